This is an optimization exercise on Yosys and OpenROAD, whose aim is small area and a short achievable clock period, not a production implementation. At most, simulation tests tie the RTL to the original design; equivalence was not proved. Order is by start time. A run may have started before the one above it ended, and the first run may already hold edits. The series may have gaps, and a smaller design here may also do less where the tests do not look. The RTL of runs 5 to 8, 11 and 16 was laid out without a check of its function. Power and IR drop assume default switching activity.

## run.sh

```bash
#!/bin/bash
# synth_recipe.tcl (not shown) runs the flow's synth.tcl, then flattens the netlist and writes it again
# the make line also repeats each setting of config.mk as NAME=value (left out here)
make -C /OpenROAD-flow-scripts/flow DESIGN_CONFIG=/design/flow/config.mk WORK_HOME=/design/flow/orfs CLKGATE_MAP_FILE= SYNTH_SCRIPT=/design/flow/synth_recipe.tcl finish
```

## config.mk

```make
export PLATFORM = sky130hd
export DESIGN_NAME = elidon_core
export DESIGN_NICKNAME = elidon_core
export VERILOG_FILES = /design/flow/design.v
export SDC_FILE = /design/flow/constraint.sdc
export NUM_CORES = 4
export LEC_CHECK = 0
export CAP_MARGIN = 20
export CORE_MARGIN = 2
export CORE_UTILIZATION = 40
export SLEW_MARGIN = 20
```

## constraint.sdc

```tcl
create_clock -name core_clock -period 32.0 [get_ports {clock}]
set_input_delay 6.4000 -clock core_clock [delete_from_list [all_inputs] [get_ports {clock}]]
set_output_delay 6.4000 -clock core_clock [all_outputs]
set_load 0.01 [all_outputs]
```

## design.v

```verilog
module FetchStage(
  input         clock,
  input         reset,
  input         io_branch_enable,
  input  [15:0] io_branch_pc,
  output [15:0] io_f2d_pc,
  output [15:0] io_f2d_instruction,
  output [15:0] io_imem_pc,
  input  [15:0] io_imem_instruction
);
  wire [15:0] instructionMemory_io_pc;  
  wire [15:0] instructionMemory_io_instruction;  
  reg [15:0] pcReg;  
  wire [15:0] _pc_T_1 = pcReg + 16'h2;  
  reg [15:0] io_f2d_instruction_REG;  
  assign io_imem_pc = instructionMemory_io_pc;
  assign instructionMemory_io_instruction = io_imem_instruction;
  assign io_f2d_pc = pcReg;  
  assign io_f2d_instruction = io_f2d_instruction_REG;  
  assign instructionMemory_io_pc = io_branch_enable ? io_branch_pc : _pc_T_1;  
  always @(posedge clock) begin
    if (reset) begin  
      pcReg <= 16'hfffe;  
    end else if (io_branch_enable) begin  
      pcReg <= io_branch_pc;
    end else begin
      pcReg <= _pc_T_1;
    end
    io_f2d_instruction_REG <= instructionMemory_io_instruction;  
  end
endmodule
module DecodeStage(
  input         clock,
  input         reset,
  input  [15:0] io_f2d_pc,
  input  [15:0] io_f2d_instruction,
  output [15:0] io_d2e_pc,
  output [15:0] io_d2e_instruction,
  output [15:0] io_d2e_rs1,
  output [15:0] io_d2e_rs2,
  input  [15:0] io_m2w_rd,
  input  [3:0]  io_m2w_rdAdress,
  input         io_m2w_writeBack
);
  reg [15:0] registerFile_0;  
  reg [15:0] registerFile_1;  
  reg [15:0] registerFile_2;  
  reg [15:0] registerFile_3;  
  reg [15:0] registerFile_4;  
  reg [15:0] registerFile_5;  
  reg [15:0] registerFile_6;  
  reg [15:0] registerFile_7;  
  reg [15:0] registerFile_8;  
  reg [15:0] registerFile_9;  
  reg [15:0] registerFile_10;  
  reg [15:0] registerFile_11;  
  reg [15:0] registerFile_12;  
  reg [15:0] registerFile_13;  
  reg [15:0] registerFile_14;  
  reg [15:0] registerFile_15;  
  wire [3:0] opcode = io_f2d_instruction[15:12];  
  reg [15:0] d2eReg_pc;  
  reg [15:0] d2eReg_instruction;  
  reg [15:0] d2eReg_rs1;  
  reg [15:0] d2eReg_rs2;  
  wire [3:0] _d2eReg_rs1_T_3 = opcode[3] ? io_f2d_instruction[7:4] : io_f2d_instruction[11:8];  
  wire [15:0] _GEN_1 = 4'h1 == _d2eReg_rs1_T_3 ? registerFile_1 : registerFile_0;  
  wire [15:0] _GEN_2 = 4'h2 == _d2eReg_rs1_T_3 ? registerFile_2 : _GEN_1;  
  wire [15:0] _GEN_3 = 4'h3 == _d2eReg_rs1_T_3 ? registerFile_3 : _GEN_2;  
  wire [15:0] _GEN_4 = 4'h4 == _d2eReg_rs1_T_3 ? registerFile_4 : _GEN_3;  
  wire [15:0] _GEN_5 = 4'h5 == _d2eReg_rs1_T_3 ? registerFile_5 : _GEN_4;  
  wire [15:0] _GEN_6 = 4'h6 == _d2eReg_rs1_T_3 ? registerFile_6 : _GEN_5;  
  wire [15:0] _GEN_7 = 4'h7 == _d2eReg_rs1_T_3 ? registerFile_7 : _GEN_6;  
  wire [15:0] _GEN_8 = 4'h8 == _d2eReg_rs1_T_3 ? registerFile_8 : _GEN_7;  
  wire [15:0] _GEN_9 = 4'h9 == _d2eReg_rs1_T_3 ? registerFile_9 : _GEN_8;  
  wire [15:0] _GEN_10 = 4'ha == _d2eReg_rs1_T_3 ? registerFile_10 : _GEN_9;  
  wire [15:0] _GEN_11 = 4'hb == _d2eReg_rs1_T_3 ? registerFile_11 : _GEN_10;  
  wire [15:0] _GEN_17 = 4'h1 == io_f2d_instruction[3:0] ? registerFile_1 : registerFile_0;  
  wire [15:0] _GEN_18 = 4'h2 == io_f2d_instruction[3:0] ? registerFile_2 : _GEN_17;  
  wire [15:0] _GEN_19 = 4'h3 == io_f2d_instruction[3:0] ? registerFile_3 : _GEN_18;  
  wire [15:0] _GEN_20 = 4'h4 == io_f2d_instruction[3:0] ? registerFile_4 : _GEN_19;  
  wire [15:0] _GEN_21 = 4'h5 == io_f2d_instruction[3:0] ? registerFile_5 : _GEN_20;  
  wire [15:0] _GEN_22 = 4'h6 == io_f2d_instruction[3:0] ? registerFile_6 : _GEN_21;  
  wire [15:0] _GEN_23 = 4'h7 == io_f2d_instruction[3:0] ? registerFile_7 : _GEN_22;  
  wire [15:0] _GEN_24 = 4'h8 == io_f2d_instruction[3:0] ? registerFile_8 : _GEN_23;  
  wire [15:0] _GEN_25 = 4'h9 == io_f2d_instruction[3:0] ? registerFile_9 : _GEN_24;  
  wire [15:0] _GEN_26 = 4'ha == io_f2d_instruction[3:0] ? registerFile_10 : _GEN_25;  
  wire [15:0] _GEN_27 = 4'hb == io_f2d_instruction[3:0] ? registerFile_11 : _GEN_26;  
  assign io_d2e_pc = d2eReg_pc;  
  assign io_d2e_instruction = d2eReg_instruction;  
  assign io_d2e_rs1 = d2eReg_rs1;  
  assign io_d2e_rs2 = d2eReg_rs2;  
  always @(posedge clock) begin
    if (reset) begin  
      registerFile_0 <= 16'h0;  
    end else if (io_m2w_writeBack) begin  
      if (4'h0 == io_m2w_rdAdress) begin  
        registerFile_0 <= io_m2w_rd;  
      end
    end
    if (reset) begin  
      registerFile_1 <= 16'h0;  
    end else if (io_m2w_writeBack) begin  
      if (4'h1 == io_m2w_rdAdress) begin  
        registerFile_1 <= io_m2w_rd;  
      end
    end
    if (reset) begin  
      registerFile_2 <= 16'h0;  
    end else if (io_m2w_writeBack) begin  
      if (4'h2 == io_m2w_rdAdress) begin  
        registerFile_2 <= io_m2w_rd;  
      end
    end
    if (reset) begin  
      registerFile_3 <= 16'h0;  
    end else if (io_m2w_writeBack) begin  
      if (4'h3 == io_m2w_rdAdress) begin  
        registerFile_3 <= io_m2w_rd;  
      end
    end
    if (reset) begin  
      registerFile_4 <= 16'h0;  
    end else if (io_m2w_writeBack) begin  
      if (4'h4 == io_m2w_rdAdress) begin  
        registerFile_4 <= io_m2w_rd;  
      end
    end
    if (reset) begin  
      registerFile_5 <= 16'h0;  
    end else if (io_m2w_writeBack) begin  
      if (4'h5 == io_m2w_rdAdress) begin  
        registerFile_5 <= io_m2w_rd;  
      end
    end
    if (reset) begin  
      registerFile_6 <= 16'h0;  
    end else if (io_m2w_writeBack) begin  
      if (4'h6 == io_m2w_rdAdress) begin  
        registerFile_6 <= io_m2w_rd;  
      end
    end
    if (reset) begin  
      registerFile_7 <= 16'h0;  
    end else if (io_m2w_writeBack) begin  
      if (4'h7 == io_m2w_rdAdress) begin  
        registerFile_7 <= io_m2w_rd;  
      end
    end
    if (reset) begin  
      registerFile_8 <= 16'h0;  
    end else if (io_m2w_writeBack) begin  
      if (4'h8 == io_m2w_rdAdress) begin  
        registerFile_8 <= io_m2w_rd;  
      end
    end
    if (reset) begin  
      registerFile_9 <= 16'h0;  
    end else if (io_m2w_writeBack) begin  
      if (4'h9 == io_m2w_rdAdress) begin  
        registerFile_9 <= io_m2w_rd;  
      end
    end
    if (reset) begin  
      registerFile_10 <= 16'h0;  
    end else if (io_m2w_writeBack) begin  
      if (4'ha == io_m2w_rdAdress) begin  
        registerFile_10 <= io_m2w_rd;  
      end
    end
    if (reset) begin  
      registerFile_11 <= 16'h0;  
    end else if (io_m2w_writeBack) begin  
      if (4'hb == io_m2w_rdAdress) begin  
        registerFile_11 <= io_m2w_rd;  
      end
    end
    if (reset) begin  
      registerFile_12 <= 16'h0;  
    end else if (io_m2w_writeBack) begin  
      if (4'hc == io_m2w_rdAdress) begin  
        registerFile_12 <= io_m2w_rd;  
      end
    end
    if (reset) begin  
      registerFile_13 <= 16'h0;  
    end else if (io_m2w_writeBack) begin  
      if (4'hd == io_m2w_rdAdress) begin  
        registerFile_13 <= io_m2w_rd;  
      end
    end
    if (reset) begin  
      registerFile_14 <= 16'h0;  
    end else if (io_m2w_writeBack) begin  
      if (4'he == io_m2w_rdAdress) begin  
        registerFile_14 <= io_m2w_rd;  
      end
    end
    if (reset) begin  
      registerFile_15 <= 16'h0;  
    end else if (io_m2w_writeBack) begin  
      if (4'hf == io_m2w_rdAdress) begin  
        registerFile_15 <= io_m2w_rd;  
      end
    end
    d2eReg_pc <= io_f2d_pc;  
    d2eReg_instruction <= io_f2d_instruction;  
    if (4'hf == _d2eReg_rs1_T_3) begin  
      d2eReg_rs1 <= registerFile_15;  
    end else if (4'he == _d2eReg_rs1_T_3) begin  
      d2eReg_rs1 <= registerFile_14;  
    end else if (4'hd == _d2eReg_rs1_T_3) begin  
      d2eReg_rs1 <= registerFile_13;  
    end else if (4'hc == _d2eReg_rs1_T_3) begin  
      d2eReg_rs1 <= registerFile_12;  
    end else begin
      d2eReg_rs1 <= _GEN_11;
    end
    if (4'hf == io_f2d_instruction[3:0]) begin  
      d2eReg_rs2 <= registerFile_15;  
    end else if (4'he == io_f2d_instruction[3:0]) begin  
      d2eReg_rs2 <= registerFile_14;  
    end else if (4'hd == io_f2d_instruction[3:0]) begin  
      d2eReg_rs2 <= registerFile_13;  
    end else if (4'hc == io_f2d_instruction[3:0]) begin  
      d2eReg_rs2 <= registerFile_12;  
    end else begin
      d2eReg_rs2 <= _GEN_27;
    end
  end
endmodule
module ExecuteStage(
  input         clock,
  input         reset,
  output        io_branch_enable,
  output [15:0] io_branch_pc,
  input  [15:0] io_d2e_pc,
  input  [15:0] io_d2e_instruction,
  input  [15:0] io_d2e_rs1,
  input  [15:0] io_d2e_rs2,
  output [15:0] io_e2m_resultOrAdress,
  output [15:0] io_e2m_rdAdressOrStoreValue,
  output        io_e2m_writeBack,
  output        io_e2m_store,
  output        io_e2m_load
);
  reg [15:0] e2mReg_resultOrAdress;  
  reg [15:0] e2mReg_rdAdressOrStoreValue;  
  reg  e2mReg_writeBack;  
  reg  e2mReg_store;  
  reg  e2mReg_load;  
  wire [3:0] opcode = io_d2e_instruction[15:12];  
  wire [15:0] _GEN_0 = 4'hf == opcode ? io_d2e_pc : 16'h0;  
  wire [15:0] _GEN_2 = 4'hc == opcode ? io_d2e_pc : _GEN_0;  
  wire [15:0] _GEN_4 = 4'he == opcode ? io_d2e_pc : _GEN_2;  
  wire [15:0] _GEN_7 = 4'hb == opcode ? 16'h0 : _GEN_4;  
  wire [15:0] _GEN_10 = 4'ha == opcode ? 16'h0 : _GEN_7;  
  wire [15:0] _GEN_12 = 4'h8 == opcode | 4'h9 == opcode ? io_d2e_rs1 : _GEN_10;  
  wire [15:0] _GEN_16 = 4'h7 == opcode ? 16'h0 : _GEN_12;  
  wire [15:0] _GEN_19 = 4'h6 == opcode ? 16'h0 : _GEN_16;  
  wire [15:0] _GEN_22 = 4'h5 == opcode ? 16'h0 : _GEN_19;  
  wire [15:0] _GEN_25 = 4'h4 == opcode ? 16'h0 : _GEN_22;  
  wire [15:0] _GEN_27 = 4'h3 == opcode ? io_d2e_rs1 : _GEN_25;  
  wire [15:0] _GEN_30 = 4'h2 == opcode ? io_d2e_rs1 : _GEN_27;  
  wire [15:0] _GEN_34 = 4'h1 == opcode ? 16'h0 : _GEN_30;  
  wire [15:0] toAdd1 = 4'h0 == opcode ? 16'h0 : _GEN_34;  
  wire [15:0] _toAdd2_T = io_d2e_rs2;  
  wire [15:0] _toAdd2_T_4 = 16'sh0 - $signed(io_d2e_rs2);  
  wire [7:0] _toAdd2Temp_T_1 = io_d2e_instruction[7:0];  
  wire [15:0] _toAdd2_T_6 = {{8{_toAdd2Temp_T_1[7]}},_toAdd2Temp_T_1};  
  wire [11:0] _toAdd2Temp_T_3 = io_d2e_instruction[11:0];  
  wire [15:0] _toAdd2_T_7 = {{4{_toAdd2Temp_T_3[11]}},_toAdd2Temp_T_3};  
  wire [15:0] _GEN_1 = 4'hf == opcode ? _toAdd2_T_7 : 16'h0;  
  wire [15:0] _GEN_3 = 4'hc == opcode ? _toAdd2_T_6 : _GEN_1;  
  wire [15:0] _GEN_5 = 4'he == opcode ? 16'h2 : _GEN_3;  
  wire [15:0] _GEN_8 = 4'hb == opcode ? 16'h0 : _GEN_5;  
  wire [15:0] _GEN_11 = 4'ha == opcode ? 16'h0 : _GEN_8;  
  wire [15:0] _GEN_13 = 4'h8 == opcode | 4'h9 == opcode ? {{12'd0}, io_d2e_instruction[3:0]} : _GEN_11;  
  wire [15:0] _GEN_17 = 4'h7 == opcode ? 16'h0 : _GEN_13;  
  wire [15:0] _GEN_20 = 4'h6 == opcode ? 16'h0 : _GEN_17;  
  wire [15:0] _GEN_23 = 4'h5 == opcode ? 16'h0 : _GEN_20;  
  wire [15:0] _GEN_26 = 4'h4 == opcode ? 16'h0 : _GEN_23;  
  wire [15:0] _GEN_28 = 4'h3 == opcode ? _toAdd2_T_4 : _GEN_26;  
  wire [15:0] _GEN_31 = 4'h2 == opcode ? io_d2e_rs2 : _GEN_28;  
  wire [15:0] _GEN_35 = 4'h1 == opcode ? 16'h0 : _GEN_31;  
  wire [15:0] toAdd2 = 4'h0 == opcode ? 16'h0 : _GEN_35;  
  wire [15:0] added = toAdd1 + toAdd2;  
  wire  _io_branch_enable_T = opcode == 4'hd;  
  wire  _io_branch_enable_T_1 = opcode == 4'he;  
  wire  _io_branch_enable_T_2 = opcode == 4'hd | _io_branch_enable_T_1;  
  wire  _io_branch_enable_T_3 = opcode == 4'hf;  
  wire  _io_branch_enable_T_4 = _io_branch_enable_T_2 | _io_branch_enable_T_3;  
  wire  _io_branch_enable_T_5 = opcode == 4'hc;  
  wire  _io_branch_enable_T_6 = io_d2e_rs1 == 16'h0;  
  wire  _io_branch_enable_T_7 = opcode == 4'hc & _io_branch_enable_T_6;  
  wire  _e2mReg_rdAdressOrStoreValue_T = opcode == 4'h9;  
  wire [15:0] _e2mReg_resultOrAdress_T = io_d2e_rs1 & io_d2e_rs2;  
  wire [15:0] _e2mReg_resultOrAdress_T_1 = io_d2e_rs1 | io_d2e_rs2;  
  wire [15:0] _e2mReg_resultOrAdress_T_2 = ~_e2mReg_resultOrAdress_T_1;  
  wire [15:0] _e2mReg_resultOrAdress_T_5 = 16'h0 - io_d2e_rs2;  
  wire [15:0] _e2mReg_resultOrAdress_T_6 = io_d2e_rs1 >> _e2mReg_resultOrAdress_T_5;  
  wire [15:0] _GEN_37 = io_d2e_rs1;  
  wire [15:0] _e2mReg_resultOrAdress_T_7 = _GEN_37 << io_d2e_rs2;  
  wire [15:0] _e2mReg_resultOrAdress_T_8 = io_d2e_rs2[15] ? _e2mReg_resultOrAdress_T_6 :
    _e2mReg_resultOrAdress_T_7;  
  wire [15:0] _e2mReg_resultOrAdress_T_9 = io_d2e_rs1;  
  wire [16:0] _e2mReg_resultOrAdress_T_14 = $signed(io_d2e_rs1) / $signed(io_d2e_rs2);  
  wire [16:0] _e2mReg_resultOrAdress_T_15 = io_d2e_rs2 == 16'h0 ? 17'h0 : _e2mReg_resultOrAdress_T_14;
  wire [31:0] _e2mReg_resultOrAdress_T_19 = $signed(io_d2e_rs1) * $signed(io_d2e_rs2);  
  wire [15:0] _e2mReg_resultOrAdress_T_22 = {io_d2e_instruction[7:0],io_d2e_rs1[7:0]};  
  wire [15:0] _e2mReg_resultOrAdress_T_25 = {io_d2e_rs1[15:8],io_d2e_instruction[7:0]};  
  wire [15:0] _GEN_6 = 4'hb == opcode ? _e2mReg_resultOrAdress_T_25 : added;  
  wire [15:0] _GEN_9 = 4'ha == opcode ? _e2mReg_resultOrAdress_T_22 : _GEN_6;  
  wire [15:0] _GEN_14 = 4'h8 == opcode | 4'h9 == opcode ? added : _GEN_9;  
  wire [31:0] _GEN_15 = 4'h7 == opcode ? _e2mReg_resultOrAdress_T_19 : {{16'd0}, _GEN_14};  
  wire [31:0] _GEN_18 = 4'h6 == opcode ? {{15'd0}, _e2mReg_resultOrAdress_T_15} : _GEN_15;  
  wire [31:0] _GEN_21 = 4'h5 == opcode ? {{31'd0}, $signed(_e2mReg_resultOrAdress_T_9) < $signed(_toAdd2_T)} : _GEN_18;  
  wire [31:0] _GEN_24 = 4'h4 == opcode ? {{16'd0}, _e2mReg_resultOrAdress_T_8} : _GEN_21;  
  wire [31:0] _GEN_29 = 4'h3 == opcode ? {{16'd0}, added} : _GEN_24;  
  wire [31:0] _GEN_32 = 4'h2 == opcode ? {{16'd0}, added} : _GEN_29;  
  wire [31:0] _GEN_33 = 4'h1 == opcode ? {{16'd0}, _e2mReg_resultOrAdress_T_2} : _GEN_32;  
  wire [31:0] _GEN_36 = 4'h0 == opcode ? {{16'd0}, _e2mReg_resultOrAdress_T} : _GEN_33;  
  wire [31:0] _GEN_39 = reset ? 32'h0 : _GEN_36;  
  assign io_branch_enable = _io_branch_enable_T_4 | _io_branch_enable_T_7;  
  assign io_branch_pc = _io_branch_enable_T_1 | _io_branch_enable_T ? io_d2e_rs1 : added;  
  assign io_e2m_resultOrAdress = e2mReg_resultOrAdress;  
  assign io_e2m_rdAdressOrStoreValue = e2mReg_rdAdressOrStoreValue;  
  assign io_e2m_writeBack = e2mReg_writeBack;  
  assign io_e2m_store = e2mReg_store;  
  assign io_e2m_load = e2mReg_load;  
  always @(posedge clock) begin
    e2mReg_resultOrAdress <= _GEN_39[15:0];  
    if (reset) begin  
      e2mReg_rdAdressOrStoreValue <= 16'h0;  
    end else if (opcode == 4'h9) begin  
      e2mReg_rdAdressOrStoreValue <= io_d2e_rs1;
    end else begin
      e2mReg_rdAdressOrStoreValue <= {{12'd0}, io_d2e_instruction[11:8]};
    end
    if (reset) begin  
      e2mReg_writeBack <= 1'h0;  
    end else begin
      e2mReg_writeBack <= ~(_e2mReg_rdAdressOrStoreValue_T | _io_branch_enable_T_3 | _io_branch_enable_T |
        _io_branch_enable_T_5);  
    end
    if (reset) begin  
      e2mReg_store <= 1'h0;  
    end else begin
      e2mReg_store <= _e2mReg_rdAdressOrStoreValue_T;  
    end
    if (reset) begin  
      e2mReg_load <= 1'h0;  
    end else begin
      e2mReg_load <= opcode == 4'h8;  
    end
  end
endmodule
module MemoryStage(
  input         clock,
  output [15:0] io_data_adress,
  output        io_data_read,
  input  [15:0] io_data_readValue,
  output        io_data_write,
  output [15:0] io_data_writeValue,
  input  [15:0] io_e2m_resultOrAdress,
  input  [15:0] io_e2m_rdAdressOrStoreValue,
  input         io_e2m_writeBack,
  input         io_e2m_store,
  input         io_e2m_load,
  output [15:0] io_m2w_rd,
  output [3:0]  io_m2w_rdAdress,
  output        io_m2w_writeBack
);
  reg [15:0] writeValueReg;  
  assign io_data_adress = io_e2m_resultOrAdress;  
  assign io_data_read = io_e2m_load;  
  assign io_data_write = io_e2m_store;  
  assign io_data_writeValue = io_e2m_rdAdressOrStoreValue;  
  assign io_m2w_rd = io_e2m_load ? io_data_readValue : writeValueReg;  
  assign io_m2w_rdAdress = io_e2m_rdAdressOrStoreValue[3:0];  
  assign io_m2w_writeBack = io_e2m_load | io_e2m_writeBack;  
  always @(posedge clock) begin
    writeValueReg <= io_e2m_rdAdressOrStoreValue;  
  end
endmodule
module elidon_core(
  input         clock,
  input         reset,
  output [15:0] imem_addr,
  input  [15:0] imem_rdata,
  output [15:0] dmem_addr,
  output        dmem_read,
  output        dmem_write,
  output [15:0] dmem_wdata,
  input  [15:0] dmem_rdata
);
  wire        branch_enable;
  wire [15:0] branch_pc;
  wire [15:0] f2d_pc;
  wire [15:0] f2d_instruction;
  wire [15:0] d2e_pc;
  wire [15:0] d2e_instruction;
  wire [15:0] d2e_rs1;
  wire [15:0] d2e_rs2;
  wire [15:0] e2m_resultOrAdress;
  wire [15:0] e2m_rdAdressOrStoreValue;
  wire        e2m_writeBack;
  wire        e2m_store;
  wire        e2m_load;
  wire [15:0] m2w_rd;
  wire [3:0]  m2w_rdAdress;
  wire        m2w_writeBack;
  FetchStage fetchStage (
    .clock(clock),
    .reset(reset),
    .io_branch_enable(branch_enable),
    .io_branch_pc(branch_pc),
    .io_f2d_pc(f2d_pc),
    .io_f2d_instruction(f2d_instruction),
    .io_imem_pc(imem_addr),
    .io_imem_instruction(imem_rdata)
  );
  DecodeStage decodeStage (
    .clock(clock),
    .reset(reset),
    .io_f2d_pc(f2d_pc),
    .io_f2d_instruction(f2d_instruction),
    .io_d2e_pc(d2e_pc),
    .io_d2e_instruction(d2e_instruction),
    .io_d2e_rs1(d2e_rs1),
    .io_d2e_rs2(d2e_rs2),
    .io_m2w_rd(m2w_rd),
    .io_m2w_rdAdress(m2w_rdAdress),
    .io_m2w_writeBack(m2w_writeBack)
  );
  ExecuteStage executeStage (
    .clock(clock),
    .reset(reset),
    .io_branch_enable(branch_enable),
    .io_branch_pc(branch_pc),
    .io_d2e_pc(d2e_pc),
    .io_d2e_instruction(d2e_instruction),
    .io_d2e_rs1(d2e_rs1),
    .io_d2e_rs2(d2e_rs2),
    .io_e2m_resultOrAdress(e2m_resultOrAdress),
    .io_e2m_rdAdressOrStoreValue(e2m_rdAdressOrStoreValue),
    .io_e2m_writeBack(e2m_writeBack),
    .io_e2m_store(e2m_store),
    .io_e2m_load(e2m_load)
  );
  MemoryStage memoryStage (
    .clock(clock),
    .io_data_adress(dmem_addr),
    .io_data_read(dmem_read),
    .io_data_readValue(dmem_rdata),
    .io_data_write(dmem_write),
    .io_data_writeValue(dmem_wdata),
    .io_e2m_resultOrAdress(e2m_resultOrAdress),
    .io_e2m_rdAdressOrStoreValue(e2m_rdAdressOrStoreValue),
    .io_e2m_writeBack(e2m_writeBack),
    .io_e2m_store(e2m_store),
    .io_e2m_load(e2m_load),
    .io_m2w_rd(m2w_rd),
    .io_m2w_rdAdress(m2w_rdAdress),
    .io_m2w_writeBack(m2w_writeBack)
  );
endmodule
```

==> run summary, run 1 <==
* Status: no timing/DRC/antenna violations
* Post-route DRC at 0
* CP arrival at 31,030 ps
* Die height at between 200 and 300 um
* Clock root buffer: clkbuf_16
* Die Wd at ~300 um
* Worst slew pin tran at approximately 1100 ps
* CTS tree: done
* Clock insertion delay at the later pin of the skew report at between 600 and 700 ps
* Vias in the first global route at between 30,000 and 40,000
* Mapped Area at between 30,000 and 40,000 sq um
* CTS sink cnt at just over 400
* Slew headroom at roughly 28%
* Top cell type's share of synthesized area at between 20% and 30%
* Clock buffer count from CTS at 45
* Slowest-stage cell, CP: a311o_2
* Hpwl dp at about 100 mm
* Die area at 89,700 sq um
* Grt ovf at 0
* Total Routed Length at around 140 mm
* Htree depth at 2
* Crit start category: register
* Top_reg_cell synth: dfxtp_1
* Final Hold Fails at 0
* EDFF count, synth at 0
* Synth area leaders: dfxtp_1, ha_1, nor2_1
* Largest family of logic cells by synthesized area: compound AO/OA/AOI/OAI gates
* Final GP Congestion at around 1.0
* ANT cells at 0
* CP startpoint: decodeStage.d2eReg_rs2[0]
* Layout Cells excl Fill at ~5,800
* Avg Inst Size Synth at approximately 7.7 sq um
* Clk_skew at 33.7 ps
* CP Class: reg2reg
* Tmin final at a little over 30,000 ps
* Via density at about 6.1
* # Max-Cap Violations at 0
* CP Max Fanout at 23
* Setup WS post-layout at between 1000 and 1500 ps
* Fmax at between 30 and 40 MHz
* Final core utilization at between 40% and 50%
* # IOs at 84
* Mux contribution to synthesized area at 5.41%
* Initial antenna violation count at 2
* R2R setup slack at 1440 ps
* Post-synthesis sequential area ratio at between 20 and 25%
* Largest net degree at the start of global routing at 121
* Post-route ant nets at 0
* Synthesized flop and latch total at between 400 and 500
* Critical Path Sink Type: register
* Post-synthesis compound-gate area fraction at a little over a quarter
* Fillcell total at around 8,700
* Cell mode on critical path: ha_1
* Mapped Cells at approximately 4,600
* Pre-CTS setup slack at -984 ps
* Yosys top cell by area: dfxtp_1
* Syn nets at ~4,900
* Hold_sp: fetchStage.io_f2d_instruction_REG[12]
* Global-route wire length before repair at approximately 210 mm
* Total number of yosys warnings at 4
* Post-CTS Hold Fix Bufs at 0
* Worst Hold Slack at between 300 and 400 ps
* Total track usage at 30.6%
* Synth unique cells at roughly 100
* Final-stage net count at 4,980
* FF-to-FF Start: decodeStage.d2eReg_rs2[0]
* Period utilization at between 90% and 100%
* 1st-iter DRT viols at 3,418
* Async S/R FF share, synth at 0%
* DR vias at around 35,000
* Pre-Repair DR Iteration Count at 8
* Crit path required time at 32,460 ps
* WL per Instance at between 20 and 25 um
* Worst path max stage delay at around 470 ps
* Synthesis-to-finish area growth at 13.9%
* Count of placed standard cells including taps at roughly 5,700
* Share of cells above drive strength 1 at 11.6%
* Adder-cell share of the synthesized area at about 15%
* Max-slew violations at 0
* Simple logic cell fraction of the synthesized area at around 19%
* Xor/xnor cell area share of the yosys netlist at under 10%
* CTS clock-pin slew for the worst setup and hold paths at around 80 ps
* Initial Util at about two fifths
* Min-Delay Path Class: reg2reg
* CTS Buffer Depth at 3
* Final setup fails at 0
* Floorplan row count at 108
* Port-buffer cells at between 80 and 90
* Core ar. at approximately 87,000 sq um
-- cell usage in the layout (no fill, tap or decap), types with 30 or more instances in the layout --
| cell | instances |
|---|---|
| a31oi_1 | 43 |
| o21a_1 | 44 |
| nor2_1 | 639 |
| or3_1 | 31 |
| a211oi_1 | 312 |
| xnor2_1 | 130 |
| nand2_1 | 398 |
| mux2_2 | 30 |
| clkdlybuf4s50_1 | 82 |
| dfxtp_1 | 401 |
| a21o_1 | 39 |
| or2_2 | 47 |
| clkbuf_16 | 45 |
| o21ai_0 | 191 |
| nand3_1 | 81 |
| o211ai_1 | 62 |
| xor2_1 | 46 |
| ha_1 | 282 |
| a22oi_1 | 40 |
| o22ai_1 | 94 |
| a21oi_1 | 261 |
| inv_1 | 203 |
| buf_4 | 218 |
| mux2i_1 | 107 |
| nand2b_1 | 34 |
| fa_1 | 80 |
| nand4_1 | 31 |
| nor3_1 | 79 |
-- worst max-delay path, delay by kind of cell (launching register included) --
family | cells | cell delay, ps
AO/OA/AOI/OAI | 69 | 14520
AND/OR/NAND/NOR | 34 | 5870
adder cells (fa/ha/maj) | 16 | 5050
buffers and inverters | 14 | 2250
multiplexers | 6 | 1790
XOR/XNOR | 2 | 590
flip-flops | 1 | 360
-- per-stage QoR --
step                      TNS (ps)  area (sq um)
after CTS                        0         39200
final                            0         39800
after global placement       -1430         37700
after global routing         -2800         39800
after floorplan                  0         35000
after detailed placement     -6910         37700
-- logic make-up after synthesis --
kind of cell | after synthesis
DFF | 403
muxes | 166
xor gates and xnor gates | 184
AOI/OAI and AO/OA | 1392
and+or+nand+nor | 1507
buffers and inverters | 535
other | 2
adders and majority gates | 362
-- area by class of cell --
type,instances,area (sq um),share of cell area [%]
clock inverter,12,136,0.343
timing repair buffer,305,2530,6.35
multi-input combinational,3614,25500,64.1
inverter,215,811,2.04
tap,1155,1450,3.63
sequential,403,8070,20.3
clock buffer,66,1310,3.28
-- cell usage after synthesis (18+ instances only) --
cell type    n
dfxtp_1    403
mux2_2      30
o22ai_1     95
xnor2_1    135
ha_1       282
a211o_1     23
nand2b_1    34
a21o_1      39
fa_1        80
clkbuf_1   280
nor2_1     657
nand4_1     31
nand2_1    401
o21ai_0    208
nand3_1     83
o211ai_1    62
nor4_1      28
o31ai_1     22
buf_1       26
a22oi_1     40
or3_1       31
mux2i_1    120
or2_2       47
nor3_1      89
a21oi_1    274
a22o_1      18
nor2b_1     27
o21a_1      47
xor2_1      47
a211oi_1   319
inv_1      204
o41ai_1     18
a222oi_1    18
a41oi_1     24
a31oi_1     47
-- layer usage --
metal	vias to the layer above	part of all wire, %	routed length [um]	track usage, %
li1	16600	-	-	-
met1	16800	41	58700	39.7
met2	1546	46	64800	49.7
met3	401	7.7	10900	4.70
met4	0	5.6	8020	14.7
met5	-	0	0	0
-- path summary, 6_finish.rpt --
| kind | to | cells past startpoint |
|---|---|---|
| max | executeStage.e2mReg_resultOrAdress[9] | 141 |
| min | decodeStage.d2eReg_instruction[12] | 0 |
| max reg2reg | executeStage.e2mReg_resultOrAdress[9] | 141 |
| min reg2reg | decodeStage.d2eReg_instruction[12] | 0 |
-- timing repair --
action                     CTS  global route
pin swaps                    0            25
resized for setup           14            89
buffers inserted             0            28
setup endpoints to repair   15            16
gates cloned                 0             1
Power of run 1 is not shown: the default activity estimate is doubtful for this run.
==> inputs of run 2 (changes only) <==
==> design.v (replaced) <==
module elidon_core(
  input         clock,
  input         reset,
  output [15:0] imem_addr,
  input  [15:0] imem_rdata,
  output [15:0] dmem_addr,
  output        dmem_read,
  output        dmem_write,
  output [15:0] dmem_wdata,
  input  [15:0] dmem_rdata
);
  localparam integer K1 = 3;
  reg  [15:0] pcReg;
  reg  [15:0] f_ins;
  reg  [255:0] rf;
  reg  [15:0] d_ins;
  reg  [15:0] d_rs1;
  reg  [15:0] d_rs2;
  reg  [15:0] d_tgt;
  reg  [2*K1-1:0]  d_rem;
  reg  [2*K1-1:0]  d_qhi;
  reg  [15-2*K1:0] d_alo;
  reg  [15:0] d_ub;
  reg  [17:0] d_ub3;
  reg         d_neg;
  reg  [15:0] e_res;
  reg         e_neg;
  reg  [15:0] e_rdsv;
  reg         e_wb;
  reg         e_st;
  reg         e_ld;
  reg  [15:0] m_wv;
  wire [3:0]  op = d_ins[15:12];
  wire        op_c = op == 4'hc;
  wire        op_d = op == 4'hd;
  wire        op_e = op == 4'he;
  wire        op_f = op == 4'hf;
  wire        rs1_zero = d_rs1 == 16'h0;
  wire        br_en = op_d | op_e | op_f | (op_c & rs1_zero);
  wire [15:0] br_pc = (op_d | op_e) ? d_rs1 : d_tgt;
  assign imem_addr = br_en ? br_pc : pcReg + 16'h2;
  always @(posedge clock) begin
    if (reset) pcReg <= 16'hfffe;
    else pcReg <= imem_addr;
    f_ins <= imem_rdata;
  end
  wire [3:0]  f_op = f_ins[15:12];
  wire [3:0]  ra = f_op[3] ? f_ins[7:4] : f_ins[11:8];
  wire [3:0]  rb = f_ins[3:0];
  wire [15:0] rA = rf[ra*16 +: 16];
  wire [15:0] rB = rf[rb*16 +: 16];
  wire [15:0] wb_data = e_ld ? dmem_rdata : m_wv;
  wire [3:0]  wb_addr = e_rdsv[3:0];
  wire        wb_en = e_ld | e_wb;
  wire [15:0] wb_d = reset ? 16'h0 : wb_data;
  genvar gi;
  generate
    for (gi = 0; gi < 16; gi = gi + 1) begin : g_rf
      always @(posedge clock) begin
        if (reset | (wb_en & (wb_addr == gi))) rf[gi*16 +: 16] <= wb_d;
      end
    end
  endgenerate
  wire [15:0] f_off = (f_op == 4'hc) ? {{8{f_ins[7]}}, f_ins[7:0]} :
                      (f_op == 4'he) ? 16'h2 : {{4{f_ins[11]}}, f_ins[11:0]};
  wire        sa = rA[15];
  wire        sb = rB[15];
  wire [15:0] ua = sa ? 16'h0 - rA : rA;
  wire [15:0] ub = sb ? 16'h0 - rB : rB;
  wire [17:0] ub3 = {2'b0, ub} + {1'b0, ub, 1'b0};
  function automatic [19:0] div_row;   
    input [16:0] x;     
    input [15:0] b;
    input [17:0] b3;
    reg [18:0] d1, d2, d3;
    begin
      d1 = {2'b0, x} - {3'b0, b};
      d2 = {2'b0, x} - {2'b0, b, 1'b0};
      d3 = {2'b0, x} - {1'b0, b3};
      if (!d3[18])      div_row = {1'b0, 2'd3, d3[16:0]};
      else if (!d2[18]) div_row = {1'b0, 2'd2, d2[16:0]};
      else if (!d1[18]) div_row = {1'b0, 2'd1, d1[16:0]};
      else              div_row = {1'b0, 2'd0, x};
    end
  endfunction
  wire [14:0] drem [0:K1];
  wire [1:0]  dq [0:K1-1];
  assign drem[0] = 15'h0;
  generate
    for (gi = 0; gi < K1; gi = gi + 1) begin : g_drow
      localparam integer WI = (2*gi < 15) ? 2*gi : 15;        
      localparam integer WO = (2*gi+2 < 15) ? 2*gi+2 : 15;    
      wire [16:0] x;
      wire [19:0] r;
      if (WI == 0) begin : g_x0
        assign x = {15'h0, ua[15-2*gi], ua[14-2*gi]};
      end else begin : g_x
        assign x = {{(15-WI){1'b0}}, drem[gi][WI-1:0], ua[15-2*gi], ua[14-2*gi]};
      end
      assign r = div_row(x, ub, ub3);
      assign dq[gi] = r[18:17];
      assign drem[gi+1] = {{(15-WO){1'b0}}, r[WO-1:0]};
    end
  endgenerate
  wire [2*K1-1:0] dq_all;
  generate
    for (gi = 0; gi < K1; gi = gi + 1) begin : g_dq
      assign dq_all[2*K1-1-2*gi -: 2] = dq[gi];
    end
  endgenerate
  always @(posedge clock) begin
    d_ins <= f_ins;
    d_rs1 <= rA;
    d_rs2 <= rB;
    d_tgt <= pcReg + f_off;
    d_rem <= drem[K1][2*K1-1:0];
    d_qhi <= dq_all;
    d_alo <= ua[15-2*K1:0];
    d_ub  <= ub;
    d_ub3 <= ub3;
    d_neg <= sa ^ sb;
  end
  wire [14:0] erem [K1:8];
  wire [1:0]  eq [K1:7];
  assign erem[K1] = {{(15-2*K1){1'b0}}, d_rem};
  generate
    for (gi = K1; gi < 8; gi = gi + 1) begin : g_erow
      localparam integer WI = (2*gi < 15) ? 2*gi : 15;
      localparam integer WO = (2*gi+2 < 15) ? 2*gi+2 : 15;
      wire [16:0] x;
      wire [19:0] r;
      assign x = {{(15-WI){1'b0}}, erem[gi][WI-1:0], d_alo[15-2*gi], d_alo[14-2*gi]};
      assign r = div_row(x, d_ub, d_ub3);
      assign eq[gi] = r[18:17];
      assign erem[gi+1] = {{(15-WO){1'b0}}, r[WO-1:0]};
    end
  endgenerate
  wire [15:0] quo;
  assign quo[15:16-2*K1] = d_qhi;
  generate
    for (gi = K1; gi < 8; gi = gi + 1) begin : g_eq
      assign quo[15-2*gi -: 2] = eq[gi];
    end
  endgenerate
  wire        b_zero = d_rs2 == 16'h0;
  wire        use_sub = (op == 4'h3) | (op == 4'h5);
  wire [15:0] add_b = use_sub ? ~d_rs2 :
                      (op[3] ? {12'h0, d_ins[3:0]} : d_rs2);
  wire [15:0] added = d_rs1 + add_b + {15'h0, use_sub};
  wire        slt = (d_rs1[15] ^ d_rs2[15]) ? d_rs1[15] : added[15];
  wire [15:0] nrs2 = 16'h0 - d_rs2;
  wire        sh_right = d_rs2[15];
  wire [3:0]  sh_amt = sh_right ? nrs2[3:0] : d_rs2[3:0];
  wire        sh_big = sh_right ? (nrs2[15:4] != 12'h0) : (d_rs2[15:4] != 12'h0);
  wire [15:0] sh_in;
  wire [15:0] sh_l = sh_in << sh_amt;
  wire [15:0] sh_out;
  generate
    for (gi = 0; gi < 16; gi = gi + 1) begin : g_rev
      assign sh_in[gi] = sh_right ? d_rs1[15-gi] : d_rs1[gi];
      assign sh_out[gi] = sh_big ? 1'b0 : (sh_right ? sh_l[15-gi] : sh_l[gi]);
    end
  endgenerate
  wire [15:0] mul = d_rs1 * d_rs2;
  reg [15:0] alu;
  always @(*) begin
    case (op)
      4'h0: alu = d_rs1 & d_rs2;
      4'h1: alu = ~(d_rs1 | d_rs2);
      4'h2: alu = added;
      4'h3: alu = added;
      4'h4: alu = sh_out;
      4'h5: alu = {15'h0, slt};
      4'h6: alu = b_zero ? 16'h0 : quo;
      4'h7: alu = mul;
      4'h8: alu = added;
      4'h9: alu = added;
      4'ha: alu = {d_ins[7:0], d_rs1[7:0]};
      4'hb: alu = {d_rs1[15:8], d_ins[7:0]};
      4'hd: alu = 16'h0;
      default: alu = d_tgt;
    endcase
  end
  always @(posedge clock) begin
    if (reset) begin
      e_res  <= 16'h0;
      e_neg  <= 1'b0;
      e_rdsv <= 16'h0;
      e_wb   <= 1'b0;
      e_st   <= 1'b0;
      e_ld   <= 1'b0;
    end else begin
      e_res  <= alu;
      e_neg  <= (op == 4'h6) & d_neg & ~b_zero;
      e_rdsv <= (op == 4'h9) ? d_rs1 : {12'h0, d_ins[11:8]};
      e_wb   <= ~((op == 4'h9) | op_f | op_d | op_c);
      e_st   <= op == 4'h9;
      e_ld   <= op == 4'h8;
    end
  end
  assign dmem_addr  = e_neg ? 16'h0 - e_res : e_res;
  assign dmem_read  = e_ld;
  assign dmem_write = e_st;
  assign dmem_wdata = e_rdsv;
  always @(posedge clock) begin
    m_wv <= e_rdsv;
  end
endmodule
==> run summary, run 2 <==
* RSZ-0062 raised after global routing: no
* Synth area leaders: edfxtp_1, dfxtp_1, ha_1
* Final GP Congestion at 0.929 (-9.0%)
* Largest net degree at the start of global routing at 75 (-38%)
* Synth unique cells at 85 (-13%)
* Fillcell total at 8,209 (-5.6%)
* Hold Path Sink: d_ins[14]
* Synthesized flop and latch total at 458 (+14%)
* Htree depth at 2 (unchanged)
* Yosys top cell by area: edfxtp_1
* Clock buffer count from CTS at 49 (+8.9%)
* Core ar. at 86,900 sq um (+0.31%)
* Regs by FF count: rf: 256 flops, d_ub3: 18 flops
* # Max-Cap Violations at 0 (unchanged)
* Post-synthesis compound-gate area fraction at 14.4% (-13 points)
* Post-route setup TNS at 0 ps (unchanged)
* Grt ovf at 0 (unchanged)
* Cell mode on critical path: a21o_1
* Initial Util at 40.4% (+0.083 points)
* Commonest non-fill, non-tap cell in the layout: ha_1
* Avg Inst Size Synth at 10.1 sq um (+32%)
* Total track usage at 23.7% (-6.8 points)
* Max-slew violations at 0 (unchanged)
* Top cell type's share of synthesized area at 21.9% (-1.2 points)
* FF-to-FF Start: d_ub3[0]
* LEAKAGE at ~16 nW
* Floorplan row count at 108 (unchanged)
* Final Hold Fails at 0 (unchanged)
* Port-buffer cells at 83 (unchanged)
* Initial antenna violation count at 3 (+1)
* Global-route wire length before repair at 163 mm (-23%)
* Top cells by count, synth: ha_1, nand2_1, edfxtp_1
* Clock insertion delay at the later pin of the skew report at 620 ps (about the same)
* Reg2reg path depth at 54 (-62%)
* Worst path max stage delay at 700 ps (+230 ps)
* Post-route ant nets at 0 (unchanged)
* Mapped Area at 35,100 sq um (+0.52%)
* Die Wd at 300 um (+0.26%)
* Most frequent cells in the layout: ha_1, nand2_1, edfxtp_1
* Largest reg by FF count: rf
* Count leader, synth: ha_1
* Pre-Repair DR Iteration Count at 8 (unchanged)
* Post-CTS Setup Inserts at 0 (unchanged)
* Worst Hold Slack at 354 ps (+23.5 ps)
* Simple logic cell fraction of the synthesized area at 13.1% (-6.2 points)
* Crit start category: register
* CP Max Fanout at 44 (+91%)
* Fmax at 68.8 MHz (+110%)
* Final-stage net count at 3,972 (-20%)
* # IOs at 84 (unchanged)
* Setup WS post-layout at 17,460 ps (+16,020 ps)
* Hold_sp: f_ins[14]
* Share of cells above drive strength 1 at 10.5% (-1.1 points)
* EDFF count, synth at 256 (+256)
* Vias in the first global route at 26,500 (-21%)
* Adder-cell share of the synthesized area at 16.8% (+2.1 points)
* Final core utilization at 45.0% (-0.96 points)
* Crit path required time at 32,510 ps (+50 ps)
* Tmin final at 14,540 ps (-16,020 ps)
* Slew headroom at 22.6% (-5.7 points)
* Finished Cell Area at 39,100 sq um (-1.8%)
* CP Class: reg2reg
* Xor/xnor cell area share of the yosys netlist at 5.99% (+1.3 points)
* CTS sink cnt at 458 (+14%)
* CTS tree: done
* Mapped Cells at 3,470 (-24%)
* Critical Path Sink Type: register
* Pre-CTS setup slack at 17,700 ps (+18,680 ps)
* Worst slew pin tran at 1160 ps (+86.2 ps)
* Top_reg_cell synth: edfxtp_1
* Die height at 300 um (+0.26%)
* Via density at 5.87 (-4.3%)
* Largest family of logic cells by synthesized area: adder cells
* Status: no timing/DRC/antenna violations
* Post-route DRC at 0 (unchanged)
* Min-Delay Path Class: reg2reg
* Syn nets at 3,912 (-21%)
* Max IR drop VDD at between 0.00005 and 0.00006 V
* Mux contribution to synthesized area at 11.9% (+6.5 points)
* Slowest-stage cell, CP: o31ai_1
* Clock root buffer: clkbuf_16
* Hpwl dp at 78.3 mm (-24%)
* Total Routed Length at 109 mm (-24%)
* Worst r2r dst: e_res[0]
* Power per cell area at slightly above 90 nW/um^2
* Total number of yosys warnings at 1 (-3)
* Hold Path Depth at 0 (unchanged)
* 1st-iter DRT viols at 2,851 (-17%)
* CTS clock-pin slew for the worst setup and hold paths at 70 ps (about the same)
* Placed Area at 37,400 sq um (-0.61%)
* Max reg flops at between 200 and 300
* Post-CTS Hold Fix Bufs at 0 (unchanged)
* Final setup fails at 0 (unchanged)
* DR vias at 27,700 (-22%)
* Period utilization at 45.4% (-50 points)
* WL per Instance at 23.0 um (-6.9%)
* Synthesis-to-finish area growth at 11.3%
* CP arrival at 15,050 ps (-15,980 ps)
* Die area at 90,200 sq um (+0.51%)
* Async S/R FF share, synth at 0% (unchanged)
* Clk_skew at 41.6 ps (+7.89 ps)
* Cts repair resizes at 0 (-14)
* Post-synthesis sequential area ratio at 33.4% (+10 points)
* R2R setup slack at 17,460 ps (+16,020 ps)
* CTS Buffer Depth at 3 (unchanged)
## run 2: logic make-up (layout without fill, tap and decap cells)
| family | Yosys count | count (layout) |
|---|---|---|
| DFF | 458 | 458 |
| adders and majority gates | 408 | 408 |
| muxes | 236 | 236 |
| AOI/OAI and AO/OA | 770 | 770 |
| other | 0 | 1 |
| buffers and inverters | 407 | 506 |
| and+or+nand+nor | 953 | 953 |
| xor gates and xnor gates | 238 | 238 |
## run 2: worst max-delay path by stage
stage | slack (ps) | startpoint | cells after the start | end
6_report | 17460 | d_ub3[0] | 54 | e_res[0]
5_1_grt | 16240 | d_ub3[0] | 54 | e_res[0]
4_1_cts | 17610 | d_ub3[0] | 54 | e_res[0]
3_5_place_dp | 17700 | d_ub3[0] | 54 | e_res[0]
3_3_place_gp | 18170 | d_ub3[0] | 54 | e_res[0]
2_1_floorplan | 20080 | d_ub3[0] | 55 | e_res[0]
## run 2: through the flow
step	instances	power (mW)
2_1_floorplan	3470	2.47
3_3_place_gp	4634	3.04
3_5_place_dp	4634	3.05
4_1_cts	4724	3.64
5_1_grt	4724	3.96
6_report	4725	3.65
## run 2: per-layer routing
metal | vias to the layer above | wire length (um) | track usage (%)
met5 | - | 12 | 0
met3 | 195 | 9190 | 4.58
met4 | 2 | 3130 | 6.87
met1 | 13600 | 47600 | 33.4
li1 | 12800 | - | -
met2 | 1174 | 48600 | 37.2
## run 2: power by group
part / switching, mW / total, mW / leakage, nW / internal [mW]
registers: 0.0604 / 0.753 / 4.33 / 0.693
clock network: 0.246 / 0.576 / 0.804 / 0.330
logic: 1.34 / 2.32 / 10.9 / 0.976
total: 1.65 / 3.65 / 16.0 / 2.00
## run 2: worst max-delay path: cells and delay by family (launching register included)
family / cells / cell delay, ps
flip-flops: 1 / 320
AND/OR/NAND/NOR: 8 / 1360
buffers and inverters: 2 / 540
AO/OA/AOI/OAI: 36 / 9200
adder cells (fa/ha/maj): 6 / 2150
multiplexers: 2 / 840
## run 2: cell type report
class	instances	area, sq um	share of cell area [%]
tap	1155	1450	3.70
timing repair buffer	158	1390	3.55
clock inverter	27	322	0.822
sequential	458	11700	30.0
antenna	1	2.50	0.00640
clock buffer	63	1330	3.39
inverter	258	968	2.48
multi-input combinational	2605	21900	56.0
==> inputs of run 3 (changes only) <==
--- a/config.mk
+++ b/config.mk
@@ -9,3 +9,3 @@
 export CORE_MARGIN = 2
-export CORE_UTILIZATION = 40
+export CORE_UTILIZATION = 70
 export SLEW_MARGIN = 20
==> run summary, run 3 <==
* Worst path max stage delay at 600 ps (-100 ps)
* CTS sink cnt at 458 (unchanged)
* Die Wd at 228 um (-24%)
* Cts repair resizes at 0 (unchanged)
* Slew headroom at 15.3% (-7.3 points)
* Via density at 7.37 (+26%)
* Setup WS post-layout at 17,090 ps (-365 ps)
* Htree depth at 2 (unchanged)
* Sequential share of power at 20.4% (-0.2 points)
* WP buf/inv at 2 (unchanged)
* Power, Total at 3.77 mW (+3.2%)
* Top cells by count, synth: ha_1, nand2_1, edfxtp_1
* # Max-Cap Violations at 0 (unchanged)
* Die area at 52,000 sq um (-42%)
* Tmin final at 14,910 ps (+365 ps)
* Count of placed standard cells including taps at 4,137 (-11%)
* LEAKAGE at 15.9 nW (-0.69%)
* Post-CTS Hold Fix Bufs at 0 (unchanged)
* 1st-iter DRT viols at 4,902 (+72%)
* Share of cells above drive strength 1 at 10.2% (-0.37 points)
* Count leader, synth: ha_1
* Die height at 228 um (-24%)
* Regs by FF count: rf: 256 flops, d_ub3: 18 flops
* Final-stage net count at 3,956 (-0.40%)
* Pre-CTS setup slack at 17,560 ps (-139 ps)
* Most frequent cells in the layout: ha_1, nand2_1, edfxtp_1
* Core ar. at 49,900 sq um (-43%)
* Synth unique cells at 85 (unchanged)
* Avg Inst Size Synth at 10.1 sq um (unchanged)
* Clock buffer count from CTS at 45 (-8.2%)
* Layout Cells excl Fill at 4,223 (-11%)
* Vias in the first global route at 31,100 (+17%)
* Total number of yosys warnings at 1 (unchanged)
* Async S/R FF share, synth at 0% (unchanged)
* Floorplan row count at 82 (-24%)
* Max reg flops at 256 (unchanged)
* Total Routed Length at 127 mm (+17%)
* CTS tree: done
* Total track usage at 48.5% (+25 points)
* Pre-Repair DR Iteration Count at 9 (+1)
* Clock Power Share at 15.2% (-0.6 points)
* CP arrival at 15,460 ps (+410 ps)
* Critical Path Sink Type: register
* Final GP Congestion at 1.01 (+8.8%)
* Fmax at 67.1 MHz (-2.5%)
* Worst slew pin tran at 1230 ps (+73.9 ps)
* Sw Share at 47.0% (+1.8 points)
* Syn nets at 3,912 (unchanged)
* Synthesis-to-finish area growth at 9.15%
* Yosys top cell by area: edfxtp_1
* Synthesized flop and latch total at 458 (unchanged)
* # IOs at 84 (unchanged)
* Final setup fails at 0 (unchanged)
* Post-route ant nets at 0 (unchanged)
* Max IR drop VDD at 0.0000900 V (+65%)
* Crit start category: register
* Largest delay share family, worst path: compound AO/OA/AOI/OAI gates
* Synth area leaders: edfxtp_1, dfxtp_1, ha_1
* Top cell type's share of synthesized area at 21.9% (unchanged)
* Net Sw Power at 1.77 mW (+7.3%)
* Combinational cell fraction of total power at 64.3% (+0.7 points)
* CTS Buffer Depth at 3 (unchanged)
* Grt ovf at 0 (unchanged)
* CP startpoint: d_ub3[0]
* Hold_sp: e_rdsv[4]
* P_int at 2.00 mW (-0.11%)
* Hpwl dp at 82.3 mm (+5.1%)
* RSZ-0062 raised after global routing: no
* Initial Util at 70.4% (+30 points)
* Global-route wire length before repair at 190 mm (+16%)
* Power per cell area at 98.3 nW/um^2 (+5.3%)
* Min-Delay Path Class: reg2reg
* Final core utilization at 76.9% (+32 points)
* CP Class: reg2reg
* Cell mode on critical path: a21o_1
* Placed Area at 36,700 sq um (-1.9%)
* Period utilization at 46.6% (+1.1 points)
* EDFF count, synth at 256 (unchanged)
* FF-to-FF Start: d_ub3[0]
* Max-slew violations at 0 (unchanged)
* Post-synthesis sequential area ratio at 33.4% (unchanged)
* Clk_skew at 69.6 ps (+28.1 ps)
* Mapped Cells at 3,470 (unchanged)
* Largest net degree at the start of global routing at 75 (unchanged)
* Crit path required time at 32,550 ps (+40 ps)
* CTS clock-pin slew for the worst setup and hold paths at 70 ps (about the same)
* Port-buffer cells at 83 (unchanged)
* Status: no timing/DRC/antenna violations
* Finished Cell Area at 38,300 sq um (-2.0%)
* CP Max Fanout at 44 (unchanged)
* Post-route DRC at 0 (unchanged)
* Post-route setup TNS at 0 ps (unchanged)
* Slowest-stage cell, CP: o31ai_1
* Initial antenna violation count at 7 (+4)
* WL per Instance at 30.0 um (+30%)
* DR vias at 31,100 (+12%)
* Worst Hold Slack at 361 ps (+7.52 ps)
* Largest reg by FF count: rf
* Mapped Area at 35,100 sq um (unchanged)
* Commonest non-fill, non-tap cell in the layout: ha_1
* Final Hold Fails at 0 (unchanged)
* Top_reg_cell synth: edfxtp_1
* Post-CTS Setup Inserts at 0 (unchanged)
* Clock insertion delay at the later pin of the skew report at 650 ps (+30 ps)
* Clock root buffer: clkbuf_16
-- run 3: cell counts after synthesis --
Identical to the previous run, type by type.
-- run 3: worst paths after layout --
kind	endpoint	slack, ps	depth (start not counted)
setup / recovery	e_res[0]	17090	55
hold / removal	m_wv[4]	360	0
setup reg to reg	e_res[0]	17090	55
hold reg to reg	m_wv[4]	360	0
-- run 3: routing by layer --
| metal | up-vias | global-route usage, % | part of all wire [%] |
|---|---|---|---|
| li1 | 12700 | - | - |
| met1 | 14600 | 58.2 | 34 |
| met2 | 2855 | 73.4 | 43 |
| met3 | 911 | 15.7 | 14 |
| met4 | 4 | 36.2 | 9.5 |
| met5 | - | 0 | 0.016 |
-- run 3: power by group through the flow --
stage	clock network [mW]	logic (mW)	registers [mW]
CTS	0.566	2.35	0.761
global placement	0	2.22	0.763
detailed placement	0	2.30	0.769
floorplan	0	1.73	0.738
finish	0.574	2.42	0.769
global route	0.586	2.64	0.773
-- run 3: cells by family (layout without fill, tap and decap cells) --
| family | count (synthesis) | count (layout) | synth area share [%] |
|---|---|---|---|
| AOI/OAI and AO/OA | 770 | 770 | 14.4 |
| other | 0 | 1 | 0 |
| DFF | 458 | 458 | 33.4 |
| muxes | 236 | 236 | 11.9 |
| xor gates and xnor gates | 238 | 238 | 5.99 |
| and+or+nand+nor | 953 | 953 | 13.1 |
| adders and majority gates | 408 | 408 | 16.8 |
| buffers and inverters | 407 | 487 | 4.51 |
-- run 3: cell type report --
| cell class | instances | area [sq um] |
|---|---|---|
| well taps | 672 | 841 |
| flip-flops and latches | 458 | 11700 |
| diodes | 1 | 2.50 |
| repair buffers | 146 | 1300 |
| clock inverters | 27 | 347 |
| inverters | 258 | 968 |
| clock buffers | 56 | 1210 |
| multi-input cells | 2605 | 21900 |
| fillers | 2956 | 11500 |
==> inputs of run 4 (changes only) <==
==> flow/run.sh (new file) <==
#!/bin/bash
set -euo pipefail
cd "$(dirname "$0")/.."
bash standard.sh SETUP_SLACK_MARGIN=20 finish > standard_flow.log 2>&1
==> standard.sh (new file) <==
#!/bin/bash
# synth_recipe.tcl (not shown) runs the flow's synth.tcl, then flattens the netlist and writes it again
# the make line also repeats each setting of config.mk as NAME=value (left out here)
make -C /OpenROAD-flow-scripts/flow DESIGN_CONFIG=/design/flow/config.mk WORK_HOME=/design/flow/orfs CLKGATE_MAP_FILE= SYNTH_SCRIPT=/design/flow/synth_recipe.tcl "${@:-finish}"
--- a/config.mk
+++ b/config.mk
@@ -9,3 +9,3 @@
 export CORE_MARGIN = 2
-export CORE_UTILIZATION = 70
+export CORE_UTILIZATION = 40
 export SLEW_MARGIN = 20
removed: run.sh
==> run summary, run 4 <==
* Grt ovf at 0 (unchanged)
* Final GP Congestion at 0.929 (-8.1%)
* Net Sw Power at 1.73 mW (-2.2%)
* CP arrival at 12,150 ps (-3310 ps)
* Power per cell area at 94.8 nW/um^2 (-3.6%)
* Tmin final at 11,730 ps (-3180 ps)
* Synthesized flop and latch total at 458 (unchanged)
* Period utilization at 36.6% (-9.9 points)
* Post-route ant nets at 0 (unchanged)
* Max IR drop VDD at 0.0000558 V (-38%)
* # Max-Cap Violations at 0 (unchanged)
* Hold Path Depth at 0 (unchanged)
* RSZ-0062 raised after global routing: yes
* Clock Power Share at 15.1% (about the same)
* Clock root buffer: clkbuf_16
* Crit path depth at 55 (unchanged)
* Die Wd at 300 um (+32%)
* Clk_skew at 41.7 ps (-27.9 ps)
* Cell mode on critical path: a21o_1
* Most frequent cells in the layout: ha_1, nand2_1, edfxtp_1
* Slowest-stage cell, CP: or3_4
* EDFF count, synth at 256 (unchanged)
* Vias in the first global route at 26,700 (-14%)
* CP Class: reg2reg
* Core ar. at 86,900 sq um (+74%)
* Final setup fails at 0 (unchanged)
* Crit start category: register
* Largest reg by FF count: rf
* Synth area leaders: edfxtp_1, dfxtp_1, ha_1
* Crit path required time at 32,420 ps (-130 ps)
* Fillcell total at 8,098 (+170%)
* Synthesis-to-finish area growth at 14.7%
* Pre-Repair DR Iteration Count at 5 (-4)
* R2R setup slack at 20,270 ps (+3180 ps)
* Async S/R FF share, synth at 0% (unchanged)
* Mapped Area at 35,100 sq um (unchanged)
* Critical Path Sink Type: register
* Port-buffer cells at 83 (unchanged)
* Max reg flops at 256 (unchanged)
* Floorplan row count at 108 (+32%)
* # IOs at 84 (unchanged)
* Slew headroom at 24.4% (+9.1 points)
* Fmax at 85.3 MHz (+27%)
* Post-synthesis sequential area ratio at 33.4% (unchanged)
* P_int at 2.09 mW (+4.4%)
* Via density at 5.86 (-20%)
* Post-route setup TNS at 0 ps (unchanged)
* Sequential share of power at 19.8% (-0.6 points)
* Reg2reg path depth at 55 (unchanged)
* WL per Instance at 23.2 um (-23%)
* Worst path max stage delay at 500 ps (-100 ps)
* Worst slew pin tran at 1130 ps (-101 ps)
* CP Max Fanout at 7 (-84%)
* Post-CTS Hold Fix Bufs at 0 (unchanged)
* Count leader, synth: ha_1
* CTS clock-pin slew for the worst setup and hold paths at 60 ps (about the same)
* Die area at 90,200 sq um (+74%)
* Largest net degree at the start of global routing at 75 (unchanged)
* Status: no timing/DRC/antenna violations
* Total number of yosys warnings at 1 (unchanged)
* Top_reg_cell synth: edfxtp_1
* Final Hold Fails at 0 (unchanged)
* Avg Inst Size Synth at 10.1 sq um (unchanged)
* Combinational cell fraction of total power at 65.2% (+0.9 points)
* CTS Buffer Depth at 3 (unchanged)
* Top cells by count, synth: ha_1, nand2_1, edfxtp_1
* CTS tree: done
* Largest delay share family, worst path: compound AO/OA/AOI/OAI gates
* Total track usage at 23.9% (-25 points)
* Top cell type's share of synthesized area at 21.9% (unchanged)
* Final-stage net count at 4,037 (+2.0%)
* Yosys top cell by area: edfxtp_1
* Mapped Cells at 3,470 (unchanged)
* Post-route DRC at 0 (unchanged)
* Share of cells above drive strength 1 at 14.6% (+4.4 points)
* Hpwl dp at 78.3 mm (-4.9%)
* Regs by FF count: rf: 256 flops, d_ub3: 18 flops
* Initial antenna violation count at 5 (-2)
* CTS sink cnt at 458 (unchanged)
* Max-slew violations at 0 (unchanged)
* Sw Share at 45.3% (-1.6 points)
* LEAKAGE at 16.4 nW (+3.2%)
* Clock buffer count from CTS at 49 (+8.9%)
* Synth unique cells at 85 (unchanged)
* WP buf/inv at 4 (+2)
* Htree depth at 2 (unchanged)
* Commonest non-fill, non-tap cell in the layout: ha_1
* Initial Util at 40.4% (-30 points)
* Total Routed Length at 111 mm (-12%)
* Syn nets at 3,912 (unchanged)
* Die height at 300 um (+32%)
* 1st-iter DRT viols at 2,750 (-44%)
* DR vias at 28,100 (-9.8%)
* Clock insertion delay at the later pin of the skew report at 620 ps (-30 ps)
* Global-route wire length before repair at 165 mm (-13%)
* Min-Delay Path Class: reg2reg
* Power, Total at 3.82 mW (+1.3%)
==> run 4: cell counts after synthesis <==
No cell type changed its count.
==> run 4: timing repair <==
action | CTS | global route
endpoints found under the setup margin | 4 | 10
setup buffers | 7 | 52
pin swaps | 7 | 41
resized for setup | 55 | 75
gates cloned | 2 | 4
==> run 4: worst paths after layout <==
path,start,end
worst max-delay path,d_ub[15],e_res[1]
worst max register to register,d_ub[15],e_res[1]
worst min-delay path,f_ins[14],d_ins[14]
worst min register to register,f_ins[14],d_ins[14]
==> run 4: logic make-up after synthesis <==
group                    synth area share (%)
buffers and inverters                    4.51
flip-flops                               33.4
AO/OA/AOI/OAI                            14.4
AND/OR/NAND/NOR                          13.1
multiplexers                             11.9
adder cells (fa/ha/maj)                  16.8
XOR/XNOR                                 5.99
==> run 4: power groups by stage <==
stage	Combinational, mW	Clock (mW)	Sequential, mW
final	2.49	0.575	0.755
after global routing	2.76	0.608	0.761
after CTS	2.35	0.584	0.752
after detailed placement	2.28	0	0.763
after global placement	2.28	0	0.762
after floorplan	1.73	0	0.738
==> run 4: layout make-up <==
cell class,count,area [sq um],area share (%)
Multi-Input combinational cell,2606,22500,55.9
Sequential cell,458,11700,29.2
Timing Repair Buffer,222,1950,4.85
Tap cell,1155,1450,3.59
Clock buffer,63,1330,3.29
Inverter,258,980,2.43
Clock inverter,27,322,0.798
Antenna cell,1,2.50,0.00621
==> run 4: metal layers <==
metal  wire (um)  global-route usage, %  share of wire [%]
met5          12                      0              0.011
met4        3050                   6.33                2.7
met3        9420                   4.24                8.5
met2       50500                   37.9                 45
met1       48100                   33.7                 43
==> run 4: through the flow <==
| step | cell area (sq um) | setup slack [ps] | hold slack [ps] | cells | util [%] |
|---|---|---|---|---|---|
| 3_3_place_gp | 37400 | 18170 | 340 | 4634 | 43.1 |
| 3_5_place_dp | 37400 | 17700 | 337 | 4634 | 43.1 |
| 4_1_cts | 39400 | 20010 | 354 | 4733 | 45.4 |
| 2_1_floorplan | 35100 | 20080 | 322 | 3470 | - |
| 5_1_grt | 40300 | 19720 | 360 | 4789 | 46.3 |
| 6_report | 40300 | 20270 | 355 | 4790 | 46.3 |
==> inputs of run 5 (changes only) <==
--- a/design.v
+++ b/design.v
@@ -11,3 +11,2 @@
 );
-  localparam integer K1 = 3;
   reg  [15:0] pcReg;
@@ -19,10 +18,12 @@
   reg  [15:0] d_tgt;
-  reg  [2*K1-1:0]  d_rem;
-  reg  [2*K1-1:0]  d_qhi;
-  reg  [15-2*K1:0] d_alo;
+  reg  [7:0] d_rem;
+  reg  [7:0] d_qhi;
+  reg  [7:0] d_alo;
   reg  [15:0] d_ub;
-  reg  [17:0] d_ub3;
-  reg         d_neg;
+  reg         d_sa;
+  reg         d_sb;
+  reg  [17:0] d_t3;
   reg  [15:0] e_res;
   reg         e_neg;
+  reg         e_inc;
   reg  [15:0] e_rdsv;
@@ -67,45 +68,58 @@
   wire        sb = rB[15];
-  wire [15:0] ua = sa ? 16'h0 - rA : rA;
-  wire [15:0] ub = sb ? 16'h0 - rB : rB;
-  wire [17:0] ub3 = {2'b0, ub} + {1'b0, ub, 1'b0};
-  function automatic [19:0] div_row;   
-    input [16:0] x;     
-    input [15:0] b;
-    input [17:0] b3;
-    reg [18:0] d1, d2, d3;
-    begin
-      d1 = {2'b0, x} - {3'b0, b};
-      d2 = {2'b0, x} - {2'b0, b, 1'b0};
-      d3 = {2'b0, x} - {1'b0, b3};
-      if (!d3[18])      div_row = {1'b0, 2'd3, d3[16:0]};
-      else if (!d2[18]) div_row = {1'b0, 2'd2, d2[16:0]};
-      else if (!d1[18]) div_row = {1'b0, 2'd1, d1[16:0]};
-      else              div_row = {1'b0, 2'd0, x};
-    end
-  endfunction
-  wire [14:0] drem [0:K1];
-  wire [1:0]  dq [0:K1-1];
-  assign drem[0] = 15'h0;
-  generate
-    for (gi = 0; gi < K1; gi = gi + 1) begin : g_drow
-      localparam integer WI = (2*gi < 15) ? 2*gi : 15;        
-      localparam integer WO = (2*gi+2 < 15) ? 2*gi+2 : 15;    
-      wire [16:0] x;
-      wire [19:0] r;
-      if (WI == 0) begin : g_x0
-        assign x = {15'h0, ua[15-2*gi], ua[14-2*gi]};
-      end else begin : g_x
-        assign x = {{(15-WI){1'b0}}, drem[gi][WI-1:0], ua[15-2*gi], ua[14-2*gi]};
-      end
-      assign r = div_row(x, ub, ub3);
-      assign dq[gi] = r[18:17];
-      assign drem[gi+1] = {{(15-WO){1'b0}}, r[WO-1:0]};
-    end
-  endgenerate
-  wire [2*K1-1:0] dq_all;
-  generate
-    for (gi = 0; gi < K1; gi = gi + 1) begin : g_dq
-      assign dq_all[2*K1-1-2*gi -: 2] = dq[gi];
-    end
-  endgenerate
+  wire [15:0] ua1 = rA ^ {16{sa}};
+  wire [15:0] nb = rB ^ {16{sb}};
+  wire [15:0] ub = nb + {15'h0, sb};
+  wire [17:0] t3 = {2'b0, ub} + {1'b0, ub, 1'b0};
+  wire [1:0] r0_x = ua1[15:14];
+  wire [3:0] r0_a1 = {1'b0, r0_x, 1'b1} + {1'b0, ~nb[1:0], ~sb};
+  wire [2:0] r0_s1 = {~r0_a1[3], r0_a1[2:1]};
+  wire r0_g1 = (nb[15:2] == 14'h0) & ~r0_s1[2];
+  wire [2:0] r0_a2 = {1'b0, r0_x[1:1], 1'b1} + {1'b0, ~nb[0:0], ~sb};
+  wire [1:0] r0_s2 = {~r0_a2[2], r0_a2[1:1]};
+  wire r0_g2 = (nb[15:1] == 15'h0) & ~r0_s2[1];
+  wire [2:0] r0_s3 = {1'b0, r0_x} - {1'b0, t3[1:0]};
+  wire r0_g3 = (sb ? (nb < 16'd1) : (nb <= 16'd1)) & ~r0_s3[2];
+  wire [1:0] r0_q = {r0_g2, r0_g3 | (r0_g1 & ~r0_g2)};
+  wire [1:0] r0_r = r0_g3 ? r0_s3[1:0] : r0_g2 ? {r0_s2[0:0], r0_x[0]} :
+                       r0_g1 ? r0_s1[1:0] : r0_x;
+  wire [1:0] r0_ro = r0_r[1:0];
+  wire [3:0] r1_x = {r0_ro[1:0], ua1[13:12]};
+  wire [5:0] r1_a1 = {1'b0, r1_x, 1'b1} + {1'b0, ~nb[3:0], ~sb};
+  wire [4:0] r1_s1 = {~r1_a1[5], r1_a1[4:1]};
+  wire r1_g1 = (nb[15:4] == 12'h0) & ~r1_s1[4];
+  wire [4:0] r1_a2 = {1'b0, r1_x[3:1], 1'b1} + {1'b0, ~nb[2:0], ~sb};
+  wire [3:0] r1_s2 = {~r1_a2[4], r1_a2[3:1]};
+  wire r1_g2 = (nb[15:3] == 13'h0) & ~r1_s2[3];
+  wire [4:0] r1_s3 = {1'b0, r1_x} - {1'b0, t3[3:0]};
+  wire r1_g3 = (sb ? (nb < 16'd5) : (nb <= 16'd5)) & ~r1_s3[4];
+  wire [1:0] r1_q = {r1_g2, r1_g3 | (r1_g1 & ~r1_g2)};
+  wire [3:0] r1_r = r1_g3 ? r1_s3[3:0] : r1_g2 ? {r1_s2[2:0], r1_x[0]} :
+                       r1_g1 ? r1_s1[3:0] : r1_x;
+  wire [3:0] r1_ro = r1_r[3:0];
+  wire [5:0] r2_x = {r1_ro[3:0], ua1[11:10]};
+  wire [7:0] r2_a1 = {1'b0, r2_x, 1'b1} + {1'b0, ~nb[5:0], ~sb};
+  wire [6:0] r2_s1 = {~r2_a1[7], r2_a1[6:1]};
+  wire r2_g1 = (nb[15:6] == 10'h0) & ~r2_s1[6];
+  wire [6:0] r2_a2 = {1'b0, r2_x[5:1], 1'b1} + {1'b0, ~nb[4:0], ~sb};
+  wire [5:0] r2_s2 = {~r2_a2[6], r2_a2[5:1]};
+  wire r2_g2 = (nb[15:5] == 11'h0) & ~r2_s2[5];
+  wire [6:0] r2_s3 = {1'b0, r2_x} - {1'b0, t3[5:0]};
+  wire r2_g3 = (sb ? (nb < 16'd21) : (nb <= 16'd21)) & ~r2_s3[6];
+  wire [1:0] r2_q = {r2_g2, r2_g3 | (r2_g1 & ~r2_g2)};
+  wire [5:0] r2_r = r2_g3 ? r2_s3[5:0] : r2_g2 ? {r2_s2[4:0], r2_x[0]} :
+                       r2_g1 ? r2_s1[5:0] : r2_x;
+  wire [5:0] r2_ro = r2_r[5:0];
+  wire [7:0] r3_x = {r2_ro[5:0], ua1[9:8]};
+  wire [9:0] r3_a1 = {1'b0, r3_x, 1'b1} + {1'b0, ~nb[7:0], ~sb};
+  wire [8:0] r3_s1 = {~r3_a1[9], r3_a1[8:1]};
+  wire r3_g1 = (nb[15:8] == 8'h0) & ~r3_s1[8];
+  wire [8:0] r3_a2 = {1'b0, r3_x[7:1], 1'b1} + {1'b0, ~nb[6:0], ~sb};
+  wire [7:0] r3_s2 = {~r3_a2[8], r3_a2[7:1]};
+  wire r3_g2 = (nb[15:7] == 9'h0) & ~r3_s2[7];
+  wire [8:0] r3_s3 = {1'b0, r3_x} - {1'b0, t3[7:0]};
+  wire r3_g3 = (sb ? (nb < 16'd85) : (nb <= 16'd85)) & ~r3_s3[8];
+  wire [1:0] r3_q = {r3_g2, r3_g3 | (r3_g1 & ~r3_g2)};
+  wire [7:0] r3_r = r3_g3 ? r3_s3[7:0] : r3_g2 ? {r3_s2[6:0], r3_x[0]} :
+                       r3_g1 ? r3_s1[7:0] : r3_x;
+  wire [7:0] r3_ro = r3_r[7:0];
   always @(posedge clock) begin
@@ -115,32 +129,59 @@
     d_tgt <= pcReg + f_off;
-    d_rem <= drem[K1][2*K1-1:0];
-    d_qhi <= dq_all;
-    d_alo <= ua[15-2*K1:0];
+    d_rem <= r3_ro;
+    d_qhi <= {r0_q, r1_q, r2_q, r3_q};
+    d_alo <= ua1[7:0];
     d_ub  <= ub;
-    d_ub3 <= ub3;
-    d_neg <= sa ^ sb;
-  end
-  wire [14:0] erem [K1:8];
-  wire [1:0]  eq [K1:7];
-  assign erem[K1] = {{(15-2*K1){1'b0}}, d_rem};
-  generate
-    for (gi = K1; gi < 8; gi = gi + 1) begin : g_erow
-      localparam integer WI = (2*gi < 15) ? 2*gi : 15;
-      localparam integer WO = (2*gi+2 < 15) ? 2*gi+2 : 15;
-      wire [16:0] x;
-      wire [19:0] r;
-      assign x = {{(15-WI){1'b0}}, erem[gi][WI-1:0], d_alo[15-2*gi], d_alo[14-2*gi]};
-      assign r = div_row(x, d_ub, d_ub3);
-      assign eq[gi] = r[18:17];
-      assign erem[gi+1] = {{(15-WO){1'b0}}, r[WO-1:0]};
-    end
-  endgenerate
-  wire [15:0] quo;
-  assign quo[15:16-2*K1] = d_qhi;
-  generate
-    for (gi = K1; gi < 8; gi = gi + 1) begin : g_eq
-      assign quo[15-2*gi -: 2] = eq[gi];
-    end
-  endgenerate
+    d_sa  <= sa;
+    d_sb  <= sb;
+    d_t3  <= t3;
+  end
+  wire [9:0] r4_x = {d_rem[7:0], d_alo[7:6]};
+  wire [10:0] r4_s1 = {1'b0, r4_x[9:0]} - {1'b0, d_ub[9:0]};
+  wire r4_g1 = (d_ub[15:10] == 6'h0) & ~r4_s1[10];
+  wire [9:0] r4_s2 = {1'b0, r4_x[9:1]} - {1'b0, d_ub[8:0]};
+  wire r4_g2 = (d_ub[15:9] == 7'h0) & ~r4_s2[9];
+  wire [10:0] r4_s3 = {1'b0, r4_x} - {1'b0, d_t3[9:0]};
+  wire r4_g3 = (d_t3[17:10] == 8'h0) & ~r4_s3[10];
+  wire [1:0] r4_q = {r4_g2, r4_g3 | (r4_g1 & ~r4_g2)};
+  wire [9:0] r4_r = r4_g3 ? r4_s3[9:0] : r4_g2 ? {r4_s2[8:0], r4_x[0]} :
+                       r4_g1 ? r4_s1[9:0] : r4_x;
+  wire [9:0] r4_ro = r4_r[9:0];
+  wire [11:0] r5_x = {r4_ro[9:0], d_alo[5:4]};
+  wire [12:0] r5_s1 = {1'b0, r5_x[11:0]} - {1'b0, d_ub[11:0]};
+  wire r5_g1 = (d_ub[15:12] == 4'h0) & ~r5_s1[12];
+  wire [11:0] r5_s2 = {1'b0, r5_x[11:1]} - {1'b0, d_ub[10:0]};
+  wire r5_g2 = (d_ub[15:11] == 5'h0) & ~r5_s2[11];
+  wire [12:0] r5_s3 = {1'b0, r5_x} - {1'b0, d_t3[11:0]};
+  wire r5_g3 = (d_t3[17:12] == 6'h0) & ~r5_s3[12];
+  wire [1:0] r5_q = {r5_g2, r5_g3 | (r5_g1 & ~r5_g2)};
+  wire [11:0] r5_r = r5_g3 ? r5_s3[11:0] : r5_g2 ? {r5_s2[10:0], r5_x[0]} :
+                       r5_g1 ? r5_s1[11:0] : r5_x;
+  wire [11:0] r5_ro = r5_r[11:0];
+  wire [13:0] r6_x = {r5_ro[11:0], d_alo[3:2]};
+  wire [14:0] r6_s1 = {1'b0, r6_x[13:0]} - {1'b0, d_ub[13:0]};
+  wire r6_g1 = (d_ub[15:14] == 2'h0) & ~r6_s1[14];
+  wire [13:0] r6_s2 = {1'b0, r6_x[13:1]} - {1'b0, d_ub[12:0]};
+  wire r6_g2 = (d_ub[15:13] == 3'h0) & ~r6_s2[13];
+  wire [14:0] r6_s3 = {1'b0, r6_x} - {1'b0, d_t3[13:0]};
+  wire r6_g3 = (d_t3[17:14] == 4'h0) & ~r6_s3[14];
+  wire [1:0] r6_q = {r6_g2, r6_g3 | (r6_g1 & ~r6_g2)};
+  wire [13:0] r6_r = r6_g3 ? r6_s3[13:0] : r6_g2 ? {r6_s2[12:0], r6_x[0]} :
+                       r6_g1 ? r6_s1[13:0] : r6_x;
+  wire [13:0] r6_ro = r6_r[13:0];
+  wire [15:0] r7_x = {r6_ro[13:0], d_alo[1:0]};
+  wire [16:0] r7_s1 = {1'b0, r7_x[15:0]} - {1'b0, d_ub[15:0]};
+  wire r7_g1 = 1'b1 & ~r7_s1[16];
+  wire [15:0] r7_s2 = {1'b0, r7_x[15:1]} - {1'b0, d_ub[14:0]};
+  wire r7_g2 = (d_ub[15:15] == 1'h0) & ~r7_s2[15];
+  wire [16:0] r7_s3 = {1'b0, r7_x} - {1'b0, d_t3[15:0]};
+  wire r7_g3 = (d_t3[17:16] == 2'h0) & ~r7_s3[16];
+  wire [1:0] r7_q = {r7_g2, r7_g3 | (r7_g1 & ~r7_g2)};
+  wire [15:0] r7_r = r7_g3 ? r7_s3[15:0] : r7_g2 ? {r7_s2[14:0], r7_x[0]} :
+                       r7_g1 ? r7_s1[15:0] : r7_x;
+  wire [14:0] r7_ro = r7_r[14:0];
+  wire [15:0] quo = {d_qhi, r4_q, r5_q, r6_q, r7_q};
+  wire [15:0] bm1 = d_ub - 16'h1;
+  wire        q_fix = d_sa & (r7_ro == bm1[14:0]);
   wire        b_zero = d_rs2 == 16'h0;
+  wire        is_div = op == 4'h6;
   wire        use_sub = (op == 4'h3) | (op == 4'h5);
@@ -163,3 +204,20 @@
   endgenerate
-  wire [15:0] mul = d_rs1 * d_rs2;
+  wire [16:0] mb = {d_rs2, 1'b0};
+  reg  [15:0] pp [0:7];
+  reg  [7:0]  pneg;
+  integer i;
+  always @(*) begin
+    for (i = 0; i < 8; i = i + 1) begin : g_booth
+      reg b0, b1, b2;
+      reg [15:0] s;
+      b0 = mb[2*i]; b1 = mb[2*i+1]; b2 = mb[2*i+2];
+      s = (b1 ^ b0) ? d_rs1 :
+          ((b2 & ~b1 & ~b0) | (~b2 & b1 & b0)) ? {d_rs1[14:0], 1'b0} : 16'h0;
+      pneg[i] = b2 & ~(b1 & b0);
+      pp[i] = (pneg[i] ? ~s : s) << (2*i);
+    end
+  end
+  wire [15:0] mul = pp[0] + pp[1] + pp[2] + pp[3] + pp[4] + pp[5] + pp[6] + pp[7] +
+    {1'b0, pneg[7], 1'b0, pneg[6], 1'b0, pneg[5], 1'b0, pneg[4],
+     1'b0, pneg[3], 1'b0, pneg[2], 1'b0, pneg[1], 1'b0, pneg[0]};
   reg [15:0] alu;
@@ -187,2 +245,3 @@
       e_neg  <= 1'b0;
+      e_inc  <= 1'b0;
       e_rdsv <= 16'h0;
@@ -193,3 +252,4 @@
       e_res  <= alu;
-      e_neg  <= (op == 4'h6) & d_neg & ~b_zero;
+      e_neg  <= is_div & ~b_zero & (d_sa ^ d_sb);
+      e_inc  <= is_div & ~b_zero & (d_sa ^ d_sb ^ q_fix);
       e_rdsv <= (op == 4'h9) ? d_rs1 : {12'h0, d_ins[11:8]};
@@ -200,3 +260,3 @@
   end
-  assign dmem_addr  = e_neg ? 16'h0 - e_res : e_res;
+  assign dmem_addr  = (e_res ^ {16{e_neg}}) + {15'h0, e_inc};
   assign dmem_read  = e_ld;
==> run summary, run 5 <==
* 1st-iter DRT viols at 3,443 (+25%)
* Yosys top cell by area: edfxtp_1
* CTS sink cnt at 462 (+0.87%)
* Vias in the first global route at 31,300 (+17%)
* Status: no timing/DRC/antenna violations
* Multi-input gate area at 25,400 sq um (+13%)
* Synthesized flop and latch total at 462 (+0.87%)
* Final GP Congestion at 0.996 (+7.2%)
* Post-route ant nets at 0 (unchanged)
* Count leader, synth: nand2_1
* Clk_skew at 50.4 ps (+8.73 ps)
* Die area at 98,100 sq um (+8.8%)
* Post-CTS Hold Fix Bufs at 0 (unchanged)
* Regs by FF count: rf: 256 flops, d_t3: 18 flops
* Avg Inst Size Synth at 9.25 sq um (-8.6%)
* Largest net degree at the start of global routing at 69 (-8.0%)
* Mapped Area at 38,200 sq um (+8.9%)
* Final core utilization at 45.2% (-1.2 points)
* RSZ-0062 raised after global routing: yes
* Async S/R FF share, synth at 0% (unchanged)
* Slew headroom at 27.7% (+3.3 points)
* Fmax at 87.8 MHz (+3.0%)
* Port-buffer cells at 83 (unchanged)
* Clock buffer count from CTS at 51 (+4.1%)
* Top cell type's share of synthesized area at 20.1% (-1.8 points)
* CP Max Fanout at 17 (+10)
* # IOs at 84 (unchanged)
* Commonest non-fill, non-tap cell in the layout: nand2_1
* EDFF count, synth at 256 (unchanged)
* Worst path max stage delay at 510 ps (about the same)
* Tmin final at 11,390 ps (-341 ps)
* Slowest-stage cell, CP: or3b_2
* Hpwl dp at 97.4 mm (+24%)
* Most frequent cells in the layout: nand2_1, ha_1, xnor2_1
* Global-route wire length before repair at 198 mm (+20%)
* Synth unique cells at 88 (+3.5%)
* Min-Delay Path Class: reg2reg
* Floorplan row count at 113 (+4.6%)
* Crit start category: register
* Post-synthesis sequential area ratio at 30.9% (-2.5 points)
* Largest delay share family, worst path: compound AO/OA/AOI/OAI gates
* CTS tree: done
* Period utilization at 35.6% (-1.1 points)
* Synth area leaders: edfxtp_1, dfxtp_1, ha_1
* CTS clock-pin slew for the worst setup and hold paths at 80 ps (+20 ps)
* CP Class: reg2reg
* Share of cells above drive strength 1 at 10.3% (-4.2 points)
* Initial antenna violation count at 1 (-4)
* Final-stage net count at 4,562 (+13%)
* WP buf/inv at 3 (-1)
* Critical Path Sink Type: register
* Max-slew violations at 0 (unchanged)
* Total track usage at 26.2% (+2.3 points)
* Total number of yosys warnings at 2 (+1)
* Pre-Repair DR Iteration Count at 7 (+2)
* Worst slew pin tran at 1080 ps (-53.7 ps)
* Die Wd at 313 um (+4.3%)
* CP arrival at 11,880 ps (-270 ps)
* Post-route DRC at 0 (unchanged)
* Post-route setup TNS at 0 ps (unchanged)
* Core ar. at 94,900 sq um (+9.2%)
* Layout Cells excl Fill at 5,470 (+14%)
* Grt ovf at 0 (unchanged)
* Largest reg by FF count: rf
* Initial Util at 40.3% (-0.11 points)
* WL per Instance at 24.2 um (+4.3%)
* # Max-Cap Violations at 0 (unchanged)
* Count of placed standard cells including taps at 5,355 (+16%)
* Via density at 6.03 (+3.0%)
* Mapped Cells at 4,133 (+19%)
* Crit path required time at 32,500 ps (+80 ps)
* Total Routed Length at 132 mm (+19%)
* Seq. cell area at 11,800 sq um (+0.67%)
* Max reg flops at 256 (unchanged)
* Final Hold Fails at 0 (unchanged)
* Pre-CTS setup slack at 18,070 ps (+375 ps)
* Setup WS post-layout at 20,610 ps (+341 ps)
* Fillcell total at 9,101 (+12%)
* Synthesis-to-finish area growth at 12.1%
* Clock root buffer: clkbuf_16
* Top cells by count, synth: nand2_1, ha_1, xnor2_1
* Cell mode on critical path: ha_1
* Die height at 313 um (+4.3%)
* CTS Buffer Depth at 3 (unchanged)
* Final setup fails at 0 (unchanged)
* Htree depth at 2 (unchanged)
* Clock insertion delay at the later pin of the skew report at 630 ps (about the same)
* Syn nets at 4,533 (+16%)
* Top_reg_cell synth: edfxtp_1
* DR vias at 33,000 (+18%)
==> run 5: layout make-up <==
cell class                      instances  area share, %
Tap cell                             1265           3.69
Clock inverter                         22          0.686
Multi-Input combinational cell       3269           59.1
Timing Repair Buffer                  185           3.77
Inverter                              193           1.74
Antenna cell                            1        0.00584
Clock buffer                           73           3.40
Sequential cell                       462           27.6
==> run 5: worst reg2reg max path, delay by kind of cell (launching register included) <==
family | cells | cell delay, ps
adders and majority gates | 5 | 1800
buffers and inverters | 3 | 530
AOI/OAI and AO/OA | 23 | 5900
DFF | 1 | 500
and+or+nand+nor | 8 | 2210
muxes | 1 | 360
==> run 5: stage by stage <==
stage,hold slack [ps],cell area (sq um)
after floorplan,322,38200
after global placement,332,40600
after detailed placement,340,40600
after CTS,350,42500
after global routing,358,42900
final,350,42900
==> run 5: cells by family (layout without fill, tap and decap cells) <==
logic type / after synthesis / in the layout / share of synthesized area (%)
buf+inv: 402 / 473 / 4.15
simple gates: 1199 / 1199 / 14.9
xor+xnor: 381 / 381 / 8.73
fa+ha+maj: 367 / 367 / 13.1
mux: 220 / 220 / 8.72
compound gates: 1102 / 1102 / 19.5
flops: 462 / 462 / 30.9
other cells: 0 / 1 / 0
==> run 5: path summary, 6_finish.rpt <==
| kind | start | to | slack [ps] | cells after the start |
|---|---|---|---|---|
| max | d_t3[0] | e_inc | 20610 | 40 |
| max reg2reg | d_t3[0] | e_inc | 20610 | 40 |
| min reg2reg | f_ins[14] | d_ins[14] | 350 | 0 |
| min | f_ins[14] | d_ins[14] | 350 | 0 |
==> run 5: repair_timing <==
item	CTS	global route
gates resized for setup	40	55
endpoints found under the setup margin	4	12
setup buffers	3	14
pin swaps	0	4
==> run 5: per-layer routing <==
layer / vias up / track usage [%] / share of wire (%)
met3: 260 / 3.16 / 6.7
met2: 1358 / 43.4 / 47
met5: - / 0 / 0.011
li1: 15400 / - / -
met4: 2 / 9.98 / 4.0
met1: 16000 / 35.0 / 43
Power of run 5 is not shown: the default activity estimate is doubtful for this run.
==> inputs of run 6 (changes only) <==
--- a/design.v
+++ b/design.v
@@ -18,5 +18,5 @@
   reg  [15:0] d_tgt;
-  reg  [7:0] d_rem;
-  reg  [7:0] d_qhi;
-  reg  [7:0] d_alo;
+  reg  [5:0] d_rem;
+  reg  [5:0] d_qhi;
+  reg  [9:0] d_alo;
   reg  [15:0] d_ub;
@@ -68,3 +68,3 @@
   wire        sb = rB[15];
-  wire [15:0] ua1 = rA ^ {16{sa}};
+  wire [15:0] ua1 = sa ? 16'h0 - rA : rA;
   wire [15:0] nb = rB ^ {16{sb}};
@@ -73,10 +73,8 @@
   wire [1:0] r0_x = ua1[15:14];
-  wire [3:0] r0_a1 = {1'b0, r0_x, 1'b1} + {1'b0, ~nb[1:0], ~sb};
-  wire [2:0] r0_s1 = {~r0_a1[3], r0_a1[2:1]};
-  wire r0_g1 = (nb[15:2] == 14'h0) & ~r0_s1[2];
-  wire [2:0] r0_a2 = {1'b0, r0_x[1:1], 1'b1} + {1'b0, ~nb[0:0], ~sb};
-  wire [1:0] r0_s2 = {~r0_a2[2], r0_a2[1:1]};
-  wire r0_g2 = (nb[15:1] == 15'h0) & ~r0_s2[1];
+  wire [2:0] r0_s1 = {1'b0, r0_x[1:0]} - {1'b0, ub[1:0]};
+  wire r0_g1 = (ub[15:2] == 14'h0) & ~r0_s1[2];
+  wire [1:0] r0_s2 = {1'b0, r0_x[1:1]} - {1'b0, ub[0:0]};
+  wire r0_g2 = (ub[15:1] == 15'h0) & ~r0_s2[1];
   wire [2:0] r0_s3 = {1'b0, r0_x} - {1'b0, t3[1:0]};
-  wire r0_g3 = (sb ? (nb < 16'd1) : (nb <= 16'd1)) & ~r0_s3[2];
+  wire r0_g3 = (t3[17:2] == 16'h0) & ~r0_s3[2];
   wire [1:0] r0_q = {r0_g2, r0_g3 | (r0_g1 & ~r0_g2)};
@@ -86,10 +84,8 @@
   wire [3:0] r1_x = {r0_ro[1:0], ua1[13:12]};
-  wire [5:0] r1_a1 = {1'b0, r1_x, 1'b1} + {1'b0, ~nb[3:0], ~sb};
-  wire [4:0] r1_s1 = {~r1_a1[5], r1_a1[4:1]};
-  wire r1_g1 = (nb[15:4] == 12'h0) & ~r1_s1[4];
-  wire [4:0] r1_a2 = {1'b0, r1_x[3:1], 1'b1} + {1'b0, ~nb[2:0], ~sb};
-  wire [3:0] r1_s2 = {~r1_a2[4], r1_a2[3:1]};
-  wire r1_g2 = (nb[15:3] == 13'h0) & ~r1_s2[3];
+  wire [4:0] r1_s1 = {1'b0, r1_x[3:0]} - {1'b0, ub[3:0]};
+  wire r1_g1 = (ub[15:4] == 12'h0) & ~r1_s1[4];
+  wire [3:0] r1_s2 = {1'b0, r1_x[3:1]} - {1'b0, ub[2:0]};
+  wire r1_g2 = (ub[15:3] == 13'h0) & ~r1_s2[3];
   wire [4:0] r1_s3 = {1'b0, r1_x} - {1'b0, t3[3:0]};
-  wire r1_g3 = (sb ? (nb < 16'd5) : (nb <= 16'd5)) & ~r1_s3[4];
+  wire r1_g3 = (t3[17:4] == 14'h0) & ~r1_s3[4];
   wire [1:0] r1_q = {r1_g2, r1_g3 | (r1_g1 & ~r1_g2)};
@@ -99,10 +95,8 @@
   wire [5:0] r2_x = {r1_ro[3:0], ua1[11:10]};
-  wire [7:0] r2_a1 = {1'b0, r2_x, 1'b1} + {1'b0, ~nb[5:0], ~sb};
-  wire [6:0] r2_s1 = {~r2_a1[7], r2_a1[6:1]};
-  wire r2_g1 = (nb[15:6] == 10'h0) & ~r2_s1[6];
-  wire [6:0] r2_a2 = {1'b0, r2_x[5:1], 1'b1} + {1'b0, ~nb[4:0], ~sb};
-  wire [5:0] r2_s2 = {~r2_a2[6], r2_a2[5:1]};
-  wire r2_g2 = (nb[15:5] == 11'h0) & ~r2_s2[5];
+  wire [6:0] r2_s1 = {1'b0, r2_x[5:0]} - {1'b0, ub[5:0]};
+  wire r2_g1 = (ub[15:6] == 10'h0) & ~r2_s1[6];
+  wire [5:0] r2_s2 = {1'b0, r2_x[5:1]} - {1'b0, ub[4:0]};
+  wire r2_g2 = (ub[15:5] == 11'h0) & ~r2_s2[5];
   wire [6:0] r2_s3 = {1'b0, r2_x} - {1'b0, t3[5:0]};
-  wire r2_g3 = (sb ? (nb < 16'd21) : (nb <= 16'd21)) & ~r2_s3[6];
+  wire r2_g3 = (t3[17:6] == 12'h0) & ~r2_s3[6];
   wire [1:0] r2_q = {r2_g2, r2_g3 | (r2_g1 & ~r2_g2)};
@@ -111,11 +105,22 @@
   wire [5:0] r2_ro = r2_r[5:0];
-  wire [7:0] r3_x = {r2_ro[5:0], ua1[9:8]};
-  wire [9:0] r3_a1 = {1'b0, r3_x, 1'b1} + {1'b0, ~nb[7:0], ~sb};
-  wire [8:0] r3_s1 = {~r3_a1[9], r3_a1[8:1]};
-  wire r3_g1 = (nb[15:8] == 8'h0) & ~r3_s1[8];
-  wire [8:0] r3_a2 = {1'b0, r3_x[7:1], 1'b1} + {1'b0, ~nb[6:0], ~sb};
-  wire [7:0] r3_s2 = {~r3_a2[8], r3_a2[7:1]};
-  wire r3_g2 = (nb[15:7] == 9'h0) & ~r3_s2[7];
-  wire [8:0] r3_s3 = {1'b0, r3_x} - {1'b0, t3[7:0]};
-  wire r3_g3 = (sb ? (nb < 16'd85) : (nb <= 16'd85)) & ~r3_s3[8];
+  always @(posedge clock) begin
+    d_ins <= f_ins;
+    d_rs1 <= rA;
+    d_rs2 <= rB;
+    d_tgt <= pcReg + f_off;
+    d_rem <= r2_ro;
+    d_qhi <= {r0_q, r1_q, r2_q};
+    d_alo <= ua1[9:0];
+    d_ub  <= ub;
+    d_sa  <= sa;
+    d_sb  <= sb;
+    d_t3  <= t3;
+  end
+  wire [7:0] r3_x = {d_rem[5:0], d_alo[9:8]};
+  wire [8:0] r3_s1 = {1'b0, r3_x[7:0]} - {1'b0, d_ub[7:0]};
+  wire r3_g1 = (d_ub[15:8] == 8'h0) & ~r3_s1[8];
+  wire [7:0] r3_s2 = {1'b0, r3_x[7:1]} - {1'b0, d_ub[6:0]};
+  wire r3_g2 = (d_ub[15:7] == 9'h0) & ~r3_s2[7];
+  wire [8:0] r3_s3 = {1'b0, r3_x} - {1'b0, d_t3[7:0]};
+  wire r3_g3 = (d_t3[17:8] == 10'h0) & ~r3_s3[8];
   wire [1:0] r3_q = {r3_g2, r3_g3 | (r3_g1 & ~r3_g2)};
@@ -124,16 +129,3 @@
   wire [7:0] r3_ro = r3_r[7:0];
-  always @(posedge clock) begin
-    d_ins <= f_ins;
-    d_rs1 <= rA;
-    d_rs2 <= rB;
-    d_tgt <= pcReg + f_off;
-    d_rem <= r3_ro;
-    d_qhi <= {r0_q, r1_q, r2_q, r3_q};
-    d_alo <= ua1[7:0];
-    d_ub  <= ub;
-    d_sa  <= sa;
-    d_sb  <= sb;
-    d_t3  <= t3;
-  end
-  wire [9:0] r4_x = {d_rem[7:0], d_alo[7:6]};
+  wire [9:0] r4_x = {r3_ro[7:0], d_alo[7:6]};
   wire [10:0] r4_s1 = {1'b0, r4_x[9:0]} - {1'b0, d_ub[9:0]};
@@ -181,5 +173,5 @@
   wire [14:0] r7_ro = r7_r[14:0];
-  wire [15:0] quo = {d_qhi, r4_q, r5_q, r6_q, r7_q};
+  wire [15:0] quo = {d_qhi, r3_q, r4_q, r5_q, r6_q, r7_q};
   wire [15:0] bm1 = d_ub - 16'h1;
-  wire        q_fix = d_sa & (r7_ro == bm1[14:0]);
+  wire        q_fix = 1'b0;
   wire        b_zero = d_rs2 == 16'h0;
==> run summary, run 6 <==
* Mux contribution to synthesized area at 12.0% (+3.3 points)
* Finished Cell Area at 40,500 sq um (-5.6%)
* Post-synthesis compound-gate area fraction at 17.0% (-2.4 points)
* Xor/xnor cell area share of the yosys netlist at 7.79% (-0.94 points)
* Slowest-stage cell, CP: a2111o_1
* Regs by FF count: rf: 256 flops, d_t3: 18 flops
* CP Class: reg2reg
* CTS Buffer Depth at 3 (unchanged)
* Crit path required time at 32,480 ps (-20 ps)
* CP arrival at 12,000 ps (+120 ps)
* Count leader, synth: ha_1
* Final GP Congestion at 0.941 (-5.5%)
* Crit start category: register
* CTS tree: done
* DR vias at 29,100 (-12%)
* WP buf/inv at 5 (+2)
* Top cell type's share of synthesized area at 21.6% (+1.5 points)
* Max reg flops at 256 (unchanged)
* Vias in the first global route at 28,000 (-11%)
* Commonest non-fill, non-tap cell in the layout: ha_1
* Worst Hold Slack at 355 ps (+4.60 ps)
* Die Wd at 303 um (-3.4%)
* CP Max Fanout at 14 (-3)
* Layout Cells excl Fill at 4,863 (-11%)
* Avg Inst Size Synth at 10.0 sq um (+8.1%)
* Share of cells above drive strength 1 at 13.1% (+2.8 points)
* Fmax at 86.7 MHz (-1.2%)
* Clock insertion delay at the later pin of the skew report at 640 ps (about the same)
* Post-route DRC at 0 (unchanged)
* Synthesis-to-finish area growth at 13.5%
* Synth unique cells at 97 (+10%)
* Simple logic cell fraction of the synthesized area at 11.3% (-3.6 points)
* WL per Instance at 24.2 um (+0.13%)
* Pre-Repair DR Iteration Count at 6 (-1)
* Worst path max stage delay at 420 ps (-90 ps)
* Final-stage net count at 4,066 (-11%)
* Max-slew violations at 0 (unchanged)
* Cell mode on critical path: a21o_1
* Die height at 303 um (-3.4%)
* Worst slew pin tran at 1160 ps (+81.8 ps)
* Clock root buffer: clkbuf_16
* Largest family of logic cells by synthesized area: compound AO/OA/AOI/OAI gates
* Via density at 5.97 (-1.0%)
* Total number of yosys warnings at 2 (unchanged)
* CTS clock-pin slew for the worst setup and hold paths at 60 ps (-20 ps)
* # Max-Cap Violations at 0 (unchanged)
* Die area at 91,500 sq um (-6.7%)
* Mapped Cells at 3,565 (-14%)
* Post-synthesis sequential area ratio at 32.9% (+2.0 points)
* Clock buffer count from CTS at 50 (-2.0%)
* Syn nets at 3,977 (-12%)
* Post-route ant nets at 0 (unchanged)
* 1st-iter DRT viols at 3,002 (-13%)
* Status: no timing/DRC/antenna violations
* Clk_skew at 55.0 ps (+4.53 ps)
* Largest net degree at the start of global routing at 67 (-2.9%)
* Most frequent cells in the layout: ha_1, edfxtp_1, nand2_1
* Async S/R FF share, synth at 0% (unchanged)
* Core ar. at 88,400 sq um (-6.8%)
* Largest reg by FF count: rf
* Total Routed Length at 118 mm (-11%)
* Period utilization at 36.0% (+0.44 points)
* Htree depth at 2 (unchanged)
* EDFF count, synth at 256 (unchanged)
* Tmin final at 11,530 ps (+142 ps)
* CTS sink cnt at 458 (-0.87%)
* Global-route wire length before repair at 175 mm (-11%)
* Floorplan row count at 109 (-3.5%)
* Critical Path Sink Type: register
* Grt ovf at 0 (unchanged)
* Adder-cell share of the synthesized area at 14.6% (+1.5 points)
* Top cells by count, synth: ha_1, edfxtp_1, nand2_1
* Final Hold Fails at 0 (unchanged)
* Top_reg_cell synth: edfxtp_1
* Placed Area at 37,800 sq um (-6.8%)
* Min-Delay Path Class: reg2reg
* Synth area leaders: edfxtp_1, dfxtp_1, ha_1
* RSZ-0062 raised after global routing: yes
* Hpwl dp at 84.7 mm (-13%)
* Synthesized flop and latch total at 458 (-0.87%)
* Total track usage at 25.2% (-1.0 points)
* Slew headroom at 22.2% (-5.5 points)
* Largest delay share family, worst path: compound AO/OA/AOI/OAI gates
* Mapped Area at 35,700 sq um (-6.8%)
* Initial Util at 40.3% (about the same)
* Initial antenna violation count at 3 (+2)
* Post-route setup TNS at 0 ps (unchanged)
* R2R setup slack at 20,470 ps (-140 ps)
* Yosys top cell by area: edfxtp_1
* # IOs at 84 (unchanged)
* Fillcell total at 8,331 (-8.5%)
* Count of placed standard cells including taps at 4,717 (-12%)
* Port-buffer cells at 83 (unchanged)
* Final setup fails at 0 (unchanged)
-- run 6: changes by cell type in the layout (fill, tap and decap cells not counted), sizes merged, moves of 17 or more --
cell | previous run | this run
inv | 189 | 217
and3 | 48 | 19
nor2 | 272 | 228
mux4 | 87 | 116
o21a | 68 | 20
xnor2 | 279 | 214
nand2 | 379 | 239
nor3 | 97 | 59
o21ai | 189 | 172
a31oi | 36 | 18
mux2i | 115 | 147
nand3 | 131 | 71
a21oi | 260 | 217
a311oi | 27 | 9
-- run 6: final timing paths --
kind	from	endpoint	cells after the start
setup / recovery	d_t3[0]	e_res[0]	55
hold / removal	e_rdsv[7]	m_wv[7]	0
setup reg to reg	d_t3[0]	e_res[0]	55
hold reg to reg	e_rdsv[7]	m_wv[7]	0
-- run 6: timing repair --
action / 4_1_cts / 5_1_grt
endpoints found under the setup margin: 7 / 9
resized for setup: 55 / 82
hold endpoints to repair: 0 / 0
buffers inserted: 16 / 31
pin swaps: 11 / 33
hold buffers: 0 / 0
cloned: 2 / 1
-- run 6: metal layers --
layer	wire length [um]	global-route usage [%]	up-vias
met5	0	0	-
met4	4280	8.39	0
met3	10600	4.98	240
met2	53400	40.2	1359
met1	49500	34.2	14100
li1	-	-	13400
-- run 6: cell families (layout without fill, tap and decap cells) --
family          after synthesis  in the layout
simple gates                843            843
flops                       458            458
xor+xnor                    317            317
other cells                   0              2
mux                         279            279
buf+inv                     381            510
fa+ha+maj                   379            379
compound gates              908            910
-- run 6: worst register-to-register path: cells and delay by family (launching register included) --
family / cells / cell delay [ps]
AO/OA/AOI/OAI: 35 / 7000
adder cells (fa/ha/maj): 6 / 1880
flip-flops: 1 / 380
AND/OR/NAND/NOR: 6 / 690
multiplexers: 3 / 690
buffers and inverters: 5 / 750
-- run 6: through the flow --
step	utilization (%)	setup slack [ps]
after detailed placement	42.8	18050
final	45.8	20470
after CTS	45.1	19890
after global routing	45.8	19870
after floorplan	-	20040
after global placement	42.8	18370
-- run 6: area by class of cell --
cell class / instances / area, sq um / share of cell area [%]
Clock buffer: 66 / 1380 / 3.42
Sequential cell: 458 / 11700 / 29.0
Inverter: 220 / 841 / 2.08
Timing Repair Buffer: 196 / 1720 / 4.24
Multi-Input combinational cell: 2728 / 23000 / 56.8
Antenna cell: 2 / 5.00 / 0.0124
Clock inverter: 28 / 342 / 0.844
Tap cell: 1165 / 1460 / 3.60
Power of run 6 is not shown: the default activity estimate is doubtful for this run.
==> inputs of run 7 (changes only) <==
==> flow/run.sh (replaced) <==
#!/bin/bash
set -euo pipefail
cd "$(dirname "$0")/.."
bash standard.sh SETUP_SLACK_MARGIN=24 finish > standard_flow.log 2>&1
==> run summary, run 7 <==
* RSZ-0062 raised after global routing: yes
* Count leader, synth: ha_1
* Final Hold Fails at 0 (unchanged)
* Grt ovf at 0 (unchanged)
* CP Max Fanout at 9 (-5)
* Synth area leaders: edfxtp_1, dfxtp_1, ha_1
* Fmax at 91.4 MHz (+5.4%)
* Top_reg_cell synth: edfxtp_1
* Post-CTS Hold Fix Bufs at 0 (unchanged)
* Top cells by count, synth: ha_1, edfxtp_1, nand2_1
* CTS Buffer Depth at 3 (unchanged)
* Total track usage at 26.9% (+1.7 points)
* Avg Inst Size Synth at 10.0 sq um (unchanged)
* Slowest-stage cell, CP: ha_1
* Worst path max stage delay at 510 ps (+90 ps)
* Floorplan row count at 109 (unchanged)
* Clock insertion delay at the later pin of the skew report at 620 ps (-20 ps)
* Pre-Repair DR Iteration Count at 6 (unchanged)
* Clock buffer count from CTS at 48 (-4.0%)
* Post-route ant nets at 0 (unchanged)
* Synth unique cells at 97 (unchanged)
* Port-buffer cells at 83 (unchanged)
* Mapped Cells at 3,565 (unchanged)
* Crit start category: register
* Regs by FF count: rf: 256 flops, d_t3: 18 flops
* Syn nets at 3,977 (unchanged)
* Initial antenna violation count at 1 (-2)
* Hpwl dp at 85.2 mm (+0.69%)
* 1st-iter DRT viols at 2,977 (-0.83%)
* Tmin final at 10,940 ps (-588 ps)
* CTS clock-pin slew for the worst setup and hold paths at 70 ps (about the same)
* CTS sink cnt at 458 (unchanged)
* Yosys top cell by area: edfxtp_1
* Post-route DRC at 0 (unchanged)
* Die area at 91,500 sq um (unchanged)
* Synthesized flop and latch total at 458 (unchanged)
* Share of cells above drive strength 1 at 26.0% (+13 points)
* Period utilization at 34.2% (-1.8 points)
* CP arrival at 11,370 ps (-630 ps)
* EDFF count, synth at 256 (unchanged)
* Via density at 5.95 (-0.34%)
* Synthesis-to-finish area growth at 26.5%
* Clock root buffer: clkbuf_16
* Mapped Area at 35,700 sq um (unchanged)
* Layout Cells excl Fill at 5,105 (+5.0%)
* Commonest non-fill, non-tap cell in the layout: ha_1
* Final setup fails at 0 (unchanged)
* Min-Delay Path Class: reg2reg
* Finished Cell Area at 45,100 sq um (+11%)
* Final-stage net count at 4,312 (+6.1%)
* Count of placed standard cells including taps at 4,711 (-0.13%)
* Top cell type's share of synthesized area at 21.6% (unchanged)
* Die Wd at 303 um (unchanged)
* ANT cells at 0 (-2)
* Worst Hold Slack at 353 ps (-1.38 ps)
* Most frequent cells in the layout: ha_1, edfxtp_1, buf_4
* Core ar. at 88,400 sq um (unchanged)
* Post-route setup TNS at 0 ps (unchanged)
* Clk_skew at 39.8 ps (-15.2 ps)
* Status: no timing/DRC/antenna violations
* Fillcell total at 7,845 (-5.8%)
* Post-synthesis sequential area ratio at 32.9% (unchanged)
* Max reg flops at 256 (unchanged)
* # IOs at 84 (unchanged)
* Vias in the first global route at 29,700 (+5.9%)
* Async S/R FF share, synth at 0% (unchanged)
* Largest reg by FF count: rf
* Total number of yosys warnings at 2 (unchanged)
* Power per cell area at 106 nW/um^2
* Die height at 303 um (unchanged)
* Max-slew violations at 0 (unchanged)
* Largest net degree at the start of global routing at 74 (+10%)
* Slew headroom at 20.9% (-1.3 points)
* Worst slew pin tran at 1180 ps (+19.7 ps)
* Power, Total at 4.78 mW
* Global-route wire length before repair at 187 mm (+6.5%)
* Total Routed Length at 127 mm (+7.7%)
* # Max-Cap Violations at 0 (unchanged)
* CP Class: reg2reg
* Final GP Congestion at 0.956 (+1.6%)
* CTS tree: done
* Critical Path Sink Type: register
* LEAKAGE at between 15 and 20 nW
* Initial Util at 40.3% (unchanged)
* DR vias at 30,400 (+4.6%)
* Htree depth at 2 (unchanged)
* Max IR drop VDD at 0.000230 V
* Placed Area at 38,200 sq um (+1.1%)
* WL per Instance at 24.9 um (+2.6%)
* Crit path required time at 32,430 ps (-50 ps)
* Cell mode on critical path: buf_6
==> run 7: cell count changes in the layout (fill, tap and decap cells not counted), moves of 25 or more <==
| cell | change |
|---|---|
| clkdlybuf4s50_1 | -36 |
| ha_1 | -31 |
| a21oi_1 | -32 |
| ha_4 | +29 |
| nor2_1 | -26 |
| o21ai_0 | -25 |
| buf_6 | +75 |
| buf_4 | +140 |
==> run 7: final cells by class <==
| class | count | area (sq um) | area share [%] |
|---|---|---|---|
| clock buffer | 68 | 1400 | 3.11 |
| clock inverter | 22 | 226 | 0.502 |
| inverter | 220 | 877 | 1.95 |
| multi-input combinational | 2726 | 24900 | 55.3 |
| sequential | 458 | 11800 | 26.2 |
| tap | 1165 | 1460 | 3.23 |
| timing repair buffer | 446 | 4400 | 9.75 |
==> run 7: final timing paths <==
check                                from       end  slack [ps]  depth (start not counted)
worst max-delay path              d_ub[7]  e_res[2]       21060                         58
worst min-delay path            e_rdsv[6]   m_wv[6]         350                          0
worst max register to register    d_ub[7]  e_res[2]       21060                         58
worst min register to register  e_rdsv[6]   m_wv[6]         350                          0
==> run 7: cells by family (layout without fill, tap and decap cells) <==
| family | Yosys count | in the layout | synth area share (%) |
|---|---|---|---|
| multiplexers | 279 | 279 | 12.0 |
| flip-flops | 458 | 458 | 32.9 |
| XOR/XNOR | 317 | 317 | 7.79 |
| adder cells (fa/ha/maj) | 379 | 379 | 14.6 |
| AND/OR/NAND/NOR | 843 | 843 | 11.3 |
| AO/OA/AOI/OAI | 908 | 908 | 17.0 |
| buffers and inverters | 381 | 756 | 4.34 |
==> run 7: timing repair <==
| action | CTS | global route |
|---|---|---|
| pin swaps | 138 | 106 |
| setup endpoints to repair | 53 | 53 |
| gates cloned | 15 | 0 |
| buffers inserted | 214 | 74 |
| resized for setup | 501 | 184 |
==> run 7: power breakdown <==
part	switching, mW	internal, mW
Clock	0.249	0.326
Combinational	1.92	1.52
Sequential	0.0772	0.697
==> run 7: per-stage QoR <==
step	worst slack (ps)	util, %
2_1_floorplan	21320	-
3_3_place_gp	19610	43.3
3_5_place_dp	19190	43.3
4_1_cts	21210	49.4
5_1_grt	20670	51.0
6_report	21060	51.0
==> run 7: worst max-delay path, delay by kind of cell (launching register included) <==
| family | cells | cell delay, ps |
|---|---|---|
| flip-flops | 1 | 370 |
| AO/OA/AOI/OAI | 19 | 4460 |
| buffers and inverters | 23 | 2740 |
| multiplexers | 1 | 330 |
| adder cells (fa/ha/maj) | 4 | 1350 |
| AND/OR/NAND/NOR | 11 | 1420 |
==> run 7: routing by layer <==
layer | share of wire (%) | vias up | global-route usage, %
li1 | - | 13900 | -
met1 | 42 | 14800 | 36.3
met2 | 46 | 1379 | 43.2
met3 | 8.5 | 286 | 5.25
met4 | 3.9 | 2 | 9.54
met5 | 0.013 | - | 0
==> inputs of run 8 (changes only) <==
==> flow/run.sh (replaced) <==
#!/bin/bash
set -euo pipefail
cd "$(dirname "$0")/.."
bash standard.sh SETUP_SLACK_MARGIN=22 finish > standard_flow.log 2>&1
==> run summary, run 8 <==
* Grt ovf at 0 (unchanged)
* Clock root buffer: clkbuf_16
* Final GP Congestion at 0.963 (+0.78%)
* RSZ-0062 raised after global routing: yes
* # IOs at 84 (unchanged)
* Global-route wire length before repair at 177 mm (-5.4%)
* Top cell type's share of synthesized area at 21.6% (unchanged)
* Die area at 91,500 sq um (unchanged)
* Final core utilization at 48.2% (-2.8 points)
* Multi-input gate area at 24,100 sq um (-3.5%)
* Largest delay share family, worst path: compound AO/OA/AOI/OAI gates
* # Max-Cap Violations at 0 (unchanged)
* Final-stage net count at 4,180 (-3.1%)
* CTS tree: done
* Clock insertion delay at the later pin of the skew report at 640 ps (+20 ps)
* Count leader, synth: ha_1
* Crit path required time at 32,480 ps (+50 ps)
* Crit start category: register
* ANT cells at 0 (unchanged)
* Mapped Area at 35,700 sq um (unchanged)
* Hpwl dp at 84.6 mm (-0.72%)
* Total Routed Length at 121 mm (-5.0%)
* Clock buffer count from CTS at 49 (+2.1%)
* CP Class: reg2reg
* Post-synthesis sequential area ratio at 32.9% (unchanged)
* EDFF count, synth at 256 (unchanged)
* CP Max Fanout at 7 (-2)
* Avg Inst Size Synth at 10.0 sq um (unchanged)
* Fmax at 92.9 MHz (+1.6%)
* Synth area leaders: edfxtp_1, dfxtp_1, ha_1
* WL per Instance at 24.2 um (-2.5%)
* Largest reg by FF count: rf
* Top_reg_cell synth: edfxtp_1
* CTS sink cnt at 458 (unchanged)
* Die Wd at 303 um (unchanged)
* Pre-Repair DR Iteration Count at 6 (unchanged)
* Vias in the first global route at 28,400 (-4.5%)
* Period utilization at 33.6% (-0.55 points)
* Post-route DRC at 0 (unchanged)
* Commonest non-fill, non-tap cell in the layout: ha_1
* Total number of yosys warnings at 2 (unchanged)
* Core ar. at 88,400 sq um (unchanged)
* Initial antenna violation count at 6 (+5)
* Die height at 303 um (unchanged)
* Fillcell total at 8,142 (+3.8%)
* Yosys top cell by area: edfxtp_1
* WP buf/inv at 12 (-48%)
* Pre-CTS setup slack at 19,120 ps (-69.6 ps)
* Most frequent cells in the layout: ha_1, edfxtp_1, nand2_1
* 1st-iter DRT viols at 2,958 (-0.64%)
* Initial Util at 40.3% (unchanged)
* Largest net degree at the start of global routing at 56 (-24%)
* Syn nets at 3,977 (unchanged)
* Critical Path Sink Type: register
* Final Hold Fails at 0 (unchanged)
* CP arrival at 11,240 ps (-130 ps)
* Max-slew violations at 0 (unchanged)
* Tmin final at 10,760 ps (-175 ps)
* Clk_skew at 70.8 ps (+31.1 ps)
* Post-route setup TNS at 0 ps (unchanged)
* Final setup fails at 0 (unchanged)
* Post-route ant nets at 0 (unchanged)
* Total track usage at 25.5% (-1.5 points)
* Min-Delay Path Class: reg2reg
* Worst slew pin tran at 1110 ps (-75.2 ps)
* Regs by FF count: rf: 256 flops, d_t3: 18 flops
* Slew headroom at 26.2% (+5.3 points)
* CTS Buffer Depth at 3 (unchanged)
* Floorplan row count at 109 (unchanged)
* Worst path max stage delay at 370 ps (-140 ps)
* Htree depth at 2 (unchanged)
* Seq. cell area at 11,800 sq um (-0.30%)
* Top cells by count, synth: ha_1, edfxtp_1, nand2_1
* Synthesized flop and latch total at 458 (unchanged)
* DR vias at 29,700 (-2.2%)
* Port-buffer cells at 83 (unchanged)
* Async S/R FF share, synth at 0% (unchanged)
* Cell mode on critical path: buf_4
* CTS clock-pin slew for the worst setup and hold paths at 60 ps (about the same)
* Mapped Cells at 3,565 (unchanged)
* Via density at 5.98 (+0.44%)
* Synth unique cells at 97 (unchanged)
* Share of cells above drive strength 1 at 19.3% (-6.7 points)
* Setup WS post-layout at 21,240 ps (+175 ps)
* Synthesis-to-finish area growth at 19.4%
* Status: no timing/DRC/antenna violations
* Slowest-stage cell, CP: a311o_1
* Max reg flops at 256 (unchanged)
## run 8: cell counts after synthesis
No cell type changed its count.
## run 8: layer usage
metal	part of all wire [%]	up-vias	track usage [%]	wire length, um
met4	3.5	4	8.03	4210
met1	42	14500	34.2	50400
met5	0.017	-	0	20
met2	46	1317	41.5	55600
met3	8.5	267	4.74	10300
li1	-	13600	-	-
## run 8: worst paths after layout
kind | startpoint | end | slack [ps] | cells after the start
setup / recovery | d_ub[1] | e_res[0] | 21240 | 59
hold / removal | e_rdsv[15] | m_wv[15] | 340 | 0
setup reg to reg | d_ub[1] | e_res[0] | 21240 | 59
hold reg to reg | e_rdsv[15] | m_wv[15] | 340 | 0
## run 8: worst register-to-register path: cells and delay by family (launching register included)
| family | cells | cell delay [ps] |
|---|---|---|
| and+or+nand+nor | 8 | 960 |
| AOI/OAI and AO/OA | 32 | 6030 |
| DFF | 1 | 330 |
| xor gates and xnor gates | 1 | 160 |
| buffers and inverters | 12 | 1440 |
| adders and majority gates | 5 | 1390 |
| muxes | 1 | 330 |
## run 8: logic make-up after synthesis
logic type	count (synthesis)	synth area share, %
compound gates	908	17.0
buf+inv	381	4.34
flops	458	32.9
xor+xnor	317	7.79
simple gates	843	11.3
mux	279	12.0
fa+ha+maj	379	14.6
## run 8: timing repair
action | CTS | global route
hold buffers | 0 | 0
gates cloned | 1 | 2
pin swaps | 66 | 78
endpoints found under the setup margin | 14 | 11
buffers inserted | 103 | 59
resized for setup | 188 | 141
## run 8: final cells by class
| class | instances | area share, % |
|---|---|---|
| clock buffers | 66 | 3.12 |
| inverters | 220 | 2.01 |
| clock inverters | 25 | 0.817 |
| multi-input cells | 2727 | 56.5 |
| repair buffers | 312 | 6.48 |
| flip-flops and latches | 458 | 27.6 |
| well taps | 1165 | 3.42 |
## run 8: metrics by stage
step / std cells / hold WS, ps / area [sq um]
final: 4973 / 338 / 42600
after global routing: 4973 / 340 / 42600
after CTS: 4910 / 321 / 41300
after detailed placement: 4715 / 331 / 37900
after global placement: 4715 / 328 / 37900
after floorplan: 3565 / 322 / 35800
Power of run 8 is not shown: the default activity estimate is doubtful for this run.
==> inputs of run 9 (changes only) <==
--- a/design.v
+++ b/design.v
@@ -13,2 +13,7 @@
   reg  [15:0] f_ins;
+  reg  [15:0] f_rA;
+  reg  [15:0] f_rB;
+  reg         f_hitA;
+  reg         f_hitB;
+  reg  [15:0] w_last;
   reg  [255:0] rf;
@@ -18,5 +23,5 @@
   reg  [15:0] d_tgt;
-  reg  [5:0] d_rem;
-  reg  [5:0] d_qhi;
-  reg  [9:0] d_alo;
+  reg  [7:0] d_rem;
+  reg  [7:0] d_qhi;
+  reg  [7:0] d_alo;
   reg  [15:0] d_ub;
@@ -48,6 +53,6 @@
   wire [3:0]  f_op = f_ins[15:12];
-  wire [3:0]  ra = f_op[3] ? f_ins[7:4] : f_ins[11:8];
-  wire [3:0]  rb = f_ins[3:0];
-  wire [15:0] rA = rf[ra*16 +: 16];
-  wire [15:0] rB = rf[rb*16 +: 16];
+  wire [3:0]  ra = imem_rdata[15] ? imem_rdata[7:4] : imem_rdata[11:8];
+  wire [3:0]  rb = imem_rdata[3:0];
+  wire [15:0] rA = f_hitA ? w_last : f_rA;
+  wire [15:0] rB = f_hitB ? w_last : f_rB;
   wire [15:0] wb_data = e_ld ? dmem_rdata : m_wv;
@@ -64,2 +69,9 @@
   endgenerate
+  always @(posedge clock) begin
+    f_rA   <= rf[ra*16 +: 16];
+    f_rB   <= rf[rb*16 +: 16];
+    f_hitA <= reset | (wb_en & (wb_addr == ra));
+    f_hitB <= reset | (wb_en & (wb_addr == rb));
+    w_last <= wb_d;
+  end
   wire [15:0] f_off = (f_op == 4'hc) ? {{8{f_ins[7]}}, f_ins[7:0]} :
@@ -105,2 +117,13 @@
   wire [5:0] r2_ro = r2_r[5:0];
+  wire [7:0] r3_x = {r2_ro[5:0], ua1[9:8]};
+  wire [8:0] r3_s1 = {1'b0, r3_x[7:0]} - {1'b0, ub[7:0]};
+  wire r3_g1 = (ub[15:8] == 8'h0) & ~r3_s1[8];
+  wire [7:0] r3_s2 = {1'b0, r3_x[7:1]} - {1'b0, ub[6:0]};
+  wire r3_g2 = (ub[15:7] == 9'h0) & ~r3_s2[7];
+  wire [8:0] r3_s3 = {1'b0, r3_x} - {1'b0, t3[7:0]};
+  wire r3_g3 = (t3[17:8] == 10'h0) & ~r3_s3[8];
+  wire [1:0] r3_q = {r3_g2, r3_g3 | (r3_g1 & ~r3_g2)};
+  wire [7:0] r3_r = r3_g3 ? r3_s3[7:0] : r3_g2 ? {r3_s2[6:0], r3_x[0]} :
+                       r3_g1 ? r3_s1[7:0] : r3_x;
+  wire [7:0] r3_ro = r3_r[7:0];
   always @(posedge clock) begin
@@ -110,5 +133,5 @@
     d_tgt <= pcReg + f_off;
-    d_rem <= r2_ro;
-    d_qhi <= {r0_q, r1_q, r2_q};
-    d_alo <= ua1[9:0];
+    d_rem <= r3_ro;
+    d_qhi <= {r0_q, r1_q, r2_q, r3_q};
+    d_alo <= ua1[7:0];
     d_ub  <= ub;
@@ -118,14 +141,3 @@
   end
-  wire [7:0] r3_x = {d_rem[5:0], d_alo[9:8]};
-  wire [8:0] r3_s1 = {1'b0, r3_x[7:0]} - {1'b0, d_ub[7:0]};
-  wire r3_g1 = (d_ub[15:8] == 8'h0) & ~r3_s1[8];
-  wire [7:0] r3_s2 = {1'b0, r3_x[7:1]} - {1'b0, d_ub[6:0]};
-  wire r3_g2 = (d_ub[15:7] == 9'h0) & ~r3_s2[7];
-  wire [8:0] r3_s3 = {1'b0, r3_x} - {1'b0, d_t3[7:0]};
-  wire r3_g3 = (d_t3[17:8] == 10'h0) & ~r3_s3[8];
-  wire [1:0] r3_q = {r3_g2, r3_g3 | (r3_g1 & ~r3_g2)};
-  wire [7:0] r3_r = r3_g3 ? r3_s3[7:0] : r3_g2 ? {r3_s2[6:0], r3_x[0]} :
-                       r3_g1 ? r3_s1[7:0] : r3_x;
-  wire [7:0] r3_ro = r3_r[7:0];
-  wire [9:0] r4_x = {r3_ro[7:0], d_alo[7:6]};
+  wire [9:0] r4_x = {d_rem[7:0], d_alo[7:6]};
   wire [10:0] r4_s1 = {1'b0, r4_x[9:0]} - {1'b0, d_ub[9:0]};
@@ -173,3 +185,3 @@
   wire [14:0] r7_ro = r7_r[14:0];
-  wire [15:0] quo = {d_qhi, r3_q, r4_q, r5_q, r6_q, r7_q};
+  wire [15:0] quo = {d_qhi, r4_q, r5_q, r6_q, r7_q};
   wire [15:0] bm1 = d_ub - 16'h1;
@@ -183,2 +195,3 @@
   wire        slt = (d_rs1[15] ^ d_rs2[15]) ? d_rs1[15] : added[15];
+  wire        is_sh = op == 4'h4;
   wire [15:0] nrs2 = 16'h0 - d_rs2;
@@ -187,12 +200,15 @@
   wire        sh_big = sh_right ? (nrs2[15:4] != 12'h0) : (d_rs2[15:4] != 12'h0);
-  wire [15:0] sh_in;
-  wire [15:0] sh_l = sh_in << sh_amt;
-  wire [15:0] sh_out;
+  wire [15:0] sh_pow = sh_big ? 16'h0 : (16'h1 << sh_amt);
+  wire [15:0] rs1_rev;
+  wire [15:0] mul_rev;
+  wire [15:0] ma = (is_sh & sh_right) ? rs1_rev : d_rs1;
+  wire [15:0] mbv = is_sh ? sh_pow : d_rs2;
   generate
     for (gi = 0; gi < 16; gi = gi + 1) begin : g_rev
-      assign sh_in[gi] = sh_right ? d_rs1[15-gi] : d_rs1[gi];
-      assign sh_out[gi] = sh_big ? 1'b0 : (sh_right ? sh_l[15-gi] : sh_l[gi]);
+      assign rs1_rev[gi] = d_rs1[15-gi];
+      assign mul_rev[gi] = mul[15-gi];
     end
   endgenerate
-  wire [16:0] mb = {d_rs2, 1'b0};
+  wire [15:0] sh_out = sh_right ? mul_rev : mul;
+  wire [16:0] mb = {mbv, 1'b0};
   reg  [15:0] pp [0:7];
@@ -205,4 +221,4 @@
       b0 = mb[2*i]; b1 = mb[2*i+1]; b2 = mb[2*i+2];
-      s = (b1 ^ b0) ? d_rs1 :
-          ((b2 & ~b1 & ~b0) | (~b2 & b1 & b0)) ? {d_rs1[14:0], 1'b0} : 16'h0;
+      s = (b1 ^ b0) ? ma :
+          ((b2 & ~b1 & ~b0) | (~b2 & b1 & b0)) ? {ma[14:0], 1'b0} : 16'h0;
       pneg[i] = b2 & ~(b1 & b0);
==> run summary, run 9 <==
* Status: no timing/DRC/antenna violations
* Count leader, synth: ha_1
* Initial Util at 40.4% (+0.071 points)
* WL per Instance at 23.3 um (-3.8%)
* Max reg flops at 256 (unchanged)
* Commonest non-fill, non-tap cell in the layout: ha_1
* Core ar. at 90,000 sq um (+1.9%)
* CP Class: reg2reg
* Synthesized flop and latch total at 509 (+11%)
* Avg Inst Size Synth at 10.3 sq um (+2.9%)
* Mapped Cells at 3,534 (-0.87%)
* 1st-iter DRT viols at 2,686 (-9.2%)
* Hold Path Depth at 0 (unchanged)
* Seq. cell area at 12,800 sq um (+8.6%)
* Die area at 93,400 sq um (+2.0%)
* # Max-Cap Violations at 0 (unchanged)
* Mapped Area at 36,400 sq um (+2.0%)
* Clock buffer count from CTS at 55 (+12%)
* Synth unique cells at 94 (-3.1%)
* Period utilization at 31.4% (-2.2 points)
* Crit path required time at 32,480 ps (about the same)
* Post-route DRC at 0 (unchanged)
* Initial antenna violation count at 1 (-5)
* Die Wd at 306 um (+1.0%)
* # IOs at 84 (unchanged)
* Synth area leaders: edfxtp_1, dfxtp_1, ha_1
* CTS clock-pin slew for the worst setup and hold paths at 60 ps (about the same)
* Floorplan row count at 110 (+0.92%)
* Port-buffer cells at 83 (unchanged)
* Share of cells above drive strength 1 at 20.1% (+0.81 points)
* Final GP Congestion at 0.947 (-1.7%)
* Fillcell total at 8,168 (+0.32%)
* Grt ovf at 0 (unchanged)
* Hpwl dp at 81.7 mm (-3.4%)
* Critical Path Sink Type: register
* DR vias at 28,800 (-3.2%)
* CTS Buffer Depth at 3 (unchanged)
* Largest reg by FF count: rf
* RSZ-0062 raised after global routing: yes
* Worst slew pin tran at 1120 ps (+15.2 ps)
* Pre-Repair DR Iteration Count at 6 (unchanged)
* Final Hold Fails at 0 (unchanged)
* Vias in the first global route at 27,700 (-2.3%)
* Tmin final at 10,050 ps (-716 ps)
* CP Max Fanout at 6 (-1)
* Regs by FF count: rf: 256 flops, d_t3: 18 flops
* Reg2reg path depth at 48 (-19%)
* Most frequent cells in the layout: ha_1, nand2_1, edfxtp_1
* Fmax at 99.5 MHz (+7.1%)
* Total track usage at 23.9% (-1.5 points)
* CTS sink cnt at 509 (+11%)
* Clock root buffer: clkbuf_16
* Async S/R FF share, synth at 0% (unchanged)
* EDFF count, synth at 256 (unchanged)
* Top_reg_cell synth: edfxtp_1
* Max-slew violations at 0 (unchanged)
* Clock insertion delay at the later pin of the skew report at 640 ps (about the same)
* Post-route ant nets at 0 (unchanged)
* Total number of yosys warnings at 2 (unchanged)
* Crit start category: register
* Post-synthesis sequential area ratio at 35.1% (+2.2 points)
* Via density at 5.80 (-3.1%)
* Synthesis-to-finish area growth at 19.2%
* CTS tree: done
* Worst path max stage delay at 500 ps (+130 ps)
* Die height at 306 um (+1.0%)
* Yosys top cell by area: edfxtp_1
* Post-CTS Hold Fix Bufs at 0 (unchanged)
* Multi-input gate area at 23,500 sq um (-2.3%)
* Final-stage net count at 4,146 (-0.81%)
* Final setup fails at 0 (unchanged)
* Largest net degree at the start of global routing at 67 (+20%)
* Cell mode on critical path: a21o_1
* Htree depth at 2 (unchanged)
* Min-Delay Path Class: reg2reg
* CP arrival at 10,530 ps (-710 ps)
* Top cells by count, synth: ha_1, nand2_1, edfxtp_1
* Clk_skew at 55.4 ps (-15.4 ps)
* Post-route setup TNS at 0 ps (unchanged)
* Global-route wire length before repair at 172 mm (-2.5%)
* Slew headroom at 24.9% (-1.3 points)
* Top cell type's share of synthesized area at 21.1% (-0.43 points)
* Total Routed Length at 116 mm (-4.0%)
* Slowest-stage cell, CP: xor2_1
* Syn nets at 3,939 (-0.96%)
==> run 9: timing repair <==
| action | 4_1_cts | 5_1_grt |
|---|---|---|
| endpoints found under the setup margin | 29 | 31 |
| setup buffers | 86 | 79 |
| pin swaps | 42 | 115 |
| gates resized for setup | 122 | 161 |
| gates cloned | 1 | 3 |
==> run 9: kinds of logic (layout without fill, tap and decap cells) <==
kind of cell             count (synthesis)  in the layout  share of synthesized area [%]
buffers and inverters                  397            650                           4.14
multiplexers                           290            290                           13.0
flip-flops                             509            509                           35.1
other                                    0              1                              0
AO/OA/AOI/OAI                          829            830                           15.1
XOR/XNOR                               296            296                           7.32
adder cells (fa/ha/maj)                371            371                           14.1
AND/OR/NAND/NOR                        842            842                           11.2
==> run 9: cell type report <==
cell class / instances / share of cell area, %
multi-input cells: 2629 / 54.3
flip-flops and latches: 509 / 29.5
repair buffers: 310 / 6.22
clock buffers: 76 / 3.79
well taps: 1176 / 3.39
inverters: 236 / 2.12
clock inverters: 28 / 0.759
diodes: 1 / 0.00577
==> run 9: worst paths after layout <==
kind | slack (ps) | endpoint | from
setup reg to reg | 21950 | d_rem[5] | f_hitB
setup / recovery | 21950 | d_rem[5] | f_hitB
hold reg to reg | 350 | m_wv[5] | e_rdsv[5]
hold / removal | 350 | m_wv[5] | e_rdsv[5]
==> run 9: critical path, delay by kind of cell, from the launching register on <==
family / cells / cell delay (ps)
compound gates: 21 / 3810
simple gates: 14 / 2690
fa+ha+maj: 4 / 1050
mux: 3 / 780
buf+inv: 5 / 740
xor+xnor: 1 / 500
flops: 1 / 360
==> run 9: routing by layer <==
layer / vias to the layer above / GRT usage [%] / share of wire (%)
met5: - / 0 / 0.0078
met4: 2 / 7.16 / 3.2
li1: 13400 / - / -
met1: 14100 / 32.6 / 43
met3: 209 / 3.03 / 6.6
met2: 1101 / 39.8 / 47
==> run 9: metrics by stage <==
| step | cell area (sq um) | hold slack [ps] | cells | setup slack [ps] | util (%) |
|---|---|---|---|---|---|
| after floorplan | 36600 | 322 | 3534 | 21980 | - |
| after global placement | 38800 | 341 | 4690 | 20230 | 43.1 |
| after detailed placement | 38800 | 345 | 4690 | 19990 | 43.1 |
| after CTS | 42000 | 357 | 4881 | 21670 | 46.7 |
| after global routing | 43400 | 360 | 4964 | 21620 | 48.2 |
| final | 43400 | 355 | 4965 | 21950 | 48.2 |
Power of run 9 is not shown: the default activity estimate is doubtful for this run.
==> inputs of run 10 (changes only) <==
==> flow/run.sh (replaced) <==
#!/bin/bash
set -euo pipefail
cd "$(dirname "$0")/.."
bash standard.sh SETUP_SLACK_MARGIN=20 finish > standard_flow.log 2>&1
==> run summary, run 10 <==
* Floorplan row count at 110 (unchanged)
* Post-route setup TNS at 0 ps (unchanged)
* Regs by FF count: rf: 256 flops, d_t3: 18 flops
* Post-route DRC at 0 (unchanged)
* FF-to-FF Start: d_alo[6]
* Syn nets at 3,939 (unchanged)
* Top cells by count, synth: ha_1, nand2_1, edfxtp_1
* # Max-Cap Violations at 0 (unchanged)
* Hold_sp: e_rdsv[9]
* CTS Buffer Depth at 3 (unchanged)
* Period utilization at 35.4% (+4.0 points)
* Crit path required time at 32,500 ps (+20 ps)
* Synthesis-to-finish area growth at 12.7%
* Count leader, synth: ha_1
* Status: no timing/DRC/antenna violations
* Cell mode on critical path: a21o_1
* Final-stage net count at 3,988 (-3.8%)
* Worst r2r dst: e_res[0]
* Async S/R FF share, synth at 0% (unchanged)
* Worst Hold Slack at 324 ps (-30.8 ps)
* Final setup fails at 0 (unchanged)
* Fmax at 88.2 MHz (-11%)
* Total track usage at 23.4% (-0.56 points)
* Crit start category: register
* Total number of yosys warnings at 2 (unchanged)
* Die Wd at 306 um (unchanged)
* Hpwl dp at 80.8 mm (-1.2%)
* Initial Util at 40.4% (unchanged)
* Tmin final at 11,340 ps (+1290 ps)
* Clock insertion delay at the later pin of the skew report at 650 ps (about the same)
* Synth area leaders: edfxtp_1, dfxtp_1, ha_1
* Port-buffer cells at 83 (unchanged)
* Post-route ant nets at 0 (unchanged)
* Initial antenna violation count at 4 (+3)
* Min-Delay Path Class: reg2reg
* Synthesized flop and latch total at 509 (unchanged)
* Commonest non-fill, non-tap cell in the layout: ha_1
* Top_reg_cell synth: edfxtp_1
* Yosys top cell by area: edfxtp_1
* Share of cells above drive strength 1 at 12.7% (-7.5 points)
* Global-route wire length before repair at 168 mm (-2.6%)
* Reg2reg path depth at 53 (+10%)
* Slew headroom at 24.4% (-0.53 points)
* Hold Path Depth at 0 (unchanged)
* Total Routed Length at 111 mm (-4.1%)
* Via density at 5.79 (-0.10%)
* CP Class: reg2reg
* Largest net degree at the start of global routing at 77 (+15%)
* Die area at 93,400 sq um (unchanged)
* ANT cells at 0 (-1)
* CTS clock-pin slew for the worst setup and hold paths at 60 ps (about the same)
* Die height at 306 um (unchanged)
* # IOs at 84 (unchanged)
* RSZ-0062 raised after global routing: no
* Htree depth at 2 (unchanged)
* CP Max Fanout at 14 (+8)
* Core ar. at 90,000 sq um (unchanged)
* 1st-iter DRT viols at 2,840 (+5.7%)
* Avg Inst Size Synth at 10.3 sq um (unchanged)
* Hold Path Sink: m_wv[9]
* Final GP Congestion at 0.957 (+1.1%)
* WP buf/inv at 4 (-1)
* Vias in the first global route at 26,800 (-3.4%)
* Mapped Area at 36,400 sq um (unchanged)
* Slowest-stage cell, CP: or4b_2
* Clock root buffer: clkbuf_16
* DR vias at 27,800 (-3.4%)
* Max-slew violations at 0 (unchanged)
* Synth unique cells at 94 (unchanged)
* Critical Path Sink Type: register
* Final Hold Fails at 0 (unchanged)
* Max reg flops at 256 (unchanged)
* Grt ovf at 0 (unchanged)
* Fillcell total at 8,468 (+3.7%)
* Largest delay share family, worst path: compound AO/OA/AOI/OAI gates
* Mapped Cells at 3,534 (unchanged)
* Post-synthesis sequential area ratio at 35.1% (unchanged)
* Top cell type's share of synthesized area at 21.1% (unchanged)
* Pre-Repair DR Iteration Count at 6 (unchanged)
* Most frequent cells in the layout: ha_1, nand2_1, edfxtp_1
* EDFF count, synth at 256 (unchanged)
* Worst path max stage delay at 600 ps (+100 ps)
* Largest reg by FF count: rf
* Clk_skew at 72.9 ps (+17.4 ps)
* R2R setup slack at 20,660 ps (-1290 ps)
* CP arrival at 11,850 ps (+1320 ps)
* Worst slew pin tran at 1130 ps (+12.0 ps)
* Clock buffer count from CTS at 54 (-1.8%)
* CTS tree: done
* WL per Instance at 23.1 um (-0.86%)
* CTS sink cnt at 509 (unchanged)
-- run 10: timing repair --
| item | 4_1_cts | 5_1_grt |
|---|---|---|
| setup buffers | 2 | 13 |
| pin swaps | 1 | 8 |
| hold buffers | 0 | 0 |
| setup endpoints to repair | 12 | 12 |
| resized for setup | 17 | 45 |
-- run 10: cells by family (layout without fill, tap and decap cells) --
kind of cell,count (synthesis),in the layout,share of synthesized area (%)
AND/OR/NAND/NOR,842,842,11.2
adder cells (fa/ha/maj),371,371,14.1
flip-flops,509,509,35.1
AO/OA/AOI/OAI,829,829,15.1
buffers and inverters,397,490,4.14
multiplexers,290,290,13.0
XOR/XNOR,296,296,7.32
-- run 10: layout make-up --
class                   instances  area, sq um  area share, %
clock buffers                  76         1600           3.89
clock inverters                24          370          0.903
inverters                     236          891           2.17
multi-input cells            2628        22600           55.0
flip-flops and latches        509        12800           31.1
well taps                    1176         1470           3.59
repair buffers                154         1370           3.34
-- run 10: worst reg2reg max path, delay by kind of cell, from the launching register on --
kind	cells	cell delay [ps]
muxes	5	1370
DFF	1	300
adders and majority gates	5	1470
AOI/OAI and AO/OA	32	6240
and+or+nand+nor	7	1300
buffers and inverters	4	550
-- run 10: stage by stage --
step | utilization, % | setup WS (ps) | instances | instance area, sq um
6_report | 45.6 | 20660 | 4803 | 41000
5_1_grt | 45.6 | 19960 | 4803 | 41000
4_1_cts | 45.2 | 20000 | 4790 | 40700
3_5_place_dp | 42.9 | 19060 | 4688 | 38600
3_3_place_gp | 42.9 | 19350 | 4688 | 38600
2_1_floorplan | - | 20760 | 3534 | 36400
-- run 10: worst max path at each step --
stage	endpoint	cells after the start	from
4_1_cts	d_rem[6]	53	f_hitB
2_1_floorplan	d_rem[6]	54	f_hitB
5_1_grt	e_res[0]	52	d_alo[6]
6_report	e_res[0]	53	d_alo[6]
3_5_place_dp	d_rem[6]	53	f_hitB
3_3_place_gp	d_rem[6]	53	f_hitB
-- run 10: routing by layer --
metal	GRT usage (%)	up-vias	share of wire (%)
met5	0	-	0.024
met3	2.44	173	6.2
met1	32.3	13500	44
met4	6.63	4	2.9
met2	38.8	1045	47
li1	-	13100	-
Power of run 10 is not shown: the default activity estimate is doubtful for this run.
==> inputs of run 11 (changes only) <==
--- a/design.v
+++ b/design.v
@@ -11,3 +11,3 @@
 );
-  reg  [15:0] pcReg;
+  reg  [15:0] pc2;
   reg  [15:0] f_ins;
@@ -23,2 +23,6 @@
   reg  [15:0] d_tgt;
+  reg         d_jmp;
+  reg         d_bez;
+  reg         d_jr;
+  reg         d_z;
   reg  [7:0] d_rem;
@@ -43,9 +47,8 @@
   wire        op_f = op == 4'hf;
-  wire        rs1_zero = d_rs1 == 16'h0;
-  wire        br_en = op_d | op_e | op_f | (op_c & rs1_zero);
-  wire [15:0] br_pc = (op_d | op_e) ? d_rs1 : d_tgt;
-  assign imem_addr = br_en ? br_pc : pcReg + 16'h2;
-  always @(posedge clock) begin
-    if (reset) pcReg <= 16'hfffe;
-    else pcReg <= imem_addr;
+  wire        br_en = d_jmp | (d_bez & d_z);
+  wire [15:0] br_pc = d_jr ? d_rs1 : d_tgt;
+  assign imem_addr = br_en ? br_pc : pc2;
+  always @(posedge clock) begin
+    if (reset) pc2 <= 16'h0;
+    else pc2 <= imem_addr + 16'h2;
     f_ins <= imem_rdata;
@@ -76,4 +79,4 @@
   end
-  wire [15:0] f_off = (f_op == 4'hc) ? {{8{f_ins[7]}}, f_ins[7:0]} :
-                      (f_op == 4'he) ? 16'h2 : {{4{f_ins[11]}}, f_ins[11:0]};
+  wire [15:0] f_offm2 = (f_op == 4'hc) ? {{8{f_ins[7]}}, f_ins[7:0]} - 16'h2 :
+                        (f_op == 4'he) ? 16'h0 : {{4{f_ins[11]}}, f_ins[11:0]} - 16'h2;
   wire        sa = rA[15];
@@ -132,3 +135,7 @@
     d_rs2 <= rB;
-    d_tgt <= pcReg + f_off;
+    d_tgt <= pc2 + f_offm2;
+    d_jmp <= (f_op == 4'hd) | (f_op == 4'he) | (f_op == 4'hf);
+    d_bez <= f_op == 4'hc;
+    d_jr  <= (f_op == 4'hd) | (f_op == 4'he);
+    d_z   <= rA == 16'h0;
     d_rem <= r3_ro;
==> flow/run.sh (replaced) <==
#!/bin/bash
set -euo pipefail
cd "$(dirname "$0")/.."
bash standard.sh SETUP_SLACK_MARGIN=22 finish > standard_flow.log 2>&1
==> run summary, run 11 <==
* Status: no timing/DRC/antenna violations
* Setup WS post-layout at 21,990 ps (+1330 ps)
* Post-CTS Hold Fix Bufs at 0 (unchanged)
* CP Class: reg2reg
* Htree depth at 2 (unchanged)
* Yosys top cell by area: edfxtp_1
* Critical Path Sink Type: register
* # IOs at 84 (unchanged)
* Syn nets at 3,982 (+1.1%)
* Final-stage net count at 4,222 (+5.9%)
* Tmin final at 10,010 ps (-1330 ps)
* Initial antenna violation count at 6 (+2)
* Core ar. at 90,100 sq um (+0.15%)
* Top cell type's share of synthesized area at 21.1% (-0.036 points)
* CTS tree: done
* Via density at 5.82 (+0.59%)
* CTS sink cnt at 513 (+0.79%)
* Pre-Repair DR Iteration Count at 9 (+3)
* Count leader, synth: ha_1
* WL per Instance at 23.5 um (+1.9%)
* Top cells by count, synth: ha_1, nand2_1, dfxtp_1
* RSZ-0062 raised after global routing: yes
* Clk_skew at 18.0 ps (-54.8 ps)
* Slew headroom at 24.3% (-0.12 points)
* Mapped Area at 36,400 sq um (+0.17%)
* CTS clock-pin slew for the worst setup and hold paths at 60 ps (about the same)
* Synth unique cells at 96 (+2.1%)
* Grt ovf at 0 (unchanged)
* Vias in the first global route at 28,600 (+6.9%)
* Top_reg_cell synth: dfxtp_1
* Commonest non-fill, non-tap cell in the layout: ha_1
* Die height at 306 um (about the same)
* Total number of yosys warnings at 2 (unchanged)
* Port-buffer cells at 83 (unchanged)
* Clock insertion delay at the later pin of the skew report at 610 ps (-40 ps)
* Post-route setup TNS at 0 ps (unchanged)
* Synthesized flop and latch total at 513 (+0.79%)
* Post-synthesis sequential area ratio at 35.2% (+0.16 points)
* Async S/R FF share, synth at 0% (unchanged)
* Final setup fails at 0 (unchanged)
* Fmax at 99.9 MHz (+13%)
* Largest reg by FF count: rf
* Total track usage at 24.6% (+1.2 points)
* 1st-iter DRT viols at 2,860 (+0.70%)
* Worst path max stage delay at 430 ps (-170 ps)
* Hpwl dp at 82.8 mm (+2.6%)
* Max-slew violations at 0 (unchanged)
* Largest net degree at the start of global routing at 67 (-13%)
* Final Hold Fails at 0 (unchanged)
* CTS Buffer Depth at 3 (unchanged)
* CP Max Fanout at 8 (-6)
* Pre-CTS setup slack at 19,750 ps (+685 ps)
* Worst slew pin tran at 1130 ps (-2.41 ps)
* Die area at 93,500 sq um (+0.17%)
* Avg Inst Size Synth at 10.2 sq um (-1.0%)
* Slowest-stage cell, CP: nor2_1
* Mapped Cells at 3,576 (+1.2%)
* DR vias at 29,300 (+5.5%)
* Clock root buffer: clkbuf_16
* Synth area leaders: edfxtp_1, dfxtp_1, ha_1
* Post-route ant nets at 0 (unchanged)
* Clock buffer count from CTS at 53 (-1.9%)
* CP arrival at 10,480 ps (-1370 ps)
* Post-route DRC at 0 (unchanged)
* Most frequent cells in the layout: ha_1, nand2_1, edfxtp_1
* ANT cells at 0 (unchanged)
* Crit path required time at 32,470 ps (-30 ps)
* Crit start category: register
* # Max-Cap Violations at 0 (unchanged)
* Share of cells above drive strength 1 at 21.6% (+8.9 points)
* Initial Util at 40.4% (about the same)
* Synthesis-to-finish area growth at 20.3%
* Max reg flops at 256 (unchanged)
* Final GP Congestion at 0.985 (+2.9%)
* Period utilization at 31.3% (-4.2 points)
* EDFF count, synth at 256 (unchanged)
* Worst Hold Slack at 357 ps (+33.6 ps)
* Global-route wire length before repair at 177 mm (+5.3%)
* Die Wd at 306 um (about the same)
* Floorplan row count at 110 (unchanged)
* Total Routed Length at 119 mm (+6.8%)
* Regs by FF count: rf: 256 flops, d_t3: 17 flops
* Min-Delay Path Class: reg2reg
==> run 11: changes by cell type after synthesis, moves of 13 or more <==
cell,change
nor2_1,+38
xor2_1,+13
a21oi_1,-32
nand2b_1,-15
or2_2,-13
nand2_1,+33
a22oi_1,+13
a21boi_0,+14
o21ai_0,+54
nand3_1,-23
mux2i_1,-26
a21o_1,-15
==> run 11: area by class of cell <==
| class | instances | area, sq um |
|---|---|---|
| repair buffers | 343 | 2950 |
| flip-flops and latches | 513 | 12900 |
| fillers | 8123 | 46300 |
| clock inverters | 22 | 236 |
| inverters | 244 | 943 |
| multi-input cells | 2661 | 23800 |
| clock buffers | 78 | 1590 |
| well taps | 1176 | 1470 |
==> run 11: layer usage <==
layer,vias to the layer above,part of all wire (%),global-route usage [%],routed length [um]
met5,-,0.037,0,44
met4,6,3.4,7.84,4080
met3,237,7.9,4.70,9320
met2,1230,46,39.5,54300
met1,14300,43,33.5,50800
li1,13600,-,-,-
==> run 11: final timing paths <==
check | from | to | slack (ps) | cells past startpoint
setup / recovery | d_ub[15] | e_res[1] | 21990 | 57
hold / removal | e_rdsv[8] | m_wv[8] | 360 | 0
setup reg to reg | d_ub[15] | e_res[1] | 21990 | 57
hold reg to reg | e_rdsv[8] | m_wv[8] | 360 | 0
==> run 11: metrics by stage <==
| stage | instances | utilization [%] | cell area (sq um) |
|---|---|---|---|
| floorplan | 3576 | - | 36600 |
| global placement | 4718 | 42.9 | 38700 |
| detailed placement | 4718 | 42.9 | 38700 |
| CTS | 4976 | 47.2 | 42600 |
| global route | 5037 | 48.6 | 43800 |
| finish | 5037 | 48.6 | 43800 |
==> run 11: repair_timing <==
item | 4_1_cts | 5_1_grt
pin swaps | 121 | 135
setup buffers | 156 | 61
gates cloned | 2 | 0
endpoints found under the setup margin | 15 | 16
gates resized for setup | 217 | 175
==> run 11: worst max-delay path: cells and delay by family (launching register included) <==
kind | cells | cell delay (ps)
AOI/OAI and AO/OA | 23 | 3970
and+or+nand+nor | 11 | 2270
buffers and inverters | 19 | 2130
adders and majority gates | 3 | 860
DFF | 1 | 350
muxes | 1 | 270
==> run 11: logic make-up (layout without fill, tap and decap cells) <==
| logic type | after synthesis | after routing | share of synthesized area, % |
|---|---|---|---|
| flip-flops | 513 | 513 | 35.2 |
| multiplexers | 256 | 256 | 12.1 |
| buffers and inverters | 402 | 687 | 4.21 |
| AND/OR/NAND/NOR | 827 | 827 | 10.5 |
| adder cells (fa/ha/maj) | 372 | 372 | 14.1 |
| XOR/XNOR | 309 | 309 | 7.60 |
| AO/OA/AOI/OAI | 897 | 897 | 16.4 |
Power of run 11 is not shown: the default activity estimate is doubtful for this run.
==> inputs of run 12 (changes only) <==
--- a/design.v
+++ b/design.v
@@ -11,3 +11,3 @@
 );
-  reg  [15:0] pc2;
+  reg  [15:0] pcReg;
   reg  [15:0] f_ins;
@@ -23,6 +23,2 @@
   reg  [15:0] d_tgt;
-  reg         d_jmp;
-  reg         d_bez;
-  reg         d_jr;
-  reg         d_z;
   reg  [7:0] d_rem;
@@ -47,8 +43,9 @@
   wire        op_f = op == 4'hf;
-  wire        br_en = d_jmp | (d_bez & d_z);
-  wire [15:0] br_pc = d_jr ? d_rs1 : d_tgt;
-  assign imem_addr = br_en ? br_pc : pc2;
-  always @(posedge clock) begin
-    if (reset) pc2 <= 16'h0;
-    else pc2 <= imem_addr + 16'h2;
+  wire        rs1_zero = d_rs1 == 16'h0;
+  wire        br_en = op_d | op_e | op_f | (op_c & rs1_zero);
+  wire [15:0] br_pc = (op_d | op_e) ? d_rs1 : d_tgt;
+  assign imem_addr = br_en ? br_pc : pcReg + 16'h2;
+  always @(posedge clock) begin
+    if (reset) pcReg <= 16'hfffe;
+    else pcReg <= imem_addr;
     f_ins <= imem_rdata;
@@ -79,4 +76,4 @@
   end
-  wire [15:0] f_offm2 = (f_op == 4'hc) ? {{8{f_ins[7]}}, f_ins[7:0]} - 16'h2 :
-                        (f_op == 4'he) ? 16'h0 : {{4{f_ins[11]}}, f_ins[11:0]} - 16'h2;
+  wire [15:0] f_off = (f_op == 4'hc) ? {{8{f_ins[7]}}, f_ins[7:0]} :
+                      (f_op == 4'he) ? 16'h2 : {{4{f_ins[11]}}, f_ins[11:0]};
   wire        sa = rA[15];
@@ -135,7 +132,3 @@
     d_rs2 <= rB;
-    d_tgt <= pc2 + f_offm2;
-    d_jmp <= (f_op == 4'hd) | (f_op == 4'he) | (f_op == 4'hf);
-    d_bez <= f_op == 4'hc;
-    d_jr  <= (f_op == 4'hd) | (f_op == 4'he);
-    d_z   <= rA == 16'h0;
+    d_tgt <= pcReg + f_off;
     d_rem <= r3_ro;
--- a/config.mk
+++ b/config.mk
@@ -9,3 +9,3 @@
 export CORE_MARGIN = 2
-export CORE_UTILIZATION = 40
+export CORE_UTILIZATION = 60
 export SLEW_MARGIN = 20
==> run summary, run 12 <==
* Status: no timing/DRC/antenna violations
* Regs by FF count: rf: 256 flops, d_t3: 18 flops
* Final-stage net count at 4,118 (-2.5%)
* EDFF count, synth at 256 (unchanged)
* WP buf/inv at 9 (-10)
* Vias in the first global route at 29,600 (+3.6%)
* Htree depth at 2 (unchanged)
* Mapped Area at 36,400 sq um (-0.17%)
* Crit path required time at 32,460 ps (about the same)
* Synth unique cells at 94 (-2.1%)
* Min-Delay Path Class: reg2reg
* Post-synthesis sequential area ratio at 35.1% (-0.16 points)
* Final setup fails at 0 (unchanged)
* Syn nets at 3,939 (-1.1%)
* Critical Path Sink Type: register
* CP arrival at 10,670 ps (+190 ps)
* 1st-iter DRT viols at 3,172 (+11%)
* Total track usage at 36.7% (+12 points)
* Fillcell total at 4,271 (-47%)
* Slew headroom at 25.0% (+0.67 points)
* RSZ-0062 raised after global routing: yes
* Grt ovf at 0 (unchanged)
* Die area at 62,600 sq um (-33%)
* Worst path max stage delay at 420 ps (about the same)
* Clock buffer count from CTS at 50 (-5.7%)
* Largest delay share family, worst path: simple AND/OR/NAND/NOR gates
* Slowest-stage cell, CP: mux2i_2
* Largest reg by FF count: rf
* Top_reg_cell synth: edfxtp_1
* Crit start category: register
* Post-route setup TNS at 0 ps (unchanged)
* Avg Inst Size Synth at 10.3 sq um (+1.0%)
* Die height at 250 um (-18%)
* Port-buffer cells at 83 (unchanged)
* Seq. cell area at 12,800 sq um (-0.65%)
* CTS tree: done
* CP Class: reg2reg
* Core ar. at 60,100 sq um (-33%)
* Tmin final at 10,210 ps (+199 ps)
* Floorplan row count at 90 (-18%)
* CTS sink cnt at 509 (-0.78%)
* CP Max Fanout at 7 (-1)
* Synthesis-to-finish area growth at 17.0%
* Yosys top cell by area: edfxtp_1
* Final core utilization at 70.8% (+22 points)
* Clock insertion delay at the later pin of the skew report at 630 ps (+20 ps)
* Synthesized flop and latch total at 509 (-0.78%)
* Synth area leaders: edfxtp_1, dfxtp_1, ha_1
* # IOs at 84 (unchanged)
* Max-slew violations at 0 (unchanged)
* Max reg flops at 256 (unchanged)
* Mapped Cells at 3,534 (-1.2%)
* Die Wd at 250 um (-18%)
* CTS Buffer Depth at 3 (unchanged)
* WL per Instance at 26.0 um (+10%)
* Period utilization at 31.9% (+0.62 points)
* Final GP Congestion at 1.00 (+1.8%)
* Multi-input gate area at 23,600 sq um (-0.61%)
* Final Hold Fails at 0 (unchanged)
* Global-route wire length before repair at 177 mm (about the same)
* Total number of yosys warnings at 2 (unchanged)
* Fmax at 98.0 MHz (-1.9%)
* Count leader, synth: ha_1
* Clk_skew at 50.0 ps (+32.0 ps)
* Post-route ant nets at 0 (unchanged)
* ANT cells at 0 (unchanged)
* Largest net degree at the start of global routing at 67 (unchanged)
* Share of cells above drive strength 1 at 19.7% (-1.9 points)
* Hpwl dp at 82.0 mm (-1.1%)
* Worst slew pin tran at 1130 ps (-5.92 ps)
* Initial antenna violation count at 1 (-5)
* Most frequent cells in the layout: ha_1, edfxtp_1, nand2_1
* DR vias at 29,900 (+1.8%)
* Commonest non-fill, non-tap cell in the layout: ha_1
* Top cells by count, synth: ha_1, nand2_1, edfxtp_1
* Clock root buffer: clkbuf_16
* CTS clock-pin slew for the worst setup and hold paths at 60 ps (about the same)
* Async S/R FF share, synth at 0% (unchanged)
* Via density at 6.58 (+13%)
* Top cell type's share of synthesized area at 21.1% (+0.036 points)
* Total Routed Length at 118 mm (-0.68%)
* Post-route DRC at 0 (unchanged)
* Pre-Repair DR Iteration Count at 6 (-3)
* # Max-Cap Violations at 0 (unchanged)
* Initial Util at 60.5% (+20 points)
[run 12: repair_timing]
action	CTS	global route
gates resized for setup	129	161
setup buffers	96	54
hold buffers	0	0
endpoints found under the setup margin	12	15
gates cloned	2	2
pin swaps	68	117
[run 12: worst reg2reg max path: cells and delay by family (launching register included)]
family / cells / cell delay (ps)
DFF: 1 / 380
AOI/OAI and AO/OA: 17 / 2740
xor gates and xnor gates: 1 / 220
adders and majority gates: 4 / 1010
muxes: 3 / 1000
buffers and inverters: 9 / 1050
and+or+nand+nor: 17 / 3650
[run 12: final cells by class]
class	instances	share of cell area [%]
clock buffer	68	3.36
sequential	509	30.0
inverter	236	2.14
tap	782	2.30
multi-input combinational	2629	55.5
timing repair buffer	287	5.82
clock inverter	25	0.858
[run 12: per-stage QoR]
stage / setup WS [ps] / cells / hold WS, ps / instance area, sq um
after detailed placement: 20030 / 4289 / 348 / 38300
after CTS: 21950 / 4480 / 350 / 41400
after global placement: 20300 / 4289 / 339 / 38300
after global routing: 21410 / 4536 / 364 / 42600
after floorplan: 21980 / 3534 / 322 / 36600
final: 21790 / 4536 / 339 / 42600
[run 12: cells by family (layout without fill, tap and decap cells)]
| logic type | Yosys count | in the layout | synth area share, % |
|---|---|---|---|
| buffers and inverters | 397 | 616 | 4.14 |
| AO/OA/AOI/OAI | 829 | 829 | 15.1 |
| multiplexers | 290 | 290 | 13.0 |
| XOR/XNOR | 296 | 296 | 7.32 |
| adder cells (fa/ha/maj) | 371 | 371 | 14.1 |
| flip-flops | 509 | 509 | 35.1 |
| AND/OR/NAND/NOR | 842 | 843 | 11.2 |
[run 12: final timing paths]
path	endpoint	cells past startpoint	from	slack (ps)
setup reg to reg	d_rem[2]	51	f_hitB	21790
setup / recovery	d_rem[2]	51	f_hitB	21790
hold / removal	m_wv[15]	0	e_rdsv[15]	340
hold reg to reg	m_wv[15]	0	e_rdsv[15]	340
[run 12: routing by layer]
layer,vias to the layer above,track usage (%),wire [um]
met5,-,0,13
met4,2,19.1,6970
met3,444,5.63,9310
met2,1543,60.9,55800
met1,14500,46.7,45600
li1,13300,-,-
Power of run 12 is not shown: the default activity estimate is doubtful for this run.
==> inputs of run 13 (changes only) <==
--- a/config.mk
+++ b/config.mk
@@ -10,2 +10,4 @@
 export CORE_UTILIZATION = 60
+export CTS_BUF_LIST = sky130_fd_sc_hd__clkbuf_4 sky130_fd_sc_hd__clkbuf_8
+export CTS_CLUSTER_SIZE = 30
 export SLEW_MARGIN = 20
==> run summary, run 13 <==
* Floorplan row count at 90 (unchanged)
* Max reg flops at 256 (unchanged)
* Share of cells above drive strength 1 at 20.8% (+1.1 points)
* Multi-input gate area at 23,600 sq um (about the same)
* Status: no timing/DRC/antenna violations
* RSZ-0062 raised after global routing: yes
* Port-buffer cells at 83 (unchanged)
* EDFF count, synth at 256 (unchanged)
* R2R setup slack at 21,950 ps (+160 ps)
* # Max-Cap Violations at 0 (unchanged)
* Most frequent cells in the layout: ha_1, edfxtp_1, nand2_1
* Critical Path Sink Type: register
* Total number of yosys warnings at 2 (unchanged)
* Avg Inst Size Synth at 10.3 sq um (unchanged)
* CP Max Fanout at 6 (-1)
* Worst r2r dst: d_rem[5]
* Slowest-stage cell, CP: a2111o_1
* Initial antenna violation count at 0 (-1)
* Top_reg_cell synth: edfxtp_1
* Final core utilization at 70.5% (-0.31 points)
* Top cell type's share of synthesized area at 21.1% (unchanged)
* Commonest non-fill, non-tap cell in the layout: ha_1
* WL per Instance at 25.3 um (-2.4%)
* Pre-Repair DR Iteration Count at 5 (-1)
* Final Hold Fails at 0 (unchanged)
* Largest delay share family, worst path: compound AO/OA/AOI/OAI gates
* Final GP Congestion at 1.00 (unchanged)
* Async S/R FF share, synth at 0% (unchanged)
* Clk_skew at 36.2 ps (-13.8 ps)
* Global-route wire length before repair at 175 mm (-1.3%)
* Crit start category: register
* Post-route DRC at 0 (unchanged)
* Placed Area at 38,300 sq um (unchanged)
* Synthesis-to-finish area growth at 16.5%
* Die height at 250 um (unchanged)
* CTS clock-pin slew for the worst setup and hold paths at 60 ps (about the same)
* Total Routed Length at 116 mm (-1.4%)
* Post-CTS Hold Fix Bufs at 0 (unchanged)
* Total track usage at 36.3% (-0.42 points)
* Top cells by count, synth: ha_1, nand2_1, edfxtp_1
* Largest net degree at the start of global routing at 67 (unchanged)
* Mapped Area at 36,400 sq um (unchanged)
* Hpwl dp at 82.0 mm (unchanged)
* # IOs at 84 (unchanged)
* Post-route setup TNS at 0 ps (unchanged)
* Yosys top cell by area: edfxtp_1
* DR vias at 29,900 (+0.14%)
* Worst path max stage delay at 420 ps (about the same)
* CTS Buffer Depth at 3 (unchanged)
* Htree depth at 3 (+1)
* Clock insertion delay at the later pin of the skew report at 680 ps (+50 ps)
* Fillcell total at 4,357 (+2.0%)
* WP buf/inv at 5 (-4)
* Mapped Cells at 3,534 (unchanged)
* FF-to-FF Start: f_hitB
* Reg2reg path depth at 47 (-7.8%)
* Core ar. at 60,100 sq um (unchanged)
* Clock root buffer: clkbuf_8
* Synth unique cells at 94 (unchanged)
* Clock buffer count from CTS at 79 (+58%)
* Max-slew violations at 0 (unchanged)
* CTS tree: done
* Min-Delay Path Class: reg2reg
* Hold Path Depth at 0 (unchanged)
* CP arrival at 10,580 ps (-90 ps)
* Grt ovf at 0 (unchanged)
* CTS sink cnt at 509 (unchanged)
* Regs by FF count: rf: 256 flops, d_t3: 18 flops
* Hold_sp: e_rdsv[15]
* Post-route ant nets at 0 (unchanged)
* 1st-iter DRT viols at 2,999 (-5.5%)
* Slew headroom at 21.4% (-3.6 points)
* Vias in the first global route at 29,600 (-0.21%)
* Largest reg by FF count: rf
* Final setup fails at 0 (unchanged)
* Seq. cell area at 12,800 sq um (unchanged)
* Final-stage net count at 4,141 (+0.56%)
* Crit path required time at 32,530 ps (+70 ps)
* Initial Util at 60.5% (unchanged)
* Via density at 6.52 (-0.93%)
* Worst slew pin tran at 1180 ps (+53.6 ps)
* Finished Cell Area at 42,400 sq um (-0.44%)
* Synth area leaders: edfxtp_1, dfxtp_1, ha_1
* Hold Path Sink: m_wv[15]
* CP Class: reg2reg
* Die area at 62,600 sq um (unchanged)
* Synthesized flop and latch total at 509 (unchanged)
* Fmax at 99.5 MHz (+1.6%)
* CP startpoint: f_hitB
* Die Wd at 250 um (unchanged)
* Tmin final at 10,050 ps (-158 ps)
* Syn nets at 3,939 (unchanged)
* Count leader, synth: ha_1
* Post-synthesis sequential area ratio at 35.1% (unchanged)
* Period utilization at 31.4% (-0.49 points)
[run 13: kinds of logic (layout without fill, tap and decap cells)]
family | Yosys count | after routing | synth area share, %
fa+ha+maj | 371 | 371 | 14.1
compound gates | 829 | 829 | 15.1
other cells | 0 | 1 | 0
mux | 290 | 290 | 13.0
xor+xnor | 296 | 296 | 7.32
buf+inv | 397 | 664 | 4.14
simple gates | 842 | 843 | 11.2
flops | 509 | 509 | 35.1
[run 13: layout make-up]
cell class	instances	share of cell area, %
diodes	1	0.00590
flip-flops and latches	509	30.1
clock buffers	121	3.53
well taps	782	2.31
inverters	236	2.15
repair buffers	281	5.72
multi-input cells	2629	55.7
clock inverters	26	0.419
[run 13: how the worst max path moves through the flow]
stage | slack [ps] | endpoint | depth (start not counted)
2_1_floorplan | 21980 | d_rem[6] | 55
3_3_place_gp | 20300 | e_res[0] | 50
3_5_place_dp | 20030 | e_res[0] | 47
4_1_cts | 21910 | e_res[0] | 53
5_1_grt | 21470 | e_res[0] | 52
6_report | 21950 | d_rem[5] | 47
[run 13: metal layers]
metal | part of all wire, % | up-vias | track usage, %
li1 | - | 13400 | -
met4 | 6.1 | 0 | 20.2
met5 | 0 | - | 0
met1 | 39 | 14500 | 45.9
met2 | 47 | 1570 | 59.8
met3 | 8.0 | 439 | 5.65
[run 13: metrics by stage]
step	setup WS, ps	std cells	hold slack, ps
after floorplan	21980	3534	322
after global routing	21470	4584	372
after detailed placement	20030	4289	348
final	21950	4585	359
after CTS	21910	4530	361
after global placement	20300	4289	339
[run 13: timing repair]
action,CTS,global route
gates resized for setup,122,162
pin swaps,66,127
setup endpoints to repair,13,16
cloned,2,2
buffers inserted,92,52
Power of run 13 is not shown: the default activity estimate is doubtful for this run.
==> inputs of run 14 (changes only) <==
--- a/config.mk
+++ b/config.mk
@@ -9,5 +9,4 @@
 export CORE_MARGIN = 2
-export CORE_UTILIZATION = 60
-export CTS_BUF_LIST = sky130_fd_sc_hd__clkbuf_4 sky130_fd_sc_hd__clkbuf_8
-export CTS_CLUSTER_SIZE = 30
+export CORE_UTILIZATION = 40
 export SLEW_MARGIN = 20
+export TNS_END_PERCENT = 5
==> run summary, run 14 <==
* Hpwl dp at 82.2 mm (+0.27%)
* Met2 Routed Length at 54.6 mm (about the same)
* CTS Buffer Depth at 3 (unchanged)
* M1 WL at 49.4 mm (+9.8%)
* Top cell type's share of synthesized area at 21.1% (unchanged)
* Largest reg by FF count: rf
* Top cells by count, synth: ha_1, nand2_1, edfxtp_1
* Clock root buffer: clkbuf_16
* Largest net degree at the start of global routing at 71 (+6.0%)
* CTS tree: done
* Count leader, synth: ha_1
* Status: no timing/DRC/antenna violations
* Yosys top cell by area: edfxtp_1
* Synth unique cells at 94 (unchanged)
* Max reg flops at 256 (unchanged)
* Most frequent cells in the layout: ha_1, nand2_1, edfxtp_1
* Pre-Repair DR Iteration Count at 6 (+1)
* CP Max Fanout at 5 (-1)
* Tmin final at 10,060 ps (+7.40 ps)
* Synthesis-to-finish area growth at 18.2%
* Post-synthesis sequential area ratio at 35.1% (unchanged)
* Total number of yosys warnings at 2 (unchanged)
* Via density at 5.83 (-11%)
* Floorplan row count at 110 (+22%)
* Post-CTS Hold Fix Bufs at 0 (unchanged)
* Mapped Area at 36,400 sq um (unchanged)
* DR vias at 28,800 (-3.6%)
* Uppermost layer routed: met5
* Critical Path Sink Type: register
* Global-route wire length before repair at 172 mm (-1.2%)
* Share of cells above drive strength 1 at 19.1% (-1.7 points)
* Fillcell total at 8,290 (+90%)
* Commonest non-fill, non-tap cell in the layout: ha_1
* EDFF count, synth at 256 (unchanged)
* Period utilization at 31.4% (about the same)
* Top_reg_cell synth: edfxtp_1
* Vias in the first global route at 27,500 (-7.0%)
* Initial Util at 40.4% (-20 points)
* Post-route ant nets at 0 (unchanged)
* Regs by FF count: rf: 256 flops, d_t3: 18 flops
* Core ar. at 90,000 sq um (+50%)
* Worst slew pin tran at 1130 ps (-48.5 ps)
* # IOs at 84 (unchanged)
* Mapped Cells at 3,534 (unchanged)
* Slew headroom at 24.6% (+3.2 points)
* Slowest-stage cell, CP: a2111oi_4
* Fmax at 99.4 MHz (about the same)
* CTS sink cnt at 509 (unchanged)
* Cell mode on critical path: a21o_1
* Final GP Congestion at 0.956 (-4.6%)
* Syn nets at 3,939 (unchanged)
* Final Hold Fails at 0 (unchanged)
* Die area at 93,400 sq um (+49%)
* # Max-Cap Violations at 0 (unchanged)
* Die Wd at 306 um (+22%)
* Final setup fails at 0 (unchanged)
* Total track usage at 24.0% (-12 points)
* Port-buffer cells at 83 (unchanged)
* Clock buffer count from CTS at 55 (-30%)
* Initial antenna violation count at 4 (+4)
* Pre-CTS setup slack at 19,960 ps (-73.3 ps)
* Synth area leaders: edfxtp_1, dfxtp_1, ha_1
* Met3 Wirelength at 7.82 mm (-16%)
* Setup WS post-layout at 21,940 ps (-7.40 ps)
* Post-route DRC at 0 (unchanged)
* Final core utilization at 47.8% (-23 points)
* Grt ovf at 0 (unchanged)
* Post-route setup TNS at 0 ps (unchanged)
* CP Class: reg2reg
* Async S/R FF share, synth at 0% (unchanged)
* Clk_skew at 35.1 ps (-1.10 ps)
* Total Routed Length at 116 mm (-0.45%)
* Worst path max stage delay at 440 ps (+20 ps)
* Synthesized flop and latch total at 509 (unchanged)
* Die height at 306 um (+22%)
* RSZ-0062 raised after global routing: yes
* Crit start category: register
* WL per Instance at 23.4 um (-7.7%)
* Min-Delay Path Class: reg2reg
* Avg Inst Size Synth at 10.3 sq um (unchanged)
* Crit path required time at 32,470 ps (-60 ps)
* Htree depth at 2 (-1)
* CTS clock-pin slew for the worst setup and hold paths at 60 ps (about the same)
* Final-stage net count at 4,126 (-0.36%)
* Clock insertion delay at the later pin of the skew report at 640 ps (-40 ps)
* 1st-iter DRT viols at 2,773 (-7.5%)
* Max-slew violations at 0 (unchanged)
* CP arrival at 10,530 ps (-50 ps)
run 14: cell counts after synthesis:
Identical to the previous run, type by type.
run 14: through the flow:
step                cells  hold slack [ps]  area [sq um]
floorplan            3534              322         36600
global placement     4690              334         38800
detailed placement   4692              332         38800
CTS                  4866              349         41700
global route         4944              359         43000
finish               4945              344         43000
run 14: per-layer routing:
metal  up-vias  global-route usage [%]
li1      13400                       -
met3       222                    3.15
met1     14100                    32.7
met5         -                       0
met4         4                    7.15
met2      1132                    39.8
run 14: worst max-delay path: cells and delay by family (launching register included):
family / cells / cell delay, ps
flops: 1 / 390
fa+ha+maj: 5 / 1260
buf+inv: 4 / 430
compound gates: 35 / 6680
mux: 2 / 660
simple gates: 5 / 500
run 14: final timing paths:
path | startpoint | to | slack [ps] | cells after the start
min reg2reg | f_ins[3] | d_ins[3] | 340 | 0
max | d_t3[0] | e_res[0] | 21940 | 51
min | f_ins[3] | d_ins[3] | 340 | 0
max reg2reg | d_t3[0] | e_res[0] | 21940 | 51
run 14: repair_timing:
item,in CTS,in global routing
pin swaps,34,119
buffers inserted,68,76
gates cloned,2,2
endpoints found under the setup margin,28,32
gates resized for setup,91,159
run 14: layout make-up:
type | count | area [sq um] | area share, %
Antenna cell | 1 | 2.50 | 0.00582
Clock buffer | 76 | 1570 | 3.64
Clock inverter | 28 | 270 | 0.629
Inverter | 236 | 918 | 2.14
Multi-Input combinational cell | 2629 | 23500 | 54.6
Sequential cell | 509 | 12800 | 29.7
Tap cell | 1176 | 1470 | 3.42
Timing Repair Buffer | 290 | 2530 | 5.89
run 14: cells by family (layout without fill, tap and decap cells):
group                      Yosys count  count (layout)  synth area share [%]
xor gates and xnor gates           296             296                  7.32
DFF                                509             509                  35.1
AOI/OAI and AO/OA                  829             829                  15.1
muxes                              290             290                  13.0
adders and majority gates          371             371                  14.1
other                                0               1                     0
buffers and inverters              397             630                  4.14
and+or+nand+nor                    842             843                  11.2
Power of run 14 is not shown: the default activity estimate is doubtful for this run.
==> inputs of run 15 (changes only) <==
--- a/config.mk
+++ b/config.mk
@@ -7,2 +7,3 @@
 export LEC_CHECK = 0
+export ABC_AREA = 1
 export CAP_MARGIN = 20
@@ -10,3 +11,4 @@
 export CORE_UTILIZATION = 40
+export CTS_BUF_LIST = sky130_fd_sc_hd__clkbuf_4 sky130_fd_sc_hd__clkbuf_8
+export CTS_CLUSTER_SIZE = 30
 export SLEW_MARGIN = 20
-export TNS_END_PERCENT = 5
==> run summary, run 15 <==
* Worst path max stage delay at 620 ps (+180 ps)
* CTS tree: done
* Count leader, synth: nand2_1
* Post-route setup TNS at 0 ps (unchanged)
* Via density at 5.45 (-6.4%)
* Htree depth at 3 (+1)
* Fmax at 103 MHz (+3.4%)
* Total track usage at 27.3% (+3.3 points)
* RSZ-0062 raised after global routing: yes
* Initial Util at 40.3% (-0.14 points)
* # Max-Cap Violations at 0 (unchanged)
* Final Hold Fails at 0 (unchanged)
* CP arrival at 3320 ps (-7210 ps)
* Top cells by count, synth: nand2_1, inv_1, o21ai_0
* Syn nets at 5,231 (+33%)
* Slew headroom at 27.5% (+2.8 points)
* Placed Area at 39,800 sq um (+2.4%)
* Finished Cell Area at 42,700 sq um (-0.67%)
* 1st-iter DRT viols at 2,736 (-1.3%)
* Synth area leaders: edfxtp_1, dfxtp_1, ha_1
* CTS sink cnt at 509 (unchanged)
* Largest delay share family, worst path: buffers and inverters
* Uppermost layer routed: met4
* Met3 Wirelength at 7.51 mm (-4.0%)
* Largest net degree at the start of global routing at 129 (+82%)
* # IOs at 84 (unchanged)
* Synthesis-to-finish area growth at 13.9%
* Critical Path Sink Type: output port
* Final setup fails at 0 (unchanged)
* EDFF count, synth at 256 (unchanged)
* Die height at 310 um (+1.5%)
* Hpwl dp at 98.0 mm (+19%)
* Clock insertion delay at the later pin of the skew report at 730 ps (+90 ps)
* Core ar. at 93,000 sq um (+3.4%)
* Worst slew pin tran at 1080 ps (-49.2 ps)
* Post-route ant nets at 0 (unchanged)
* Most frequent cells in the layout: nand2_1, inv_1, o21ai_0
* Slowest-stage cell, CP: clkdlybuf4s50_1
* Grt ovf at 0 (unchanged)
* Pre-Repair DR Iteration Count at 6 (unchanged)
* Total Routed Length at 134 mm (+16%)
* Period utilization at 30.4% (-1.0 points)
* Total number of yosys warnings at 2 (unchanged)
* Die Wd at 310 um (+1.5%)
* Final GP Congestion at 0.988 (+3.3%)
* Mapped Area at 37,500 sq um (+3.0%)
* Port-buffer cells at 83 (unchanged)
* CP Max Fanout at 25 (+20)
* M1 WL at 56.6 mm (+14%)
* WP buf/inv at 3 (-1)
* Clk_skew at 51.5 ps (+16.4 ps)
* Final-stage net count at 5,331 (+29%)
* CP Class: reg2out
* Initial antenna violation count at 4 (unchanged)
* Multi-input gate area at 22,400 sq um (-4.6%)
* Max-slew violations at 0 (unchanged)
* Die area at 96,200 sq um (+3.0%)
* Met2 Routed Length at 63.4 mm (+16%)
* Status: no timing/DRC/antenna violations
* Clock root buffer: clkbuf_8
* FF-to-FF Start: d_ub[2]
* Global-route wire length before repair at 198 mm (+15%)
* WL per Instance at 21.4 um (-8.6%)
* CP startpoint: d_rs1[11]
* Share of cells above drive strength 1 at 11.0% (-8.1 points)
* Synth unique cells at 70 (-26%)
* Crit path required time at 25,600 ps (-6870 ps)
* Top_reg_cell synth: edfxtp_1
* Post-route DRC at 0 (unchanged)
* Min-Delay Path Class: reg2reg
* Hold_sp: e_rdsv[9]
* Floorplan row count at 112 (+1.8%)
* Commonest non-fill, non-tap cell in the layout: nand2_1
* Tmin final at 9720 ps (-335 ps)
* DR vias at 34,100 (+18%)
* CTS Buffer Depth at 3 (unchanged)
* Mapped Cells at 4,826 (+37%)
* Regs by FF count: rf: 256 flops, d_t3: 18 flops
* Vias in the first global route at 32,400 (+18%)
* Seq. cell area at 12,800 sq um (about the same)
* Cell mode on critical path: nand4_1
* Largest reg by FF count: rf
* Clock buffer count from CTS at 82 (+49%)
* Synthesized flop and latch total at 509 (unchanged)
* Yosys top cell by area: edfxtp_1
* Async S/R FF share, synth at 0% (unchanged)
* Crit start category: register
* Top cell type's share of synthesized area at 20.5% (-0.62 points)
* CP Cell Sequence: inv_1 -> nand4_1 -> nor2_1 -> nand4_1 -> o21ai_1 -> buf_4 -> o211ai_1 -> o21ai_0 -> clkdlybuf4s50_1
* Avg Inst Size Synth at 7.77 sq um (-25%)
* CTS clock-pin slew for the worst setup and hold paths at 60 ps (about the same)
* Fillcell total at 9,368 (+13%)
* Post-synthesis sequential area ratio at 34.0% (-1.0 points)
* Max reg flops at 256 (unchanged)
==> run 15: worst paths after layout <==
| check | endpoint | slack, ps | cells after the start |
|---|---|---|---|
| min | m_wv[9] | 350 | 0 |
| min reg2reg | m_wv[9] | 350 | 0 |
| max | imem_addr[1] | 22280 | 9 |
| max reg2reg | e_res[0] | 22610 | 66 |
==> run 15: layout make-up <==
| cell class | count | area share, % |
|---|---|---|
| Inverter | 642 | 5.73 |
| Multi-Input combinational cell | 3500 | 52.4 |
| Tap cell | 1254 | 3.67 |
| Timing Repair Buffer | 191 | 3.94 |
| Sequential cell | 509 | 29.9 |
| Antenna cell | 2 | 0.0117 |
| Clock inverter | 32 | 0.797 |
| Clock buffer | 121 | 3.52 |
==> run 15: metrics by stage <==
| step | std cells | setup slack [ps] | util [%] | hold slack, ps |
|---|---|---|---|---|
| floorplan | 4826 | 23200 | - | 324 |
| global placement | 6050 | 21090 | 42.7 | 334 |
| detailed placement | 6051 | 20830 | 42.7 | 338 |
| global route | 6250 | 21890 | 45.9 | 356 |
| CTS | 6209 | 21940 | 44.9 | 351 |
| finish | 6251 | 22280 | 45.9 | 350 |
==> run 15: cells by family (layout without fill, tap and decap cells) <==
kind of cell               after synthesis  after routing  synth area share, %
other                                    0              2                    0
muxes                                    3              3               0.0835
xor gates and xnor gates               253            253                 5.97
adders and majority gates              371            371                 13.6
buffers and inverters                  817            986                 8.37
AOI/OAI and AO/OA                     1333           1333                 20.3
and+or+nand+nor                       1540           1540                 17.6
DFF                                    509            509                 34.0
==> run 15: repair_timing <==
item | in CTS | in global routing
resized for setup | 36 | 129
setup buffers | 5 | 39
hold buffers | 0 | 0
hold endpoints to repair | 0 | 0
pin swaps | 2 | 20
endpoints found under the setup margin | 13 | 16
cloned | 0 | 1
==> run 15: per-layer routing <==
layer  global-route usage, %  vias to the layer above
met5                       0                        -
met2                    46.6                     1154
met4                    12.0                        0
met3                    3.21                      287
met1                    34.7                    16000
li1                        -                    16700
Power of run 15 is not shown: the default activity estimate is doubtful for this run.
==> inputs of run 16 (changes only) <==
--- a/design.v
+++ b/design.v
@@ -32,3 +32,2 @@
   reg         e_neg;
-  reg         e_inc;
   reg  [15:0] e_rdsv;
@@ -253,3 +252,2 @@
       e_neg  <= 1'b0;
-      e_inc  <= 1'b0;
       e_rdsv <= 16'h0;
@@ -261,3 +259,2 @@
       e_neg  <= is_div & ~b_zero & (d_sa ^ d_sb);
-      e_inc  <= is_div & ~b_zero & (d_sa ^ d_sb ^ q_fix);
       e_rdsv <= (op == 4'h9) ? d_rs1 : {12'h0, d_ins[11:8]};
@@ -268,3 +265,10 @@
   end
-  assign dmem_addr  = (e_res ^ {16{e_neg}}) + {15'h0, e_inc};
+  wire [15:0] below;
+  assign below[0] = 1'b0;
+  generate
+    for (gi = 1; gi < 16; gi = gi + 1) begin : g_below
+      assign below[gi] = |e_res[gi-1:0];
+    end
+  endgenerate
+  assign dmem_addr  = e_res ^ (below & {16{e_neg}});
   assign dmem_read  = e_ld;
==> run summary, run 16 <==
* Status: no timing/DRC/antenna violations
* RSZ-0062 raised after global routing: no
* FF-to-FF Start: f_hitB
* Die height at 308 um (-0.69%)
* Crit path required time at 25,600 ps (about the same)
* Post-route setup TNS at 0 ps (unchanged)
* Worst path max stage delay at 640 ps (+20 ps)
* CP Cell Sequence: inv_1 -> nand4_1 -> nor2_1 -> nand4_1 -> o21ai_1 -> buf_4 -> inv_1 -> o21ai_0 -> a21o_1 -> nand2_1 -> clkdlybuf4s50_1
* Post-CTS Hold Fix Bufs at 0 (unchanged)
* DR vias at 34,100 (+0.17%)
* Die Wd at 308 um (-0.69%)
* Post-route ant nets at 0 (unchanged)
* Tmin final at 9760 ps (+42.4 ps)
* Share of cells above drive strength 1 at 11.3% (+0.30 points)
* Core ar. at 91,700 sq um (-1.5%)
* Fmax at 102 MHz (-0.43%)
* Largest delay share family, worst path: buffers and inverters
* CP arrival at 3360 ps (+40 ps)
* Grt ovf at 0 (unchanged)
* CTS sink cnt at 509 (unchanged)
* Slowest-stage cell, CP: dfxtp_1
* Total track usage at 26.2% (-1.1 points)
* Top_reg_cell synth: edfxtp_1
* Worst slew pin tran at 1040 ps (-39.4 ps)
* Max-slew violations at 0 (unchanged)
* Async S/R FF share, synth at 0% (unchanged)
* Total Routed Length at 128 mm (-4.0%)
* CP Max Fanout at 25 (unchanged)
* Post-route DRC at 0 (unchanged)
* CP startpoint: d_rs1[5]
* Syn nets at 5,134 (-1.9%)
* CTS clock-pin slew for the worst setup and hold paths at 70 ps (about the same)
* Global-route wire length before repair at 190 mm (-3.8%)
* Yosys top cell by area: edfxtp_1
* Clk_skew at 53.8 ps (+2.31 ps)
* LEAKAGE at between 15 and 20 nW
* Initial antenna violation count at 4 (unchanged)
* Via density at 5.58 (+2.3%)
* Final-stage net count at 5,262 (-1.3%)
* # Max-Cap Violations at 0 (unchanged)
* Initial Util at 40.3% (+0.041 points)
* Hold_sp: e_rdsv[15]
* 1st-iter DRT viols at 3,294 (+20%)
* Die area at 94,800 sq um (-1.4%)
* Power per cell area at between 80 and 90 nW/um^2
* Count leader, synth: nand2_1
* CTS tree: done
* Mapped Cells at 4,731 (-2.0%)
* Clock insertion delay at the later pin of the skew report at 730 ps (about the same)
* Period utilization at 30.5% (+0.13 points)
* Power, Total at about 3.8 mW
* Crit start category: register
* Mapped Area at 37,000 sq um (-1.4%)
* Port-buffer cells at 83 (unchanged)
* Most frequent cells in the layout: nand2_1, o21ai_0, inv_1
* Hpwl dp at 91.1 mm (-7.1%)
* Max reg flops at 256 (unchanged)
* Total number of yosys warnings at 2 (unchanged)
* Slew headroom at 30.5% (+3.0 points)
* Synthesized flop and latch total at 509 (unchanged)
* CP Class: reg2out
* EDFF count, synth at 256 (unchanged)
* Commonest non-fill, non-tap cell in the layout: nand2_1
* Largest reg by FF count: rf
* # IOs at 84 (unchanged)
* Regs by FF count: rf: 256 flops, d_t3: 18 flops
* Critical Path Sink Type: output port
* Min-Delay Path Class: reg2reg
* Top cell type's share of synthesized area at 20.8% (+0.29 points)
* Largest net degree at the start of global routing at 102 (-21%)
* Post-synthesis sequential area ratio at 34.5% (+0.48 points)
* Clock buffer count from CTS at 89 (+8.5%)
* WL per Instance at 20.9 um (-2.0%)
* Floorplan row count at 111 (-0.89%)
* Final GP Congestion at 1.05 (+6.2%)
* Clock root buffer: clkbuf_8
* CTS Buffer Depth at 3 (unchanged)
* WP buf/inv at 4 (+1)
* Vias in the first global route at 31,600 (-2.5%)
* Avg Inst Size Synth at 7.81 sq um (+0.59%)
* Top cells by count, synth: nand2_1, o21ai_0, inv_1
* Htree depth at 3 (unchanged)
* Pre-Repair DR Iteration Count at 8 (+2)
* Synthesis-to-finish area growth at 14.9%
* Final Hold Fails at 0 (unchanged)
* Max IR drop VDD at ~0.000086 V
* Synth area leaders: edfxtp_1, dfxtp_1, ha_1
* Final setup fails at 0 (unchanged)
* Synth unique cells at 70 (unchanged)
[run 16: layout make-up]
type / count / area, sq um
timing repair buffer: 210 / 1830
tap: 1186 / 1480
clock inverter: 21 / 265
antenna: 1 / 2.50
fill: 9026 / 49200
sequential: 509 / 12800
multi-input combinational: 3450 / 22100
clock buffer: 143 / 1760
inverter: 599 / 2300
[run 16: repair_timing]
action                                  4_1_cts  5_1_grt
endpoints found under the setup margin       13       14
setup buffers                                14       55
hold endpoints to repair                      0        0
pin swaps                                     3       30
gates resized for setup                      44      147
cloned                                        0        2
[run 16: report_power, final]
group	total [mW]	switching (mW)	internal (mW)
Sequential	0.823	0.0645	0.759
Combinational	2.29	1.44	0.850
Clock	0.672	0.293	0.379
Total	3.78	1.80	1.99
[run 16: final timing paths]
kind / endpoint / slack, ps / depth (start not counted)
hold / removal: m_wv[15] / 350 / 0
setup / recovery: imem_addr[15] / 22240 / 11
setup reg to reg: d_rem[7] / 22500 / 63
hold reg to reg: m_wv[15] / 350 / 0
[run 16: routing by layer]
layer / up-vias / routed length (um) / GRT usage [%]
met5: - / 26 / 0
met2: 1331 / 56900 / 41.5
li1: 16400 / - / -
met4: 4 / 5880 / 10.8
met1: 16100 / 56000 / 35.8
met3: 307 / 9320 / 3.53
[run 16: kinds of logic after synthesis]
group,Yosys count,synth area share [%]
fa+ha+maj,369,13.8
buf+inv,773,8.05
flops,509,34.5
xor+xnor,247,5.91
simple gates,1551,17.7
mux,6,0.166
compound gates,1276,19.9
[run 16: per-stage QoR]
step / instance area [sq um] / utilization [%] / worst slack (ps) / instances / hold WS, ps
detailed placement: 39200 / 42.7 / 20290 / 5883 / 344
global placement: 39200 / 42.7 / 20460 / 5883 / 336
CTS: 41400 / 45.2 / 21970 / 6061 / 348
finish: 42500 / 46.3 / 22240 / 6119 / 347
floorplan: 37000 / - / 22970 / 4731 / 324
global route: 42500 / 46.3 / 21910 / 6119 / 355
==> inputs of run 17 (changes only) <==
--- a/design.v
+++ b/design.v
@@ -32,2 +32,3 @@
   reg         e_neg;
+  reg         e_inc;
   reg  [15:0] e_rdsv;
@@ -252,2 +253,3 @@
       e_neg  <= 1'b0;
+      e_inc  <= 1'b0;
       e_rdsv <= 16'h0;
@@ -259,2 +261,3 @@
       e_neg  <= is_div & ~b_zero & (d_sa ^ d_sb);
+      e_inc  <= is_div & ~b_zero & (d_sa ^ d_sb ^ q_fix);
       e_rdsv <= (op == 4'h9) ? d_rs1 : {12'h0, d_ins[11:8]};
@@ -265,10 +268,3 @@
   end
-  wire [15:0] below;
-  assign below[0] = 1'b0;
-  generate
-    for (gi = 1; gi < 16; gi = gi + 1) begin : g_below
-      assign below[gi] = |e_res[gi-1:0];
-    end
-  endgenerate
-  assign dmem_addr  = e_res ^ (below & {16{e_neg}});
+  assign dmem_addr  = (e_res ^ {16{e_neg}}) + {15'h0, e_inc};
   assign dmem_read  = e_ld;
==> flow/run.sh (replaced) <==
#!/bin/bash
set -euo pipefail
cd "$(dirname "$0")/.."
bash standard.sh SETUP_SLACK_MARGIN=23 finish > standard_flow.log 2>&1
==> run summary, run 17 <==
* Crit path required time at 25,600 ps (about the same)
* Yosys top cell by area: edfxtp_1
* Min-Delay Path Class: reg2reg
* Htree depth at 3 (unchanged)
* DR vias at 35,600 (+4.1%)
* Initial Util at 40.3% (-0.041 points)
* CP Max Fanout at 5 (-80%)
* 1st-iter DRT viols at 2,959 (-10%)
* Total Routed Length at 140 mm (+9.1%)
* Global-route wire length before repair at 202 mm (+6.2%)
* CTS Buffer Depth at 3 (unchanged)
* Crit start category: register
* WL per Instance at 21.7 um (+3.4%)
* Final setup fails at 0 (unchanged)
* Worst Hold Slack at 351 ps (+4.68 ps)
* Post-route ant nets at 0 (unchanged)
* Post-route setup TNS at 0 ps (unchanged)
* Clock root buffer: clkbuf_8
* FF-to-FF Start: d_ub[1]
* Async S/R FF share, synth at 0% (unchanged)
* Die height at 310 um (+0.69%)
* Slowest-stage cell, CP: dfxtp_4
* Hold Path Sink: m_wv[9]
* Synthesis-to-finish area growth at 23.1%
* Synth unique cells at 70 (unchanged)
* EDFF count, synth at 256 (unchanged)
* Most frequent cells in the layout: nand2_1, inv_1, o21ai_0
* Grt ovf at 0 (unchanged)
* Largest reg by FF count: rf
* Post-synthesis sequential area ratio at 34.0% (-0.48 points)
* Critical Path Sink Type: output port
* Die area at 96,200 sq um (+1.4%)
* Max reg flops at 256 (unchanged)
* Largest net degree at the start of global routing at 129 (+26%)
* Total number of yosys warnings at 2 (unchanged)
* Count leader, synth: nand2_1
* RSZ-0062 raised after global routing: yes
* Syn nets at 5,231 (+1.9%)
* # IOs at 84 (unchanged)
* Max-slew violations at 0 (unchanged)
* Hold Path Depth at 0 (unchanged)
* WP buf/inv at 5 (+1)
* Port-buffer cells at 83 (unchanged)
* CTS clock-pin slew for the worst setup and hold paths at 70 ps (about the same)
* Clock insertion delay at the later pin of the skew report at 730 ps (about the same)
* Mapped Cells at 4,826 (+2.0%)
* Avg Inst Size Synth at 7.77 sq um (-0.59%)
* Initial antenna violation count at 4 (unchanged)
* Core ar. at 93,000 sq um (+1.5%)
* Hpwl dp at 98.0 mm (+7.7%)
* Floorplan row count at 112 (+0.90%)
* Tmin final at 9200 ps (-561 ps)
* Largest delay share family, worst path: simple AND/OR/NAND/NOR gates
* Commonest non-fill, non-tap cell in the layout: nand2_1
* Worst r2r dst: e_res[0]
* Clk_skew at 53.8 ps (-0.0228 ps)
* CTS tree: done
* Clock buffer count from CTS at 82 (-7.9%)
* Post-CTS Hold Fix Bufs at 0 (unchanged)
* Regs by FF count: rf: 256 flops, d_t3: 18 flops
* Share of cells above drive strength 1 at 20.0% (+8.7 points)
* Vias in the first global route at 33,300 (+5.1%)
* Via density at 5.51 (-1.2%)
* Synth area leaders: edfxtp_1, dfxtp_1, ha_1
* Top cell type's share of synthesized area at 20.5% (-0.29 points)
* Layout Cells excl Fill at 6,452 (+5.4%)
* Count of placed standard cells including taps at 6,051 (+2.9%)
* Mapped Area at 37,500 sq um (+1.4%)
* CP Cell Sequence: buf_16 -> xnor2_4 -> nor2_2 -> nand2_2 -> nor3_4 -> inv_2 -> nor4_4 -> buf_4 -> buf_6 -> nand3_2 -> xor2_1 -> buf_2
* CP Class: reg2out
* Reg2reg path depth at 64 (+1.6%)
* Worst path max stage delay at 380 ps (-260 ps)
* Pre-Repair DR Iteration Count at 6 (-2)
* Slew headroom at 33.9% (+3.4 points)
* Period utilization at 28.8% (-1.8 points)
* Final core utilization at 49.6% (+3.2 points)
* Final-stage net count at 5,532 (+5.1%)
* # Max-Cap Violations at 0 (unchanged)
* Status: no timing/DRC/antenna violations
* Top_reg_cell synth: edfxtp_1
* Top cells by count, synth: nand2_1, inv_1, o21ai_0
* Die Wd at 310 um (+0.69%)
* R2R setup slack at 23,000 ps (+500 ps)
* Fmax at 109 MHz (+6.1%)
* CP arrival at 2800 ps (-560 ps)
* Post-route DRC at 0 (unchanged)
* Synthesized flop and latch total at 509 (unchanged)
* Final Hold Fails at 0 (unchanged)
* Final GP Congestion at 0.988 (-5.9%)
* Worst slew pin tran at 989 ps (-53.5 ps)
* Hold_sp: e_rdsv[9]
* Total track usage at 27.8% (+1.7 points)
* CTS sink cnt at 509 (unchanged)
[run 17: worst max path at each step]
stage | endpoint | start | cells after the start | slack, ps
after floorplan | d_rem[4] | f_hitB | 62 | 23200
after global placement | e_res[0] | d_t3[0] | 62 | 21090
after detailed placement | e_res[0] | d_t3[0] | 63 | 20830
after CTS | dmem_addr[14] | e_neg | 14 | 22760
after global routing | e_res[0] | d_ub[2] | 65 | 22410
final | dmem_addr[13] | e_neg | 12 | 22800
[run 17: metrics by stage]
stage	setup WS [ps]	area [sq um]
floorplan	23200	37500
global placement	21090	39700
detailed placement	20830	39800
CTS	22760	43200
global route	22410	46100
finish	22800	46100
[run 17: area by class of cell]
| class | instances | area (sq um) |
|---|---|---|
| sequential | 509 | 12800 |
| timing repair inverter | 3 | 16.3 |
| timing repair buffer | 385 | 3310 |
| fill | 8964 | 46900 |
| inverter | 642 | 2560 |
| antenna | 2 | 5.00 |
| clock inverter | 32 | 340 |
| tap | 1254 | 1570 |
| multi-input combinational | 3504 | 24000 |
| clock buffer | 121 | 1500 |
[run 17: what timing repair did]
action                     CTS  global route
cloned                       5             7
setup endpoints to repair   59            50
resized for setup          290           410
pin swaps                   32           193
setup buffers               81           153
[run 17: per-layer routing]
metal  track usage (%)  share of wire, %  vias up
met3              3.47               5.9      373
met2              47.4                47     1265
met4              13.6               5.5        2
met1              34.9                41    16900
li1                  -                 -    17000
met5                 0            0.0093        -
[run 17: logic make-up after synthesis]
group / after synthesis / synth area share [%]
AND/OR/NAND/NOR: 1540 / 17.6
AO/OA/AOI/OAI: 1333 / 20.3
buffers and inverters: 817 / 8.37
flip-flops: 509 / 34.0
adder cells (fa/ha/maj): 371 / 13.6
XOR/XNOR: 253 / 5.97
multiplexers: 3 / 0.0835
[run 17: worst reg2reg max path, delay by kind of cell, from the launching register on]
family | cells | cell delay (ps)
buffers and inverters | 6 | 670
adders and majority gates | 4 | 1280
DFF | 1 | 380
AOI/OAI and AO/OA | 29 | 4250
and+or+nand+nor | 25 | 2300
Power of run 17 is not shown: the default activity estimate is doubtful for this run.
==> inputs of run 18 (changes only) <==
--- a/design.v
+++ b/design.v
@@ -11,3 +11,3 @@
 );
-  reg  [15:0] pcReg;
+  reg  [15:0] pc2;
   reg  [15:0] f_ins;
@@ -23,2 +23,6 @@
   reg  [15:0] d_tgt;
+  reg         d_jmp;
+  reg         d_bez;
+  reg         d_jr;
+  reg         d_z;
   reg  [7:0] d_rem;
@@ -32,3 +36,2 @@
   reg         e_neg;
-  reg         e_inc;
   reg  [15:0] e_rdsv;
@@ -43,9 +46,8 @@
   wire        op_f = op == 4'hf;
-  wire        rs1_zero = d_rs1 == 16'h0;
-  wire        br_en = op_d | op_e | op_f | (op_c & rs1_zero);
-  wire [15:0] br_pc = (op_d | op_e) ? d_rs1 : d_tgt;
-  assign imem_addr = br_en ? br_pc : pcReg + 16'h2;
-  always @(posedge clock) begin
-    if (reset) pcReg <= 16'hfffe;
-    else pcReg <= imem_addr;
+  wire        br_en = d_jmp | (d_bez & d_z);
+  wire [15:0] br_pc = d_jr ? d_rs1 : d_tgt;
+  assign imem_addr = br_en ? br_pc : pc2;
+  always @(posedge clock) begin
+    if (reset) pc2 <= 16'h0;
+    else pc2 <= imem_addr + 16'h2;
     f_ins <= imem_rdata;
@@ -76,4 +78,4 @@
   end
-  wire [15:0] f_off = (f_op == 4'hc) ? {{8{f_ins[7]}}, f_ins[7:0]} :
-                      (f_op == 4'he) ? 16'h2 : {{4{f_ins[11]}}, f_ins[11:0]};
+  wire [15:0] f_offm2 = (f_op == 4'hc) ? {{8{f_ins[7]}}, f_ins[7:0]} - 16'h2 :
+                        (f_op == 4'he) ? 16'h0 : {{4{f_ins[11]}}, f_ins[11:0]} - 16'h2;
   wire        sa = rA[15];
@@ -132,3 +134,7 @@
     d_rs2 <= rB;
-    d_tgt <= pcReg + f_off;
+    d_tgt <= pc2 + f_offm2;
+    d_jmp <= (f_op == 4'hd) | (f_op == 4'he) | (f_op == 4'hf);
+    d_bez <= f_op == 4'hc;
+    d_jr  <= (f_op == 4'hd) | (f_op == 4'he);
+    d_z   <= rA == 16'h0;
     d_rem <= r3_ro;
@@ -253,3 +259,2 @@
       e_neg  <= 1'b0;
-      e_inc  <= 1'b0;
       e_rdsv <= 16'h0;
@@ -261,3 +266,2 @@
       e_neg  <= is_div & ~b_zero & (d_sa ^ d_sb);
-      e_inc  <= is_div & ~b_zero & (d_sa ^ d_sb ^ q_fix);
       e_rdsv <= (op == 4'h9) ? d_rs1 : {12'h0, d_ins[11:8]};
@@ -268,3 +272,10 @@
   end
-  assign dmem_addr  = (e_res ^ {16{e_neg}}) + {15'h0, e_inc};
+  wire [15:0] below;
+  assign below[0] = 1'b0;
+  generate
+    for (gi = 1; gi < 16; gi = gi + 1) begin : g_below
+      assign below[gi] = |e_res[gi-1:0];
+    end
+  endgenerate
+  assign dmem_addr  = e_res ^ (below & {16{e_neg}});
   assign dmem_read  = e_ld;
==> flow/run.sh (replaced) <==
#!/bin/bash
set -euo pipefail
cd "$(dirname "$0")/.."
bash standard.sh SETUP_SLACK_MARGIN=23 "BUFFER_PORTS_ARGS=-buffer_cell sky130_fd_sc_hd__buf_4" finish > standard_flow.log 2>&1
==> run summary, run 18 <==
* Status: no timing/DRC/antenna violations
* Hold Path Sink: m_wv[13]
* CP arrival at 10,240 ps (+7440 ps)
* Fillcell total at 8,719 (-2.7%)
* Max reg flops at 256 (unchanged)
* Count leader, synth: nand2_1
* Clk_skew at 38.9 ps (-14.9 ps)
* Worst Hold Slack at 356 ps (+4.88 ps)
* Initial Util at 40.4% (+0.17 points)
* Top cells by count, synth: nand2_1, inv_1, o21ai_0
* Adder-cell share of the synthesized area at 13.7% (+0.074 points)
* Largest family of logic cells by synthesized area: compound AO/OA/AOI/OAI gates
* Critical Path Sink Type: register
* FF-to-FF Start: f_hitB
* Die height at 309 um (-0.39%)
* Xor/xnor cell area share of the yosys netlist at 6.01% (+0.034 points)
* Core ar. at 91,900 sq um (-1.2%)
* Global-route wire length before repair at 198 mm (-2.2%)
* Mapped Cells at 4,736 (-1.9%)
* Total number of yosys warnings at 2 (unchanged)
* Grt ovf at 0 (unchanged)
* CTS sink cnt at 513 (+0.79%)
* WL per Instance at 21.4 um (-1.1%)
* Reg2reg path depth at 65 (+1.6%)
* Clock insertion delay at the later pin of the skew report at 740 ps (about the same)
* Hpwl dp at 91.9 mm (-6.3%)
* CTS clock-pin slew for the worst setup and hold paths at 60 ps (about the same)
* Min-Delay Path Class: reg2reg
* Hold Path Depth at 0 (unchanged)
* Vias in the first global route at 33,200 (-0.23%)
* Crit path required time at 32,580 ps (+6980 ps)
* Async S/R FF share, synth at 0% (unchanged)
* 1st-iter DRT viols at 3,608 (+22%)
* RSZ-0062 raised after global routing: yes
* Post-route ant nets at 0 (unchanged)
* Largest reg by FF count: rf
* Share of cells above drive strength 1 at 19.9% (-0.028 points)
* Fmax at 103 MHz (-4.7%)
* Synth area leaders: edfxtp_1, dfxtp_1, ha_1
* Final setup fails at 0 (unchanged)
* Post-route DRC at 0 (unchanged)
* Total Routed Length at 136 mm (-2.3%)
* Slew headroom at 21.7% (-12 points)
* Post-CTS Hold Fix Bufs at 0 (unchanged)
* Simple logic cell fraction of the synthesized area at 16.5% (-1.2 points)
* CTS tree: done
* Post-synthesis sequential area ratio at 34.5% (+0.48 points)
* Cell mode on critical path: nand2_2
* Mapped Area at 37,200 sq um (-0.78%)
* Clock root buffer: clkbuf_8
* Largest delay share family, worst path: simple AND/OR/NAND/NOR gates
* LEAKAGE at between 20 and 25 nW
* Synthesis-to-finish area growth at 23.5%
* Final-stage net count at 5,456 (-1.4%)
* Top_reg_cell synth: dfxtp_1
* Final GP Congestion at 1.01 (+1.8%)
* Htree depth at 3 (unchanged)
* Most frequent cells in the layout: nand2_1, inv_1, o21ai_0
* Syn nets at 5,140 (-1.7%)
* Slowest-stage cell, CP: nor4_4
* Initial antenna violation count at 6 (+2)
* Pre-Repair DR Iteration Count at 8 (+2)
* Max-slew violations at 0 (unchanged)
* EDFF count, synth at 256 (unchanged)
* Total track usage at 27.1% (-0.69 points)
* R2R setup slack at 22,340 ps (-660 ps)
* Mux contribution to synthesized area at 1.02% (+0.94 points)
* Port-buffer cells at 83 (unchanged)
* Post-synthesis compound-gate area fraction at 19.8% (-0.45 points)
* Die area at 95,400 sq um (-0.77%)
* CP Max Fanout at 8 (+3)
* Regs by FF count: rf: 256 flops, d_t3: 18 flops
* Synth unique cells at 65 (-7.1%)
* Commonest non-fill, non-tap cell in the layout: nand2_1
* DR vias at 35,600 (+0.25%)
* # Max-Cap Violations at 0 (unchanged)
* Floorplan row count at 111 (-0.89%)
* Period utilization at 30.2% (+1.4 points)
* Synthesized flop and latch total at 513 (+0.79%)
* Hold_sp: e_rdsv[13]
* Post-route setup TNS at 0 ps (unchanged)
* Final Hold Fails at 0 (unchanged)
* Crit start category: register
* Die Wd at 309 um (-0.39%)
* Top cell type's share of synthesized area at 20.7% (+0.16 points)
* Worst slew pin tran at 1170 ps (+179 ps)
* Power per cell area at 90.2 nW/um^2
* CP Class: reg2reg
* Largest net degree at the start of global routing at 133 (+3.1%)
* # IOs at 84 (unchanged)
* Avg Inst Size Synth at 7.85 sq um (+1.1%)
* CTS Buffer Depth at 3 (unchanged)
* Yosys top cell by area: edfxtp_1
* Tmin final at 9660 ps (+458 ps)
* Clock buffer count from CTS at 90 (+9.8%)
* WP buf/inv at 12 (+7)
* Worst path max stage delay at 380 ps (about the same)
* Max IR drop VDD at 0.000106 V
* Via density at 5.60 (+1.5%)
* Worst r2r dst: d_rem[7]
run 18: cell families after synthesis:
group	count (synthesis)
and+or+nand+nor	1442
muxes	38
adders and majority gates	370
xor gates and xnor gates	255
buffers and inverters	822
AOI/OAI and AO/OA	1296
DFF	513
run 18: through the flow:
step | utilization (%) | instance area [sq um] | total power, mW | std cells | worst slack (ps)
6_report | 50.0 | 45900 | 4.14 | 6370 | 22340
5_1_grt | 50.0 | 45900 | 4.43 | 6370 | 21920
4_1_cts | 47.4 | 43500 | 3.81 | 6261 | 22960
3_5_place_dp | 42.6 | 39200 | 2.99 | 5939 | 20580
3_3_place_gp | 42.6 | 39200 | 2.96 | 5939 | 20530
2_1_floorplan | - | 37200 | 2.33 | 4736 | 23260
run 18: worst max path at each step:
| stage | depth (start not counted) | from | end | slack, ps |
|---|---|---|---|---|
| floorplan | 65 | f_hitB | d_rem[3] | 23260 |
| global placement | 62 | f_hitB | d_rem[3] | 20530 |
| detailed placement | 61 | f_hitB | d_rem[3] | 20580 |
| CTS | 72 | f_hitB | d_t3[16] | 22960 |
| global route | 61 | f_hitB | d_rem[7] | 21920 |
| finish | 65 | f_hitB | d_rem[7] | 22340 |
run 18: worst register-to-register path, delay by kind of cell, from the launching register on:
family | cells | cell delay, ps
and+or+nand+nor | 30 | 3900
AOI/OAI and AO/OA | 17 | 2830
buffers and inverters | 12 | 1060
adders and majority gates | 4 | 1020
DFF | 1 | 360
xor gates and xnor gates | 2 | 350
run 18: final cells by class:
type	instances	area, sq um	area share (%)
timing repair inverter	1	5.00	0.0109
tap	1243	1560	3.39
antenna	4	10.0	0.0218
multi-input combinational	3404	23600	51.4
sequential	513	12800	28.0
inverter	648	2540	5.54
clock inverter	24	253	0.550
clock buffer	139	1690	3.69
timing repair buffer	394	3390	7.38
run 18: timing repair:
action | CTS | global route
cloned | 4 | 2
resized for setup | 279 | 333
setup endpoints to repair | 24 | 42
pin swaps | 88 | 182
setup buffers | 155 | 103
run 18: power breakdown:
| part | total [mW] | switching (mW) | internal, mW |
|---|---|---|---|
| Clock | 0.653 | 0.288 | 0.365 |
| Combinational | 2.68 | 1.64 | 1.03 |
| Sequential | 0.814 | 0.0566 | 0.758 |
| Total | 4.14 | 1.99 | 2.16 |
run 18: routing by layer:
metal / wire, um / global-route usage, % / share of wire (%) / vias to the layer above
met2: 61700 / 43.3 / 45 / 1608
li1: - / - / - / 16800
met3: 11500 / 4.65 / 8.5 / 366
met1: 56500 / 36.1 / 41 / 16900
met4: 6670 / 12.0 / 4.9 / 0
met5: 0 / 0 / 0 / -
==> inputs of run 19 (changes only) <==
==> flow/run.sh (replaced) <==
#!/bin/bash
set -euo pipefail
cd "$(dirname "$0")/.."
bash standard.sh SETUP_SLACK_MARGIN=22 finish > standard_flow.log 2>&1
==> run summary, run 19 <==
* Critical path capture point: dmem_addr[15]
* Xor/xnor cell area share of the yosys netlist at 6.01% (unchanged)
* Via density at 5.48 (-2.1%)
* Mapped Cells at 4,736 (unchanged)
* Avg Inst Size Synth at 7.85 sq um (unchanged)
* Crit path depth at 14 (-78%)
* Syn nets at 5,140 (unchanged)
* Pre-Repair DR Iteration Count at 6 (-2)
* Global-route wire length before repair at 191 mm (-3.6%)
* R2R setup slack at 22,520 ps (+180 ps)
* EDFF count, synth at 256 (unchanged)
* Top cells by count, synth: nand2_1, inv_1, o21ai_0
* 1st-iter DRT viols at 3,235 (-10%)
* CTS clock-pin slew for the worst setup and hold paths at 50 ps (about the same)
* CP startpoint: e_res[1]
* Clock insertion delay at the later pin of the skew report at 740 ps (about the same)
* Vias in the first global route at 31,600 (-4.7%)
* Die height at 309 um (unchanged)
* Clock buffer count from CTS at 88 (-2.2%)
* Clk_skew at 46.0 ps (+7.12 ps)
* CP Class: reg2out
* Critical Path Sink Type: output port
* Post-route ant nets at 0 (unchanged)
* Mapped Area at 37,200 sq um (unchanged)
* Htree depth at 3 (unchanged)
* CTS sink cnt at 513 (unchanged)
* Worst r2r dst: d_rem[1]
* Reg2reg path depth at 61 (-6.2%)
* Final GP Congestion at 1.03 (+2.5%)
* Post-route setup TNS at 0 ps (unchanged)
* Grt ovf at 0 (unchanged)
* Period utilization at 29.8% (-0.41 points)
* Hpwl dp at 92.0 mm (+0.11%)
* Power per cell area at 88.0 nW/um^2 (-2.5%)
* Largest reg by FF count: rf
* Post-CTS Hold Fix Bufs at 0 (unchanged)
* Power, Total at 3.76 mW (-9.3%)
* FF-to-FF Start: f_hitB
* Synth unique cells at 65 (unchanged)
* Floorplan row count at 111 (unchanged)
* Pre-CTS setup slack at 20,190 ps (-390 ps)
* Top_reg_cell synth: dfxtp_1
* Simple logic cell fraction of the synthesized area at 16.5% (unchanged)
* CTS tree: done
* Crit path required time at 25,600 ps (-6980 ps)
* Most frequent cells in the layout: nand2_1, inv_1, o21ai_0
* Synthesis-to-finish area growth at 14.9%
* Synth area leaders: edfxtp_1, dfxtp_1, ha_1
* Min-Delay Path Class: reg2reg
* CP arrival at 3130 ps (-7110 ps)
* CP Cell Sequence: nor2_1 -> nand2_1 -> nor2_1 -> nand2_1 -> nor2_1 -> inv_1 -> nor2_1 -> nand2_1 -> nor2_1 -> inv_1 -> o21ai_0 -> nand2_1 -> xor2_1 -> clkdlybuf4s50_1
* Worst path max stage delay at 570 ps (+190 ps)
* Max reg flops at 256 (unchanged)
* Adder-cell share of the synthesized area at 13.7% (unchanged)
* Total number of yosys warnings at 2 (unchanged)
* Max-slew violations at 0 (unchanged)
* Share of cells above drive strength 1 at 10.6% (-9.4 points)
* Slew headroom at 26.8% (+5.2 points)
* Largest delay share family, worst path: simple AND/OR/NAND/NOR gates
* Port-buffer cells at 83 (unchanged)
* Slowest-stage cell, CP: clkdlybuf4s50_1
* Setup WS post-layout at 22,470 ps (+130 ps)
* Count leader, synth: nand2_1
* CP Max Fanout at 3 (-5)
* Max IR drop VDD at 0.000109 V (+3.0%)
* Largest net degree at the start of global routing at 118 (-11%)
* Mux contribution to synthesized area at 1.02% (unchanged)
* Synthesized flop and latch total at 513 (unchanged)
* Yosys top cell by area: edfxtp_1
* Total Routed Length at 128 mm (-6.5%)
* # IOs at 84 (unchanged)
* Post-synthesis compound-gate area fraction at 19.8% (unchanged)
* WP buf/inv at 3 (-9)
* DR vias at 33,800 (-5.1%)
* CTS Buffer Depth at 3 (unchanged)
* Initial Util at 40.4% (unchanged)
* Cell mode on critical path: nor2_1
* Final Hold Fails at 0 (unchanged)
* Initial antenna violation count at 5 (-1)
* Clock root buffer: clkbuf_8
* Worst slew pin tran at 1100 ps (-70.1 ps)
* RSZ-0062 raised after global routing: yes
* Regs by FF count: rf: 256 flops, d_t3: 18 flops
* Post-route DRC at 0 (unchanged)
* Final-stage net count at 5,259 (-3.6%)
* Async S/R FF share, synth at 0% (unchanged)
* Core ar. at 91,900 sq um (unchanged)
* Crit start category: register
* Hold Path Depth at 0 (unchanged)
* Largest family of logic cells by synthesized area: compound AO/OA/AOI/OAI gates
* Post-synthesis sequential area ratio at 34.5% (unchanged)
* Total track usage at 26.2% (-0.95 points)
* WL per Instance at 20.7 um (-3.4%)
* Status: no timing/DRC/antenna violations
* Fmax at 105 MHz (+1.4%)
* Top cell type's share of synthesized area at 20.7% (unchanged)
* # Max-Cap Violations at 0 (unchanged)
* Commonest non-fill, non-tap cell in the layout: nand2_1
* Tmin final at 9530 ps (-130 ps)
* Die area at 95,400 sq um (unchanged)
* Die Wd at 309 um (unchanged)
* LEAKAGE at 19.1 nW (-6.6%)
* Final setup fails at 0 (unchanged)
-- run 19: cell counts after synthesis --
No cell type changed its count.
-- run 19: power by group --
group / switching [mW] / internal (mW)
logic: 1.45 / 0.839
clock network: 0.291 / 0.363
registers: 0.0567 / 0.757
-- run 19: how the worst min path moves through the flow --
stage                from        end  slack, ps
2_1_floorplan   f_ins[15]  d_ins[15]        330
3_3_place_gp     f_ins[8]   d_ins[8]        340
3_5_place_dp    e_rdsv[9]    m_wv[9]        340
4_1_cts         e_rdsv[9]    m_wv[9]        350
5_1_grt        e_rdsv[13]   m_wv[13]        360
6_report       e_rdsv[13]   m_wv[13]        350
-- run 19: kinds of logic after synthesis --
group | after synthesis
adders and majority gates | 370
muxes | 38
DFF | 513
AOI/OAI and AO/OA | 1296
buffers and inverters | 822
and+or+nand+nor | 1442
xor gates and xnor gates | 255
-- run 19: routing by layer --
metal / up-vias / wire length (um) / GRT usage [%]
li1: 16400 / - / -
met1: 15800 / 56300 / 36.1
met2: 1320 / 56000 / 40.9
met3: 291 / 9640 / 3.96
met4: 4 / 5660 / 11.0
met5: - / 31 / 0
-- run 19: repair_timing --
| item | CTS | global route |
|---|---|---|
| pin swaps | 10 | 34 |
| gates resized for setup | 71 | 137 |
| endpoints found under the setup margin | 12 | 12 |
| hold endpoints to repair | 0 | 0 |
| gates cloned | 0 | 2 |
| buffers inserted | 12 | 54 |
-- run 19: layout make-up --
class | instances | area [sq um]
antenna | 1 | 2.50
clock buffer | 130 | 1620
clock inverter | 32 | 338
fill | 9187 | 49200
inverter | 648 | 2470
multi-input combinational | 3402 | 22100
sequential | 513 | 12800
tap | 1243 | 1560
timing repair buffer | 202 | 1760
-- run 19: per-stage QoR --
step | hold WS, ps | std cells | cell area [sq um] | utilization (%)
2_1_floorplan | 331 | 4736 | 37200 | -
3_3_place_gp | 339 | 5940 | 39400 | 42.8
3_5_place_dp | 344 | 5940 | 39400 | 42.8
4_1_cts | 354 | 6114 | 41700 | 45.3
5_1_grt | 362 | 6171 | 42700 | 46.5
6_report | 354 | 6171 | 42700 | 46.5
==> inputs of run 20 (changes only) <==
--- a/design.v
+++ b/design.v
@@ -82,5 +82,14 @@
   wire        sb = rB[15];
-  wire [15:0] ua1 = sa ? 16'h0 - rA : rA;
-  wire [15:0] nb = rB ^ {16{sb}};
-  wire [15:0] ub = nb + {15'h0, sb};
+  wire [15:0] a_below;
+  wire [15:0] b_below;
+  assign a_below[0] = 1'b0;
+  assign b_below[0] = 1'b0;
+  generate
+    for (gi = 1; gi < 16; gi = gi + 1) begin : g_abs
+      assign a_below[gi] = |rA[gi-1:0];
+      assign b_below[gi] = |rB[gi-1:0];
+    end
+  endgenerate
+  wire [15:0] ua1 = rA ^ ({16{sa}} & a_below);
+  wire [15:0] ub = rB ^ ({16{sb}} & b_below);
   wire [17:0] t3 = {2'b0, ub} + {1'b0, ub, 1'b0};
@@ -88,7 +97,7 @@
   wire [2:0] r0_s1 = {1'b0, r0_x[1:0]} - {1'b0, ub[1:0]};
-  wire r0_g1 = (ub[15:2] == 14'h0) & ~r0_s1[2];
+  wire r0_g1 = (sb ? ((&rB[15:2]) & (|rB[1:0])) : ~(|rB[15:2])) & ~r0_s1[2];
   wire [1:0] r0_s2 = {1'b0, r0_x[1:1]} - {1'b0, ub[0:0]};
-  wire r0_g2 = (ub[15:1] == 15'h0) & ~r0_s2[1];
+  wire r0_g2 = (sb ? ((&rB[15:1]) & (|rB[0:0])) : ~(|rB[15:1])) & ~r0_s2[1];
   wire [2:0] r0_s3 = {1'b0, r0_x} - {1'b0, t3[1:0]};
-  wire r0_g3 = (t3[17:2] == 16'h0) & ~r0_s3[2];
+  wire r0_g3 = (sb ? (rB >= 16'd65535) : (rB <= 16'd1)) & ~r0_s3[2];
   wire [1:0] r0_q = {r0_g2, r0_g3 | (r0_g1 & ~r0_g2)};
@@ -99,7 +108,7 @@
   wire [4:0] r1_s1 = {1'b0, r1_x[3:0]} - {1'b0, ub[3:0]};
-  wire r1_g1 = (ub[15:4] == 12'h0) & ~r1_s1[4];
+  wire r1_g1 = (sb ? ((&rB[15:4]) & (|rB[3:0])) : ~(|rB[15:4])) & ~r1_s1[4];
   wire [3:0] r1_s2 = {1'b0, r1_x[3:1]} - {1'b0, ub[2:0]};
-  wire r1_g2 = (ub[15:3] == 13'h0) & ~r1_s2[3];
+  wire r1_g2 = (sb ? ((&rB[15:3]) & (|rB[2:0])) : ~(|rB[15:3])) & ~r1_s2[3];
   wire [4:0] r1_s3 = {1'b0, r1_x} - {1'b0, t3[3:0]};
-  wire r1_g3 = (t3[17:4] == 14'h0) & ~r1_s3[4];
+  wire r1_g3 = (sb ? (rB >= 16'd65531) : (rB <= 16'd5)) & ~r1_s3[4];
   wire [1:0] r1_q = {r1_g2, r1_g3 | (r1_g1 & ~r1_g2)};
@@ -110,7 +119,7 @@
   wire [6:0] r2_s1 = {1'b0, r2_x[5:0]} - {1'b0, ub[5:0]};
-  wire r2_g1 = (ub[15:6] == 10'h0) & ~r2_s1[6];
+  wire r2_g1 = (sb ? ((&rB[15:6]) & (|rB[5:0])) : ~(|rB[15:6])) & ~r2_s1[6];
   wire [5:0] r2_s2 = {1'b0, r2_x[5:1]} - {1'b0, ub[4:0]};
-  wire r2_g2 = (ub[15:5] == 11'h0) & ~r2_s2[5];
+  wire r2_g2 = (sb ? ((&rB[15:5]) & (|rB[4:0])) : ~(|rB[15:5])) & ~r2_s2[5];
   wire [6:0] r2_s3 = {1'b0, r2_x} - {1'b0, t3[5:0]};
-  wire r2_g3 = (t3[17:6] == 12'h0) & ~r2_s3[6];
+  wire r2_g3 = (sb ? (rB >= 16'd65515) : (rB <= 16'd21)) & ~r2_s3[6];
   wire [1:0] r2_q = {r2_g2, r2_g3 | (r2_g1 & ~r2_g2)};
@@ -121,7 +130,7 @@
   wire [8:0] r3_s1 = {1'b0, r3_x[7:0]} - {1'b0, ub[7:0]};
-  wire r3_g1 = (ub[15:8] == 8'h0) & ~r3_s1[8];
+  wire r3_g1 = (sb ? ((&rB[15:8]) & (|rB[7:0])) : ~(|rB[15:8])) & ~r3_s1[8];
   wire [7:0] r3_s2 = {1'b0, r3_x[7:1]} - {1'b0, ub[6:0]};
-  wire r3_g2 = (ub[15:7] == 9'h0) & ~r3_s2[7];
+  wire r3_g2 = (sb ? ((&rB[15:7]) & (|rB[6:0])) : ~(|rB[15:7])) & ~r3_s2[7];
   wire [8:0] r3_s3 = {1'b0, r3_x} - {1'b0, t3[7:0]};
-  wire r3_g3 = (t3[17:8] == 10'h0) & ~r3_s3[8];
+  wire r3_g3 = (sb ? (rB >= 16'd65451) : (rB <= 16'd85)) & ~r3_s3[8];
   wire [1:0] r3_q = {r3_g2, r3_g3 | (r3_g1 & ~r3_g2)};
==> flow/run.sh (replaced) <==
#!/bin/bash
set -euo pipefail
cd "$(dirname "$0")/.."
bash standard.sh SETUP_SLACK_MARGIN=22 "BUFFER_PORTS_ARGS=-buffer_cell sky130_fd_sc_hd__buf_4" finish > standard_flow.log 2>&1
==> run summary, run 20 <==
* Status: no timing/DRC/antenna violations
* Tmin final at 9190 ps (-339 ps)
* Cell mode on critical path: nand2_1
* Fillcell total at 9,156 (-0.34%)
* Global-route wire length before repair at 186 mm (-2.2%)
* # Max-Cap Violations at 0 (unchanged)
* P_int at 2.12 mW (+8.0%)
* Total track usage at 25.7% (-0.47 points)
* Synthesized flop and latch total at 513 (unchanged)
* WL per Instance at 20.5 um (-0.71%)
* Worst slew pin tran at 1290 ps (+194 ps)
* Total number of yosys warnings at 2 (unchanged)
* Most frequent cells in the layout: nand2_1, o21ai_0, inv_1
* Grt ovf at 0 (unchanged)
* Synth area leaders: edfxtp_1, dfxtp_1, ha_1
* Slew headroom at 13.0% (-14 points)
* # IOs at 84 (unchanged)
* Share of cells above drive strength 1 at 9.78% (-0.78 points)
* Max reg flops at 256 (unchanged)
* Commonest non-fill, non-tap cell in the layout: nand2_1
* DR vias at 33,100 (-2.1%)
* Period utilization at 28.7% (-1.1 points)
* Top_reg_cell synth: dfxtp_1
* Post-route ant nets at 0 (unchanged)
* Sequential share of power at 19.6% (-2.1 points)
* CTS Buffer Depth at 3 (unchanged)
* Setup WS post-layout at 22,810 ps (+339 ps)
* Hold_sp: f_ins[0]
* Final setup fails at 0 (unchanged)
* Total Routed Length at 123 mm (-3.4%)
* CP arrival at 9760 ps (+6630 ps)
* Critical Path Sink Type: register
* Post-CTS Hold Fix Bufs at 0 (unchanged)
* 1st-iter DRT viols at 3,354 (+3.7%)
* Slowest-stage cell, CP: o21ai_4
* Crit path required time at 32,570 ps (+6970 ps)
* Post-synthesis sequential area ratio at 35.0% (+0.49 points)
* Regs by FF count: rf: 256 flops, d_t3: 18 flops
* Largest reg by FF count: rf
* Crit start category: register
* Sw Share at 49.0% (+1.1 points)
* Power per cell area at 102 nW/um^2 (+15%)
* Post-route DRC at 0 (unchanged)
* Post-route setup TNS at 0 ps (unchanged)
* R2R setup slack at 22,810 ps (+290 ps)
* Synth unique cells at 68 (+4.6%)
* Net Sw Power at 2.03 mW (+13%)
* Final GP Congestion at 0.993 (-3.6%)
* Avg Inst Size Synth at 7.82 sq um (-0.36%)
* Count leader, synth: nand2_1
* CTS clock-pin slew for the worst setup and hold paths at 60 ps (about the same)
* CP Class: reg2reg
* M1 WL at 53.5 mm (-5.1%)
* Die height at 307 um (-0.70%)
* Clock Power Share at 15.1% (-2.3 points)
* Min-Delay Path Class: reg2reg
* Max-slew violations at 0 (unchanged)
* Final Hold Fails at 0 (unchanged)
* Pre-Repair DR Iteration Count at 7 (+1)
* Hpwl dp at 87.8 mm (-4.6%)
* Clock insertion delay at the later pin of the skew report at 680 ps (-60 ps)
* Fmax at 109 MHz (+3.7%)
* Initial antenna violation count at 5 (unchanged)
* Floorplan row count at 111 (unchanged)
* Top cell type's share of synthesized area at 21.0% (+0.30 points)
* Final-stage net count at 5,136 (-2.3%)
* Power, Total at 4.15 mW (+10%)
* Htree depth at 3 (unchanged)
* Async S/R FF share, synth at 0% (unchanged)
* Yosys top cell by area: edfxtp_1
* Mapped Cells at 4,686 (-1.1%)
* EDFF count, synth at 256 (unchanged)
* Largest net degree at the start of global routing at 129 (+9.3%)
* Clock root buffer: clkbuf_8
* Vias in the first global route at 31,200 (-1.4%)
* Met2 Routed Length at 55.6 mm (-0.66%)
* Combinational cell fraction of total power at 65.3% (+4.4 points)
* Uppermost layer routed: met5
* Port-buffer cells at 83 (unchanged)
* Clk_skew at 28.0 ps (-18.0 ps)
* FF-to-FF Start: d_t3[0]
* RSZ-0062 raised after global routing: yes
* Core ar. at 91,200 sq um (-0.76%)
* CP Max Fanout at 29 (+26)
* Top cells by count, synth: nand2_1, o21ai_0, inv_1
* Initial Util at 40.2% (-0.27 points)
* Met3 Wirelength at 8.61 mm (-11%)
* CTS tree: done
* Via density at 5.52 (+0.62%)
* Pre-CTS setup slack at 21,030 ps (+841 ps)
* CTS sink cnt at 513 (unchanged)
* Worst path max stage delay at 640 ps (+70 ps)
* Clock buffer count from CTS at 88 (unchanged)
* LEAKAGE at 18.3 nW (-4.4%)
* Mapped Area at 36,700 sq um (-1.4%)
* Syn nets at 5,074 (-1.3%)
* Die Wd at 307 um (-0.70%)
* Die area at 94,100 sq um (-1.4%)
* CP startpoint: d_t3[0]
* Max IR drop VDD at 0.000114 V (+4.5%)
* Synthesis-to-finish area growth at 11.5%
run 20: changes by cell type after synthesis, moves of 17 or more:
cell | before | now
mux2i_1 | 38 | 4
xor2_1 | 184 | 167
o21ai_0 | 582 | 630
nand3_1 | 219 | 197
nand2_1 | 718 | 683
inv_1 | 634 | 610
run 20: timing repair:
item,in CTS,in global routing
resized for setup,15,61
gates cloned,0,2
setup endpoints to repair,10,12
setup buffers,2,32
pin swaps,0,7
hold endpoints to repair,0,0
run 20: metal layers:
layer	vias up	track usage, %
met5	-	0
met4	4	11.3
met3	268	3.29
met2	1274	41.4
met1	15400	34.6
li1	16200	-
run 20: power by group through the flow:
stage | clock (mW) | sequential, mW | combinational, mW
after floorplan | 0 | 0.800 | 1.87
after global placement | 0 | 0.824 | 2.57
after detailed placement | 0 | 0.825 | 2.59
after CTS | 0.638 | 0.812 | 2.62
after global routing | 0.668 | 0.820 | 3.05
final | 0.627 | 0.813 | 2.71
run 20: cell type report:
cell class | instances | area, sq um | area share [%]
multi-input combinational | 3362 | 21100 | 51.7
sequential | 513 | 12800 | 31.4
inverter | 635 | 2430 | 5.94
clock buffer | 136 | 1730 | 4.24
tap | 1186 | 1480 | 3.63
timing repair buffer | 147 | 1110 | 2.71
clock inverter | 23 | 159 | 0.389
timing repair inverter | 1 | 5.00 | 0.0122
antenna | 2 | 5.00 | 0.0122
run 20: per-stage QoR:
stage                     hold WS (ps)  std cells  util [%]  area, sq um
after floorplan                    331       4686         -        36700
final                              352       6005      44.8        40900
after detailed placement           341       5808      42.2        38500
after CTS                          352       5969      44.3        40400
after global placement             352       5808      42.2        38500
after global routing               362       6005      44.8        40900
run 20: cells by family after synthesis:
group	after synthesis	synth area share [%]
DFF	513	35.0
xor gates and xnor gates	239	5.73
adders and majority gates	354	13.4
muxes	5	0.140
AOI/OAI and AO/OA	1400	21.8
and+or+nand+nor	1363	15.5
buffers and inverters	812	8.43
run 20: worst paths after layout:
| path | to | depth (start not counted) |
|---|---|---|
| worst max-delay path | e_res[15] | 40 |
| worst min-delay path | d_ins[0] | 0 |
| worst max register to register | e_res[15] | 40 |
| worst min register to register | d_ins[0] | 0 |
run 20: critical path, delay by kind of cell, from the launching register on:
kind	cells	cell delay, ps
and+or+nand+nor	20	2150
AOI/OAI and AO/OA	9	2500
adders and majority gates	7	2910
xor gates and xnor gates	1	240
DFF	1	320
buffers and inverters	3	910
==> inputs of run 21 (changes only) <==
==> flow/run.sh (replaced) <==
#!/bin/bash
set -euo pipefail
cd "$(dirname "$0")/.."
bash standard.sh SETUP_SLACK_MARGIN=23 "BUFFER_PORTS_ARGS=-buffer_cell sky130_fd_sc_hd__buf_4" finish > standard_flow.log 2>&1
==> run summary, run 21 <==
* Mapped Cells at 4,686 (unchanged)
* Power per cell area at 105 nW/um^2 (+3.5%)
* Crit start category: register
* Slew headroom at 18.9% (+5.9 points)
* Share of cells above drive strength 1 at 13.9% (+4.1 points)
* Htree depth at 3 (unchanged)
* Via density at 5.54 (+0.49%)
* Status: no timing/DRC/antenna violations
* Die height at 307 um (unchanged)
* Setup WS post-layout at 23,180 ps (+372 ps)
* Reg2reg path depth at 61 (+53%)
* Die area at 94,100 sq um (unchanged)
* Syn nets at 5,074 (unchanged)
* FF-to-FF Start: d_ub[2]
* Post-route ant nets at 0 (unchanged)
* Core ar. at 91,200 sq um (unchanged)
* Sw Share at 48.7% (-0.27 points)
* Hpwl dp at 87.8 mm (unchanged)
* Most frequent cells in the layout: nand2_1, inv_1, o21ai_0
* Final Hold Fails at 0 (unchanged)
* LEAKAGE at 18.7 nW (+2.6%)
* Clock insertion delay at the later pin of the skew report at 680 ps (about the same)
* Top_reg_cell synth: dfxtp_1
* M1 WL at 53.4 mm (-0.13%)
* Slowest-stage cell, CP: dfxtp_4
* Crit path required time at 25,600 ps (-6970 ps)
* Hold Path Depth at 0 (unchanged)
* Max reg flops at 256 (unchanged)
* Pre-CTS setup slack at 21,030 ps (unchanged)
* RSZ-0062 raised after global routing: yes
* Vias in the first global route at 31,400 (+0.67%)
* Total track usage at 25.9% (+0.21 points)
* Max-slew violations at 0 (unchanged)
* Cell mode on critical path: nand2_1
* Post-route setup TNS at 0 ps (unchanged)
* Min-Delay Path Class: reg2reg
* Clk_skew at 23.2 ps (-4.84 ps)
* Fillcell total at 9,018 (-1.5%)
* Synthesized flop and latch total at 513 (unchanged)
* Die Wd at 307 um (unchanged)
* 1st-iter DRT viols at 3,349 (-0.15%)
* Max IR drop VDD at 0.000116 V (+1.8%)
* CP Class: reg2out
* CTS sink cnt at 513 (unchanged)
* Grt ovf at 0 (unchanged)
* Global-route wire length before repair at 188 mm (+0.87%)
* EDFF count, synth at 256 (unchanged)
* Hold_sp: f_ins[0]
* Async S/R FF share, synth at 0% (unchanged)
* CTS clock-pin slew for the worst setup and hold paths at 80 ps (+20 ps)
* Mapped Area at 36,700 sq um (unchanged)
* Clock Power Share at 14.1% (-1.0 points)
* CP Cell Sequence: nor2_4 -> nand2_2 -> nor2_2 -> nand2_1 -> nor2_1 -> inv_1 -> nor2_2 -> nand2_1 -> nor2_1 -> inv_1 -> o21ai_2 -> nand2_1 -> xor2_1 -> buf_4
* P_int at 2.29 mW (+8.1%)
* Initial antenna violation count at 3 (-2)
* Worst r2r dst: e_res[0]
* Largest net degree at the start of global routing at 129 (unchanged)
* Post-synthesis sequential area ratio at 35.0% (unchanged)
* Synth area leaders: edfxtp_1, dfxtp_1, ha_1
* Floorplan row count at 111 (unchanged)
* Clock root buffer: clkbuf_8
* Post-route DRC at 0 (unchanged)
* Final setup fails at 0 (unchanged)
* Combinational cell fraction of total power at 67.6% (+2.3 points)
* CTS Buffer Depth at 3 (unchanged)
* Regs by FF count: rf: 256 flops, d_t3: 18 flops
* DR vias at 33,700 (+1.7%)
* Clock buffer count from CTS at 88 (unchanged)
* Hold Path Sink: d_ins[0]
* CTS tree: done
* Yosys top cell by area: edfxtp_1
* Avg Inst Size Synth at 7.82 sq um (unchanged)
* Fmax at 113 MHz (+4.2%)
* Period utilization at 27.6% (-1.2 points)
* Sequential share of power at 18.3% (-1.3 points)
* Worst path max stage delay at 380 ps (-260 ps)
* Count leader, synth: nand2_1
* Critical Path Sink Type: output port
* R2R setup slack at 23,290 ps (+480 ps)
* WL per Instance at 20.6 um (+0.46%)
* Total Routed Length at 125 mm (+1.6%)
* # Max-Cap Violations at 0 (unchanged)
* Tmin final at 8820 ps (-372 ps)
* Met3 Wirelength at 9.11 mm (+5.9%)
* Uppermost layer routed: met4
* CP arrival at 2420 ps (-7340 ps)
* Largest reg by FF count: rf
* Port-buffer cells at 83 (unchanged)
* Top cell type's share of synthesized area at 21.0% (unchanged)
* Final-stage net count at 5,207 (+1.4%)
* Met2 Routed Length at 57.1 mm (+2.7%)
* Net Sw Power at 2.17 mW (+6.9%)
* Final GP Congestion at 0.993 (unchanged)
* Initial Util at 40.2% (unchanged)
* Commonest non-fill, non-tap cell in the layout: nand2_1
* CP Max Fanout at 3 (-90%)
* # IOs at 84 (unchanged)
* Top cells by count, synth: nand2_1, o21ai_0, inv_1
* Synth unique cells at 68 (unchanged)
* Pre-Repair DR Iteration Count at 8 (+1)
* Total number of yosys warnings at 2 (unchanged)
* Worst slew pin tran at 1200 ps (-87.7 ps)
* Synthesis-to-finish area growth at 15.8%
run 21: routing by layer:
metal  global-route usage (%)  up-vias
met5                        0        -
met4                     11.4        0
met3                     3.29      265
met2                     41.8     1259
met1                     34.9    15800
li1                         -    16300
run 21: how the worst max path moves through the flow:
stage	startpoint	endpoint	slack [ps]
3_3_place_gp	d_ub[1]	e_res[0]	21190
3_5_place_dp	d_ub[1]	e_res[0]	21030
2_1_floorplan	d_t3[0]	e_res[0]	23280
5_1_grt	d_ub[2]	e_res[0]	22590
6_report	e_res[0]	dmem_addr[15]	23180
4_1_cts	d_alo[6]	e_res[0]	22960
run 21: area by class of cell:
class | count | area (sq um) | area share, %
Clock inverter | 23 | 159 | 0.374
Multi-Input combinational cell | 3366 | 22100 | 52.0
Inverter | 635 | 2450 | 5.78
Antenna cell | 2 | 5.00 | 0.0118
Timing Repair Buffer | 213 | 1670 | 3.94
Timing Repair inverter | 2 | 12.5 | 0.0295
Tap cell | 1186 | 1480 | 3.50
Sequential cell | 513 | 12900 | 30.3
Clock buffer | 136 | 1730 | 4.09
run 21: power groups by stage:
stage	sequential [mW]	combinational, mW	clock [mW]
CTS	0.813	2.68	0.638
global route	0.823	3.35	0.669
global placement	0.824	2.57	0
finish	0.816	3.02	0.627
floorplan	0.800	1.87	0
detailed placement	0.825	2.59	0
run 21: timing repair:
item,CTS,global route
hold buffers,0,0
cloned,3,4
pin swaps,11,87
resized for setup,83,221
endpoints found under the setup margin,21,40
buffers inserted,26,74
run 21: cell families after synthesis:
family / Yosys count / share of synthesized area (%)
AOI/OAI and AO/OA: 1400 / 21.8
and+or+nand+nor: 1363 / 15.5
buffers and inverters: 812 / 8.43
DFF: 513 / 35.0
adders and majority gates: 354 / 13.4
xor gates and xnor gates: 239 / 5.73
muxes: 5 / 0.140
run 21: critical path: cells and delay by family, from the launching register on:
family | cells | cell delay, ps
AND/OR/NAND/NOR | 9 | 780
flip-flops | 1 | 380
buffers and inverters | 3 | 260
AO/OA/AOI/OAI | 1 | 160
XOR/XNOR | 1 | 140
run 21: per-stage QoR:
stage | instance area, sq um | hold WS (ps) | util [%] | cells | total power [mW]
after floorplan | 36700 | 331 | - | 4686 | 2.67
after global placement | 38500 | 352 | 42.2 | 5808 | 3.39
after detailed placement | 38500 | 341 | 42.2 | 5808 | 3.42
after CTS | 40900 | 352 | 44.8 | 5996 | 4.13
after global routing | 42400 | 362 | 46.5 | 6076 | 4.84
final | 42400 | 351 | 46.5 | 6076 | 4.46
==> inputs of run 22 (changes only) <==
==> flow/run.sh (replaced) <==
#!/bin/bash
set -euo pipefail
cd "$(dirname "$0")/.."
bash standard.sh SETUP_SLACK_MARGIN=24 "BUFFER_PORTS_ARGS=-buffer_cell sky130_fd_sc_hd__buf_4" finish > standard_flow.log 2>&1
==> run summary, run 22 <==
* Status: no timing/DRC/antenna violations
* Post-CTS Hold Fix Bufs at 0 (unchanged)
* Post-route ant nets at 0 (unchanged)
* Power per cell area at 104 nW/um^2 (-0.59%)
* Met3 Wirelength at 9.75 mm (+7.0%)
* Synthesized flop and latch total at 513 (unchanged)
* Pre-Repair DR Iteration Count at 6 (-2)
* Crit path required time at 25,600 ps (about the same)
* Worst slew pin tran at 1210 ps (+5.35 ps)
* Post-route DRC at 0 (unchanged)
* Floorplan row count at 111 (unchanged)
* Slowest-stage cell, CP: dfxtp_4
* Total number of yosys warnings at 2 (unchanged)
* Synthesis-to-finish area growth at 22.9%
* Min-Delay Path Class: reg2reg
* Critical Path Sink Type: output port
* Fillcell total at 8,600 (-4.6%)
* Top_reg_cell synth: dfxtp_1
* Avg Inst Size Synth at 7.82 sq um (unchanged)
* # IOs at 84 (unchanged)
* WL per Instance at 21.2 um (+2.9%)
* Largest net degree at the start of global routing at 119 (-7.8%)
* Htree depth at 3 (unchanged)
* Syn nets at 5,074 (unchanged)
* Max reg flops at 256 (unchanged)
* Initial Util at 40.2% (unchanged)
* Largest reg by FF count: rf
* Synth unique cells at 68 (unchanged)
* Port-buffer cells at 83 (unchanged)
* Final-stage net count at 5,334 (+2.4%)
* Top cells by count, synth: nand2_1, o21ai_0, inv_1
* Share of cells above drive strength 1 at 20.4% (+6.5 points)
* CTS tree: done
* CP Cell Sequence: nor2_4 -> nand2_2 -> nor2_4 -> nand2_2 -> nor2_2 -> inv_2 -> nor2_4 -> nand2_2 -> nor2_1 -> inv_1 -> o21ai_2 -> nand2_1 -> xor2_2 -> buf_4
* CP Class: reg2out
* Final Hold Fails at 0 (unchanged)
* Global-route wire length before repair at 191 mm (+1.6%)
* Power, Total at 4.71 mW (+5.5%)
* Post-route setup TNS at 0 ps (unchanged)
* Met2 Routed Length at 61.1 mm (+7.1%)
* Synth area leaders: edfxtp_1, dfxtp_1, ha_1
* Fmax at 113 MHz (-0.43%)
* Crit start category: register
* Top cell type's share of synthesized area at 21.0% (unchanged)
* EDFF count, synth at 256 (unchanged)
* Commonest non-fill, non-tap cell in the layout: nand2_1
* DR vias at 34,700 (+3.0%)
* Mapped Area at 36,700 sq um (unchanged)
* LEAKAGE at 19.7 nW (+4.9%)
* Setup WS post-layout at 23,140 ps (-38.5 ps)
* # Max-Cap Violations at 0 (unchanged)
* Mapped Cells at 4,686 (unchanged)
* CP arrival at 2460 ps (+40 ps)
* CP Max Fanout at 3 (unchanged)
* Final setup fails at 0 (unchanged)
* Max-slew violations at 0 (unchanged)
* Worst Hold Slack at 349 ps (-1.50 ps)
* CTS Buffer Depth at 3 (unchanged)
* Yosys top cell by area: edfxtp_1
* Clock root buffer: clkbuf_8
* Grt ovf at 0 (unchanged)
* Hpwl dp at 87.5 mm (-0.24%)
* Total Routed Length at 132 mm (+5.1%)
* Tmin final at 8860 ps (+38.5 ps)
* Die height at 307 um (unchanged)
* Async S/R FF share, synth at 0% (unchanged)
* Period utilization at 27.7% (+0.12 points)
* RSZ-0062 raised after global routing: yes
* Count leader, synth: nand2_1
* Most frequent cells in the layout: nand2_1, inv_1, o21ai_0
* Post-synthesis sequential area ratio at 35.0% (unchanged)
* Via density at 5.59 (+0.86%)
* Uppermost layer routed: met4
* Pre-CTS setup slack at 21,690 ps (+659 ps)
* Vias in the first global route at 31,800 (+1.4%)
* Total track usage at 26.4% (+0.41 points)
* CTS sink cnt at 513 (unchanged)
* M1 WL at 55.0 mm (+3.0%)
* Final GP Congestion at 0.993 (about the same)
* Die area at 94,100 sq um (unchanged)
* Initial antenna violation count at 2 (-1)
* Die Wd at 307 um (unchanged)
* Worst path max stage delay at 380 ps (about the same)
* Clk_skew at 27.2 ps (+3.98 ps)
* Regs by FF count: rf: 256 flops, d_t3: 18 flops
* Clock insertion delay at the later pin of the skew report at 690 ps (about the same)
* Max IR drop VDD at 0.000121 V (+4.3%)
* Core ar. at 91,200 sq um (unchanged)
* 1st-iter DRT viols at 3,273 (-2.3%)
* Slew headroom at 17.3% (-1.6 points)
* Clock buffer count from CTS at 89 (+1.1%)
* CTS clock-pin slew for the worst setup and hold paths at 60 ps (-20 ps)
run 22: cells by family after synthesis:
group	count (synthesis)	synth area share [%]
compound gates	1400	21.8
simple gates	1363	15.5
buf+inv	812	8.43
flops	513	35.0
fa+ha+maj	354	13.4
xor+xnor	239	5.73
mux	5	0.140
run 22: path summary, 6_finish.rpt:
check | slack (ps) | to | cells past startpoint | from
worst max-delay path | 23140 | dmem_addr[15] | 14 | e_res[1]
worst min-delay path | 350 | m_wv[7] | 0 | e_rdsv[7]
worst max register to register | 23500 | e_res[0] | 63 | d_alo[6]
worst min register to register | 350 | m_wv[7] | 0 | e_rdsv[7]
run 22: what timing repair did:
item | CTS | global route
pin swaps | 75 | 162
gates cloned | 9 | 7
endpoints found under the hold margin | 0 | 0
gates resized for setup | 312 | 375
setup endpoints to repair | 270 | 178
buffers inserted | 113 | 104
run 22: critical path: cells and delay by family (launching register included):
family                    cells  cell delay, ps
buffers and inverters         3             260
and+or+nand+nor               9             850
AOI/OAI and AO/OA             1             130
xor gates and xnor gates      1             150
DFF                           1             380
run 22: final cells by class:
class	count	area [sq um]	share of cell area, %
clock inverters	26	226	0.503
flip-flops and latches	513	12900	28.6
clock buffers	136	1690	3.75
diodes	1	2.50	0.00555
repair inverters	5	30.0	0.0666
inverters	635	2520	5.58
repair buffers	333	2890	6.42
well taps	1186	1480	3.29
multi-input cells	3369	23300	51.8
run 22: layer usage:
layer  vias to the layer above  global-route usage, %
met1                     16400                   35.0
met4                         0                   11.3
met3                       298                   3.42
met5                         -                      0
met2                      1404                   43.1
li1                      16600                      -
run 22: through the flow:
stage	area [sq um]	utilization [%]	std cells
after global placement	38600	42.3	5808
after detailed placement	38600	42.3	5808
after global routing	45100	49.4	6204
final	45100	49.4	6204
after floorplan	36800	-	4686
after CTS	42600	46.7	6092
run 22: report_power, final:
group	total (mW)	switching (mW)	internal, mW
Clock	0.638	0.276	0.362
Combinational	3.25	1.92	1.33
Sequential	0.822	0.0617	0.760
Total	4.71	2.26	2.45
==> inputs of run 23 (changes only) <==
==> flow/run.sh (replaced) <==
#!/bin/bash
set -euo pipefail
cd "$(dirname "$0")/.."
bash standard.sh SETUP_SLACK_MARGIN=23 "BUFFER_PORTS_ARGS=-buffer_cell sky130_fd_sc_hd__buf_4" finish > standard_flow.log 2>&1
--- a/config.mk
+++ b/config.mk
@@ -10,3 +10,3 @@
 export CORE_MARGIN = 2
-export CORE_UTILIZATION = 40
+export CORE_UTILIZATION = 60
 export CTS_BUF_LIST = sky130_fd_sc_hd__clkbuf_4 sky130_fd_sc_hd__clkbuf_8
==> run summary, run 23 <==
* CP Max Fanout at 3 (unchanged)
* 1st-iter DRT viols at 3,192 (-2.5%)
* Async S/R FF share, synth at 0% (unchanged)
* Count leader, synth: nand2_1
* R2R setup slack at 23,240 ps (-260 ps)
* Core ar. at 60,400 sq um (-34%)
* Critical path capture point: dmem_addr[15]
* Post-route ant nets at 0 (unchanged)
* Power per cell area at 105 nW/um^2 (+0.76%)
* Final Hold Fails at 0 (unchanged)
* LEAKAGE at 18.7 nW (-5.0%)
* Die area at 63,100 sq um (-33%)
* Total number of yosys warnings at 2 (unchanged)
* # Max-Cap Violations at 0 (unchanged)
* Post-route DRC at 0 (unchanged)
* CP startpoint: e_res[1]
* Synth area leaders: edfxtp_1, dfxtp_1, ha_1
* Via density at 6.03 (+7.9%)
* Largest reg by FF count: rf
* Regs by FF count: rf: 256 flops, d_t3: 18 flops
* CTS Buffer Depth at 3 (unchanged)
* Setup WS post-layout at 23,170 ps (+25.6 ps)
* Clk_skew at 61.2 ps (+34.1 ps)
* Min-Delay Path Class: reg2reg
* Initial Util at 60.7% (+21 points)
* Reg2reg path depth at 59 (-6.3%)
* # IOs at 84 (unchanged)
* Post-synthesis sequential area ratio at 35.0% (unchanged)
* Floorplan row count at 90 (-19%)
* Yosys top cell by area: edfxtp_1
* Clock root buffer: clkbuf_8
* Die height at 251 um (-18%)
* CTS sink cnt at 513 (unchanged)
* Tmin final at 8830 ps (-25.6 ps)
* Synthesized flop and latch total at 513 (unchanged)
* WL per Instance at 21.3 um (+0.51%)
* Commonest non-fill, non-tap cell in the layout: nand2_1
* Fillcell total at 5,055 (-41%)
* Critical Path Sink Type: output port
* Syn nets at 5,074 (unchanged)
* Layout Cells excl Fill at 5,670 (-8.6%)
* Crit path required time at 25,600 ps (about the same)
* Fmax at 113 MHz (+0.29%)
* DR vias at 34,200 (-1.4%)
* EDFF count, synth at 256 (unchanged)
* Crit start category: register
* Share of cells above drive strength 1 at 13.9% (-6.5 points)
* Vias in the first global route at 31,600 (-0.84%)
* Largest net degree at the start of global routing at 136 (+14%)
* Grt ovf at 0 (unchanged)
* FF-to-FF Start: d_ub[13]
* Hpwl dp at 83.5 mm (-4.6%)
* Slew headroom at 26.6% (+9.3 points)
* Worst slew pin tran at 1100 ps (-112 ps)
* Top_reg_cell synth: dfxtp_1
* Synth unique cells at 68 (unchanged)
* RSZ-0062 raised after global routing: yes
* Period utilization at 27.6% (-0.080 points)
* Top cell type's share of synthesized area at 21.0% (unchanged)
* CP arrival at 2430 ps (-30 ps)
* Count of placed standard cells including taps at 5,410 (-6.9%)
* Max-slew violations at 0 (unchanged)
* Post-route setup TNS at 0 ps (unchanged)
* Clock insertion delay at the later pin of the skew report at 710 ps (+20 ps)
* Max IR drop VDD at 0.000118 V (-2.6%)
* Max reg flops at 256 (unchanged)
* Power, Total at 4.40 mW (-6.5%)
* Final-stage net count at 5,213 (-2.3%)
* Mapped Area at 36,700 sq um (unchanged)
* CP Class: reg2out
* CTS tree: done
* Synthesis-to-finish area growth at 14.1%
* Die Wd at 251 um (-18%)
* Status: no timing/DRC/antenna violations
* Global-route wire length before repair at 179 mm (-6.3%)
* Clock buffer count from CTS at 78 (-12%)
* Initial antenna violation count at 2 (unchanged)
* Worst r2r dst: e_res[0]
* Top cells by count, synth: nand2_1, o21ai_0, inv_1
* Post-CTS Hold Fix Bufs at 0 (unchanged)
* Pre-Repair DR Iteration Count at 6 (unchanged)
* Total track usage at 36.9% (+11 points)
* Htree depth at 3 (unchanged)
* Most frequent cells in the layout: nand2_1, inv_1, o21ai_0
* Port-buffer cells at 83 (unchanged)
* CTS clock-pin slew for the worst setup and hold paths at 60 ps (about the same)
* Pre-CTS setup slack at 21,000 ps (-682 ps)
* Final setup fails at 0 (unchanged)
* Total Routed Length at 121 mm (-8.1%)
* Final GP Congestion at 1.04 (+4.8%)
* Worst Hold Slack at 351 ps (+1.99 ps)
* Avg Inst Size Synth at 7.82 sq um (unchanged)
* Mapped Cells at 4,686 (unchanged)
[run 23: cell counts after synthesis]
Identical to the previous run, type by type.
[run 23: worst min path at each step]
stage                           end      start  slack, ps  depth (start not counted)
final                      d_ins[0]   f_ins[0]        350                          0
after global routing       d_ins[0]   f_ins[0]        360                          0
after CTS                  d_ins[0]   f_ins[0]        350                          0
after detailed placement   d_ins[0]   f_ins[0]        340                          0
after global placement     d_ins[0]   f_ins[0]        340                          0
after floorplan           d_ins[15]  f_ins[15]        330                          0
[run 23: final cells by class]
cell class | instances | area [sq um] | share of cell area, %
antenna | 1 | 2.50 | 0.00598
clock buffer | 117 | 1470 | 3.51
clock inverter | 25 | 268 | 0.640
inverter | 635 | 2460 | 5.88
multi-input combinational | 3368 | 22000 | 52.7
sequential | 513 | 12900 | 30.7
tap | 782 | 978 | 2.34
timing repair buffer | 227 | 1750 | 4.18
timing repair inverter | 2 | 10.0 | 0.0239
[run 23: worst max-delay path, stage by stage, from the launching register on]
cell     delay (ps)
dfxtp_2         370
nor2_1          110
nand2_1          80
nor2_2          110
nand2_1          80
nor2_1           80
inv_1            60
nor2_2          110
nand2_1          90
nor2_2           80
inv_1            60
o21ai_2         140
nand2_1          80
xor2_1          140
buf_4           140
[run 23: report_power, final]
group	switching, mW	internal [mW]
Combinational	1.83	1.16
Clock	0.264	0.330
Sequential	0.0584	0.759
Total	2.15	2.25
[run 23: metal layers]
layer / GRT usage, % / wire length, um
met2: 60.2 / 55400
met3: 5.61 / 10300
met4: 20.0 / 6710
met5: 0 / 0
met1: 47.2 / 48600
[run 23: cells by family (layout without fill, tap and decap cells)]
logic type / count (synthesis) / after routing / share of synthesized area [%]
AO/OA/AOI/OAI: 1400 / 1401 / 21.8
AND/OR/NAND/NOR: 1363 / 1369 / 15.5
buffers and inverters: 812 / 1006 / 8.43
flip-flops: 513 / 513 / 35.0
adder cells (fa/ha/maj): 354 / 354 / 13.4
XOR/XNOR: 239 / 239 / 5.73
multiplexers: 5 / 5 / 0.140
other: 0 / 1 / 0
[run 23: timing repair]
action	in CTS	in global routing
pin swaps	11	95
cloned	2	7
setup buffers	25	81
endpoints found under the hold margin	0	0
resized for setup	75	232
setup endpoints to repair	23	25
[run 23: stage by stage]
step / util [%] / instance area [sq um]
after floorplan: - / 36700
after global placement: 63.0 / 38000
final: 69.3 / 41800
after global routing: 69.3 / 41800
after CTS: 66.6 / 40200
after detailed placement: 63.0 / 38000
==> inputs of run 24 (changes only) <==
--- a/config.mk
+++ b/config.mk
@@ -10,4 +10,5 @@
 export CORE_MARGIN = 2
-export CORE_UTILIZATION = 60
-export CTS_BUF_LIST = sky130_fd_sc_hd__clkbuf_4 sky130_fd_sc_hd__clkbuf_8
+export CORE_UTILIZATION = 40
+export CTS_BUF_LIST = sky130_fd_sc_hd__clkbuf_8 sky130_fd_sc_hd__clkbuf_16
+export CTS_CLUSTER_DIAMETER = 120
 export CTS_CLUSTER_SIZE = 30
==> run summary, run 24 <==
* Status: no timing/DRC/antenna violations
* Die height at 307 um (+22%)
* LEAKAGE at 18.1 nW (-2.9%)
* Crit start category: register
* Initial antenna violation count at 3 (+1)
* Critical Path Sink Type: register
* Hold Path Sink: d_ins[0]
* Die area at 94,100 sq um (+49%)
* Mapped Area at 36,700 sq um (unchanged)
* Reg2reg path depth at 65 (+10%)
* Setup WS post-layout at 23,180 ps (+12.9 ps)
* Tmin final at 8820 ps (-12.9 ps)
* Placed Area at 38,500 sq um (+1.2%)
* Most frequent cells in the layout: nand2_1, inv_1, o21ai_0
* Period utilization at 27.6% (-0.040 points)
* Multi-input gate area at 22,100 sq um (+0.44%)
* Count leader, synth: nand2_1
* CP Class: reg2reg
* Synthesis-to-finish area growth at 12.7%
* CP arrival at 9310 ps (+6880 ps)
* Floorplan row count at 111 (+23%)
* Clk_skew at 22.4 ps (-38.8 ps)
* Avg Inst Size Synth at 7.82 sq um (unchanged)
* Commonest non-fill, non-tap cell in the layout: nand2_1
* Via density at 5.59 (-7.4%)
* Post-route setup TNS at 0 ps (unchanged)
* Fillcell total at 9,059 (+79%)
* Worst slew pin tran at 1120 ps (+25.2 ps)
* Hold_sp: f_ins[0]
* Layout Cells excl Fill at 5,962 (+5.1%)
* Pre-Repair DR Iteration Count at 6 (unchanged)
* Final GP Congestion at 0.993 (-4.5%)
* 1st-iter DRT viols at 3,388 (+6.1%)
* FF-to-FF Start: d_ub[2]
* Max-slew violations at 0 (unchanged)
* Post-route ant nets at 0 (unchanged)
* Post-synthesis sequential area ratio at 35.0% (unchanged)
* Pre-CTS setup slack at 21,030 ps (+22.7 ps)
* Power per cell area at 102 nW/um^2 (-3.2%)
* CTS tree: done
* Global-route wire length before repair at 185 mm (+3.6%)
* Largest reg by FF count: rf
* Regs by FF count: rf: 256 flops, d_t3: 18 flops
* CTS Buffer Depth at 3 (unchanged)
* # IOs at 84 (unchanged)
* CP Max Fanout at 8 (+5)
* Min-Delay Path Class: reg2reg
* Max reg flops at 256 (unchanged)
* Max IR drop VDD at 0.000116 V (-1.4%)
* Yosys top cell by area: edfxtp_1
* Slowest-stage cell, CP: dfxtp_2
* Vias in the first global route at 30,600 (-2.9%)
* Worst r2r dst: e_res[1]
* Top cell type's share of synthesized area at 21.0% (unchanged)
* DR vias at 33,300 (-2.6%)
* Total Routed Length at 124 mm (+2.8%)
* Final Hold Fails at 0 (unchanged)
* Seq. cell area at 12,800 sq um (about the same)
* CTS sink cnt at 513 (unchanged)
* Fmax at 113 MHz (+0.15%)
* RSZ-0062 raised after global routing: yes
* Top_reg_cell synth: dfxtp_1
* Htree depth at 1 (-2)
* Count of placed standard cells including taps at 5,808 (+7.4%)
* Post-route DRC at 0 (unchanged)
* Total number of yosys warnings at 2 (unchanged)
* Mapped Cells at 4,686 (unchanged)
* Hold Path Depth at 0 (unchanged)
* Async S/R FF share, synth at 0% (unchanged)
* Clock buffer count from CTS at 21 (-73%)
* Slew headroom at 24.9% (-1.7 points)
* Port-buffer cells at 83 (unchanged)
* Syn nets at 5,074 (unchanged)
* Largest net degree at the start of global routing at 129 (-5.1%)
* Cell mode on critical path: nand2_1
* Hpwl dp at 87.8 mm (+5.1%)
* R2R setup slack at 23,180 ps (-60 ps)
* Clock insertion delay at the later pin of the skew report at 590 ps (-120 ps)
* # Max-Cap Violations at 0 (unchanged)
* Total track usage at 25.5% (-11 points)
* CTS clock-pin slew for the worst setup and hold paths at 110 ps (+50 ps)
* Synth area leaders: edfxtp_1, dfxtp_1, ha_1
* Share of cells above drive strength 1 at 11.9% (-2.0 points)
* Worst path max stage delay at 360 ps (about the same)
* Grt ovf at 0 (unchanged)
* ANT cells at 0 (-1)
* WL per Instance at 20.9 um (-2.2%)
* Clock root buffer: clkbuf_16
* Synth unique cells at 68 (unchanged)
* Final setup fails at 0 (unchanged)
* Finished Cell Area at 41,300 sq um (-1.2%)
* Die Wd at 307 um (+22%)
* Synthesized flop and latch total at 513 (unchanged)
* Core ar. at 91,200 sq um (+51%)
* Final-stage net count at 5,151 (-1.2%)
* Initial Util at 40.2% (-21 points)
* Crit path required time at 32,490 ps (+6890 ps)
* EDFF count, synth at 256 (unchanged)
* Top cells by count, synth: nand2_1, o21ai_0, inv_1
==> run 24: cell counts after synthesis <==
Identical to the previous run, type by type.
==> run 24: metrics by stage <==
step / hold slack (ps) / total power, mW / utilization (%)
after global routing: 360 / 4.57 / 45.3
after detailed placement: 341 / 3.42 / 42.2
after global placement: 352 / 3.39 / 42.2
after floorplan: 331 / 2.67 / -
after CTS: 355 / 3.83 / 43.4
final: 353 / 4.21 / 45.3
==> run 24: worst max path at each step <==
stage | start | to | slack [ps] | cells past startpoint
2_1_floorplan | d_t3[0] | e_res[0] | 23280 | 65
3_3_place_gp | d_ub[1] | e_res[0] | 21190 | 62
3_5_place_dp | d_ub[1] | e_res[0] | 21030 | 62
4_1_cts | d_alo[6] | e_res[0] | 22920 | 66
5_1_grt | d_ub[2] | e_res[0] | 22580 | 64
6_report | d_ub[2] | e_res[1] | 23180 | 65
==> run 24: what timing repair did <==
item | in CTS | in global routing
gates cloned | 3 | 5
buffers inserted | 26 | 84
resized for setup | 80 | 243
hold buffers | 0 | 0
setup endpoints to repair | 18 | 41
pin swaps | 11 | 101
==> run 24: power by group <==
part           internal [mW]  switching [mW]
sequential             0.758          0.0565
combinational           1.20            1.87
clock                  0.124           0.208
==> run 24: cells by family (layout without fill, tap and decap cells) <==
| family | after synthesis | count (layout) | synth area share, % |
|---|---|---|---|
| and+or+nand+nor | 1363 | 1367 | 15.5 |
| xor gates and xnor gates | 239 | 239 | 5.73 |
| muxes | 5 | 5 | 0.140 |
| DFF | 513 | 513 | 35.0 |
| buffers and inverters | 812 | 897 | 8.43 |
| AOI/OAI and AO/OA | 1400 | 1401 | 21.8 |
| adders and majority gates | 354 | 354 | 13.4 |
==> run 24: area by class of cell <==
| class | count | area share [%] |
|---|---|---|
| Multi-Input combinational cell | 3366 | 53.6 |
| Sequential cell | 513 | 31.1 |
| Inverter | 635 | 5.96 |
| Timing Repair Buffer | 223 | 4.24 |
| Tap cell | 1186 | 3.59 |
| Clock buffer | 21 | 1.27 |
| Clock inverter | 15 | 0.188 |
| Timing Repair inverter | 3 | 0.0454 |
==> run 24: critical path, delay by kind of cell (launching register included) <==
kind                     cells  cell delay, ps
AO/OA/AOI/OAI               26            4190
adder cells (fa/ha/maj)      4            1000
AND/OR/NAND/NOR             28            2270
buffers and inverters        7             850
flip-flops                   1             360
==> run 24: per-layer routing <==
| metal | track usage (%) | part of all wire, % | vias to the layer above |
|---|---|---|---|
| met5 | 0 | 0.010 | - |
| met1 | 34.9 | 43 | 15700 |
| met3 | 2.40 | 7.1 | 248 |
| met4 | 9.92 | 4.6 | 2 |
| li1 | - | - | 16100 |
| met2 | 41.5 | 46 | 1265 |
==> inputs of run 25 (changes only) <==
--- a/design.v
+++ b/design.v
@@ -21,3 +21,2 @@
   reg  [15:0] d_rs1;
-  reg  [15:0] d_rs2;
   reg  [15:0] d_tgt;
@@ -142,3 +141,2 @@
     d_rs1 <= rA;
-    d_rs2 <= rB;
     d_tgt <= pc2 + f_offm2;
@@ -201,16 +199,21 @@
   wire [15:0] quo = {d_qhi, r4_q, r5_q, r6_q, r7_q};
-  wire [15:0] bm1 = d_ub - 16'h1;
-  wire        q_fix = 1'b0;
-  wire        b_zero = d_rs2 == 16'h0;
+  wire        b_zero = d_ub == 16'h0;
+  wire [15:0] ub_below;
+  assign ub_below[0] = 1'b0;
+  generate
+    for (gi = 1; gi < 16; gi = gi + 1) begin : g_rs2
+      assign ub_below[gi] = |d_ub[gi-1:0];
+    end
+  endgenerate
+  wire [15:0] rs2 = d_ub ^ ({16{d_sb}} & ub_below);
   wire        is_div = op == 4'h6;
   wire        use_sub = (op == 4'h3) | (op == 4'h5);
-  wire [15:0] add_b = use_sub ? ~d_rs2 :
-                      (op[3] ? {12'h0, d_ins[3:0]} : d_rs2);
+  wire [15:0] add_b = use_sub ? ~rs2 :
+                      (op[3] ? {12'h0, d_ins[3:0]} : rs2);
   wire [15:0] added = d_rs1 + add_b + {15'h0, use_sub};
-  wire        slt = (d_rs1[15] ^ d_rs2[15]) ? d_rs1[15] : added[15];
+  wire        slt = (d_rs1[15] ^ rs2[15]) ? d_rs1[15] : added[15];
   wire        is_sh = op == 4'h4;
-  wire [15:0] nrs2 = 16'h0 - d_rs2;
-  wire        sh_right = d_rs2[15];
-  wire [3:0]  sh_amt = sh_right ? nrs2[3:0] : d_rs2[3:0];
-  wire        sh_big = sh_right ? (nrs2[15:4] != 12'h0) : (d_rs2[15:4] != 12'h0);
+  wire        sh_right = d_sb;
+  wire [3:0]  sh_amt = d_ub[3:0];
+  wire        sh_big = d_ub[15:4] != 12'h0;
   wire [15:0] sh_pow = sh_big ? 16'h0 : (16'h1 << sh_amt);
@@ -219,3 +222,3 @@
   wire [15:0] ma = (is_sh & sh_right) ? rs1_rev : d_rs1;
-  wire [15:0] mbv = is_sh ? sh_pow : d_rs2;
+  wire [15:0] mbv = is_sh ? sh_pow : rs2;
   generate
@@ -248,4 +251,4 @@
     case (op)
-      4'h0: alu = d_rs1 & d_rs2;
-      4'h1: alu = ~(d_rs1 | d_rs2);
+      4'h0: alu = d_rs1 & rs2;
+      4'h1: alu = ~(d_rs1 | rs2);
       4'h2: alu = added;
--- a/config.mk
+++ b/config.mk
@@ -12,3 +12,3 @@
 export CTS_BUF_LIST = sky130_fd_sc_hd__clkbuf_8 sky130_fd_sc_hd__clkbuf_16
-export CTS_CLUSTER_DIAMETER = 120
+export CTS_CLUSTER_DIAMETER = 100
 export CTS_CLUSTER_SIZE = 30
==> run summary, run 25 <==
* Avg Inst Size Synth at 7.70 sq um (-1.5%)
* Regs by FF count: rf: 256 flops, d_t3: 18 flops
* Tmin final at 8810 ps (-15.1 ps)
* Vias in the first global route at 31,200 (+1.7%)
* CP Max Fanout at 113 (+105)
* Clk_skew at 41.5 ps (+19.0 ps)
* DR vias at 33,500 (+0.57%)
* Fillcell total at 9,242 (+2.0%)
* Htree depth at 1 (unchanged)
* CP arrival at 9290 ps (-20 ps)
* Clock buffer count from CTS at 23 (+9.5%)
* Hpwl dp at 89.4 mm (+1.9%)
* Worst slew pin tran at 1180 ps (+56.5 ps)
* Max-slew violations at 0 (unchanged)
* Count leader, synth: nand2_1
* Final GP Congestion at 0.985 (-0.84%)
* CTS clock-pin slew for the worst setup and hold paths at 110 ps (about the same)
* Hold_sp: f_ins[2]
* Top cell type's share of synthesized area at 20.8% (-0.14 points)
* Via density at 5.55 (-0.60%)
* Share of cells above drive strength 1 at 9.78% (-2.1 points)
* CTS tree: done
* CP startpoint: imem_rdata[15]
* Most frequent cells in the layout: nand2_1, inv_1, o21ai_0
* Initial antenna violation count at 2 (-1)
* Async S/R FF share, synth at 0% (unchanged)
* Max reg flops at 256 (unchanged)
* Core ar. at 91,500 sq um (+0.30%)
* Fmax at 114 MHz (+0.17%)
* Post-synthesis sequential area ratio at 34.0% (-0.99 points)
* RSZ-0062 raised after global routing: yes
* Global-route wire length before repair at 186 mm (+0.28%)
* Floorplan row count at 111 (unchanged)
* Seq. cell area at 12,600 sq um (-2.2%)
* EDFF count, synth at 256 (unchanged)
* Mapped Cells at 4,790 (+2.2%)
* Synthesis-to-finish area growth at 10.4%
* WL per Instance at 20.5 um (-1.7%)
* Largest reg by FF count: rf
* CTS Buffer Depth at 3 (unchanged)
* Total Routed Length at 124 mm (-0.53%)
* Die area at 94,700 sq um (+0.66%)
* Clock root buffer: clkbuf_16
* Count of placed standard cells including taps at 5,935 (+2.2%)
* Top cells by count, synth: nand2_1, inv_1, o21ai_0
* Total track usage at 25.3% (-0.14 points)
* Final Hold Fails at 0 (unchanged)
* Crit path required time at 32,480 ps (about the same)
* Total number of yosys warnings at 2 (unchanged)
* Clock insertion delay at the later pin of the skew report at 590 ps (about the same)
* Top_reg_cell synth: edfxtp_1
* CP Cell Sequence: buf_4 -> inv_1 -> or2_2 -> nand2_2 -> buf_4 -> inv_6 -> buf_6 -> a21oi_1 -> o21ai_0 -> o21ai_0 -> o221ai_1 -> nand2_1
* Mapped Area at 36,900 sq um (+0.67%)
* Min-Delay Path Class: reg2reg
* # Max-Cap Violations at 0 (unchanged)
* Layout Cells excl Fill at 6,032 (+1.2%)
* Grt ovf at 0 (unchanged)
* Post-route ant nets at 0 (unchanged)
* Port-buffer cells at 83 (unchanged)
* Yosys top cell by area: edfxtp_1
* Post-route setup TNS at 0 ps (unchanged)
* # IOs at 84 (unchanged)
* Period utilization at 27.5% (-0.047 points)
* Slew headroom at 20.8% (-4.1 points)
* Initial Util at 40.3% (+0.15 points)
* Pre-Repair DR Iteration Count at 5 (-1)
* Syn nets at 5,175 (+2.0%)
* Status: no timing/DRC/antenna violations
* Final setup fails at 0 (unchanged)
* Multi-input gate area at 22,000 sq um (-0.60%)
* Crit start category: input pin
* ANT cells at 0 (unchanged)
* Critical Path Sink Type: register
* CTS sink cnt at 499 (-2.7%)
* 1st-iter DRT viols at 3,089 (-8.8%)
* Setup WS post-layout at 23,190 ps (+15.1 ps)
* Largest net degree at the start of global routing at 127 (-1.6%)
* Synthesized flop and latch total at 499 (-2.7%)
* Synth area leaders: edfxtp_1, dfxtp_1, ha_1
* Die height at 308 um (+0.33%)
* Commonest non-fill, non-tap cell in the layout: nand2_1
* Die Wd at 308 um (+0.33%)
* Worst path max stage delay at 690 ps (+330 ps)
* FF-to-FF Start: d_t3[17]
* Post-route DRC at 0 (unchanged)
* CP Class: in2reg
* Final-stage net count at 5,215 (+1.2%)
* Slowest-stage cell, CP: buf_6
* Synth unique cells at 69 (+1.5%)
* Pre-CTS setup slack at 21,560 ps (+535 ps)
==> run 25: cell count changes after synthesis, moves of 17 or more <==
cell,delta
nand3_1,+36
a21oi_1,+27
o21ai_0,-35
nand2_1,+83
o211ai_1,-17
==> run 25: repair_timing <==
item	in CTS	in global routing
setup endpoints to repair	11	35
resized for setup	30	123
endpoints found under the hold margin	0	0
pin swaps	0	20
gates cloned	0	3
buffers inserted	11	41
hold buffers	0	0
==> run 25: area by class of cell <==
cell class / count / share of cell area, %
inverter: 643 / 6.07
sequential: 499 / 30.8
clock buffer: 24 / 1.47
tap: 1186 / 3.64
multi-input combinational: 3484 / 54.0
clock inverter: 17 / 0.516
timing repair buffer: 179 / 3.47
==> run 25: worst paths after layout <==
kind                            endpoint  slack, ps  cells after the start
worst max register to register  e_res[0]      23290                     54
worst min-delay path            d_ins[2]        360                      0
worst min register to register  d_ins[2]        360                      0
worst max-delay path             f_rA[6]      23190                     12
==> run 25: per-layer routing <==
layer	vias to the layer above	GRT usage (%)	part of all wire [%]
li1	16400	-	-
met1	15700	34.1	43
met3	200	2.32	6.1
met2	1126	42.6	47
met4	4	8.39	3.8
met5	-	0	0.022
==> run 25: metrics by stage <==
step,hold slack [ps],util [%],cell area (sq um)
after floorplan,331,-,36900
after detailed placement,341,42.4,38800
after global routing,367,44.5,40800
after global placement,337,42.4,38800
after CTS,361,43.5,39800
final,361,44.5,40800
==> run 25: kinds of logic after synthesis <==
logic type               synth area share (%)
buffers and inverters                    8.48
multiplexers                            0.122
AND/OR/NAND/NOR                          17.8
AO/OA/AOI/OAI                            20.9
XOR/XNOR                                 5.44
adder cells (fa/ha/maj)                  13.2
flip-flops                               34.0
==> run 25: critical path, delay by kind of cell <==
| family | cells | cell delay (ps) |
|---|---|---|
| AND/OR/NAND/NOR | 3 | 260 |
| buffers and inverters | 5 | 1890 |
| AO/OA/AOI/OAI | 4 | 650 |
Power of run 25 is not shown: the default activity estimate is doubtful for this run.
==> inputs of run 26 (changes only) <==
--- a/config.mk
+++ b/config.mk
@@ -11,4 +11,3 @@
 export CORE_UTILIZATION = 40
-export CTS_BUF_LIST = sky130_fd_sc_hd__clkbuf_8 sky130_fd_sc_hd__clkbuf_16
-export CTS_CLUSTER_DIAMETER = 100
+export CTS_BUF_LIST = sky130_fd_sc_hd__clkbuf_4 sky130_fd_sc_hd__clkbuf_8
 export CTS_CLUSTER_SIZE = 30
==> run summary, run 26 <==
* Most frequent cells in the layout: nand2_1, inv_1, o21ai_0
* Total Routed Length at 126 mm (+1.6%)
* Top cell type's share of synthesized area at 20.8% (unchanged)
* Synthesized flop and latch total at 499 (unchanged)
* CTS clock-pin slew for the worst setup and hold paths at 60 ps (-50 ps)
* Largest net degree at the start of global routing at 127 (unchanged)
* Regs by FF count: rf: 256 flops, d_t3: 18 flops
* Total number of yosys warnings at 2 (unchanged)
* Slew headroom at 29.7% (+8.9 points)
* Cell mode on critical path: nand2_1
* Count leader, synth: nand2_1
* CTS sink cnt at 499 (unchanged)
* Yosys top cell by area: edfxtp_1
* Mapped Area at 36,900 sq um (unchanged)
* Post-synthesis sequential area ratio at 34.0% (unchanged)
* Worst slew pin tran at 1050 ps (-129 ps)
* Syn nets at 5,175 (unchanged)
* Hpwl dp at 89.4 mm (unchanged)
* # IOs at 84 (unchanged)
* Floorplan row count at 111 (unchanged)
* RSZ-0062 raised after global routing: yes
* Synthesis-to-finish area growth at 13.1%
* Post-CTS Hold Fix Bufs at 0 (unchanged)
* Tmin final at 8830 ps (+22.2 ps)
* Fillcell total at 9,170 (-0.78%)
* Die height at 308 um (unchanged)
* Async S/R FF share, synth at 0% (unchanged)
* Period utilization at 27.6% (+0.069 points)
* Htree depth at 3 (+2)
* Final GP Congestion at 0.985 (unchanged)
* Layout Cells excl Fill at 6,160 (+2.1%)
* Setup WS post-layout at 23,170 ps (-22.2 ps)
* 1st-iter DRT viols at 3,164 (+2.4%)
* CP Class: reg2out
* Clk_skew at 44.4 ps (+2.94 ps)
* Fmax at 113 MHz (-0.25%)
* Initial antenna violation count at 2 (unchanged)
* WL per Instance at 20.4 um (-0.49%)
* Synth area leaders: edfxtp_1, dfxtp_1, ha_1
* Avg Inst Size Synth at 7.70 sq um (unchanged)
* Clock insertion delay at the later pin of the skew report at 710 ps (+120 ps)
* DR vias at 34,100 (+1.7%)
* Die Wd at 308 um (unchanged)
* Max reg flops at 256 (unchanged)
* Clock buffer count from CTS at 88 (+280%)
* Pre-Repair DR Iteration Count at 6 (+1)
* Die area at 94,700 sq um (unchanged)
* EDFF count, synth at 256 (unchanged)
* Via density at 5.53 (-0.41%)
* Initial Util at 40.3% (unchanged)
* Post-route ant nets at 0 (unchanged)
* Commonest non-fill, non-tap cell in the layout: nand2_1
* Synth unique cells at 69 (unchanged)
* Multi-input gate area at 21,900 sq um (-0.38%)
* Crit path required time at 25,600 ps (-6880 ps)
* Top_reg_cell synth: edfxtp_1
* CP arrival at 2430 ps (-6860 ps)
* Seq. cell area at 12,600 sq um (about the same)
* Port-buffer cells at 83 (unchanged)
* Share of cells above drive strength 1 at 12.0% (+2.2 points)
* Final setup fails at 0 (unchanged)
* Core ar. at 91,500 sq um (unchanged)
* CTS Buffer Depth at 3 (unchanged)
* Post-route setup TNS at 0 ps (unchanged)
* CTS tree: done
* CP Max Fanout at 4 (-96%)
* Slowest-stage cell, CP: dfxtp_2
* Clock root buffer: clkbuf_8
* Top cells by count, synth: nand2_1, inv_1, o21ai_0
* Count of placed standard cells including taps at 5,935 (unchanged)
* Mapped Cells at 4,790 (unchanged)
* Largest delay share family, worst path: simple AND/OR/NAND/NOR gates
* Vias in the first global route at 31,900 (+2.3%)
* Pre-CTS setup slack at 21,560 ps (unchanged)
* Final-stage net count at 5,284 (+1.3%)
* Global-route wire length before repair at 189 mm (+1.6%)
* Total track usage at 25.9% (+0.53 points)
* # Max-Cap Violations at 0 (unchanged)
* Grt ovf at 0 (unchanged)
* Status: no timing/DRC/antenna violations
* WP buf/inv at 3 (-2)
* Critical Path Sink Type: output port
* Largest reg by FF count: rf
* Min-Delay Path Class: reg2reg
* Worst path max stage delay at 370 ps (-320 ps)
* Crit start category: register
* CP Cell Sequence: nor2_1 -> nand2_1 -> nor2_2 -> nand2_1 -> nor2_1 -> inv_1 -> nor2_2 -> nand2_1 -> nor2_1 -> inv_1 -> o21ai_2 -> nand2_1 -> xor2_1 -> buf_4
* Post-route DRC at 0 (unchanged)
* Max-slew violations at 0 (unchanged)
* Final core utilization at 45.6% (+1.1 points)
* Final Hold Fails at 0 (unchanged)
## run 26: final cells by class
type | count | share of cell area [%]
multi-input combinational | 3484 | 52.5
timing repair buffer | 183 | 3.43
antenna | 2 | 0.0120
tap | 1186 | 3.56
sequential | 499 | 30.1
clock buffer | 138 | 3.97
clock inverter | 25 | 0.489
inverter | 643 | 5.92
## run 26: what timing repair did
item | 4_1_cts | 5_1_grt
setup endpoints to repair | 16 | 26
cloned | 0 | 3
buffers inserted | 13 | 43
gates resized for setup | 34 | 117
pin swaps | 0 | 21
## run 26: worst reg2reg max path, delay by kind of cell (launching register included)
kind	cells	cell delay (ps)
compound gates	18	2960
simple gates	28	2690
fa+ha+maj	4	1340
buf+inv	9	1080
flops	1	380
## run 26: kinds of logic after synthesis
kind of cell	synth area share (%)
buffers and inverters	8.48
multiplexers	0.122
XOR/XNOR	5.44
adder cells (fa/ha/maj)	13.2
AND/OR/NAND/NOR	17.8
flip-flops	34.0
AO/OA/AOI/OAI	20.9
## run 26: final timing paths
kind | start | end | slack (ps) | cells after the start
setup / recovery | e_res[0] | dmem_addr[15] | 23170 | 14
hold reg to reg | f_ins[3] | d_ins[3] | 350 | 0
setup reg to reg | d_ub[5] | e_res[0] | 23410 | 59
hold / removal | f_ins[3] | d_ins[3] | 350 | 0
## run 26: metrics by stage
stage,hold WS [ps],cell area (sq um)
final,355,41700
after global placement,337,38800
after global routing,359,41700
after CTS,350,40900
after detailed placement,341,38800
after floorplan,331,36900
## run 26: routing by layer
metal	wire length [um]	GRT usage, %	vias to the layer above
met5	13	0	-
met4	4950	9.69	2
met3	8240	3.21	253
met2	58400	42.9	1239
met1	54300	34.4	16000
li1	-	-	16600
Power of run 26 is not shown: the default activity estimate is doubtful for this run.
==> inputs of run 27 (changes only) <==
--- a/config.mk
+++ b/config.mk
@@ -11,4 +11,5 @@
 export CORE_UTILIZATION = 40
-export CTS_BUF_LIST = sky130_fd_sc_hd__clkbuf_4 sky130_fd_sc_hd__clkbuf_8
-export CTS_CLUSTER_SIZE = 30
+export CTS_BUF_LIST = sky130_fd_sc_hd__clkbuf_8 sky130_fd_sc_hd__clkbuf_16
+export CTS_CLUSTER_DIAMETER = 100
+export CTS_CLUSTER_SIZE = 20
 export SLEW_MARGIN = 20
==> run summary, run 27 <==
* # Max-Cap Violations at 0 (unchanged)
* Synthesis-to-finish area growth at 10.7%
* Fillcell total at 9,229 (+0.64%)
* CP arrival at 2430 ps (about the same)
* CTS sink cnt at 499 (unchanged)
* Regs by FF count: rf: 256 flops, d_t3: 18 flops
* Final setup fails at 0 (unchanged)
* Core ar. at 91,500 sq um (unchanged)
* Initial antenna violation count at 1 (-1)
* WL per Instance at 20.6 um (+0.92%)
* Initial Util at 40.3% (unchanged)
* Total track usage at 25.4% (-0.45 points)
* Period utilization at 27.6% (about the same)
* Post-route DRC at 0 (unchanged)
* Die height at 308 um (unchanged)
* Die Wd at 308 um (unchanged)
* Final Hold Fails at 0 (unchanged)
* Port-buffer cells at 83 (unchanged)
* Max-slew violations at 0 (unchanged)
* EDFF count, synth at 256 (unchanged)
* Final-stage net count at 5,230 (-1.0%)
* Grt ovf at 0 (unchanged)
* Vias in the first global route at 31,300 (-1.9%)
* Mapped Cells at 4,790 (unchanged)
* DR vias at 33,700 (-1.2%)
* Crit start category: register
* Post-synthesis sequential area ratio at 34.0% (unchanged)
* Most frequent cells in the layout: nand2_1, inv_1, o21ai_0
* Final GP Congestion at 0.985 (unchanged)
* Synthesized flop and latch total at 499 (unchanged)
* Yosys top cell by area: edfxtp_1
* Critical Path Sink Type: output port
* Mapped Area at 36,900 sq um (unchanged)
* Status: no timing/DRC/antenna violations
* # IOs at 84 (unchanged)
* Largest reg by FF count: rf
* Slew headroom at 27.8% (-2.0 points)
* Hpwl dp at 89.4 mm (unchanged)
* Post-route setup TNS at 0 ps (unchanged)
* Worst slew pin tran at 1070 ps (+22.6 ps)
* Avg Inst Size Synth at 7.70 sq um (unchanged)
* Synth area leaders: edfxtp_1, dfxtp_1, ha_1
* Commonest non-fill, non-tap cell in the layout: nand2_1
* Clk_skew at 30.4 ps (-14.0 ps)
* Syn nets at 5,175 (unchanged)
* Count leader, synth: nand2_1
* Clock insertion delay at the later pin of the skew report at 640 ps (-70 ps)
* CP Class: reg2out
* Share of cells above drive strength 1 at 10.0% (-2.0 points)
* CP Max Fanout at 3 (-1)
* ANT cells at 0 (-2)
* CTS clock-pin slew for the worst setup and hold paths at 80 ps (+20 ps)
* Tmin final at 8830 ps (-1.90 ps)
* Clock root buffer: clkbuf_16
* 1st-iter DRT viols at 2,971 (-6.1%)
* Via density at 5.56 (+0.58%)
* Total number of yosys warnings at 2 (unchanged)
* CTS Buffer Depth at 3 (unchanged)
* Htree depth at 1 (-2)
* Min-Delay Path Class: reg2reg
* RSZ-0062 raised after global routing: yes
* Fmax at 113 MHz (about the same)
* Floorplan row count at 111 (unchanged)
* Top cell type's share of synthesized area at 20.8% (unchanged)
* Top_reg_cell synth: edfxtp_1
* Top cells by count, synth: nand2_1, inv_1, o21ai_0
* Die area at 94,700 sq um (unchanged)
* Post-route ant nets at 0 (unchanged)
* Max reg flops at 256 (unchanged)
* Global-route wire length before repair at 187 mm (-1.2%)
* Synth unique cells at 69 (unchanged)
* CTS tree: done
* Largest net degree at the start of global routing at 127 (unchanged)
* Total Routed Length at 125 mm (-0.88%)
* Pre-Repair DR Iteration Count at 6 (unchanged)
* Clock buffer count from CTS at 30 (-66%)
* Async S/R FF share, synth at 0% (unchanged)
* Crit path required time at 25,600 ps (about the same)
## run 27: final timing paths
path	from	end	slack, ps	depth (start not counted)
worst max-delay path	e_res[1]	dmem_addr[15]	23170	14
worst min-delay path	f_ins[0]	d_ins[0]	360	0
worst max register to register	d_t3[1]	e_res[0]	23410	62
worst min register to register	f_ins[0]	d_ins[0]	360	0
## run 27: what timing repair did
| item | CTS | global route |
|---|---|---|
| pin swaps | 0 | 25 |
| hold buffers | 0 | 0 |
| resized for setup | 32 | 130 |
| buffers inserted | 11 | 48 |
| cloned | 0 | 4 |
| setup endpoints to repair | 12 | 40 |
## run 27: kinds of logic (layout without fill, tap and decap cells)
| group | Yosys count | count (layout) | share of synthesized area (%) |
|---|---|---|---|
| buffers and inverters | 810 | 880 | 8.48 |
| flip-flops | 499 | 499 | 34.0 |
| adder cells (fa/ha/maj) | 351 | 351 | 13.2 |
| AO/OA/AOI/OAI | 1361 | 1361 | 20.9 |
| XOR/XNOR | 229 | 229 | 5.44 |
| multiplexers | 4 | 4 | 0.122 |
| AND/OR/NAND/NOR | 1536 | 1540 | 17.8 |
## run 27: area by class of cell
type                    instances  area (sq um)  share of cell area (%)
inverters                     643          2470                    6.05
flip-flops and latches        499         12600                    30.8
well taps                    1186          1480                    3.63
repair buffers                186          1440                    3.53
clock inverters                19           129                   0.316
clock buffers                  32           778                    1.91
multi-input cells            3485         22000                    53.8
## run 27: per-layer routing
| metal | vias to the layer above | GRT usage (%) | part of all wire [%] |
|---|---|---|---|
| li1 | 16400 | - | - |
| met1 | 15800 | 34.3 | 43 |
| met2 | 1178 | 42.7 | 47 |
| met3 | 220 | 2.20 | 6.3 |
| met4 | 2 | 8.78 | 4.0 |
| met5 | - | 0 | 0.010 |
## run 27: through the flow
| step | hold WS, ps | cell area [sq um] | utilization, % | worst slack (ps) | std cells |
|---|---|---|---|---|---|
| after CTS | 357 | 39900 | 43.6 | 23000 | 5997 |
| final | 356 | 40800 | 44.6 | 23170 | 6050 |
| after detailed placement | 341 | 38800 | 42.4 | 21560 | 5935 |
| after global placement | 337 | 38800 | 42.4 | 21630 | 5935 |
| after global routing | 363 | 40800 | 44.6 | 22680 | 6050 |
| after floorplan | 331 | 36900 | - | 23890 | 4790 |
## run 27: critical path, stage by stage, from the launching register on
cell	delay [ps]
dfxtp_4	370
nor2_4	110
nand2_2	80
nor2_4	120
nand2_2	60
nor2_2	120
inv_2	60
nor2_4	130
nand2_2	70
nor2_2	120
inv_2	40
o21ai_2	160
nand2_1	80
xor2_1	160
buf_4	140
Power of run 27 is not shown: the default activity estimate is doubtful for this run.
==> inputs of run 28 (changes only) <==
==> flow/run.sh (replaced) <==
#!/bin/bash
set -euo pipefail
cd "$(dirname "$0")/.."
bash standard.sh SETUP_SLACK_MARGIN=23.5 "BUFFER_PORTS_ARGS=-buffer_cell sky130_fd_sc_hd__buf_4" finish > standard_flow.log 2>&1
--- a/config.mk
+++ b/config.mk
@@ -11,5 +11,4 @@
 export CORE_UTILIZATION = 40
-export CTS_BUF_LIST = sky130_fd_sc_hd__clkbuf_8 sky130_fd_sc_hd__clkbuf_16
-export CTS_CLUSTER_DIAMETER = 100
-export CTS_CLUSTER_SIZE = 20
+export CTS_BUF_LIST = sky130_fd_sc_hd__clkbuf_4 sky130_fd_sc_hd__clkbuf_8
+export CTS_CLUSTER_SIZE = 30
 export SLEW_MARGIN = 20
==> run summary, run 28 <==
* Initial Util at 40.3% (unchanged)
* Htree depth at 3 (+2)
* Post-route DRC at 0 (unchanged)
* Regs by FF count: rf: 256 flops, d_t3: 18 flops
* Floorplan row count at 111 (unchanged)
* Core ar. at 91,500 sq um (unchanged)
* CP Class: reg2out
* Mapped Area at 36,900 sq um (unchanged)
* Grt ovf at 0 (unchanged)
* Die Wd at 308 um (unchanged)
* Initial antenna violation count at 1 (unchanged)
* Clock root buffer: clkbuf_8
* Via density at 5.54 (-0.41%)
* Status: no timing/DRC/antenna violations
* Avg Inst Size Synth at 7.70 sq um (unchanged)
* Post-synthesis sequential area ratio at 34.0% (unchanged)
* Post-route ant nets at 0 (unchanged)
* Synth unique cells at 69 (unchanged)
* # IOs at 84 (unchanged)
* Reg2reg path depth at 55 (-11%)
* Final GP Congestion at 0.985 (unchanged)
* Final Hold Fails at 0 (unchanged)
* Crit path required time at 25,600 ps (about the same)
* CTS clock-pin slew for the worst setup and hold paths at 60 ps (-20 ps)
* Worst r2r dst: e_res[0]
* 1st-iter DRT viols at 3,145 (+5.9%)
* Seq. cell area at 12,600 sq um (+0.12%)
* Top cells by count, synth: nand2_1, inv_1, o21ai_0
* Multi-input gate area at 22,700 sq um (+3.4%)
* Max-slew violations at 0 (unchanged)
* Vias in the first global route at 32,200 (+2.8%)
* Global-route wire length before repair at 190 mm (+1.7%)
* Post-CTS Hold Fix Bufs at 0 (unchanged)
* Share of cells above drive strength 1 at 15.8% (+5.8 points)
* CTS sink cnt at 499 (unchanged)
* Slowest-stage cell, CP: dfxtp_4
* Most frequent cells in the layout: nand2_1, inv_1, o21ai_0
* Total number of yosys warnings at 2 (unchanged)
* Cell mode on critical path: buf_4
* Async S/R FF share, synth at 0% (unchanged)
* Hold_sp: f_ins[3]
* Top_reg_cell synth: edfxtp_1
* DR vias at 34,600 (+2.7%)
* RSZ-0062 raised after global routing: yes
* Crit start category: register
* Yosys top cell by area: edfxtp_1
* Synth area leaders: edfxtp_1, dfxtp_1, ha_1
* CP arrival at 2530 ps (+100 ps)
* Largest reg by FF count: rf
* Synthesized flop and latch total at 499 (unchanged)
* EDFF count, synth at 256 (unchanged)
* Fillcell total at 9,068 (-1.7%)
* Post-route setup TNS at 0 ps (unchanged)
* # Max-Cap Violations at 0 (unchanged)
* Clock insertion delay at the later pin of the skew report at 720 ps (+80 ps)
* Syn nets at 5,175 (unchanged)
* Worst Hold Slack at 352 ps (-4.41 ps)
* Top cell type's share of synthesized area at 20.8% (unchanged)
* CTS Buffer Depth at 3 (unchanged)
* WP buf/inv at 8 (+5)
* Tmin final at 8930 ps (+107 ps)
* Hold Path Depth at 0 (unchanged)
* Critical Path Sink Type: output port
* Total track usage at 26.0% (+0.55 points)
* Port-buffer cells at 83 (unchanged)
* Worst path max stage delay at 380 ps (about the same)
* WL per Instance at 20.6 um (-0.26%)
* Fmax at 112 MHz (-1.2%)
* Commonest non-fill, non-tap cell in the layout: nand2_1
* Total Routed Length at 128 mm (+2.9%)
* FF-to-FF Start: d_ub[15]
* Mapped Cells at 4,790 (unchanged)
* Count leader, synth: nand2_1
* CTS tree: done
* Die area at 94,700 sq um (unchanged)
* Final setup fails at 0 (unchanged)
* Min-Delay Path Class: reg2reg
* Period utilization at 27.9% (+0.34 points)
* R2R setup slack at 23,720 ps (+310 ps)
* Hpwl dp at 89.4 mm (unchanged)
* Largest delay share family, worst path: buffers and inverters
* Largest net degree at the start of global routing at 127 (unchanged)
* Worst slew pin tran at 1060 ps (-13.8 ps)
* CP Cell Sequence: nor2_4 -> nand2_2 -> nor2_4 -> buf_4 -> buf_4 -> buf_4 -> buf_4 -> buf_4 -> buf_4 -> inv_2 -> o21ai_0 -> xnor2_1 -> buf_4
* Final-stage net count at 5,362 (+2.5%)
* Pre-Repair DR Iteration Count at 6 (unchanged)
* Die height at 308 um (unchanged)
* Max reg flops at 256 (unchanged)
* Clock buffer count from CTS at 88 (+190%)
* Clk_skew at 39.2 ps (+8.82 ps)
* Hold Path Sink: d_ins[3]
* Slew headroom at 29.2% (+1.4 points)
* CP startpoint: e_res[0]
* CP Max Fanout at 2 (-1)
* Synthesis-to-finish area growth at 17.2%
## run 28: cells by family after synthesis
family / after synthesis / synth area share (%)
flip-flops: 499 / 34.0
XOR/XNOR: 229 / 5.44
multiplexers: 4 / 0.122
AO/OA/AOI/OAI: 1361 / 20.9
adder cells (fa/ha/maj): 351 / 13.2
AND/OR/NAND/NOR: 1536 / 17.8
buffers and inverters: 810 / 8.48
## run 28: what timing repair did
item / CTS / global route
gates resized for setup: 92 / 255
setup endpoints to repair: 46 / 40
setup buffers: 49 / 82
pin swaps: 12 / 89
cloned: 0 / 6
## run 28: how the worst max path moves through the flow
stage / end / slack [ps] / cells past startpoint
2_1_floorplan: imem_addr[12] / 23890 / 7
6_report: dmem_addr[5] / 23070 / 13
3_3_place_gp: e_res[0] / 21630 / 57
5_1_grt: dmem_addr[13] / 22910 / 15
3_5_place_dp: e_res[0] / 21560 / 56
4_1_cts: dmem_addr[15] / 23160 / 14
## run 28: cell type report
type	count	area share, %
multi-input combinational	3486	52.5
sequential	499	29.1
antenna	3	0.0174
tap	1186	3.43
clock inverter	25	0.472
inverter	643	5.76
timing repair buffer	259	4.88
clock buffer	138	3.83
## run 28: metal layers
layer | vias to the layer above | global-route usage, % | share of wire [%]
met5 | - | 0 | 0
met4 | 0 | 9.94 | 4.2
met3 | 259 | 3.19 | 6.1
met2 | 1218 | 43.1 | 47
met1 | 16300 | 34.4 | 43
li1 | 16800 | - | -
## run 28: through the flow
step	setup WS [ps]	std cells	area, sq um	utilization (%)
4_1_cts	23160	6147	41400	45.2
3_3_place_gp	21630	5935	38800	42.4
6_report	23070	6239	43200	47.2
2_1_floorplan	23890	4790	36900	-
3_5_place_dp	21560	5935	38800	42.4
5_1_grt	22910	6238	43200	47.2
Power of run 28 is not shown: the default activity estimate is doubtful for this run.
==> inputs of run 29 (changes only) <==
==> flow/run.sh (replaced) <==
#!/bin/bash
# Layout flow: the standard flow (standard.sh: the standard synthesis and the ORFS
# steps, unchanged), run whole, with two optimisation settings passed to ORFS's make:
set -euo pipefail
cd "$(dirname "$0")/.."
bash standard.sh SETUP_SLACK_MARGIN=23 "BUFFER_PORTS_ARGS=-buffer_cell sky130_fd_sc_hd__buf_4" finish > standard_flow.log 2>&1
--- a/config.mk
+++ b/config.mk
@@ -11,4 +11,5 @@
 export CORE_UTILIZATION = 40
-export CTS_BUF_LIST = sky130_fd_sc_hd__clkbuf_4 sky130_fd_sc_hd__clkbuf_8
-export CTS_CLUSTER_SIZE = 30
+export CTS_BUF_LIST = sky130_fd_sc_hd__clkbuf_8 sky130_fd_sc_hd__clkbuf_16
+export CTS_CLUSTER_DIAMETER = 100
+export CTS_CLUSTER_SIZE = 20
 export SLEW_MARGIN = 20
==> run summary, run 29 <==
* Status: no timing/DRC/antenna violations
* Final Hold Fails at 0 (unchanged)
* CTS clock-pin slew for the worst setup and hold paths at 80 ps (+20 ps)
* Post-route ant nets at 0 (unchanged)
* Die height at 308 um (unchanged)
* Share of cells above drive strength 1 at 10.0% (-5.8 points)
* 1st-iter DRT viols at 2,971 (-5.5%)
* Max reg flops at 256 (unchanged)
* WL per Instance at 20.6 um (+0.26%)
* FF-to-FF Start: d_t3[1]
* Async S/R FF share, synth at 0% (unchanged)
* Synth unique cells at 69 (unchanged)
* CP Class: reg2out
* Top cell type's share of synthesized area at 20.8% (unchanged)
* Regs by FF count: rf: 256 flops, d_t3: 18 flops
* Top cells by count, synth: nand2_1, inv_1, o21ai_0
* Grt ovf at 0 (unchanged)
* Worst path max stage delay at 370 ps (about the same)
* Hold_sp: f_ins[0]
* Hpwl dp at 89.4 mm (unchanged)
* Most frequent cells in the layout: nand2_1, inv_1, o21ai_0
* Global-route wire length before repair at 187 mm (-1.6%)
* R2R setup slack at 23,410 ps (-310 ps)
* Initial Util at 40.3% (unchanged)
* Tmin final at 8830 ps (-107 ps)
* Via density at 5.56 (+0.41%)
* Hold Path Depth at 0 (unchanged)
* DR vias at 33,700 (-2.6%)
* CTS tree: done
* Die Wd at 308 um (unchanged)
* Yosys top cell by area: edfxtp_1
* Largest reg by FF count: rf
* RSZ-0062 raised after global routing: yes
* Max-slew violations at 0 (unchanged)
* Core ar. at 91,500 sq um (unchanged)
* CTS Buffer Depth at 3 (unchanged)
* Htree depth at 1 (-2)
* Slowest-stage cell, CP: dfxtp_4
* Clk_skew at 30.4 ps (-8.82 ps)
* Clock buffer count from CTS at 30 (-66%)
* Min-Delay Path Class: reg2reg
* Post-route setup TNS at 0 ps (unchanged)
* # IOs at 84 (unchanged)
* Crit path required time at 25,600 ps (about the same)
* Mapped Area at 36,900 sq um (unchanged)
* # Max-Cap Violations at 0 (unchanged)
* CP Cell Sequence: nor2_4 -> nand2_2 -> nor2_4 -> nand2_2 -> nor2_2 -> inv_2 -> nor2_4 -> nand2_2 -> nor2_2 -> inv_2 -> o21ai_2 -> nand2_1 -> xor2_1 -> buf_4
* Post-CTS Hold Fix Bufs at 0 (unchanged)
* EDFF count, synth at 256 (unchanged)
* Pre-CTS setup slack at 21,560 ps (unchanged)
* Pre-Repair DR Iteration Count at 6 (unchanged)
* Synth area leaders: edfxtp_1, dfxtp_1, ha_1
* Die area at 94,700 sq um (unchanged)
* Worst Hold Slack at 356 ps (+4.41 ps)
* Synthesis-to-finish area growth at 10.7%
* Crit start category: register
* CP arrival at 2430 ps (-100 ps)
* Worst slew pin tran at 1070 ps (+13.8 ps)
* CP Max Fanout at 3 (+1)
* Total number of yosys warnings at 2 (unchanged)
* Total Routed Length at 125 mm (-2.8%)
* Placed Area at 38,800 sq um (unchanged)
* Mapped Cells at 4,790 (unchanged)
* Period utilization at 27.6% (-0.34 points)
* Fmax at 113 MHz (+1.2%)
* Synthesized flop and latch total at 499 (unchanged)
* Initial antenna violation count at 1 (unchanged)
* Clock insertion delay at the later pin of the skew report at 640 ps (-80 ps)
* Floorplan row count at 111 (unchanged)
* Final GP Congestion at 0.985 (unchanged)
* Clock root buffer: clkbuf_16
* Post-synthesis sequential area ratio at 34.0% (unchanged)
* Critical Path Sink Type: output port
* Finished Cell Area at 40,800 sq um (-5.5%)
* Hold Path Sink: d_ins[0]
* Final setup fails at 0 (unchanged)
* Avg Inst Size Synth at 7.70 sq um (unchanged)
* Total track usage at 25.4% (-0.55 points)
* Top_reg_cell synth: edfxtp_1
* Count leader, synth: nand2_1
* Slew headroom at 27.8% (-1.4 points)
* Syn nets at 5,175 (unchanged)
* Setup WS post-layout at 23,170 ps (+107 ps)
* ANT cells at 0 (-3)
* Worst r2r dst: e_res[0]
* Vias in the first global route at 31,300 (-2.7%)
* Largest net degree at the start of global routing at 127 (unchanged)
* Post-route DRC at 0 (unchanged)
* Reg2reg path depth at 62 (+13%)
* Port-buffer cells at 83 (unchanged)
* Commonest non-fill, non-tap cell in the layout: nand2_1
* Final-stage net count at 5,230 (-2.5%)
* CTS sink cnt at 499 (unchanged)
-- run 29: cell counts after synthesis --
Identical to the previous run, type by type.
-- run 29: stage by stage --
stage / cells / util (%)
final: 6050 / 44.6
after global routing: 6050 / 44.6
after CTS: 5997 / 43.6
after detailed placement: 5935 / 42.4
after global placement: 5935 / 42.4
after floorplan: 4790 / -
-- run 29: layout make-up --
type                    count  area, sq um
fillers                  9229        50700
multi-input cells        3485        22000
flip-flops and latches    499        12600
inverters                 643         2470
well taps                1186         1480
repair buffers            186         1440
clock buffers              32          778
clock inverters            19          129
-- run 29: per-layer routing --
| layer | vias to the layer above | wire length (um) | track usage, % | share of wire [%] |
|---|---|---|---|---|
| li1 | 16400 | - | - | - |
| met1 | 15800 | 53800 | 34.3 | 43 |
| met2 | 1178 | 58000 | 42.7 | 47 |
| met3 | 220 | 7920 | 2.20 | 6.3 |
| met4 | 2 | 4950 | 8.78 | 4.0 |
| met5 | - | 13 | 0 | 0.010 |
-- run 29: logic make-up (layout without fill, tap and decap cells) --
family                     Yosys count  in the layout  share of synthesized area (%)
AOI/OAI and AO/OA                 1361           1361                           20.9
xor gates and xnor gates           229            229                           5.44
adders and majority gates          351            351                           13.2
buffers and inverters              810            880                           8.48
DFF                                499            499                           34.0
muxes                                4              4                          0.122
and+or+nand+nor                   1536           1540                           17.8
-- run 29: repair_timing --
action | 4_1_cts | 5_1_grt
setup endpoints to repair | 12 | 40
pin swaps | 0 | 25
setup buffers | 11 | 48
gates cloned | 0 | 4
resized for setup | 32 | 130
-- run 29: how the worst max path moves through the flow --
stage / cells after the start / endpoint / from / slack, ps
2_1_floorplan: 7 / imem_addr[12] / d_bez / 23890
3_3_place_gp: 57 / e_res[0] / d_ub[1] / 21630
3_5_place_dp: 56 / e_res[0] / d_ub[1] / 21560
4_1_cts: 66 / e_res[0] / d_alo[6] / 23000
5_1_grt: 64 / e_res[0] / d_ub[5] / 22680
6_report: 14 / dmem_addr[15] / e_res[1] / 23170
-- run 29: worst max-delay path: cells and delay by family, from the launching register on --
family	cells	cell delay, ps
AOI/OAI and AO/OA	1	160
DFF	1	370
xor gates and xnor gates	1	160
buffers and inverters	3	240
and+or+nand+nor	9	890
Power of run 29 is not shown: the default activity estimate is doubtful for this run.
==> inputs of run 30 (changes only) <==
--- a/config.mk
+++ b/config.mk
@@ -14,2 +14,3 @@
 export CTS_CLUSTER_SIZE = 20
+export PLACE_DENSITY = 0.7
 export SLEW_MARGIN = 20
==> run summary, run 30 <==
* Status: no timing/DRC/antenna violations
* Slowest-stage cell, CP: dfxtp_1
* Largest net degree at the start of global routing at 125 (-1.6%)
* Floorplan row count at 111 (unchanged)
* Htree depth at 1 (unchanged)
* Initial antenna violation count at 0 (-1)
* RSZ-0062 raised after global routing: yes
* Final GP Congestion at 1.01 (+2.8%)
* Largest delay share family, worst path: simple AND/OR/NAND/NOR gates
* # Max-Cap Violations at 0 (unchanged)
* Top cells by count, synth: nand2_1, inv_1, o21ai_0
* Count leader, synth: nand2_1
* CTS Buffer Depth at 3 (unchanged)
* Global-route wire length before repair at 181 mm (-2.9%)
* Seq. cell area at 12,600 sq um (about the same)
* CP startpoint: e_res[1]
* 1st-iter DRT viols at 3,679 (+24%)
* Crit start category: register
* Worst r2r dst: e_res[0]
* Die area at 94,700 sq um (unchanged)
* Mapped Cells at 4,790 (unchanged)
* Post-route ant nets at 0 (unchanged)
* Die height at 308 um (unchanged)
* Total track usage at 24.4% (-1.0 points)
* Max-slew violations at 0 (unchanged)
* CP Class: reg2out
* Die Wd at 308 um (unchanged)
* Synth unique cells at 69 (unchanged)
* ANT cells at 0 (unchanged)
* Via density at 5.68 (+2.1%)
* CTS sink cnt at 499 (unchanged)
* Clock root buffer: clkbuf_16
* Async S/R FF share, synth at 0% (unchanged)
* Min-Delay Path Class: reg2reg
* Multi-input gate area at 21,900 sq um (about the same)
* Final-stage net count at 5,223 (-0.13%)
* Final setup fails at 0 (unchanged)
* Core ar. at 91,500 sq um (unchanged)
* Reg2reg path depth at 55 (-11%)
* Tmin final at 8790 ps (-32.0 ps)
* EDFF count, synth at 256 (unchanged)
* Fmax at 114 MHz (+0.36%)
* Largest reg by FF count: rf
* Post-route setup TNS at 0 ps (unchanged)
* Critical path capture point: dmem_addr[15]
* Met3 Wirelength at 9.70 mm (+23%)
* DR vias at 34,300 (+2.0%)
* Share of cells above drive strength 1 at 9.70% (-0.31 points)
* M1 WL at 50.7 mm (-5.7%)
* # IOs at 84 (unchanged)
* Clk_skew at 51.0 ps (+20.6 ps)
* Most frequent cells in the layout: nand2_1, inv_1, o21ai_0
* Fillcell total at 9,014 (-2.3%)
* Pre-Repair DR Iteration Count at 6 (unchanged)
* Syn nets at 5,175 (unchanged)
* Total number of yosys warnings at 2 (unchanged)
* Clock buffer count from CTS at 30 (unchanged)
* Uppermost layer routed: met4
* Grt ovf at 0 (unchanged)
* Post-synthesis sequential area ratio at 34.0% (unchanged)
* Initial Util at 40.3% (unchanged)
* Final Hold Fails at 0 (unchanged)
* Mapped Area at 36,900 sq um (unchanged)
* Synthesized flop and latch total at 499 (unchanged)
* Vias in the first global route at 31,600 (+0.91%)
* Max reg flops at 256 (unchanged)
* Worst path max stage delay at 350 ps (-20 ps)
* WL per Instance at 20.0 um (-3.1%)
* Clock insertion delay at the later pin of the skew report at 640 ps (about the same)
* Regs by FF count: rf: 256 flops, d_t3: 18 flops
* Critical Path Sink Type: output port
* Top cell type's share of synthesized area at 20.8% (unchanged)
* Commonest non-fill, non-tap cell in the layout: nand2_1
* Avg Inst Size Synth at 7.70 sq um (unchanged)
* Port-buffer cells at 83 (unchanged)
* Crit path depth at 14 (unchanged)
* Worst slew pin tran at 1300 ps (+224 ps)
* Synth area leaders: edfxtp_1, dfxtp_1, ha_1
* Top_reg_cell synth: edfxtp_1
* CTS tree: done
* Post-route DRC at 0 (unchanged)
* Period utilization at 27.5% (-0.10 points)
* Synthesis-to-finish area growth at 10.6% (about the same)
* Crit path required time at 25,600 ps (about the same)
* Met2 Routed Length at 54.8 mm (-5.5%)
* CP Max Fanout at 3 (unchanged)
* Yosys top cell by area: edfxtp_1
* FF-to-FF Start: d_t3[17]
* Total Routed Length at 121 mm (-3.2%)
* CTS clock-pin slew for the worst setup and hold paths at 80 ps (about the same)
* WP buf/inv at 3 (unchanged)
* R2R setup slack at 23,440 ps (+30 ps)
* CP Cell Sequence: nor2_1 -> nand2_1 -> nor2_1 -> nand2_1 -> nor2_1 -> inv_1 -> nor2_2 -> nand2_1 -> nor2_1 -> inv_1 -> o21ai_2 -> nand2_1 -> xor2_1 -> buf_4
* Hpwl dp at 86.5 mm (-3.3%)
* CP arrival at 2390 ps (-40 ps)
* Slew headroom at 13.3% (-14 points)
run 30: cell counts after synthesis:
Identical to the previous run, type by type.
run 30: worst min path at each step:
stage	start	end	slack, ps	cells after the start
detailed placement	f_ins[2]	d_ins[2]	350	0
finish	f_ins[2]	d_ins[2]	360	0
CTS	f_ins[2]	d_ins[2]	360	0
global route	f_ins[0]	d_ins[0]	360	0
global placement	f_ins[0]	d_ins[0]	330	0
floorplan	f_ins[15]	d_ins[15]	330	0
run 30: metrics by stage:
| step | worst slack, ps | hold slack [ps] | utilization, % | instances | instance area, sq um |
|---|---|---|---|---|---|
| after floorplan | 23890 | 331 | - | 4790 | 36900 |
| after CTS | 22990 | 359 | 43.6 | 5999 | 39900 |
| after detailed placement | 21660 | 346 | 42.4 | 5937 | 38800 |
| after global placement | 21810 | 335 | 42.4 | 5937 | 38800 |
| after global routing | 22800 | 364 | 44.6 | 6043 | 40800 |
| final | 23210 | 359 | 44.6 | 6043 | 40800 |
run 30: routing by layer:
metal | vias up | global-route usage (%)
met2 | 1521 | 39.8
li1 | 16400 | -
met5 | - | 0
met1 | 16100 | 32.6
met3 | 299 | 3.28
met4 | 0 | 9.62
run 30: final cells by class:
| cell class | count | area share, % |
|---|---|---|
| clock buffers | 32 | 1.91 |
| repair buffers | 181 | 3.44 |
| multi-input cells | 3483 | 53.8 |
| well taps | 1186 | 3.64 |
| clock inverters | 19 | 0.374 |
| flip-flops and latches | 499 | 30.8 |
| inverters | 643 | 6.05 |
run 30: timing repair:
action / CTS / global route
hold buffers: 0 / 0
gates resized for setup: 40 / 125
setup endpoints to repair: 12 / 19
pin swaps: 2 / 25
buffers inserted: 11 / 42
cloned: 0 / 2
run 30: cells by family after synthesis:
| family | after synthesis | share of synthesized area (%) |
|---|---|---|
| XOR/XNOR | 229 | 5.44 |
| buffers and inverters | 810 | 8.48 |
| multiplexers | 4 | 0.122 |
| AND/OR/NAND/NOR | 1536 | 17.8 |
| flip-flops | 499 | 34.0 |
| AO/OA/AOI/OAI | 1361 | 20.9 |
| adder cells (fa/ha/maj) | 351 | 13.2 |
run 30: worst reg2reg max path, delay by kind of cell, from the launching register on:
family	cells	cell delay, ps
AND/OR/NAND/NOR	27	3660
AO/OA/AOI/OAI	19	2840
adder cells (fa/ha/maj)	3	930
buffers and inverters	6	670
flip-flops	1	320
Power of run 30 is not shown: the default activity estimate is doubtful for this run.
==> inputs of run 31 (changes only) <==
--- a/design.v
+++ b/design.v
@@ -35,2 +35,3 @@
   reg         e_neg;
+  reg         e_lo;
   reg  [15:0] e_rdsv;
@@ -271,2 +272,3 @@
       e_neg  <= 1'b0;
+      e_lo   <= 1'b0;
       e_rdsv <= 16'h0;
@@ -277,2 +279,3 @@
       e_res  <= alu;
+      e_lo   <= |alu[7:0];
       e_neg  <= is_div & ~b_zero & (d_sa ^ d_sb);
@@ -288,3 +291,7 @@
     for (gi = 1; gi < 16; gi = gi + 1) begin : g_below
-      assign below[gi] = |e_res[gi-1:0];
+      if (gi <= 8) begin : g_lo
+        assign below[gi] = |e_res[gi-1:0];
+      end else begin : g_hi
+        assign below[gi] = e_lo | (|e_res[gi-1:8]);
+      end
     end
--- a/config.mk
+++ b/config.mk
@@ -14,3 +14,2 @@
 export CTS_CLUSTER_SIZE = 20
-export PLACE_DENSITY = 0.7
 export SLEW_MARGIN = 20
==> run summary, run 31 <==
* Status: no timing/DRC/antenna violations
* CP arrival at 2350 ps (-40 ps)
* CTS sink cnt at 500 (+0.20%)
* Largest net degree at the start of global routing at 128 (+2.4%)
* Top cell type's share of synthesized area at 20.6% (-0.26 points)
* Die area at 95,900 sq um (+1.2%)
* Max reg flops at 256 (unchanged)
* Simple logic cell fraction of the synthesized area at 18.9% (+1.1 points)
* Total track usage at 25.4% (+0.99 points)
* Worst Hold Slack at 361 ps (+2.31 ps)
* Count of placed standard cells including taps at 6,086 (+2.5%)
* M1 WL at 54.2 mm (+6.8%)
* Most frequent cells in the layout: nand2_1, inv_1, o21ai_0
* Layout Cells excl Fill at 6,172 (+2.1%)
* Final Hold Fails at 0 (unchanged)
* Port-buffer cells at 83 (unchanged)
* Crit path required time at 25,600 ps (about the same)
* Async S/R FF share, synth at 0% (unchanged)
* Hold_sp: f_ins[0]
* Clock buffer count from CTS at 29 (-3.3%)
* Critical Path Sink Type: output port
* Synthesis-to-finish area growth at 9.08%
* Via density at 5.50 (-3.3%)
* Worst slew pin tran at 1050 ps (-247 ps)
* Uppermost layer routed: met4
* CTS tree: done
* Avg Inst Size Synth at 7.66 sq um (-0.57%)
* WL per Instance at 20.1 um (+0.72%)
* Yosys top cell by area: edfxtp_1
* CP startpoint: e_neg
* Mux contribution to synthesized area at 0.0536% (-0.068 points)
* DR vias at 33,900 (-1.2%)
* EDFF count, synth at 256 (unchanged)
* Post-route DRC at 0 (unchanged)
* Final-stage net count at 5,286 (+1.2%)
* Period utilization at 27.3% (-0.15 points)
* Top cells by count, synth: nand2_1, o21ai_0, inv_1
* Share of cells above drive strength 1 at 9.05% (-0.65 points)
* # IOs at 84 (unchanged)
* Core ar. at 92,900 sq um (+1.5%)
* Mapped Area at 37,400 sq um (+1.2%)
* Clock root buffer: clkbuf_16
* Die height at 310 um (+0.61%)
* Adder-cell share of the synthesized area at 13.0% (-0.16 points)
* Synth unique cells at 67 (-2.9%)
* Multi-input gate area at 22,000 sq um (+0.42%)
* Total Routed Length at 124 mm (+2.9%)
* # Max-Cap Violations at 0 (unchanged)
* Largest reg by FF count: rf
* CP Max Fanout at 11 (+8)
* Final setup fails at 0 (unchanged)
* Min-Delay Path Class: reg2reg
* Initial Util at 40.2% (-0.11 points)
* Htree depth at 1 (unchanged)
* Slew headroom at 29.8% (+17 points)
* CP Class: reg2out
* Synthesized flop and latch total at 500 (+0.20%)
* Largest family of logic cells by synthesized area: compound AO/OA/AOI/OAI gates
* Count leader, synth: nand2_1
* Global-route wire length before repair at 188 mm (+3.8%)
* Met3 Wirelength at 6.96 mm (-28%)
* Tmin final at 8750 ps (-48.3 ps)
* Hpwl dp at 91.7 mm (+6.1%)
* Post-route ant nets at 0 (unchanged)
* Regs by FF count: rf: 256 flops, d_t3: 18 flops
* Initial antenna violation count at 0 (unchanged)
* Max-slew violations at 0 (unchanged)
* Post-route setup TNS at 0 ps (unchanged)
* FF-to-FF Start: d_t3[0]
* RSZ-0062 raised after global routing: yes
* Pre-Repair DR Iteration Count at 5 (-1)
* Clk_skew at 40.0 ps (-11.1 ps)
* Seq. cell area at 12,600 sq um (+0.14%)
* Met2 Routed Length at 58.2 mm (+6.1%)
* Final GP Congestion at 0.982 (-2.9%)
* Top_reg_cell synth: edfxtp_1
* Post-synthesis sequential area ratio at 33.7% (-0.36 points)
* Commonest non-fill, non-tap cell in the layout: nand2_1
* CTS clock-pin slew for the worst setup and hold paths at 80 ps (about the same)
* Mapped Cells at 4,877 (+1.8%)
* CTS Buffer Depth at 3 (unchanged)
* Floorplan row count at 112 (+0.90%)
* Setup WS post-layout at 23,250 ps (+48.3 ps)
* Vias in the first global route at 31,800 (+0.79%)
* Xor/xnor cell area share of the yosys netlist at 5.15% (-0.28 points)
* Fillcell total at 9,360 (+3.8%)
* Total number of yosys warnings at 2 (unchanged)
* Post-CTS Hold Fix Bufs at 0 (unchanged)
* 1st-iter DRT viols at 3,163 (-14%)
* Clock insertion delay at the later pin of the skew report at 630 ps (about the same)
* Synth area leaders: edfxtp_1, dfxtp_1, ha_1
* Crit start category: register
* Fmax at 114 MHz (+0.55%)
* Syn nets at 5,262 (+1.7%)
* Die Wd at 310 um (+0.61%)
* Grt ovf at 0 (unchanged)
* Post-synthesis compound-gate area fraction at 20.8% (-0.17 points)
* Pre-CTS setup slack at 21,830 ps (+168 ps)
run 31: changes by cell type in the layout (fill, tap and decap cells not counted), sizes merged, moves of 5 or more:
cell,change
nor2,+15
o21bai,-6
nand4,-10
o221ai,+5
nor3,-10
nand3b,-5
a21o,+6
o22ai,-9
o21ai,+21
nand3,+52
nand2,+35
buf,-17
xnor2,-11
run 31: path summary, 6_finish.rpt:
kind,slack (ps),cells after the start,to
worst max-delay path,23250,9,dmem_addr[8]
worst min-delay path,360,0,d_ins[0]
worst max register to register,23570,49,e_lo
worst min register to register,360,0,d_ins[0]
run 31: cells by family after synthesis:
group | count (synthesis)
compound gates | 1372
fa+ha+maj | 351
mux | 2
flops | 500
simple gates | 1618
xor+xnor | 219
buf+inv | 815
run 31: final cells by class:
type	instances	share of cell area (%)
tap	1254	3.85
clock buffer	30	1.84
sequential	500	30.9
clock inverter	17	0.230
multi-input combinational	3562	54.1
inverter	644	6.05
timing repair buffer	164	3.06
antenna	1	0.00614
run 31: metal layers:
metal / up-vias / GRT usage (%)
li1: 16700 / -
met1: 15900 / 34.1
met2: 1128 / 42.6
met3: 224 / 2.25
met4: 0 / 9.17
met5: - / 0
run 31: critical path, stage by stage, from the launching register on:
cell     delay (ps)
dfxtp_2         400
inv_2           120
o21ai_0         140
a21oi_1         190
o21ai_0         160
a21oi_1         200
o21ai_1         140
a21oi_2         130
xnor2_1         130
buf_4           140
run 31: per-stage QoR:
step / cell area (sq um) / utilization, %
3_5_place_dp: 39300 / 42.3
2_1_floorplan: 37400 / -
5_1_grt: 40700 / 43.9
6_report: 40800 / 43.9
3_3_place_gp: 39300 / 42.3
4_1_cts: 40200 / 43.3
run 31: repair_timing:
action,4_1_cts,5_1_grt
hold endpoints to repair,0,0
setup buffers,8,29
resized for setup,24,80
gates cloned,0,0
endpoints found under the setup margin,9,33
pin swaps,0,2
Power of run 31 is not shown: the default activity estimate is doubtful for this run.
==> inputs of run 32 (changes only) <==
--- a/config.mk
+++ b/config.mk
@@ -14,2 +14,3 @@
 export CTS_CLUSTER_SIZE = 20
+export PLACE_DENSITY = 0.7
 export SLEW_MARGIN = 20
==> run summary, run 32 <==
* Htree depth at 1 (unchanged)
* CTS tree: done
* Via density at 5.62 (+2.2%)
* Clk_skew at 59.6 ps (+19.7 ps)
* Min-Delay Path Class: reg2reg
* Initial Util at 40.2% (unchanged)
* WL per Instance at 19.8 um (-1.8%)
* Top_reg_cell synth: edfxtp_1
* CTS clock-pin slew for the worst setup and hold paths at 90 ps (about the same)
* Die height at 310 um (unchanged)
* EDFF count, synth at 256 (unchanged)
* Post-route DRC at 0 (unchanged)
* Port-buffer cells at 83 (unchanged)
* Synthesized flop and latch total at 500 (unchanged)
* CP Cell Sequence: inv_2 -> o21ai_0 -> a21oi_1 -> o21ai_1 -> a21oi_1 -> o21ai_0 -> a21oi_1 -> xnor2_1 -> buf_4
* Synth area leaders: edfxtp_1, dfxtp_1, ha_1
* Worst r2r dst: e_lo
* Final setup fails at 0 (unchanged)
* Max-slew violations at 0 (unchanged)
* Floorplan row count at 112 (unchanged)
* Layout Cells excl Fill at 6,173 (+0.016%)
* Period utilization at 27.4% (+0.12 points)
* Clock root buffer: clkbuf_16
* Clock buffer count from CTS at 28 (-3.4%)
* ANT cells at 0 (-1)
* Yosys top cell by area: edfxtp_1
* Fmax at 114 MHz (-0.42%)
* RSZ-0062 raised after global routing: yes
* CTS sink cnt at 500 (unchanged)
* Critical Path Sink Type: output port
* Final GP Congestion at 0.976 (-0.58%)
* Total Routed Length at 122 mm (-1.7%)
* FF-to-FF Start: d_ub[1]
* Post-synthesis sequential area ratio at 33.7% (unchanged)
* Uppermost layer routed: met4
* Max reg flops at 256 (unchanged)
* Commonest non-fill, non-tap cell in the layout: nand2_1
* Slowest-stage cell, CP: dfxtp_2
* Hold_sp: e_rdsv[7]
* CTS Buffer Depth at 3 (unchanged)
* Mapped Cells at 4,877 (unchanged)
* Clock insertion delay at the later pin of the skew report at 640 ps (about the same)
* CP Class: reg2out
* Slew headroom at 28.9% (-0.93 points)
* Hpwl dp at 89.8 mm (-2.1%)
* Grt ovf at 0 (unchanged)
* Synth unique cells at 67 (unchanged)
* Total number of yosys warnings at 2 (unchanged)
* Worst slew pin tran at 1060 ps (+13.9 ps)
* Most frequent cells in the layout: nand2_1, inv_1, o21ai_0
* Cell mode on critical path: a21oi_1
* Post-CTS Hold Fix Bufs at 0 (unchanged)
* Vias in the first global route at 32,000 (+0.54%)
* Initial antenna violation count at 0 (unchanged)
* # Max-Cap Violations at 0 (unchanged)
* 1st-iter DRT viols at 3,523 (+11%)
* Met3 Wirelength at 10.0 mm (+44%)
* DR vias at 34,700 (+2.2%)
* Top cell type's share of synthesized area at 20.6% (unchanged)
* Worst path max stage delay at 390 ps (about the same)
* Status: no timing/DRC/antenna violations
* Setup WS post-layout at 23,220 ps (-37.2 ps)
* Hold Path Depth at 0 (unchanged)
* Count of placed standard cells including taps at 6,086 (unchanged)
* Avg Inst Size Synth at 7.66 sq um (unchanged)
* Count leader, synth: nand2_1
* Pre-Repair DR Iteration Count at 6 (+1)
* Core ar. at 92,900 sq um (unchanged)
* Die Wd at 310 um (unchanged)
* CP Max Fanout at 11 (unchanged)
* Final-stage net count at 5,289 (+0.057%)
* Post-route ant nets at 0 (unchanged)
* Final Hold Fails at 0 (unchanged)
* R2R setup slack at 23,510 ps (-60 ps)
* Total track usage at 24.7% (-0.68 points)
* Post-route setup TNS at 0 ps (unchanged)
* Async S/R FF share, synth at 0% (unchanged)
* Mapped Area at 37,400 sq um (unchanged)
* CP arrival at 2380 ps (+30 ps)
* Reg2reg path depth at 53 (+8.2%)
* Synthesis-to-finish area growth at 8.96%
* Regs by FF count: rf: 256 flops, d_t3: 18 flops
* Top cells by count, synth: nand2_1, o21ai_0, inv_1
* Met2 Routed Length at 54.6 mm (-6.2%)
* Hold Path Sink: m_wv[7]
* Tmin final at 8780 ps (+37.2 ps)
* # IOs at 84 (unchanged)
* Die area at 95,900 sq um (unchanged)
* Crit path required time at 25,600 ps (about the same)
* M1 WL at 51.5 mm (-5.1%)
* Largest reg by FF count: rf
* Largest net degree at the start of global routing at 147 (+15%)
* Crit start category: register
* Global-route wire length before repair at 184 mm (-2.0%)
* Share of cells above drive strength 1 at 8.97% (-0.085 points)
* Pre-CTS setup slack at 21,930 ps (+105 ps)
* Syn nets at 5,262 (unchanged)
-- run 32: cell counts after synthesis --
Identical to the previous run, type by type.
-- run 32: metal layers --
layer  vias to the layer above  global-route usage (%)
met1                     16200                    33.5
met5                         -                       0
met3                       302                    2.67
li1                      16700                       -
met2                      1566                    40.0
met4                         0                    10.4
-- run 32: how the worst max path moves through the flow --
stage	end	slack [ps]	from	cells past startpoint
after floorplan	dmem_addr[8]	23960	e_neg	9
after global placement	e_lo	22110	d_ub[1]	51
after detailed placement	e_lo	21930	d_ub[1]	52
after CTS	e_lo	22990	d_ub[2]	55
after global routing	e_lo	22930	d_ub[1]	52
final	dmem_addr[8]	23220	e_neg	9
-- run 32: cell type report --
cell class / instances / area (sq um)
Clock inverter: 17 / 90.1
Multi-Input combinational cell: 3562 / 22000
Clock buffer: 28 / 701
Inverter: 644 / 2480
Timing Repair Buffer: 168 / 1280
Sequential cell: 500 / 12600
Tap cell: 1254 / 1570
Fill cell: 9215 / 52200
-- run 32: what timing repair did --
action / in CTS / in global routing
resized for setup: 26 / 81
hold endpoints to repair: 0 / 0
setup endpoints to repair: 13 / 32
pin swaps: 0 / 5
buffers inserted: 5 / 37
-- run 32: cells by family (layout without fill, tap and decap cells) --
group | after synthesis | after routing | share of synthesized area (%)
simple gates | 1618 | 1618 | 18.9
buf+inv | 815 | 857 | 8.41
mux | 2 | 2 | 0.0536
compound gates | 1372 | 1372 | 20.8
fa+ha+maj | 351 | 351 | 13.0
xor+xnor | 219 | 219 | 5.15
flops | 500 | 500 | 33.7
-- run 32: worst max-delay path, delay by kind of cell (launching register included) --
family	cells	cell delay (ps)
AOI/OAI and AO/OA	6	1010
DFF	1	390
xor gates and xnor gates	1	130
buffers and inverters	2	250
-- run 32: per-stage QoR --
stage               util (%)  hold WS (ps)  instance area, sq um
finish                  43.8           346                 40700
global route            43.8           366                 40700
CTS                     43.2           360                 40200
detailed placement      42.3           346                 39300
global placement        42.3           339                 39300
floorplan                  -           331                 37400
Power of run 32 is not shown: the default activity estimate is doubtful for this run.

-- separate check: timing with driven ports --
Ports are ideal in the flow. The routed layouts listed here were re-timed in OpenROAD.
Step 1, drivers: a clkbuf_16 drives clock and a buf_2 each remaining input, both assumed.
Step 2 times the ports against the registers' clock, not the clock port: input delays grow and output delays shrink by t, the midpoint of the rising clock arrivals with the driver on.
Slacks: ideal ports / drivers / drivers and shift; pairs: ideal ports / drivers.
| run | t, ns | setup slack, ns | worst data-port slew with drivers (ns) |
|---|---|---|---|
| run 1 | 0.659 | 1.437 / 1.437 / 1.437 | 0.06 |
| run 2 | 0.661 | 17.457 / 17.457 / 17.457 | 0.08 |
| run 3 | 0.678 | 17.091 / 17.091 / 17.091 | 0.07 |
| run 4 | 0.660 | 20.273 / 20.273 / 20.273 | 0.08 |
| run 5 | 0.665 | 20.614 / 20.614 / 20.614 | 0.05 |
| run 6 | 0.677 | 20.472 / 20.472 / 20.472 | 0.06 |
| run 7 | 0.665 | 21.060 / 21.060 / 21.060 | 0.06 |
| run 8 | 0.670 | 21.235 / 21.235 / 21.235 | 0.05 |
| run 9 | 0.676 | 21.952 / 21.952 / 21.912 | 0.06 |
| run 10 | 0.681 | 20.657 / 20.657 / 20.657 | 0.06 |
| run 11 | 0.665 | 21.991 / 21.991 / 21.894 | 0.05 |
| run 12 | 0.666 | 21.792 / 21.792 / 21.792 | 0.04 |
| run 13 | 0.720 | 21.950 / 21.950 / 21.894 | 0.04 |
| run 14 | 0.684 | 21.942 / 21.942 / 21.866 | 0.05 |
| run 15 | 0.766 | 22.278 / 22.211 / 21.612 | 0.04 |
| run 16 | 0.762 | 22.235 / 22.175 / 21.942 | 0.07 |
| run 17 | 0.765 | 22.796 / 22.729 / 22.483 | 0.05 |
| run 18 | 0.780 | 22.338 / 22.338 / 22.338 | 0.08 |
| run 19 | 0.782 | 22.468 / 22.407 / 21.878 | 0.09 |
| run 20 | 0.728 | 22.807 / 22.807 / 22.316 | 0.05 |
| run 21 | 0.728 | 23.180 / 23.120 / 22.591 | 0.05 |
| run 22 | 0.734 | 23.141 / 23.080 / 23.334 | 0.04 |
| run 23 | 0.741 | 23.167 / 23.108 / 22.497 | 0.05 |
| run 24 | 0.639 | 23.180 / 23.167 / 22.647 | 0.05 |
| run 25 | 0.648 | 23.195 / 23.138 / 22.585 | 0.05 |
| run 26 | 0.750 | 23.172 / 23.111 / 22.569 | 0.05 |
| run 27 | 0.686 | 23.174 / 23.111 / 22.599 | 0.05 |
| run 28 | 0.754 | 23.067 / 23.007 / 22.928 | 0.05 |
| run 29 | 0.686 | 23.174 / 23.111 / 22.599 | 0.05 |
| run 30 | 0.683 | 23.206 / 23.144 / 22.688 | 0.05 |
| run 31 | 0.677 | 23.255 / 23.189 / 22.701 | 0.06 |
| run 32 | 0.671 | 23.217 / 23.156 / 22.651 | 0.06 |
After both steps setup and hold are still met in every run listed. For run 23, which loses most, drivers alone change the setup slack by -0.059 ns; drivers and shift together by -0.670 ns.
